This is an optimization exercise on Yosys and OpenROAD, whose aim is small area and a short achievable clock period, not a production implementation.
At most, simulation tests tie the RTL to the original design; equivalence was not proved.
The runs stand in the order in which they began. Some may have run side by side, so a run need not build on the results above it, and the first need not be the original design.
The series may have gaps, and a smaller design here may also do less where the tests do not look.
Function not checked in runs 2 to 5, 8, 12, 20 and 21: the RTL went through the layout flow alone.
Power figures rest on the tool's default switching activity, not on a simulated workload.

## design/flow/config.mk

```make
export PLATFORM = sky130hd
export DESIGN_NAME = npu
export DESIGN_NICKNAME = npu
export VERILOG_FILES = /design/flow/design.v
export SDC_FILE = /design/flow/constraint.sdc
export NUM_CORES = 4
export LEC_CHECK = 0
export CAP_MARGIN = 20
export CORE_MARGIN = 2
export CORE_UTILIZATION = 40
export PLACE_DENSITY = 0.6
export SLEW_MARGIN = 20
```

## design/flow/constraint.sdc

```tcl
create_clock -name core_clock -period 5.5 [get_ports {clk}]
set_input_delay 1.1000 -clock core_clock [delete_from_list [all_inputs] [get_ports {clk}]]
set_output_delay 1.1000 -clock core_clock [all_outputs]
set_load 0.01 [all_outputs]
```

## design/flow/design.v

```verilog
 module MAC #(
    parameter int bit_width = 8,
    parameter int acc_width = 24
 )(
  /*verilator lint_off UNUSED*/
    input logic   clk,
    input logic   control,
    input logic   reset,
    input logic [acc_width - 1:0]  acc_in,
    input logic [bit_width - 1:0]  data_in,
    input logic [bit_width - 1:0]  wt_path_in,
    output logic [acc_width - 1:0] acc_out,
    output logic [bit_width - 1:0] data_out,
    output logic [bit_width - 1:0] wt_path_out
  /*verilator lint_on UNUSED*/
 );
    logic [acc_width - 1:0] result;
    logic [acc_width - 1:0] acc_reg;
    always_ff @(posedge clk) begin
        if (reset) begin
            acc_out <= '0;
            wt_path_out <= '0;
   data_out<='0;
        end
        else if (!reset) begin
            acc_out <= acc_reg;
            wt_path_out <= wt_path_in;
            data_out <= data_in;
        end
    end
    always_comb begin
        result = data_in * wt_path_in;
        acc_reg = acc_in + result;
    end
 endmodule
module MMU #(
    parameter int depth = 3,
    parameter int bit_width = 8,
    parameter int acc_width = 24,
    parameter int size = 3
)(
  /*verilator lint_off UNUSED*/
    input logic				      clk,
    input logic				      control,
    input logic				      reset,
    input logic [(bit_width * depth) - 1 : 0] data_arr,
    input logic [(bit_width * depth) - 1 : 0] wt_arr,
    output logic [(acc_width * size) - 1 : 0] acc_out
);
    logic [bit_width - 1:0] data_out00, data_out01, data_out02;
    logic [bit_width - 1:0] data_out10, data_out11, data_out12;
    logic [bit_width - 1:0] data_out20, data_out21, data_out22;
    logic [bit_width - 1:0] wt_out00, wt_out01, wt_out02;
    logic [bit_width - 1:0] wt_out10, wt_out11, wt_out12;
    logic [bit_width - 1:0] wt_out20, wt_out21, wt_out22;
    logic [acc_width - 1:0] acc_out00, acc_out01, acc_out02;
    logic [acc_width - 1:0] acc_out10, acc_out11, acc_out12;
    logic [acc_width - 1:0] acc_out20, acc_out21, acc_out22;
   /*verilator lint_on UNUSED*/
    MAC #(.bit_width(bit_width), .acc_width(acc_width)) m00 (
        .clk(clk), .control(control), .reset(reset), .acc_in(24'b0), .acc_out(acc_out00), 
        .data_in(data_arr[7:0]), .wt_path_in(wt_arr[7:0]), .data_out(data_out00), .wt_path_out(wt_out00)
    );
    MAC #(.bit_width(bit_width), .acc_width(acc_width)) m10 (
        .clk(clk), .control(control), .reset(reset), .acc_in(24'b0), .acc_out(acc_out10), 
        .data_in(data_out00), .wt_path_in(wt_arr[15:8]), .data_out(data_out10), .wt_path_out(wt_out10)
    );
    MAC #(.bit_width(bit_width), .acc_width(acc_width)) m20 (
        .clk(clk), .control(control), .reset(reset), .acc_in(24'b0), .acc_out(acc_out20), 
        .data_in(data_out10), .wt_path_in(wt_arr[23:16]), .data_out(data_out20), .wt_path_out(wt_out20)
    );
    MAC #(.bit_width(bit_width), .acc_width(acc_width)) m01 (
        .clk(clk), .control(control), .reset(reset), .acc_in(acc_out00), .acc_out(acc_out01), 
        .data_in(data_arr[15:8]), .wt_path_in(wt_out00), .data_out(data_out01), .wt_path_out(wt_out01)
    );
    MAC #(.bit_width(bit_width), .acc_width(acc_width)) m11 (
        .clk(clk), .control(control), .reset(reset), .acc_in(acc_out10), .acc_out(acc_out11), 
        .data_in(data_out01), .wt_path_in(wt_out10), .data_out(data_out11), .wt_path_out(wt_out11)
    );
    MAC #(.bit_width(bit_width), .acc_width(acc_width)) m21 (
        .clk(clk), .control(control), .reset(reset), .acc_in(acc_out20), .acc_out(acc_out21), 
        .data_in(data_out11), .wt_path_in(wt_out20), .data_out(data_out21), .wt_path_out(wt_out21)
    );
    MAC #(.bit_width(bit_width), .acc_width(acc_width)) m02 (
        .clk(clk), .control(control), .reset(reset), .acc_in(acc_out01), .acc_out(acc_out02), 
        .data_in(data_arr[23:16]), .wt_path_in(wt_out01), .data_out(data_out02), .wt_path_out(wt_out02)
    );
    MAC #(.bit_width(bit_width), .acc_width(acc_width)) m12 (
        .clk(clk), .control(control), .reset(reset), .acc_in(acc_out11), .acc_out(acc_out12), 
        .data_in(data_out02), .wt_path_in(wt_out11), .data_out(data_out12), .wt_path_out(wt_out12)
    );
    MAC #(.bit_width(bit_width), .acc_width(acc_width)) m22 (
        .clk(clk), .control(control), .reset(reset), .acc_in(acc_out21), .acc_out(acc_out22), 
        .data_in(data_out12), .wt_path_in(wt_out21), .data_out(data_out22), .wt_path_out(wt_out22)
    );
    always_ff @(posedge clk) begin
        acc_out <= {acc_out22, acc_out12, acc_out02};
    end
endmodule
module multiplier (
    input  [7:0]        a,
    input  [7:0]        b,
    output logic [15:0] result
);
    assign result = a * b;
endmodule
module adder (
    input  [15:0]       a,
    input  [15:0]       b,
    output logic [15:0] result
);
    assign result = a + b;
endmodule
module pe (
    input		clk,
    input		rst,
    input [7:0]		input_data,
    input [7:0]		weight,
    input [15:0]	accum_in,
    output logic [15:0]	accum_out
);
    logic [15:0] mul_result;
    logic [15:0] add_result;
    multiplier mult (
        .a(input_data),
        .b(weight),
        .result(mul_result)
    );
    adder add (
        .a(mul_result),
        .b(accum_in),
        .result(add_result)
    );
    always @(posedge clk) begin
        if (rst) begin
            accum_out <= 0;
        end else if (!rst) begin
            accum_out <= add_result;
        end
    end
endmodule
module top_module (
    input		clk,
    input		rst,
    input logic [7:0]	data_pe0,
    input logic [7:0]	data_pe1,
    input logic [7:0]	data_pe2,
    input logic [7:0]	data_pe3,
    input logic [7:0]	data_pe4,
    input logic [7:0]	data_pe5,
    input logic [7:0]	data_pe6,
    input logic [7:0]	data_pe7,
    input logic [7:0]	data_pe8,
    input logic [7:0]	wt_pe0,
    input logic [7:0]	wt_pe1,
    input logic [7:0]	wt_pe2,
    input logic [7:0]	wt_pe3,
    input logic [7:0]	wt_pe4,
    input logic [7:0]	wt_pe5,
    input logic [7:0]	wt_pe6,
    input logic [7:0]	wt_pe7,
    input logic [7:0]	wt_pe8,
    output logic [15:0]	output_data,
    output logic	fin
);
    logic [15:0]		pe_out0;
    logic [15:0]		pe_out1;
    logic [15:0]		pe_out2;
    logic [15:0]		pe_out3;
    logic [15:0]		pe_out4;
    logic [15:0]		pe_out5;
    logic [15:0]		pe_out6;
    logic [15:0]		pe_out7;
    logic [15:0]		pe_out8;
    pe pe0 (
        .clk(clk),
        .rst(rst),
        .input_data(data_pe0),
        .weight(wt_pe0),
        .accum_in(16'b0),
        .accum_out(pe_out0)
    );
    pe pe1 (
        .clk(clk),
        .rst(rst),
        .input_data(data_pe1),
        .weight(wt_pe1),
        .accum_in(pe_out0),
        .accum_out(pe_out1)
    );
    pe pe2 (
        .clk(clk),
        .rst(rst),
        .input_data(data_pe2),
        .weight(wt_pe2),
        .accum_in(pe_out1),
        .accum_out(pe_out2)
    );
    pe pe3 (
        .clk(clk),
        .rst(rst),
        .input_data(data_pe3),
        .weight(wt_pe3),
        .accum_in(pe_out2),
        .accum_out(pe_out3)
    );
    pe pe4 (
        .clk(clk),
        .rst(rst),
        .input_data(data_pe4),
        .weight(wt_pe4),
        .accum_in(pe_out3),
        .accum_out(pe_out4)
    );
    pe pe5 (
        .clk(clk),
        .rst(rst),
        .input_data(data_pe5),
        .weight(wt_pe5),
        .accum_in(pe_out4),
        .accum_out(pe_out5)
    );
    pe pe6 (
        .clk(clk),
        .rst(rst),
        .input_data(data_pe6),
        .weight(wt_pe6),
        .accum_in(pe_out5),
        .accum_out(pe_out6)
    );
    pe pe7 (
        .clk(clk),
        .rst(rst),
        .input_data(data_pe7),
        .weight(wt_pe7),
        .accum_in(pe_out6),
        .accum_out(pe_out7)
    );
    pe pe8 (
        .clk(clk),
        .rst(rst),
        .input_data(data_pe8),
        .weight(wt_pe8),
        .accum_in(pe_out7),
        .accum_out(pe_out8)
    );
    always_ff @ (posedge clk) begin
       if (rst) begin
	  output_data <= 0;
	  fin <= 0;
       end
       else begin
	     output_data <= pe_out8;
	     fin <= 1'b1;
       end
    end
endmodule
module con_input (
    input	       clk, rst,
    input [23:0]       data,
    input [23:0]       wt,
    input	       send,
    output logic [7:0] data_pe0,
    output logic [7:0] data_pe1,
    output logic [7:0] data_pe2,
    output logic [7:0] data_pe3,
    output logic [7:0] data_pe4,
    output logic [7:0] data_pe5,
    output logic [7:0] data_pe6,
    output logic [7:0] data_pe7,
    output logic [7:0] data_pe8,
    output logic [7:0] wt_pe0,
    output logic [7:0] wt_pe1,
    output logic [7:0] wt_pe2,
    output logic [7:0] wt_pe3,
    output logic [7:0] wt_pe4,
    output logic [7:0] wt_pe5,
    output logic [7:0] wt_pe6,
    output logic [7:0] wt_pe7,
    output logic [7:0] wt_pe8
);
   logic [3:0] cnt;
   logic [7:0]	fdata_pe0;
   logic [7:0]	fdata_pe1;
   logic [7:0]	fdata_pe2;
   logic [7:0]	fdata_pe3;
   logic [7:0]	fdata_pe4;
   logic [7:0]	fdata_pe5;
   logic [7:0]	fdata_pe6;
   logic [7:0]	fdata_pe7;
   logic [7:0]	fdata_pe8;
   logic [7:0]	fwt_pe0;
   logic [7:0]	fwt_pe1;
   logic [7:0]	fwt_pe2;
   logic [7:0]	fwt_pe3;
   logic [7:0]	fwt_pe4;
   logic [7:0]	fwt_pe5;
   logic [7:0]	fwt_pe6;
   logic [7:0]	fwt_pe7;
   logic [7:0]	fwt_pe8;
   always_ff @ (posedge clk) begin
      if (rst) begin
         fdata_pe0 <= 0;
         fdata_pe1 <= 0;
         fdata_pe2 <= 0;
         fdata_pe3 <= 0;
         fdata_pe4 <= 0;
         fdata_pe5 <= 0;
         fdata_pe6 <= 0;
         fdata_pe7 <= 0;
         fdata_pe8 <= 0;
         fwt_pe0   <= 0;
         fwt_pe1   <= 0;
         fwt_pe2   <= 0;
         fwt_pe3   <= 0;
         fwt_pe4   <= 0;
         fwt_pe5   <= 0;
         fwt_pe6   <= 0;
         fwt_pe7   <= 0;
         fwt_pe8   <= 0;
         cnt <= 0;
         data_pe0 <= 0;
         data_pe1 <= 0;
         data_pe2 <= 0;
         data_pe3 <= 0;
         data_pe4 <= 0;
         data_pe5 <= 0;
         data_pe6 <= 0;
         data_pe7 <= 0;
         data_pe8 <= 0;
         wt_pe0    <= 0;
         wt_pe1    <= 0;
         wt_pe2    <= 0;
         wt_pe3    <= 0;
         wt_pe4    <= 0;
         wt_pe5    <= 0;
         wt_pe6    <= 0;
         wt_pe7    <= 0;
         wt_pe8    <= 0;
      end else begin
         if (send) begin
            if (cnt == 0) begin
               fdata_pe6 <= data[23:16];
               fdata_pe7 <= data[15:8];
               fdata_pe8 <= data[7:0];
               fwt_pe6 <= wt[23:16];
               fwt_pe7 <= wt[15:8];
               fwt_pe8 <= wt[7:0];
               cnt <= 1;
            end else if (cnt == 1) begin
               fdata_pe3 <= data[23:16];
               fdata_pe4 <= data[15:8];
               fdata_pe5 <= data[7:0];
               fwt_pe3 <= wt[23:16];
               fwt_pe4 <= wt[15:8];
               fwt_pe5 <= wt[7:0];
               cnt <= 2;
            end else if (cnt == 2) begin
               fdata_pe0 <= data[23:16];
               fdata_pe1 <= data[15:8];
               fdata_pe2 <= data[7:0];
               fwt_pe0 <= wt[23:16];
               fwt_pe1 <= wt[15:8];
               fwt_pe2 <= wt[7:0];
               cnt <= 3;
            end else if (cnt==3) begin
	       data_pe0 <= fdata_pe0;
	       data_pe1 <= fdata_pe1;
	       data_pe2 <= fdata_pe2;
	       data_pe3 <= fdata_pe3;
	       data_pe4 <= fdata_pe4;
	       data_pe5 <= fdata_pe5;
	       data_pe6 <= fdata_pe6;
	       data_pe7 <= fdata_pe7;
	       data_pe8 <= fdata_pe8;
	       wt_pe0 <= fwt_pe0;
	       wt_pe1 <= fwt_pe1;
	       wt_pe2 <= fwt_pe2;
	       wt_pe3 <= fwt_pe3;
	       wt_pe4 <= fwt_pe4;
	       wt_pe5 <= fwt_pe5;
	       wt_pe6 <= fwt_pe6;
	       wt_pe7 <= fwt_pe7;
	       wt_pe8 <= fwt_pe8;
	       cnt <= 4;
	    end else if (cnt==4) begin  
	       cnt <= 5;
	    end else if (cnt==5) begin
	       cnt <= 6;
	    end else if (cnt==6) begin
	       cnt <= 7;
            end else if (cnt==7) begin
	       cnt <=8;
            end else if (cnt==8) begin
	       cnt <= 9;
            end else if (cnt==9) begin
	       cnt <= 8;
            end else if (cnt==10) begin
	       cnt <= 9;
            end else if (cnt==11) begin
	       cnt <= 10;
            end else if (cnt==12) begin
	       cnt <= 11;
            end else if (cnt==13) begin
	       cnt <= 12;
            end else if (cnt==14) begin
	       cnt <= 15;
            end else begin
	       cnt <= 0;
	       data_pe0 <= 0;
	       data_pe1 <= 0;
	       data_pe2 <= 0;
	       data_pe3 <= 0;
	       data_pe4 <= 0;
	       data_pe5 <= 0;
	       data_pe6 <= 0;
	       data_pe7 <= 0;
	       data_pe8 <= 0;
	       wt_pe0 <= 0;
	       wt_pe1 <= 0;
	       wt_pe2 <= 0;
	       wt_pe3 <= 0;
	       wt_pe4 <= 0;
	       wt_pe5 <= 0;
	       wt_pe6 <= 0;
	       wt_pe7 <= 0;
	       wt_pe8 <= 0;
	    end
         end  
	 else begin
	    cnt <= 0;
	    data_pe0 <= 0;
            data_pe1 <= 0;
	    data_pe2 <= 0;
            data_pe3 <= 0;
            data_pe4 <= 0;
	    data_pe5 <= 0;
            data_pe6 <= 0;
	    data_pe7 <= 0;
            data_pe8 <= 0;
            wt_pe0 <= 0;
            wt_pe1 <= 0;
            wt_pe2 <= 0;
            wt_pe3 <= 0;
            wt_pe4 <= 0;
            wt_pe5 <= 0;
            wt_pe6 <= 0;
            wt_pe7 <= 0;
            wt_pe8 <= 0;
	 end  
      end
   end
endmodule
module conv(
	    /*verilator lint_off UNUSED*/
	    input		clk, rst,
	    input [23:0]	data,
	    input [23:0]	wt,
	    input		send,
	    output logic [15:0]	output_data,
	    output logic	fin
	    /*verilator lint_on UNUSED*/
	    );
/*verilator lint_off UNUSED*/
   logic [7:0]	data_pe0;
   logic [7:0]	data_pe1;
   logic [7:0]	data_pe2;
   logic [7:0]	data_pe3;
   logic [7:0]	data_pe4;
   logic [7:0]	data_pe5;
   logic [7:0]	data_pe6;
   logic [7:0]	data_pe7;
   logic [7:0]	data_pe8;
   logic [7:0]	wt_pe0;
   logic [7:0]	wt_pe1;
   logic [7:0]	wt_pe2;
   logic [7:0]	wt_pe3;
   logic [7:0]	wt_pe4;
   logic [7:0]	wt_pe5;
   logic [7:0]	wt_pe6;
   logic [7:0]	wt_pe7;
   logic [7:0]	wt_pe8;
   /*verilator lint_on UNUSED*/
   con_input in_buf (
		     .data_pe0		(data_pe0[7:0]),
		     .data_pe1		(data_pe1[7:0]),
		     .data_pe2		(data_pe2[7:0]),
		     .data_pe3		(data_pe3[7:0]),
		     .data_pe4		(data_pe4[7:0]),
		     .data_pe5		(data_pe5[7:0]),
		     .data_pe6		(data_pe6[7:0]),
		     .data_pe7		(data_pe7[7:0]),
		     .data_pe8		(data_pe8[7:0]),
		     .wt_pe0		(wt_pe0[7:0]),
		     .wt_pe1		(wt_pe1[7:0]),
		     .wt_pe2		(wt_pe2[7:0]),
		     .wt_pe3		(wt_pe3[7:0]),
		     .wt_pe4		(wt_pe4[7:0]),
		     .wt_pe5		(wt_pe5[7:0]),
		     .wt_pe6		(wt_pe6[7:0]),
		     .wt_pe7		(wt_pe7[7:0]),
		     .wt_pe8		(wt_pe8[7:0]),
		     .clk		(clk),
		     .rst		(rst),
		     .data		(data[23:0]),
		     .wt		(wt[23:0]),
		     .send		(send));
   top_module con (
		   .output_data		(output_data[15:0]),
		   .fin                 (fin),
		   .clk			(clk),
		   .rst			(rst),
		   .data_pe0		(data_pe0[7:0]),
		   .data_pe1		(data_pe1[7:0]),
		   .data_pe2		(data_pe2[7:0]),
		   .data_pe3		(data_pe3[7:0]),
		   .data_pe4		(data_pe4[7:0]),
		   .data_pe5		(data_pe5[7:0]),
		   .data_pe6		(data_pe6[7:0]),
		   .data_pe7		(data_pe7[7:0]),
		   .data_pe8		(data_pe8[7:0]),
		   .wt_pe0		(wt_pe0[7:0]),
		   .wt_pe1		(wt_pe1[7:0]),
		   .wt_pe2		(wt_pe2[7:0]),
		   .wt_pe3		(wt_pe3[7:0]),
		   .wt_pe4		(wt_pe4[7:0]),
		   .wt_pe5		(wt_pe5[7:0]),
		   .wt_pe6		(wt_pe6[7:0]),
		   .wt_pe7		(wt_pe7[7:0]),
		   .wt_pe8		(wt_pe8[7:0]));
endmodule  
module npu (
    input               clk,
    input               reset,
    input               cov,
    input  [23:0]       data,
    input  [23:0]       wt,
    output logic [71:0] mmu_out,
    output logic [15:0] conv_out,
    output logic        conv_fin
);
    MMU mmu (
        .clk(clk),
        .control(1'b0),
        .reset(reset),
        .data_arr(data),
        .wt_arr(wt),
        .acc_out(mmu_out)
    );
    conv con (
        .clk(clk),
        .rst(reset),
        .data(data),
        .wt(wt),
        .send(cov),
        .output_data(conv_out),
        .fin(conv_fin)
    );
endmodule
```

## design/flow/run.sh

```bash
#!/bin/bash
# synth_recipe.tcl (not shown) runs the flow's synth.tcl, then flattens the netlist and writes it again
# the make line also repeats each setting of config.mk as NAME=value (left out here)
make -C /OpenROAD-flow-scripts/flow DESIGN_CONFIG=/design/flow/config.mk WORK_HOME=/design/flow/orfs CLKGATE_MAP_FILE= SYNTH_SCRIPT=/design/flow/synth_recipe.tcl finish
```

==> results.txt, run 1 <==
core box area 165000 um^2; first-pass GRT wire length 263 mm; Area Overhead vs Synth 11.7%; cts-stage hold buffer count 0; DR DRC count 0; maximum VDD drop 254 uV; part of the power in combinational logic 25.6%; largest net degree at the start of global routing 178; worst skew pair latency 0.70 ns; CTS tree built; CP Cell Sequence clkdlybuf4s50_1 > buf_4 > nand2_1 > fa_1 > inv_1 > fa_1 > ha_1 > inv_1 > fa_1 > inv_1 > ha_1 > nor2b_1 > o31a_1 > o21ai_1 > a21oi_1 > o2111a_1 > or4_1; drt pass-1 iters 5; Internal 11.5 mW; Synth area leader fa_1; Worst path max stage delay 0.62 ns; WHS Path Cells 0; share of cells above drive strength 1 5.06%; Clock Tree Buf Depth 3; CP Data Required Time 6.07 ns; Crit Path Class input port to flop; worst-path maximum fanout 7; startpoint types input port; Post-synth ARST share 0%; Initial Util 40.2%; Cells after Synth 7497; number of global-route vias before repair 49300; Boundary Pins 140; max-cap violation count 0; Worst Skew 0.0217 ns; Fin. Hold Viols 0; sequential share of the synthesized area 23.2%; #FFs+latches synth 765; Ys Warns 5; Post-synth EDFFs 0; hold crit path type flop to flop; Tot Pwr 16.7 mW; run status complete, no violations; CP delay by family, top adder cells; CTS root buf clkbuf_16; Setup violations, final 0; Sw Share 30.7%; crit share post-route 93.1%; power density cells 226 nW/um^2; fmax 195 MHz; Sequential Power Share 36.8%; Yosys top cell area share 25.6%; DR iter-0 viols 2648; Critical Path Sink Type flop; top_reg_cell synth dfxtp_1; unrepaired setup endpoints after global routing false; PostCTS Resize Cnt 0; antenna violations before repair 8; Rows 149; FF-to-FF path depth 15; routed vias 47700; Final ANT Viol Nets 0; max_slew headroom 31.5%; Die Height 411 um; WL/cell 16.1 um; net switching power 5.11 mW; via/cell ratio 4.82; nets 9200; gr usage total 19.4%; Port-buffer cells 124; Routed WL 160 mm; Synth top cells by count inv_1, fa_1, nand2_1; routability-driven placement congestion ratio 0.857; count leader, synth inv_1; CTS H-Tree Depth 3; Post-Syn Area 66100 um^2; number of distinct library cells after synthesis 73; Worst-Margin Slew 1.03 ns; Critical Path AT 5.69 ns; Slowest cell on crit path clkdlybuf4s50_1; fin util 44.9%; R2R Setup Slk 0.63 ns; GRT Residual Overflow 0; number of buffers created by CTS 89; Slew Viols, Final 0; clock sinks 765; syn avg cell area 8.82 um^2; die area 169000 um^2; Area contributors post-synth fa_1, dfxtp_1, ha_1; Clock power frac 37.6%; Leakage 35.9 nW; minimum clock period 5.12 ns; Setup Buffers After CTS 0; Crit path depth 17; Die X 411 um; clk slew on worst S/H paths 0.06 ns; CP Buf/Inv Count 5; dpl hpwl 126 mm
==> layer usage <==
layer / routed length, um / global-route usage (%)
met1: 76000 / 26.8
met2: 74000 / 32.0
met3: 6450 / 2.17
met4: 3430 / 5.32
met5: 13 / 0
==> final cells by class <==
class,count,area (um^2)
Inverter,1577,5920
Sequential cell,765,15300
Clock inverter,53,653
Fill cell,15900,90700
Antenna cell,6,15.0
Multi-Input combinational cell,4898,43900
Tap cell,2189,2740
Timing Repair Buffer,307,2900
Clock buffer,114,2440
==> final timing paths <==
kind                                             endpoint              startpoint
worst max-delay path                  mmu.m02.acc_out[13]                data[20]
worst min-delay path                      mmu.acc_out[27]      mmu.m12.acc_out[3]
worst max register to register  con.con.pe8.accum_out[14]  con.in_buf.data_pe8[5]
worst min register to register            mmu.acc_out[27]      mmu.m12.acc_out[3]
==> metrics by stage <==
step	setup TNS, ns	setup slack [ns]	area (um^2)	hold WS (ns)	std cells
after floorplan	0	0.271	66200	0.310	7511
final	0	0.381	73900	0.318	9909
after CTS	0	0.477	73900	0.320	9903
after global routing	0	0.190	73900	0.319	9904
after detailed placement	-3.39	-0.271	70800	0.312	9736
after global placement	-2.43	-0.251	70800	0.311	9736
==> state kept, by name (all words and copies together) (netlist names), 16 cells and up <==
name,count
mmu.m21.acc_out,18
con.con.pe4.accum_out,16
con.con.pe2.accum_out,16
mmu.acc_out,57
con.con.pe6.accum_out,16
con.con.pe7.accum_out,16
con.con.pe8.accum_out,16
mmu.m02.acc_out,19
con.con.output_data,16
mmu.m22.acc_out,19
mmu.m11.acc_out,18
mmu.m12.acc_out,19
con.con.pe3.accum_out,16
con.con.pe0.accum_out,16
con.con.pe1.accum_out,16
con.con.pe5.accum_out,16
mmu.m01.acc_out,18
mmu.m10.acc_out,16
mmu.m00.acc_out,16
mmu.m20.acc_out,16
==> worst reg2reg max path: stages (launching register included) <==
cell and delay [ns]:
dfxtp_1 0.64, nand2_1 0.16, fa_1 0.53, inv_1 0.05, fa_1 0.44, fa_1 0.51
inv_1 0.05, fa_1 0.48, inv_1 0.04, ha_1 0.34, a21oi_1 0.28, nor2b_1 0.07
o21ai_0 0.12, or4b_1 0.52, o31ai_1 0.30, mux2i_1 0.24
==> placed cells by master, fill, tap and decap left out, types with 98 or more instances in the layout <==
| master | instances |
|---|---|
| nand2_1 | 836 |
| dfxtp_1 | 765 |
| inv_1 | 1576 |
| o21ai_0 | 98 |
| a21oi_1 | 276 |
| nor2b_1 | 234 |
| clkdlybuf4s50_1 | 123 |
| a22oi_1 | 144 |
| ha_1 | 664 |
| fa_1 | 847 |
| nor2_1 | 401 |
| and2_1 | 684 |
| buf_4 | 161 |
==> kinds of logic after synthesis <==
kind of cell / Yosys count / share of synthesized area (%)
AO/OA/AOI/OAI: 798 / 7.82
flip-flops: 765 / 23.2
multiplexers: 25 / 0.414
buffers and inverters: 1848 / 10.6
AND/OR/NAND/NOR: 2413 / 18.0
adder cells (fa/ha/maj): 1511 / 38.2
XOR/XNOR: 136 / 1.80
other: 1 / 0.00567
==> power by group through the flow <==
stage	clock [mW]	combinational, mW	sequential (mW)
floorplan	0	2.86	6.18
global placement	0	4.23	6.25
detailed placement	0	4.27	6.25
CTS	6.44	4.31	6.13
global route	6.65	4.86	6.16
finish	6.26	4.27	6.13
==> run 2: changes to the inputs <==
==> design/flow/design.v (replaced) <==
module npu (
    input               clk,
    input               reset,
    input               cov,
    input  [23:0]       data,
    input  [23:0]       wt,
    output logic [71:0] mmu_out,
    output logic [15:0] conv_out,
    output logic        conv_fin
);
    logic [23:0] rD, rW;           
    logic        fin;              
    logic        rk2;              
    logic        kw;               
    wire         rk = ~fin;        
    always_ff @(posedge clk) begin
        rD  <= data;
        rW  <= wt;
        fin <= ~reset;
        rk2 <= rk;
        kw  <= reset | rk | rk2;
    end
    assign conv_fin = fin;
    logic [7:0]  A1;               
    logic [9:0]  S, S1, S2;        
    logic [23:0] W1, W2;           
    logic [17:0] m0, m1, m2;
    always_ff @(posedge clk) begin
        A1 <= (reset | rk) ? 8'd0 : rD[7:0];
        S  <= A1 + (rk ? 8'd0 : rD[15:8]) + data[23:16];
        S1 <= S;
        S2 <= S1;
        W1 <= rW;
        W2 <= W1;
    end
    wire [7:0] w0 = kw ? 8'd0 : W2[7:0];
    wire [7:0] w1 = kw ? 8'd0 : W2[15:8];
    wire [7:0] w2 = kw ? 8'd0 : W2[23:16];
    always_ff @(posedge clk) begin
        m0 <= w0 * S;
        m1 <= w1 * S1;
        m2 <= w2 * S2;
    end
    assign mmu_out = {6'd0, m2, 6'd0, m1, 6'd0, m0};
    logic [1:0]  cnt;
    logic        v, v1, v2;
    logic [15:0] P0, P1, P2, P3, P4, P5, P6, P7, P8;
    always_ff @(posedge clk) begin
        if (reset | ~cov) begin
            cnt <= 2'd0;
            v   <= 1'b0;
        end else if (!v) begin
            cnt <= cnt + 2'd1;
            if (cnt == 2'd3) v <= 1'b1;
        end
        v1 <= v & ~reset;
        v2 <= v1;
    end
    wire [15:0] pa = rD[23:16] * rW[23:16];
    wire [15:0] pb = rD[15:8]  * rW[15:8];
    wire [15:0] pc = rD[7:0]   * rW[7:0];
    wire        ld = cov & ~v;
    always_ff @(posedge clk) begin
        if (ld && cnt == 2'd1) begin P6 <= pa; P7 <= pb; P8 <= pc; end
        if (ld && cnt == 2'd2) begin P3 <= pa; P4 <= pb; P5 <= pc; end
        if (ld && cnt == 2'd3) begin P0 <= pa; P1 <= pb; P2 <= pc; end
    end
    logic [15:0] q1, q2, q3, q4, q5, q6, q7, q8;
    wire  [15:0] q0 = v2 ? P0 : 16'd0;
    always_ff @(posedge clk) begin
        q1 <= rk ? 16'd0 : q0 + (v1 ? P1 : 16'd0);
        q2 <= rk ? 16'd0 : q1 + (v1 ? P2 : 16'd0);
        q3 <= rk ? 16'd0 : q2 + (v1 ? P3 : 16'd0);
        q4 <= rk ? 16'd0 : q3 + (v1 ? P4 : 16'd0);
        q5 <= rk ? 16'd0 : q4 + (v1 ? P5 : 16'd0);
        q6 <= rk ? 16'd0 : q5 + (v1 ? P6 : 16'd0);
        q7 <= rk ? 16'd0 : q6 + (v1 ? P7 : 16'd0);
        q8 <= rk ? 16'd0 : q7 + (v1 ? P8 : 16'd0);
    end
    assign conv_out = q8;
endmodule
==> run 2 against run 1 <==
  * Still clean
  * Via count fell by 53%
  * Maximum frequency is 1.4% lower
  * Synthesized cell count is 57% lower
  * Critical path depth fell by 1
  * Sequential power down about 30%
  * Register-to-register slack got worse by 0.32 ns
  * Setup slack got worse by 0.072 ns
  * First-iteration DRC count shrank 56%
  * Critical path type is now flop to flop
  * Highest routed layer is now met4
==> results.txt, run 2 <==
Crit Path Class flop to flop; worst-path maximum fanout 8 (+1); Clock power frac 32.2% (-5.4 points); Synth area leader dfxtp_1; part of the power in combinational logic 29.8% (+4.2 points); Post-synth EDFFs 144 (+144); largest net degree at the start of global routing 69 (-61%); met1 Usage GRT 25.2% (-1.6 points); Critical R2R Launch kw; met3 Use GR 2.39% (+0.23 points); top_reg_cell synth dfxtp_1; HP Start W1[7]; Cells after Synth 3250 (-57%); CTS H-Tree Depth 2 (-1); Post-synth ARST share 0% (unchanged); Routed WL 74.2 mm (-54%); Die X 289 um (-30%); syn avg cell area 10.0 um^2 (+13%); FF-to-FF path depth 16 (+1); run status complete, no violations; clock sinks 468 (-39%); routed vias 22300 (-53%); Port-buffer cells 121 (-2.4%); Setup Buffers After CTS 0 (unchanged); Sw Share 34.4% (+3.7 points); maximum VDD drop 269 uV (+6.1%); Worst Hold End W2[7]; Post-Syn Area 32500 um^2 (-51%); Fin. Hold Viols 0 (unchanged); #FFs+latches synth 468 (-39%); via/cell ratio 4.92 (+2.1%); DR iter-0 viols 1163 (-56%); Reg-to-Reg End m0[16]; met2 GRT Util 29.5% (-2.4 points); routability-driven placement congestion ratio 0.834 (-2.7%); hold crit path type flop to flop; Setup TNS 0 ns (unchanged); share of cells above drive strength 1 4.80% (-0.26 points); Internal 7.42 mW (-36%); Setup violations, final 0 (unchanged); Clock Tree Buf Depth 3 (unchanged); Slew Viols, Final 0 (unchanged); Boundary Pins 140 (unchanged); CP Data Required Time 6.02 ns (-0.05 ns); crit share post-route 94.4% (+1.3 points); commonest cells after routing, fill and taps aside and2_1, inv_1, ha_1; worst skew pair latency 0.63 ns (-0.07 ns); die area 83600 um^2 (-50%); GRT Residual Overflow 0 (unchanged); Critical Path Sink Type flop; nets 4106 (-55%); busiest layer in global routing met2; clk slew on worst S/H paths 0.06 ns (about the same); startpoint types flop; WHS Path Cells 0 (unchanged); Ys Warns 1 (-4); sequential share of the synthesized area 33.2% (+10 points); Worst Skew 0.0242 ns (+0.00256 ns); fmax 193 MHz (-1.4%); Synth top cells by count and2_1, inv_1, ha_1; minimum clock period 5.19 ns (+0.0723 ns); unrepaired setup endpoints after global routing false; count leader, synth and2_1; Area contributors post-synth dfxtp_1, fa_1, ha_1; Critical Path AT 5.71 ns (+0.02 ns); antenna violations before repair 15 (+7); Die Height 289 um (-30%); Sequential Power Share 38.1% (+1.3 points); Final ANT Viol Nets 0 (unchanged); net switching power 3.89 mW (-24%); WL/cell 16.3 um (+1.2%); number of global-route vias before repair 22400 (-55%); Initial Util 40.4% (+0.22 points); R2R Setup Slk 0.31 ns (-0.32 ns); first-pass GRT wire length 119 mm (-55%); dpl hpwl 57.4 mm (-54%); Leakage 17.5 nW (-51%); gr usage total 18.2% (-1.2 points); power density cells 305 nW/um^2 (+35%); drt pass-1 iters 5 (unchanged); max_slew headroom 35.5% (+4.0 points); CTS root buf clkbuf_16; Yosys top cell area share 19.9% (-5.7 points); Tot Pwr 11.3 mW (-32%); Rows 104 (-30%); number of distinct library cells after synthesis 68 (-6.8%); CTS tree built; core box area 80500 um^2 (-51%); Worst-Margin Slew 0.960 ns (-0.0674 ns); DR DRC count 0 (unchanged); commonest non-fill, non-tap cell in the layout and2_1; Area Overhead vs Synth 14.0%; number of buffers created by CTS 55 (-38%); max-cap violation count 0 (unchanged); fillers 7637 (-52%)
-- run 2: cell count changes in the layout (fill, tap and decap cells not counted), moves of 34 or more --
cell	change
fa_1	-578
a22oi_1	-143
nor2b_1	-177
dfxtp_1	-443
ha_1	-312
nor2_1	-218
clkbuf_16	-34
inv_1	-1179
nand2_1	-652
a21oi_1	-153
and2_1	-182
edfxtp_1	+144
buf_4	-107
-- run 2: power by group through the flow --
stage                     registers, mW  logic, mW  clock network [mW]
after detailed placement           4.38       3.39                   0
final                              4.30       3.37                3.64
after floorplan                    4.27       1.72                   0
after CTS                          4.31       3.42                3.75
after global routing               4.34       3.73                3.88
after global placement             4.38       3.39                   0
-- run 2: routing by layer --
layer | share of wire [%] | vias up | wire (um)
met5 | 0 | - | 0
met4 | 2.8 | 0 | 2060
met3 | 4.1 | 110 | 3060
met2 | 46 | 383 | 33800
met1 | 48 | 10900 | 35300
li1 | - | 11000 | -
-- run 2: through the flow --
stage | setup WS [ns] | cell area [um^2] | util (%) | hold WS, ns | std cells
6_report | 0.309 | 37100 | 46.0 | 0.318 | 4542
4_1_cts | 0.138 | 37100 | 46.0 | 0.319 | 4541
2_1_floorplan | 0.165 | 32600 | - | 0.310 | 3267
5_1_grt | 0.0507 | 37100 | 46.0 | 0.321 | 4542
3_5_place_dp | 0.231 | 35200 | 43.7 | 0.312 | 4437
3_3_place_gp | 0.305 | 35200 | 43.7 | 0.310 | 4437
-- run 2: kinds of logic (layout without fill, tap and decap cells) --
logic type	after synthesis	count (layout)	synth area share [%]
AND/OR/NAND/NOR	1090	1090	18.0
other	1	19	0.0115
buffers and inverters	464	678	5.56
flip-flops	468	468	33.2
AO/OA/AOI/OAI	445	445	8.74
XOR/XNOR	152	152	4.09
multiplexers	9	9	0.281
adder cells (fa/ha/maj)	621	621	30.1
-- run 2: area by class of cell --
type / instances / area (um^2) / share of cell area (%)
Inverter: 399 / 1500 / 4.04
Tap cell: 1060 / 1330 / 3.58
Clock buffer: 75 / 1500 / 4.05
Antenna cell: 1 / 2.50 / 0.00675
Multi-Input combinational cell: 2335 / 20000 / 53.9
Sequential cell: 468 / 10800 / 29.2
Clock inverter: 29 / 320 / 0.864
Timing Repair Buffer: 175 / 1620 / 4.36
-- run 2: worst max-delay path by stage --
stage	startpoint	to	slack [ns]	depth (start not counted)
after global placement	kw	m0[16]	0.31	16
after global routing	kw	m2[14]	0.05	16
final	kw	m0[16]	0.31	16
after detailed placement	kw	m0[16]	0.23	16
after CTS	kw	m0[16]	0.14	16
after floorplan	kw	m0[16]	0.17	18
-- run 2: critical path: stages, from the launching register on --
cell	delay [ns]
dfxtp_1	0.43
nor2b_2	0.31
nand2_1	0.13
fa_1	0.51
fa_1	0.56
inv_1	0.05
fa_1	0.48
inv_1	0.05
fa_1	0.47
inv_1	0.04
ha_1	0.33
nor2b_1	0.15
a311o_2	0.39
a32o_2	0.29
or4_4	0.42
a2111o_1	0.37
o311ai_1	0.09
-- run 2: what timing repair did --
action                                  CTS  global route
hold buffers                              0             0
endpoints found under the setup margin    0             3
resized for setup                         0             5
==> run 3: changes to the inputs <==
--- a/design/flow/config.mk
+++ b/design/flow/config.mk
@@ -7,2 +7,3 @@
 export LEC_CHECK = 0
+export ABC_CLOCK_PERIOD_IN_PS = 3500
 export CAP_MARGIN = 20
@@ -11,2 +12,3 @@
 export PLACE_DENSITY = 0.6
+export SETUP_SLACK_MARGIN = 2.0
 export SLEW_MARGIN = 20
==> run 3 against run 2 <==
  * Clock power rose by 5%
  * Utilization rose by 3.5 points
  * Combinational power rose by 42%
  * Hold slack got worse by 0.0096 ns
  * Critical path type unchanged
  * Largest power group is now combinational cells
  * Critical endpoint unchanged
  * Die area did not move
  * Sequential cell count did not move
  * Count of clock-buffer cells in the layout fell by 12
  * Sequential power barely moved
  * Register-to-register slack improved by 0.35 ns
  * Cell area rose by 7.6%
  * Still clean on timing, DRC and antenna
  * Final cell count rose by 2.6%
==> results.txt, run 3 <==
run status complete, no violations; Crit Path Class flop to flop; gr usage total 19.1% (+0.90 points); sequential share of the synthesized area 33.2% (unchanged); R2R Setup Slk 0.66 ns (+0.35 ns); DR DRC count 0 (unchanged); most used cell, CP fa_1; Slowest cell on crit path fa_1; FF-to-FF path depth 17 (+1); WL/cell 17.1 um (+4.5%); Area Overhead vs Synth 22.6%; CTS tree built; Synth area leader dfxtp_1; Clock Tree Buf Depth 3 (unchanged); syn avg cell area 10.0 um^2 (unchanged); number of distinct library cells after synthesis 68 (unchanged); minimum clock period 4.84 ns (-0.354 ns); Slew Viols, Final 0 (unchanged); startpoint types flop; DR iter-0 viols 1088 (-6.4%); Cells after Synth 3250 (unchanged); Critical R2R Launch kw; Sequential Power Share 33.3% (-4.8 points); nets 4225 (+2.9%); worst-path maximum fanout 8 (unchanged); Setup crit start kw; dpl hpwl 58.7 mm (+2.3%); Final ANT Viol Nets 0 (unchanged); Worst path max stage delay 0.49 ns (-0.07 ns); Initial Util 40.4% (unchanged); max-cap violation count 0 (unchanged); clk slew on worst S/H paths 0.07 ns (about the same); CP Data Required Time 6.02 ns (about the same); unrepaired setup endpoints after global routing true; commonest non-fill, non-tap cell in the layout and2_1; Post-Syn Area 32500 um^2 (unchanged); antenna violations before repair 13 (-2); fillers 7373 (-3.5%); routability-driven placement congestion ratio 0.844 (+1.2%); Routed WL 79.5 mm (+7.2%); #FFs+latches synth 468 (unchanged); GRT Residual Overflow 0 (unchanged); Internal 8.50 mW (+15%); commonest cells after routing, fill and taps aside and2_1, inv_1, ha_1; CTS root buf clkbuf_16; top_reg_cell synth dfxtp_1; Post-synth ARST share 0% (unchanged); Crit path depth 17 (+1); Worst Skew 0.0403 ns (+0.0160 ns); Reg area 11000 um^2 (+1.2%); worst setup path endpoint m0[16]; Die X 289 um (unchanged); part of the power in combinational logic 37.1% (+7.3 points); multi-input logic area 21400 um^2 (+7.2%); clock sinks 468 (unchanged); Setup violations, final 0 (unchanged); worst skew pair latency 0.64 ns (about the same); die area 83600 um^2 (unchanged); via/cell ratio 4.92 (about the same); Critical Path Sink Type flop; maximum VDD drop 416 uV (+54%); core box area 80500 um^2 (unchanged); Post-synth EDFFs 144 (unchanged); Fin. Hold Viols 0 (unchanged); CTS H-Tree Depth 2 (unchanged); Critical Path AT 5.35 ns (-0.36 ns); placed cell count 4421 (-0.36%); number of buffers created by CTS 54 (-1.8%); Ys Warns 1 (unchanged); Synth top cells by count and2_1, inv_1, ha_1; Reg-to-Reg End m0[16]; Clock power frac 29.6% (-2.6 points); drt pass-1 iters 7 (+2); Area contributors post-synth dfxtp_1, fa_1, ha_1; Boundary Pins 140 (unchanged); count leader, synth and2_1; power density cells 324 nW/um^2 (+6.2%); fin cells 4659 (+2.6%); Port-buffer cells 121 (unchanged); max_slew headroom 30.8% (-4.7 points); CP Cell Sequence nor2b_4 > buf_12 > and2_4 > fa_2 > fa_1 > inv_1 > fa_1 > fa_1 > inv_1 > ha_4 > a21oi_4 > nor2b_4 > a311o_2 > a32o_2 > or4_4 > a2111o_1 > o311ai_1; number of global-route vias before repair 23200 (+3.4%); CP delay by family, top adder cells; Sw Share 34.2% (-0.18 points); Setup TNS 0 ns (unchanged); largest net degree at the start of global routing 64 (-7.2%); Rows 104 (unchanged); Die Height 289 um (unchanged); first-pass GRT wire length 125 mm (+4.6%); routed vias 22900 (+2.6%); Worst-Margin Slew 1.04 ns (+0.0776 ns); hold crit path type flop to flop; share of cells above drive strength 1 15.6% (+11 points); Leakage 18.5 nW (+5.9%); crit share post-route 88.0% (-6.4 points); fmax 207 MHz (+7.3%); net switching power 4.42 mW (+14%); Yosys top cell area share 19.9% (unchanged); CP Buf/Inv Count 3 (unchanged)
run 3: changes by cell type in the layout (fill, tap and decap cells not counted), sizes merged:
cell    previous run  this run
clkinv            19        22
buf               54       170
nor2b             62        65
bufinv             3         8
inv              402       403
clkbuf            75        64
run 3: repair_timing:
item                       in CTS  in global routing
setup endpoints to repair     136                128
resized for setup             168                162
cloned                          2                  3
setup buffers                  71                 60
hold buffers                    0                  0
pin swaps                      51                 75
run 3: routing by layer:
| metal | share of wire [%] | wire, um | GRT usage [%] |
|---|---|---|---|
| met2 | 47 | 37500 | 31.6 |
| met3 | 4.1 | 3280 | 2.62 |
| met4 | 2.3 | 1810 | 5.34 |
| met1 | 46 | 36900 | 26.2 |
| met5 | 0 | 0 | 0 |
run 3: logic make-up after synthesis:
logic type	Yosys count	synth area share, %
mux	9	0.281
flops	468	33.2
xor+xnor	152	4.09
fa+ha+maj	621	30.1
buf+inv	464	5.56
simple gates	1090	18.0
compound gates	445	8.74
other cells	1	0.0115
run 3: power groups by stage:
stage                     combinational, mW  sequential [mW]  clock, mW
final                                  4.79             4.30       3.83
after detailed placement               3.56             4.39          0
after global placement                 3.55             4.39          0
after CTS                              4.36             4.30       3.92
after global routing                   5.18             4.33       4.05
after floorplan                        1.96             4.27          0
run 3: worst min-delay path by stage:
stage	startpoint	end	slack (ns)	depth (start not counted)
global placement	W1[9]	W2[9]	0.31	0
CTS	W1[20]	W2[20]	0.31	0
finish	W1[20]	W2[20]	0.31	0
global route	W1[20]	W2[20]	0.32	0
floorplan	W1[0]	W2[0]	0.31	0
detailed placement	W1[9]	W2[9]	0.31	0
run 3: through the flow:
stage	power, mW	hold WS [ns]	util [%]	cell area [um^2]	setup slack, ns
detailed placement	7.95	0.312	44.1	35500	0.444
floorplan	6.23	0.310	-	33000	0.640
global route	13.6	0.318	49.5	39900	0.560
finish	12.9	0.308	49.5	39900	0.662
CTS	12.6	0.311	48.1	38700	0.694
global placement	7.94	0.310	44.1	35500	0.525
run 3: area by class of cell:
type                       instances  area share [%]
antenna                            1         0.00627
clock buffer                      63            3.57
clock inverter                    38            1.19
inverter                         399            3.76
multi-input combinational       2338            53.7
sequential                       468            27.4
tap                             1060            3.32
timing repair buffer             292            6.98
==> run 4: changes to the inputs <==
--- a/design/flow/config.mk
+++ b/design/flow/config.mk
@@ -7,3 +7,3 @@
 export LEC_CHECK = 0
-export ABC_CLOCK_PERIOD_IN_PS = 3500
+export ABC_CLOCK_PERIOD_IN_PS = 3000
 export CAP_MARGIN = 20
@@ -12,3 +12,3 @@
 export PLACE_DENSITY = 0.6
-export SETUP_SLACK_MARGIN = 2.0
+export SETUP_SLACK_MARGIN = 2.5
 export SLEW_MARGIN = 20
==> run 4 against run 3 <==
  * Utilization is 0.70 points higher
  * Maximum frequency is 0.38% lower
  * Sequential cell count stayed put
  * Hold slack better by 0.012 ns
  * Cell area is 1.4% higher
  * Count of clock-buffer cells in the layout is 12 higher
  * Sequential power hardly changed
==> results.txt, run 4 <==
Clock Tree Buf Depth 3 (unchanged); Critical R2R Launch kw; Boundary Pins 140 (unchanged); Final ANT Viol Nets 0 (unchanged); Fin. Hold Viols 0 (unchanged); number of global-route vias before repair 23000 (-0.57%); Post-synth EDFFs 144 (unchanged); Die X 289 um (unchanged); DR DRC count 0 (unchanged); Critical Path AT 5.38 ns (+0.03 ns); simple-gate share of the synthesized area 18.0% (unchanged); Synth top cells by count and2_1, inv_1, ha_1; crit share post-route 88.3% (+0.33 points); hold crit path type flop to flop; Area contributors post-synth dfxtp_1, fa_1, ha_1; minimum clock period 4.86 ns (+0.0184 ns); Post-Syn Area 32500 um^2 (unchanged); Worst Hold End W2[19]; WL/cell 17.3 um (+1.1%); fmax 206 MHz (-0.38%); Worst path max stage delay 0.56 ns (+0.07 ns); largest family of logic cells by synthesized area adder cells; Cells after Synth 3250 (unchanged); DR iter-0 viols 1226 (+13%); Compound-Gate Fraction of Synth Area 8.74% (unchanged); worst-path maximum fanout 7 (-1); CTS tree built; maximum VDD drop 334 uV (-20%); gr usage total 19.1% (+0.021 points); Setup TNS 0 ns (unchanged); DP Area 35600 um^2 (+0.18%); cts-stage hold buffer count 0 (unchanged); mux contribution to synthesized area 0.281% (unchanged); sequential share of the synthesized area 33.2% (unchanged); max-cap violation count 0 (unchanged); CTS H-Tree Depth 2 (unchanged); core box area 80500 um^2 (unchanged); GRT Residual Overflow 0 (unchanged); number of buffers created by CTS 56 (+3.7%); post-route cell area 40500 um^2 (+1.4%); Ys Warns 1 (unchanged); Routed WL 81.1 mm (+2.0%); commonest non-fill, non-tap cell in the layout and2_1; Synth area leader dfxtp_1; top_reg_cell synth dfxtp_1; antenna violations before repair 22 (+9); first-pass GRT wire length 125 mm (-0.28%); Worst-Margin Slew 0.971 ns (-0.0663 ns); most used cell, CP fa_1; syn avg cell area 10.0 um^2 (unchanged); clk slew on worst S/H paths 0.06 ns (about the same); routability-driven placement congestion ratio 0.816 (-3.4%); Port-buffer cells 121 (unchanged); FF-to-FF path depth 17 (unchanged); run status complete, no violations; Setup violations, final 0 (unchanged); CP Buf/Inv Count 4 (+1); dpl hpwl 58.2 mm (-0.74%); Yosys top cell area share 19.9% (unchanged); drt pass-1 iters 5 (-2); commonest cells after routing, fill and taps aside and2_1, inv_1, ha_1; largest net degree at the start of global routing 80 (+25%); fin util 50.2% (+0.70 points); R2R Setup Slk 0.64 ns (-0.02 ns); Post-synth ARST share 0% (unchanged); power density cells 321 nW/um^2 (-0.72%); worst skew pair latency 0.62 ns (-0.02 ns); Area Overhead vs Synth 24.4%; Setup crit start kw; Crit Path Class flop to flop; Synth Area in Adders 30.1% (unchanged); CP Cell Sequence buf_12 > nor2b_4 > nand2_1 > fa_1 > fa_1 > inv_2 > fa_1 > inv_1 > fa_1 > inv_2 > ha_4 > nor2b_4 > a311o_2 > a32o_2 > or4_4 > a2111o_1 > o311ai_1; count leader, synth and2_1; CTS root buf clkbuf_16; Worst Skew 0.0160 ns (-0.0243 ns); clock sinks 468 (unchanged); max_slew headroom 35.2% (+4.4 points); nets 4259 (+0.80%); die area 83600 um^2 (unchanged); CP delay by family, top adder cells; CP Data Required Time 6.03 ns (about the same); Die Height 289 um (unchanged); Rows 104 (unchanged); routed vias 23400 (+1.8%); Reg-to-Reg End m0[16]; startpoint types flop; via/cell ratio 4.97 (+0.99%); #FFs+latches synth 468 (unchanged); Critical Path Sink Type flop; number of distinct library cells after synthesis 68 (unchanged); Slowest cell on crit path fa_1; Hold Slack 0.320 ns (+0.0123 ns); Initial Util 40.4% (unchanged); Leakage 18.8 nW (+1.3%); share of cells above drive strength 1 17.9% (+2.3 points); Synth Area in XOR/XNOR 4.09% (unchanged); Crit path depth 17 (unchanged); Tot Pwr 13.0 mW (+0.69%); unrepaired setup endpoints after global routing true; Slew Viols, Final 0 (unchanged); HP Start W1[19]; WHS Path Cells 0 (unchanged)
-- run 4: how the worst max path moves through the flow --
| stage | end |
|---|---|
| global placement | m2[17] |
| finish | m0[16] |
| global route | m0[16] |
| detailed placement | m2[17] |
| CTS | m0[16] |
| floorplan | m0[16] |
-- run 4: metrics by stage --
step | instances | setup WS [ns]
floorplan | 3267 | 0.640
global placement | 4423 | 0.497
detailed placement | 4423 | 0.406
CTS | 4616 | 0.703
global route | 4695 | 0.526
finish | 4698 | 0.644
-- run 4: power by group --
| group | internal [mW] | total [mW] | switching (mW) |
|---|---|---|---|
| clock network | 2.23 | 3.77 | 1.54 |
| logic | 2.26 | 4.94 | 2.68 |
| registers | 4.05 | 4.30 | 0.247 |
| total | 8.55 | 13.0 | 4.46 |
-- run 4: repair_timing --
action	in CTS	in global routing
gates cloned	2	5
setup buffers	88	71
gates resized for setup	218	200
setup endpoints to repair	208	175
pin swaps	66	87
-- run 4: logic make-up after synthesis --
group,count (synthesis)
adder cells (fa/ha/maj),621
AND/OR/NAND/NOR,1090
flip-flops,468
AO/OA/AOI/OAI,445
buffers and inverters,464
other,1
multiplexers,9
XOR/XNOR,152
-- run 4: final cells by class --
type | count | area (um^2)
well taps | 1060 | 1330
repair buffers | 323 | 3100
diodes | 6 | 15.0
clock buffers | 75 | 1510
clock inverters | 28 | 359
flip-flops and latches | 468 | 10900
fillers | 7361 | 40100
inverters | 399 | 1500
multi-input cells | 2339 | 21700
-- run 4: routing by layer --
metal | vias to the layer above | global-route usage [%] | wire, um
met4 | 0 | 5.40 | 2020
met1 | 11500 | 26.4 | 37500
met2 | 442 | 31.0 | 37600
li1 | 11300 | - | -
met5 | - | 0 | 0
met3 | 109 | 2.98 | 3970
==> run 5: changes to the inputs <==
==> design/flow/design.v (replaced) <==
module npu (
    input               clk,
    input               reset,
    input               cov,
    input  [23:0]       data,
    input  [23:0]       wt,
    output logic [71:0] mmu_out,
    output logic [15:0] conv_out,
    output logic        conv_fin
);
    logic fin, rk2;
    wire  rk = ~fin;                        
    wire  kill = reset | rk | rk2;          
    always_ff @(posedge clk) begin
        fin <= ~reset;
        rk2 <= rk;
    end
    assign conv_fin = fin;
    logic [7:0]  rD0;     
    logic [9:0]  r3D0;    
    logic [8:0]  T;       
    logic [10:0] T3;      
    logic [9:0]  S, S1;   
    logic [23:0] rW;      
    wire  [7:0]  D0 = data[7:0], D1 = data[15:8], D2 = data[23:16];
    wire  [9:0]  Sc  = T + D2;
    wire  [11:0] S3c = T3 + D2 + {D2, 1'b0};
    wire  [11:0] S3r = S + {S, 1'b0};
    wire  [11:0] S13r = S1 + {S1, 1'b0};
    always_ff @(posedge clk) begin
        rD0  <= D0;
        r3D0 <= D0 + {D0, 1'b0};
        T    <= reset ? 9'd0  : (rk ? 8'd0 : rD0)  + D1;
        T3   <= reset ? 11'd0 : (rk ? 10'd0 : r3D0) + D1 + {D1, 1'b0};
        S    <= Sc;
        S1   <= S;
        rW   <= wt;
    end
    wire e1_n = rW[2];
    wire e1_a = rW[1] ^ rW[2];
    wire e1_b = rW[0] ^ rW[2];
    wire e1_c = 1'b0 ^ rW[2];
    wire e1_1 = (e1_b ^ e1_c) & ~e1_a;
    wire e1_2 = (e1_a & ~e1_b & ~e1_c) | (~e1_a & e1_b & e1_c);
    wire e1_3 = e1_a & (e1_b ^ e1_c);
    wire e1_4 = e1_a & e1_b & e1_c;
    wire e2_n = rW[5];
    wire e2_a = rW[4] ^ rW[5];
    wire e2_b = rW[3] ^ rW[5];
    wire e2_c = rW[2] ^ rW[5];
    wire e2_1 = (e2_b ^ e2_c) & ~e2_a;
    wire e2_2 = (e2_a & ~e2_b & ~e2_c) | (~e2_a & e2_b & e2_c);
    wire e2_3 = e2_a & (e2_b ^ e2_c);
    wire e2_4 = e2_a & e2_b & e2_c;
    wire e3_1 = (rW[6] ^ rW[5]) & ~rW[7];
    wire e3_2 = (rW[7] & ~rW[6] & ~rW[5]) | (~rW[7] & rW[6] & rW[5]);
    wire e3_3 = rW[7] & (rW[6] ^ rW[5]);
    wire e3_4 = rW[7] & rW[6] & rW[5];
    logic we0_0_one, we0_0_two, we0_0_three, we0_0_four, we0_0_neg;
    always_ff @(posedge clk) begin
        we0_0_one <= e1_1;
        we0_0_two <= e1_2;
        we0_0_three <= e1_3;
        we0_0_four <= e1_4;
        we0_0_neg <= e1_n;
    end
    logic we0_1_one, we0_1_two, we0_1_three, we0_1_four, we0_1_neg;
    always_ff @(posedge clk) begin
        we0_1_one <= e2_1;
        we0_1_two <= e2_2;
        we0_1_three <= e2_3;
        we0_1_four <= e2_4;
        we0_1_neg <= e2_n;
    end
    logic we0_2_one, we0_2_two, we0_2_three, we0_2_four;
    always_ff @(posedge clk) begin
        we0_2_one <= e3_1;
        we0_2_two <= e3_2;
        we0_2_three <= e3_3;
        we0_2_four <= e3_4;
    end
    wire e4_n = rW[10];
    wire e4_a = rW[9] ^ rW[10];
    wire e4_b = rW[8] ^ rW[10];
    wire e4_c = 1'b0 ^ rW[10];
    wire e4_1 = (e4_b ^ e4_c) & ~e4_a;
    wire e4_2 = (e4_a & ~e4_b & ~e4_c) | (~e4_a & e4_b & e4_c);
    wire e4_3 = e4_a & (e4_b ^ e4_c);
    wire e4_4 = e4_a & e4_b & e4_c;
    wire e5_n = rW[13];
    wire e5_a = rW[12] ^ rW[13];
    wire e5_b = rW[11] ^ rW[13];
    wire e5_c = rW[10] ^ rW[13];
    wire e5_1 = (e5_b ^ e5_c) & ~e5_a;
    wire e5_2 = (e5_a & ~e5_b & ~e5_c) | (~e5_a & e5_b & e5_c);
    wire e5_3 = e5_a & (e5_b ^ e5_c);
    wire e5_4 = e5_a & e5_b & e5_c;
    wire e6_1 = (rW[14] ^ rW[13]) & ~rW[15];
    wire e6_2 = (rW[15] & ~rW[14] & ~rW[13]) | (~rW[15] & rW[14] & rW[13]);
    wire e6_3 = rW[15] & (rW[14] ^ rW[13]);
    wire e6_4 = rW[15] & rW[14] & rW[13];
    logic we1_0_one, we1_0_two, we1_0_three, we1_0_four, we1_0_neg;
    always_ff @(posedge clk) begin
        we1_0_one <= e4_1;
        we1_0_two <= e4_2;
        we1_0_three <= e4_3;
        we1_0_four <= e4_4;
        we1_0_neg <= e4_n;
    end
    logic we1_1_one, we1_1_two, we1_1_three, we1_1_four, we1_1_neg;
    always_ff @(posedge clk) begin
        we1_1_one <= e5_1;
        we1_1_two <= e5_2;
        we1_1_three <= e5_3;
        we1_1_four <= e5_4;
        we1_1_neg <= e5_n;
    end
    logic we1_2_one, we1_2_two, we1_2_three, we1_2_four;
    always_ff @(posedge clk) begin
        we1_2_one <= e6_1;
        we1_2_two <= e6_2;
        we1_2_three <= e6_3;
        we1_2_four <= e6_4;
    end
    wire e7_n = rW[18];
    wire e7_a = rW[17] ^ rW[18];
    wire e7_b = rW[16] ^ rW[18];
    wire e7_c = 1'b0 ^ rW[18];
    wire e7_1 = (e7_b ^ e7_c) & ~e7_a;
    wire e7_2 = (e7_a & ~e7_b & ~e7_c) | (~e7_a & e7_b & e7_c);
    wire e7_3 = e7_a & (e7_b ^ e7_c);
    wire e7_4 = e7_a & e7_b & e7_c;
    wire e8_n = rW[21];
    wire e8_a = rW[20] ^ rW[21];
    wire e8_b = rW[19] ^ rW[21];
    wire e8_c = rW[18] ^ rW[21];
    wire e8_1 = (e8_b ^ e8_c) & ~e8_a;
    wire e8_2 = (e8_a & ~e8_b & ~e8_c) | (~e8_a & e8_b & e8_c);
    wire e8_3 = e8_a & (e8_b ^ e8_c);
    wire e8_4 = e8_a & e8_b & e8_c;
    wire e9_1 = (rW[22] ^ rW[21]) & ~rW[23];
    wire e9_2 = (rW[23] & ~rW[22] & ~rW[21]) | (~rW[23] & rW[22] & rW[21]);
    wire e9_3 = rW[23] & (rW[22] ^ rW[21]);
    wire e9_4 = rW[23] & rW[22] & rW[21];
    logic we2_0_one, we2_0_two, we2_0_three, we2_0_four, we2_0_neg;
    always_ff @(posedge clk) begin
        we2_0_one <= e7_1;
        we2_0_two <= e7_2;
        we2_0_three <= e7_3;
        we2_0_four <= e7_4;
        we2_0_neg <= e7_n;
    end
    logic we2_1_one, we2_1_two, we2_1_three, we2_1_four, we2_1_neg;
    always_ff @(posedge clk) begin
        we2_1_one <= e8_1;
        we2_1_two <= e8_2;
        we2_1_three <= e8_3;
        we2_1_four <= e8_4;
        we2_1_neg <= e8_n;
    end
    logic we2_2_one, we2_2_two, we2_2_three, we2_2_four;
    always_ff @(posedge clk) begin
        we2_2_one <= e9_1;
        we2_2_two <= e9_2;
        we2_2_three <= e9_3;
        we2_2_four <= e9_4;
    end
    logic [11:0] pp0_0;
    logic pp0_0n;
    always_ff @(posedge clk) begin
        pp0_0 <= kill ? 12'd0 : {((we0_0_three & S3c[11]) | (we0_0_four & Sc[9])) ^ we0_0_neg, ((we0_0_two & Sc[9]) | (we0_0_three & S3c[10]) | (we0_0_four & Sc[8])) ^ we0_0_neg, ((we0_0_one & Sc[9]) | (we0_0_two & Sc[8]) | (we0_0_three & S3c[9]) | (we0_0_four & Sc[7])) ^ we0_0_neg, ((we0_0_one & Sc[8]) | (we0_0_two & Sc[7]) | (we0_0_three & S3c[8]) | (we0_0_four & Sc[6])) ^ we0_0_neg, ((we0_0_one & Sc[7]) | (we0_0_two & Sc[6]) | (we0_0_three & S3c[7]) | (we0_0_four & Sc[5])) ^ we0_0_neg, ((we0_0_one & Sc[6]) | (we0_0_two & Sc[5]) | (we0_0_three & S3c[6]) | (we0_0_four & Sc[4])) ^ we0_0_neg, ((we0_0_one & Sc[5]) | (we0_0_two & Sc[4]) | (we0_0_three & S3c[5]) | (we0_0_four & Sc[3])) ^ we0_0_neg, ((we0_0_one & Sc[4]) | (we0_0_two & Sc[3]) | (we0_0_three & S3c[4]) | (we0_0_four & Sc[2])) ^ we0_0_neg, ((we0_0_one & Sc[3]) | (we0_0_two & Sc[2]) | (we0_0_three & S3c[3]) | (we0_0_four & Sc[1])) ^ we0_0_neg, ((we0_0_one & Sc[2]) | (we0_0_two & Sc[1]) | (we0_0_three & S3c[2]) | (we0_0_four & Sc[0])) ^ we0_0_neg, ((we0_0_one & Sc[1]) | (we0_0_two & Sc[0]) | (we0_0_three & S3c[1])) ^ we0_0_neg, ((we0_0_one & Sc[0]) | (we0_0_three & S3c[0])) ^ we0_0_neg};
        pp0_0n <= kill ? 1'b0 : we0_0_neg;
    end
    logic [11:0] pp0_1;
    logic pp0_1n;
    always_ff @(posedge clk) begin
        pp0_1 <= kill ? 12'd0 : {((we0_1_three & S3c[11]) | (we0_1_four & Sc[9])) ^ we0_1_neg, ((we0_1_two & Sc[9]) | (we0_1_three & S3c[10]) | (we0_1_four & Sc[8])) ^ we0_1_neg, ((we0_1_one & Sc[9]) | (we0_1_two & Sc[8]) | (we0_1_three & S3c[9]) | (we0_1_four & Sc[7])) ^ we0_1_neg, ((we0_1_one & Sc[8]) | (we0_1_two & Sc[7]) | (we0_1_three & S3c[8]) | (we0_1_four & Sc[6])) ^ we0_1_neg, ((we0_1_one & Sc[7]) | (we0_1_two & Sc[6]) | (we0_1_three & S3c[7]) | (we0_1_four & Sc[5])) ^ we0_1_neg, ((we0_1_one & Sc[6]) | (we0_1_two & Sc[5]) | (we0_1_three & S3c[6]) | (we0_1_four & Sc[4])) ^ we0_1_neg, ((we0_1_one & Sc[5]) | (we0_1_two & Sc[4]) | (we0_1_three & S3c[5]) | (we0_1_four & Sc[3])) ^ we0_1_neg, ((we0_1_one & Sc[4]) | (we0_1_two & Sc[3]) | (we0_1_three & S3c[4]) | (we0_1_four & Sc[2])) ^ we0_1_neg, ((we0_1_one & Sc[3]) | (we0_1_two & Sc[2]) | (we0_1_three & S3c[3]) | (we0_1_four & Sc[1])) ^ we0_1_neg, ((we0_1_one & Sc[2]) | (we0_1_two & Sc[1]) | (we0_1_three & S3c[2]) | (we0_1_four & Sc[0])) ^ we0_1_neg, ((we0_1_one & Sc[1]) | (we0_1_two & Sc[0]) | (we0_1_three & S3c[1])) ^ we0_1_neg, ((we0_1_one & Sc[0]) | (we0_1_three & S3c[0])) ^ we0_1_neg};
        pp0_1n <= kill ? 1'b0 : we0_1_neg;
    end
    logic [11:0] pp0_2;
    always_ff @(posedge clk) begin
        pp0_2 <= kill ? 12'd0 : {(we0_2_three & S3c[11]) | (we0_2_four & Sc[9]), (we0_2_two & Sc[9]) | (we0_2_three & S3c[10]) | (we0_2_four & Sc[8]), (we0_2_one & Sc[9]) | (we0_2_two & Sc[8]) | (we0_2_three & S3c[9]) | (we0_2_four & Sc[7]), (we0_2_one & Sc[8]) | (we0_2_two & Sc[7]) | (we0_2_three & S3c[8]) | (we0_2_four & Sc[6]), (we0_2_one & Sc[7]) | (we0_2_two & Sc[6]) | (we0_2_three & S3c[7]) | (we0_2_four & Sc[5]), (we0_2_one & Sc[6]) | (we0_2_two & Sc[5]) | (we0_2_three & S3c[6]) | (we0_2_four & Sc[4]), (we0_2_one & Sc[5]) | (we0_2_two & Sc[4]) | (we0_2_three & S3c[5]) | (we0_2_four & Sc[3]), (we0_2_one & Sc[4]) | (we0_2_two & Sc[3]) | (we0_2_three & S3c[4]) | (we0_2_four & Sc[2]), (we0_2_one & Sc[3]) | (we0_2_two & Sc[2]) | (we0_2_three & S3c[3]) | (we0_2_four & Sc[1]), (we0_2_one & Sc[2]) | (we0_2_two & Sc[1]) | (we0_2_three & S3c[2]) | (we0_2_four & Sc[0]), (we0_2_one & Sc[1]) | (we0_2_two & Sc[0]) | (we0_2_three & S3c[1]), (we0_2_one & Sc[0]) | (we0_2_three & S3c[0])};
    end
    wire m0_s0 = ~pp0_0n ^ pp0_1[9];
    wire m0_c0 = ~pp0_0n & pp0_1[9];
    wire m0_s1 = pp0_1[10] ^ pp0_2[7];
    wire m0_c1 = pp0_1[10] & pp0_2[7];
    wire m0_s2 = pp0_1[11] ^ pp0_2[8];
    wire m0_c2 = pp0_1[11] & pp0_2[8];
    wire m0_s3 = pp0_0[3] ^ pp0_1[0];
    wire m0_c3 = pp0_0[3] & pp0_1[0];
    wire m0_s4 = pp0_0[4] ^ pp0_1[1];
    wire m0_c4 = pp0_0[4] & pp0_1[1];
    wire m0_s5 = pp0_0[5] ^ pp0_1[2];
    wire m0_c5 = pp0_0[5] & pp0_1[2];
    wire m0_s6 = pp0_0[6] ^ pp0_1[3] ^ pp0_2[0];
    wire m0_c6 = (pp0_0[6] & pp0_1[3]) | (pp0_0[6] & pp0_2[0]) | (pp0_1[3] & pp0_2[0]);
    wire m0_s7 = pp0_0[7] ^ pp0_1[4] ^ pp0_2[1];
    wire m0_c7 = (pp0_0[7] & pp0_1[4]) | (pp0_0[7] & pp0_2[1]) | (pp0_1[4] & pp0_2[1]);
    wire m0_s8 = pp0_0[8] ^ pp0_1[5] ^ pp0_2[2];
    wire m0_c8 = (pp0_0[8] & pp0_1[5]) | (pp0_0[8] & pp0_2[2]) | (pp0_1[5] & pp0_2[2]);
    wire m0_s9 = pp0_0[9] ^ pp0_1[6] ^ pp0_2[3];
    wire m0_c9 = (pp0_0[9] & pp0_1[6]) | (pp0_0[9] & pp0_2[3]) | (pp0_1[6] & pp0_2[3]);
    wire m0_s10 = pp0_0[10] ^ pp0_1[7] ^ pp0_2[4];
    wire m0_c10 = (pp0_0[10] & pp0_1[7]) | (pp0_0[10] & pp0_2[4]) | (pp0_1[7] & pp0_2[4]);
    wire m0_s11 = pp0_0[11] ^ pp0_1[8] ^ pp0_2[5];
    wire m0_c11 = (pp0_0[11] & pp0_1[8]) | (pp0_0[11] & pp0_2[5]) | (pp0_1[8] & pp0_2[5]);
    wire m0_s12 = m0_s0 ^ pp0_2[6] ^ 1'b1;
    wire m0_c12 = (m0_s0 & pp0_2[6]) | (m0_s0 & 1'b1) | (pp0_2[6] & 1'b1);
    wire m0_s13 = m0_c0 ^ m0_s1 ^ 1'b1;
    wire m0_c13 = (m0_c0 & m0_s1) | (m0_c0 & 1'b1) | (m0_s1 & 1'b1);
    wire m0_s14 = m0_c1 ^ m0_s2 ^ 1'b1;
    wire m0_c14 = (m0_c1 & m0_s2) | (m0_c1 & 1'b1) | (m0_s2 & 1'b1);
    wire m0_s15 = m0_c2 ^ ~pp0_1n ^ pp0_2[9];
    wire m0_c15 = (m0_c2 & ~pp0_1n) | (m0_c2 & pp0_2[9]) | (~pp0_1n & pp0_2[9]);
    wire m0_s16 = pp0_2[10] ^ 1'b1;
    wire m0_c16 = pp0_2[10] & 1'b1;
    wire m0_s17 = pp0_2[11] ^ 1'b1;
    wire m0_c17 = pp0_2[11] & 1'b1;
    logic [17:0] m0;
    always_ff @(posedge clk) m0 <= {m0_c16, m0_c15, m0_c14, m0_c13, m0_c12, m0_c11, m0_c10, m0_c9, m0_c8, m0_c7, m0_c6, m0_c5, m0_c4, m0_c3, m0_s3, pp0_0[2], pp0_0[1], pp0_0[0]} + {m0_s17, m0_s16, m0_s15, m0_s14, m0_s13, m0_s12, m0_s11, m0_s10, m0_s9, m0_s8, m0_s7, m0_s6, m0_s5, m0_s4, pp0_1n, 1'b0, 1'b0, pp0_0n};
    logic [11:0] pp1_0;
    logic pp1_0n;
    always_ff @(posedge clk) begin
        pp1_0 <= kill ? 12'd0 : {((we1_0_three & S3r[11]) | (we1_0_four & S[9])) ^ we1_0_neg, ((we1_0_two & S[9]) | (we1_0_three & S3r[10]) | (we1_0_four & S[8])) ^ we1_0_neg, ((we1_0_one & S[9]) | (we1_0_two & S[8]) | (we1_0_three & S3r[9]) | (we1_0_four & S[7])) ^ we1_0_neg, ((we1_0_one & S[8]) | (we1_0_two & S[7]) | (we1_0_three & S3r[8]) | (we1_0_four & S[6])) ^ we1_0_neg, ((we1_0_one & S[7]) | (we1_0_two & S[6]) | (we1_0_three & S3r[7]) | (we1_0_four & S[5])) ^ we1_0_neg, ((we1_0_one & S[6]) | (we1_0_two & S[5]) | (we1_0_three & S3r[6]) | (we1_0_four & S[4])) ^ we1_0_neg, ((we1_0_one & S[5]) | (we1_0_two & S[4]) | (we1_0_three & S3r[5]) | (we1_0_four & S[3])) ^ we1_0_neg, ((we1_0_one & S[4]) | (we1_0_two & S[3]) | (we1_0_three & S3r[4]) | (we1_0_four & S[2])) ^ we1_0_neg, ((we1_0_one & S[3]) | (we1_0_two & S[2]) | (we1_0_three & S3r[3]) | (we1_0_four & S[1])) ^ we1_0_neg, ((we1_0_one & S[2]) | (we1_0_two & S[1]) | (we1_0_three & S3r[2]) | (we1_0_four & S[0])) ^ we1_0_neg, ((we1_0_one & S[1]) | (we1_0_two & S[0]) | (we1_0_three & S3r[1])) ^ we1_0_neg, ((we1_0_one & S[0]) | (we1_0_three & S3r[0])) ^ we1_0_neg};
        pp1_0n <= kill ? 1'b0 : we1_0_neg;
    end
    logic [11:0] pp1_1;
    logic pp1_1n;
    always_ff @(posedge clk) begin
        pp1_1 <= kill ? 12'd0 : {((we1_1_three & S3r[11]) | (we1_1_four & S[9])) ^ we1_1_neg, ((we1_1_two & S[9]) | (we1_1_three & S3r[10]) | (we1_1_four & S[8])) ^ we1_1_neg, ((we1_1_one & S[9]) | (we1_1_two & S[8]) | (we1_1_three & S3r[9]) | (we1_1_four & S[7])) ^ we1_1_neg, ((we1_1_one & S[8]) | (we1_1_two & S[7]) | (we1_1_three & S3r[8]) | (we1_1_four & S[6])) ^ we1_1_neg, ((we1_1_one & S[7]) | (we1_1_two & S[6]) | (we1_1_three & S3r[7]) | (we1_1_four & S[5])) ^ we1_1_neg, ((we1_1_one & S[6]) | (we1_1_two & S[5]) | (we1_1_three & S3r[6]) | (we1_1_four & S[4])) ^ we1_1_neg, ((we1_1_one & S[5]) | (we1_1_two & S[4]) | (we1_1_three & S3r[5]) | (we1_1_four & S[3])) ^ we1_1_neg, ((we1_1_one & S[4]) | (we1_1_two & S[3]) | (we1_1_three & S3r[4]) | (we1_1_four & S[2])) ^ we1_1_neg, ((we1_1_one & S[3]) | (we1_1_two & S[2]) | (we1_1_three & S3r[3]) | (we1_1_four & S[1])) ^ we1_1_neg, ((we1_1_one & S[2]) | (we1_1_two & S[1]) | (we1_1_three & S3r[2]) | (we1_1_four & S[0])) ^ we1_1_neg, ((we1_1_one & S[1]) | (we1_1_two & S[0]) | (we1_1_three & S3r[1])) ^ we1_1_neg, ((we1_1_one & S[0]) | (we1_1_three & S3r[0])) ^ we1_1_neg};
        pp1_1n <= kill ? 1'b0 : we1_1_neg;
    end
    logic [11:0] pp1_2;
    always_ff @(posedge clk) begin
        pp1_2 <= kill ? 12'd0 : {(we1_2_three & S3r[11]) | (we1_2_four & S[9]), (we1_2_two & S[9]) | (we1_2_three & S3r[10]) | (we1_2_four & S[8]), (we1_2_one & S[9]) | (we1_2_two & S[8]) | (we1_2_three & S3r[9]) | (we1_2_four & S[7]), (we1_2_one & S[8]) | (we1_2_two & S[7]) | (we1_2_three & S3r[8]) | (we1_2_four & S[6]), (we1_2_one & S[7]) | (we1_2_two & S[6]) | (we1_2_three & S3r[7]) | (we1_2_four & S[5]), (we1_2_one & S[6]) | (we1_2_two & S[5]) | (we1_2_three & S3r[6]) | (we1_2_four & S[4]), (we1_2_one & S[5]) | (we1_2_two & S[4]) | (we1_2_three & S3r[5]) | (we1_2_four & S[3]), (we1_2_one & S[4]) | (we1_2_two & S[3]) | (we1_2_three & S3r[4]) | (we1_2_four & S[2]), (we1_2_one & S[3]) | (we1_2_two & S[2]) | (we1_2_three & S3r[3]) | (we1_2_four & S[1]), (we1_2_one & S[2]) | (we1_2_two & S[1]) | (we1_2_three & S3r[2]) | (we1_2_four & S[0]), (we1_2_one & S[1]) | (we1_2_two & S[0]) | (we1_2_three & S3r[1]), (we1_2_one & S[0]) | (we1_2_three & S3r[0])};
    end
    wire m1_s0 = ~pp1_0n ^ pp1_1[9];
    wire m1_c0 = ~pp1_0n & pp1_1[9];
    wire m1_s1 = pp1_1[10] ^ pp1_2[7];
    wire m1_c1 = pp1_1[10] & pp1_2[7];
    wire m1_s2 = pp1_1[11] ^ pp1_2[8];
    wire m1_c2 = pp1_1[11] & pp1_2[8];
    wire m1_s3 = pp1_0[3] ^ pp1_1[0];
    wire m1_c3 = pp1_0[3] & pp1_1[0];
    wire m1_s4 = pp1_0[4] ^ pp1_1[1];
    wire m1_c4 = pp1_0[4] & pp1_1[1];
    wire m1_s5 = pp1_0[5] ^ pp1_1[2];
    wire m1_c5 = pp1_0[5] & pp1_1[2];
    wire m1_s6 = pp1_0[6] ^ pp1_1[3] ^ pp1_2[0];
    wire m1_c6 = (pp1_0[6] & pp1_1[3]) | (pp1_0[6] & pp1_2[0]) | (pp1_1[3] & pp1_2[0]);
    wire m1_s7 = pp1_0[7] ^ pp1_1[4] ^ pp1_2[1];
    wire m1_c7 = (pp1_0[7] & pp1_1[4]) | (pp1_0[7] & pp1_2[1]) | (pp1_1[4] & pp1_2[1]);
    wire m1_s8 = pp1_0[8] ^ pp1_1[5] ^ pp1_2[2];
    wire m1_c8 = (pp1_0[8] & pp1_1[5]) | (pp1_0[8] & pp1_2[2]) | (pp1_1[5] & pp1_2[2]);
    wire m1_s9 = pp1_0[9] ^ pp1_1[6] ^ pp1_2[3];
    wire m1_c9 = (pp1_0[9] & pp1_1[6]) | (pp1_0[9] & pp1_2[3]) | (pp1_1[6] & pp1_2[3]);
    wire m1_s10 = pp1_0[10] ^ pp1_1[7] ^ pp1_2[4];
    wire m1_c10 = (pp1_0[10] & pp1_1[7]) | (pp1_0[10] & pp1_2[4]) | (pp1_1[7] & pp1_2[4]);
    wire m1_s11 = pp1_0[11] ^ pp1_1[8] ^ pp1_2[5];
    wire m1_c11 = (pp1_0[11] & pp1_1[8]) | (pp1_0[11] & pp1_2[5]) | (pp1_1[8] & pp1_2[5]);
    wire m1_s12 = m1_s0 ^ pp1_2[6] ^ 1'b1;
    wire m1_c12 = (m1_s0 & pp1_2[6]) | (m1_s0 & 1'b1) | (pp1_2[6] & 1'b1);
    wire m1_s13 = m1_c0 ^ m1_s1 ^ 1'b1;
    wire m1_c13 = (m1_c0 & m1_s1) | (m1_c0 & 1'b1) | (m1_s1 & 1'b1);
    wire m1_s14 = m1_c1 ^ m1_s2 ^ 1'b1;
    wire m1_c14 = (m1_c1 & m1_s2) | (m1_c1 & 1'b1) | (m1_s2 & 1'b1);
    wire m1_s15 = m1_c2 ^ ~pp1_1n ^ pp1_2[9];
    wire m1_c15 = (m1_c2 & ~pp1_1n) | (m1_c2 & pp1_2[9]) | (~pp1_1n & pp1_2[9]);
    wire m1_s16 = pp1_2[10] ^ 1'b1;
    wire m1_c16 = pp1_2[10] & 1'b1;
    wire m1_s17 = pp1_2[11] ^ 1'b1;
    wire m1_c17 = pp1_2[11] & 1'b1;
    logic [17:0] m1;
    always_ff @(posedge clk) m1 <= {m1_c16, m1_c15, m1_c14, m1_c13, m1_c12, m1_c11, m1_c10, m1_c9, m1_c8, m1_c7, m1_c6, m1_c5, m1_c4, m1_c3, m1_s3, pp1_0[2], pp1_0[1], pp1_0[0]} + {m1_s17, m1_s16, m1_s15, m1_s14, m1_s13, m1_s12, m1_s11, m1_s10, m1_s9, m1_s8, m1_s7, m1_s6, m1_s5, m1_s4, pp1_1n, 1'b0, 1'b0, pp1_0n};
    logic [11:0] pp2_0;
    logic pp2_0n;
    always_ff @(posedge clk) begin
        pp2_0 <= kill ? 12'd0 : {((we2_0_three & S13r[11]) | (we2_0_four & S1[9])) ^ we2_0_neg, ((we2_0_two & S1[9]) | (we2_0_three & S13r[10]) | (we2_0_four & S1[8])) ^ we2_0_neg, ((we2_0_one & S1[9]) | (we2_0_two & S1[8]) | (we2_0_three & S13r[9]) | (we2_0_four & S1[7])) ^ we2_0_neg, ((we2_0_one & S1[8]) | (we2_0_two & S1[7]) | (we2_0_three & S13r[8]) | (we2_0_four & S1[6])) ^ we2_0_neg, ((we2_0_one & S1[7]) | (we2_0_two & S1[6]) | (we2_0_three & S13r[7]) | (we2_0_four & S1[5])) ^ we2_0_neg, ((we2_0_one & S1[6]) | (we2_0_two & S1[5]) | (we2_0_three & S13r[6]) | (we2_0_four & S1[4])) ^ we2_0_neg, ((we2_0_one & S1[5]) | (we2_0_two & S1[4]) | (we2_0_three & S13r[5]) | (we2_0_four & S1[3])) ^ we2_0_neg, ((we2_0_one & S1[4]) | (we2_0_two & S1[3]) | (we2_0_three & S13r[4]) | (we2_0_four & S1[2])) ^ we2_0_neg, ((we2_0_one & S1[3]) | (we2_0_two & S1[2]) | (we2_0_three & S13r[3]) | (we2_0_four & S1[1])) ^ we2_0_neg, ((we2_0_one & S1[2]) | (we2_0_two & S1[1]) | (we2_0_three & S13r[2]) | (we2_0_four & S1[0])) ^ we2_0_neg, ((we2_0_one & S1[1]) | (we2_0_two & S1[0]) | (we2_0_three & S13r[1])) ^ we2_0_neg, ((we2_0_one & S1[0]) | (we2_0_three & S13r[0])) ^ we2_0_neg};
        pp2_0n <= kill ? 1'b0 : we2_0_neg;
    end
    logic [11:0] pp2_1;
    logic pp2_1n;
    always_ff @(posedge clk) begin
        pp2_1 <= kill ? 12'd0 : {((we2_1_three & S13r[11]) | (we2_1_four & S1[9])) ^ we2_1_neg, ((we2_1_two & S1[9]) | (we2_1_three & S13r[10]) | (we2_1_four & S1[8])) ^ we2_1_neg, ((we2_1_one & S1[9]) | (we2_1_two & S1[8]) | (we2_1_three & S13r[9]) | (we2_1_four & S1[7])) ^ we2_1_neg, ((we2_1_one & S1[8]) | (we2_1_two & S1[7]) | (we2_1_three & S13r[8]) | (we2_1_four & S1[6])) ^ we2_1_neg, ((we2_1_one & S1[7]) | (we2_1_two & S1[6]) | (we2_1_three & S13r[7]) | (we2_1_four & S1[5])) ^ we2_1_neg, ((we2_1_one & S1[6]) | (we2_1_two & S1[5]) | (we2_1_three & S13r[6]) | (we2_1_four & S1[4])) ^ we2_1_neg, ((we2_1_one & S1[5]) | (we2_1_two & S1[4]) | (we2_1_three & S13r[5]) | (we2_1_four & S1[3])) ^ we2_1_neg, ((we2_1_one & S1[4]) | (we2_1_two & S1[3]) | (we2_1_three & S13r[4]) | (we2_1_four & S1[2])) ^ we2_1_neg, ((we2_1_one & S1[3]) | (we2_1_two & S1[2]) | (we2_1_three & S13r[3]) | (we2_1_four & S1[1])) ^ we2_1_neg, ((we2_1_one & S1[2]) | (we2_1_two & S1[1]) | (we2_1_three & S13r[2]) | (we2_1_four & S1[0])) ^ we2_1_neg, ((we2_1_one & S1[1]) | (we2_1_two & S1[0]) | (we2_1_three & S13r[1])) ^ we2_1_neg, ((we2_1_one & S1[0]) | (we2_1_three & S13r[0])) ^ we2_1_neg};
        pp2_1n <= kill ? 1'b0 : we2_1_neg;
    end
    logic [11:0] pp2_2;
    always_ff @(posedge clk) begin
        pp2_2 <= kill ? 12'd0 : {(we2_2_three & S13r[11]) | (we2_2_four & S1[9]), (we2_2_two & S1[9]) | (we2_2_three & S13r[10]) | (we2_2_four & S1[8]), (we2_2_one & S1[9]) | (we2_2_two & S1[8]) | (we2_2_three & S13r[9]) | (we2_2_four & S1[7]), (we2_2_one & S1[8]) | (we2_2_two & S1[7]) | (we2_2_three & S13r[8]) | (we2_2_four & S1[6]), (we2_2_one & S1[7]) | (we2_2_two & S1[6]) | (we2_2_three & S13r[7]) | (we2_2_four & S1[5]), (we2_2_one & S1[6]) | (we2_2_two & S1[5]) | (we2_2_three & S13r[6]) | (we2_2_four & S1[4]), (we2_2_one & S1[5]) | (we2_2_two & S1[4]) | (we2_2_three & S13r[5]) | (we2_2_four & S1[3]), (we2_2_one & S1[4]) | (we2_2_two & S1[3]) | (we2_2_three & S13r[4]) | (we2_2_four & S1[2]), (we2_2_one & S1[3]) | (we2_2_two & S1[2]) | (we2_2_three & S13r[3]) | (we2_2_four & S1[1]), (we2_2_one & S1[2]) | (we2_2_two & S1[1]) | (we2_2_three & S13r[2]) | (we2_2_four & S1[0]), (we2_2_one & S1[1]) | (we2_2_two & S1[0]) | (we2_2_three & S13r[1]), (we2_2_one & S1[0]) | (we2_2_three & S13r[0])};
    end
    wire m2_s0 = ~pp2_0n ^ pp2_1[9];
    wire m2_c0 = ~pp2_0n & pp2_1[9];
    wire m2_s1 = pp2_1[10] ^ pp2_2[7];
    wire m2_c1 = pp2_1[10] & pp2_2[7];
    wire m2_s2 = pp2_1[11] ^ pp2_2[8];
    wire m2_c2 = pp2_1[11] & pp2_2[8];
    wire m2_s3 = pp2_0[3] ^ pp2_1[0];
    wire m2_c3 = pp2_0[3] & pp2_1[0];
    wire m2_s4 = pp2_0[4] ^ pp2_1[1];
    wire m2_c4 = pp2_0[4] & pp2_1[1];
    wire m2_s5 = pp2_0[5] ^ pp2_1[2];
    wire m2_c5 = pp2_0[5] & pp2_1[2];
    wire m2_s6 = pp2_0[6] ^ pp2_1[3] ^ pp2_2[0];
    wire m2_c6 = (pp2_0[6] & pp2_1[3]) | (pp2_0[6] & pp2_2[0]) | (pp2_1[3] & pp2_2[0]);
    wire m2_s7 = pp2_0[7] ^ pp2_1[4] ^ pp2_2[1];
    wire m2_c7 = (pp2_0[7] & pp2_1[4]) | (pp2_0[7] & pp2_2[1]) | (pp2_1[4] & pp2_2[1]);
    wire m2_s8 = pp2_0[8] ^ pp2_1[5] ^ pp2_2[2];
    wire m2_c8 = (pp2_0[8] & pp2_1[5]) | (pp2_0[8] & pp2_2[2]) | (pp2_1[5] & pp2_2[2]);
    wire m2_s9 = pp2_0[9] ^ pp2_1[6] ^ pp2_2[3];
    wire m2_c9 = (pp2_0[9] & pp2_1[6]) | (pp2_0[9] & pp2_2[3]) | (pp2_1[6] & pp2_2[3]);
    wire m2_s10 = pp2_0[10] ^ pp2_1[7] ^ pp2_2[4];
    wire m2_c10 = (pp2_0[10] & pp2_1[7]) | (pp2_0[10] & pp2_2[4]) | (pp2_1[7] & pp2_2[4]);
    wire m2_s11 = pp2_0[11] ^ pp2_1[8] ^ pp2_2[5];
    wire m2_c11 = (pp2_0[11] & pp2_1[8]) | (pp2_0[11] & pp2_2[5]) | (pp2_1[8] & pp2_2[5]);
    wire m2_s12 = m2_s0 ^ pp2_2[6] ^ 1'b1;
    wire m2_c12 = (m2_s0 & pp2_2[6]) | (m2_s0 & 1'b1) | (pp2_2[6] & 1'b1);
    wire m2_s13 = m2_c0 ^ m2_s1 ^ 1'b1;
    wire m2_c13 = (m2_c0 & m2_s1) | (m2_c0 & 1'b1) | (m2_s1 & 1'b1);
    wire m2_s14 = m2_c1 ^ m2_s2 ^ 1'b1;
    wire m2_c14 = (m2_c1 & m2_s2) | (m2_c1 & 1'b1) | (m2_s2 & 1'b1);
    wire m2_s15 = m2_c2 ^ ~pp2_1n ^ pp2_2[9];
    wire m2_c15 = (m2_c2 & ~pp2_1n) | (m2_c2 & pp2_2[9]) | (~pp2_1n & pp2_2[9]);
    wire m2_s16 = pp2_2[10] ^ 1'b1;
    wire m2_c16 = pp2_2[10] & 1'b1;
    wire m2_s17 = pp2_2[11] ^ 1'b1;
    wire m2_c17 = pp2_2[11] & 1'b1;
    logic [17:0] m2;
    always_ff @(posedge clk) m2 <= {m2_c16, m2_c15, m2_c14, m2_c13, m2_c12, m2_c11, m2_c10, m2_c9, m2_c8, m2_c7, m2_c6, m2_c5, m2_c4, m2_c3, m2_s3, pp2_0[2], pp2_0[1], pp2_0[0]} + {m2_s17, m2_s16, m2_s15, m2_s14, m2_s13, m2_s12, m2_s11, m2_s10, m2_s9, m2_s8, m2_s7, m2_s6, m2_s5, m2_s4, pp2_1n, 1'b0, 1'b0, pp2_0n};
    assign mmu_out = {6'd0, m2, 6'd0, m1, 6'd0, m0};
    logic [1:0] cnt;
    logic       v, v1, v2;
    always_ff @(posedge clk) begin
        if (reset | ~cov) begin
            cnt <= 2'd0;
            v   <= 1'b0;
        end else if (!v) begin
            cnt <= cnt + 2'd1;
            if (cnt == 2'd3) v <= 1'b1;
        end
        v1 <= v & ~reset;
        v2 <= v1;
    end
    wire [9:0] w3_0 = wt[7:0] + {wt[7:0], 1'b0};
    wire e10_n = data[2];
    wire e10_a = data[1] ^ data[2];
    wire e10_b = data[0] ^ data[2];
    wire e10_c = 1'b0 ^ data[2];
    wire e10_1 = (e10_b ^ e10_c) & ~e10_a;
    wire e10_2 = (e10_a & ~e10_b & ~e10_c) | (~e10_a & e10_b & e10_c);
    wire e10_3 = e10_a & (e10_b ^ e10_c);
    wire e10_4 = e10_a & e10_b & e10_c;
    logic [9:0] cp0_0;
    logic cp0_0n;
    always_ff @(posedge clk) begin
        cp0_0 <= {((e10_3 & w3_0[9]) | (e10_4 & wt[7])) ^ e10_n, ((e10_2 & wt[7]) | (e10_3 & w3_0[8]) | (e10_4 & wt[6])) ^ e10_n, ((e10_1 & wt[7]) | (e10_2 & wt[6]) | (e10_3 & w3_0[7]) | (e10_4 & wt[5])) ^ e10_n, ((e10_1 & wt[6]) | (e10_2 & wt[5]) | (e10_3 & w3_0[6]) | (e10_4 & wt[4])) ^ e10_n, ((e10_1 & wt[5]) | (e10_2 & wt[4]) | (e10_3 & w3_0[5]) | (e10_4 & wt[3])) ^ e10_n, ((e10_1 & wt[4]) | (e10_2 & wt[3]) | (e10_3 & w3_0[4]) | (e10_4 & wt[2])) ^ e10_n, ((e10_1 & wt[3]) | (e10_2 & wt[2]) | (e10_3 & w3_0[3]) | (e10_4 & wt[1])) ^ e10_n, ((e10_1 & wt[2]) | (e10_2 & wt[1]) | (e10_3 & w3_0[2]) | (e10_4 & wt[0])) ^ e10_n, ((e10_1 & wt[1]) | (e10_2 & wt[0]) | (e10_3 & w3_0[1])) ^ e10_n, ((e10_1 & wt[0]) | (e10_3 & w3_0[0])) ^ e10_n};
        cp0_0n <= e10_n;
    end
    wire e11_n = data[5];
    wire e11_a = data[4] ^ data[5];
    wire e11_b = data[3] ^ data[5];
    wire e11_c = data[2] ^ data[5];
    wire e11_1 = (e11_b ^ e11_c) & ~e11_a;
    wire e11_2 = (e11_a & ~e11_b & ~e11_c) | (~e11_a & e11_b & e11_c);
    wire e11_3 = e11_a & (e11_b ^ e11_c);
    wire e11_4 = e11_a & e11_b & e11_c;
    logic [9:0] cp0_1;
    logic cp0_1n;
    always_ff @(posedge clk) begin
        cp0_1 <= {((e11_3 & w3_0[9]) | (e11_4 & wt[7])) ^ e11_n, ((e11_2 & wt[7]) | (e11_3 & w3_0[8]) | (e11_4 & wt[6])) ^ e11_n, ((e11_1 & wt[7]) | (e11_2 & wt[6]) | (e11_3 & w3_0[7]) | (e11_4 & wt[5])) ^ e11_n, ((e11_1 & wt[6]) | (e11_2 & wt[5]) | (e11_3 & w3_0[6]) | (e11_4 & wt[4])) ^ e11_n, ((e11_1 & wt[5]) | (e11_2 & wt[4]) | (e11_3 & w3_0[5]) | (e11_4 & wt[3])) ^ e11_n, ((e11_1 & wt[4]) | (e11_2 & wt[3]) | (e11_3 & w3_0[4]) | (e11_4 & wt[2])) ^ e11_n, ((e11_1 & wt[3]) | (e11_2 & wt[2]) | (e11_3 & w3_0[3]) | (e11_4 & wt[1])) ^ e11_n, ((e11_1 & wt[2]) | (e11_2 & wt[1]) | (e11_3 & w3_0[2]) | (e11_4 & wt[0])) ^ e11_n, ((e11_1 & wt[1]) | (e11_2 & wt[0]) | (e11_3 & w3_0[1])) ^ e11_n, ((e11_1 & wt[0]) | (e11_3 & w3_0[0])) ^ e11_n};
        cp0_1n <= e11_n;
    end
    wire e12_1 = (data[6] ^ data[5]) & ~data[7];
    wire e12_2 = (data[7] & ~data[6] & ~data[5]) | (~data[7] & data[6] & data[5]);
    wire e12_3 = data[7] & (data[6] ^ data[5]);
    wire e12_4 = data[7] & data[6] & data[5];
    logic [9:0] cp0_2;
    always_ff @(posedge clk) begin
        cp0_2 <= {(e12_3 & w3_0[9]) | (e12_4 & wt[7]), (e12_2 & wt[7]) | (e12_3 & w3_0[8]) | (e12_4 & wt[6]), (e12_1 & wt[7]) | (e12_2 & wt[6]) | (e12_3 & w3_0[7]) | (e12_4 & wt[5]), (e12_1 & wt[6]) | (e12_2 & wt[5]) | (e12_3 & w3_0[6]) | (e12_4 & wt[4]), (e12_1 & wt[5]) | (e12_2 & wt[4]) | (e12_3 & w3_0[5]) | (e12_4 & wt[3]), (e12_1 & wt[4]) | (e12_2 & wt[3]) | (e12_3 & w3_0[4]) | (e12_4 & wt[2]), (e12_1 & wt[3]) | (e12_2 & wt[2]) | (e12_3 & w3_0[3]) | (e12_4 & wt[1]), (e12_1 & wt[2]) | (e12_2 & wt[1]) | (e12_3 & w3_0[2]) | (e12_4 & wt[0]), (e12_1 & wt[1]) | (e12_2 & wt[0]) | (e12_3 & w3_0[1]), (e12_1 & wt[0]) | (e12_3 & w3_0[0])};
    end
    wire c0_s0 = ~cp0_0n ^ cp0_1[7];
    wire c0_c0 = ~cp0_0n & cp0_1[7];
    wire c0_s1 = cp0_1[8] ^ cp0_2[5];
    wire c0_c1 = cp0_1[8] & cp0_2[5];
    wire c0_s2 = cp0_1[9] ^ cp0_2[6];
    wire c0_c2 = cp0_1[9] & cp0_2[6];
    wire c0_s3 = cp0_0[3] ^ cp0_1[0];
    wire c0_c3 = cp0_0[3] & cp0_1[0];
    wire c0_s4 = cp0_0[4] ^ cp0_1[1];
    wire c0_c4 = cp0_0[4] & cp0_1[1];
    wire c0_s5 = cp0_0[5] ^ cp0_1[2];
    wire c0_c5 = cp0_0[5] & cp0_1[2];
    wire c0_s6 = cp0_0[6] ^ cp0_1[3] ^ cp0_2[0];
    wire c0_c6 = (cp0_0[6] & cp0_1[3]) | (cp0_0[6] & cp0_2[0]) | (cp0_1[3] & cp0_2[0]);
    wire c0_s7 = cp0_0[7] ^ cp0_1[4] ^ cp0_2[1];
    wire c0_c7 = (cp0_0[7] & cp0_1[4]) | (cp0_0[7] & cp0_2[1]) | (cp0_1[4] & cp0_2[1]);
    wire c0_s8 = cp0_0[8] ^ cp0_1[5] ^ cp0_2[2];
    wire c0_c8 = (cp0_0[8] & cp0_1[5]) | (cp0_0[8] & cp0_2[2]) | (cp0_1[5] & cp0_2[2]);
    wire c0_s9 = cp0_0[9] ^ cp0_1[6] ^ cp0_2[3];
    wire c0_c9 = (cp0_0[9] & cp0_1[6]) | (cp0_0[9] & cp0_2[3]) | (cp0_1[6] & cp0_2[3]);
    wire c0_s10 = c0_s0 ^ cp0_2[4] ^ 1'b1;
    wire c0_c10 = (c0_s0 & cp0_2[4]) | (c0_s0 & 1'b1) | (cp0_2[4] & 1'b1);
    wire c0_s11 = c0_c0 ^ c0_s1 ^ 1'b1;
    wire c0_c11 = (c0_c0 & c0_s1) | (c0_c0 & 1'b1) | (c0_s1 & 1'b1);
    wire c0_s12 = c0_c1 ^ c0_s2 ^ 1'b1;
    wire c0_c12 = (c0_c1 & c0_s2) | (c0_c1 & 1'b1) | (c0_s2 & 1'b1);
    wire c0_s13 = c0_c2 ^ ~cp0_1n ^ cp0_2[7];
    wire c0_c13 = (c0_c2 & ~cp0_1n) | (c0_c2 & cp0_2[7]) | (~cp0_1n & cp0_2[7]);
    wire c0_s14 = cp0_2[8] ^ 1'b1;
    wire c0_c14 = cp0_2[8] & 1'b1;
    wire c0_s15 = cp0_2[9] ^ 1'b1;
    wire c0_c15 = cp0_2[9] & 1'b1;
    wire [15:0] prod0 = {c0_c14, c0_c13, c0_c12, c0_c11, c0_c10, c0_c9, c0_c8, c0_c7, c0_c6, c0_c5, c0_c4, c0_c3, c0_s3, cp0_0[2], cp0_0[1], cp0_0[0]} + {c0_s15, c0_s14, c0_s13, c0_s12, c0_s11, c0_s10, c0_s9, c0_s8, c0_s7, c0_s6, c0_s5, c0_s4, cp0_1n, 1'b0, 1'b0, cp0_0n};
    wire [9:0] w3_1 = wt[15:8] + {wt[15:8], 1'b0};
    wire e13_n = data[10];
    wire e13_a = data[9] ^ data[10];
    wire e13_b = data[8] ^ data[10];
    wire e13_c = 1'b0 ^ data[10];
    wire e13_1 = (e13_b ^ e13_c) & ~e13_a;
    wire e13_2 = (e13_a & ~e13_b & ~e13_c) | (~e13_a & e13_b & e13_c);
    wire e13_3 = e13_a & (e13_b ^ e13_c);
    wire e13_4 = e13_a & e13_b & e13_c;
    logic [9:0] cp1_0;
    logic cp1_0n;
    always_ff @(posedge clk) begin
        cp1_0 <= {((e13_3 & w3_1[9]) | (e13_4 & wt[15])) ^ e13_n, ((e13_2 & wt[15]) | (e13_3 & w3_1[8]) | (e13_4 & wt[14])) ^ e13_n, ((e13_1 & wt[15]) | (e13_2 & wt[14]) | (e13_3 & w3_1[7]) | (e13_4 & wt[13])) ^ e13_n, ((e13_1 & wt[14]) | (e13_2 & wt[13]) | (e13_3 & w3_1[6]) | (e13_4 & wt[12])) ^ e13_n, ((e13_1 & wt[13]) | (e13_2 & wt[12]) | (e13_3 & w3_1[5]) | (e13_4 & wt[11])) ^ e13_n, ((e13_1 & wt[12]) | (e13_2 & wt[11]) | (e13_3 & w3_1[4]) | (e13_4 & wt[10])) ^ e13_n, ((e13_1 & wt[11]) | (e13_2 & wt[10]) | (e13_3 & w3_1[3]) | (e13_4 & wt[9])) ^ e13_n, ((e13_1 & wt[10]) | (e13_2 & wt[9]) | (e13_3 & w3_1[2]) | (e13_4 & wt[8])) ^ e13_n, ((e13_1 & wt[9]) | (e13_2 & wt[8]) | (e13_3 & w3_1[1])) ^ e13_n, ((e13_1 & wt[8]) | (e13_3 & w3_1[0])) ^ e13_n};
        cp1_0n <= e13_n;
    end
    wire e14_n = data[13];
    wire e14_a = data[12] ^ data[13];
    wire e14_b = data[11] ^ data[13];
    wire e14_c = data[10] ^ data[13];
    wire e14_1 = (e14_b ^ e14_c) & ~e14_a;
    wire e14_2 = (e14_a & ~e14_b & ~e14_c) | (~e14_a & e14_b & e14_c);
    wire e14_3 = e14_a & (e14_b ^ e14_c);
    wire e14_4 = e14_a & e14_b & e14_c;
    logic [9:0] cp1_1;
    logic cp1_1n;
    always_ff @(posedge clk) begin
        cp1_1 <= {((e14_3 & w3_1[9]) | (e14_4 & wt[15])) ^ e14_n, ((e14_2 & wt[15]) | (e14_3 & w3_1[8]) | (e14_4 & wt[14])) ^ e14_n, ((e14_1 & wt[15]) | (e14_2 & wt[14]) | (e14_3 & w3_1[7]) | (e14_4 & wt[13])) ^ e14_n, ((e14_1 & wt[14]) | (e14_2 & wt[13]) | (e14_3 & w3_1[6]) | (e14_4 & wt[12])) ^ e14_n, ((e14_1 & wt[13]) | (e14_2 & wt[12]) | (e14_3 & w3_1[5]) | (e14_4 & wt[11])) ^ e14_n, ((e14_1 & wt[12]) | (e14_2 & wt[11]) | (e14_3 & w3_1[4]) | (e14_4 & wt[10])) ^ e14_n, ((e14_1 & wt[11]) | (e14_2 & wt[10]) | (e14_3 & w3_1[3]) | (e14_4 & wt[9])) ^ e14_n, ((e14_1 & wt[10]) | (e14_2 & wt[9]) | (e14_3 & w3_1[2]) | (e14_4 & wt[8])) ^ e14_n, ((e14_1 & wt[9]) | (e14_2 & wt[8]) | (e14_3 & w3_1[1])) ^ e14_n, ((e14_1 & wt[8]) | (e14_3 & w3_1[0])) ^ e14_n};
        cp1_1n <= e14_n;
    end
    wire e15_1 = (data[14] ^ data[13]) & ~data[15];
    wire e15_2 = (data[15] & ~data[14] & ~data[13]) | (~data[15] & data[14] & data[13]);
    wire e15_3 = data[15] & (data[14] ^ data[13]);
    wire e15_4 = data[15] & data[14] & data[13];
    logic [9:0] cp1_2;
    always_ff @(posedge clk) begin
        cp1_2 <= {(e15_3 & w3_1[9]) | (e15_4 & wt[15]), (e15_2 & wt[15]) | (e15_3 & w3_1[8]) | (e15_4 & wt[14]), (e15_1 & wt[15]) | (e15_2 & wt[14]) | (e15_3 & w3_1[7]) | (e15_4 & wt[13]), (e15_1 & wt[14]) | (e15_2 & wt[13]) | (e15_3 & w3_1[6]) | (e15_4 & wt[12]), (e15_1 & wt[13]) | (e15_2 & wt[12]) | (e15_3 & w3_1[5]) | (e15_4 & wt[11]), (e15_1 & wt[12]) | (e15_2 & wt[11]) | (e15_3 & w3_1[4]) | (e15_4 & wt[10]), (e15_1 & wt[11]) | (e15_2 & wt[10]) | (e15_3 & w3_1[3]) | (e15_4 & wt[9]), (e15_1 & wt[10]) | (e15_2 & wt[9]) | (e15_3 & w3_1[2]) | (e15_4 & wt[8]), (e15_1 & wt[9]) | (e15_2 & wt[8]) | (e15_3 & w3_1[1]), (e15_1 & wt[8]) | (e15_3 & w3_1[0])};
    end
    wire c1_s0 = ~cp1_0n ^ cp1_1[7];
    wire c1_c0 = ~cp1_0n & cp1_1[7];
    wire c1_s1 = cp1_1[8] ^ cp1_2[5];
    wire c1_c1 = cp1_1[8] & cp1_2[5];
    wire c1_s2 = cp1_1[9] ^ cp1_2[6];
    wire c1_c2 = cp1_1[9] & cp1_2[6];
    wire c1_s3 = cp1_0[3] ^ cp1_1[0];
    wire c1_c3 = cp1_0[3] & cp1_1[0];
    wire c1_s4 = cp1_0[4] ^ cp1_1[1];
    wire c1_c4 = cp1_0[4] & cp1_1[1];
    wire c1_s5 = cp1_0[5] ^ cp1_1[2];
    wire c1_c5 = cp1_0[5] & cp1_1[2];
    wire c1_s6 = cp1_0[6] ^ cp1_1[3] ^ cp1_2[0];
    wire c1_c6 = (cp1_0[6] & cp1_1[3]) | (cp1_0[6] & cp1_2[0]) | (cp1_1[3] & cp1_2[0]);
    wire c1_s7 = cp1_0[7] ^ cp1_1[4] ^ cp1_2[1];
    wire c1_c7 = (cp1_0[7] & cp1_1[4]) | (cp1_0[7] & cp1_2[1]) | (cp1_1[4] & cp1_2[1]);
    wire c1_s8 = cp1_0[8] ^ cp1_1[5] ^ cp1_2[2];
    wire c1_c8 = (cp1_0[8] & cp1_1[5]) | (cp1_0[8] & cp1_2[2]) | (cp1_1[5] & cp1_2[2]);
    wire c1_s9 = cp1_0[9] ^ cp1_1[6] ^ cp1_2[3];
    wire c1_c9 = (cp1_0[9] & cp1_1[6]) | (cp1_0[9] & cp1_2[3]) | (cp1_1[6] & cp1_2[3]);
    wire c1_s10 = c1_s0 ^ cp1_2[4] ^ 1'b1;
    wire c1_c10 = (c1_s0 & cp1_2[4]) | (c1_s0 & 1'b1) | (cp1_2[4] & 1'b1);
    wire c1_s11 = c1_c0 ^ c1_s1 ^ 1'b1;
    wire c1_c11 = (c1_c0 & c1_s1) | (c1_c0 & 1'b1) | (c1_s1 & 1'b1);
    wire c1_s12 = c1_c1 ^ c1_s2 ^ 1'b1;
    wire c1_c12 = (c1_c1 & c1_s2) | (c1_c1 & 1'b1) | (c1_s2 & 1'b1);
    wire c1_s13 = c1_c2 ^ ~cp1_1n ^ cp1_2[7];
    wire c1_c13 = (c1_c2 & ~cp1_1n) | (c1_c2 & cp1_2[7]) | (~cp1_1n & cp1_2[7]);
    wire c1_s14 = cp1_2[8] ^ 1'b1;
    wire c1_c14 = cp1_2[8] & 1'b1;
    wire c1_s15 = cp1_2[9] ^ 1'b1;
    wire c1_c15 = cp1_2[9] & 1'b1;
    wire [15:0] prod1 = {c1_c14, c1_c13, c1_c12, c1_c11, c1_c10, c1_c9, c1_c8, c1_c7, c1_c6, c1_c5, c1_c4, c1_c3, c1_s3, cp1_0[2], cp1_0[1], cp1_0[0]} + {c1_s15, c1_s14, c1_s13, c1_s12, c1_s11, c1_s10, c1_s9, c1_s8, c1_s7, c1_s6, c1_s5, c1_s4, cp1_1n, 1'b0, 1'b0, cp1_0n};
    wire [9:0] w3_2 = wt[23:16] + {wt[23:16], 1'b0};
    wire e16_n = data[18];
    wire e16_a = data[17] ^ data[18];
    wire e16_b = data[16] ^ data[18];
    wire e16_c = 1'b0 ^ data[18];
    wire e16_1 = (e16_b ^ e16_c) & ~e16_a;
    wire e16_2 = (e16_a & ~e16_b & ~e16_c) | (~e16_a & e16_b & e16_c);
    wire e16_3 = e16_a & (e16_b ^ e16_c);
    wire e16_4 = e16_a & e16_b & e16_c;
    logic [9:0] cp2_0;
    logic cp2_0n;
    always_ff @(posedge clk) begin
        cp2_0 <= {((e16_3 & w3_2[9]) | (e16_4 & wt[23])) ^ e16_n, ((e16_2 & wt[23]) | (e16_3 & w3_2[8]) | (e16_4 & wt[22])) ^ e16_n, ((e16_1 & wt[23]) | (e16_2 & wt[22]) | (e16_3 & w3_2[7]) | (e16_4 & wt[21])) ^ e16_n, ((e16_1 & wt[22]) | (e16_2 & wt[21]) | (e16_3 & w3_2[6]) | (e16_4 & wt[20])) ^ e16_n, ((e16_1 & wt[21]) | (e16_2 & wt[20]) | (e16_3 & w3_2[5]) | (e16_4 & wt[19])) ^ e16_n, ((e16_1 & wt[20]) | (e16_2 & wt[19]) | (e16_3 & w3_2[4]) | (e16_4 & wt[18])) ^ e16_n, ((e16_1 & wt[19]) | (e16_2 & wt[18]) | (e16_3 & w3_2[3]) | (e16_4 & wt[17])) ^ e16_n, ((e16_1 & wt[18]) | (e16_2 & wt[17]) | (e16_3 & w3_2[2]) | (e16_4 & wt[16])) ^ e16_n, ((e16_1 & wt[17]) | (e16_2 & wt[16]) | (e16_3 & w3_2[1])) ^ e16_n, ((e16_1 & wt[16]) | (e16_3 & w3_2[0])) ^ e16_n};
        cp2_0n <= e16_n;
    end
    wire e17_n = data[21];
    wire e17_a = data[20] ^ data[21];
    wire e17_b = data[19] ^ data[21];
    wire e17_c = data[18] ^ data[21];
    wire e17_1 = (e17_b ^ e17_c) & ~e17_a;
    wire e17_2 = (e17_a & ~e17_b & ~e17_c) | (~e17_a & e17_b & e17_c);
    wire e17_3 = e17_a & (e17_b ^ e17_c);
    wire e17_4 = e17_a & e17_b & e17_c;
    logic [9:0] cp2_1;
    logic cp2_1n;
    always_ff @(posedge clk) begin
        cp2_1 <= {((e17_3 & w3_2[9]) | (e17_4 & wt[23])) ^ e17_n, ((e17_2 & wt[23]) | (e17_3 & w3_2[8]) | (e17_4 & wt[22])) ^ e17_n, ((e17_1 & wt[23]) | (e17_2 & wt[22]) | (e17_3 & w3_2[7]) | (e17_4 & wt[21])) ^ e17_n, ((e17_1 & wt[22]) | (e17_2 & wt[21]) | (e17_3 & w3_2[6]) | (e17_4 & wt[20])) ^ e17_n, ((e17_1 & wt[21]) | (e17_2 & wt[20]) | (e17_3 & w3_2[5]) | (e17_4 & wt[19])) ^ e17_n, ((e17_1 & wt[20]) | (e17_2 & wt[19]) | (e17_3 & w3_2[4]) | (e17_4 & wt[18])) ^ e17_n, ((e17_1 & wt[19]) | (e17_2 & wt[18]) | (e17_3 & w3_2[3]) | (e17_4 & wt[17])) ^ e17_n, ((e17_1 & wt[18]) | (e17_2 & wt[17]) | (e17_3 & w3_2[2]) | (e17_4 & wt[16])) ^ e17_n, ((e17_1 & wt[17]) | (e17_2 & wt[16]) | (e17_3 & w3_2[1])) ^ e17_n, ((e17_1 & wt[16]) | (e17_3 & w3_2[0])) ^ e17_n};
        cp2_1n <= e17_n;
    end
    wire e18_1 = (data[22] ^ data[21]) & ~data[23];
    wire e18_2 = (data[23] & ~data[22] & ~data[21]) | (~data[23] & data[22] & data[21]);
    wire e18_3 = data[23] & (data[22] ^ data[21]);
    wire e18_4 = data[23] & data[22] & data[21];
    logic [9:0] cp2_2;
    always_ff @(posedge clk) begin
        cp2_2 <= {(e18_3 & w3_2[9]) | (e18_4 & wt[23]), (e18_2 & wt[23]) | (e18_3 & w3_2[8]) | (e18_4 & wt[22]), (e18_1 & wt[23]) | (e18_2 & wt[22]) | (e18_3 & w3_2[7]) | (e18_4 & wt[21]), (e18_1 & wt[22]) | (e18_2 & wt[21]) | (e18_3 & w3_2[6]) | (e18_4 & wt[20]), (e18_1 & wt[21]) | (e18_2 & wt[20]) | (e18_3 & w3_2[5]) | (e18_4 & wt[19]), (e18_1 & wt[20]) | (e18_2 & wt[19]) | (e18_3 & w3_2[4]) | (e18_4 & wt[18]), (e18_1 & wt[19]) | (e18_2 & wt[18]) | (e18_3 & w3_2[3]) | (e18_4 & wt[17]), (e18_1 & wt[18]) | (e18_2 & wt[17]) | (e18_3 & w3_2[2]) | (e18_4 & wt[16]), (e18_1 & wt[17]) | (e18_2 & wt[16]) | (e18_3 & w3_2[1]), (e18_1 & wt[16]) | (e18_3 & w3_2[0])};
    end
    wire c2_s0 = ~cp2_0n ^ cp2_1[7];
    wire c2_c0 = ~cp2_0n & cp2_1[7];
    wire c2_s1 = cp2_1[8] ^ cp2_2[5];
    wire c2_c1 = cp2_1[8] & cp2_2[5];
    wire c2_s2 = cp2_1[9] ^ cp2_2[6];
    wire c2_c2 = cp2_1[9] & cp2_2[6];
    wire c2_s3 = cp2_0[3] ^ cp2_1[0];
    wire c2_c3 = cp2_0[3] & cp2_1[0];
    wire c2_s4 = cp2_0[4] ^ cp2_1[1];
    wire c2_c4 = cp2_0[4] & cp2_1[1];
    wire c2_s5 = cp2_0[5] ^ cp2_1[2];
    wire c2_c5 = cp2_0[5] & cp2_1[2];
    wire c2_s6 = cp2_0[6] ^ cp2_1[3] ^ cp2_2[0];
    wire c2_c6 = (cp2_0[6] & cp2_1[3]) | (cp2_0[6] & cp2_2[0]) | (cp2_1[3] & cp2_2[0]);
    wire c2_s7 = cp2_0[7] ^ cp2_1[4] ^ cp2_2[1];
    wire c2_c7 = (cp2_0[7] & cp2_1[4]) | (cp2_0[7] & cp2_2[1]) | (cp2_1[4] & cp2_2[1]);
    wire c2_s8 = cp2_0[8] ^ cp2_1[5] ^ cp2_2[2];
    wire c2_c8 = (cp2_0[8] & cp2_1[5]) | (cp2_0[8] & cp2_2[2]) | (cp2_1[5] & cp2_2[2]);
    wire c2_s9 = cp2_0[9] ^ cp2_1[6] ^ cp2_2[3];
    wire c2_c9 = (cp2_0[9] & cp2_1[6]) | (cp2_0[9] & cp2_2[3]) | (cp2_1[6] & cp2_2[3]);
    wire c2_s10 = c2_s0 ^ cp2_2[4] ^ 1'b1;
    wire c2_c10 = (c2_s0 & cp2_2[4]) | (c2_s0 & 1'b1) | (cp2_2[4] & 1'b1);
    wire c2_s11 = c2_c0 ^ c2_s1 ^ 1'b1;
    wire c2_c11 = (c2_c0 & c2_s1) | (c2_c0 & 1'b1) | (c2_s1 & 1'b1);
    wire c2_s12 = c2_c1 ^ c2_s2 ^ 1'b1;
    wire c2_c12 = (c2_c1 & c2_s2) | (c2_c1 & 1'b1) | (c2_s2 & 1'b1);
    wire c2_s13 = c2_c2 ^ ~cp2_1n ^ cp2_2[7];
    wire c2_c13 = (c2_c2 & ~cp2_1n) | (c2_c2 & cp2_2[7]) | (~cp2_1n & cp2_2[7]);
    wire c2_s14 = cp2_2[8] ^ 1'b1;
    wire c2_c14 = cp2_2[8] & 1'b1;
    wire c2_s15 = cp2_2[9] ^ 1'b1;
    wire c2_c15 = cp2_2[9] & 1'b1;
    wire [15:0] prod2 = {c2_c14, c2_c13, c2_c12, c2_c11, c2_c10, c2_c9, c2_c8, c2_c7, c2_c6, c2_c5, c2_c4, c2_c3, c2_s3, cp2_0[2], cp2_0[1], cp2_0[0]} + {c2_s15, c2_s14, c2_s13, c2_s12, c2_s11, c2_s10, c2_s9, c2_s8, c2_s7, c2_s6, c2_s5, c2_s4, cp2_1n, 1'b0, 1'b0, cp2_0n};
    logic [15:0] P0, P1, P2, P3, P4, P5, P6, P7, P8;
    wire ld = cov & ~v;
    always_ff @(posedge clk) begin
        if (ld && cnt == 2'd1) begin P6 <= prod2; P7 <= prod1; P8 <= prod0; end
        if (ld && cnt == 2'd2) begin P3 <= prod2; P4 <= prod1; P5 <= prod0; end
        if (ld && cnt == 2'd3) begin P0 <= prod2; P1 <= prod1; P2 <= prod0; end
    end
    wire [15:0] q0 = v2 ? P0 : 16'd0;
    wire [15:0] x1 = v1 ? P1 : 16'd0;
    logic [15:0] q1;
    logic [3:1] q1c;
    wire q1s0 = q0[0] ^ x1[0];
    wire q1k0 = q0[0] & x1[0];
    wire q1s1 = q0[1] ^ x1[1] ^ q1k0;
    wire q1k1 = (q0[1] & x1[1]) | (q0[1] & q1k0) | (x1[1] & q1k0);
    wire q1s2 = q0[2] ^ x1[2] ^ q1k1;
    wire q1k2 = (q0[2] & x1[2]) | (q0[2] & q1k1) | (x1[2] & q1k1);
    wire q1s3 = q0[3] ^ x1[3] ^ q1k2;
    wire q1k3 = (q0[3] & x1[3]) | (q0[3] & q1k2) | (x1[3] & q1k2);
    wire q1s4 = q0[4] ^ x1[4];
    wire q1k4 = q0[4] & x1[4];
    wire q1s5 = q0[5] ^ x1[5] ^ q1k4;
    wire q1k5 = (q0[5] & x1[5]) | (q0[5] & q1k4) | (x1[5] & q1k4);
    wire q1s6 = q0[6] ^ x1[6] ^ q1k5;
    wire q1k6 = (q0[6] & x1[6]) | (q0[6] & q1k5) | (x1[6] & q1k5);
    wire q1s7 = q0[7] ^ x1[7] ^ q1k6;
    wire q1k7 = (q0[7] & x1[7]) | (q0[7] & q1k6) | (x1[7] & q1k6);
    wire q1s8 = q0[8] ^ x1[8];
    wire q1k8 = q0[8] & x1[8];
    wire q1s9 = q0[9] ^ x1[9] ^ q1k8;
    wire q1k9 = (q0[9] & x1[9]) | (q0[9] & q1k8) | (x1[9] & q1k8);
    wire q1s10 = q0[10] ^ x1[10] ^ q1k9;
    wire q1k10 = (q0[10] & x1[10]) | (q0[10] & q1k9) | (x1[10] & q1k9);
    wire q1s11 = q0[11] ^ x1[11] ^ q1k10;
    wire q1k11 = (q0[11] & x1[11]) | (q0[11] & q1k10) | (x1[11] & q1k10);
    wire q1s12 = q0[12] ^ x1[12];
    wire q1k12 = q0[12] & x1[12];
    wire q1s13 = q0[13] ^ x1[13] ^ q1k12;
    wire q1k13 = (q0[13] & x1[13]) | (q0[13] & q1k12) | (x1[13] & q1k12);
    wire q1s14 = q0[14] ^ x1[14] ^ q1k13;
    wire q1k14 = (q0[14] & x1[14]) | (q0[14] & q1k13) | (x1[14] & q1k13);
    wire q1s15 = q0[15] ^ x1[15] ^ q1k14;
    wire q1k15 = (q0[15] & x1[15]) | (q0[15] & q1k14) | (x1[15] & q1k14);
    always_ff @(posedge clk) begin
        q1 <= rk ? 16'd0 : {q1s15, q1s14, q1s13, q1s12, q1s11, q1s10, q1s9, q1s8, q1s7, q1s6, q1s5, q1s4, q1s3, q1s2, q1s1, q1s0};
        q1c <= rk ? 3'd0 : {q1k11, q1k7, q1k3};
    end
    wire [15:0] x2 = v1 ? P2 : 16'd0;
    logic [15:0] q2;
    logic [3:1] q2c;
    wire q2s0 = q1[0] ^ x2[0];
    wire q2k0 = q1[0] & x2[0];
    wire q2s1 = q1[1] ^ x2[1] ^ q2k0;
    wire q2k1 = (q1[1] & x2[1]) | (q1[1] & q2k0) | (x2[1] & q2k0);
    wire q2s2 = q1[2] ^ x2[2] ^ q2k1;
    wire q2k2 = (q1[2] & x2[2]) | (q1[2] & q2k1) | (x2[2] & q2k1);
    wire q2s3 = q1[3] ^ x2[3] ^ q2k2;
    wire q2k3 = (q1[3] & x2[3]) | (q1[3] & q2k2) | (x2[3] & q2k2);
    wire q2s4 = q1[4] ^ x2[4] ^ q1c[1];
    wire q2k4 = (q1[4] & x2[4]) | (q1[4] & q1c[1]) | (x2[4] & q1c[1]);
    wire q2s5 = q1[5] ^ x2[5] ^ q2k4;
    wire q2k5 = (q1[5] & x2[5]) | (q1[5] & q2k4) | (x2[5] & q2k4);
    wire q2s6 = q1[6] ^ x2[6] ^ q2k5;
    wire q2k6 = (q1[6] & x2[6]) | (q1[6] & q2k5) | (x2[6] & q2k5);
    wire q2s7 = q1[7] ^ x2[7] ^ q2k6;
    wire q2k7 = (q1[7] & x2[7]) | (q1[7] & q2k6) | (x2[7] & q2k6);
    wire q2s8 = q1[8] ^ x2[8] ^ q1c[2];
    wire q2k8 = (q1[8] & x2[8]) | (q1[8] & q1c[2]) | (x2[8] & q1c[2]);
    wire q2s9 = q1[9] ^ x2[9] ^ q2k8;
    wire q2k9 = (q1[9] & x2[9]) | (q1[9] & q2k8) | (x2[9] & q2k8);
    wire q2s10 = q1[10] ^ x2[10] ^ q2k9;
    wire q2k10 = (q1[10] & x2[10]) | (q1[10] & q2k9) | (x2[10] & q2k9);
    wire q2s11 = q1[11] ^ x2[11] ^ q2k10;
    wire q2k11 = (q1[11] & x2[11]) | (q1[11] & q2k10) | (x2[11] & q2k10);
    wire q2s12 = q1[12] ^ x2[12] ^ q1c[3];
    wire q2k12 = (q1[12] & x2[12]) | (q1[12] & q1c[3]) | (x2[12] & q1c[3]);
    wire q2s13 = q1[13] ^ x2[13] ^ q2k12;
    wire q2k13 = (q1[13] & x2[13]) | (q1[13] & q2k12) | (x2[13] & q2k12);
    wire q2s14 = q1[14] ^ x2[14] ^ q2k13;
    wire q2k14 = (q1[14] & x2[14]) | (q1[14] & q2k13) | (x2[14] & q2k13);
    wire q2s15 = q1[15] ^ x2[15] ^ q2k14;
    wire q2k15 = (q1[15] & x2[15]) | (q1[15] & q2k14) | (x2[15] & q2k14);
    always_ff @(posedge clk) begin
        q2 <= rk ? 16'd0 : {q2s15, q2s14, q2s13, q2s12, q2s11, q2s10, q2s9, q2s8, q2s7, q2s6, q2s5, q2s4, q2s3, q2s2, q2s1, q2s0};
        q2c <= rk ? 3'd0 : {q2k11, q2k7, q2k3};
    end
    wire [15:0] x3 = v1 ? P3 : 16'd0;
    logic [15:0] q3;
    logic [3:1] q3c;
    wire q3s0 = q2[0] ^ x3[0];
    wire q3k0 = q2[0] & x3[0];
    wire q3s1 = q2[1] ^ x3[1] ^ q3k0;
    wire q3k1 = (q2[1] & x3[1]) | (q2[1] & q3k0) | (x3[1] & q3k0);
    wire q3s2 = q2[2] ^ x3[2] ^ q3k1;
    wire q3k2 = (q2[2] & x3[2]) | (q2[2] & q3k1) | (x3[2] & q3k1);
    wire q3s3 = q2[3] ^ x3[3] ^ q3k2;
    wire q3k3 = (q2[3] & x3[3]) | (q2[3] & q3k2) | (x3[3] & q3k2);
    wire q3s4 = q2[4] ^ x3[4] ^ q2c[1];
    wire q3k4 = (q2[4] & x3[4]) | (q2[4] & q2c[1]) | (x3[4] & q2c[1]);
    wire q3s5 = q2[5] ^ x3[5] ^ q3k4;
    wire q3k5 = (q2[5] & x3[5]) | (q2[5] & q3k4) | (x3[5] & q3k4);
    wire q3s6 = q2[6] ^ x3[6] ^ q3k5;
    wire q3k6 = (q2[6] & x3[6]) | (q2[6] & q3k5) | (x3[6] & q3k5);
    wire q3s7 = q2[7] ^ x3[7] ^ q3k6;
    wire q3k7 = (q2[7] & x3[7]) | (q2[7] & q3k6) | (x3[7] & q3k6);
    wire q3s8 = q2[8] ^ x3[8] ^ q2c[2];
    wire q3k8 = (q2[8] & x3[8]) | (q2[8] & q2c[2]) | (x3[8] & q2c[2]);
    wire q3s9 = q2[9] ^ x3[9] ^ q3k8;
    wire q3k9 = (q2[9] & x3[9]) | (q2[9] & q3k8) | (x3[9] & q3k8);
    wire q3s10 = q2[10] ^ x3[10] ^ q3k9;
    wire q3k10 = (q2[10] & x3[10]) | (q2[10] & q3k9) | (x3[10] & q3k9);
    wire q3s11 = q2[11] ^ x3[11] ^ q3k10;
    wire q3k11 = (q2[11] & x3[11]) | (q2[11] & q3k10) | (x3[11] & q3k10);
    wire q3s12 = q2[12] ^ x3[12] ^ q2c[3];
    wire q3k12 = (q2[12] & x3[12]) | (q2[12] & q2c[3]) | (x3[12] & q2c[3]);
    wire q3s13 = q2[13] ^ x3[13] ^ q3k12;
    wire q3k13 = (q2[13] & x3[13]) | (q2[13] & q3k12) | (x3[13] & q3k12);
    wire q3s14 = q2[14] ^ x3[14] ^ q3k13;
    wire q3k14 = (q2[14] & x3[14]) | (q2[14] & q3k13) | (x3[14] & q3k13);
    wire q3s15 = q2[15] ^ x3[15] ^ q3k14;
    wire q3k15 = (q2[15] & x3[15]) | (q2[15] & q3k14) | (x3[15] & q3k14);
    always_ff @(posedge clk) begin
        q3 <= rk ? 16'd0 : {q3s15, q3s14, q3s13, q3s12, q3s11, q3s10, q3s9, q3s8, q3s7, q3s6, q3s5, q3s4, q3s3, q3s2, q3s1, q3s0};
        q3c <= rk ? 3'd0 : {q3k11, q3k7, q3k3};
    end
    wire [15:0] x4 = v1 ? P4 : 16'd0;
    logic [15:0] q4;
    logic [3:1] q4c;
    wire q4s0 = q3[0] ^ x4[0];
    wire q4k0 = q3[0] & x4[0];
    wire q4s1 = q3[1] ^ x4[1] ^ q4k0;
    wire q4k1 = (q3[1] & x4[1]) | (q3[1] & q4k0) | (x4[1] & q4k0);
    wire q4s2 = q3[2] ^ x4[2] ^ q4k1;
    wire q4k2 = (q3[2] & x4[2]) | (q3[2] & q4k1) | (x4[2] & q4k1);
    wire q4s3 = q3[3] ^ x4[3] ^ q4k2;
    wire q4k3 = (q3[3] & x4[3]) | (q3[3] & q4k2) | (x4[3] & q4k2);
    wire q4s4 = q3[4] ^ x4[4] ^ q3c[1];
    wire q4k4 = (q3[4] & x4[4]) | (q3[4] & q3c[1]) | (x4[4] & q3c[1]);
    wire q4s5 = q3[5] ^ x4[5] ^ q4k4;
    wire q4k5 = (q3[5] & x4[5]) | (q3[5] & q4k4) | (x4[5] & q4k4);
    wire q4s6 = q3[6] ^ x4[6] ^ q4k5;
    wire q4k6 = (q3[6] & x4[6]) | (q3[6] & q4k5) | (x4[6] & q4k5);
    wire q4s7 = q3[7] ^ x4[7] ^ q4k6;
    wire q4k7 = (q3[7] & x4[7]) | (q3[7] & q4k6) | (x4[7] & q4k6);
    wire q4s8 = q3[8] ^ x4[8] ^ q3c[2];
    wire q4k8 = (q3[8] & x4[8]) | (q3[8] & q3c[2]) | (x4[8] & q3c[2]);
    wire q4s9 = q3[9] ^ x4[9] ^ q4k8;
    wire q4k9 = (q3[9] & x4[9]) | (q3[9] & q4k8) | (x4[9] & q4k8);
    wire q4s10 = q3[10] ^ x4[10] ^ q4k9;
    wire q4k10 = (q3[10] & x4[10]) | (q3[10] & q4k9) | (x4[10] & q4k9);
    wire q4s11 = q3[11] ^ x4[11] ^ q4k10;
    wire q4k11 = (q3[11] & x4[11]) | (q3[11] & q4k10) | (x4[11] & q4k10);
    wire q4s12 = q3[12] ^ x4[12] ^ q3c[3];
    wire q4k12 = (q3[12] & x4[12]) | (q3[12] & q3c[3]) | (x4[12] & q3c[3]);
    wire q4s13 = q3[13] ^ x4[13] ^ q4k12;
    wire q4k13 = (q3[13] & x4[13]) | (q3[13] & q4k12) | (x4[13] & q4k12);
    wire q4s14 = q3[14] ^ x4[14] ^ q4k13;
    wire q4k14 = (q3[14] & x4[14]) | (q3[14] & q4k13) | (x4[14] & q4k13);
    wire q4s15 = q3[15] ^ x4[15] ^ q4k14;
    wire q4k15 = (q3[15] & x4[15]) | (q3[15] & q4k14) | (x4[15] & q4k14);
    always_ff @(posedge clk) begin
        q4 <= rk ? 16'd0 : {q4s15, q4s14, q4s13, q4s12, q4s11, q4s10, q4s9, q4s8, q4s7, q4s6, q4s5, q4s4, q4s3, q4s2, q4s1, q4s0};
        q4c <= rk ? 3'd0 : {q4k11, q4k7, q4k3};
    end
    wire [15:0] x5 = v1 ? P5 : 16'd0;
    logic [15:0] q5;
    logic [3:1] q5c;
    wire q5s0 = q4[0] ^ x5[0];
    wire q5k0 = q4[0] & x5[0];
    wire q5s1 = q4[1] ^ x5[1] ^ q5k0;
    wire q5k1 = (q4[1] & x5[1]) | (q4[1] & q5k0) | (x5[1] & q5k0);
    wire q5s2 = q4[2] ^ x5[2] ^ q5k1;
    wire q5k2 = (q4[2] & x5[2]) | (q4[2] & q5k1) | (x5[2] & q5k1);
    wire q5s3 = q4[3] ^ x5[3] ^ q5k2;
    wire q5k3 = (q4[3] & x5[3]) | (q4[3] & q5k2) | (x5[3] & q5k2);
    wire q5s4 = q4[4] ^ x5[4] ^ q4c[1];
    wire q5k4 = (q4[4] & x5[4]) | (q4[4] & q4c[1]) | (x5[4] & q4c[1]);
    wire q5s5 = q4[5] ^ x5[5] ^ q5k4;
    wire q5k5 = (q4[5] & x5[5]) | (q4[5] & q5k4) | (x5[5] & q5k4);
    wire q5s6 = q4[6] ^ x5[6] ^ q5k5;
    wire q5k6 = (q4[6] & x5[6]) | (q4[6] & q5k5) | (x5[6] & q5k5);
    wire q5s7 = q4[7] ^ x5[7] ^ q5k6;
    wire q5k7 = (q4[7] & x5[7]) | (q4[7] & q5k6) | (x5[7] & q5k6);
    wire q5s8 = q4[8] ^ x5[8] ^ q4c[2];
    wire q5k8 = (q4[8] & x5[8]) | (q4[8] & q4c[2]) | (x5[8] & q4c[2]);
    wire q5s9 = q4[9] ^ x5[9] ^ q5k8;
    wire q5k9 = (q4[9] & x5[9]) | (q4[9] & q5k8) | (x5[9] & q5k8);
    wire q5s10 = q4[10] ^ x5[10] ^ q5k9;
    wire q5k10 = (q4[10] & x5[10]) | (q4[10] & q5k9) | (x5[10] & q5k9);
    wire q5s11 = q4[11] ^ x5[11] ^ q5k10;
    wire q5k11 = (q4[11] & x5[11]) | (q4[11] & q5k10) | (x5[11] & q5k10);
    wire q5s12 = q4[12] ^ x5[12] ^ q4c[3];
    wire q5k12 = (q4[12] & x5[12]) | (q4[12] & q4c[3]) | (x5[12] & q4c[3]);
    wire q5s13 = q4[13] ^ x5[13] ^ q5k12;
    wire q5k13 = (q4[13] & x5[13]) | (q4[13] & q5k12) | (x5[13] & q5k12);
    wire q5s14 = q4[14] ^ x5[14] ^ q5k13;
    wire q5k14 = (q4[14] & x5[14]) | (q4[14] & q5k13) | (x5[14] & q5k13);
    wire q5s15 = q4[15] ^ x5[15] ^ q5k14;
    wire q5k15 = (q4[15] & x5[15]) | (q4[15] & q5k14) | (x5[15] & q5k14);
    always_ff @(posedge clk) begin
        q5 <= rk ? 16'd0 : {q5s15, q5s14, q5s13, q5s12, q5s11, q5s10, q5s9, q5s8, q5s7, q5s6, q5s5, q5s4, q5s3, q5s2, q5s1, q5s0};
        q5c <= rk ? 3'd0 : {q5k11, q5k7, q5k3};
    end
    wire [15:0] x6 = v1 ? P6 : 16'd0;
    logic [15:0] q6;
    logic [3:1] q6c;
    wire q6s0 = q5[0] ^ x6[0];
    wire q6k0 = q5[0] & x6[0];
    wire q6s1 = q5[1] ^ x6[1] ^ q6k0;
    wire q6k1 = (q5[1] & x6[1]) | (q5[1] & q6k0) | (x6[1] & q6k0);
    wire q6s2 = q5[2] ^ x6[2] ^ q6k1;
    wire q6k2 = (q5[2] & x6[2]) | (q5[2] & q6k1) | (x6[2] & q6k1);
    wire q6s3 = q5[3] ^ x6[3] ^ q6k2;
    wire q6k3 = (q5[3] & x6[3]) | (q5[3] & q6k2) | (x6[3] & q6k2);
    wire q6s4 = q5[4] ^ x6[4] ^ q5c[1];
    wire q6k4 = (q5[4] & x6[4]) | (q5[4] & q5c[1]) | (x6[4] & q5c[1]);
    wire q6s5 = q5[5] ^ x6[5] ^ q6k4;
    wire q6k5 = (q5[5] & x6[5]) | (q5[5] & q6k4) | (x6[5] & q6k4);
    wire q6s6 = q5[6] ^ x6[6] ^ q6k5;
    wire q6k6 = (q5[6] & x6[6]) | (q5[6] & q6k5) | (x6[6] & q6k5);
    wire q6s7 = q5[7] ^ x6[7] ^ q6k6;
    wire q6k7 = (q5[7] & x6[7]) | (q5[7] & q6k6) | (x6[7] & q6k6);
    wire q6s8 = q5[8] ^ x6[8] ^ q5c[2];
    wire q6k8 = (q5[8] & x6[8]) | (q5[8] & q5c[2]) | (x6[8] & q5c[2]);
    wire q6s9 = q5[9] ^ x6[9] ^ q6k8;
    wire q6k9 = (q5[9] & x6[9]) | (q5[9] & q6k8) | (x6[9] & q6k8);
    wire q6s10 = q5[10] ^ x6[10] ^ q6k9;
    wire q6k10 = (q5[10] & x6[10]) | (q5[10] & q6k9) | (x6[10] & q6k9);
    wire q6s11 = q5[11] ^ x6[11] ^ q6k10;
    wire q6k11 = (q5[11] & x6[11]) | (q5[11] & q6k10) | (x6[11] & q6k10);
    wire q6s12 = q5[12] ^ x6[12] ^ q5c[3];
    wire q6k12 = (q5[12] & x6[12]) | (q5[12] & q5c[3]) | (x6[12] & q5c[3]);
    wire q6s13 = q5[13] ^ x6[13] ^ q6k12;
    wire q6k13 = (q5[13] & x6[13]) | (q5[13] & q6k12) | (x6[13] & q6k12);
    wire q6s14 = q5[14] ^ x6[14] ^ q6k13;
    wire q6k14 = (q5[14] & x6[14]) | (q5[14] & q6k13) | (x6[14] & q6k13);
    wire q6s15 = q5[15] ^ x6[15] ^ q6k14;
    wire q6k15 = (q5[15] & x6[15]) | (q5[15] & q6k14) | (x6[15] & q6k14);
    always_ff @(posedge clk) begin
        q6 <= rk ? 16'd0 : {q6s15, q6s14, q6s13, q6s12, q6s11, q6s10, q6s9, q6s8, q6s7, q6s6, q6s5, q6s4, q6s3, q6s2, q6s1, q6s0};
        q6c <= rk ? 3'd0 : {q6k11, q6k7, q6k3};
    end
    wire [15:0] x7 = v1 ? P7 : 16'd0;
    logic [15:0] q7;
    logic [3:1] q7c;
    wire q7s0 = q6[0] ^ x7[0];
    wire q7k0 = q6[0] & x7[0];
    wire q7s1 = q6[1] ^ x7[1] ^ q7k0;
    wire q7k1 = (q6[1] & x7[1]) | (q6[1] & q7k0) | (x7[1] & q7k0);
    wire q7s2 = q6[2] ^ x7[2] ^ q7k1;
    wire q7k2 = (q6[2] & x7[2]) | (q6[2] & q7k1) | (x7[2] & q7k1);
    wire q7s3 = q6[3] ^ x7[3] ^ q7k2;
    wire q7k3 = (q6[3] & x7[3]) | (q6[3] & q7k2) | (x7[3] & q7k2);
    wire q7s4 = q6[4] ^ x7[4] ^ q6c[1];
    wire q7k4 = (q6[4] & x7[4]) | (q6[4] & q6c[1]) | (x7[4] & q6c[1]);
    wire q7s5 = q6[5] ^ x7[5] ^ q7k4;
    wire q7k5 = (q6[5] & x7[5]) | (q6[5] & q7k4) | (x7[5] & q7k4);
    wire q7s6 = q6[6] ^ x7[6] ^ q7k5;
    wire q7k6 = (q6[6] & x7[6]) | (q6[6] & q7k5) | (x7[6] & q7k5);
    wire q7s7 = q6[7] ^ x7[7] ^ q7k6;
    wire q7k7 = (q6[7] & x7[7]) | (q6[7] & q7k6) | (x7[7] & q7k6);
    wire q7s8 = q6[8] ^ x7[8] ^ q6c[2];
    wire q7k8 = (q6[8] & x7[8]) | (q6[8] & q6c[2]) | (x7[8] & q6c[2]);
    wire q7s9 = q6[9] ^ x7[9] ^ q7k8;
    wire q7k9 = (q6[9] & x7[9]) | (q6[9] & q7k8) | (x7[9] & q7k8);
    wire q7s10 = q6[10] ^ x7[10] ^ q7k9;
    wire q7k10 = (q6[10] & x7[10]) | (q6[10] & q7k9) | (x7[10] & q7k9);
    wire q7s11 = q6[11] ^ x7[11] ^ q7k10;
    wire q7k11 = (q6[11] & x7[11]) | (q6[11] & q7k10) | (x7[11] & q7k10);
    wire q7s12 = q6[12] ^ x7[12] ^ q6c[3];
    wire q7k12 = (q6[12] & x7[12]) | (q6[12] & q6c[3]) | (x7[12] & q6c[3]);
    wire q7s13 = q6[13] ^ x7[13] ^ q7k12;
    wire q7k13 = (q6[13] & x7[13]) | (q6[13] & q7k12) | (x7[13] & q7k12);
    wire q7s14 = q6[14] ^ x7[14] ^ q7k13;
    wire q7k14 = (q6[14] & x7[14]) | (q6[14] & q7k13) | (x7[14] & q7k13);
    wire q7s15 = q6[15] ^ x7[15] ^ q7k14;
    wire q7k15 = (q6[15] & x7[15]) | (q6[15] & q7k14) | (x7[15] & q7k14);
    always_ff @(posedge clk) begin
        q7 <= rk ? 16'd0 : {q7s15, q7s14, q7s13, q7s12, q7s11, q7s10, q7s9, q7s8, q7s7, q7s6, q7s5, q7s4, q7s3, q7s2, q7s1, q7s0};
        q7c <= rk ? 3'd0 : {q7k11, q7k7, q7k3};
    end
    wire [15:0] x8 = v1 ? P8 : 16'd0;
    logic [15:0] q8;
    always_ff @(posedge clk) q8 <= rk ? 16'd0 : q7 + x8 + {1'b0, 1'b0, 1'b0, q7c[3], 1'b0, 1'b0, 1'b0, q7c[2], 1'b0, 1'b0, 1'b0, q7c[1], 1'b0, 1'b0, 1'b0, 1'b0};
    assign conv_out = q8;
endmodule
--- a/design/flow/config.mk
+++ b/design/flow/config.mk
@@ -7,3 +7,3 @@
 export LEC_CHECK = 0
-export ABC_CLOCK_PERIOD_IN_PS = 3000
+export ABC_CLOCK_PERIOD_IN_PS = 2500
 export CAP_MARGIN = 20
@@ -12,3 +12,3 @@
 export PLACE_DENSITY = 0.6
-export SETUP_SLACK_MARGIN = 2.5
+export SETUP_SLACK_MARGIN = 3.0
 export SLEW_MARGIN = 20
==> run 5 against run 4 <==
  * Still clean
  * Setup slack improved by 1.8 ns
  * Non-clock buffer count decreased by 11
  * Die area increased by 12%
  * Utilization increased by 0.77 points
==> results.txt, run 5 <==
Rows 110 (+5.8%); commonest cells after routing, fill and taps aside dfxtp_1, inv_1, nand2_1; Post-synth EDFFs 144 (unchanged); Yosys top cell area share 29.6% (+9.6 points); startpoint types input port; Post-synth ARST share 0% (unchanged); max_slew headroom 44.6% (+9.4 points); GRT Residual Overflow 0 (unchanged); Critical Path AT 3.57 ns (-1.81 ns); CP delay by family, top adder cells; sequential share of the synthesized area 41.4% (+8.2 points); Critical Path Sink Type flop; routed vias 26900 (+15%); top_reg_cell synth dfxtp_1; Final ANT Viol Nets 0 (unchanged); first-pass GRT wire length 143 mm (+15%); power density cells 387 nW/um^2 (+20%); Fin. Hold Viols 0 (unchanged); Setup WS pre-CTS 1.19 ns (+0.781 ns); drt pass-1 iters 10 (+5); DR iter-0 viols 2180 (+78%); Worst Skew 0.0202 ns (+0.00417 ns); clk slew on worst S/H paths 0.06 ns (about the same); gr usage total 19.1% (-0.026 points); Slew Viols, Final 0 (unchanged); clock sinks 684 (+46%); Synth area leader dfxtp_1; Worst path max stage delay 0.50 ns (-0.06 ns); antenna violations before repair 7 (-68%); Cells after Synth 3627 (+12%); Synth top cells by count dfxtp_1, ha_1, inv_1; largest net degree at the start of global routing 49 (-39%); Slowest cell on crit path fa_1; syn avg cell area 10.1 um^2 (+0.73%); CP Data Required Time 5.97 ns (-0.06 ns); Port-buffer cells 121 (unchanged); unrepaired setup endpoints after global routing true; crit share post-route 56.4% (-32 points); max-cap violation count 0 (unchanged); CP Cell Sequence buf_12 > fa_1 > ha_2 > inv_2 > fa_2 > nand2b_4 > a21boi_4 > a311o_1 > and3_4 > nor3b_2 > a2111o_1 > mux2i_1; dpl hpwl 62.0 mm (+6.5%); run status complete, no violations; Die X 306 um (+5.9%); Worst-Margin Slew 0.829 ns (-0.142 ns); count leader, synth dfxtp_1; routability-driven placement congestion ratio 0.856 (+4.9%); DR DRC count 0 (unchanged); worst-path maximum fanout 3 (-4); hold crit path type flop to flop; CP Buf/Inv Count 2 (-2); worst skew pair latency 0.62 ns (about the same); Setup TNS 0 ns (unchanged); fmax 323 MHz (+57%); Routed WL 93.1 mm (+15%); Leakage 19.4 nW (+3.2%); met1 Usage GRT 25.8% (-0.63 points); Die Height 306 um (+5.9%); die area 93900 um^2 (+12%); Boundary Pins 140 (unchanged); Clock Tree Buf Depth 3 (unchanged); Area contributors post-synth dfxtp_1, edfxtp_1, ha_1; Setup violations, final 0 (unchanged); number of distinct library cells after synthesis 79 (+16%); Area Overhead vs Synth 25.9%; CTS tree built; Tot Pwr 17.8 mW (+37%); nets 4335 (+1.8%); commonest non-fill, non-tap cell in the layout dfxtp_1; via/cell ratio 5.29 (+6.5%); Worst Slack Setup Final 2.40 ns (+1.76 ns); number of buffers created by CTS 79 (+41%); Crit Path Class input port to flop; minimum clock period 3.10 ns (-1.76 ns); maximum VDD drop 239 uV (-28%); max reg flops 24; cts-stage hold buffer count 0 (unchanged); CTS H-Tree Depth 3 (+1); CTS root buf clkbuf_16; Initial Util 40.5% (+0.12 points); WL/cell 18.3 um (+6.2%); Ys Warns 1 (unchanged); #FFs+latches synth 684 (+46%); Top reg by flops rW; met2 GRT Util 30.7% (-0.38 points); core box area 90300 um^2 (+12%); met3 Use GR 3.67% (+0.69 points); share of cells above drive strength 1 22.3% (+4.4 points); number of global-route vias before repair 26300 (+14%); Post-Syn Area 36600 um^2 (+12%); busiest layer in global routing met2
-- run 5: cell types whose count changed in the layout (fill, tap and decap cells not counted), moves of 41 or more --
cell,before,now
and2_1,469,204
dfxtp_1,277,513
fa_1,248,80
clkdlybuf4s50_1,117,3
inv_1,360,255
ha_1,313,210
a222oi_1,0,89
dlygate4sd2_1,0,75
nand2_1,165,235
xnor2_1,77,146
fa_2,21,79
nor2_1,173,228
mux2i_1,8,49
-- run 5: timing repair --
action | CTS | global route
setup buffers | 92 | 57
resized for setup | 550 | 303
pin swaps | 157 | 196
setup endpoints to repair | 413 | 256
gates cloned | 9 | 8
-- run 5: final timing paths --
kind,cells after the start,slack (ns),start,endpoint
worst min register to register,0,0.43,rW[5],we0_1_neg
worst min-delay path,0,0.43,rW[5],we0_1_neg
worst max register to register,9,2.65,cp0_0[7],P5[15]
worst max-delay path,12,2.40,data[17],pp0_1[9]
-- run 5: worst register-to-register path: stages, from the launching register on --
cell and delay, ns:
dfxtp_2 0.32, fa_1 0.57, ha_4 0.22, a21o_1 0.16, a21o_1 0.18, a221o_1 0.37
a21oi_4 0.20, a21oi_4 0.09, or4_4 0.43, nand3_4 0.14
-- run 5: area by class of cell --
cell class	count	area, um^2
fillers	8046	44200
multi-input cells	2473	22400
repair buffers	312	3350
inverters	289	1100
diodes	1	2.50
flip-flops and latches	684	15200
clock buffers	114	2300
clock inverters	28	228
well taps	1176	1470
-- run 5: cell families after synthesis --
family / synth area share (%)
mux: 1.77
fa+ha+maj: 18.5
xor+xnor: 6.42
flops: 41.4
other cells: 0.0103
compound gates: 14.0
buf+inv: 5.25
simple gates: 12.7
-- run 5: power breakdown --
group | switching [mW] | internal, mW | total [mW]
sequential | 0.392 | 5.92 | 6.31
clock | 2.06 | 3.01 | 5.07
combinational | 3.55 | 2.91 | 6.46
total | 6.00 | 11.8 | 17.8
-- run 5: per-stage QoR --
step                      std cells  hold WS (ns)  instance area [um^2]  utilization, %
final                          5077         0.433                 46100            51.0
after global routing           5076         0.448                 46000            51.0
after CTS                      5011         0.434                 44300            49.1
after detailed placement       4768         0.432                 39500            43.7
after global placement         4768         0.430                 39500            43.7
after floorplan                3644         0.329                 37500               -
-- run 5: layer usage --
metal | part of all wire (%) | routed length, um
met5 | 0.057 | 53
met4 | 2.8 | 2590
met3 | 6.1 | 5700
met2 | 46 | 42600
met1 | 45 | 42200
==> run 6: changes to the inputs <==
--- a/design/flow/design.v
+++ b/design/flow/design.v
@@ -18,13 +18,10 @@
     assign conv_fin = fin;
-    logic [7:0]  rD0;     
-    logic [9:0]  r3D0;    
-    logic [8:0]  T;       
-    logic [10:0] T3;      
-    logic [9:0]  S, S1;   
-    logic [23:0] rW;      
+    logic [7:0]  rD0;              
+    logic [9:0]  r3D0;             
+    logic [8:0]  T;                
+    logic [10:0] T3;               
+    logic [9:0]  S0, S1, S2;       
+    logic [11:0] U0, U1, U2;       
+    logic [23:0] rW, rW1;          
     wire  [7:0]  D0 = data[7:0], D1 = data[15:8], D2 = data[23:16];
-    wire  [9:0]  Sc  = T + D2;
-    wire  [11:0] S3c = T3 + D2 + {D2, 1'b0};
-    wire  [11:0] S3r = S + {S, 1'b0};
-    wire  [11:0] S13r = S1 + {S1, 1'b0};
     always_ff @(posedge clk) begin
@@ -34,10 +31,13 @@
         T3   <= reset ? 11'd0 : (rk ? 10'd0 : r3D0) + D1 + {D1, 1'b0};
-        S    <= Sc;
-        S1   <= S;
+        S0   <= T + D2;
+        U0   <= T3 + D2 + {D2, 1'b0};
+        S1   <= S0;  S2 <= S1;
+        U1   <= U0;  U2 <= U1;
         rW   <= wt;
+        rW1  <= rW;
     end
-    wire e1_n = rW[2];
-    wire e1_a = rW[1] ^ rW[2];
-    wire e1_b = rW[0] ^ rW[2];
-    wire e1_c = 1'b0 ^ rW[2];
+    wire e1_n = rW1[2];
+    wire e1_a = rW1[1] ^ rW1[2];
+    wire e1_b = rW1[0] ^ rW1[2];
+    wire e1_c = 1'b0 ^ rW1[2];
     wire e1_1 = (e1_b ^ e1_c) & ~e1_a;
@@ -46,6 +46,15 @@
     wire e1_4 = e1_a & e1_b & e1_c;
-    wire e2_n = rW[5];
-    wire e2_a = rW[4] ^ rW[5];
-    wire e2_b = rW[3] ^ rW[5];
-    wire e2_c = rW[2] ^ rW[5];
+    logic we0_0_one, we0_0_two, we0_0_three, we0_0_four, we0_0_neg;
+    always_ff @(posedge clk) begin
+        we0_0_one <= kill ? 1'b0 : e1_1;
+        we0_0_two <= kill ? 1'b0 : e1_2;
+        we0_0_three <= kill ? 1'b0 : e1_3;
+        we0_0_four <= kill ? 1'b0 : e1_4;
+        we0_0_neg <= kill ? 1'b0 : e1_n;
+    end
+    wire [11:0] pp0_0 = {((we0_0_three & U0[11]) | (we0_0_four & S0[9])) ^ we0_0_neg, ((we0_0_two & S0[9]) | (we0_0_three & U0[10]) | (we0_0_four & S0[8])) ^ we0_0_neg, ((we0_0_one & S0[9]) | (we0_0_two & S0[8]) | (we0_0_three & U0[9]) | (we0_0_four & S0[7])) ^ we0_0_neg, ((we0_0_one & S0[8]) | (we0_0_two & S0[7]) | (we0_0_three & U0[8]) | (we0_0_four & S0[6])) ^ we0_0_neg, ((we0_0_one & S0[7]) | (we0_0_two & S0[6]) | (we0_0_three & U0[7]) | (we0_0_four & S0[5])) ^ we0_0_neg, ((we0_0_one & S0[6]) | (we0_0_two & S0[5]) | (we0_0_three & U0[6]) | (we0_0_four & S0[4])) ^ we0_0_neg, ((we0_0_one & S0[5]) | (we0_0_two & S0[4]) | (we0_0_three & U0[5]) | (we0_0_four & S0[3])) ^ we0_0_neg, ((we0_0_one & S0[4]) | (we0_0_two & S0[3]) | (we0_0_three & U0[4]) | (we0_0_four & S0[2])) ^ we0_0_neg, ((we0_0_one & S0[3]) | (we0_0_two & S0[2]) | (we0_0_three & U0[3]) | (we0_0_four & S0[1])) ^ we0_0_neg, ((we0_0_one & S0[2]) | (we0_0_two & S0[1]) | (we0_0_three & U0[2]) | (we0_0_four & S0[0])) ^ we0_0_neg, ((we0_0_one & S0[1]) | (we0_0_two & S0[0]) | (we0_0_three & U0[1])) ^ we0_0_neg, ((we0_0_one & S0[0]) | (we0_0_three & U0[0])) ^ we0_0_neg};
+    wire e2_n = rW1[5];
+    wire e2_a = rW1[4] ^ rW1[5];
+    wire e2_b = rW1[3] ^ rW1[5];
+    wire e2_c = rW1[2] ^ rW1[5];
     wire e2_1 = (e2_b ^ e2_c) & ~e2_a;
@@ -54,133 +63,25 @@
     wire e2_4 = e2_a & e2_b & e2_c;
-    wire e3_1 = (rW[6] ^ rW[5]) & ~rW[7];
-    wire e3_2 = (rW[7] & ~rW[6] & ~rW[5]) | (~rW[7] & rW[6] & rW[5]);
-    wire e3_3 = rW[7] & (rW[6] ^ rW[5]);
-    wire e3_4 = rW[7] & rW[6] & rW[5];
-    logic we0_0_one, we0_0_two, we0_0_three, we0_0_four, we0_0_neg;
-    always_ff @(posedge clk) begin
-        we0_0_one <= e1_1;
-        we0_0_two <= e1_2;
-        we0_0_three <= e1_3;
-        we0_0_four <= e1_4;
-        we0_0_neg <= e1_n;
-    end
     logic we0_1_one, we0_1_two, we0_1_three, we0_1_four, we0_1_neg;
     always_ff @(posedge clk) begin
-        we0_1_one <= e2_1;
-        we0_1_two <= e2_2;
-        we0_1_three <= e2_3;
-        we0_1_four <= e2_4;
-        we0_1_neg <= e2_n;
-    end
+        we0_1_one <= kill ? 1'b0 : e2_1;
+        we0_1_two <= kill ? 1'b0 : e2_2;
+        we0_1_three <= kill ? 1'b0 : e2_3;
+        we0_1_four <= kill ? 1'b0 : e2_4;
+        we0_1_neg <= kill ? 1'b0 : e2_n;
+    end
+    wire [11:0] pp0_1 = {((we0_1_three & U0[11]) | (we0_1_four & S0[9])) ^ we0_1_neg, ((we0_1_two & S0[9]) | (we0_1_three & U0[10]) | (we0_1_four & S0[8])) ^ we0_1_neg, ((we0_1_one & S0[9]) | (we0_1_two & S0[8]) | (we0_1_three & U0[9]) | (we0_1_four & S0[7])) ^ we0_1_neg, ((we0_1_one & S0[8]) | (we0_1_two & S0[7]) | (we0_1_three & U0[8]) | (we0_1_four & S0[6])) ^ we0_1_neg, ((we0_1_one & S0[7]) | (we0_1_two & S0[6]) | (we0_1_three & U0[7]) | (we0_1_four & S0[5])) ^ we0_1_neg, ((we0_1_one & S0[6]) | (we0_1_two & S0[5]) | (we0_1_three & U0[6]) | (we0_1_four & S0[4])) ^ we0_1_neg, ((we0_1_one & S0[5]) | (we0_1_two & S0[4]) | (we0_1_three & U0[5]) | (we0_1_four & S0[3])) ^ we0_1_neg, ((we0_1_one & S0[4]) | (we0_1_two & S0[3]) | (we0_1_three & U0[4]) | (we0_1_four & S0[2])) ^ we0_1_neg, ((we0_1_one & S0[3]) | (we0_1_two & S0[2]) | (we0_1_three & U0[3]) | (we0_1_four & S0[1])) ^ we0_1_neg, ((we0_1_one & S0[2]) | (we0_1_two & S0[1]) | (we0_1_three & U0[2]) | (we0_1_four & S0[0])) ^ we0_1_neg, ((we0_1_one & S0[1]) | (we0_1_two & S0[0]) | (we0_1_three & U0[1])) ^ we0_1_neg, ((we0_1_one & S0[0]) | (we0_1_three & U0[0])) ^ we0_1_neg};
+    wire e3_1 = (rW1[6] ^ rW1[5]) & ~rW1[7];
+    wire e3_2 = (rW1[7] & ~rW1[6] & ~rW1[5]) | (~rW1[7] & rW1[6] & rW1[5]);
+    wire e3_3 = rW1[7] & (rW1[6] ^ rW1[5]);
+    wire e3_4 = rW1[7] & rW1[6] & rW1[5];
     logic we0_2_one, we0_2_two, we0_2_three, we0_2_four;
     always_ff @(posedge clk) begin
-        we0_2_one <= e3_1;
-        we0_2_two <= e3_2;
-        we0_2_three <= e3_3;
-        we0_2_four <= e3_4;
-    end
-    wire e4_n = rW[10];
-    wire e4_a = rW[9] ^ rW[10];
-    wire e4_b = rW[8] ^ rW[10];
-    wire e4_c = 1'b0 ^ rW[10];
-    wire e4_1 = (e4_b ^ e4_c) & ~e4_a;
-    wire e4_2 = (e4_a & ~e4_b & ~e4_c) | (~e4_a & e4_b & e4_c);
-    wire e4_3 = e4_a & (e4_b ^ e4_c);
-    wire e4_4 = e4_a & e4_b & e4_c;
-    wire e5_n = rW[13];
-    wire e5_a = rW[12] ^ rW[13];
-    wire e5_b = rW[11] ^ rW[13];
-    wire e5_c = rW[10] ^ rW[13];
-    wire e5_1 = (e5_b ^ e5_c) & ~e5_a;
-    wire e5_2 = (e5_a & ~e5_b & ~e5_c) | (~e5_a & e5_b & e5_c);
-    wire e5_3 = e5_a & (e5_b ^ e5_c);
-    wire e5_4 = e5_a & e5_b & e5_c;
-    wire e6_1 = (rW[14] ^ rW[13]) & ~rW[15];
-    wire e6_2 = (rW[15] & ~rW[14] & ~rW[13]) | (~rW[15] & rW[14] & rW[13]);
-    wire e6_3 = rW[15] & (rW[14] ^ rW[13]);
-    wire e6_4 = rW[15] & rW[14] & rW[13];
-    logic we1_0_one, we1_0_two, we1_0_three, we1_0_four, we1_0_neg;
-    always_ff @(posedge clk) begin
-        we1_0_one <= e4_1;
-        we1_0_two <= e4_2;
-        we1_0_three <= e4_3;
-        we1_0_four <= e4_4;
-        we1_0_neg <= e4_n;
-    end
-    logic we1_1_one, we1_1_two, we1_1_three, we1_1_four, we1_1_neg;
-    always_ff @(posedge clk) begin
-        we1_1_one <= e5_1;
-        we1_1_two <= e5_2;
-        we1_1_three <= e5_3;
-        we1_1_four <= e5_4;
-        we1_1_neg <= e5_n;
-    end
-    logic we1_2_one, we1_2_two, we1_2_three, we1_2_four;
-    always_ff @(posedge clk) begin
-        we1_2_one <= e6_1;
-        we1_2_two <= e6_2;
-        we1_2_three <= e6_3;
-        we1_2_four <= e6_4;
-    end
-    wire e7_n = rW[18];
-    wire e7_a = rW[17] ^ rW[18];
-    wire e7_b = rW[16] ^ rW[18];
-    wire e7_c = 1'b0 ^ rW[18];
-    wire e7_1 = (e7_b ^ e7_c) & ~e7_a;
-    wire e7_2 = (e7_a & ~e7_b & ~e7_c) | (~e7_a & e7_b & e7_c);
-    wire e7_3 = e7_a & (e7_b ^ e7_c);
-    wire e7_4 = e7_a & e7_b & e7_c;
-    wire e8_n = rW[21];
-    wire e8_a = rW[20] ^ rW[21];
-    wire e8_b = rW[19] ^ rW[21];
-    wire e8_c = rW[18] ^ rW[21];
-    wire e8_1 = (e8_b ^ e8_c) & ~e8_a;
-    wire e8_2 = (e8_a & ~e8_b & ~e8_c) | (~e8_a & e8_b & e8_c);
-    wire e8_3 = e8_a & (e8_b ^ e8_c);
-    wire e8_4 = e8_a & e8_b & e8_c;
-    wire e9_1 = (rW[22] ^ rW[21]) & ~rW[23];
-    wire e9_2 = (rW[23] & ~rW[22] & ~rW[21]) | (~rW[23] & rW[22] & rW[21]);
-    wire e9_3 = rW[23] & (rW[22] ^ rW[21]);
-    wire e9_4 = rW[23] & rW[22] & rW[21];
-    logic we2_0_one, we2_0_two, we2_0_three, we2_0_four, we2_0_neg;
-    always_ff @(posedge clk) begin
-        we2_0_one <= e7_1;
-        we2_0_two <= e7_2;
-        we2_0_three <= e7_3;
-        we2_0_four <= e7_4;
-        we2_0_neg <= e7_n;
-    end
-    logic we2_1_one, we2_1_two, we2_1_three, we2_1_four, we2_1_neg;
-    always_ff @(posedge clk) begin
-        we2_1_one <= e8_1;
-        we2_1_two <= e8_2;
-        we2_1_three <= e8_3;
-        we2_1_four <= e8_4;
-        we2_1_neg <= e8_n;
-    end
-    logic we2_2_one, we2_2_two, we2_2_three, we2_2_four;
-    always_ff @(posedge clk) begin
-        we2_2_one <= e9_1;
-        we2_2_two <= e9_2;
-        we2_2_three <= e9_3;
-        we2_2_four <= e9_4;
-    end
-    logic [11:0] pp0_0;
-    logic pp0_0n;
-    always_ff @(posedge clk) begin
-        pp0_0 <= kill ? 12'd0 : {((we0_0_three & S3c[11]) | (we0_0_four & Sc[9])) ^ we0_0_neg, ((we0_0_two & Sc[9]) | (we0_0_three & S3c[10]) | (we0_0_four & Sc[8])) ^ we0_0_neg, ((we0_0_one & Sc[9]) | (we0_0_two & Sc[8]) | (we0_0_three & S3c[9]) | (we0_0_four & Sc[7])) ^ we0_0_neg, ((we0_0_one & Sc[8]) | (we0_0_two & Sc[7]) | (we0_0_three & S3c[8]) | (we0_0_four & Sc[6])) ^ we0_0_neg, ((we0_0_one & Sc[7]) | (we0_0_two & Sc[6]) | (we0_0_three & S3c[7]) | (we0_0_four & Sc[5])) ^ we0_0_neg, ((we0_0_one & Sc[6]) | (we0_0_two & Sc[5]) | (we0_0_three & S3c[6]) | (we0_0_four & Sc[4])) ^ we0_0_neg, ((we0_0_one & Sc[5]) | (we0_0_two & Sc[4]) | (we0_0_three & S3c[5]) | (we0_0_four & Sc[3])) ^ we0_0_neg, ((we0_0_one & Sc[4]) | (we0_0_two & Sc[3]) | (we0_0_three & S3c[4]) | (we0_0_four & Sc[2])) ^ we0_0_neg, ((we0_0_one & Sc[3]) | (we0_0_two & Sc[2]) | (we0_0_three & S3c[3]) | (we0_0_four & Sc[1])) ^ we0_0_neg, ((we0_0_one & Sc[2]) | (we0_0_two & Sc[1]) | (we0_0_three & S3c[2]) | (we0_0_four & Sc[0])) ^ we0_0_neg, ((we0_0_one & Sc[1]) | (we0_0_two & Sc[0]) | (we0_0_three & S3c[1])) ^ we0_0_neg, ((we0_0_one & Sc[0]) | (we0_0_three & S3c[0])) ^ we0_0_neg};
-        pp0_0n <= kill ? 1'b0 : we0_0_neg;
-    end
-    logic [11:0] pp0_1;
-    logic pp0_1n;
-    always_ff @(posedge clk) begin
-        pp0_1 <= kill ? 12'd0 : {((we0_1_three & S3c[11]) | (we0_1_four & Sc[9])) ^ we0_1_neg, ((we0_1_two & Sc[9]) | (we0_1_three & S3c[10]) | (we0_1_four & Sc[8])) ^ we0_1_neg, ((we0_1_one & Sc[9]) | (we0_1_two & Sc[8]) | (we0_1_three & S3c[9]) | (we0_1_four & Sc[7])) ^ we0_1_neg, ((we0_1_one & Sc[8]) | (we0_1_two & Sc[7]) | (we0_1_three & S3c[8]) | (we0_1_four & Sc[6])) ^ we0_1_neg, ((we0_1_one & Sc[7]) | (we0_1_two & Sc[6]) | (we0_1_three & S3c[7]) | (we0_1_four & Sc[5])) ^ we0_1_neg, ((we0_1_one & Sc[6]) | (we0_1_two & Sc[5]) | (we0_1_three & S3c[6]) | (we0_1_four & Sc[4])) ^ we0_1_neg, ((we0_1_one & Sc[5]) | (we0_1_two & Sc[4]) | (we0_1_three & S3c[5]) | (we0_1_four & Sc[3])) ^ we0_1_neg, ((we0_1_one & Sc[4]) | (we0_1_two & Sc[3]) | (we0_1_three & S3c[4]) | (we0_1_four & Sc[2])) ^ we0_1_neg, ((we0_1_one & Sc[3]) | (we0_1_two & Sc[2]) | (we0_1_three & S3c[3]) | (we0_1_four & Sc[1])) ^ we0_1_neg, ((we0_1_one & Sc[2]) | (we0_1_two & Sc[1]) | (we0_1_three & S3c[2]) | (we0_1_four & Sc[0])) ^ we0_1_neg, ((we0_1_one & Sc[1]) | (we0_1_two & Sc[0]) | (we0_1_three & S3c[1])) ^ we0_1_neg, ((we0_1_one & Sc[0]) | (we0_1_three & S3c[0])) ^ we0_1_neg};
-        pp0_1n <= kill ? 1'b0 : we0_1_neg;
-    end
-    logic [11:0] pp0_2;
-    always_ff @(posedge clk) begin
-        pp0_2 <= kill ? 12'd0 : {(we0_2_three & S3c[11]) | (we0_2_four & Sc[9]), (we0_2_two & Sc[9]) | (we0_2_three & S3c[10]) | (we0_2_four & Sc[8]), (we0_2_one & Sc[9]) | (we0_2_two & Sc[8]) | (we0_2_three & S3c[9]) | (we0_2_four & Sc[7]), (we0_2_one & Sc[8]) | (we0_2_two & Sc[7]) | (we0_2_three & S3c[8]) | (we0_2_four & Sc[6]), (we0_2_one & Sc[7]) | (we0_2_two & Sc[6]) | (we0_2_three & S3c[7]) | (we0_2_four & Sc[5]), (we0_2_one & Sc[6]) | (we0_2_two & Sc[5]) | (we0_2_three & S3c[6]) | (we0_2_four & Sc[4]), (we0_2_one & Sc[5]) | (we0_2_two & Sc[4]) | (we0_2_three & S3c[5]) | (we0_2_four & Sc[3]), (we0_2_one & Sc[4]) | (we0_2_two & Sc[3]) | (we0_2_three & S3c[4]) | (we0_2_four & Sc[2]), (we0_2_one & Sc[3]) | (we0_2_two & Sc[2]) | (we0_2_three & S3c[3]) | (we0_2_four & Sc[1]), (we0_2_one & Sc[2]) | (we0_2_two & Sc[1]) | (we0_2_three & S3c[2]) | (we0_2_four & Sc[0]), (we0_2_one & Sc[1]) | (we0_2_two & Sc[0]) | (we0_2_three & S3c[1]), (we0_2_one & Sc[0]) | (we0_2_three & S3c[0])};
-    end
-    wire m0_s0 = ~pp0_0n ^ pp0_1[9];
-    wire m0_c0 = ~pp0_0n & pp0_1[9];
+        we0_2_one <= kill ? 1'b0 : e3_1;
+        we0_2_two <= kill ? 1'b0 : e3_2;
+        we0_2_three <= kill ? 1'b0 : e3_3;
+        we0_2_four <= kill ? 1'b0 : e3_4;
+    end
+    wire [11:0] pp0_2 = {(we0_2_three & U0[11]) | (we0_2_four & S0[9]), (we0_2_two & S0[9]) | (we0_2_three & U0[10]) | (we0_2_four & S0[8]), (we0_2_one & S0[9]) | (we0_2_two & S0[8]) | (we0_2_three & U0[9]) | (we0_2_four & S0[7]), (we0_2_one & S0[8]) | (we0_2_two & S0[7]) | (we0_2_three & U0[8]) | (we0_2_four & S0[6]), (we0_2_one & S0[7]) | (we0_2_two & S0[6]) | (we0_2_three & U0[7]) | (we0_2_four & S0[5]), (we0_2_one & S0[6]) | (we0_2_two & S0[5]) | (we0_2_three & U0[6]) | (we0_2_four & S0[4]), (we0_2_one & S0[5]) | (we0_2_two & S0[4]) | (we0_2_three & U0[5]) | (we0_2_four & S0[3]), (we0_2_one & S0[4]) | (we0_2_two & S0[3]) | (we0_2_three & U0[4]) | (we0_2_four & S0[2]), (we0_2_one & S0[3]) | (we0_2_two & S0[2]) | (we0_2_three & U0[3]) | (we0_2_four & S0[1]), (we0_2_one & S0[2]) | (we0_2_two & S0[1]) | (we0_2_three & U0[2]) | (we0_2_four & S0[0]), (we0_2_one & S0[1]) | (we0_2_two & S0[0]) | (we0_2_three & U0[1]), (we0_2_one & S0[0]) | (we0_2_three & U0[0])};
+    wire m0_s0 = ~we0_0_neg ^ pp0_1[9];
+    wire m0_c0 = ~we0_0_neg & pp0_1[9];
     wire m0_s1 = pp0_1[10] ^ pp0_2[7];
@@ -213,4 +114,4 @@
     wire m0_c14 = (m0_c1 & m0_s2) | (m0_c1 & 1'b1) | (m0_s2 & 1'b1);
-    wire m0_s15 = m0_c2 ^ ~pp0_1n ^ pp0_2[9];
-    wire m0_c15 = (m0_c2 & ~pp0_1n) | (m0_c2 & pp0_2[9]) | (~pp0_1n & pp0_2[9]);
+    wire m0_s15 = m0_c2 ^ ~we0_1_neg ^ pp0_2[9];
+    wire m0_c15 = (m0_c2 & ~we0_1_neg) | (m0_c2 & pp0_2[9]) | (~we0_1_neg & pp0_2[9]);
     wire m0_s16 = pp0_2[10] ^ 1'b1;
@@ -220,21 +121,51 @@
     logic [17:0] m0;
-    always_ff @(posedge clk) m0 <= {m0_c16, m0_c15, m0_c14, m0_c13, m0_c12, m0_c11, m0_c10, m0_c9, m0_c8, m0_c7, m0_c6, m0_c5, m0_c4, m0_c3, m0_s3, pp0_0[2], pp0_0[1], pp0_0[0]} + {m0_s17, m0_s16, m0_s15, m0_s14, m0_s13, m0_s12, m0_s11, m0_s10, m0_s9, m0_s8, m0_s7, m0_s6, m0_s5, m0_s4, pp0_1n, 1'b0, 1'b0, pp0_0n};
-    logic [11:0] pp1_0;
-    logic pp1_0n;
+    always_ff @(posedge clk) m0 <= {m0_c16, m0_c15, m0_c14, m0_c13, m0_c12, m0_c11, m0_c10, m0_c9, m0_c8, m0_c7, m0_c6, m0_c5, m0_c4, m0_c3, m0_s3, pp0_0[2], pp0_0[1], pp0_0[0]} + {m0_s17, m0_s16, m0_s15, m0_s14, m0_s13, m0_s12, m0_s11, m0_s10, m0_s9, m0_s8, m0_s7, m0_s6, m0_s5, m0_s4, we0_1_neg, 1'b0, 1'b0, we0_0_neg};
+    wire e4_n = rW1[10];
+    wire e4_a = rW1[9] ^ rW1[10];
+    wire e4_b = rW1[8] ^ rW1[10];
+    wire e4_c = 1'b0 ^ rW1[10];
+    wire e4_1 = (e4_b ^ e4_c) & ~e4_a;
+    wire e4_2 = (e4_a & ~e4_b & ~e4_c) | (~e4_a & e4_b & e4_c);
+    wire e4_3 = e4_a & (e4_b ^ e4_c);
+    wire e4_4 = e4_a & e4_b & e4_c;
+    logic we1_0_one, we1_0_two, we1_0_three, we1_0_four, we1_0_neg;
     always_ff @(posedge clk) begin
-        pp1_0 <= kill ? 12'd0 : {((we1_0_three & S3r[11]) | (we1_0_four & S[9])) ^ we1_0_neg, ((we1_0_two & S[9]) | (we1_0_three & S3r[10]) | (we1_0_four & S[8])) ^ we1_0_neg, ((we1_0_one & S[9]) | (we1_0_two & S[8]) | (we1_0_three & S3r[9]) | (we1_0_four & S[7])) ^ we1_0_neg, ((we1_0_one & S[8]) | (we1_0_two & S[7]) | (we1_0_three & S3r[8]) | (we1_0_four & S[6])) ^ we1_0_neg, ((we1_0_one & S[7]) | (we1_0_two & S[6]) | (we1_0_three & S3r[7]) | (we1_0_four & S[5])) ^ we1_0_neg, ((we1_0_one & S[6]) | (we1_0_two & S[5]) | (we1_0_three & S3r[6]) | (we1_0_four & S[4])) ^ we1_0_neg, ((we1_0_one & S[5]) | (we1_0_two & S[4]) | (we1_0_three & S3r[5]) | (we1_0_four & S[3])) ^ we1_0_neg, ((we1_0_one & S[4]) | (we1_0_two & S[3]) | (we1_0_three & S3r[4]) | (we1_0_four & S[2])) ^ we1_0_neg, ((we1_0_one & S[3]) | (we1_0_two & S[2]) | (we1_0_three & S3r[3]) | (we1_0_four & S[1])) ^ we1_0_neg, ((we1_0_one & S[2]) | (we1_0_two & S[1]) | (we1_0_three & S3r[2]) | (we1_0_four & S[0])) ^ we1_0_neg, ((we1_0_one & S[1]) | (we1_0_two & S[0]) | (we1_0_three & S3r[1])) ^ we1_0_neg, ((we1_0_one & S[0]) | (we1_0_three & S3r[0])) ^ we1_0_neg};
-        pp1_0n <= kill ? 1'b0 : we1_0_neg;
-    end
-    logic [11:0] pp1_1;
-    logic pp1_1n;
+        we1_0_one <= kill ? 1'b0 : e4_1;
+        we1_0_two <= kill ? 1'b0 : e4_2;
+        we1_0_three <= kill ? 1'b0 : e4_3;
+        we1_0_four <= kill ? 1'b0 : e4_4;
+        we1_0_neg <= kill ? 1'b0 : e4_n;
+    end
+    wire [11:0] pp1_0 = {((we1_0_three & U1[11]) | (we1_0_four & S1[9])) ^ we1_0_neg, ((we1_0_two & S1[9]) | (we1_0_three & U1[10]) | (we1_0_four & S1[8])) ^ we1_0_neg, ((we1_0_one & S1[9]) | (we1_0_two & S1[8]) | (we1_0_three & U1[9]) | (we1_0_four & S1[7])) ^ we1_0_neg, ((we1_0_one & S1[8]) | (we1_0_two & S1[7]) | (we1_0_three & U1[8]) | (we1_0_four & S1[6])) ^ we1_0_neg, ((we1_0_one & S1[7]) | (we1_0_two & S1[6]) | (we1_0_three & U1[7]) | (we1_0_four & S1[5])) ^ we1_0_neg, ((we1_0_one & S1[6]) | (we1_0_two & S1[5]) | (we1_0_three & U1[6]) | (we1_0_four & S1[4])) ^ we1_0_neg, ((we1_0_one & S1[5]) | (we1_0_two & S1[4]) | (we1_0_three & U1[5]) | (we1_0_four & S1[3])) ^ we1_0_neg, ((we1_0_one & S1[4]) | (we1_0_two & S1[3]) | (we1_0_three & U1[4]) | (we1_0_four & S1[2])) ^ we1_0_neg, ((we1_0_one & S1[3]) | (we1_0_two & S1[2]) | (we1_0_three & U1[3]) | (we1_0_four & S1[1])) ^ we1_0_neg, ((we1_0_one & S1[2]) | (we1_0_two & S1[1]) | (we1_0_three & U1[2]) | (we1_0_four & S1[0])) ^ we1_0_neg, ((we1_0_one & S1[1]) | (we1_0_two & S1[0]) | (we1_0_three & U1[1])) ^ we1_0_neg, ((we1_0_one & S1[0]) | (we1_0_three & U1[0])) ^ we1_0_neg};
+    wire e5_n = rW1[13];
+    wire e5_a = rW1[12] ^ rW1[13];
+    wire e5_b = rW1[11] ^ rW1[13];
+    wire e5_c = rW1[10] ^ rW1[13];
+    wire e5_1 = (e5_b ^ e5_c) & ~e5_a;
+    wire e5_2 = (e5_a & ~e5_b & ~e5_c) | (~e5_a & e5_b & e5_c);
+    wire e5_3 = e5_a & (e5_b ^ e5_c);
+    wire e5_4 = e5_a & e5_b & e5_c;
+    logic we1_1_one, we1_1_two, we1_1_three, we1_1_four, we1_1_neg;
     always_ff @(posedge clk) begin
-        pp1_1 <= kill ? 12'd0 : {((we1_1_three & S3r[11]) | (we1_1_four & S[9])) ^ we1_1_neg, ((we1_1_two & S[9]) | (we1_1_three & S3r[10]) | (we1_1_four & S[8])) ^ we1_1_neg, ((we1_1_one & S[9]) | (we1_1_two & S[8]) | (we1_1_three & S3r[9]) | (we1_1_four & S[7])) ^ we1_1_neg, ((we1_1_one & S[8]) | (we1_1_two & S[7]) | (we1_1_three & S3r[8]) | (we1_1_four & S[6])) ^ we1_1_neg, ((we1_1_one & S[7]) | (we1_1_two & S[6]) | (we1_1_three & S3r[7]) | (we1_1_four & S[5])) ^ we1_1_neg, ((we1_1_one & S[6]) | (we1_1_two & S[5]) | (we1_1_three & S3r[6]) | (we1_1_four & S[4])) ^ we1_1_neg, ((we1_1_one & S[5]) | (we1_1_two & S[4]) | (we1_1_three & S3r[5]) | (we1_1_four & S[3])) ^ we1_1_neg, ((we1_1_one & S[4]) | (we1_1_two & S[3]) | (we1_1_three & S3r[4]) | (we1_1_four & S[2])) ^ we1_1_neg, ((we1_1_one & S[3]) | (we1_1_two & S[2]) | (we1_1_three & S3r[3]) | (we1_1_four & S[1])) ^ we1_1_neg, ((we1_1_one & S[2]) | (we1_1_two & S[1]) | (we1_1_three & S3r[2]) | (we1_1_four & S[0])) ^ we1_1_neg, ((we1_1_one & S[1]) | (we1_1_two & S[0]) | (we1_1_three & S3r[1])) ^ we1_1_neg, ((we1_1_one & S[0]) | (we1_1_three & S3r[0])) ^ we1_1_neg};
-        pp1_1n <= kill ? 1'b0 : we1_1_neg;
-    end
-    logic [11:0] pp1_2;
+        we1_1_one <= kill ? 1'b0 : e5_1;
+        we1_1_two <= kill ? 1'b0 : e5_2;
+        we1_1_three <= kill ? 1'b0 : e5_3;
+        we1_1_four <= kill ? 1'b0 : e5_4;
+        we1_1_neg <= kill ? 1'b0 : e5_n;
+    end
+    wire [11:0] pp1_1 = {((we1_1_three & U1[11]) | (we1_1_four & S1[9])) ^ we1_1_neg, ((we1_1_two & S1[9]) | (we1_1_three & U1[10]) | (we1_1_four & S1[8])) ^ we1_1_neg, ((we1_1_one & S1[9]) | (we1_1_two & S1[8]) | (we1_1_three & U1[9]) | (we1_1_four & S1[7])) ^ we1_1_neg, ((we1_1_one & S1[8]) | (we1_1_two & S1[7]) | (we1_1_three & U1[8]) | (we1_1_four & S1[6])) ^ we1_1_neg, ((we1_1_one & S1[7]) | (we1_1_two & S1[6]) | (we1_1_three & U1[7]) | (we1_1_four & S1[5])) ^ we1_1_neg, ((we1_1_one & S1[6]) | (we1_1_two & S1[5]) | (we1_1_three & U1[6]) | (we1_1_four & S1[4])) ^ we1_1_neg, ((we1_1_one & S1[5]) | (we1_1_two & S1[4]) | (we1_1_three & U1[5]) | (we1_1_four & S1[3])) ^ we1_1_neg, ((we1_1_one & S1[4]) | (we1_1_two & S1[3]) | (we1_1_three & U1[4]) | (we1_1_four & S1[2])) ^ we1_1_neg, ((we1_1_one & S1[3]) | (we1_1_two & S1[2]) | (we1_1_three & U1[3]) | (we1_1_four & S1[1])) ^ we1_1_neg, ((we1_1_one & S1[2]) | (we1_1_two & S1[1]) | (we1_1_three & U1[2]) | (we1_1_four & S1[0])) ^ we1_1_neg, ((we1_1_one & S1[1]) | (we1_1_two & S1[0]) | (we1_1_three & U1[1])) ^ we1_1_neg, ((we1_1_one & S1[0]) | (we1_1_three & U1[0])) ^ we1_1_neg};
+    wire e6_1 = (rW1[14] ^ rW1[13]) & ~rW1[15];
+    wire e6_2 = (rW1[15] & ~rW1[14] & ~rW1[13]) | (~rW1[15] & rW1[14] & rW1[13]);
+    wire e6_3 = rW1[15] & (rW1[14] ^ rW1[13]);
+    wire e6_4 = rW1[15] & rW1[14] & rW1[13];
+    logic we1_2_one, we1_2_two, we1_2_three, we1_2_four;
     always_ff @(posedge clk) begin
-        pp1_2 <= kill ? 12'd0 : {(we1_2_three & S3r[11]) | (we1_2_four & S[9]), (we1_2_two & S[9]) | (we1_2_three & S3r[10]) | (we1_2_four & S[8]), (we1_2_one & S[9]) | (we1_2_two & S[8]) | (we1_2_three & S3r[9]) | (we1_2_four & S[7]), (we1_2_one & S[8]) | (we1_2_two & S[7]) | (we1_2_three & S3r[8]) | (we1_2_four & S[6]), (we1_2_one & S[7]) | (we1_2_two & S[6]) | (we1_2_three & S3r[7]) | (we1_2_four & S[5]), (we1_2_one & S[6]) | (we1_2_two & S[5]) | (we1_2_three & S3r[6]) | (we1_2_four & S[4]), (we1_2_one & S[5]) | (we1_2_two & S[4]) | (we1_2_three & S3r[5]) | (we1_2_four & S[3]), (we1_2_one & S[4]) | (we1_2_two & S[3]) | (we1_2_three & S3r[4]) | (we1_2_four & S[2]), (we1_2_one & S[3]) | (we1_2_two & S[2]) | (we1_2_three & S3r[3]) | (we1_2_four & S[1]), (we1_2_one & S[2]) | (we1_2_two & S[1]) | (we1_2_three & S3r[2]) | (we1_2_four & S[0]), (we1_2_one & S[1]) | (we1_2_two & S[0]) | (we1_2_three & S3r[1]), (we1_2_one & S[0]) | (we1_2_three & S3r[0])};
-    end
-    wire m1_s0 = ~pp1_0n ^ pp1_1[9];
-    wire m1_c0 = ~pp1_0n & pp1_1[9];
+        we1_2_one <= kill ? 1'b0 : e6_1;
+        we1_2_two <= kill ? 1'b0 : e6_2;
+        we1_2_three <= kill ? 1'b0 : e6_3;
+        we1_2_four <= kill ? 1'b0 : e6_4;
+    end
+    wire [11:0] pp1_2 = {(we1_2_three & U1[11]) | (we1_2_four & S1[9]), (we1_2_two & S1[9]) | (we1_2_three & U1[10]) | (we1_2_four & S1[8]), (we1_2_one & S1[9]) | (we1_2_two & S1[8]) | (we1_2_three & U1[9]) | (we1_2_four & S1[7]), (we1_2_one & S1[8]) | (we1_2_two & S1[7]) | (we1_2_three & U1[8]) | (we1_2_four & S1[6]), (we1_2_one & S1[7]) | (we1_2_two & S1[6]) | (we1_2_three & U1[7]) | (we1_2_four & S1[5]), (we1_2_one & S1[6]) | (we1_2_two & S1[5]) | (we1_2_three & U1[6]) | (we1_2_four & S1[4]), (we1_2_one & S1[5]) | (we1_2_two & S1[4]) | (we1_2_three & U1[5]) | (we1_2_four & S1[3]), (we1_2_one & S1[4]) | (we1_2_two & S1[3]) | (we1_2_three & U1[4]) | (we1_2_four & S1[2]), (we1_2_one & S1[3]) | (we1_2_two & S1[2]) | (we1_2_three & U1[3]) | (we1_2_four & S1[1]), (we1_2_one & S1[2]) | (we1_2_two & S1[1]) | (we1_2_three & U1[2]) | (we1_2_four & S1[0]), (we1_2_one & S1[1]) | (we1_2_two & S1[0]) | (we1_2_three & U1[1]), (we1_2_one & S1[0]) | (we1_2_three & U1[0])};
+    wire m1_s0 = ~we1_0_neg ^ pp1_1[9];
+    wire m1_c0 = ~we1_0_neg & pp1_1[9];
     wire m1_s1 = pp1_1[10] ^ pp1_2[7];
@@ -267,4 +198,4 @@
     wire m1_c14 = (m1_c1 & m1_s2) | (m1_c1 & 1'b1) | (m1_s2 & 1'b1);
-    wire m1_s15 = m1_c2 ^ ~pp1_1n ^ pp1_2[9];
-    wire m1_c15 = (m1_c2 & ~pp1_1n) | (m1_c2 & pp1_2[9]) | (~pp1_1n & pp1_2[9]);
+    wire m1_s15 = m1_c2 ^ ~we1_1_neg ^ pp1_2[9];
+    wire m1_c15 = (m1_c2 & ~we1_1_neg) | (m1_c2 & pp1_2[9]) | (~we1_1_neg & pp1_2[9]);
     wire m1_s16 = pp1_2[10] ^ 1'b1;
@@ -274,21 +205,51 @@
     logic [17:0] m1;
-    always_ff @(posedge clk) m1 <= {m1_c16, m1_c15, m1_c14, m1_c13, m1_c12, m1_c11, m1_c10, m1_c9, m1_c8, m1_c7, m1_c6, m1_c5, m1_c4, m1_c3, m1_s3, pp1_0[2], pp1_0[1], pp1_0[0]} + {m1_s17, m1_s16, m1_s15, m1_s14, m1_s13, m1_s12, m1_s11, m1_s10, m1_s9, m1_s8, m1_s7, m1_s6, m1_s5, m1_s4, pp1_1n, 1'b0, 1'b0, pp1_0n};
-    logic [11:0] pp2_0;
-    logic pp2_0n;
+    always_ff @(posedge clk) m1 <= {m1_c16, m1_c15, m1_c14, m1_c13, m1_c12, m1_c11, m1_c10, m1_c9, m1_c8, m1_c7, m1_c6, m1_c5, m1_c4, m1_c3, m1_s3, pp1_0[2], pp1_0[1], pp1_0[0]} + {m1_s17, m1_s16, m1_s15, m1_s14, m1_s13, m1_s12, m1_s11, m1_s10, m1_s9, m1_s8, m1_s7, m1_s6, m1_s5, m1_s4, we1_1_neg, 1'b0, 1'b0, we1_0_neg};
+    wire e7_n = rW1[18];
+    wire e7_a = rW1[17] ^ rW1[18];
+    wire e7_b = rW1[16] ^ rW1[18];
+    wire e7_c = 1'b0 ^ rW1[18];
+    wire e7_1 = (e7_b ^ e7_c) & ~e7_a;
+    wire e7_2 = (e7_a & ~e7_b & ~e7_c) | (~e7_a & e7_b & e7_c);
+    wire e7_3 = e7_a & (e7_b ^ e7_c);
+    wire e7_4 = e7_a & e7_b & e7_c;
+    logic we2_0_one, we2_0_two, we2_0_three, we2_0_four, we2_0_neg;
     always_ff @(posedge clk) begin
-        pp2_0 <= kill ? 12'd0 : {((we2_0_three & S13r[11]) | (we2_0_four & S1[9])) ^ we2_0_neg, ((we2_0_two & S1[9]) | (we2_0_three & S13r[10]) | (we2_0_four & S1[8])) ^ we2_0_neg, ((we2_0_one & S1[9]) | (we2_0_two & S1[8]) | (we2_0_three & S13r[9]) | (we2_0_four & S1[7])) ^ we2_0_neg, ((we2_0_one & S1[8]) | (we2_0_two & S1[7]) | (we2_0_three & S13r[8]) | (we2_0_four & S1[6])) ^ we2_0_neg, ((we2_0_one & S1[7]) | (we2_0_two & S1[6]) | (we2_0_three & S13r[7]) | (we2_0_four & S1[5])) ^ we2_0_neg, ((we2_0_one & S1[6]) | (we2_0_two & S1[5]) | (we2_0_three & S13r[6]) | (we2_0_four & S1[4])) ^ we2_0_neg, ((we2_0_one & S1[5]) | (we2_0_two & S1[4]) | (we2_0_three & S13r[5]) | (we2_0_four & S1[3])) ^ we2_0_neg, ((we2_0_one & S1[4]) | (we2_0_two & S1[3]) | (we2_0_three & S13r[4]) | (we2_0_four & S1[2])) ^ we2_0_neg, ((we2_0_one & S1[3]) | (we2_0_two & S1[2]) | (we2_0_three & S13r[3]) | (we2_0_four & S1[1])) ^ we2_0_neg, ((we2_0_one & S1[2]) | (we2_0_two & S1[1]) | (we2_0_three & S13r[2]) | (we2_0_four & S1[0])) ^ we2_0_neg, ((we2_0_one & S1[1]) | (we2_0_two & S1[0]) | (we2_0_three & S13r[1])) ^ we2_0_neg, ((we2_0_one & S1[0]) | (we2_0_three & S13r[0])) ^ we2_0_neg};
-        pp2_0n <= kill ? 1'b0 : we2_0_neg;
-    end
-    logic [11:0] pp2_1;
-    logic pp2_1n;
+        we2_0_one <= kill ? 1'b0 : e7_1;
+        we2_0_two <= kill ? 1'b0 : e7_2;
+        we2_0_three <= kill ? 1'b0 : e7_3;
+        we2_0_four <= kill ? 1'b0 : e7_4;
+        we2_0_neg <= kill ? 1'b0 : e7_n;
+    end
+    wire [11:0] pp2_0 = {((we2_0_three & U2[11]) | (we2_0_four & S2[9])) ^ we2_0_neg, ((we2_0_two & S2[9]) | (we2_0_three & U2[10]) | (we2_0_four & S2[8])) ^ we2_0_neg, ((we2_0_one & S2[9]) | (we2_0_two & S2[8]) | (we2_0_three & U2[9]) | (we2_0_four & S2[7])) ^ we2_0_neg, ((we2_0_one & S2[8]) | (we2_0_two & S2[7]) | (we2_0_three & U2[8]) | (we2_0_four & S2[6])) ^ we2_0_neg, ((we2_0_one & S2[7]) | (we2_0_two & S2[6]) | (we2_0_three & U2[7]) | (we2_0_four & S2[5])) ^ we2_0_neg, ((we2_0_one & S2[6]) | (we2_0_two & S2[5]) | (we2_0_three & U2[6]) | (we2_0_four & S2[4])) ^ we2_0_neg, ((we2_0_one & S2[5]) | (we2_0_two & S2[4]) | (we2_0_three & U2[5]) | (we2_0_four & S2[3])) ^ we2_0_neg, ((we2_0_one & S2[4]) | (we2_0_two & S2[3]) | (we2_0_three & U2[4]) | (we2_0_four & S2[2])) ^ we2_0_neg, ((we2_0_one & S2[3]) | (we2_0_two & S2[2]) | (we2_0_three & U2[3]) | (we2_0_four & S2[1])) ^ we2_0_neg, ((we2_0_one & S2[2]) | (we2_0_two & S2[1]) | (we2_0_three & U2[2]) | (we2_0_four & S2[0])) ^ we2_0_neg, ((we2_0_one & S2[1]) | (we2_0_two & S2[0]) | (we2_0_three & U2[1])) ^ we2_0_neg, ((we2_0_one & S2[0]) | (we2_0_three & U2[0])) ^ we2_0_neg};
+    wire e8_n = rW1[21];
+    wire e8_a = rW1[20] ^ rW1[21];
+    wire e8_b = rW1[19] ^ rW1[21];
+    wire e8_c = rW1[18] ^ rW1[21];
+    wire e8_1 = (e8_b ^ e8_c) & ~e8_a;
+    wire e8_2 = (e8_a & ~e8_b & ~e8_c) | (~e8_a & e8_b & e8_c);
+    wire e8_3 = e8_a & (e8_b ^ e8_c);
+    wire e8_4 = e8_a & e8_b & e8_c;
+    logic we2_1_one, we2_1_two, we2_1_three, we2_1_four, we2_1_neg;
     always_ff @(posedge clk) begin
-        pp2_1 <= kill ? 12'd0 : {((we2_1_three & S13r[11]) | (we2_1_four & S1[9])) ^ we2_1_neg, ((we2_1_two & S1[9]) | (we2_1_three & S13r[10]) | (we2_1_four & S1[8])) ^ we2_1_neg, ((we2_1_one & S1[9]) | (we2_1_two & S1[8]) | (we2_1_three & S13r[9]) | (we2_1_four & S1[7])) ^ we2_1_neg, ((we2_1_one & S1[8]) | (we2_1_two & S1[7]) | (we2_1_three & S13r[8]) | (we2_1_four & S1[6])) ^ we2_1_neg, ((we2_1_one & S1[7]) | (we2_1_two & S1[6]) | (we2_1_three & S13r[7]) | (we2_1_four & S1[5])) ^ we2_1_neg, ((we2_1_one & S1[6]) | (we2_1_two & S1[5]) | (we2_1_three & S13r[6]) | (we2_1_four & S1[4])) ^ we2_1_neg, ((we2_1_one & S1[5]) | (we2_1_two & S1[4]) | (we2_1_three & S13r[5]) | (we2_1_four & S1[3])) ^ we2_1_neg, ((we2_1_one & S1[4]) | (we2_1_two & S1[3]) | (we2_1_three & S13r[4]) | (we2_1_four & S1[2])) ^ we2_1_neg, ((we2_1_one & S1[3]) | (we2_1_two & S1[2]) | (we2_1_three & S13r[3]) | (we2_1_four & S1[1])) ^ we2_1_neg, ((we2_1_one & S1[2]) | (we2_1_two & S1[1]) | (we2_1_three & S13r[2]) | (we2_1_four & S1[0])) ^ we2_1_neg, ((we2_1_one & S1[1]) | (we2_1_two & S1[0]) | (we2_1_three & S13r[1])) ^ we2_1_neg, ((we2_1_one & S1[0]) | (we2_1_three & S13r[0])) ^ we2_1_neg};
-        pp2_1n <= kill ? 1'b0 : we2_1_neg;
-    end
-    logic [11:0] pp2_2;
+        we2_1_one <= kill ? 1'b0 : e8_1;
+        we2_1_two <= kill ? 1'b0 : e8_2;
+        we2_1_three <= kill ? 1'b0 : e8_3;
+        we2_1_four <= kill ? 1'b0 : e8_4;
+        we2_1_neg <= kill ? 1'b0 : e8_n;
+    end
+    wire [11:0] pp2_1 = {((we2_1_three & U2[11]) | (we2_1_four & S2[9])) ^ we2_1_neg, ((we2_1_two & S2[9]) | (we2_1_three & U2[10]) | (we2_1_four & S2[8])) ^ we2_1_neg, ((we2_1_one & S2[9]) | (we2_1_two & S2[8]) | (we2_1_three & U2[9]) | (we2_1_four & S2[7])) ^ we2_1_neg, ((we2_1_one & S2[8]) | (we2_1_two & S2[7]) | (we2_1_three & U2[8]) | (we2_1_four & S2[6])) ^ we2_1_neg, ((we2_1_one & S2[7]) | (we2_1_two & S2[6]) | (we2_1_three & U2[7]) | (we2_1_four & S2[5])) ^ we2_1_neg, ((we2_1_one & S2[6]) | (we2_1_two & S2[5]) | (we2_1_three & U2[6]) | (we2_1_four & S2[4])) ^ we2_1_neg, ((we2_1_one & S2[5]) | (we2_1_two & S2[4]) | (we2_1_three & U2[5]) | (we2_1_four & S2[3])) ^ we2_1_neg, ((we2_1_one & S2[4]) | (we2_1_two & S2[3]) | (we2_1_three & U2[4]) | (we2_1_four & S2[2])) ^ we2_1_neg, ((we2_1_one & S2[3]) | (we2_1_two & S2[2]) | (we2_1_three & U2[3]) | (we2_1_four & S2[1])) ^ we2_1_neg, ((we2_1_one & S2[2]) | (we2_1_two & S2[1]) | (we2_1_three & U2[2]) | (we2_1_four & S2[0])) ^ we2_1_neg, ((we2_1_one & S2[1]) | (we2_1_two & S2[0]) | (we2_1_three & U2[1])) ^ we2_1_neg, ((we2_1_one & S2[0]) | (we2_1_three & U2[0])) ^ we2_1_neg};
+    wire e9_1 = (rW1[22] ^ rW1[21]) & ~rW1[23];
+    wire e9_2 = (rW1[23] & ~rW1[22] & ~rW1[21]) | (~rW1[23] & rW1[22] & rW1[21]);
+    wire e9_3 = rW1[23] & (rW1[22] ^ rW1[21]);
+    wire e9_4 = rW1[23] & rW1[22] & rW1[21];
+    logic we2_2_one, we2_2_two, we2_2_three, we2_2_four;
     always_ff @(posedge clk) begin
-        pp2_2 <= kill ? 12'd0 : {(we2_2_three & S13r[11]) | (we2_2_four & S1[9]), (we2_2_two & S1[9]) | (we2_2_three & S13r[10]) | (we2_2_four & S1[8]), (we2_2_one & S1[9]) | (we2_2_two & S1[8]) | (we2_2_three & S13r[9]) | (we2_2_four & S1[7]), (we2_2_one & S1[8]) | (we2_2_two & S1[7]) | (we2_2_three & S13r[8]) | (we2_2_four & S1[6]), (we2_2_one & S1[7]) | (we2_2_two & S1[6]) | (we2_2_three & S13r[7]) | (we2_2_four & S1[5]), (we2_2_one & S1[6]) | (we2_2_two & S1[5]) | (we2_2_three & S13r[6]) | (we2_2_four & S1[4]), (we2_2_one & S1[5]) | (we2_2_two & S1[4]) | (we2_2_three & S13r[5]) | (we2_2_four & S1[3]), (we2_2_one & S1[4]) | (we2_2_two & S1[3]) | (we2_2_three & S13r[4]) | (we2_2_four & S1[2]), (we2_2_one & S1[3]) | (we2_2_two & S1[2]) | (we2_2_three & S13r[3]) | (we2_2_four & S1[1]), (we2_2_one & S1[2]) | (we2_2_two & S1[1]) | (we2_2_three & S13r[2]) | (we2_2_four & S1[0]), (we2_2_one & S1[1]) | (we2_2_two & S1[0]) | (we2_2_three & S13r[1]), (we2_2_one & S1[0]) | (we2_2_three & S13r[0])};
-    end
-    wire m2_s0 = ~pp2_0n ^ pp2_1[9];
-    wire m2_c0 = ~pp2_0n & pp2_1[9];
+        we2_2_one <= kill ? 1'b0 : e9_1;
+        we2_2_two <= kill ? 1'b0 : e9_2;
+        we2_2_three <= kill ? 1'b0 : e9_3;
+        we2_2_four <= kill ? 1'b0 : e9_4;
+    end
+    wire [11:0] pp2_2 = {(we2_2_three & U2[11]) | (we2_2_four & S2[9]), (we2_2_two & S2[9]) | (we2_2_three & U2[10]) | (we2_2_four & S2[8]), (we2_2_one & S2[9]) | (we2_2_two & S2[8]) | (we2_2_three & U2[9]) | (we2_2_four & S2[7]), (we2_2_one & S2[8]) | (we2_2_two & S2[7]) | (we2_2_three & U2[8]) | (we2_2_four & S2[6]), (we2_2_one & S2[7]) | (we2_2_two & S2[6]) | (we2_2_three & U2[7]) | (we2_2_four & S2[5]), (we2_2_one & S2[6]) | (we2_2_two & S2[5]) | (we2_2_three & U2[6]) | (we2_2_four & S2[4]), (we2_2_one & S2[5]) | (we2_2_two & S2[4]) | (we2_2_three & U2[5]) | (we2_2_four & S2[3]), (we2_2_one & S2[4]) | (we2_2_two & S2[3]) | (we2_2_three & U2[4]) | (we2_2_four & S2[2]), (we2_2_one & S2[3]) | (we2_2_two & S2[2]) | (we2_2_three & U2[3]) | (we2_2_four & S2[1]), (we2_2_one & S2[2]) | (we2_2_two & S2[1]) | (we2_2_three & U2[2]) | (we2_2_four & S2[0]), (we2_2_one & S2[1]) | (we2_2_two & S2[0]) | (we2_2_three & U2[1]), (we2_2_one & S2[0]) | (we2_2_three & U2[0])};
+    wire m2_s0 = ~we2_0_neg ^ pp2_1[9];
+    wire m2_c0 = ~we2_0_neg & pp2_1[9];
     wire m2_s1 = pp2_1[10] ^ pp2_2[7];
@@ -321,4 +282,4 @@
     wire m2_c14 = (m2_c1 & m2_s2) | (m2_c1 & 1'b1) | (m2_s2 & 1'b1);
-    wire m2_s15 = m2_c2 ^ ~pp2_1n ^ pp2_2[9];
-    wire m2_c15 = (m2_c2 & ~pp2_1n) | (m2_c2 & pp2_2[9]) | (~pp2_1n & pp2_2[9]);
+    wire m2_s15 = m2_c2 ^ ~we2_1_neg ^ pp2_2[9];
+    wire m2_c15 = (m2_c2 & ~we2_1_neg) | (m2_c2 & pp2_2[9]) | (~we2_1_neg & pp2_2[9]);
     wire m2_s16 = pp2_2[10] ^ 1'b1;
@@ -328,3 +289,3 @@
     logic [17:0] m2;
-    always_ff @(posedge clk) m2 <= {m2_c16, m2_c15, m2_c14, m2_c13, m2_c12, m2_c11, m2_c10, m2_c9, m2_c8, m2_c7, m2_c6, m2_c5, m2_c4, m2_c3, m2_s3, pp2_0[2], pp2_0[1], pp2_0[0]} + {m2_s17, m2_s16, m2_s15, m2_s14, m2_s13, m2_s12, m2_s11, m2_s10, m2_s9, m2_s8, m2_s7, m2_s6, m2_s5, m2_s4, pp2_1n, 1'b0, 1'b0, pp2_0n};
+    always_ff @(posedge clk) m2 <= {m2_c16, m2_c15, m2_c14, m2_c13, m2_c12, m2_c11, m2_c10, m2_c9, m2_c8, m2_c7, m2_c6, m2_c5, m2_c4, m2_c3, m2_s3, pp2_0[2], pp2_0[1], pp2_0[0]} + {m2_s17, m2_s16, m2_s15, m2_s14, m2_s13, m2_s12, m2_s11, m2_s10, m2_s9, m2_s8, m2_s7, m2_s6, m2_s5, m2_s4, we2_1_neg, 1'b0, 1'b0, we2_0_neg};
     assign mmu_out = {6'd0, m2, 6'd0, m1, 6'd0, m0};
--- a/design/flow/config.mk
+++ b/design/flow/config.mk
@@ -7,3 +7,2 @@
 export LEC_CHECK = 0
-export ABC_CLOCK_PERIOD_IN_PS = 2500
 export CAP_MARGIN = 20
==> run 6 against run 5 <==
  * Sequential share of layout area decreased by 0.69 points
  * Global-route usage increased by 1.4 points
  * Final cell count decreased by 3.5%
  * Count of clock-buffer cells in the layout decreased by 14
  * Routed wire length increased by 1.2%
  * Non-clock buffer count increased by 30
  * Utilization increased by 0.44 points
  * Sequential cell count decreased by 47
  * Highest routed layer unchanged
==> results.txt, run 6 <==
run status complete, no violations; startpoint types flop; share of cells above drive strength 1 25.8% (+3.5 points); Area contributors post-synth dfxtp_1, edfxtp_1, ha_1; Yosys top cell area share 28.4% (-1.2 points); Leakage 18.5 nW (-4.3%); Tot Pwr 16.5 mW (-7.8%); Setup TNS 0 ns (unchanged); DR DRC count 0 (unchanged); CP Data Required Time 6.05 ns (+0.08 ns); Reg area 14400 um^2 (-5.4%); Cells after Synth 3452 (-4.8%); Routed WL 94.2 mm (+1.2%); worst-path maximum fanout 6 (+3); DR iter-0 viols 2023 (-7.2%); Post-synth EDFFs 144 (unchanged); max-cap violation count 0 (unchanged); via/cell ratio 5.31 (+0.25%); number of distinct library cells after synthesis 84 (+6.3%); #FFs+latches synth 637 (-6.9%); Critical Path AT 3.60 ns (+0.03 ns); maximum VDD drop 237 uV (-1.2%); routed vias 26000 (-3.3%); GRT Residual Overflow 0 (unchanged); CP Cell Sequence buf_6 > a22o_1 > a221oi_2 > xnor2_1 > fa_1 > ha_4 > buf_12 > buf_4 > nand4_1 > o211ai_1 > a311o_1 > xnor2_1; Final ANT Viol Nets 0 (unchanged); clk slew on worst S/H paths 0.06 ns (about the same); Boundary Pins 140 (unchanged); largest net degree at the start of global routing 47 (-4.1%); Critical R2R Launch we2_0_three; worst skew pair latency 0.62 ns (about the same); power density cells 370 nW/um^2 (-4.5%); Port-buffer cells 121 (unchanged); cts-stage hold buffer count 0 (unchanged); max_slew headroom 46.0% (+1.4 points); CTS tree built; die area 89400 um^2 (-4.7%); first-pass GRT wire length 145 mm (+1.5%); Setup violations, final 0 (unchanged); commonest cells after routing, fill and taps aside dfxtp_1, inv_1, nor2_1; CTS root buf clkbuf_16; minimum clock period 3.05 ns (-0.0465 ns); Synth area leader dfxtp_1; antenna violations before repair 7 (unchanged); top_reg_cell synth dfxtp_1; Clock Tree Buf Depth 3 (unchanged); Critical Path Sink Type flop; HP Start rW[23]; Post-synth ARST share 0% (unchanged); Ys Warns 1 (unchanged); multi-input logic area 21600 um^2 (-3.7%); number of buffers created by CTS 73 (-7.6%); unrepaired setup endpoints after global routing true; dpl hpwl 62.2 mm (+0.37%); Slowest cell on crit path fa_1; number of global-route vias before repair 25600 (-2.6%); drt pass-1 iters 10 (unchanged); Synth top cells by count dfxtp_1, inv_1, ha_1; top flop regs rW1 (24), rW (24); count leader, synth dfxtp_1; core box area 86500 um^2 (-4.2%); most used cell, CP xnor2_1; Crit Path Class flop to flop; clock sinks 637 (-6.9%); hold crit path type flop to flop; Worst Skew 0.0198 ns (-0.000388 ns); Slew Viols, Final 0 (unchanged); gr usage total 20.4% (+1.4 points); Worst-Margin Slew 0.810 ns (-0.0193 ns); CP Buf/Inv Count 3 (+1); Post-Syn Area 34800 um^2 (-4.8%); Setup crit start we2_0_three; Fin. Hold Viols 0 (unchanged); WL/cell 19.2 um (+4.9%); nets 4149 (-4.3%); Area Overhead vs Synth 27.8%; crit share post-route 55.5% (-0.85 points); Worst path max stage delay 0.48 ns (-0.02 ns); CTS H-Tree Depth 3 (unchanged); syn avg cell area 10.1 um^2 (about the same); Rows 108 (-1.8%); commonest non-fill, non-tap cell in the layout dfxtp_1; Initial Util 40.3% (-0.25 points); Die X 299 um (-2.4%); fillers 7743 (-3.8%); routability-driven placement congestion ratio 0.871 (+1.8%); Die Height 299 um (-2.4%); sequential share of the synthesized area 40.8% (-0.62 points); fmax 327 MHz (+1.5%); CP delay by family, top compound AO/OA/AOI/OAI gates
run 6: layer usage:
metal	global-route usage [%]	wire length (um)	vias up
li1	-	-	12400
met3	2.36	4950	120
met4	6.29	2090	2
met1	29.1	43400	12700
met2	32.6	43800	778
met5	0	13	-
run 6: area by class of cell:
type	instances	area share, %
antenna	4	0.0225
clock buffer	100	4.56
clock inverter	35	0.911
inverter	304	2.59
multi-input combinational	2321	48.5
sequential	637	32.3
tap	1155	3.25
timing repair buffer	342	7.88
run 6: repair_timing:
| action | CTS | global route |
|---|---|---|
| setup buffers | 120 | 61 |
| gates resized for setup | 547 | 296 |
| endpoints found under the setup margin | 393 | 234 |
| pin swaps | 194 | 184 |
| cloned | 12 | 6 |
run 6: power by group:
| part | switching, mW | internal [mW] | total, mW |
|---|---|---|---|
| logic | 2.89 | 2.41 | 5.30 |
| registers | 0.547 | 5.67 | 6.22 |
| clock network | 2.02 | 2.91 | 4.93 |
run 6: kinds of logic after synthesis:
group                    count (synthesis)  share of synthesized area [%]
buffers and inverters                  514                           5.79
adder cells (fa/ha/maj)                422                           18.5
other                                    1                         0.0108
multiplexers                            32                          0.970
flip-flops                             637                           40.8
AO/OA/AOI/OAI                          754                           15.4
AND/OR/NAND/NOR                        807                           11.5
XOR/XNOR                               285                           7.17
run 6: worst reg2reg max path, stage by stage, from the launching register on:
cell,delay (ns)
dfxtp_4,0.37
buf_6,0.13
a22o_1,0.21
a221oi_2,0.24
xnor2_1,0.18
fa_1,0.48
ha_4,0.31
buf_12,0.10
buf_4,0.10
nand4_1,0.13
o211ai_1,0.37
a311o_1,0.26
xnor2_1,0.12
run 6: worst paths after layout:
check / cells past startpoint / slack [ns] / end
worst min register to register: 0 / 0.32 / rW1[23]
worst min-delay path: 0 / 0.32 / rW1[23]
worst max-delay path: 12 / 2.45 / m2[16]
worst max register to register: 12 / 2.45 / m2[16]
run 6: through the flow:
step	cell area (um^2)	hold slack, ns	utilization [%]	setup WS, ns	std cells
6_report	44500	0.322	51.4	2.45	4898
5_1_grt	44500	0.321	51.4	2.31	4898
4_1_cts	42800	0.315	49.5	2.38	4827
3_5_place_dp	37900	0.312	43.8	1.43	4560
3_3_place_gp	37900	0.311	43.8	1.46	4560
2_1_floorplan	36100	0.310	-	2.38	3469
==> run 7: changes to the inputs <==
--- a/design/flow/config.mk
+++ b/design/flow/config.mk
@@ -11,3 +11,3 @@
 export PLACE_DENSITY = 0.6
-export SETUP_SLACK_MARGIN = 3.0
+export SETUP_SLACK_MARGIN = 2.2
 export SLEW_MARGIN = 20
==> run 7 against run 6 <==
  * Cell area decreased by 9.7%
  * Final cell count decreased by 3.8%
  * Register-to-register slack got worse by 0.19 ns
  * Synthesized cell count unchanged
  * Sequential share of layout area increased by 3.2 points
  * Die area unchanged
  * Global-route usage decreased by 1.5 points
  * Via count decreased by 4.8%
  * Critical path type unchanged
  * Critical endpoint is now m1[17]
  * Largest power group unchanged
==> results.txt, run 7 <==
CTS root buf clkbuf_16; drt pass-1 iters 9 (-1); Die Height 299 um (unchanged); Final ANT Viol Nets 0 (unchanged); number of global-route vias before repair 24000 (-6.3%); DP Area 36800 um^2 (-2.7%); run status complete, no violations; syn avg cell area 10.1 um^2 (unchanged); largest net degree at the start of global routing 50 (+6.4%); Post-synth ARST share 0% (unchanged); Slew Viols, Final 0 (unchanged); routed vias 24700 (-4.8%); WHS Path Cells 0 (unchanged); Routed WL 85.4 mm (-9.4%); max-cap violation count 0 (unchanged); hold crit path type flop to flop; worst skew pair latency 0.62 ns (about the same); R2R Setup Slk 2.25 ns (-0.19 ns); Critical Path Sink Type flop; top flop regs rW1 (24), rW (24); routability-driven placement congestion ratio 0.877 (+0.73%); Worst Hold End rW1[14]; Clock Tree Buf Depth 3 (unchanged); commonest non-fill, non-tap cell in the layout dfxtp_1; top_reg_cell synth dfxtp_1; Synth area leader dfxtp_1; FF-to-FF path depth 14 (+2); #FFs+latches synth 637 (unchanged); placed cell count 4558 (-0.044%); Ys Warns 1 (unchanged); fin util 46.5% (-5.0 points); Fin. Hold Viols 0 (unchanged); post-route cell area 40200 um^2 (-9.7%); gr usage total 18.9% (-1.5 points); DR DRC count 0 (unchanged); first-pass GRT wire length 135 mm (-7.2%); CP Data Required Time 5.99 ns (-0.06 ns); count leader, synth dfxtp_1; Die X 299 um (unchanged); Post-synth EDFFs 144 (unchanged); power density cells 386 nW/um^2 (+4.4%); Rows 108 (unchanged); max_slew headroom 36.9% (-9.1 points); Leakage 16.9 nW (-8.5%); Yosys top cell area share 28.4% (unchanged); Clock power frac 34.1% (+4.1 points); CTS tree built; die area 89400 um^2 (unchanged); Worst-Margin Slew 0.940 ns (+0.130 ns); commonest cells after routing, fill and taps aside dfxtp_1, inv_1, ha_1; Area Overhead vs Synth 15.4%; part of the power in combinational logic 25.8% (-6.4 points); Boundary Pins 140 (unchanged); minimum clock period 3.25 ns (+0.193 ns); Worst Slack Setup Final 2.25 ns (-0.193 ns); via/cell ratio 5.25 (-1.1%); clock sinks 637 (unchanged); cts-stage hold buffer count 0 (unchanged); Setup TNS 0 ns (unchanged); Sw Share 32.1% (-1.1 points); dpl hpwl 61.6 mm (-0.97%); Post-Syn Area 34800 um^2 (unchanged); Crit Path Class flop to flop; Hold Slack 0.325 ns (+0.00395 ns); unrepaired setup endpoints after global routing true; maximum VDD drop 249 uV (+5.0%); Internal 10.5 mW (-4.2%); crit share post-route 59.0% (+3.5 points); Synth top cells by count dfxtp_1, inv_1, ha_1; Cells after Synth 3452 (unchanged); Tot Pwr 15.5 mW (-5.7%); sequential share of the synthesized area 40.8% (unchanged); worst-path maximum fanout 6 (unchanged); Critical Path AT 3.74 ns (+0.14 ns); DR iter-0 viols 2156 (+6.6%); clk slew on worst S/H paths 0.06 ns (about the same); number of buffers created by CTS 73 (unchanged); fmax 308 MHz (-5.9%); WL/cell 18.1 um (-5.8%); CTS H-Tree Depth 3 (unchanged); number of distinct library cells after synthesis 84 (unchanged); Initial Util 40.3% (unchanged); Reg-to-Reg End m1[17]; share of cells above drive strength 1 9.06% (-17 points); HP Start rW[14]; Port-buffer cells 121 (unchanged); Setup violations, final 0 (unchanged); fin cells 4713 (-3.8%); Worst Skew 0.0169 ns (-0.00291 ns); Setup WS pre-CTS 1.28 ns (-0.154 ns); core box area 86500 um^2 (unchanged); startpoint types flop; Critical R2R Launch U1[9]; Area contributors post-synth dfxtp_1, edfxtp_1, ha_1; antenna violations before repair 7 (unchanged); Sequential Power Share 40.1% (+2.3 points); GRT Residual Overflow 0 (unchanged); net switching power 4.99 mW (-8.7%); nets 3963 (-4.5%)
==> run 7: logic make-up after synthesis <==
family,after synthesis,synth area share (%)
adder cells (fa/ha/maj),422,18.5
other,1,0.0108
multiplexers,32,0.970
buffers and inverters,514,5.79
AO/OA/AOI/OAI,754,15.4
XOR/XNOR,285,7.17
AND/OR/NAND/NOR,807,11.5
flip-flops,637,40.8
==> run 7: layout make-up <==
| class | instances | area (um^2) |
|---|---|---|
| flip-flops and latches | 637 | 14300 |
| diodes | 4 | 10.0 |
| repair buffers | 159 | 1580 |
| clock inverters | 43 | 569 |
| inverters | 304 | 1150 |
| clock buffers | 93 | 2110 |
| well taps | 1155 | 1450 |
| fillers | 8139 | 46300 |
| multi-input cells | 2318 | 19100 |
==> run 7: worst max-delay path, cell delays in order, from the launching register on <==
cell      delay, ns
dfxtp_1        0.40
a22o_1         0.26
a221oi_1       0.27
xnor2_1        0.12
ha_1           0.29
inv_1          0.04
ha_1           0.27
inv_1          0.04
ha_1           0.24
or3_1          0.38
o21ai_0        0.15
a211oi_2       0.09
o31ai_1        0.33
buf_4          0.16
a31oi_1        0.08
==> run 7: routing by layer <==
layer | global-route usage [%] | vias up | wire [um]
met2 | 30.1 | 715 | 39300
met3 | 2.14 | 89 | 4220
met4 | 5.08 | 0 | 1370
met1 | 27.2 | 12000 | 40500
met5 | 0 | - | 0
li1 | - | 12000 | -
==> run 7: what timing repair did <==
item,in CTS,in global routing
resized for setup,62,94
endpoints found under the setup margin,50,57
gates cloned,0,1
setup buffers,9,5
pin swaps,5,18
==> run 7: worst max-delay path by stage <==
stage / startpoint / endpoint / slack (ns) / cells after the start
3_3_place_gp: data[10] / cp1_0[6] / 1.33 / 10
6_report: U1[9] / m1[17] / 2.25 / 14
5_1_grt: we1_1_three / m1[17] / 2.10 / 11
4_1_cts: fin / conv_fin / 2.09 / 2
2_1_floorplan: we0_0_three / m0[16] / 2.20 / 13
3_5_place_dp: wt[9] / cp1_0[9] / 1.28 / 10
==> run 7: power by group through the flow <==
stage                     sequential (mW)  clock [mW]  combinational (mW)
after global placement               6.25           0                3.87
after global routing                 6.27        5.60                4.41
after CTS                            6.17        5.41                3.95
after floorplan                      5.98           0                2.59
after detailed placement             6.26           0                3.88
final                                6.22        5.29                4.01
==> run 8: changes to the inputs <==
--- a/design/flow/design.v
+++ b/design/flow/design.v
@@ -84,40 +84,34 @@
     wire [11:0] pp0_2 = {(we0_2_three & U0[11]) | (we0_2_four & S0[9]), (we0_2_two & S0[9]) | (we0_2_three & U0[10]) | (we0_2_four & S0[8]), (we0_2_one & S0[9]) | (we0_2_two & S0[8]) | (we0_2_three & U0[9]) | (we0_2_four & S0[7]), (we0_2_one & S0[8]) | (we0_2_two & S0[7]) | (we0_2_three & U0[8]) | (we0_2_four & S0[6]), (we0_2_one & S0[7]) | (we0_2_two & S0[6]) | (we0_2_three & U0[7]) | (we0_2_four & S0[5]), (we0_2_one & S0[6]) | (we0_2_two & S0[5]) | (we0_2_three & U0[6]) | (we0_2_four & S0[4]), (we0_2_one & S0[5]) | (we0_2_two & S0[4]) | (we0_2_three & U0[5]) | (we0_2_four & S0[3]), (we0_2_one & S0[4]) | (we0_2_two & S0[3]) | (we0_2_three & U0[4]) | (we0_2_four & S0[2]), (we0_2_one & S0[3]) | (we0_2_two & S0[2]) | (we0_2_three & U0[3]) | (we0_2_four & S0[1]), (we0_2_one & S0[2]) | (we0_2_two & S0[1]) | (we0_2_three & U0[2]) | (we0_2_four & S0[0]), (we0_2_one & S0[1]) | (we0_2_two & S0[0]) | (we0_2_three & U0[1]), (we0_2_one & S0[0]) | (we0_2_three & U0[0])};
-    wire m0_s0 = ~we0_0_neg ^ pp0_1[9];
-    wire m0_c0 = ~we0_0_neg & pp0_1[9];
-    wire m0_s1 = pp0_1[10] ^ pp0_2[7];
-    wire m0_c1 = pp0_1[10] & pp0_2[7];
-    wire m0_s2 = pp0_1[11] ^ pp0_2[8];
-    wire m0_c2 = pp0_1[11] & pp0_2[8];
-    wire m0_s3 = pp0_0[3] ^ pp0_1[0];
-    wire m0_c3 = pp0_0[3] & pp0_1[0];
-    wire m0_s4 = pp0_0[4] ^ pp0_1[1];
-    wire m0_c4 = pp0_0[4] & pp0_1[1];
-    wire m0_s5 = pp0_0[5] ^ pp0_1[2];
-    wire m0_c5 = pp0_0[5] & pp0_1[2];
-    wire m0_s6 = pp0_0[6] ^ pp0_1[3] ^ pp0_2[0];
-    wire m0_c6 = (pp0_0[6] & pp0_1[3]) | (pp0_0[6] & pp0_2[0]) | (pp0_1[3] & pp0_2[0]);
-    wire m0_s7 = pp0_0[7] ^ pp0_1[4] ^ pp0_2[1];
-    wire m0_c7 = (pp0_0[7] & pp0_1[4]) | (pp0_0[7] & pp0_2[1]) | (pp0_1[4] & pp0_2[1]);
-    wire m0_s8 = pp0_0[8] ^ pp0_1[5] ^ pp0_2[2];
-    wire m0_c8 = (pp0_0[8] & pp0_1[5]) | (pp0_0[8] & pp0_2[2]) | (pp0_1[5] & pp0_2[2]);
-    wire m0_s9 = pp0_0[9] ^ pp0_1[6] ^ pp0_2[3];
-    wire m0_c9 = (pp0_0[9] & pp0_1[6]) | (pp0_0[9] & pp0_2[3]) | (pp0_1[6] & pp0_2[3]);
-    wire m0_s10 = pp0_0[10] ^ pp0_1[7] ^ pp0_2[4];
-    wire m0_c10 = (pp0_0[10] & pp0_1[7]) | (pp0_0[10] & pp0_2[4]) | (pp0_1[7] & pp0_2[4]);
-    wire m0_s11 = pp0_0[11] ^ pp0_1[8] ^ pp0_2[5];
-    wire m0_c11 = (pp0_0[11] & pp0_1[8]) | (pp0_0[11] & pp0_2[5]) | (pp0_1[8] & pp0_2[5]);
-    wire m0_s12 = m0_s0 ^ pp0_2[6] ^ 1'b1;
-    wire m0_c12 = (m0_s0 & pp0_2[6]) | (m0_s0 & 1'b1) | (pp0_2[6] & 1'b1);
-    wire m0_s13 = m0_c0 ^ m0_s1 ^ 1'b1;
-    wire m0_c13 = (m0_c0 & m0_s1) | (m0_c0 & 1'b1) | (m0_s1 & 1'b1);
-    wire m0_s14 = m0_c1 ^ m0_s2 ^ 1'b1;
-    wire m0_c14 = (m0_c1 & m0_s2) | (m0_c1 & 1'b1) | (m0_s2 & 1'b1);
-    wire m0_s15 = m0_c2 ^ ~we0_1_neg ^ pp0_2[9];
-    wire m0_c15 = (m0_c2 & ~we0_1_neg) | (m0_c2 & pp0_2[9]) | (~we0_1_neg & pp0_2[9]);
-    wire m0_s16 = pp0_2[10] ^ 1'b1;
-    wire m0_c16 = pp0_2[10] & 1'b1;
-    wire m0_s17 = pp0_2[11] ^ 1'b1;
-    wire m0_c17 = pp0_2[11] & 1'b1;
+    wire m0_s0 = pp0_0[3] ^ pp0_1[0];
+    wire m0_c0 = pp0_0[3] & pp0_1[0];
+    wire m0_s1 = pp0_0[4] ^ pp0_1[1];
+    wire m0_c1 = pp0_0[4] & pp0_1[1];
+    wire m0_s2 = pp0_0[5] ^ pp0_1[2];
+    wire m0_c2 = pp0_0[5] & pp0_1[2];
+    wire m0_s3 = pp0_0[6] ^ pp0_1[3] ^ pp0_2[0];
+    wire m0_c3 = (pp0_0[6] & pp0_1[3]) | (pp0_0[6] & pp0_2[0]) | (pp0_1[3] & pp0_2[0]);
+    wire m0_s4 = pp0_0[7] ^ pp0_1[4] ^ pp0_2[1];
+    wire m0_c4 = (pp0_0[7] & pp0_1[4]) | (pp0_0[7] & pp0_2[1]) | (pp0_1[4] & pp0_2[1]);
+    wire m0_s5 = pp0_0[8] ^ pp0_1[5] ^ pp0_2[2];
+    wire m0_c5 = (pp0_0[8] & pp0_1[5]) | (pp0_0[8] & pp0_2[2]) | (pp0_1[5] & pp0_2[2]);
+    wire m0_s6 = pp0_0[9] ^ pp0_1[6] ^ pp0_2[3];
+    wire m0_c6 = (pp0_0[9] & pp0_1[6]) | (pp0_0[9] & pp0_2[3]) | (pp0_1[6] & pp0_2[3]);
+    wire m0_s7 = pp0_0[10] ^ pp0_1[7] ^ pp0_2[4];
+    wire m0_c7 = (pp0_0[10] & pp0_1[7]) | (pp0_0[10] & pp0_2[4]) | (pp0_1[7] & pp0_2[4]);
+    wire m0_s8 = pp0_0[11] ^ pp0_1[8] ^ pp0_2[5];
+    wire m0_c8 = (pp0_0[11] & pp0_1[8]) | (pp0_0[11] & pp0_2[5]) | (pp0_1[8] & pp0_2[5]);
+    wire m0_s9 = we0_0_neg ^ pp0_1[9] ^ pp0_2[6];
+    wire m0_c9 = (we0_0_neg & pp0_1[9]) | (we0_0_neg & pp0_2[6]) | (pp0_1[9] & pp0_2[6]);
+    wire m0_s10 = we0_0_neg ^ pp0_1[10] ^ pp0_2[7];
+    wire m0_c10 = (we0_0_neg & pp0_1[10]) | (we0_0_neg & pp0_2[7]) | (pp0_1[10] & pp0_2[7]);
+    wire m0_s11 = we0_0_neg ^ pp0_1[11] ^ pp0_2[8];
+    wire m0_c11 = (we0_0_neg & pp0_1[11]) | (we0_0_neg & pp0_2[8]) | (pp0_1[11] & pp0_2[8]);
+    wire m0_s12 = we0_0_neg ^ we0_1_neg ^ pp0_2[9];
+    wire m0_c12 = (we0_0_neg & we0_1_neg) | (we0_0_neg & pp0_2[9]) | (we0_1_neg & pp0_2[9]);
+    wire m0_s13 = we0_0_neg ^ we0_1_neg ^ pp0_2[10];
+    wire m0_c13 = (we0_0_neg & we0_1_neg) | (we0_0_neg & pp0_2[10]) | (we0_1_neg & pp0_2[10]);
+    wire m0_s14 = we0_0_neg ^ we0_1_neg ^ pp0_2[11];
+    wire m0_c14 = (we0_0_neg & we0_1_neg) | (we0_0_neg & pp0_2[11]) | (we0_1_neg & pp0_2[11]);
     logic [17:0] m0;
-    always_ff @(posedge clk) m0 <= {m0_c16, m0_c15, m0_c14, m0_c13, m0_c12, m0_c11, m0_c10, m0_c9, m0_c8, m0_c7, m0_c6, m0_c5, m0_c4, m0_c3, m0_s3, pp0_0[2], pp0_0[1], pp0_0[0]} + {m0_s17, m0_s16, m0_s15, m0_s14, m0_s13, m0_s12, m0_s11, m0_s10, m0_s9, m0_s8, m0_s7, m0_s6, m0_s5, m0_s4, we0_1_neg, 1'b0, 1'b0, we0_0_neg};
+    always_ff @(posedge clk) m0 <= {m0_c13, m0_c12, m0_c11, m0_c10, m0_c9, m0_c8, m0_c7, m0_c6, m0_c5, m0_c4, m0_c3, m0_c2, m0_c1, m0_c0, m0_s0, pp0_0[2], pp0_0[1], pp0_0[0]} + {m0_s14, m0_s13, m0_s12, m0_s11, m0_s10, m0_s9, m0_s8, m0_s7, m0_s6, m0_s5, m0_s4, m0_s3, m0_s2, m0_s1, we0_1_neg, 1'b0, 1'b0, we0_0_neg};
     wire e4_n = rW1[10];
@@ -168,40 +162,34 @@
     wire [11:0] pp1_2 = {(we1_2_three & U1[11]) | (we1_2_four & S1[9]), (we1_2_two & S1[9]) | (we1_2_three & U1[10]) | (we1_2_four & S1[8]), (we1_2_one & S1[9]) | (we1_2_two & S1[8]) | (we1_2_three & U1[9]) | (we1_2_four & S1[7]), (we1_2_one & S1[8]) | (we1_2_two & S1[7]) | (we1_2_three & U1[8]) | (we1_2_four & S1[6]), (we1_2_one & S1[7]) | (we1_2_two & S1[6]) | (we1_2_three & U1[7]) | (we1_2_four & S1[5]), (we1_2_one & S1[6]) | (we1_2_two & S1[5]) | (we1_2_three & U1[6]) | (we1_2_four & S1[4]), (we1_2_one & S1[5]) | (we1_2_two & S1[4]) | (we1_2_three & U1[5]) | (we1_2_four & S1[3]), (we1_2_one & S1[4]) | (we1_2_two & S1[3]) | (we1_2_three & U1[4]) | (we1_2_four & S1[2]), (we1_2_one & S1[3]) | (we1_2_two & S1[2]) | (we1_2_three & U1[3]) | (we1_2_four & S1[1]), (we1_2_one & S1[2]) | (we1_2_two & S1[1]) | (we1_2_three & U1[2]) | (we1_2_four & S1[0]), (we1_2_one & S1[1]) | (we1_2_two & S1[0]) | (we1_2_three & U1[1]), (we1_2_one & S1[0]) | (we1_2_three & U1[0])};
-    wire m1_s0 = ~we1_0_neg ^ pp1_1[9];
-    wire m1_c0 = ~we1_0_neg & pp1_1[9];
-    wire m1_s1 = pp1_1[10] ^ pp1_2[7];
-    wire m1_c1 = pp1_1[10] & pp1_2[7];
-    wire m1_s2 = pp1_1[11] ^ pp1_2[8];
-    wire m1_c2 = pp1_1[11] & pp1_2[8];
-    wire m1_s3 = pp1_0[3] ^ pp1_1[0];
-    wire m1_c3 = pp1_0[3] & pp1_1[0];
-    wire m1_s4 = pp1_0[4] ^ pp1_1[1];
-    wire m1_c4 = pp1_0[4] & pp1_1[1];
-    wire m1_s5 = pp1_0[5] ^ pp1_1[2];
-    wire m1_c5 = pp1_0[5] & pp1_1[2];
-    wire m1_s6 = pp1_0[6] ^ pp1_1[3] ^ pp1_2[0];
-    wire m1_c6 = (pp1_0[6] & pp1_1[3]) | (pp1_0[6] & pp1_2[0]) | (pp1_1[3] & pp1_2[0]);
-    wire m1_s7 = pp1_0[7] ^ pp1_1[4] ^ pp1_2[1];
-    wire m1_c7 = (pp1_0[7] & pp1_1[4]) | (pp1_0[7] & pp1_2[1]) | (pp1_1[4] & pp1_2[1]);
-    wire m1_s8 = pp1_0[8] ^ pp1_1[5] ^ pp1_2[2];
-    wire m1_c8 = (pp1_0[8] & pp1_1[5]) | (pp1_0[8] & pp1_2[2]) | (pp1_1[5] & pp1_2[2]);
-    wire m1_s9 = pp1_0[9] ^ pp1_1[6] ^ pp1_2[3];
-    wire m1_c9 = (pp1_0[9] & pp1_1[6]) | (pp1_0[9] & pp1_2[3]) | (pp1_1[6] & pp1_2[3]);
-    wire m1_s10 = pp1_0[10] ^ pp1_1[7] ^ pp1_2[4];
-    wire m1_c10 = (pp1_0[10] & pp1_1[7]) | (pp1_0[10] & pp1_2[4]) | (pp1_1[7] & pp1_2[4]);
-    wire m1_s11 = pp1_0[11] ^ pp1_1[8] ^ pp1_2[5];
-    wire m1_c11 = (pp1_0[11] & pp1_1[8]) | (pp1_0[11] & pp1_2[5]) | (pp1_1[8] & pp1_2[5]);
-    wire m1_s12 = m1_s0 ^ pp1_2[6] ^ 1'b1;
-    wire m1_c12 = (m1_s0 & pp1_2[6]) | (m1_s0 & 1'b1) | (pp1_2[6] & 1'b1);
-    wire m1_s13 = m1_c0 ^ m1_s1 ^ 1'b1;
-    wire m1_c13 = (m1_c0 & m1_s1) | (m1_c0 & 1'b1) | (m1_s1 & 1'b1);
-    wire m1_s14 = m1_c1 ^ m1_s2 ^ 1'b1;
-    wire m1_c14 = (m1_c1 & m1_s2) | (m1_c1 & 1'b1) | (m1_s2 & 1'b1);
-    wire m1_s15 = m1_c2 ^ ~we1_1_neg ^ pp1_2[9];
-    wire m1_c15 = (m1_c2 & ~we1_1_neg) | (m1_c2 & pp1_2[9]) | (~we1_1_neg & pp1_2[9]);
-    wire m1_s16 = pp1_2[10] ^ 1'b1;
-    wire m1_c16 = pp1_2[10] & 1'b1;
-    wire m1_s17 = pp1_2[11] ^ 1'b1;
-    wire m1_c17 = pp1_2[11] & 1'b1;
+    wire m1_s0 = pp1_0[3] ^ pp1_1[0];
+    wire m1_c0 = pp1_0[3] & pp1_1[0];
+    wire m1_s1 = pp1_0[4] ^ pp1_1[1];
+    wire m1_c1 = pp1_0[4] & pp1_1[1];
+    wire m1_s2 = pp1_0[5] ^ pp1_1[2];
+    wire m1_c2 = pp1_0[5] & pp1_1[2];
+    wire m1_s3 = pp1_0[6] ^ pp1_1[3] ^ pp1_2[0];
+    wire m1_c3 = (pp1_0[6] & pp1_1[3]) | (pp1_0[6] & pp1_2[0]) | (pp1_1[3] & pp1_2[0]);
+    wire m1_s4 = pp1_0[7] ^ pp1_1[4] ^ pp1_2[1];
+    wire m1_c4 = (pp1_0[7] & pp1_1[4]) | (pp1_0[7] & pp1_2[1]) | (pp1_1[4] & pp1_2[1]);
+    wire m1_s5 = pp1_0[8] ^ pp1_1[5] ^ pp1_2[2];
+    wire m1_c5 = (pp1_0[8] & pp1_1[5]) | (pp1_0[8] & pp1_2[2]) | (pp1_1[5] & pp1_2[2]);
+    wire m1_s6 = pp1_0[9] ^ pp1_1[6] ^ pp1_2[3];
+    wire m1_c6 = (pp1_0[9] & pp1_1[6]) | (pp1_0[9] & pp1_2[3]) | (pp1_1[6] & pp1_2[3]);
+    wire m1_s7 = pp1_0[10] ^ pp1_1[7] ^ pp1_2[4];
+    wire m1_c7 = (pp1_0[10] & pp1_1[7]) | (pp1_0[10] & pp1_2[4]) | (pp1_1[7] & pp1_2[4]);
+    wire m1_s8 = pp1_0[11] ^ pp1_1[8] ^ pp1_2[5];
+    wire m1_c8 = (pp1_0[11] & pp1_1[8]) | (pp1_0[11] & pp1_2[5]) | (pp1_1[8] & pp1_2[5]);
+    wire m1_s9 = we1_0_neg ^ pp1_1[9] ^ pp1_2[6];
+    wire m1_c9 = (we1_0_neg & pp1_1[9]) | (we1_0_neg & pp1_2[6]) | (pp1_1[9] & pp1_2[6]);
+    wire m1_s10 = we1_0_neg ^ pp1_1[10] ^ pp1_2[7];
+    wire m1_c10 = (we1_0_neg & pp1_1[10]) | (we1_0_neg & pp1_2[7]) | (pp1_1[10] & pp1_2[7]);
+    wire m1_s11 = we1_0_neg ^ pp1_1[11] ^ pp1_2[8];
+    wire m1_c11 = (we1_0_neg & pp1_1[11]) | (we1_0_neg & pp1_2[8]) | (pp1_1[11] & pp1_2[8]);
+    wire m1_s12 = we1_0_neg ^ we1_1_neg ^ pp1_2[9];
+    wire m1_c12 = (we1_0_neg & we1_1_neg) | (we1_0_neg & pp1_2[9]) | (we1_1_neg & pp1_2[9]);
+    wire m1_s13 = we1_0_neg ^ we1_1_neg ^ pp1_2[10];
+    wire m1_c13 = (we1_0_neg & we1_1_neg) | (we1_0_neg & pp1_2[10]) | (we1_1_neg & pp1_2[10]);
+    wire m1_s14 = we1_0_neg ^ we1_1_neg ^ pp1_2[11];
+    wire m1_c14 = (we1_0_neg & we1_1_neg) | (we1_0_neg & pp1_2[11]) | (we1_1_neg & pp1_2[11]);
     logic [17:0] m1;
-    always_ff @(posedge clk) m1 <= {m1_c16, m1_c15, m1_c14, m1_c13, m1_c12, m1_c11, m1_c10, m1_c9, m1_c8, m1_c7, m1_c6, m1_c5, m1_c4, m1_c3, m1_s3, pp1_0[2], pp1_0[1], pp1_0[0]} + {m1_s17, m1_s16, m1_s15, m1_s14, m1_s13, m1_s12, m1_s11, m1_s10, m1_s9, m1_s8, m1_s7, m1_s6, m1_s5, m1_s4, we1_1_neg, 1'b0, 1'b0, we1_0_neg};
+    always_ff @(posedge clk) m1 <= {m1_c13, m1_c12, m1_c11, m1_c10, m1_c9, m1_c8, m1_c7, m1_c6, m1_c5, m1_c4, m1_c3, m1_c2, m1_c1, m1_c0, m1_s0, pp1_0[2], pp1_0[1], pp1_0[0]} + {m1_s14, m1_s13, m1_s12, m1_s11, m1_s10, m1_s9, m1_s8, m1_s7, m1_s6, m1_s5, m1_s4, m1_s3, m1_s2, m1_s1, we1_1_neg, 1'b0, 1'b0, we1_0_neg};
     wire e7_n = rW1[18];
@@ -252,40 +240,34 @@
     wire [11:0] pp2_2 = {(we2_2_three & U2[11]) | (we2_2_four & S2[9]), (we2_2_two & S2[9]) | (we2_2_three & U2[10]) | (we2_2_four & S2[8]), (we2_2_one & S2[9]) | (we2_2_two & S2[8]) | (we2_2_three & U2[9]) | (we2_2_four & S2[7]), (we2_2_one & S2[8]) | (we2_2_two & S2[7]) | (we2_2_three & U2[8]) | (we2_2_four & S2[6]), (we2_2_one & S2[7]) | (we2_2_two & S2[6]) | (we2_2_three & U2[7]) | (we2_2_four & S2[5]), (we2_2_one & S2[6]) | (we2_2_two & S2[5]) | (we2_2_three & U2[6]) | (we2_2_four & S2[4]), (we2_2_one & S2[5]) | (we2_2_two & S2[4]) | (we2_2_three & U2[5]) | (we2_2_four & S2[3]), (we2_2_one & S2[4]) | (we2_2_two & S2[3]) | (we2_2_three & U2[4]) | (we2_2_four & S2[2]), (we2_2_one & S2[3]) | (we2_2_two & S2[2]) | (we2_2_three & U2[3]) | (we2_2_four & S2[1]), (we2_2_one & S2[2]) | (we2_2_two & S2[1]) | (we2_2_three & U2[2]) | (we2_2_four & S2[0]), (we2_2_one & S2[1]) | (we2_2_two & S2[0]) | (we2_2_three & U2[1]), (we2_2_one & S2[0]) | (we2_2_three & U2[0])};
-    wire m2_s0 = ~we2_0_neg ^ pp2_1[9];
-    wire m2_c0 = ~we2_0_neg & pp2_1[9];
-    wire m2_s1 = pp2_1[10] ^ pp2_2[7];
-    wire m2_c1 = pp2_1[10] & pp2_2[7];
-    wire m2_s2 = pp2_1[11] ^ pp2_2[8];
-    wire m2_c2 = pp2_1[11] & pp2_2[8];
-    wire m2_s3 = pp2_0[3] ^ pp2_1[0];
-    wire m2_c3 = pp2_0[3] & pp2_1[0];
-    wire m2_s4 = pp2_0[4] ^ pp2_1[1];
-    wire m2_c4 = pp2_0[4] & pp2_1[1];
-    wire m2_s5 = pp2_0[5] ^ pp2_1[2];
-    wire m2_c5 = pp2_0[5] & pp2_1[2];
-    wire m2_s6 = pp2_0[6] ^ pp2_1[3] ^ pp2_2[0];
-    wire m2_c6 = (pp2_0[6] & pp2_1[3]) | (pp2_0[6] & pp2_2[0]) | (pp2_1[3] & pp2_2[0]);
-    wire m2_s7 = pp2_0[7] ^ pp2_1[4] ^ pp2_2[1];
-    wire m2_c7 = (pp2_0[7] & pp2_1[4]) | (pp2_0[7] & pp2_2[1]) | (pp2_1[4] & pp2_2[1]);
-    wire m2_s8 = pp2_0[8] ^ pp2_1[5] ^ pp2_2[2];
-    wire m2_c8 = (pp2_0[8] & pp2_1[5]) | (pp2_0[8] & pp2_2[2]) | (pp2_1[5] & pp2_2[2]);
-    wire m2_s9 = pp2_0[9] ^ pp2_1[6] ^ pp2_2[3];
-    wire m2_c9 = (pp2_0[9] & pp2_1[6]) | (pp2_0[9] & pp2_2[3]) | (pp2_1[6] & pp2_2[3]);
-    wire m2_s10 = pp2_0[10] ^ pp2_1[7] ^ pp2_2[4];
-    wire m2_c10 = (pp2_0[10] & pp2_1[7]) | (pp2_0[10] & pp2_2[4]) | (pp2_1[7] & pp2_2[4]);
-    wire m2_s11 = pp2_0[11] ^ pp2_1[8] ^ pp2_2[5];
-    wire m2_c11 = (pp2_0[11] & pp2_1[8]) | (pp2_0[11] & pp2_2[5]) | (pp2_1[8] & pp2_2[5]);
-    wire m2_s12 = m2_s0 ^ pp2_2[6] ^ 1'b1;
-    wire m2_c12 = (m2_s0 & pp2_2[6]) | (m2_s0 & 1'b1) | (pp2_2[6] & 1'b1);
-    wire m2_s13 = m2_c0 ^ m2_s1 ^ 1'b1;
-    wire m2_c13 = (m2_c0 & m2_s1) | (m2_c0 & 1'b1) | (m2_s1 & 1'b1);
-    wire m2_s14 = m2_c1 ^ m2_s2 ^ 1'b1;
-    wire m2_c14 = (m2_c1 & m2_s2) | (m2_c1 & 1'b1) | (m2_s2 & 1'b1);
-    wire m2_s15 = m2_c2 ^ ~we2_1_neg ^ pp2_2[9];
-    wire m2_c15 = (m2_c2 & ~we2_1_neg) | (m2_c2 & pp2_2[9]) | (~we2_1_neg & pp2_2[9]);
-    wire m2_s16 = pp2_2[10] ^ 1'b1;
-    wire m2_c16 = pp2_2[10] & 1'b1;
-    wire m2_s17 = pp2_2[11] ^ 1'b1;
-    wire m2_c17 = pp2_2[11] & 1'b1;
+    wire m2_s0 = pp2_0[3] ^ pp2_1[0];
+    wire m2_c0 = pp2_0[3] & pp2_1[0];
+    wire m2_s1 = pp2_0[4] ^ pp2_1[1];
+    wire m2_c1 = pp2_0[4] & pp2_1[1];
+    wire m2_s2 = pp2_0[5] ^ pp2_1[2];
+    wire m2_c2 = pp2_0[5] & pp2_1[2];
+    wire m2_s3 = pp2_0[6] ^ pp2_1[3] ^ pp2_2[0];
+    wire m2_c3 = (pp2_0[6] & pp2_1[3]) | (pp2_0[6] & pp2_2[0]) | (pp2_1[3] & pp2_2[0]);
+    wire m2_s4 = pp2_0[7] ^ pp2_1[4] ^ pp2_2[1];
+    wire m2_c4 = (pp2_0[7] & pp2_1[4]) | (pp2_0[7] & pp2_2[1]) | (pp2_1[4] & pp2_2[1]);
+    wire m2_s5 = pp2_0[8] ^ pp2_1[5] ^ pp2_2[2];
+    wire m2_c5 = (pp2_0[8] & pp2_1[5]) | (pp2_0[8] & pp2_2[2]) | (pp2_1[5] & pp2_2[2]);
+    wire m2_s6 = pp2_0[9] ^ pp2_1[6] ^ pp2_2[3];
+    wire m2_c6 = (pp2_0[9] & pp2_1[6]) | (pp2_0[9] & pp2_2[3]) | (pp2_1[6] & pp2_2[3]);
+    wire m2_s7 = pp2_0[10] ^ pp2_1[7] ^ pp2_2[4];
+    wire m2_c7 = (pp2_0[10] & pp2_1[7]) | (pp2_0[10] & pp2_2[4]) | (pp2_1[7] & pp2_2[4]);
+    wire m2_s8 = pp2_0[11] ^ pp2_1[8] ^ pp2_2[5];
+    wire m2_c8 = (pp2_0[11] & pp2_1[8]) | (pp2_0[11] & pp2_2[5]) | (pp2_1[8] & pp2_2[5]);
+    wire m2_s9 = we2_0_neg ^ pp2_1[9] ^ pp2_2[6];
+    wire m2_c9 = (we2_0_neg & pp2_1[9]) | (we2_0_neg & pp2_2[6]) | (pp2_1[9] & pp2_2[6]);
+    wire m2_s10 = we2_0_neg ^ pp2_1[10] ^ pp2_2[7];
+    wire m2_c10 = (we2_0_neg & pp2_1[10]) | (we2_0_neg & pp2_2[7]) | (pp2_1[10] & pp2_2[7]);
+    wire m2_s11 = we2_0_neg ^ pp2_1[11] ^ pp2_2[8];
+    wire m2_c11 = (we2_0_neg & pp2_1[11]) | (we2_0_neg & pp2_2[8]) | (pp2_1[11] & pp2_2[8]);
+    wire m2_s12 = we2_0_neg ^ we2_1_neg ^ pp2_2[9];
+    wire m2_c12 = (we2_0_neg & we2_1_neg) | (we2_0_neg & pp2_2[9]) | (we2_1_neg & pp2_2[9]);
+    wire m2_s13 = we2_0_neg ^ we2_1_neg ^ pp2_2[10];
+    wire m2_c13 = (we2_0_neg & we2_1_neg) | (we2_0_neg & pp2_2[10]) | (we2_1_neg & pp2_2[10]);
+    wire m2_s14 = we2_0_neg ^ we2_1_neg ^ pp2_2[11];
+    wire m2_c14 = (we2_0_neg & we2_1_neg) | (we2_0_neg & pp2_2[11]) | (we2_1_neg & pp2_2[11]);
     logic [17:0] m2;
-    always_ff @(posedge clk) m2 <= {m2_c16, m2_c15, m2_c14, m2_c13, m2_c12, m2_c11, m2_c10, m2_c9, m2_c8, m2_c7, m2_c6, m2_c5, m2_c4, m2_c3, m2_s3, pp2_0[2], pp2_0[1], pp2_0[0]} + {m2_s17, m2_s16, m2_s15, m2_s14, m2_s13, m2_s12, m2_s11, m2_s10, m2_s9, m2_s8, m2_s7, m2_s6, m2_s5, m2_s4, we2_1_neg, 1'b0, 1'b0, we2_0_neg};
+    always_ff @(posedge clk) m2 <= {m2_c13, m2_c12, m2_c11, m2_c10, m2_c9, m2_c8, m2_c7, m2_c6, m2_c5, m2_c4, m2_c3, m2_c2, m2_c1, m2_c0, m2_s0, pp2_0[2], pp2_0[1], pp2_0[0]} + {m2_s14, m2_s13, m2_s12, m2_s11, m2_s10, m2_s9, m2_s8, m2_s7, m2_s6, m2_s5, m2_s4, m2_s3, m2_s2, m2_s1, we2_1_neg, 1'b0, 1'b0, we2_0_neg};
     assign mmu_out = {6'd0, m2, 6'd0, m1, 6'd0, m0};
@@ -341,35 +323,29 @@
     end
-    wire c0_s0 = ~cp0_0n ^ cp0_1[7];
-    wire c0_c0 = ~cp0_0n & cp0_1[7];
-    wire c0_s1 = cp0_1[8] ^ cp0_2[5];
-    wire c0_c1 = cp0_1[8] & cp0_2[5];
-    wire c0_s2 = cp0_1[9] ^ cp0_2[6];
-    wire c0_c2 = cp0_1[9] & cp0_2[6];
-    wire c0_s3 = cp0_0[3] ^ cp0_1[0];
-    wire c0_c3 = cp0_0[3] & cp0_1[0];
-    wire c0_s4 = cp0_0[4] ^ cp0_1[1];
-    wire c0_c4 = cp0_0[4] & cp0_1[1];
-    wire c0_s5 = cp0_0[5] ^ cp0_1[2];
-    wire c0_c5 = cp0_0[5] & cp0_1[2];
-    wire c0_s6 = cp0_0[6] ^ cp0_1[3] ^ cp0_2[0];
-    wire c0_c6 = (cp0_0[6] & cp0_1[3]) | (cp0_0[6] & cp0_2[0]) | (cp0_1[3] & cp0_2[0]);
-    wire c0_s7 = cp0_0[7] ^ cp0_1[4] ^ cp0_2[1];
-    wire c0_c7 = (cp0_0[7] & cp0_1[4]) | (cp0_0[7] & cp0_2[1]) | (cp0_1[4] & cp0_2[1]);
-    wire c0_s8 = cp0_0[8] ^ cp0_1[5] ^ cp0_2[2];
-    wire c0_c8 = (cp0_0[8] & cp0_1[5]) | (cp0_0[8] & cp0_2[2]) | (cp0_1[5] & cp0_2[2]);
-    wire c0_s9 = cp0_0[9] ^ cp0_1[6] ^ cp0_2[3];
-    wire c0_c9 = (cp0_0[9] & cp0_1[6]) | (cp0_0[9] & cp0_2[3]) | (cp0_1[6] & cp0_2[3]);
-    wire c0_s10 = c0_s0 ^ cp0_2[4] ^ 1'b1;
-    wire c0_c10 = (c0_s0 & cp0_2[4]) | (c0_s0 & 1'b1) | (cp0_2[4] & 1'b1);
-    wire c0_s11 = c0_c0 ^ c0_s1 ^ 1'b1;
-    wire c0_c11 = (c0_c0 & c0_s1) | (c0_c0 & 1'b1) | (c0_s1 & 1'b1);
-    wire c0_s12 = c0_c1 ^ c0_s2 ^ 1'b1;
-    wire c0_c12 = (c0_c1 & c0_s2) | (c0_c1 & 1'b1) | (c0_s2 & 1'b1);
-    wire c0_s13 = c0_c2 ^ ~cp0_1n ^ cp0_2[7];
-    wire c0_c13 = (c0_c2 & ~cp0_1n) | (c0_c2 & cp0_2[7]) | (~cp0_1n & cp0_2[7]);
-    wire c0_s14 = cp0_2[8] ^ 1'b1;
-    wire c0_c14 = cp0_2[8] & 1'b1;
-    wire c0_s15 = cp0_2[9] ^ 1'b1;
-    wire c0_c15 = cp0_2[9] & 1'b1;
-    wire [15:0] prod0 = {c0_c14, c0_c13, c0_c12, c0_c11, c0_c10, c0_c9, c0_c8, c0_c7, c0_c6, c0_c5, c0_c4, c0_c3, c0_s3, cp0_0[2], cp0_0[1], cp0_0[0]} + {c0_s15, c0_s14, c0_s13, c0_s12, c0_s11, c0_s10, c0_s9, c0_s8, c0_s7, c0_s6, c0_s5, c0_s4, cp0_1n, 1'b0, 1'b0, cp0_0n};
+    wire c0_s0 = cp0_0[3] ^ cp0_1[0];
+    wire c0_c0 = cp0_0[3] & cp0_1[0];
+    wire c0_s1 = cp0_0[4] ^ cp0_1[1];
+    wire c0_c1 = cp0_0[4] & cp0_1[1];
+    wire c0_s2 = cp0_0[5] ^ cp0_1[2];
+    wire c0_c2 = cp0_0[5] & cp0_1[2];
+    wire c0_s3 = cp0_0[6] ^ cp0_1[3] ^ cp0_2[0];
+    wire c0_c3 = (cp0_0[6] & cp0_1[3]) | (cp0_0[6] & cp0_2[0]) | (cp0_1[3] & cp0_2[0]);
+    wire c0_s4 = cp0_0[7] ^ cp0_1[4] ^ cp0_2[1];
+    wire c0_c4 = (cp0_0[7] & cp0_1[4]) | (cp0_0[7] & cp0_2[1]) | (cp0_1[4] & cp0_2[1]);
+    wire c0_s5 = cp0_0[8] ^ cp0_1[5] ^ cp0_2[2];
+    wire c0_c5 = (cp0_0[8] & cp0_1[5]) | (cp0_0[8] & cp0_2[2]) | (cp0_1[5] & cp0_2[2]);
+    wire c0_s6 = cp0_0[9] ^ cp0_1[6] ^ cp0_2[3];
+    wire c0_c6 = (cp0_0[9] & cp0_1[6]) | (cp0_0[9] & cp0_2[3]) | (cp0_1[6] & cp0_2[3]);
+    wire c0_s7 = cp0_0n ^ cp0_1[7] ^ cp0_2[4];
+    wire c0_c7 = (cp0_0n & cp0_1[7]) | (cp0_0n & cp0_2[4]) | (cp0_1[7] & cp0_2[4]);
+    wire c0_s8 = cp0_0n ^ cp0_1[8] ^ cp0_2[5];
+    wire c0_c8 = (cp0_0n & cp0_1[8]) | (cp0_0n & cp0_2[5]) | (cp0_1[8] & cp0_2[5]);
+    wire c0_s9 = cp0_0n ^ cp0_1[9] ^ cp0_2[6];
+    wire c0_c9 = (cp0_0n & cp0_1[9]) | (cp0_0n & cp0_2[6]) | (cp0_1[9] & cp0_2[6]);
+    wire c0_s10 = cp0_0n ^ cp0_1n ^ cp0_2[7];
+    wire c0_c10 = (cp0_0n & cp0_1n) | (cp0_0n & cp0_2[7]) | (cp0_1n & cp0_2[7]);
+    wire c0_s11 = cp0_0n ^ cp0_1n ^ cp0_2[8];
+    wire c0_c11 = (cp0_0n & cp0_1n) | (cp0_0n & cp0_2[8]) | (cp0_1n & cp0_2[8]);
+    wire c0_s12 = cp0_0n ^ cp0_1n ^ cp0_2[9];
+    wire c0_c12 = (cp0_0n & cp0_1n) | (cp0_0n & cp0_2[9]) | (cp0_1n & cp0_2[9]);
+    wire [15:0] prod0 = {c0_c11, c0_c10, c0_c9, c0_c8, c0_c7, c0_c6, c0_c5, c0_c4, c0_c3, c0_c2, c0_c1, c0_c0, c0_s0, cp0_0[2], cp0_0[1], cp0_0[0]} + {c0_s12, c0_s11, c0_s10, c0_s9, c0_s8, c0_s7, c0_s6, c0_s5, c0_s4, c0_s3, c0_s2, c0_s1, cp0_1n, 1'b0, 1'b0, cp0_0n};
     wire [9:0] w3_1 = wt[15:8] + {wt[15:8], 1'b0};
@@ -411,35 +387,29 @@
     end
-    wire c1_s0 = ~cp1_0n ^ cp1_1[7];
-    wire c1_c0 = ~cp1_0n & cp1_1[7];
-    wire c1_s1 = cp1_1[8] ^ cp1_2[5];
-    wire c1_c1 = cp1_1[8] & cp1_2[5];
-    wire c1_s2 = cp1_1[9] ^ cp1_2[6];
-    wire c1_c2 = cp1_1[9] & cp1_2[6];
-    wire c1_s3 = cp1_0[3] ^ cp1_1[0];
-    wire c1_c3 = cp1_0[3] & cp1_1[0];
-    wire c1_s4 = cp1_0[4] ^ cp1_1[1];
-    wire c1_c4 = cp1_0[4] & cp1_1[1];
-    wire c1_s5 = cp1_0[5] ^ cp1_1[2];
-    wire c1_c5 = cp1_0[5] & cp1_1[2];
-    wire c1_s6 = cp1_0[6] ^ cp1_1[3] ^ cp1_2[0];
-    wire c1_c6 = (cp1_0[6] & cp1_1[3]) | (cp1_0[6] & cp1_2[0]) | (cp1_1[3] & cp1_2[0]);
-    wire c1_s7 = cp1_0[7] ^ cp1_1[4] ^ cp1_2[1];
-    wire c1_c7 = (cp1_0[7] & cp1_1[4]) | (cp1_0[7] & cp1_2[1]) | (cp1_1[4] & cp1_2[1]);
-    wire c1_s8 = cp1_0[8] ^ cp1_1[5] ^ cp1_2[2];
-    wire c1_c8 = (cp1_0[8] & cp1_1[5]) | (cp1_0[8] & cp1_2[2]) | (cp1_1[5] & cp1_2[2]);
-    wire c1_s9 = cp1_0[9] ^ cp1_1[6] ^ cp1_2[3];
-    wire c1_c9 = (cp1_0[9] & cp1_1[6]) | (cp1_0[9] & cp1_2[3]) | (cp1_1[6] & cp1_2[3]);
-    wire c1_s10 = c1_s0 ^ cp1_2[4] ^ 1'b1;
-    wire c1_c10 = (c1_s0 & cp1_2[4]) | (c1_s0 & 1'b1) | (cp1_2[4] & 1'b1);
-    wire c1_s11 = c1_c0 ^ c1_s1 ^ 1'b1;
-    wire c1_c11 = (c1_c0 & c1_s1) | (c1_c0 & 1'b1) | (c1_s1 & 1'b1);
-    wire c1_s12 = c1_c1 ^ c1_s2 ^ 1'b1;
-    wire c1_c12 = (c1_c1 & c1_s2) | (c1_c1 & 1'b1) | (c1_s2 & 1'b1);
-    wire c1_s13 = c1_c2 ^ ~cp1_1n ^ cp1_2[7];
-    wire c1_c13 = (c1_c2 & ~cp1_1n) | (c1_c2 & cp1_2[7]) | (~cp1_1n & cp1_2[7]);
-    wire c1_s14 = cp1_2[8] ^ 1'b1;
-    wire c1_c14 = cp1_2[8] & 1'b1;
-    wire c1_s15 = cp1_2[9] ^ 1'b1;
-    wire c1_c15 = cp1_2[9] & 1'b1;
-    wire [15:0] prod1 = {c1_c14, c1_c13, c1_c12, c1_c11, c1_c10, c1_c9, c1_c8, c1_c7, c1_c6, c1_c5, c1_c4, c1_c3, c1_s3, cp1_0[2], cp1_0[1], cp1_0[0]} + {c1_s15, c1_s14, c1_s13, c1_s12, c1_s11, c1_s10, c1_s9, c1_s8, c1_s7, c1_s6, c1_s5, c1_s4, cp1_1n, 1'b0, 1'b0, cp1_0n};
+    wire c1_s0 = cp1_0[3] ^ cp1_1[0];
+    wire c1_c0 = cp1_0[3] & cp1_1[0];
+    wire c1_s1 = cp1_0[4] ^ cp1_1[1];
+    wire c1_c1 = cp1_0[4] & cp1_1[1];
+    wire c1_s2 = cp1_0[5] ^ cp1_1[2];
+    wire c1_c2 = cp1_0[5] & cp1_1[2];
+    wire c1_s3 = cp1_0[6] ^ cp1_1[3] ^ cp1_2[0];
+    wire c1_c3 = (cp1_0[6] & cp1_1[3]) | (cp1_0[6] & cp1_2[0]) | (cp1_1[3] & cp1_2[0]);
+    wire c1_s4 = cp1_0[7] ^ cp1_1[4] ^ cp1_2[1];
+    wire c1_c4 = (cp1_0[7] & cp1_1[4]) | (cp1_0[7] & cp1_2[1]) | (cp1_1[4] & cp1_2[1]);
+    wire c1_s5 = cp1_0[8] ^ cp1_1[5] ^ cp1_2[2];
+    wire c1_c5 = (cp1_0[8] & cp1_1[5]) | (cp1_0[8] & cp1_2[2]) | (cp1_1[5] & cp1_2[2]);
+    wire c1_s6 = cp1_0[9] ^ cp1_1[6] ^ cp1_2[3];
+    wire c1_c6 = (cp1_0[9] & cp1_1[6]) | (cp1_0[9] & cp1_2[3]) | (cp1_1[6] & cp1_2[3]);
+    wire c1_s7 = cp1_0n ^ cp1_1[7] ^ cp1_2[4];
+    wire c1_c7 = (cp1_0n & cp1_1[7]) | (cp1_0n & cp1_2[4]) | (cp1_1[7] & cp1_2[4]);
+    wire c1_s8 = cp1_0n ^ cp1_1[8] ^ cp1_2[5];
+    wire c1_c8 = (cp1_0n & cp1_1[8]) | (cp1_0n & cp1_2[5]) | (cp1_1[8] & cp1_2[5]);
+    wire c1_s9 = cp1_0n ^ cp1_1[9] ^ cp1_2[6];
+    wire c1_c9 = (cp1_0n & cp1_1[9]) | (cp1_0n & cp1_2[6]) | (cp1_1[9] & cp1_2[6]);
+    wire c1_s10 = cp1_0n ^ cp1_1n ^ cp1_2[7];
+    wire c1_c10 = (cp1_0n & cp1_1n) | (cp1_0n & cp1_2[7]) | (cp1_1n & cp1_2[7]);
+    wire c1_s11 = cp1_0n ^ cp1_1n ^ cp1_2[8];
+    wire c1_c11 = (cp1_0n & cp1_1n) | (cp1_0n & cp1_2[8]) | (cp1_1n & cp1_2[8]);
+    wire c1_s12 = cp1_0n ^ cp1_1n ^ cp1_2[9];
+    wire c1_c12 = (cp1_0n & cp1_1n) | (cp1_0n & cp1_2[9]) | (cp1_1n & cp1_2[9]);
+    wire [15:0] prod1 = {c1_c11, c1_c10, c1_c9, c1_c8, c1_c7, c1_c6, c1_c5, c1_c4, c1_c3, c1_c2, c1_c1, c1_c0, c1_s0, cp1_0[2], cp1_0[1], cp1_0[0]} + {c1_s12, c1_s11, c1_s10, c1_s9, c1_s8, c1_s7, c1_s6, c1_s5, c1_s4, c1_s3, c1_s2, c1_s1, cp1_1n, 1'b0, 1'b0, cp1_0n};
     wire [9:0] w3_2 = wt[23:16] + {wt[23:16], 1'b0};
@@ -481,35 +451,29 @@
     end
-    wire c2_s0 = ~cp2_0n ^ cp2_1[7];
-    wire c2_c0 = ~cp2_0n & cp2_1[7];
-    wire c2_s1 = cp2_1[8] ^ cp2_2[5];
-    wire c2_c1 = cp2_1[8] & cp2_2[5];
-    wire c2_s2 = cp2_1[9] ^ cp2_2[6];
-    wire c2_c2 = cp2_1[9] & cp2_2[6];
-    wire c2_s3 = cp2_0[3] ^ cp2_1[0];
-    wire c2_c3 = cp2_0[3] & cp2_1[0];
-    wire c2_s4 = cp2_0[4] ^ cp2_1[1];
-    wire c2_c4 = cp2_0[4] & cp2_1[1];
-    wire c2_s5 = cp2_0[5] ^ cp2_1[2];
-    wire c2_c5 = cp2_0[5] & cp2_1[2];
-    wire c2_s6 = cp2_0[6] ^ cp2_1[3] ^ cp2_2[0];
-    wire c2_c6 = (cp2_0[6] & cp2_1[3]) | (cp2_0[6] & cp2_2[0]) | (cp2_1[3] & cp2_2[0]);
-    wire c2_s7 = cp2_0[7] ^ cp2_1[4] ^ cp2_2[1];
-    wire c2_c7 = (cp2_0[7] & cp2_1[4]) | (cp2_0[7] & cp2_2[1]) | (cp2_1[4] & cp2_2[1]);
-    wire c2_s8 = cp2_0[8] ^ cp2_1[5] ^ cp2_2[2];
-    wire c2_c8 = (cp2_0[8] & cp2_1[5]) | (cp2_0[8] & cp2_2[2]) | (cp2_1[5] & cp2_2[2]);
-    wire c2_s9 = cp2_0[9] ^ cp2_1[6] ^ cp2_2[3];
-    wire c2_c9 = (cp2_0[9] & cp2_1[6]) | (cp2_0[9] & cp2_2[3]) | (cp2_1[6] & cp2_2[3]);
-    wire c2_s10 = c2_s0 ^ cp2_2[4] ^ 1'b1;
-    wire c2_c10 = (c2_s0 & cp2_2[4]) | (c2_s0 & 1'b1) | (cp2_2[4] & 1'b1);
-    wire c2_s11 = c2_c0 ^ c2_s1 ^ 1'b1;
-    wire c2_c11 = (c2_c0 & c2_s1) | (c2_c0 & 1'b1) | (c2_s1 & 1'b1);
-    wire c2_s12 = c2_c1 ^ c2_s2 ^ 1'b1;
-    wire c2_c12 = (c2_c1 & c2_s2) | (c2_c1 & 1'b1) | (c2_s2 & 1'b1);
-    wire c2_s13 = c2_c2 ^ ~cp2_1n ^ cp2_2[7];
-    wire c2_c13 = (c2_c2 & ~cp2_1n) | (c2_c2 & cp2_2[7]) | (~cp2_1n & cp2_2[7]);
-    wire c2_s14 = cp2_2[8] ^ 1'b1;
-    wire c2_c14 = cp2_2[8] & 1'b1;
-    wire c2_s15 = cp2_2[9] ^ 1'b1;
-    wire c2_c15 = cp2_2[9] & 1'b1;
-    wire [15:0] prod2 = {c2_c14, c2_c13, c2_c12, c2_c11, c2_c10, c2_c9, c2_c8, c2_c7, c2_c6, c2_c5, c2_c4, c2_c3, c2_s3, cp2_0[2], cp2_0[1], cp2_0[0]} + {c2_s15, c2_s14, c2_s13, c2_s12, c2_s11, c2_s10, c2_s9, c2_s8, c2_s7, c2_s6, c2_s5, c2_s4, cp2_1n, 1'b0, 1'b0, cp2_0n};
+    wire c2_s0 = cp2_0[3] ^ cp2_1[0];
+    wire c2_c0 = cp2_0[3] & cp2_1[0];
+    wire c2_s1 = cp2_0[4] ^ cp2_1[1];
+    wire c2_c1 = cp2_0[4] & cp2_1[1];
+    wire c2_s2 = cp2_0[5] ^ cp2_1[2];
+    wire c2_c2 = cp2_0[5] & cp2_1[2];
+    wire c2_s3 = cp2_0[6] ^ cp2_1[3] ^ cp2_2[0];
+    wire c2_c3 = (cp2_0[6] & cp2_1[3]) | (cp2_0[6] & cp2_2[0]) | (cp2_1[3] & cp2_2[0]);
+    wire c2_s4 = cp2_0[7] ^ cp2_1[4] ^ cp2_2[1];
+    wire c2_c4 = (cp2_0[7] & cp2_1[4]) | (cp2_0[7] & cp2_2[1]) | (cp2_1[4] & cp2_2[1]);
+    wire c2_s5 = cp2_0[8] ^ cp2_1[5] ^ cp2_2[2];
+    wire c2_c5 = (cp2_0[8] & cp2_1[5]) | (cp2_0[8] & cp2_2[2]) | (cp2_1[5] & cp2_2[2]);
+    wire c2_s6 = cp2_0[9] ^ cp2_1[6] ^ cp2_2[3];
+    wire c2_c6 = (cp2_0[9] & cp2_1[6]) | (cp2_0[9] & cp2_2[3]) | (cp2_1[6] & cp2_2[3]);
+    wire c2_s7 = cp2_0n ^ cp2_1[7] ^ cp2_2[4];
+    wire c2_c7 = (cp2_0n & cp2_1[7]) | (cp2_0n & cp2_2[4]) | (cp2_1[7] & cp2_2[4]);
+    wire c2_s8 = cp2_0n ^ cp2_1[8] ^ cp2_2[5];
+    wire c2_c8 = (cp2_0n & cp2_1[8]) | (cp2_0n & cp2_2[5]) | (cp2_1[8] & cp2_2[5]);
+    wire c2_s9 = cp2_0n ^ cp2_1[9] ^ cp2_2[6];
+    wire c2_c9 = (cp2_0n & cp2_1[9]) | (cp2_0n & cp2_2[6]) | (cp2_1[9] & cp2_2[6]);
+    wire c2_s10 = cp2_0n ^ cp2_1n ^ cp2_2[7];
+    wire c2_c10 = (cp2_0n & cp2_1n) | (cp2_0n & cp2_2[7]) | (cp2_1n & cp2_2[7]);
+    wire c2_s11 = cp2_0n ^ cp2_1n ^ cp2_2[8];
+    wire c2_c11 = (cp2_0n & cp2_1n) | (cp2_0n & cp2_2[8]) | (cp2_1n & cp2_2[8]);
+    wire c2_s12 = cp2_0n ^ cp2_1n ^ cp2_2[9];
+    wire c2_c12 = (cp2_0n & cp2_1n) | (cp2_0n & cp2_2[9]) | (cp2_1n & cp2_2[9]);
+    wire [15:0] prod2 = {c2_c11, c2_c10, c2_c9, c2_c8, c2_c7, c2_c6, c2_c5, c2_c4, c2_c3, c2_c2, c2_c1, c2_c0, c2_s0, cp2_0[2], cp2_0[1], cp2_0[0]} + {c2_s12, c2_s11, c2_s10, c2_s9, c2_s8, c2_s7, c2_s6, c2_s5, c2_s4, c2_s3, c2_s2, c2_s1, cp2_1n, 1'b0, 1'b0, cp2_0n};
     logic [15:0] P0, P1, P2, P3, P4, P5, P6, P7, P8;
--- a/design/flow/config.mk
+++ b/design/flow/config.mk
@@ -11,3 +11,4 @@
 export PLACE_DENSITY = 0.6
-export SETUP_SLACK_MARGIN = 2.2
+export SETUP_SLACK_MARGIN = 3.0
 export SLEW_MARGIN = 20
+export TNS_END_PERCENT = 5
==> run 8 against run 7 <==
  * Still clean
  * Final cell count shrank 1.1%
  * Critical path depth is 1 lower
  * Utilization grew 2.4 points
  * Via count decreased by 2.9%
  * Register-to-register slack improved by 0.04 ns
  * Sequential power is 0.8% lower
  * Critical endpoint is now m2[14]
==> results.txt, run 8 <==
CTS tree built; multi-input logic area 19500 um^2 (+2.2%); commonest cells after routing, fill and taps aside dfxtp_1, xnor2_1, inv_1; gr usage total 18.8% (-0.12 points); core box area 85000 um^2 (-1.7%); WHS Path Cells 0 (unchanged); GRT Residual Overflow 0 (unchanged); Reg area 14300 um^2 (+0.68%); Critical Path Sink Type flop; Final ANT Viol Nets 0 (unchanged); Yosys top cell area share 28.9% (+0.50 points); hold crit path type flop to flop; Rows 107 (-0.93%); worst skew pair latency 0.63 ns (about the same); Critical Path AT 3.71 ns (-0.03 ns); cts-stage hold buffer count 0 (unchanged); Slew Viols, Final 0 (unchanged); Internal 10.5 mW (-0.57%); Clock Tree Buf Depth 3 (unchanged); Critical R2R Launch we2_0_three; Synth top cells by count dfxtp_1, ha_1, inv_1, xnor2_1, nor2_1; commonest non-fill, non-tap cell in the layout dfxtp_1; Sequential Power Share 40.3% (+0.2 points); top_reg_cell synth dfxtp_1; FF-to-FF path depth 13 (-1); fmax 311 MHz (+1.1%); #FFs+latches synth 637 (unchanged); nets 3919 (-1.1%); Setup TNS 0 ns (unchanged); top flop regs rW1 (24), rW (24); fin cells 4660 (-1.1%); routed vias 24000 (-2.9%); Setup violations, final 0 (unchanged); sequential share of the synthesized area 41.5% (+0.72 points); Synth area leader dfxtp_1; clk slew on worst S/H paths 0.05 ns (about the same); Fin. Hold Viols 0 (unchanged); Cells after Synth 3283 (-4.9%); Routed WL 83.5 mm (-2.3%); startpoint types flop; Post-synth ARST share 0% (unchanged); power density cells 369 nW/um^2 (-4.5%); Initial Util 40.2% (about the same); max-cap violation count 0 (unchanged); WL/cell 17.9 um (-1.1%); clock sinks 637 (unchanged); net switching power 4.84 mW (-2.8%); number of distinct library cells after synthesis 79 (-6.0%); drt pass-1 iters 8 (-1); Post-Syn Area 34200 um^2 (-1.7%); Post-synth EDFFs 144 (unchanged); number of buffers created by CTS 73 (unchanged); share of cells above drive strength 1 17.1% (+8.0 points); max_slew headroom 28.5% (-8.4 points); DR DRC count 0 (unchanged); placed cell count 4378 (-3.9%); R2R Setup Slk 2.29 ns (+0.04 ns); worst-path maximum fanout 6 (unchanged); Die X 296 um (-0.86%); antenna violations before repair 7 (unchanged); run status complete, no violations; fillers 7619 (-6.4%); number of global-route vias before repair 23100 (-3.9%); count leader, synth dfxtp_1; crit share post-route 58.4% (-0.64 points); CP Data Required Time 6.00 ns (about the same); routability-driven placement congestion ratio 0.881 (+0.39%); dpl hpwl 58.4 mm (-5.2%); Die Height 296 um (-0.86%); Boundary Pins 140 (unchanged); HP Start rW[4]; Ys Warns 1 (unchanged); CTS root buf clkbuf_16; Worst-Margin Slew 1.07 ns (+0.132 ns); via/cell ratio 5.16 (-1.8%); DR iter-0 viols 1848 (-14%); Area contributors post-synth dfxtp_1, edfxtp_1, fa_1; Worst Hold End rW1[4]; part of the power in combinational logic 25.0% (-0.8 points); syn avg cell area 10.4 um^2 (+3.3%); unrepaired setup endpoints after global routing true; Crit Path Class flop to flop; Sw Share 31.6% (-0.50 points); CTS H-Tree Depth 3 (unchanged); Leakage 17.3 nW (+2.0%); Port-buffer cells 121 (unchanged); Reg-to-Reg End m2[14]; largest net degree at the start of global routing 71 (+42%); first-pass GRT wire length 130 mm (-3.9%); Worst Skew 0.0409 ns (+0.0240 ns); Area Overhead vs Synth 21.5%; maximum VDD drop 236 uV (-4.9%); Clock power frac 34.8% (+0.7 points); die area 87900 um^2 (-1.7%); minimum clock period 3.21 ns (-0.0354 ns)
[run 8: cell count changes in the layout (fill, tap and decap cells not counted), sizes merged, moves of 20 or more]
cell   delta
buf     +138
nor3     -20
fa       +27
nand2    -23
inv      -60
ha       -30
[run 8: worst max-delay path: stages (launching register included)]
cell and delay, ns:
dfxtp_4 0.36, buf_6 0.13, a22o_1 0.21, a221oi_2 0.27, xnor2_2 0.12, fa_1 0.52
inv_2 0.05, ha_4 0.18, a21o_1 0.19, a21oi_2 0.13, nor2b_1 0.05, a311o_1 0.38
and4b_1 0.20, or3_1 0.29
[run 8: area by class of cell]
type,count,area share (%)
clock buffer,98,5.07
antenna,3,0.0181
timing repair buffer,283,6.39
tap,1144,3.45
multi-input combinational,2217,46.9
inverter,240,2.18
clock inverter,38,1.45
sequential,637,34.5
[run 8: power by group through the flow]
stage / Clock, mW / Sequential, mW / Combinational (mW)
after floorplan: 0 / 5.90 / 2.32
after global routing: 5.65 / 6.21 / 4.19
after CTS: 5.46 / 6.13 / 3.65
final: 5.33 / 6.17 / 3.82
after detailed placement: 0 / 6.22 / 3.39
after global placement: 0 / 6.22 / 3.39
[run 8: how the worst max path moves through the flow]
stage / startpoint / endpoint / slack (ns) / cells after the start
floorplan: data[8] / T3[9] / 2.27 / 12
global placement: data[10] / T3[10] / 1.37 / 12
detailed placement: data[10] / T3[8] / 1.35 / 12
CTS: we1_1_three / m1[15] / 2.30 / 13
global route: we2_0_three / m2[14] / 2.18 / 12
finish: we2_0_three / m2[14] / 2.29 / 13
[run 8: cells by family (layout without fill, tap and decap cells)]
group                      after synthesis  after routing  share of synthesized area, %
muxes                                   37             37                          1.14
other                                    1             21                        0.0110
AOI/OAI and AO/OA                      693            693                          14.3
adders and majority gates              416            416                          19.2
xor gates and xnor gates               301            301                          7.71
DFF                                    637            637                          41.5
and+or+nand+nor                        752            752                          11.0
buffers and inverters                  446            659                          5.22
[run 8: metrics by stage]
step | power [mW] | setup WS (ns) | util, % | hold WS [ns] | instance area (um^2)
global route | 16.0 | 2.18 | 48.9 | 0.330 | 41500
CTS | 15.2 | 2.30 | 47.9 | 0.317 | 40700
floorplan | 8.23 | 2.27 | - | 0.310 | 34700
finish | 15.3 | 2.29 | 48.9 | 0.324 | 41500
detailed placement | 9.61 | 1.35 | 43.0 | 0.312 | 36500
global placement | 9.61 | 1.37 | 43.0 | 0.310 | 36500
[run 8: what timing repair did]
item	4_1_cts	5_1_grt
gates cloned	5	0
endpoints found under the setup margin	468	443
pin swaps	86	84
resized for setup	281	139
buffers inserted	90	48
[run 8: layer usage]
| metal | share of wire [%] | global-route usage [%] |
|---|---|---|
| met5 | 0.038 | 0 |
| met3 | 5.7 | 3.38 |
| met2 | 45 | 29.2 |
| met1 | 47 | 27.1 |
| met4 | 1.9 | 4.51 |
==> run 9: changes to the inputs <==
==> design/flow/design.v: back to that of run 6 <==
--- a/design/flow/config.mk
+++ b/design/flow/config.mk
@@ -10,2 +10,3 @@
 export CORE_UTILIZATION = 40
+export CTS_BUF_LIST = sky130_fd_sc_hd__clkbuf_4 sky130_fd_sc_hd__clkbuf_8
 export PLACE_DENSITY = 0.6
==> run 9 against run 8 <==
  * Global-route usage is 0.23 points higher
  * Cell area shrank 0.33%
  * Critical path type unchanged
  * First-iteration DRC count shrank 4.9%
==> results.txt, run 9 <==
run status complete, no violations; core box area 86500 um^2 (+1.7%); Yosys top cell area share 28.4% (-0.50 points); top flop regs rW1 (24), rW (24); worst-path maximum fanout 4 (-2); largest net degree at the start of global routing 53 (-25%); Critical Path AT 3.70 ns (about the same); Synth area leader dfxtp_1; Post-synth ARST share 0% (unchanged); DP Area 37100 um^2 (+1.6%); routed vias 25100 (+4.6%); Synth top cells by count dfxtp_1, inv_1, ha_1; commonest cells after routing, fill and taps aside dfxtp_1, inv_1, ha_1; number of buffers created by CTS 109 (+49%); unrepaired setup endpoints after global routing true; R2R Setup Slk 2.39 ns (+0.10 ns); nets 4070 (+3.9%); routability-driven placement congestion ratio 0.881 (about the same); CTS H-Tree Depth 3 (unchanged); WL/cell 17.7 um (-1.2%); Die X 299 um (+0.87%); fmax 322 MHz (+3.3%); Crit Path Class flop to flop; Setup violations, final 0 (unchanged); max_slew headroom 33.1% (+4.6 points); crit share post-route 56.5% (-1.9 points); CP Data Required Time 6.09 ns (+0.09 ns); CP Cell Sequence a22o_1 > a221oi_2 > xnor2_1 > fa_1 > ha_4 > a21o_1 > a21oi_2 > o21a_1 > a21oi_4 > a221oi_2 > a31oi_1 > xor2_1; Reg-to-Reg End m0[16]; top_reg_cell synth dfxtp_1; max-cap violation count 0 (unchanged); hold crit path type flop to flop; Routed WL 86.0 mm (+3.0%); Area Overhead vs Synth 18.9%; power density cells 368 nW/um^2 (-0.23%); maximum VDD drop 226 uV (-4.1%); FF-to-FF path depth 12 (-1); Critical Path Sink Type flop; number of global-route vias before repair 24200 (+4.8%); #FFs+latches synth 637 (unchanged); via/cell ratio 5.17 (+0.36%); share of cells above drive strength 1 16.9% (-0.22 points); GRT Residual Overflow 0 (unchanged); Worst Hold End rW1[20]; drt pass-1 iters 8 (unchanged); number of distinct library cells after synthesis 84 (+6.3%); Area contributors post-synth dfxtp_1, edfxtp_1, ha_1; Fin. Hold Viols 0 (unchanged); Cells after Synth 3452 (+5.1%); dpl hpwl 60.8 mm (+4.0%); Slowest cell on crit path fa_1; Die Height 299 um (+0.87%); sequential share of the synthesized area 40.8% (-0.72 points); Initial Util 40.3% (about the same); die area 89400 um^2 (+1.7%); Ys Warns 1 (unchanged); fillers 8049 (+5.6%); Final ANT Viol Nets 0 (unchanged); Rows 108 (+0.93%); worst skew pair latency 0.76 ns (+0.13 ns); Post-synth EDFFs 144 (unchanged); Setup TNS 0 ns (unchanged); commonest non-fill, non-tap cell in the layout dfxtp_1; startpoint types flop; first-pass GRT wire length 136 mm (+4.7%); Slew Viols, Final 0 (unchanged); clk slew on worst S/H paths 0.06 ns (about the same); minimum clock period 3.11 ns (-0.103 ns); Clock Tree Buf Depth 3 (unchanged); HP Start rW[20]; syn avg cell area 10.1 um^2 (-3.2%); Post-Syn Area 34800 um^2 (+1.8%); CTS root buf clkbuf_8; gr usage total 19.0% (+0.23 points); most used cell, CP a221oi_2; Leakage 17.4 nW (+0.51%); DR iter-0 viols 1757 (-4.9%); antenna violations before repair 9 (+2); clock sinks 637 (unchanged); Port-buffer cells 121 (unchanged); DR DRC count 0 (unchanged); Boundary Pins 140 (unchanged); Worst path max stage delay 0.62 ns (+0.10 ns); post-route cell area 41400 um^2 (-0.33%); CTS tree built; Worst Skew 0.0599 ns (+0.0190 ns); Worst-Margin Slew 1.00 ns (-0.0695 ns); WHS Path Cells 0 (unchanged); count leader, synth dfxtp_1; Critical R2R Launch U0[6]
-- run 9: timing repair --
item,4_1_cts,5_1_grt
hold buffers,0,0
gates cloned,1,1
resized for setup,275,109
pin swaps,78,49
setup buffers,60,28
endpoints found under the setup margin,409,409
-- run 9: final cells by class --
| type | instances | area [um^2] | area share (%) |
|---|---|---|---|
| antenna | 6 | 15.0 | 0.0363 |
| clock buffer | 176 | 2150 | 5.20 |
| timing repair buffer | 230 | 2220 | 5.36 |
| inverter | 304 | 1150 | 2.79 |
| tap | 1155 | 1450 | 3.49 |
| clock inverter | 31 | 299 | 0.722 |
| sequential | 637 | 14300 | 34.6 |
| multi-input combinational | 2318 | 19800 | 47.8 |
-- run 9: per-layer routing --
layer  vias up  part of all wire, %  GRT usage [%]
met1     12200                   47           26.8
met4         2                  2.4           6.10
met2       630                   45           29.8
met5         -                0.015              0
met3       124                  5.3           3.20
li1      12200                    -              -
-- run 9: worst max-delay path by stage --
stage / start / to / slack [ns] / cells after the start
final: U0[6] / m0[16] / 2.39 / 12
after global routing: U0[6] / m0[16] / 2.24 / 12
after CTS: data[9] / T3[10] / 2.36 / 10
after detailed placement: wt[9] / cp1_0[9] / 1.36 / 10
after global placement: wt[9] / cp1_0[9] / 1.39 / 10
after floorplan: data[8] / T3[9] / 2.38 / 11
-- run 9: cells by family (layout without fill, tap and decap cells) --
group	count (synthesis)	after routing	synth area share (%)
AND/OR/NAND/NOR	807	807	11.5
AO/OA/AOI/OAI	754	754	15.4
flip-flops	637	637	40.8
buffers and inverters	514	741	5.79
adder cells (fa/ha/maj)	422	422	18.5
XOR/XNOR	285	285	7.17
multiplexers	32	32	0.970
other	1	24	0.0108
-- run 9: where the power goes --
group | internal, mW | switching, mW
Combinational | 1.80 | 2.51
Sequential | 5.68 | 0.546
Clock | 2.68 | 2.02
Total | 10.2 | 5.08
-- run 9: worst max-delay path, delay by kind of cell, from the launching register on --
| family | cells | cell delay [ns] |
|---|---|---|
| flip-flops | 1 | 0.35 |
| AO/OA/AOI/OAI | 8 | 1.49 |
| XOR/XNOR | 2 | 0.31 |
| adder cells (fa/ha/maj) | 2 | 0.84 |
-- run 9: stage by stage --
| stage | worst slack [ns] | power (mW) | util [%] | hold WS [ns] | cells |
|---|---|---|---|---|---|
| after floorplan | 2.38 | 8.64 | - | 0.310 | 3469 |
| after CTS | 2.36 | 15.2 | 47.2 | 0.297 | 4822 |
| final | 2.39 | 15.2 | 47.9 | 0.304 | 4857 |
| after global routing | 2.24 | 16.1 | 47.9 | 0.285 | 4856 |
| after global placement | 1.39 | 10.2 | 42.9 | 0.311 | 4554 |
| after detailed placement | 1.36 | 10.2 | 42.9 | 0.312 | 4554 |
==> run 10: changes to the inputs <==
--- a/design/flow/config.mk
+++ b/design/flow/config.mk
@@ -9,5 +9,4 @@
 export CORE_MARGIN = 2
-export CORE_UTILIZATION = 40
-export CTS_BUF_LIST = sky130_fd_sc_hd__clkbuf_4 sky130_fd_sc_hd__clkbuf_8
-export PLACE_DENSITY = 0.6
+export CORE_UTILIZATION = 60
+export PLACE_DENSITY = 0.75
 export SETUP_SLACK_MARGIN = 3.0
==> run 10 against run 9 <==
  * Maximum frequency hardly changed
  * Cell area fell by 0.43%
  * Via count grew 3.4%
  * Routed wire length up 4.3%
  * Global-route usage increased by 11 points
  * Utilization rose by 24 points
  * Count of clock-buffer cells in the layout down 91
  * Sequential share of layout area is 0.058 points higher
  * Critical path depth decreased by 5
  * Critical path type unchanged
  * Largest cell class unchanged
  * Largest power group unchanged
==> results.txt, run 10 <==
Setup WS pre-CTS 1.24 ns (-0.113 ns); dpl hpwl 61.9 mm (+1.8%); Setup TNS 0 ns (unchanged); Rows 88 (-19%); max-cap violation count 0 (unchanged); number of buffers created by CTS 71 (-35%); commonest non-fill, non-tap cell in the layout dfxtp_1; minimum clock period 3.11 ns (+0.00213 ns); gr usage total 29.7% (+11 points); Cells after Synth 3452 (unchanged); WHS Path Cells 0 (unchanged); GRT Residual Overflow 0 (unchanged); Leakage 17.5 nW (+0.74%); Area Overhead vs Synth 18.4%; syn avg cell area 10.1 um^2 (unchanged); worst skew pair latency 0.62 ns (-0.14 ns); fmax 322 MHz (about the same); maximum VDD drop 339 uV (+50%); CTS root buf clkbuf_16; Final ANT Viol Nets 0 (unchanged); DR iter-0 viols 2400 (+37%); #FFs+latches synth 637 (unchanged); Setup violations, final 0 (unchanged); Worst Skew 0.0258 ns (-0.0341 ns); CTS H-Tree Depth 3 (unchanged); share of cells above drive strength 1 15.6% (-1.3 points); Worst-Margin Slew 1.10 ns (+0.0971 ns); Clock Tree Buf Depth 3 (unchanged); CP Data Required Time 5.83 ns (-0.26 ns); Routed WL 89.6 mm (+4.3%); hold crit path type flop to flop; clock sinks 637 (unchanged); net switching power 5.09 mW (+0.28%); Yosys top cell area share 28.4% (unchanged); Tot Pwr 15.6 mW (+2.8%); DR DRC count 0 (unchanged); max_slew headroom 26.1% (-7.0 points); Worst Slack Setup Final 2.39 ns (-0.00213 ns); antenna violations before repair 4 (-5); power density cells 380 nW/um^2 (+3.2%); Critical Path AT 3.44 ns (-0.26 ns); Internal 10.6 mW (+4.0%); clk slew on worst S/H paths 0.06 ns (about the same); FF-to-FF path depth 7 (-5); Slowest cell on crit path a2bb2oi_1; drt pass-1 iters 9 (+1); Sequential Power Share 40.0% (-0.9 points); number of distinct library cells after synthesis 84 (unchanged); CP Cell Sequence fa_1 > ha_1 > a21o_1 > a21oi_1 > o21ai_0 > a211oi_1 > a2bb2oi_1; run status complete, no violations; sequential share of the synthesized area 40.8% (unchanged); Post-Syn Area 34800 um^2 (unchanged); core box area 57500 um^2 (-34%); Critical Path Sink Type flop; via/cell ratio 5.90 (+14%); Post-synth EDFFs 144 (unchanged); Slew Viols, Final 0 (unchanged); Fin. Hold Viols 0 (unchanged); Post-synth ARST share 0% (unchanged); WL/cell 20.3 um (+15%); Ys Warns 1 (unchanged); part of the power in combinational logic 27.2% (-1.1 points); die area 60000 um^2 (-33%); Die X 245 um (-18%); Synth area leader dfxtp_1; Sw Share 32.5% (-0.80 points); Die Height 245 um (-18%); Initial Util 60.6% (+20 points); routability-driven placement congestion ratio 0.933 (+5.9%); top_reg_cell synth dfxtp_1; worst-path maximum fanout 4 (unchanged); Crit Path Class flop to flop; unrepaired setup endpoints after global routing true; Port-buffer cells 121 (unchanged); startpoint types flop; top flop regs rW1 (24), rW (24); Boundary Pins 140 (unchanged); largest net degree at the start of global routing 83 (+57%); commonest cells after routing, fill and taps aside dfxtp_1, inv_1, ha_1; Synth top cells by count dfxtp_1, inv_1, ha_1; routed vias 26000 (+3.4%); crit share post-route 56.6% (about the same); Area contributors post-synth dfxtp_1, edfxtp_1, ha_1; nets 4051 (-0.47%); first-pass GRT wire length 141 mm (+4.1%); count leader, synth dfxtp_1; Worst path max stage delay 0.60 ns (-0.02 ns); Clock power frac 32.8% (+2.0 points); CTS tree built; number of global-route vias before repair 26000 (+7.5%)
-- run 10: cell count changes in the layout (fill, tap and decap cells not counted), sizes merged, moves of 3 or more --
cell	previous run	this run
clkinvlp	8	12
inv	301	305
bufinv	4	12
buf	118	135
diode	6	3
clkbuf	182	104
clkdlybuf4s50	83	76
-- run 10: repair_timing --
item,CTS,global route
pin swaps,57,50
hold buffers,0,0
cloned,2,5
resized for setup,264,155
setup buffers,55,51
endpoints found under the setup margin,470,423
-- run 10: power groups by stage --
stage,clock (mW),sequential [mW],combinational (mW)
global placement,0,6.28,3.75
global route,5.42,6.29,4.66
floorplan,0,5.98,2.66
detailed placement,0,6.29,3.85
finish,5.14,6.25,4.26
CTS,5.21,6.21,4.06
-- run 10: kinds of logic (layout without fill, tap and decap cells) --
| family | Yosys count | count (layout) | share of synthesized area (%) |
|---|---|---|---|
| flops | 637 | 637 | 40.8 |
| compound gates | 754 | 754 | 15.4 |
| buf+inv | 514 | 684 | 5.79 |
| other cells | 1 | 21 | 0.0108 |
| xor+xnor | 285 | 285 | 7.17 |
| mux | 32 | 32 | 0.970 |
| simple gates | 807 | 807 | 11.5 |
| fa+ha+maj | 422 | 422 | 18.5 |
-- run 10: worst paths after layout --
| kind | startpoint | to | slack, ns |
|---|---|---|---|
| max | cp0_1[4] | P5[12] | 2.39 |
| min reg2reg | rW[23] | rW1[23] | 0.33 |
| min | rW[23] | rW1[23] | 0.33 |
| max reg2reg | cp0_1[4] | P5[12] | 2.39 |
-- run 10: area by class of cell --
type | count | area [um^2]
repair buffers | 249 | 2400
clock inverters | 46 | 636
multi-input cells | 2318 | 19800
diodes | 3 | 7.51
clock buffers | 85 | 1930
fillers | 4123 | 16200
well taps | 765 | 957
flip-flops and latches | 637 | 14300
inverters | 304 | 1150
-- run 10: per-stage QoR --
step	cell area (um^2)	utilization (%)	hold slack, ns	cells
2_1_floorplan	35300	-	0.310	3469
3_3_place_gp	36600	63.7	0.311	4160
3_5_place_dp	36600	63.7	0.312	4160
4_1_cts	40300	70.1	0.326	4348
5_1_grt	41200	71.7	0.336	4407
6_report	41200	71.7	0.327	4407
-- run 10: routing by layer --
metal  global-route usage, %  part of all wire [%]  wire [um]  up-vias
met5                       0                 0.015         13        -
met1                    40.3                    43      38400    12700
met3                    4.35                   6.7       6040      194
met2                    48.4                    47      42200      958
met4                    11.2                   3.3       2980        2
li1                        -                     -          -    12200
-- run 10: critical path: cells and delay by family, from the launching register on --
| kind | cells | cell delay, ns |
|---|---|---|
| compound gates | 5 | 1.63 |
| fa+ha+maj | 2 | 0.80 |
| flops | 1 | 0.39 |
==> run 11: changes to the inputs <==
--- a/design/flow/config.mk
+++ b/design/flow/config.mk
@@ -9,4 +9,4 @@
 export CORE_MARGIN = 2
-export CORE_UTILIZATION = 60
-export PLACE_DENSITY = 0.75
+export CORE_UTILIZATION = 40
+export PLACE_DENSITY = 0.6
 export SETUP_SLACK_MARGIN = 3.0
==> run 11 against run 10 <==
  * Utilization shrank 24 points
  * Hold slack lost 0.015 ns
  * Die area grew 49%
  * Power shrank 1.6%
  * Largest cell class unchanged
  * Highest routed layer unchanged
==> results.txt, run 11 <==
run status complete, no violations; CTS root buf clkbuf_16; Ys Warns 1 (unchanged); DR DRC count 0 (unchanged); largest net degree at the start of global routing 53 (-36%); first-pass GRT wire length 134 mm (-4.8%); Worst Slack Setup Final 2.40 ns (+0.0133 ns); Post-synth ARST share 0% (unchanged); met3 Use GR 2.99% (-1.4 points); Synth top cells by count dfxtp_1, inv_1, ha_1; Routed WL 85.5 mm (-4.6%); Critical Path Sink Type flop; count leader, synth dfxtp_1; commonest cells after routing, fill and taps aside dfxtp_1, inv_1, ha_1; Worst-Margin Slew 0.993 ns (-0.108 ns); busiest layer in global routing met2; Worst Skew 0.0354 ns (+0.00966 ns); Area Overhead vs Synth 18.8%; unrepaired setup endpoints after global routing true; CTS tree built; syn avg cell area 10.1 um^2 (unchanged); Setup WS pre-CTS 1.36 ns (+0.113 ns); Leakage 17.2 nW (-2.1%); CP Data Required Time 6.00 ns (+0.17 ns); nets 4010 (-1.0%); via/cell ratio 5.23 (-11%); top flop regs rW1 (24), rW (24); power density cells 372 nW/um^2 (-1.9%); core box area 86500 um^2 (+50%); clock sinks 637 (unchanged); Rows 108 (+23%); Boundary Pins 140 (unchanged); fin util 47.8% (-24 points); Reg-to-Reg End m0[16]; CTS H-Tree Depth 3 (unchanged); clk slew on worst S/H paths 0.06 ns (about the same); WL/cell 18.0 um (-12%); Critical Path AT 3.60 ns (+0.16 ns); max-cap violation count 0 (unchanged); cts-stage hold buffer count 0 (unchanged); Synth area leader dfxtp_1; worst setup path endpoint m0[16]; #FFs+latches synth 637 (unchanged); Setup violations, final 0 (unchanged); Cells after Synth 3452 (unchanged); max_slew headroom 33.8% (+7.7 points); met2 GRT Util 29.6% (-19 points); Die Height 299 um (+22%); Post-Syn Area 34800 um^2 (unchanged); Area contributors post-synth dfxtp_1, edfxtp_1, ha_1; DP Area 37100 um^2 (+1.4%); Die X 299 um (+22%); Yosys top cell area share 28.4% (unchanged); DR iter-0 viols 1756 (-27%); die area 89400 um^2 (+49%); number of global-route vias before repair 23800 (-8.5%); Hold Slack 0.312 ns (-0.0148 ns); Tot Pwr 15.4 mW (-1.6%); top_reg_cell synth dfxtp_1; fmax 323 MHz (+0.43%); R2R Setup Slk 2.40 ns (about the same); post-route cell area 41400 um^2 (+0.30%); worst skew pair latency 0.62 ns (about the same); gr usage total 18.8% (-11 points); Setup crit start U0[3]; Critical R2R Launch U0[3]; share of cells above drive strength 1 14.9% (-0.68 points); HP Start rW[22]; Crit Path Class flop to flop; Initial Util 40.3% (-20 points); number of distinct library cells after synthesis 84 (unchanged); commonest non-fill, non-tap cell in the layout dfxtp_1; Slew Viols, Final 0 (unchanged); met1 Usage GRT 26.7% (-14 points); Port-buffer cells 121 (unchanged); drt pass-1 iters 8 (-1); fin cells 4758 (+8.0%); Clock Tree Buf Depth 3 (unchanged); antenna violations before repair 9 (+5); number of buffers created by CTS 72 (+1.4%); routed vias 24900 (-4.3%); GRT Residual Overflow 0 (unchanged); sequential share of the synthesized area 40.8% (unchanged); worst-path maximum fanout 4 (unchanged); dpl hpwl 60.8 mm (-1.8%); Fin. Hold Viols 0 (unchanged); placed cell count 4554 (+9.5%); startpoint types flop; Final ANT Viol Nets 0 (unchanged); Post-synth EDFFs 144 (unchanged); hold crit path type flop to flop; FF-to-FF path depth 12 (+5); crit share post-route 56.3% (-0.24 points); minimum clock period 3.10 ns (-0.0133 ns); maximum VDD drop 211 uV (-38%); Setup TNS 0 ns (unchanged); routability-driven placement congestion ratio 0.881 (-5.6%)
[run 11: metal layers]
metal	wire length, um	part of all wire (%)	vias up
li1	-	-	12100
met1	40300	47	12000
met2	38700	45	637
met3	4510	5.3	129
met4	1900	2.2	2
met5	13	0.015	-
[run 11: worst max-delay path, stage by stage (launching register included)]
cell      delay, ns
dfxtp_4        0.37
a22o_1         0.24
a221oi_2       0.21
xnor2_1        0.13
fa_1           0.58
ha_4           0.22
a21o_1         0.17
a21oi_2        0.19
o21a_1         0.23
a21oi_4        0.05
a221oi_2       0.28
a31oi_1        0.15
xor2_1         0.16
[run 11: power by group]
part	switching [mW]	leakage (nW)	internal, mW
Combinational	2.48	10.6	1.77
Clock	1.93	1.18	2.97
Sequential	0.575	5.40	5.67
Total	4.99	17.2	10.4
[run 11: logic make-up (layout without fill, tap and decap cells)]
logic type / count (synthesis) / count (layout) / synth area share [%]
AND/OR/NAND/NOR: 807 / 807 / 11.5
adder cells (fa/ha/maj): 422 / 422 / 18.5
multiplexers: 32 / 32 / 0.970
buffers and inverters: 514 / 642 / 5.79
other: 1 / 24 / 0.0108
flip-flops: 637 / 637 / 40.8
XOR/XNOR: 285 / 285 / 7.17
AO/OA/AOI/OAI: 754 / 754 / 15.4
[run 11: how the worst min path moves through the flow]
stage,slack (ns),cells after the start,endpoint
floorplan,0.31,0,rW1[0]
global placement,0.31,0,rW1[3]
detailed placement,0.31,0,rW1[8]
CTS,0.31,0,rW1[21]
global route,0.31,0,rW1[20]
finish,0.31,0,rW1[22]
[run 11: final cells by class]
cell class                 instances  area, um^2
fill                            7993       45100
multi-input combinational       2318       20000
sequential                       637       14300
clock buffer                     109        2130
timing repair buffer             207        2010
tap                             1155        1450
inverter                         304        1150
clock inverter                    22         289
antenna                            6        15.0
[run 11: what timing repair did]
action	4_1_cts	5_1_grt
setup endpoints to repair	443	460
setup buffers	44	21
gates cloned	2	0
pin swaps	74	86
resized for setup	337	107
==> run 12: changes to the inputs <==
--- a/design/flow/design.v
+++ b/design/flow/design.v
@@ -46,11 +46,16 @@
     wire e1_4 = e1_a & e1_b & e1_c;
-    logic we0_0_one, we0_0_two, we0_0_three, we0_0_four, we0_0_neg;
+    wire we0_0_tn = e1_n & (e1_1 | e1_2 | e1_3 | e1_4);
+    logic we0_0_p1, we0_0_m1, we0_0_p2, we0_0_m2, we0_0_p3, we0_0_m3, we0_0_p4, we0_0_m4, we0_0_neg;
     always_ff @(posedge clk) begin
-        we0_0_one <= kill ? 1'b0 : e1_1;
-        we0_0_two <= kill ? 1'b0 : e1_2;
-        we0_0_three <= kill ? 1'b0 : e1_3;
-        we0_0_four <= kill ? 1'b0 : e1_4;
-        we0_0_neg <= kill ? 1'b0 : e1_n;
+        we0_0_p1 <= kill ? 1'b0 : ~e1_n & e1_1;
+        we0_0_m1 <= kill ? 1'b0 : we0_0_tn & e1_1;
+        we0_0_p2 <= kill ? 1'b0 : ~e1_n & e1_2;
+        we0_0_m2 <= kill ? 1'b0 : we0_0_tn & e1_2;
+        we0_0_p3 <= kill ? 1'b0 : ~e1_n & e1_3;
+        we0_0_m3 <= kill ? 1'b0 : we0_0_tn & e1_3;
+        we0_0_p4 <= kill ? 1'b0 : ~e1_n & e1_4;
+        we0_0_m4 <= kill ? 1'b0 : we0_0_tn & e1_4;
+        we0_0_neg <= kill ? 1'b0 : we0_0_tn;
     end
-    wire [11:0] pp0_0 = {((we0_0_three & U0[11]) | (we0_0_four & S0[9])) ^ we0_0_neg, ((we0_0_two & S0[9]) | (we0_0_three & U0[10]) | (we0_0_four & S0[8])) ^ we0_0_neg, ((we0_0_one & S0[9]) | (we0_0_two & S0[8]) | (we0_0_three & U0[9]) | (we0_0_four & S0[7])) ^ we0_0_neg, ((we0_0_one & S0[8]) | (we0_0_two & S0[7]) | (we0_0_three & U0[8]) | (we0_0_four & S0[6])) ^ we0_0_neg, ((we0_0_one & S0[7]) | (we0_0_two & S0[6]) | (we0_0_three & U0[7]) | (we0_0_four & S0[5])) ^ we0_0_neg, ((we0_0_one & S0[6]) | (we0_0_two & S0[5]) | (we0_0_three & U0[6]) | (we0_0_four & S0[4])) ^ we0_0_neg, ((we0_0_one & S0[5]) | (we0_0_two & S0[4]) | (we0_0_three & U0[5]) | (we0_0_four & S0[3])) ^ we0_0_neg, ((we0_0_one & S0[4]) | (we0_0_two & S0[3]) | (we0_0_three & U0[4]) | (we0_0_four & S0[2])) ^ we0_0_neg, ((we0_0_one & S0[3]) | (we0_0_two & S0[2]) | (we0_0_three & U0[3]) | (we0_0_four & S0[1])) ^ we0_0_neg, ((we0_0_one & S0[2]) | (we0_0_two & S0[1]) | (we0_0_three & U0[2]) | (we0_0_four & S0[0])) ^ we0_0_neg, ((we0_0_one & S0[1]) | (we0_0_two & S0[0]) | (we0_0_three & U0[1])) ^ we0_0_neg, ((we0_0_one & S0[0]) | (we0_0_three & U0[0])) ^ we0_0_neg};
+    wire [11:0] pp0_0 = {we0_0_m1 | we0_0_m2 | (we0_0_p3 & U0[11]) | (we0_0_m3 & ~U0[11]) | (we0_0_p4 & S0[9]) | (we0_0_m4 & ~S0[9]), we0_0_m1 | (we0_0_p2 & S0[9]) | (we0_0_m2 & ~S0[9]) | (we0_0_p3 & U0[10]) | (we0_0_m3 & ~U0[10]) | (we0_0_p4 & S0[8]) | (we0_0_m4 & ~S0[8]), (we0_0_p1 & S0[9]) | (we0_0_m1 & ~S0[9]) | (we0_0_p2 & S0[8]) | (we0_0_m2 & ~S0[8]) | (we0_0_p3 & U0[9]) | (we0_0_m3 & ~U0[9]) | (we0_0_p4 & S0[7]) | (we0_0_m4 & ~S0[7]), (we0_0_p1 & S0[8]) | (we0_0_m1 & ~S0[8]) | (we0_0_p2 & S0[7]) | (we0_0_m2 & ~S0[7]) | (we0_0_p3 & U0[8]) | (we0_0_m3 & ~U0[8]) | (we0_0_p4 & S0[6]) | (we0_0_m4 & ~S0[6]), (we0_0_p1 & S0[7]) | (we0_0_m1 & ~S0[7]) | (we0_0_p2 & S0[6]) | (we0_0_m2 & ~S0[6]) | (we0_0_p3 & U0[7]) | (we0_0_m3 & ~U0[7]) | (we0_0_p4 & S0[5]) | (we0_0_m4 & ~S0[5]), (we0_0_p1 & S0[6]) | (we0_0_m1 & ~S0[6]) | (we0_0_p2 & S0[5]) | (we0_0_m2 & ~S0[5]) | (we0_0_p3 & U0[6]) | (we0_0_m3 & ~U0[6]) | (we0_0_p4 & S0[4]) | (we0_0_m4 & ~S0[4]), (we0_0_p1 & S0[5]) | (we0_0_m1 & ~S0[5]) | (we0_0_p2 & S0[4]) | (we0_0_m2 & ~S0[4]) | (we0_0_p3 & U0[5]) | (we0_0_m3 & ~U0[5]) | (we0_0_p4 & S0[3]) | (we0_0_m4 & ~S0[3]), (we0_0_p1 & S0[4]) | (we0_0_m1 & ~S0[4]) | (we0_0_p2 & S0[3]) | (we0_0_m2 & ~S0[3]) | (we0_0_p3 & U0[4]) | (we0_0_m3 & ~U0[4]) | (we0_0_p4 & S0[2]) | (we0_0_m4 & ~S0[2]), (we0_0_p1 & S0[3]) | (we0_0_m1 & ~S0[3]) | (we0_0_p2 & S0[2]) | (we0_0_m2 & ~S0[2]) | (we0_0_p3 & U0[3]) | (we0_0_m3 & ~U0[3]) | (we0_0_p4 & S0[1]) | (we0_0_m4 & ~S0[1]), (we0_0_p1 & S0[2]) | (we0_0_m1 & ~S0[2]) | (we0_0_p2 & S0[1]) | (we0_0_m2 & ~S0[1]) | (we0_0_p3 & U0[2]) | (we0_0_m3 & ~U0[2]) | (we0_0_p4 & S0[0]) | (we0_0_m4 & ~S0[0]), (we0_0_p1 & S0[1]) | (we0_0_m1 & ~S0[1]) | (we0_0_p2 & S0[0]) | (we0_0_m2 & ~S0[0]) | (we0_0_p3 & U0[1]) | (we0_0_m3 & ~U0[1]) | we0_0_m4, (we0_0_p1 & S0[0]) | (we0_0_m1 & ~S0[0]) | we0_0_m2 | (we0_0_p3 & U0[0]) | (we0_0_m3 & ~U0[0]) | we0_0_m4};
     wire e2_n = rW1[5];
@@ -63,11 +68,16 @@
     wire e2_4 = e2_a & e2_b & e2_c;
-    logic we0_1_one, we0_1_two, we0_1_three, we0_1_four, we0_1_neg;
+    wire we0_1_tn = e2_n & (e2_1 | e2_2 | e2_3 | e2_4);
+    logic we0_1_p1, we0_1_m1, we0_1_p2, we0_1_m2, we0_1_p3, we0_1_m3, we0_1_p4, we0_1_m4, we0_1_neg;
     always_ff @(posedge clk) begin
-        we0_1_one <= kill ? 1'b0 : e2_1;
-        we0_1_two <= kill ? 1'b0 : e2_2;
-        we0_1_three <= kill ? 1'b0 : e2_3;
-        we0_1_four <= kill ? 1'b0 : e2_4;
-        we0_1_neg <= kill ? 1'b0 : e2_n;
+        we0_1_p1 <= kill ? 1'b0 : ~e2_n & e2_1;
+        we0_1_m1 <= kill ? 1'b0 : we0_1_tn & e2_1;
+        we0_1_p2 <= kill ? 1'b0 : ~e2_n & e2_2;
+        we0_1_m2 <= kill ? 1'b0 : we0_1_tn & e2_2;
+        we0_1_p3 <= kill ? 1'b0 : ~e2_n & e2_3;
+        we0_1_m3 <= kill ? 1'b0 : we0_1_tn & e2_3;
+        we0_1_p4 <= kill ? 1'b0 : ~e2_n & e2_4;
+        we0_1_m4 <= kill ? 1'b0 : we0_1_tn & e2_4;
+        we0_1_neg <= kill ? 1'b0 : we0_1_tn;
     end
-    wire [11:0] pp0_1 = {((we0_1_three & U0[11]) | (we0_1_four & S0[9])) ^ we0_1_neg, ((we0_1_two & S0[9]) | (we0_1_three & U0[10]) | (we0_1_four & S0[8])) ^ we0_1_neg, ((we0_1_one & S0[9]) | (we0_1_two & S0[8]) | (we0_1_three & U0[9]) | (we0_1_four & S0[7])) ^ we0_1_neg, ((we0_1_one & S0[8]) | (we0_1_two & S0[7]) | (we0_1_three & U0[8]) | (we0_1_four & S0[6])) ^ we0_1_neg, ((we0_1_one & S0[7]) | (we0_1_two & S0[6]) | (we0_1_three & U0[7]) | (we0_1_four & S0[5])) ^ we0_1_neg, ((we0_1_one & S0[6]) | (we0_1_two & S0[5]) | (we0_1_three & U0[6]) | (we0_1_four & S0[4])) ^ we0_1_neg, ((we0_1_one & S0[5]) | (we0_1_two & S0[4]) | (we0_1_three & U0[5]) | (we0_1_four & S0[3])) ^ we0_1_neg, ((we0_1_one & S0[4]) | (we0_1_two & S0[3]) | (we0_1_three & U0[4]) | (we0_1_four & S0[2])) ^ we0_1_neg, ((we0_1_one & S0[3]) | (we0_1_two & S0[2]) | (we0_1_three & U0[3]) | (we0_1_four & S0[1])) ^ we0_1_neg, ((we0_1_one & S0[2]) | (we0_1_two & S0[1]) | (we0_1_three & U0[2]) | (we0_1_four & S0[0])) ^ we0_1_neg, ((we0_1_one & S0[1]) | (we0_1_two & S0[0]) | (we0_1_three & U0[1])) ^ we0_1_neg, ((we0_1_one & S0[0]) | (we0_1_three & U0[0])) ^ we0_1_neg};
+    wire [11:0] pp0_1 = {we0_1_m1 | we0_1_m2 | (we0_1_p3 & U0[11]) | (we0_1_m3 & ~U0[11]) | (we0_1_p4 & S0[9]) | (we0_1_m4 & ~S0[9]), we0_1_m1 | (we0_1_p2 & S0[9]) | (we0_1_m2 & ~S0[9]) | (we0_1_p3 & U0[10]) | (we0_1_m3 & ~U0[10]) | (we0_1_p4 & S0[8]) | (we0_1_m4 & ~S0[8]), (we0_1_p1 & S0[9]) | (we0_1_m1 & ~S0[9]) | (we0_1_p2 & S0[8]) | (we0_1_m2 & ~S0[8]) | (we0_1_p3 & U0[9]) | (we0_1_m3 & ~U0[9]) | (we0_1_p4 & S0[7]) | (we0_1_m4 & ~S0[7]), (we0_1_p1 & S0[8]) | (we0_1_m1 & ~S0[8]) | (we0_1_p2 & S0[7]) | (we0_1_m2 & ~S0[7]) | (we0_1_p3 & U0[8]) | (we0_1_m3 & ~U0[8]) | (we0_1_p4 & S0[6]) | (we0_1_m4 & ~S0[6]), (we0_1_p1 & S0[7]) | (we0_1_m1 & ~S0[7]) | (we0_1_p2 & S0[6]) | (we0_1_m2 & ~S0[6]) | (we0_1_p3 & U0[7]) | (we0_1_m3 & ~U0[7]) | (we0_1_p4 & S0[5]) | (we0_1_m4 & ~S0[5]), (we0_1_p1 & S0[6]) | (we0_1_m1 & ~S0[6]) | (we0_1_p2 & S0[5]) | (we0_1_m2 & ~S0[5]) | (we0_1_p3 & U0[6]) | (we0_1_m3 & ~U0[6]) | (we0_1_p4 & S0[4]) | (we0_1_m4 & ~S0[4]), (we0_1_p1 & S0[5]) | (we0_1_m1 & ~S0[5]) | (we0_1_p2 & S0[4]) | (we0_1_m2 & ~S0[4]) | (we0_1_p3 & U0[5]) | (we0_1_m3 & ~U0[5]) | (we0_1_p4 & S0[3]) | (we0_1_m4 & ~S0[3]), (we0_1_p1 & S0[4]) | (we0_1_m1 & ~S0[4]) | (we0_1_p2 & S0[3]) | (we0_1_m2 & ~S0[3]) | (we0_1_p3 & U0[4]) | (we0_1_m3 & ~U0[4]) | (we0_1_p4 & S0[2]) | (we0_1_m4 & ~S0[2]), (we0_1_p1 & S0[3]) | (we0_1_m1 & ~S0[3]) | (we0_1_p2 & S0[2]) | (we0_1_m2 & ~S0[2]) | (we0_1_p3 & U0[3]) | (we0_1_m3 & ~U0[3]) | (we0_1_p4 & S0[1]) | (we0_1_m4 & ~S0[1]), (we0_1_p1 & S0[2]) | (we0_1_m1 & ~S0[2]) | (we0_1_p2 & S0[1]) | (we0_1_m2 & ~S0[1]) | (we0_1_p3 & U0[2]) | (we0_1_m3 & ~U0[2]) | (we0_1_p4 & S0[0]) | (we0_1_m4 & ~S0[0]), (we0_1_p1 & S0[1]) | (we0_1_m1 & ~S0[1]) | (we0_1_p2 & S0[0]) | (we0_1_m2 & ~S0[0]) | (we0_1_p3 & U0[1]) | (we0_1_m3 & ~U0[1]) | we0_1_m4, (we0_1_p1 & S0[0]) | (we0_1_m1 & ~S0[0]) | we0_1_m2 | (we0_1_p3 & U0[0]) | (we0_1_m3 & ~U0[0]) | we0_1_m4};
     wire e3_1 = (rW1[6] ^ rW1[5]) & ~rW1[7];
@@ -76,10 +86,10 @@
     wire e3_4 = rW1[7] & rW1[6] & rW1[5];
-    logic we0_2_one, we0_2_two, we0_2_three, we0_2_four;
+    logic we0_2_p1, we0_2_p2, we0_2_p3, we0_2_p4;
     always_ff @(posedge clk) begin
-        we0_2_one <= kill ? 1'b0 : e3_1;
-        we0_2_two <= kill ? 1'b0 : e3_2;
-        we0_2_three <= kill ? 1'b0 : e3_3;
-        we0_2_four <= kill ? 1'b0 : e3_4;
+        we0_2_p1 <= kill ? 1'b0 : e3_1;
+        we0_2_p2 <= kill ? 1'b0 : e3_2;
+        we0_2_p3 <= kill ? 1'b0 : e3_3;
+        we0_2_p4 <= kill ? 1'b0 : e3_4;
     end
-    wire [11:0] pp0_2 = {(we0_2_three & U0[11]) | (we0_2_four & S0[9]), (we0_2_two & S0[9]) | (we0_2_three & U0[10]) | (we0_2_four & S0[8]), (we0_2_one & S0[9]) | (we0_2_two & S0[8]) | (we0_2_three & U0[9]) | (we0_2_four & S0[7]), (we0_2_one & S0[8]) | (we0_2_two & S0[7]) | (we0_2_three & U0[8]) | (we0_2_four & S0[6]), (we0_2_one & S0[7]) | (we0_2_two & S0[6]) | (we0_2_three & U0[7]) | (we0_2_four & S0[5]), (we0_2_one & S0[6]) | (we0_2_two & S0[5]) | (we0_2_three & U0[6]) | (we0_2_four & S0[4]), (we0_2_one & S0[5]) | (we0_2_two & S0[4]) | (we0_2_three & U0[5]) | (we0_2_four & S0[3]), (we0_2_one & S0[4]) | (we0_2_two & S0[3]) | (we0_2_three & U0[4]) | (we0_2_four & S0[2]), (we0_2_one & S0[3]) | (we0_2_two & S0[2]) | (we0_2_three & U0[3]) | (we0_2_four & S0[1]), (we0_2_one & S0[2]) | (we0_2_two & S0[1]) | (we0_2_three & U0[2]) | (we0_2_four & S0[0]), (we0_2_one & S0[1]) | (we0_2_two & S0[0]) | (we0_2_three & U0[1]), (we0_2_one & S0[0]) | (we0_2_three & U0[0])};
+    wire [11:0] pp0_2 = {(we0_2_p3 & U0[11]) | (we0_2_p4 & S0[9]), (we0_2_p2 & S0[9]) | (we0_2_p3 & U0[10]) | (we0_2_p4 & S0[8]), (we0_2_p1 & S0[9]) | (we0_2_p2 & S0[8]) | (we0_2_p3 & U0[9]) | (we0_2_p4 & S0[7]), (we0_2_p1 & S0[8]) | (we0_2_p2 & S0[7]) | (we0_2_p3 & U0[8]) | (we0_2_p4 & S0[6]), (we0_2_p1 & S0[7]) | (we0_2_p2 & S0[6]) | (we0_2_p3 & U0[7]) | (we0_2_p4 & S0[5]), (we0_2_p1 & S0[6]) | (we0_2_p2 & S0[5]) | (we0_2_p3 & U0[6]) | (we0_2_p4 & S0[4]), (we0_2_p1 & S0[5]) | (we0_2_p2 & S0[4]) | (we0_2_p3 & U0[5]) | (we0_2_p4 & S0[3]), (we0_2_p1 & S0[4]) | (we0_2_p2 & S0[3]) | (we0_2_p3 & U0[4]) | (we0_2_p4 & S0[2]), (we0_2_p1 & S0[3]) | (we0_2_p2 & S0[2]) | (we0_2_p3 & U0[3]) | (we0_2_p4 & S0[1]), (we0_2_p1 & S0[2]) | (we0_2_p2 & S0[1]) | (we0_2_p3 & U0[2]) | (we0_2_p4 & S0[0]), (we0_2_p1 & S0[1]) | (we0_2_p2 & S0[0]) | (we0_2_p3 & U0[1]), (we0_2_p1 & S0[0]) | (we0_2_p3 & U0[0])};
     wire m0_s0 = ~we0_0_neg ^ pp0_1[9];
@@ -130,11 +140,16 @@
     wire e4_4 = e4_a & e4_b & e4_c;
-    logic we1_0_one, we1_0_two, we1_0_three, we1_0_four, we1_0_neg;
+    wire we1_0_tn = e4_n & (e4_1 | e4_2 | e4_3 | e4_4);
+    logic we1_0_p1, we1_0_m1, we1_0_p2, we1_0_m2, we1_0_p3, we1_0_m3, we1_0_p4, we1_0_m4, we1_0_neg;
     always_ff @(posedge clk) begin
-        we1_0_one <= kill ? 1'b0 : e4_1;
-        we1_0_two <= kill ? 1'b0 : e4_2;
-        we1_0_three <= kill ? 1'b0 : e4_3;
-        we1_0_four <= kill ? 1'b0 : e4_4;
-        we1_0_neg <= kill ? 1'b0 : e4_n;
+        we1_0_p1 <= kill ? 1'b0 : ~e4_n & e4_1;
+        we1_0_m1 <= kill ? 1'b0 : we1_0_tn & e4_1;
+        we1_0_p2 <= kill ? 1'b0 : ~e4_n & e4_2;
+        we1_0_m2 <= kill ? 1'b0 : we1_0_tn & e4_2;
+        we1_0_p3 <= kill ? 1'b0 : ~e4_n & e4_3;
+        we1_0_m3 <= kill ? 1'b0 : we1_0_tn & e4_3;
+        we1_0_p4 <= kill ? 1'b0 : ~e4_n & e4_4;
+        we1_0_m4 <= kill ? 1'b0 : we1_0_tn & e4_4;
+        we1_0_neg <= kill ? 1'b0 : we1_0_tn;
     end
-    wire [11:0] pp1_0 = {((we1_0_three & U1[11]) | (we1_0_four & S1[9])) ^ we1_0_neg, ((we1_0_two & S1[9]) | (we1_0_three & U1[10]) | (we1_0_four & S1[8])) ^ we1_0_neg, ((we1_0_one & S1[9]) | (we1_0_two & S1[8]) | (we1_0_three & U1[9]) | (we1_0_four & S1[7])) ^ we1_0_neg, ((we1_0_one & S1[8]) | (we1_0_two & S1[7]) | (we1_0_three & U1[8]) | (we1_0_four & S1[6])) ^ we1_0_neg, ((we1_0_one & S1[7]) | (we1_0_two & S1[6]) | (we1_0_three & U1[7]) | (we1_0_four & S1[5])) ^ we1_0_neg, ((we1_0_one & S1[6]) | (we1_0_two & S1[5]) | (we1_0_three & U1[6]) | (we1_0_four & S1[4])) ^ we1_0_neg, ((we1_0_one & S1[5]) | (we1_0_two & S1[4]) | (we1_0_three & U1[5]) | (we1_0_four & S1[3])) ^ we1_0_neg, ((we1_0_one & S1[4]) | (we1_0_two & S1[3]) | (we1_0_three & U1[4]) | (we1_0_four & S1[2])) ^ we1_0_neg, ((we1_0_one & S1[3]) | (we1_0_two & S1[2]) | (we1_0_three & U1[3]) | (we1_0_four & S1[1])) ^ we1_0_neg, ((we1_0_one & S1[2]) | (we1_0_two & S1[1]) | (we1_0_three & U1[2]) | (we1_0_four & S1[0])) ^ we1_0_neg, ((we1_0_one & S1[1]) | (we1_0_two & S1[0]) | (we1_0_three & U1[1])) ^ we1_0_neg, ((we1_0_one & S1[0]) | (we1_0_three & U1[0])) ^ we1_0_neg};
+    wire [11:0] pp1_0 = {we1_0_m1 | we1_0_m2 | (we1_0_p3 & U1[11]) | (we1_0_m3 & ~U1[11]) | (we1_0_p4 & S1[9]) | (we1_0_m4 & ~S1[9]), we1_0_m1 | (we1_0_p2 & S1[9]) | (we1_0_m2 & ~S1[9]) | (we1_0_p3 & U1[10]) | (we1_0_m3 & ~U1[10]) | (we1_0_p4 & S1[8]) | (we1_0_m4 & ~S1[8]), (we1_0_p1 & S1[9]) | (we1_0_m1 & ~S1[9]) | (we1_0_p2 & S1[8]) | (we1_0_m2 & ~S1[8]) | (we1_0_p3 & U1[9]) | (we1_0_m3 & ~U1[9]) | (we1_0_p4 & S1[7]) | (we1_0_m4 & ~S1[7]), (we1_0_p1 & S1[8]) | (we1_0_m1 & ~S1[8]) | (we1_0_p2 & S1[7]) | (we1_0_m2 & ~S1[7]) | (we1_0_p3 & U1[8]) | (we1_0_m3 & ~U1[8]) | (we1_0_p4 & S1[6]) | (we1_0_m4 & ~S1[6]), (we1_0_p1 & S1[7]) | (we1_0_m1 & ~S1[7]) | (we1_0_p2 & S1[6]) | (we1_0_m2 & ~S1[6]) | (we1_0_p3 & U1[7]) | (we1_0_m3 & ~U1[7]) | (we1_0_p4 & S1[5]) | (we1_0_m4 & ~S1[5]), (we1_0_p1 & S1[6]) | (we1_0_m1 & ~S1[6]) | (we1_0_p2 & S1[5]) | (we1_0_m2 & ~S1[5]) | (we1_0_p3 & U1[6]) | (we1_0_m3 & ~U1[6]) | (we1_0_p4 & S1[4]) | (we1_0_m4 & ~S1[4]), (we1_0_p1 & S1[5]) | (we1_0_m1 & ~S1[5]) | (we1_0_p2 & S1[4]) | (we1_0_m2 & ~S1[4]) | (we1_0_p3 & U1[5]) | (we1_0_m3 & ~U1[5]) | (we1_0_p4 & S1[3]) | (we1_0_m4 & ~S1[3]), (we1_0_p1 & S1[4]) | (we1_0_m1 & ~S1[4]) | (we1_0_p2 & S1[3]) | (we1_0_m2 & ~S1[3]) | (we1_0_p3 & U1[4]) | (we1_0_m3 & ~U1[4]) | (we1_0_p4 & S1[2]) | (we1_0_m4 & ~S1[2]), (we1_0_p1 & S1[3]) | (we1_0_m1 & ~S1[3]) | (we1_0_p2 & S1[2]) | (we1_0_m2 & ~S1[2]) | (we1_0_p3 & U1[3]) | (we1_0_m3 & ~U1[3]) | (we1_0_p4 & S1[1]) | (we1_0_m4 & ~S1[1]), (we1_0_p1 & S1[2]) | (we1_0_m1 & ~S1[2]) | (we1_0_p2 & S1[1]) | (we1_0_m2 & ~S1[1]) | (we1_0_p3 & U1[2]) | (we1_0_m3 & ~U1[2]) | (we1_0_p4 & S1[0]) | (we1_0_m4 & ~S1[0]), (we1_0_p1 & S1[1]) | (we1_0_m1 & ~S1[1]) | (we1_0_p2 & S1[0]) | (we1_0_m2 & ~S1[0]) | (we1_0_p3 & U1[1]) | (we1_0_m3 & ~U1[1]) | we1_0_m4, (we1_0_p1 & S1[0]) | (we1_0_m1 & ~S1[0]) | we1_0_m2 | (we1_0_p3 & U1[0]) | (we1_0_m3 & ~U1[0]) | we1_0_m4};
     wire e5_n = rW1[13];
@@ -147,11 +162,16 @@
     wire e5_4 = e5_a & e5_b & e5_c;
-    logic we1_1_one, we1_1_two, we1_1_three, we1_1_four, we1_1_neg;
+    wire we1_1_tn = e5_n & (e5_1 | e5_2 | e5_3 | e5_4);
+    logic we1_1_p1, we1_1_m1, we1_1_p2, we1_1_m2, we1_1_p3, we1_1_m3, we1_1_p4, we1_1_m4, we1_1_neg;
     always_ff @(posedge clk) begin
-        we1_1_one <= kill ? 1'b0 : e5_1;
-        we1_1_two <= kill ? 1'b0 : e5_2;
-        we1_1_three <= kill ? 1'b0 : e5_3;
-        we1_1_four <= kill ? 1'b0 : e5_4;
-        we1_1_neg <= kill ? 1'b0 : e5_n;
+        we1_1_p1 <= kill ? 1'b0 : ~e5_n & e5_1;
+        we1_1_m1 <= kill ? 1'b0 : we1_1_tn & e5_1;
+        we1_1_p2 <= kill ? 1'b0 : ~e5_n & e5_2;
+        we1_1_m2 <= kill ? 1'b0 : we1_1_tn & e5_2;
+        we1_1_p3 <= kill ? 1'b0 : ~e5_n & e5_3;
+        we1_1_m3 <= kill ? 1'b0 : we1_1_tn & e5_3;
+        we1_1_p4 <= kill ? 1'b0 : ~e5_n & e5_4;
+        we1_1_m4 <= kill ? 1'b0 : we1_1_tn & e5_4;
+        we1_1_neg <= kill ? 1'b0 : we1_1_tn;
     end
-    wire [11:0] pp1_1 = {((we1_1_three & U1[11]) | (we1_1_four & S1[9])) ^ we1_1_neg, ((we1_1_two & S1[9]) | (we1_1_three & U1[10]) | (we1_1_four & S1[8])) ^ we1_1_neg, ((we1_1_one & S1[9]) | (we1_1_two & S1[8]) | (we1_1_three & U1[9]) | (we1_1_four & S1[7])) ^ we1_1_neg, ((we1_1_one & S1[8]) | (we1_1_two & S1[7]) | (we1_1_three & U1[8]) | (we1_1_four & S1[6])) ^ we1_1_neg, ((we1_1_one & S1[7]) | (we1_1_two & S1[6]) | (we1_1_three & U1[7]) | (we1_1_four & S1[5])) ^ we1_1_neg, ((we1_1_one & S1[6]) | (we1_1_two & S1[5]) | (we1_1_three & U1[6]) | (we1_1_four & S1[4])) ^ we1_1_neg, ((we1_1_one & S1[5]) | (we1_1_two & S1[4]) | (we1_1_three & U1[5]) | (we1_1_four & S1[3])) ^ we1_1_neg, ((we1_1_one & S1[4]) | (we1_1_two & S1[3]) | (we1_1_three & U1[4]) | (we1_1_four & S1[2])) ^ we1_1_neg, ((we1_1_one & S1[3]) | (we1_1_two & S1[2]) | (we1_1_three & U1[3]) | (we1_1_four & S1[1])) ^ we1_1_neg, ((we1_1_one & S1[2]) | (we1_1_two & S1[1]) | (we1_1_three & U1[2]) | (we1_1_four & S1[0])) ^ we1_1_neg, ((we1_1_one & S1[1]) | (we1_1_two & S1[0]) | (we1_1_three & U1[1])) ^ we1_1_neg, ((we1_1_one & S1[0]) | (we1_1_three & U1[0])) ^ we1_1_neg};
+    wire [11:0] pp1_1 = {we1_1_m1 | we1_1_m2 | (we1_1_p3 & U1[11]) | (we1_1_m3 & ~U1[11]) | (we1_1_p4 & S1[9]) | (we1_1_m4 & ~S1[9]), we1_1_m1 | (we1_1_p2 & S1[9]) | (we1_1_m2 & ~S1[9]) | (we1_1_p3 & U1[10]) | (we1_1_m3 & ~U1[10]) | (we1_1_p4 & S1[8]) | (we1_1_m4 & ~S1[8]), (we1_1_p1 & S1[9]) | (we1_1_m1 & ~S1[9]) | (we1_1_p2 & S1[8]) | (we1_1_m2 & ~S1[8]) | (we1_1_p3 & U1[9]) | (we1_1_m3 & ~U1[9]) | (we1_1_p4 & S1[7]) | (we1_1_m4 & ~S1[7]), (we1_1_p1 & S1[8]) | (we1_1_m1 & ~S1[8]) | (we1_1_p2 & S1[7]) | (we1_1_m2 & ~S1[7]) | (we1_1_p3 & U1[8]) | (we1_1_m3 & ~U1[8]) | (we1_1_p4 & S1[6]) | (we1_1_m4 & ~S1[6]), (we1_1_p1 & S1[7]) | (we1_1_m1 & ~S1[7]) | (we1_1_p2 & S1[6]) | (we1_1_m2 & ~S1[6]) | (we1_1_p3 & U1[7]) | (we1_1_m3 & ~U1[7]) | (we1_1_p4 & S1[5]) | (we1_1_m4 & ~S1[5]), (we1_1_p1 & S1[6]) | (we1_1_m1 & ~S1[6]) | (we1_1_p2 & S1[5]) | (we1_1_m2 & ~S1[5]) | (we1_1_p3 & U1[6]) | (we1_1_m3 & ~U1[6]) | (we1_1_p4 & S1[4]) | (we1_1_m4 & ~S1[4]), (we1_1_p1 & S1[5]) | (we1_1_m1 & ~S1[5]) | (we1_1_p2 & S1[4]) | (we1_1_m2 & ~S1[4]) | (we1_1_p3 & U1[5]) | (we1_1_m3 & ~U1[5]) | (we1_1_p4 & S1[3]) | (we1_1_m4 & ~S1[3]), (we1_1_p1 & S1[4]) | (we1_1_m1 & ~S1[4]) | (we1_1_p2 & S1[3]) | (we1_1_m2 & ~S1[3]) | (we1_1_p3 & U1[4]) | (we1_1_m3 & ~U1[4]) | (we1_1_p4 & S1[2]) | (we1_1_m4 & ~S1[2]), (we1_1_p1 & S1[3]) | (we1_1_m1 & ~S1[3]) | (we1_1_p2 & S1[2]) | (we1_1_m2 & ~S1[2]) | (we1_1_p3 & U1[3]) | (we1_1_m3 & ~U1[3]) | (we1_1_p4 & S1[1]) | (we1_1_m4 & ~S1[1]), (we1_1_p1 & S1[2]) | (we1_1_m1 & ~S1[2]) | (we1_1_p2 & S1[1]) | (we1_1_m2 & ~S1[1]) | (we1_1_p3 & U1[2]) | (we1_1_m3 & ~U1[2]) | (we1_1_p4 & S1[0]) | (we1_1_m4 & ~S1[0]), (we1_1_p1 & S1[1]) | (we1_1_m1 & ~S1[1]) | (we1_1_p2 & S1[0]) | (we1_1_m2 & ~S1[0]) | (we1_1_p3 & U1[1]) | (we1_1_m3 & ~U1[1]) | we1_1_m4, (we1_1_p1 & S1[0]) | (we1_1_m1 & ~S1[0]) | we1_1_m2 | (we1_1_p3 & U1[0]) | (we1_1_m3 & ~U1[0]) | we1_1_m4};
     wire e6_1 = (rW1[14] ^ rW1[13]) & ~rW1[15];
@@ -160,10 +180,10 @@
     wire e6_4 = rW1[15] & rW1[14] & rW1[13];
-    logic we1_2_one, we1_2_two, we1_2_three, we1_2_four;
+    logic we1_2_p1, we1_2_p2, we1_2_p3, we1_2_p4;
     always_ff @(posedge clk) begin
-        we1_2_one <= kill ? 1'b0 : e6_1;
-        we1_2_two <= kill ? 1'b0 : e6_2;
-        we1_2_three <= kill ? 1'b0 : e6_3;
-        we1_2_four <= kill ? 1'b0 : e6_4;
+        we1_2_p1 <= kill ? 1'b0 : e6_1;
+        we1_2_p2 <= kill ? 1'b0 : e6_2;
+        we1_2_p3 <= kill ? 1'b0 : e6_3;
+        we1_2_p4 <= kill ? 1'b0 : e6_4;
     end
-    wire [11:0] pp1_2 = {(we1_2_three & U1[11]) | (we1_2_four & S1[9]), (we1_2_two & S1[9]) | (we1_2_three & U1[10]) | (we1_2_four & S1[8]), (we1_2_one & S1[9]) | (we1_2_two & S1[8]) | (we1_2_three & U1[9]) | (we1_2_four & S1[7]), (we1_2_one & S1[8]) | (we1_2_two & S1[7]) | (we1_2_three & U1[8]) | (we1_2_four & S1[6]), (we1_2_one & S1[7]) | (we1_2_two & S1[6]) | (we1_2_three & U1[7]) | (we1_2_four & S1[5]), (we1_2_one & S1[6]) | (we1_2_two & S1[5]) | (we1_2_three & U1[6]) | (we1_2_four & S1[4]), (we1_2_one & S1[5]) | (we1_2_two & S1[4]) | (we1_2_three & U1[5]) | (we1_2_four & S1[3]), (we1_2_one & S1[4]) | (we1_2_two & S1[3]) | (we1_2_three & U1[4]) | (we1_2_four & S1[2]), (we1_2_one & S1[3]) | (we1_2_two & S1[2]) | (we1_2_three & U1[3]) | (we1_2_four & S1[1]), (we1_2_one & S1[2]) | (we1_2_two & S1[1]) | (we1_2_three & U1[2]) | (we1_2_four & S1[0]), (we1_2_one & S1[1]) | (we1_2_two & S1[0]) | (we1_2_three & U1[1]), (we1_2_one & S1[0]) | (we1_2_three & U1[0])};
+    wire [11:0] pp1_2 = {(we1_2_p3 & U1[11]) | (we1_2_p4 & S1[9]), (we1_2_p2 & S1[9]) | (we1_2_p3 & U1[10]) | (we1_2_p4 & S1[8]), (we1_2_p1 & S1[9]) | (we1_2_p2 & S1[8]) | (we1_2_p3 & U1[9]) | (we1_2_p4 & S1[7]), (we1_2_p1 & S1[8]) | (we1_2_p2 & S1[7]) | (we1_2_p3 & U1[8]) | (we1_2_p4 & S1[6]), (we1_2_p1 & S1[7]) | (we1_2_p2 & S1[6]) | (we1_2_p3 & U1[7]) | (we1_2_p4 & S1[5]), (we1_2_p1 & S1[6]) | (we1_2_p2 & S1[5]) | (we1_2_p3 & U1[6]) | (we1_2_p4 & S1[4]), (we1_2_p1 & S1[5]) | (we1_2_p2 & S1[4]) | (we1_2_p3 & U1[5]) | (we1_2_p4 & S1[3]), (we1_2_p1 & S1[4]) | (we1_2_p2 & S1[3]) | (we1_2_p3 & U1[4]) | (we1_2_p4 & S1[2]), (we1_2_p1 & S1[3]) | (we1_2_p2 & S1[2]) | (we1_2_p3 & U1[3]) | (we1_2_p4 & S1[1]), (we1_2_p1 & S1[2]) | (we1_2_p2 & S1[1]) | (we1_2_p3 & U1[2]) | (we1_2_p4 & S1[0]), (we1_2_p1 & S1[1]) | (we1_2_p2 & S1[0]) | (we1_2_p3 & U1[1]), (we1_2_p1 & S1[0]) | (we1_2_p3 & U1[0])};
     wire m1_s0 = ~we1_0_neg ^ pp1_1[9];
@@ -214,11 +234,16 @@
     wire e7_4 = e7_a & e7_b & e7_c;
-    logic we2_0_one, we2_0_two, we2_0_three, we2_0_four, we2_0_neg;
+    wire we2_0_tn = e7_n & (e7_1 | e7_2 | e7_3 | e7_4);
+    logic we2_0_p1, we2_0_m1, we2_0_p2, we2_0_m2, we2_0_p3, we2_0_m3, we2_0_p4, we2_0_m4, we2_0_neg;
     always_ff @(posedge clk) begin
-        we2_0_one <= kill ? 1'b0 : e7_1;
-        we2_0_two <= kill ? 1'b0 : e7_2;
-        we2_0_three <= kill ? 1'b0 : e7_3;
-        we2_0_four <= kill ? 1'b0 : e7_4;
-        we2_0_neg <= kill ? 1'b0 : e7_n;
+        we2_0_p1 <= kill ? 1'b0 : ~e7_n & e7_1;
+        we2_0_m1 <= kill ? 1'b0 : we2_0_tn & e7_1;
+        we2_0_p2 <= kill ? 1'b0 : ~e7_n & e7_2;
+        we2_0_m2 <= kill ? 1'b0 : we2_0_tn & e7_2;
+        we2_0_p3 <= kill ? 1'b0 : ~e7_n & e7_3;
+        we2_0_m3 <= kill ? 1'b0 : we2_0_tn & e7_3;
+        we2_0_p4 <= kill ? 1'b0 : ~e7_n & e7_4;
+        we2_0_m4 <= kill ? 1'b0 : we2_0_tn & e7_4;
+        we2_0_neg <= kill ? 1'b0 : we2_0_tn;
     end
-    wire [11:0] pp2_0 = {((we2_0_three & U2[11]) | (we2_0_four & S2[9])) ^ we2_0_neg, ((we2_0_two & S2[9]) | (we2_0_three & U2[10]) | (we2_0_four & S2[8])) ^ we2_0_neg, ((we2_0_one & S2[9]) | (we2_0_two & S2[8]) | (we2_0_three & U2[9]) | (we2_0_four & S2[7])) ^ we2_0_neg, ((we2_0_one & S2[8]) | (we2_0_two & S2[7]) | (we2_0_three & U2[8]) | (we2_0_four & S2[6])) ^ we2_0_neg, ((we2_0_one & S2[7]) | (we2_0_two & S2[6]) | (we2_0_three & U2[7]) | (we2_0_four & S2[5])) ^ we2_0_neg, ((we2_0_one & S2[6]) | (we2_0_two & S2[5]) | (we2_0_three & U2[6]) | (we2_0_four & S2[4])) ^ we2_0_neg, ((we2_0_one & S2[5]) | (we2_0_two & S2[4]) | (we2_0_three & U2[5]) | (we2_0_four & S2[3])) ^ we2_0_neg, ((we2_0_one & S2[4]) | (we2_0_two & S2[3]) | (we2_0_three & U2[4]) | (we2_0_four & S2[2])) ^ we2_0_neg, ((we2_0_one & S2[3]) | (we2_0_two & S2[2]) | (we2_0_three & U2[3]) | (we2_0_four & S2[1])) ^ we2_0_neg, ((we2_0_one & S2[2]) | (we2_0_two & S2[1]) | (we2_0_three & U2[2]) | (we2_0_four & S2[0])) ^ we2_0_neg, ((we2_0_one & S2[1]) | (we2_0_two & S2[0]) | (we2_0_three & U2[1])) ^ we2_0_neg, ((we2_0_one & S2[0]) | (we2_0_three & U2[0])) ^ we2_0_neg};
+    wire [11:0] pp2_0 = {we2_0_m1 | we2_0_m2 | (we2_0_p3 & U2[11]) | (we2_0_m3 & ~U2[11]) | (we2_0_p4 & S2[9]) | (we2_0_m4 & ~S2[9]), we2_0_m1 | (we2_0_p2 & S2[9]) | (we2_0_m2 & ~S2[9]) | (we2_0_p3 & U2[10]) | (we2_0_m3 & ~U2[10]) | (we2_0_p4 & S2[8]) | (we2_0_m4 & ~S2[8]), (we2_0_p1 & S2[9]) | (we2_0_m1 & ~S2[9]) | (we2_0_p2 & S2[8]) | (we2_0_m2 & ~S2[8]) | (we2_0_p3 & U2[9]) | (we2_0_m3 & ~U2[9]) | (we2_0_p4 & S2[7]) | (we2_0_m4 & ~S2[7]), (we2_0_p1 & S2[8]) | (we2_0_m1 & ~S2[8]) | (we2_0_p2 & S2[7]) | (we2_0_m2 & ~S2[7]) | (we2_0_p3 & U2[8]) | (we2_0_m3 & ~U2[8]) | (we2_0_p4 & S2[6]) | (we2_0_m4 & ~S2[6]), (we2_0_p1 & S2[7]) | (we2_0_m1 & ~S2[7]) | (we2_0_p2 & S2[6]) | (we2_0_m2 & ~S2[6]) | (we2_0_p3 & U2[7]) | (we2_0_m3 & ~U2[7]) | (we2_0_p4 & S2[5]) | (we2_0_m4 & ~S2[5]), (we2_0_p1 & S2[6]) | (we2_0_m1 & ~S2[6]) | (we2_0_p2 & S2[5]) | (we2_0_m2 & ~S2[5]) | (we2_0_p3 & U2[6]) | (we2_0_m3 & ~U2[6]) | (we2_0_p4 & S2[4]) | (we2_0_m4 & ~S2[4]), (we2_0_p1 & S2[5]) | (we2_0_m1 & ~S2[5]) | (we2_0_p2 & S2[4]) | (we2_0_m2 & ~S2[4]) | (we2_0_p3 & U2[5]) | (we2_0_m3 & ~U2[5]) | (we2_0_p4 & S2[3]) | (we2_0_m4 & ~S2[3]), (we2_0_p1 & S2[4]) | (we2_0_m1 & ~S2[4]) | (we2_0_p2 & S2[3]) | (we2_0_m2 & ~S2[3]) | (we2_0_p3 & U2[4]) | (we2_0_m3 & ~U2[4]) | (we2_0_p4 & S2[2]) | (we2_0_m4 & ~S2[2]), (we2_0_p1 & S2[3]) | (we2_0_m1 & ~S2[3]) | (we2_0_p2 & S2[2]) | (we2_0_m2 & ~S2[2]) | (we2_0_p3 & U2[3]) | (we2_0_m3 & ~U2[3]) | (we2_0_p4 & S2[1]) | (we2_0_m4 & ~S2[1]), (we2_0_p1 & S2[2]) | (we2_0_m1 & ~S2[2]) | (we2_0_p2 & S2[1]) | (we2_0_m2 & ~S2[1]) | (we2_0_p3 & U2[2]) | (we2_0_m3 & ~U2[2]) | (we2_0_p4 & S2[0]) | (we2_0_m4 & ~S2[0]), (we2_0_p1 & S2[1]) | (we2_0_m1 & ~S2[1]) | (we2_0_p2 & S2[0]) | (we2_0_m2 & ~S2[0]) | (we2_0_p3 & U2[1]) | (we2_0_m3 & ~U2[1]) | we2_0_m4, (we2_0_p1 & S2[0]) | (we2_0_m1 & ~S2[0]) | we2_0_m2 | (we2_0_p3 & U2[0]) | (we2_0_m3 & ~U2[0]) | we2_0_m4};
     wire e8_n = rW1[21];
@@ -231,11 +256,16 @@
     wire e8_4 = e8_a & e8_b & e8_c;
-    logic we2_1_one, we2_1_two, we2_1_three, we2_1_four, we2_1_neg;
+    wire we2_1_tn = e8_n & (e8_1 | e8_2 | e8_3 | e8_4);
+    logic we2_1_p1, we2_1_m1, we2_1_p2, we2_1_m2, we2_1_p3, we2_1_m3, we2_1_p4, we2_1_m4, we2_1_neg;
     always_ff @(posedge clk) begin
-        we2_1_one <= kill ? 1'b0 : e8_1;
-        we2_1_two <= kill ? 1'b0 : e8_2;
-        we2_1_three <= kill ? 1'b0 : e8_3;
-        we2_1_four <= kill ? 1'b0 : e8_4;
-        we2_1_neg <= kill ? 1'b0 : e8_n;
+        we2_1_p1 <= kill ? 1'b0 : ~e8_n & e8_1;
+        we2_1_m1 <= kill ? 1'b0 : we2_1_tn & e8_1;
+        we2_1_p2 <= kill ? 1'b0 : ~e8_n & e8_2;
+        we2_1_m2 <= kill ? 1'b0 : we2_1_tn & e8_2;
+        we2_1_p3 <= kill ? 1'b0 : ~e8_n & e8_3;
+        we2_1_m3 <= kill ? 1'b0 : we2_1_tn & e8_3;
+        we2_1_p4 <= kill ? 1'b0 : ~e8_n & e8_4;
+        we2_1_m4 <= kill ? 1'b0 : we2_1_tn & e8_4;
+        we2_1_neg <= kill ? 1'b0 : we2_1_tn;
     end
-    wire [11:0] pp2_1 = {((we2_1_three & U2[11]) | (we2_1_four & S2[9])) ^ we2_1_neg, ((we2_1_two & S2[9]) | (we2_1_three & U2[10]) | (we2_1_four & S2[8])) ^ we2_1_neg, ((we2_1_one & S2[9]) | (we2_1_two & S2[8]) | (we2_1_three & U2[9]) | (we2_1_four & S2[7])) ^ we2_1_neg, ((we2_1_one & S2[8]) | (we2_1_two & S2[7]) | (we2_1_three & U2[8]) | (we2_1_four & S2[6])) ^ we2_1_neg, ((we2_1_one & S2[7]) | (we2_1_two & S2[6]) | (we2_1_three & U2[7]) | (we2_1_four & S2[5])) ^ we2_1_neg, ((we2_1_one & S2[6]) | (we2_1_two & S2[5]) | (we2_1_three & U2[6]) | (we2_1_four & S2[4])) ^ we2_1_neg, ((we2_1_one & S2[5]) | (we2_1_two & S2[4]) | (we2_1_three & U2[5]) | (we2_1_four & S2[3])) ^ we2_1_neg, ((we2_1_one & S2[4]) | (we2_1_two & S2[3]) | (we2_1_three & U2[4]) | (we2_1_four & S2[2])) ^ we2_1_neg, ((we2_1_one & S2[3]) | (we2_1_two & S2[2]) | (we2_1_three & U2[3]) | (we2_1_four & S2[1])) ^ we2_1_neg, ((we2_1_one & S2[2]) | (we2_1_two & S2[1]) | (we2_1_three & U2[2]) | (we2_1_four & S2[0])) ^ we2_1_neg, ((we2_1_one & S2[1]) | (we2_1_two & S2[0]) | (we2_1_three & U2[1])) ^ we2_1_neg, ((we2_1_one & S2[0]) | (we2_1_three & U2[0])) ^ we2_1_neg};
+    wire [11:0] pp2_1 = {we2_1_m1 | we2_1_m2 | (we2_1_p3 & U2[11]) | (we2_1_m3 & ~U2[11]) | (we2_1_p4 & S2[9]) | (we2_1_m4 & ~S2[9]), we2_1_m1 | (we2_1_p2 & S2[9]) | (we2_1_m2 & ~S2[9]) | (we2_1_p3 & U2[10]) | (we2_1_m3 & ~U2[10]) | (we2_1_p4 & S2[8]) | (we2_1_m4 & ~S2[8]), (we2_1_p1 & S2[9]) | (we2_1_m1 & ~S2[9]) | (we2_1_p2 & S2[8]) | (we2_1_m2 & ~S2[8]) | (we2_1_p3 & U2[9]) | (we2_1_m3 & ~U2[9]) | (we2_1_p4 & S2[7]) | (we2_1_m4 & ~S2[7]), (we2_1_p1 & S2[8]) | (we2_1_m1 & ~S2[8]) | (we2_1_p2 & S2[7]) | (we2_1_m2 & ~S2[7]) | (we2_1_p3 & U2[8]) | (we2_1_m3 & ~U2[8]) | (we2_1_p4 & S2[6]) | (we2_1_m4 & ~S2[6]), (we2_1_p1 & S2[7]) | (we2_1_m1 & ~S2[7]) | (we2_1_p2 & S2[6]) | (we2_1_m2 & ~S2[6]) | (we2_1_p3 & U2[7]) | (we2_1_m3 & ~U2[7]) | (we2_1_p4 & S2[5]) | (we2_1_m4 & ~S2[5]), (we2_1_p1 & S2[6]) | (we2_1_m1 & ~S2[6]) | (we2_1_p2 & S2[5]) | (we2_1_m2 & ~S2[5]) | (we2_1_p3 & U2[6]) | (we2_1_m3 & ~U2[6]) | (we2_1_p4 & S2[4]) | (we2_1_m4 & ~S2[4]), (we2_1_p1 & S2[5]) | (we2_1_m1 & ~S2[5]) | (we2_1_p2 & S2[4]) | (we2_1_m2 & ~S2[4]) | (we2_1_p3 & U2[5]) | (we2_1_m3 & ~U2[5]) | (we2_1_p4 & S2[3]) | (we2_1_m4 & ~S2[3]), (we2_1_p1 & S2[4]) | (we2_1_m1 & ~S2[4]) | (we2_1_p2 & S2[3]) | (we2_1_m2 & ~S2[3]) | (we2_1_p3 & U2[4]) | (we2_1_m3 & ~U2[4]) | (we2_1_p4 & S2[2]) | (we2_1_m4 & ~S2[2]), (we2_1_p1 & S2[3]) | (we2_1_m1 & ~S2[3]) | (we2_1_p2 & S2[2]) | (we2_1_m2 & ~S2[2]) | (we2_1_p3 & U2[3]) | (we2_1_m3 & ~U2[3]) | (we2_1_p4 & S2[1]) | (we2_1_m4 & ~S2[1]), (we2_1_p1 & S2[2]) | (we2_1_m1 & ~S2[2]) | (we2_1_p2 & S2[1]) | (we2_1_m2 & ~S2[1]) | (we2_1_p3 & U2[2]) | (we2_1_m3 & ~U2[2]) | (we2_1_p4 & S2[0]) | (we2_1_m4 & ~S2[0]), (we2_1_p1 & S2[1]) | (we2_1_m1 & ~S2[1]) | (we2_1_p2 & S2[0]) | (we2_1_m2 & ~S2[0]) | (we2_1_p3 & U2[1]) | (we2_1_m3 & ~U2[1]) | we2_1_m4, (we2_1_p1 & S2[0]) | (we2_1_m1 & ~S2[0]) | we2_1_m2 | (we2_1_p3 & U2[0]) | (we2_1_m3 & ~U2[0]) | we2_1_m4};
     wire e9_1 = (rW1[22] ^ rW1[21]) & ~rW1[23];
@@ -244,10 +274,10 @@
     wire e9_4 = rW1[23] & rW1[22] & rW1[21];
-    logic we2_2_one, we2_2_two, we2_2_three, we2_2_four;
+    logic we2_2_p1, we2_2_p2, we2_2_p3, we2_2_p4;
     always_ff @(posedge clk) begin
-        we2_2_one <= kill ? 1'b0 : e9_1;
-        we2_2_two <= kill ? 1'b0 : e9_2;
-        we2_2_three <= kill ? 1'b0 : e9_3;
-        we2_2_four <= kill ? 1'b0 : e9_4;
+        we2_2_p1 <= kill ? 1'b0 : e9_1;
+        we2_2_p2 <= kill ? 1'b0 : e9_2;
+        we2_2_p3 <= kill ? 1'b0 : e9_3;
+        we2_2_p4 <= kill ? 1'b0 : e9_4;
     end
-    wire [11:0] pp2_2 = {(we2_2_three & U2[11]) | (we2_2_four & S2[9]), (we2_2_two & S2[9]) | (we2_2_three & U2[10]) | (we2_2_four & S2[8]), (we2_2_one & S2[9]) | (we2_2_two & S2[8]) | (we2_2_three & U2[9]) | (we2_2_four & S2[7]), (we2_2_one & S2[8]) | (we2_2_two & S2[7]) | (we2_2_three & U2[8]) | (we2_2_four & S2[6]), (we2_2_one & S2[7]) | (we2_2_two & S2[6]) | (we2_2_three & U2[7]) | (we2_2_four & S2[5]), (we2_2_one & S2[6]) | (we2_2_two & S2[5]) | (we2_2_three & U2[6]) | (we2_2_four & S2[4]), (we2_2_one & S2[5]) | (we2_2_two & S2[4]) | (we2_2_three & U2[5]) | (we2_2_four & S2[3]), (we2_2_one & S2[4]) | (we2_2_two & S2[3]) | (we2_2_three & U2[4]) | (we2_2_four & S2[2]), (we2_2_one & S2[3]) | (we2_2_two & S2[2]) | (we2_2_three & U2[3]) | (we2_2_four & S2[1]), (we2_2_one & S2[2]) | (we2_2_two & S2[1]) | (we2_2_three & U2[2]) | (we2_2_four & S2[0]), (we2_2_one & S2[1]) | (we2_2_two & S2[0]) | (we2_2_three & U2[1]), (we2_2_one & S2[0]) | (we2_2_three & U2[0])};
+    wire [11:0] pp2_2 = {(we2_2_p3 & U2[11]) | (we2_2_p4 & S2[9]), (we2_2_p2 & S2[9]) | (we2_2_p3 & U2[10]) | (we2_2_p4 & S2[8]), (we2_2_p1 & S2[9]) | (we2_2_p2 & S2[8]) | (we2_2_p3 & U2[9]) | (we2_2_p4 & S2[7]), (we2_2_p1 & S2[8]) | (we2_2_p2 & S2[7]) | (we2_2_p3 & U2[8]) | (we2_2_p4 & S2[6]), (we2_2_p1 & S2[7]) | (we2_2_p2 & S2[6]) | (we2_2_p3 & U2[7]) | (we2_2_p4 & S2[5]), (we2_2_p1 & S2[6]) | (we2_2_p2 & S2[5]) | (we2_2_p3 & U2[6]) | (we2_2_p4 & S2[4]), (we2_2_p1 & S2[5]) | (we2_2_p2 & S2[4]) | (we2_2_p3 & U2[5]) | (we2_2_p4 & S2[3]), (we2_2_p1 & S2[4]) | (we2_2_p2 & S2[3]) | (we2_2_p3 & U2[4]) | (we2_2_p4 & S2[2]), (we2_2_p1 & S2[3]) | (we2_2_p2 & S2[2]) | (we2_2_p3 & U2[3]) | (we2_2_p4 & S2[1]), (we2_2_p1 & S2[2]) | (we2_2_p2 & S2[1]) | (we2_2_p3 & U2[2]) | (we2_2_p4 & S2[0]), (we2_2_p1 & S2[1]) | (we2_2_p2 & S2[0]) | (we2_2_p3 & U2[1]), (we2_2_p1 & S2[0]) | (we2_2_p3 & U2[0])};
     wire m2_s0 = ~we2_0_neg ^ pp2_1[9];
==> run 12 against run 11 <==
  * Sequential power grew 4.3%
  * Critical path depth increased by 2
  * Power up 7.8%
  * Clock skew down 0.0026 ns
  * Critical path type unchanged
  * Maximum frequency decreased by 3.3%
  * First-iteration DRC count fell by 1.1%
  * Final cell count rose by 4.0%
  * Utilization increased by 1.2 points
  * Combinational power is 22% higher
  * Still clean on timing, DRC and antenna
  * Via count rose by 2.2%
==> results.txt, run 12 <==
Setup TNS 0 ns (unchanged); met1 Usage GRT 26.3% (-0.35 points); simple-gate share of the synthesized area 12.0% (+0.58 points); commonest non-fill, non-tap cell in the layout dfxtp_1; fin cells 4949 (+4.0%); DR iter-0 viols 1736 (-1.1%); routability-driven placement congestion ratio 0.849 (-3.6%); Synth top cells by count dfxtp_1, inv_1, ha_1; Cells after Synth 3527 (+2.2%); count leader, synth dfxtp_1; Compound-Gate Fraction of Synth Area 11.7% (-3.6 points); share of cells above drive strength 1 17.0% (+2.1 points); worst skew pair latency 0.64 ns (+0.02 ns); routed vias 25400 (+2.2%); number of buffers created by CTS 75 (+4.2%); WL/cell 17.5 um (-2.5%); dpl hpwl 60.4 mm (-0.71%); top_reg_cell synth dfxtp_1; Fin. Hold Viols 0 (unchanged); #FFs+latches synth 661 (+3.8%); nets 4195 (+4.6%); Routed WL 86.7 mm (+1.4%); cts-stage hold buffer count 0 (unchanged); gr usage total 18.8% (-0.036 points); placed cell count 4637 (+1.8%); met3 Use GR 3.29% (+0.30 points); unrepaired setup endpoints after global routing true; WHS Path Cells 0 (unchanged); Initial Util 40.4% (+0.12 points); clock sinks 661 (+3.8%); top flop regs rW1 (24), rW (24); Area contributors post-synth dfxtp_1, edfxtp_1, ha_1; mux contribution to synthesized area 5.96% (+5.0 points); Die Height 303 um (+1.3%); Die X 303 um (+1.3%); Hold Slack 0.324 ns (+0.0117 ns); max-cap violation count 0 (unchanged); Boundary Pins 140 (unchanged); R2R Setup Slk 2.30 ns (-0.11 ns); startpoint types flop; run status complete, no violations; worst-path maximum fanout 9 (+5); Slew Viols, Final 0 (unchanged); Critical Path Sink Type flop; CTS H-Tree Depth 3 (unchanged); Post-Syn Area 35700 um^2 (+2.7%); minimum clock period 3.20 ns (+0.105 ns); CP Cell Sequence nand2_1 > o21ai_0 > a211oi_2 > nand3_1 > fa_2 > ha_4 > a211o_1 > a31oi_4 > o31a_1 > o21bai_2 > o31ai_2 > nand2b_1 > a21oi_2 > xnor2_1; maximum VDD drop 245 uV (+16%); CTS tree built; met2 GRT Util 29.5% (-0.10 points); clk slew on worst S/H paths 0.06 ns (about the same); number of global-route vias before repair 24600 (+3.2%); Leakage 18.3 nW (+7.0%); Crit Path Class flop to flop; DR DRC count 0 (unchanged); Setup violations, final 0 (unchanged); largest net degree at the start of global routing 47 (-11%); largest family of logic cells by synthesized area adder cells; number of distinct library cells after synthesis 76 (-9.5%); FF-to-FF path depth 14 (+2); Rows 109 (+0.93%); die area 91700 um^2 (+2.6%); syn avg cell area 10.1 um^2 (+0.47%); fmax 312 MHz (-3.3%); Synth Area in XOR/XNOR 5.24% (-1.9 points); Worst-Margin Slew 1.03 ns (+0.0325 ns); Synth Area in Adders 18.1% (-0.36 points); drt pass-1 iters 22 (+14); Worst Skew 0.0328 ns (-0.00261 ns); CP Data Required Time 6.06 ns (+0.06 ns); busiest layer in global routing met2; Port-buffer cells 121 (unchanged); Yosys top cell area share 29.0% (+0.61 points); Critical R2R Launch S1[5]; commonest cells after routing, fill and taps aside dfxtp_1, inv_1, nand2_1; Area Overhead vs Synth 21.5%; power density cells 382 nW/um^2 (+2.7%); sequential share of the synthesized area 41.1% (+0.29 points); Setup WS pre-CTS 1.24 ns (-0.123 ns); crit share post-route 58.2% (+1.9 points); hold crit path type flop to flop; core box area 88500 um^2 (+2.3%); Reg-to-Reg End m1[16]; Clock Tree Buf Depth 3 (unchanged); max_slew headroom 31.6% (-2.2 points); Post-synth EDFFs 144 (unchanged); Worst path max stage delay 0.59 ns (about the same); first-pass GRT wire length 137 mm (+1.5%); antenna violations before repair 9 (unchanged); Setup crit start S1[5]; Ys Warns 1 (unchanged); via/cell ratio 5.13 (-1.8%); Critical Path AT 3.76 ns (+0.16 ns); Worst Slack Setup Final 2.30 ns (-0.105 ns); Slowest cell on crit path fa_2; CTS root buf clkbuf_16; worst setup path endpoint m1[16]; Final ANT Viol Nets 0 (unchanged); GRT Residual Overflow 0 (unchanged); Synth area leader dfxtp_1; Post-synth ARST share 0% (unchanged)
run 12: cell count changes after synthesis, sizes merged, moves of 16 or more:
cell    previous run  this run
mux2i             18       198
xnor2            219       164
a221oi            76        23
a22o              77        32
a21o              74        37
nand2            194       225
dfxtp            493       517
a21oi            160       139
and3              23         4
nor2b             31        49
xor2              66        50
run 12: cells by family (layout without fill, tap and decap cells):
family                   count (synthesis)  after routing
XOR/XNOR                               214            214
AND/OR/NAND/NOR                        869            869
adder cells (fa/ha/maj)                423            423
buffers and inverters                  534            768
flip-flops                             661            661
AO/OA/AOI/OAI                          614            614
multiplexers                           211            211
other                                    1             24
run 12: power breakdown:
| part | switching [mW] | total [mW] | internal (mW) |
|---|---|---|---|
| Combinational | 2.74 | 5.18 | 2.44 |
| Sequential | 0.615 | 6.51 | 5.90 |
| Clock | 2.02 | 4.91 | 2.89 |
| Total | 5.37 | 16.6 | 11.2 |
run 12: timing repair:
item / 4_1_cts / 5_1_grt
resized for setup: 379 / 82
buffers inserted: 124 / 43
cloned: 5 / 0
pin swaps: 109 / 75
setup endpoints to repair: 438 / 484
run 12: layout make-up:
type | count | area, um^2
inverter | 317 | 1190
clock buffer | 111 | 2170
timing repair buffer | 314 | 2950
fill | 8014 | 45100
multi-input combinational | 2352 | 20500
tap | 1165 | 1460
sequential | 661 | 14900
clock inverter | 26 | 254
antenna | 3 | 7.51
run 12: stage by stage:
stage	area, um^2	utilization (%)	power [mW]
6_report	43400	49.1	16.6
5_1_grt	43400	49.1	17.5
4_1_cts	42700	48.2	16.4
3_5_place_dp	38200	43.2	10.9
3_3_place_gp	38200	43.2	10.9
2_1_floorplan	36500	-	9.28
run 12: per-layer routing:
layer  part of all wire [%]  routed length, um
met1                     47              40800
met2                     45              39100
met3                    5.4               4720
met4                    2.3               2010
met5                  0.039                 34
run 12: how the worst min path moves through the flow:
stage	startpoint	end	slack, ns
3_3_place_gp	rW[19]	rW1[19]	0.31
5_1_grt	rW[6]	rW1[6]	0.33
3_5_place_dp	rW[21]	rW1[21]	0.31
6_report	rW[23]	rW1[23]	0.32
2_1_floorplan	rW[0]	rW1[0]	0.31
4_1_cts	rW[7]	rW1[7]	0.32
run 12: worst max-delay path, delay by kind of cell, from the launching register on:
kind                     cells  cell delay [ns]
XOR/XNOR                     1             0.11
AND/OR/NAND/NOR              3             0.31
AO/OA/AOI/OAI                8             1.51
flip-flops                   1             0.39
adder cells (fa/ha/maj)      2             0.82
==> run 13: changes to the inputs <==
==> design/flow/design.v: back to that of run 6 <==
--- a/design/flow/config.mk
+++ b/design/flow/config.mk
@@ -10,2 +10,4 @@
 export CORE_UTILIZATION = 40
+export CTS_CLUSTER_DIAMETER = 120
+export CTS_CLUSTER_SIZE = 30
 export PLACE_DENSITY = 0.6
==> run 13 against run 12 <==
  * Critical endpoint is now m0[16]
  * Sequential power fell by 4.6%
  * Largest cell class unchanged
  * Register-to-register slack better by 0.12 ns
  * Sequential share of layout area increased by 1.3 points
  * First-iteration DRC count grew 10%
  * Critical path depth is the same
  * Maximum frequency increased by 3.8%
  * Power decreased by 20%
  * Via count fell by 2.5%
  * Final cell count decreased by 4.6%
==> results.txt, run 13 <==
run status complete, no violations; fmax 324 MHz (+3.8%); Post-synth EDFFs 144 (unchanged); startpoint types flop; DR iter-0 viols 1909 (+10%); max-cap violation count 0 (unchanged); sequential share of the synthesized area 40.8% (-0.29 points); Die Height 299 um (-1.3%); Routed WL 84.7 mm (-2.3%); dpl hpwl 60.8 mm (+0.72%); antenna violations before repair 10 (+1); number of global-route vias before repair 23500 (-4.5%); Synth top cells by count dfxtp_1, inv_1, ha_1; Yosys top cell area share 28.4% (-0.61 points); Hold Slack 0.339 ns (+0.0150 ns); fin util 46.5% (-2.5 points); Cells after Synth 3452 (-2.1%); hold crit path type flop to flop; Leakage 16.7 nW (-9.2%); CP Buf/Inv Count 3 (+3); Worst-Margin Slew 0.990 ns (-0.0356 ns); maximum VDD drop 273 uV (+11%); Post-Syn Area 34800 um^2 (-2.6%); CP delay by family, top compound AO/OA/AOI/OAI gates; power density cells 329 nW/um^2 (-14%); Worst Skew 0.0156 ns (-0.0172 ns); Area contributors post-synth dfxtp_1, edfxtp_1, ha_1; DP Area 37100 um^2 (-2.8%); Die X 299 um (-1.3%); routability-driven placement congestion ratio 0.881 (+3.7%); Slew Viols, Final 0 (unchanged); commonest cells after routing, fill and taps aside dfxtp_1, inv_1, ha_1; minimum clock period 3.09 ns (-0.117 ns); Setup TNS 0 ns (unchanged); nets 4011 (-4.4%); WL/cell 17.9 um (+2.4%); cts-stage hold buffer count 0 (unchanged); worst skew pair latency 0.62 ns (-0.02 ns); post-route cell area 40200 um^2 (-7.3%); CTS H-Tree Depth 1 (-2); most used cell, CP a221oi_2; Tot Pwr 13.2 mW (-20%); Rows 108 (-0.92%); CTS tree built; GRT Residual Overflow 0 (unchanged); die area 89400 um^2 (-2.6%); routed vias 24800 (-2.5%); R2R Setup Slk 2.41 ns (+0.12 ns); Critical Path AT 3.60 ns (-0.16 ns); Worst path max stage delay 0.51 ns (-0.08 ns); number of buffers created by CTS 27 (-64%); Post-synth ARST share 0% (unchanged); top flop regs rW1 (24), rW (24); Clock Tree Buf Depth 3 (unchanged); count leader, synth dfxtp_1; Setup violations, final 0 (unchanged); DR DRC count 0 (unchanged); first-pass GRT wire length 133 mm (-2.3%); Area Overhead vs Synth 15.6%; Port-buffer cells 121 (unchanged); via/cell ratio 5.25 (+2.2%); worst-path maximum fanout 3 (-6); commonest non-fill, non-tap cell in the layout dfxtp_1; gr usage total 18.5% (-0.27 points); #FFs+latches synth 637 (-3.6%); Crit Path Class flop to flop; top_reg_cell synth dfxtp_1; Slowest cell on crit path fa_1; drt pass-1 iters 9 (-59%); Synth area leader dfxtp_1; number of distinct library cells after synthesis 84 (+11%); clk slew on worst S/H paths 0.12 ns (+0.06 ns); Fin. Hold Viols 0 (unchanged); Boundary Pins 140 (unchanged); CP Data Required Time 6.02 ns (-0.04 ns); Initial Util 40.3% (-0.12 points); largest net degree at the start of global routing 53 (+13%); clock sinks 637 (-3.6%); core box area 86500 um^2 (-2.3%); max_slew headroom 34.0% (+2.4 points); crit share post-route 56.1% (-2.1 points); Final ANT Viol Nets 0 (unchanged); Ys Warns 1 (unchanged); CTS root buf clkbuf_16; Critical Path Sink Type flop; CP Cell Sequence buf_4 > buf_6 > a22o_1 > a221oi_2 > xnor2_1 > fa_1 > inv_2 > ha_4 > a21o_1 > a21oi_4 > nor2_2 > a221oi_2 > a31oi_1 > xor2_1; unrepaired setup endpoints after global routing true; share of cells above drive strength 1 14.6% (-2.4 points); syn avg cell area 10.1 um^2 (-0.47%)
## run 13: cell types whose count changed in the layout (fill, tap and decap cells not counted), moves of 34 or more
cell,before,now
nand2_1,223,189
clkbuf_16,78,27
a221oi_2,7,53
a22o_1,32,77
mux2i_1,197,18
xnor2_1,155,214
a21o_1,37,74
o21ai_1,70,16
o21ai_0,46,91
buf_4,167,108
## run 13: logic make-up after synthesis
logic type	share of synthesized area, %
mux	0.970
compound gates	15.4
fa+ha+maj	18.5
buf+inv	5.79
xor+xnor	7.17
flops	40.8
simple gates	11.5
other cells	0.0108
## run 13: stage by stage
step / cells / setup WS (ns)
2_1_floorplan: 3469 / 2.38
3_3_place_gp: 4554 / 1.39
3_5_place_dp: 4554 / 1.36
4_1_cts: 4672 / 2.35
5_1_grt: 4720 / 2.30
6_report: 4722 / 2.41
## run 13: path summary, 6_finish.rpt
| check | start | to | cells after the start |
|---|---|---|---|
| worst max-delay path | U0[6] | m0[16] | 14 |
| worst min-delay path | rW[19] | rW1[19] | 0 |
| worst max register to register | U0[6] | m0[16] | 14 |
| worst min register to register | rW[19] | rW1[19] | 0 |
## run 13: cell type report
type / instances / area [um^2]
tap: 1155 / 1450
clock inverter: 9 / 108
fill: 8119 / 46200
timing repair buffer: 253 / 2430
clock buffer: 38 / 727
antenna: 8 / 20.0
multi-input combinational: 2318 / 20000
inverter: 304 / 1150
sequential: 637 / 14400
## run 13: layer usage
metal	share of wire [%]	vias up	global-route usage, %
met5	0.015	-	0
met2	46	604	29.7
met1	48	12000	27.0
met4	2.0	2	4.25
met3	4.6	86	1.91
li1	-	12000	-
## run 13: timing repair
| item | 4_1_cts | 5_1_grt |
|---|---|---|
| resized for setup | 355 | 109 |
| setup buffers | 69 | 42 |
| setup endpoints to repair | 440 | 403 |
| pin swaps | 90 | 91 |
| gates cloned | 2 | 0 |
## run 13: power breakdown
group          leakage, nW  switching [mW]  internal (mW)
combinational         10.9            2.58           1.91
sequential            5.40           0.541           5.67
clock                0.405            1.56          0.974
total                 16.7            4.68           8.55
## run 13: worst reg2reg max path, cell delays in order, from the launching register on
cell      delay, ns
dfxtp_4        0.37
buf_4          0.13
buf_6          0.12
a22o_1         0.21
a221oi_2       0.23
xnor2_1        0.12
fa_1           0.51
inv_2          0.05
ha_4           0.25
a21o_1         0.21
a21oi_4        0.19
nor2_2         0.06
a221oi_2       0.22
a31oi_1        0.14
xor2_1         0.18
==> run 14: changes to the inputs <==
--- a/design/flow/config.mk
+++ b/design/flow/config.mk
@@ -10,7 +10,5 @@
 export CORE_UTILIZATION = 40
-export CTS_CLUSTER_DIAMETER = 120
-export CTS_CLUSTER_SIZE = 30
 export PLACE_DENSITY = 0.6
-export SETUP_SLACK_MARGIN = 3.0
+export SETUP_SLACK_MARGIN = 2.8
 export SLEW_MARGIN = 20
-export TNS_END_PERCENT = 5
+export TNS_END_PERCENT = 1
==> run 14 against run 13 <==
  * Still clean on timing, DRC and antenna
  * Sequential power about the same
  * Clock skew up 0.0040 ns
  * Clock power up 98%
  * Power up 15%
  * Utilization up 0.069 points
  * Sequential share of layout area down 0.25 points
  * Synthesized cell count unchanged
  * First-iteration DRC count up 4.7%
  * Largest cell class unchanged
  * Largest power group unchanged
==> results.txt, run 14 <==
clock sinks 637 (unchanged); #FFs+latches synth 637 (unchanged); R2R Setup Slk 2.38 ns (-0.03 ns); Post-synth EDFFs 144 (unchanged); number of global-route vias before repair 23800 (+1.1%); first-pass GRT wire length 132 mm (-0.80%); Synth area leader dfxtp_1; Crit Path Class input port to flop; share of cells above drive strength 1 10.2% (-4.4 points); Critical Path Sink Type flop; FF-to-FF path depth 12 (-2); net switching power 4.93 mW (+5.4%); Critical Path AT 3.66 ns (+0.06 ns); Post-synth ARST share 0% (unchanged); number of buffers created by CTS 73 (+170%); antenna violations before repair 7 (-3); Critical R2R Launch U0[3]; fillers 8094 (-0.31%); worst-path maximum fanout 13 (+10); Ys Warns 1 (unchanged); part of the power in combinational logic 26.2% (-7.7 points); hold crit path type flop to flop; WHS Path Cells 0 (unchanged); post-route cell area 40300 um^2 (+0.15%); Cells after Synth 3452 (unchanged); routability-driven placement congestion ratio 0.878 (-0.24%); maximum VDD drop 262 uV (-3.9%); Setup TNS 0 ns (unchanged); Worst-Margin Slew 0.982 ns (-0.00806 ns); top flop regs rW1 (24), rW (24); Boundary Pins 140 (unchanged); Internal 10.3 mW (+20%); Area contributors post-synth dfxtp_1, edfxtp_1, ha_1; Sequential Power Share 40.8% (-6.1 points); clk slew on worst S/H paths 0.05 ns (-0.07 ns); Synth top cells by count dfxtp_1, inv_1, ha_1; GRT Residual Overflow 0 (unchanged); Worst Slack Setup Final 2.34 ns (-0.0703 ns); Rows 108 (unchanged); Die X 299 um (unchanged); Initial Util 40.3% (unchanged); commonest cells after routing, fill and taps aside dfxtp_1, inv_1, ha_1; minimum clock period 3.16 ns (+0.0703 ns); max-cap violation count 0 (unchanged); Leakage 16.9 nW (+1.2%); unrepaired setup endpoints after global routing true; WL met3 4.22 mm (+7.4%); dpl hpwl 60.6 mm (-0.31%); routed vias 24700 (-0.25%); HP Start rW[16]; worst skew pair latency 0.62 ns (about the same); WL/cell 17.8 um (-0.65%); max_slew headroom 34.6% (+0.54 points); CP delay by family, top compound AO/OA/AOI/OAI gates; CP Buf/Inv Count 1 (-2); CTS tree built; number of distinct library cells after synthesis 84 (unchanged); die area 89400 um^2 (unchanged); largest net degree at the start of global routing 70 (+32%); Port-buffer cells 121 (unchanged); Fin. Hold Viols 0 (unchanged); run status complete, no violations; Worst Skew 0.0196 ns (+0.00399 ns); power density cells 378 nW/um^2 (+15%); DR iter-0 viols 1998 (+4.7%); CTS root buf clkbuf_16; Yosys top cell area share 28.4% (unchanged); core box area 86500 um^2 (unchanged); Slew Viols, Final 0 (unchanged); startpoint types input port; Setup violations, final 0 (unchanged); Slowest cell on crit path dlygate4sd2_1; syn avg cell area 10.1 um^2 (unchanged); top layer in use met4; gr usage total 18.6% (+0.042 points); metal1 wirelength 40.2 mm (-0.75%); Worst path max stage delay 0.44 ns (-0.07 ns); Clock power frac 32.9% (+14 points); Sw Share 32.4% (-3.0 points); Clock Tree Buf Depth 3 (unchanged); nets 3966 (-1.1%); fin util 46.6% (+0.069 points); crit share post-route 57.4% (+1.3 points); DR DRC count 0 (unchanged); CTS H-Tree Depth 3 (+2); via/cell ratio 5.24 (about the same); Worst Hold End rW1[16]; Post-Syn Area 34800 um^2 (unchanged); count leader, synth dfxtp_1; Setup WS pre-CTS 1.26 ns (-0.0943 ns); CP Data Required Time 6.01 ns (about the same); Reg-to-Reg End m0[16]; top_reg_cell synth dfxtp_1; Routed WL 84.0 mm (-0.82%); fmax 317 MHz (-2.2%); CP Cell Sequence dlygate4sd2_1 > ha_1 > fa_1 > a21o_1 > a21oi_1 > o21bai_1 > a31oi_2 > nor2_1 > mux2_2 > a22o_1; Final ANT Viol Nets 0 (unchanged); met2 WL 37.5 mm (-2.7%); DP Area 36900 um^2 (-0.49%); Area Overhead vs Synth 15.8%; drt pass-1 iters 8 (-1); Die Height 299 um (unchanged); commonest non-fill, non-tap cell in the layout dfxtp_1; sequential share of the synthesized area 40.8% (unchanged)
## run 14: metrics by stage
| stage | instances | hold slack [ns] | power, mW |
|---|---|---|---|
| 3_3_place_gp | 4557 | 0.311 | 10.1 |
| 2_1_floorplan | 3469 | 0.310 | 8.59 |
| 3_5_place_dp | 4557 | 0.312 | 10.1 |
| 4_1_cts | 4705 | 0.325 | 15.3 |
| 5_1_grt | 4714 | 0.328 | 16.0 |
| 6_report | 4714 | 0.325 | 15.2 |
## run 14: logic make-up (layout without fill, tap and decap cells)
kind of cell,after synthesis,after routing,share of synthesized area (%)
AOI/OAI and AO/OA,754,754,15.4
muxes,32,32,0.970
adders and majority gates,422,422,18.5
xor gates and xnor gates,285,285,7.17
DFF,637,637,40.8
and+or+nand+nor,807,807,11.5
other,1,24,0.0108
buffers and inverters,514,598,5.79
## run 14: worst max path at each step
stage	startpoint	to	depth (start not counted)
6_report	wt[8]	cp1_0[9]	10
5_1_grt	we2_1_three	m2[16]	12
4_1_cts	U0[3]	m0[16]	12
3_5_place_dp	wt[8]	cp1_0[9]	10
3_3_place_gp	wt[9]	cp1_0[9]	10
2_1_floorplan	data[8]	T3[9]	11
## run 14: power by group through the flow
stage                     combinational [mW]  clock [mW]  sequential [mW]
after floorplan                         2.60           0             5.98
after global placement                  3.84           0             6.26
after detailed placement                3.85           0             6.26
after CTS                               3.95        5.13             6.20
after global routing                    4.44        5.32             6.27
final                                   4.00        5.02             6.22
## run 14: timing repair
action                     CTS  global route
setup endpoints to repair  253           265
hold buffers                 0             0
buffers inserted            15             1
gates cloned                 1             2
gates resized for setup    155            55
pin swaps                   27             8
## run 14: metal layers
metal  vias to the layer above  global-route usage, %
met2                       655                   29.0
met3                       133                   2.55
met1                     11900                   26.7
met4                         0                   5.87
met5                         -                      0
li1                      12000                      -
## run 14: area by class of cell
type,instances,area (um^2),area share (%)
inverter,304,1140,2.84
clock buffer,96,2070,5.13
multi-input combinational,2318,19300,47.9
clock inverter,36,427,1.06
timing repair buffer,162,1620,4.02
tap,1155,1450,3.59
antenna,6,15.0,0.0372
sequential,637,14300,35.5
==> run 15: changes to the inputs <==
--- a/design/flow/config.mk
+++ b/design/flow/config.mk
@@ -10,5 +10,7 @@
 export CORE_UTILIZATION = 40
+export CTS_CLUSTER_DIAMETER = 100
+export CTS_CLUSTER_SIZE = 24
 export PLACE_DENSITY = 0.6
-export SETUP_SLACK_MARGIN = 2.8
+export SETUP_SLACK_MARGIN = 3.0
 export SLEW_MARGIN = 20
-export TNS_END_PERCENT = 1
+export TNS_END_PERCENT = 5
==> run 15 against run 14 <==
  * Still clean on timing, DRC and antenna
  * Via count increased by 0.41%
  * Clock skew increased by 0.014 ns
  * Register-to-register slack improved by 0.02 ns
  * Non-clock buffer count increased by 72
  * Routed wire length increased by 1.3%
  * Clock power decreased by 41%
  * Power decreased by 11%
  * Die area unchanged
  * Combinational power increased by 12%
  * Critical path depth increased by 2
  * First-iteration DRC count decreased by 4.4%
  * Critical path type is now flop to flop
  * Critical endpoint is now m0[16]
  * Largest cell class unchanged
==> results.txt, run 15 <==
Initial Util 40.3% (unchanged); DR DRC count 0 (unchanged); Synth area leader dfxtp_1; CTS root buf clkbuf_16; Routed WL 85.1 mm (+1.3%); HP Start rW[20]; routed vias 24800 (+0.41%); Synth Area in Adders 18.5% (unchanged); count leader, synth dfxtp_1; routability-driven placement congestion ratio 0.881 (+0.24%); via/cell ratio 5.27 (+0.46%); Post-synth ARST share 0% (unchanged); cts-stage hold buffer count 0 (unchanged); Rows 108 (unchanged); clk slew on worst S/H paths 0.09 ns (+0.04 ns); commonest non-fill, non-tap cell in the layout dfxtp_1; CP Data Required Time 5.95 ns (-0.06 ns); crit share post-route 56.3% (-1.1 points); max-cap violation count 0 (unchanged); Critical Path AT 3.55 ns (-0.11 ns); first-pass GRT wire length 133 mm (+0.78%); GRT Residual Overflow 0 (unchanged); mux contribution to synthesized area 0.970% (unchanged); Clock Tree Buf Depth 3 (unchanged); DR iter-0 viols 1910 (-4.4%); Area contributors post-synth dfxtp_1, edfxtp_1, ha_1; Post-Syn Area 34800 um^2 (unchanged); Worst Hold End rW1[20]; max_slew headroom 32.9% (-1.7 points); share of cells above drive strength 1 14.5% (+4.3 points); run status complete, no violations; nets 4000 (+0.86%); CP Buf/Inv Count 0 (-1); Die X 299 um (unchanged); Setup violations, final 0 (unchanged); syn avg cell area 10.1 um^2 (unchanged); top_reg_cell synth dfxtp_1; Final ANT Viol Nets 0 (unchanged); power density cells 337 nW/um^2 (-11%); CTS H-Tree Depth 2 (-1); #FFs+latches synth 637 (unchanged); most used cell, CP a221oi_2; WL/cell 18.1 um (+1.3%); top flop regs rW1 (24), rW (24); Synth Area in XOR/XNOR 7.17% (unchanged); Slowest cell on crit path fa_1; top layer in use met5; Die Height 299 um (unchanged); fillers 8094 (unchanged); R2R Setup Slk 2.40 ns (+0.02 ns); unrepaired setup endpoints after global routing true; Leakage 16.7 nW (-1.1%); FF-to-FF path depth 12 (unchanged); metal1 wirelength 40.5 mm (+0.68%); number of buffers created by CTS 35 (-52%); antenna violations before repair 9 (+2); drt pass-1 iters 10 (+2); Yosys top cell area share 28.4% (unchanged); DP Area 37100 um^2 (+0.49%); largest net degree at the start of global routing 53 (-24%); Slew Viols, Final 0 (unchanged); sequential share of the synthesized area 40.8% (unchanged); largest family of logic cells by synthesized area adder cells; Critical Path Sink Type flop; Post-synth EDFFs 144 (unchanged); CP delay by family, top compound AO/OA/AOI/OAI gates; CTS tree built; CP Cell Sequence a22o_1 > a221oi_2 > xnor2_1 > fa_1 > ha_4 > a21o_1 > a21oi_2 > o21a_1 > a21oi_4 > a221oi_2 > a31oi_1 > xor2_1; WHS Path Cells 0 (unchanged); Worst Skew 0.0336 ns (+0.0140 ns); Crit Path Class flop to flop; dpl hpwl 60.8 mm (+0.31%); met2 WL 38.8 mm (+3.3%); worst-path maximum fanout 4 (-9); Worst path max stage delay 0.58 ns (+0.14 ns); Boundary Pins 140 (unchanged); Area Overhead vs Synth 16.1%; commonest cells after routing, fill and taps aside dfxtp_1, inv_1, ha_1; Reg-to-Reg End m0[16]; gr usage total 18.6% (+0.036 points); startpoint types flop; Cells after Synth 3452 (unchanged); worst skew pair latency 0.60 ns (-0.02 ns); Compound-Gate Fraction of Synth Area 15.4% (unchanged); Fin. Hold Viols 0 (unchanged); core box area 86500 um^2 (unchanged); simple-gate share of the synthesized area 11.5% (unchanged); minimum clock period 3.10 ns (-0.0602 ns); Port-buffer cells 121 (unchanged); maximum VDD drop 223 uV (-15%); hold crit path type flop to flop; Critical R2R Launch U0[3]; die area 89400 um^2 (unchanged); fmax 323 MHz (+1.9%); Synth top cells by count dfxtp_1, inv_1, ha_1; Setup TNS 0 ns (unchanged); number of global-route vias before repair 23600 (-0.80%); number of distinct library cells after synthesis 84 (unchanged); WL met3 4.11 mm (-2.6%); post-route cell area 40400 um^2 (+0.26%); Ys Warns 1 (unchanged); Worst-Margin Slew 1.01 ns (+0.0248 ns); clock sinks 637 (unchanged)
run 15: cell counts after synthesis:
No cell type changed its count.
run 15: what timing repair did:
action / in CTS / in global routing
pin swaps: 69 / 93
hold endpoints to repair: 0 / 0
resized for setup: 335 / 133
cloned: 4 / 0
setup endpoints to repair: 443 / 475
buffers inserted: 55 / 35
run 15: logic make-up after synthesis:
| kind of cell | Yosys count |
|---|---|
| and+or+nand+nor | 807 |
| AOI/OAI and AO/OA | 754 |
| DFF | 637 |
| buffers and inverters | 514 |
| adders and majority gates | 422 |
| xor gates and xnor gates | 285 |
| muxes | 32 |
| other | 1 |
run 15: how the worst max path moves through the flow:
stage | startpoint | to | slack, ns | depth (start not counted)
floorplan | data[8] | T3[9] | 2.38 | 11
global placement | wt[9] | cp1_0[9] | 1.39 | 10
detailed placement | wt[9] | cp1_0[9] | 1.36 | 10
CTS | rD0[2] | P5[11] | 2.34 | 10
global route | S0[1] | m0[16] | 2.27 | 12
finish | U0[3] | m0[16] | 2.40 | 12
run 15: per-layer routing:
metal / vias to the layer above / track usage [%]
li1: 12000 / -
met1: 12100 / 26.8
met2: 617 / 29.6
met3: 96 / 2.49
met4: 2 / 4.48
met5: - / 0
run 15: final cells by class:
class	count	area, um^2	share of cell area, %
multi-input combinational	2318	20100	49.6
sequential	637	14400	35.5
timing repair buffer	234	2290	5.66
tap	1155	1450	3.58
inverter	304	1150	2.85
clock buffer	49	981	2.43
clock inverter	11	126	0.313
antenna	4	10.0	0.0248
run 15: through the flow:
| step | hold slack, ns | power (mW) | util (%) | std cells | setup slack (ns) |
|---|---|---|---|---|---|
| after floorplan | 0.310 | 8.64 | - | 3469 | 2.38 |
| after global placement | 0.311 | 10.2 | 42.9 | 4554 | 1.39 |
| after detailed placement | 0.312 | 10.2 | 42.9 | 4554 | 1.36 |
| after CTS | 0.329 | 13.4 | 45.8 | 4673 | 2.34 |
| after global routing | 0.335 | 14.4 | 46.7 | 4712 | 2.27 |
| final | 0.328 | 13.6 | 46.7 | 4712 | 2.40 |
run 15: power by group:
part | internal [mW] | switching [mW]
Sequential | 5.66 | 0.552
Combinational | 1.90 | 2.56
Clock | 1.30 | 1.64
Total | 8.86 | 4.75
run 15: worst reg2reg max path: stages (launching register included):
cell,delay (ns)
dfxtp_4,0.38
a22o_1,0.24
a221oi_2,0.21
xnor2_1,0.13
fa_1,0.58
ha_4,0.22
a21o_1,0.17
a21oi_2,0.19
o21a_1,0.23
a21oi_4,0.06
a221oi_2,0.29
a31oi_1,0.14
xor2_1,0.16
==> run 16: changes to the inputs <==
==> design/flow/flow/run.sh (new file) <==
#!/bin/bash
# Own flow: the standard layout (standard.sh, all steps, standard synthesis),
# with one change: the port buffers that global placement inserts on every input
# and output are buf_2 cells instead of the resizer's default pick (a 0.5 ns delay
# buffer). The whole make output goes to standard.log in this folder; ORFS keeps
# each step's own log under orfs/logs/.
set -euo pipefail
export BUFFER_PORTS_ARGS="-buffer_cell sky130_fd_sc_hd__buf_2"
bash standard.sh > standard.log 2>&1
==> design/flow/standard.sh (new file) <==
#!/bin/bash
# synth_recipe.tcl (not shown) runs the flow's synth.tcl, then flattens the netlist and writes it again
# the make line also repeats each setting of config.mk as NAME=value (left out here)
make -C /OpenROAD-flow-scripts/flow DESIGN_CONFIG=/design/flow/config.mk WORK_HOME=/design/flow/orfs CLKGATE_MAP_FILE= SYNTH_SCRIPT=/design/flow/synth_recipe.tcl "${@:-finish}"
--- a/design/flow/config.mk
+++ b/design/flow/config.mk
@@ -10,4 +10,4 @@
 export CORE_UTILIZATION = 40
-export CTS_CLUSTER_DIAMETER = 100
-export CTS_CLUSTER_SIZE = 24
+export CTS_CLUSTER_DIAMETER = 120
+export CTS_CLUSTER_SIZE = 30
 export PLACE_DENSITY = 0.6
removed: design/flow/run.sh
==> run 16 against run 15 <==
  * Synthesized area did not move
  * Highest routed layer unchanged
  * Setup slack got worse by 0.023 ns
  * Die area did not move
  * First-iteration DRC count rose by 9.8%
  * Count of clock-buffer cells in the layout fell by 12
  * Non-clock buffer count fell by 25
  * Register-to-register slack got worse by 0.02 ns
  * Still clean on timing, DRC and antenna
==> results.txt, run 16 <==
run status complete, no violations; Synth area leader dfxtp_1; Worst Skew 0.0201 ns (-0.0134 ns); antenna violations before repair 9 (unchanged); Setup violations, final 0 (unchanged); dpl hpwl 60.1 mm (-1.1%); max_slew headroom 39.2% (+6.3 points); WL/cell 17.8 um (-1.7%); CP Data Required Time 6.02 ns (+0.07 ns); most used cell, CP ha_1; syn avg cell area 10.1 um^2 (unchanged); Sw Share 35.1% (+0.19 points); core box area 86500 um^2 (unchanged); Hold Slack 0.337 ns (+0.00844 ns); drt pass-1 iters 9 (-1); fmax 321 MHz (-0.73%); clk slew on worst S/H paths 0.12 ns (+0.03 ns); die area 89400 um^2 (unchanged); CP delay by family, top compound AO/OA/AOI/OAI gates; Clock power frac 19.1% (-2.5 points); Rows 108 (unchanged); Worst-Margin Slew 0.906 ns (-0.101 ns); Synth top cells by count dfxtp_1, inv_1, ha_1; commonest non-fill, non-tap cell in the layout dfxtp_1; Fin. Hold Viols 0 (unchanged); Internal 8.30 mW (-6.3%); #FFs+latches synth 637 (unchanged); DP Area 36500 um^2 (-1.7%); via/cell ratio 5.21 (-1.1%); GRT Residual Overflow 0 (unchanged); Final ANT Viol Nets 0 (unchanged); Critical Path AT 3.64 ns (+0.09 ns); share of cells above drive strength 1 14.6% (+0.088 points); Initial Util 40.3% (unchanged); Ys Warns 1 (unchanged); Setup WS pre-CTS 1.57 ns (+0.213 ns); Post-synth ARST share 0% (unchanged); worst-path maximum fanout 10 (+6); fin util 44.9% (-1.8 points); largest net degree at the start of global routing 63 (+19%); top flop regs rW1 (24), rW (24); count leader, synth dfxtp_1; Clock Tree Buf Depth 3 (unchanged); worst skew pair latency 0.62 ns (+0.02 ns); Cells after Synth 3452 (unchanged); Boundary Pins 140 (unchanged); Area contributors post-synth dfxtp_1, edfxtp_1, ha_1; routed vias 24300 (-2.0%); net switching power 4.49 mW (-5.5%); post-route cell area 38900 um^2 (-3.8%); number of global-route vias before repair 23100 (-2.2%); power density cells 329 nW/um^2 (-2.3%); Critical Path Sink Type flop; Die X 299 um (unchanged); Setup TNS 0 ns (unchanged); commonest cells after routing, fill and taps aside dfxtp_1, inv_1, ha_1; Slowest cell on crit path dfxtp_1; gr usage total 18.0% (-0.62 points); fillers 8290 (+2.4%); Area Overhead vs Synth 11.7%; routability-driven placement congestion ratio 0.882 (+0.20%); clock sinks 637 (unchanged); crit share post-route 56.7% (+0.41 points); Post-synth EDFFs 144 (unchanged); DR iter-0 viols 2098 (+9.8%); Routed WL 82.9 mm (-2.6%); cts-stage hold buffer count 0 (unchanged); Leakage 16.3 nW (-2.0%); Post-Syn Area 34800 um^2 (unchanged); Crit Path Class flop to flop; Yosys top cell area share 28.4% (unchanged); max-cap violation count 0 (unchanged); Port-buffer cells 121 (unchanged); startpoint types flop; minimum clock period 3.12 ns (+0.0226 ns); Worst Slack Setup Final 2.38 ns (-0.0226 ns); top_reg_cell synth dfxtp_1; Die Height 299 um (unchanged); CTS H-Tree Depth 1 (-1); unrepaired setup endpoints after global routing true; CTS tree built; fin cells 4669 (-0.91%); sequential share of the synthesized area 40.8% (unchanged); CP Buf/Inv Count 1 (+1); part of the power in combinational logic 32.4% (-0.3 points); CTS root buf clkbuf_16; hold crit path type flop to flop; Sequential Power Share 48.5% (+2.8 points); nets 3965 (-0.88%); number of distinct library cells after synthesis 84 (unchanged); DR DRC count 0 (unchanged); Slew Viols, Final 0 (unchanged); first-pass GRT wire length 130 mm (-2.8%); Worst path max stage delay 0.60 ns (+0.02 ns); CP Cell Sequence o21ai_0 > xnor2_1 > ha_1 > ha_1 > nand2_1 > nor2_1 > a311oi_2 > buf_4 > a21oi_4 > a221oi_2 > a31oi_1 > xor2_1; maximum VDD drop 245 uV (+9.6%); Tot Pwr 12.8 mW (-6.0%); number of buffers created by CTS 25 (-29%); placed cell count 4547 (-0.15%)
[run 16: cell count changes in the layout (fill, tap and decap cells not counted), moves of 5 or more]
cell             change
a21oi_2             -12
buf_4               -24
dlygate4sd2_1       -10
a21oi_1             +16
clkbuf_16           -11
ha_4                 -7
xnor2_1              +5
clkdlybuf4s15_2     -11
ha_1                +13
buf_2              +109
ha_2                 -6
clkdlybuf4s50_1     -79
[run 16: power by group through the flow]
stage | combinational, mW | clock (mW) | sequential [mW]
after floorplan | 2.66 | 0 | 5.98
after global placement | 3.75 | 0 | 6.26
after detailed placement | 3.77 | 0 | 6.27
after CTS | 4.08 | 2.51 | 6.18
after global routing | 4.58 | 2.67 | 6.26
final | 4.15 | 2.44 | 6.21
[run 16: cells by family after synthesis]
| family | Yosys count | share of synthesized area (%) |
|---|---|---|
| other | 1 | 0.0108 |
| AOI/OAI and AO/OA | 754 | 15.4 |
| adders and majority gates | 422 | 18.5 |
| DFF | 637 | 40.8 |
| xor gates and xnor gates | 285 | 7.17 |
| buffers and inverters | 514 | 5.79 |
| and+or+nand+nor | 807 | 11.5 |
| muxes | 32 | 0.970 |
[run 16: metal layers]
layer	vias to the layer above	routed length, um	track usage [%]
li1	11900	-	-
met1	11800	39600	26.1
met2	521	38300	29.1
met3	90	3500	1.84
met4	6	1470	3.71
met5	-	34	0
[run 16: timing repair]
action,CTS,global route
gates cloned,0,1
gates resized for setup,180,90
setup buffers,46,29
endpoints found under the hold margin,0,0
setup endpoints to repair,249,315
pin swaps,52,66
[run 16: layout make-up]
class	count	area (um^2)	area share [%]
multi-input cells	2318	19800	50.8
flip-flops and latches	637	14300	36.9
well taps	1155	1450	3.72
repair buffers	209	1410	3.63
inverters	304	1150	2.95
clock buffers	37	671	1.73
clock inverters	6	90.1	0.232
diodes	3	7.51	0.0193
[run 16: final timing paths]
path         cells after the start   start  slack, ns       to
min reg2reg                      0  rW[17]       0.34  rW1[17]
max reg2reg                     12   U0[0]       2.38   m0[16]
min                              0  rW[17]       0.34  rW1[17]
max                             12   U0[0]       2.38   m0[16]
[run 16: worst reg2reg max path: cells and delay by family, from the launching register on]
family | cells | cell delay (ns)
xor+xnor | 2 | 0.34
buf+inv | 1 | 0.18
compound gates | 5 | 1.08
simple gates | 2 | 0.19
flops | 1 | 0.60
fa+ha+maj | 2 | 0.65
==> run 17: changes to the inputs <==
==> design/flow/flow/run.sh (replaced) <==
#!/bin/bash
# Own flow: the standard layout (standard.sh, all steps, standard synthesis),
# with one change: the port buffers that global placement inserts on every input
# and output are buf_1 cells instead of the resizer's default pick (a 0.5 ns delay
# buffer). The whole make output goes to standard.log in this folder; ORFS keeps
# each step's own log under orfs/logs/.
set -euo pipefail
export BUFFER_PORTS_ARGS="-buffer_cell sky130_fd_sc_hd__buf_1"
bash standard.sh > standard.log 2>&1
--- a/design/flow/config.mk
+++ b/design/flow/config.mk
@@ -10,4 +10,4 @@
 export CORE_UTILIZATION = 40
-export CTS_CLUSTER_DIAMETER = 120
-export CTS_CLUSTER_SIZE = 30
+export CTS_CLUSTER_DIAMETER = 100
+export CTS_CLUSTER_SIZE = 24
 export PLACE_DENSITY = 0.6
==> run 17 against run 16 <==
  * Still clean on timing, DRC and antenna
  * Cell area up 1.2%
  * Synthesized area unchanged
  * Routed wire length up 2.2%
  * Clock power up 22%
  * Sequential power about the same
  * Critical path depth unchanged
  * Combinational power about the same
  * Sequential share of layout area down 0.44 points
  * Global-route usage up 0.70 points
  * Via count up 1.5%
  * Non-clock buffer count up 20
  * Critical path type unchanged
==> results.txt, run 17 <==
CTS H-Tree Depth 2 (+1); Setup violations, final 0 (unchanged); maximum VDD drop 211 uV (-14%); routed vias 24700 (+1.5%); max_slew headroom 39.3% (+0.084 points); Yosys top cell area share 28.4% (unchanged); post-route cell area 39400 um^2 (+1.2%); Die Height 299 um (unchanged); Worst Skew 0.0374 ns (+0.0173 ns); nets 3994 (+0.73%); number of global-route vias before repair 23700 (+2.9%); sequential share of the synthesized area 40.8% (unchanged); Post-Syn Area 34800 um^2 (unchanged); DP Area 36400 um^2 (-0.20%); clk slew on worst S/H paths 0.10 ns (-0.02 ns); power density cells 339 nW/um^2 (+3.0%); Worst-Margin Slew 0.911 ns (+0.00525 ns); WL/cell 18.0 um (+1.4%); Crit Path Class flop to flop; gr usage total 18.7% (+0.70 points); largest net degree at the start of global routing 72 (+14%); worst-path maximum fanout 7 (-3); CTS root buf clkbuf_16; syn avg cell area 10.1 um^2 (unchanged); Initial Util 40.3% (unchanged); clock sinks 637 (unchanged); first-pass GRT wire length 134 mm (+3.1%); Ys Warns 1 (unchanged); DR iter-0 viols 2016 (-3.9%); startpoint types flop; Synth top cells by count dfxtp_1, inv_1, ha_1; Die X 299 um (unchanged); Cells after Synth 3452 (unchanged); share of cells above drive strength 1 12.3% (-2.2 points); commonest cells after routing, fill and taps aside dfxtp_1, inv_1, ha_1; antenna violations before repair 9 (unchanged); die area 89400 um^2 (unchanged); Leakage 16.2 nW (-0.61%); number of buffers created by CTS 34 (+36%); Critical Path AT 3.61 ns (-0.03 ns); top flop regs rW1 (24), rW (24); Worst path max stage delay 0.48 ns (-0.12 ns); cts-stage hold buffer count 0 (unchanged); Final ANT Viol Nets 0 (unchanged); Synth area leader dfxtp_1; via/cell ratio 5.24 (+0.70%); Slew Viols, Final 0 (unchanged); Routed WL 84.8 mm (+2.2%); Post-synth EDFFs 144 (unchanged); Area contributors post-synth dfxtp_1, edfxtp_1, ha_1; run status complete, no violations; routability-driven placement congestion ratio 0.885 (+0.33%); CP Cell Sequence buf_6 > a22o_1 > a221oi_2 > xnor2_1 > fa_1 > ha_4 > buf_4 > a21o_1 > o2111ai_4 > a21boi_2 > or3_1 > o2111ai_1; unrepaired setup endpoints after global routing true; CP delay by family, top compound AO/OA/AOI/OAI gates; CTS tree built; commonest non-fill, non-tap cell in the layout dfxtp_1; CP Buf/Inv Count 2 (+1); top_reg_cell synth dfxtp_1; hold crit path type flop to flop; worst skew pair latency 0.60 ns (-0.02 ns); DR DRC count 0 (unchanged); Rows 108 (unchanged); Fin. Hold Viols 0 (unchanged); Post-synth ARST share 0% (unchanged); CP Data Required Time 6.01 ns (about the same); drt pass-1 iters 7 (-2); #FFs+latches synth 637 (unchanged); Slowest cell on crit path fa_1; Setup TNS 0 ns (unchanged); Clock Tree Buf Depth 3 (unchanged); crit share post-route 56.3% (-0.39 points); Critical Path Sink Type flop; Port-buffer cells 121 (unchanged); count leader, synth dfxtp_1; Boundary Pins 140 (unchanged); dpl hpwl 60.7 mm (+0.96%); core box area 86500 um^2 (unchanged); fmax 323 MHz (+0.69%); GRT Residual Overflow 0 (unchanged); Area Overhead vs Synth 13.0%; minimum clock period 3.10 ns (-0.0212 ns); max-cap violation count 0 (unchanged); number of distinct library cells after synthesis 84 (unchanged)
==> run 17: cell counts after synthesis <==
No cell type changed its count.
==> run 17: per-layer routing <==
metal  up-vias  share of wire [%]  GRT usage (%)
li1      12000                  -              -
met1     11900                 47           26.7
met5         -              0.024              0
met4         4                2.3           4.80
met2       653                 46           30.1
met3       122                5.0           2.15
==> run 17: worst paths after layout <==
path | start | endpoint | slack [ns] | cells past startpoint
hold / removal | rW[17] | rW1[17] | 0.33 | 0
setup / recovery | we2_0_three | m2[17] | 2.40 | 12
hold reg to reg | rW[17] | rW1[17] | 0.33 | 0
setup reg to reg | we2_0_three | m2[17] | 2.40 | 12
==> run 17: kinds of logic (layout without fill, tap and decap cells) <==
| group | Yosys count | after routing | synth area share [%] |
|---|---|---|---|
| XOR/XNOR | 285 | 285 | 7.17 |
| AND/OR/NAND/NOR | 807 | 807 | 11.5 |
| buffers and inverters | 514 | 593 | 5.79 |
| adder cells (fa/ha/maj) | 422 | 422 | 18.5 |
| AO/OA/AOI/OAI | 754 | 754 | 15.4 |
| flip-flops | 637 | 637 | 40.8 |
| other | 1 | 22 | 0.0108 |
| multiplexers | 32 | 32 | 0.970 |
==> run 17: layout make-up <==
| cell class | count | area, um^2 |
|---|---|---|
| repair buffers | 229 | 1480 |
| diodes | 4 | 10.0 |
| multi-input cells | 2318 | 19800 |
| well taps | 1155 | 1450 |
| inverters | 304 | 1140 |
| flip-flops and latches | 637 | 14300 |
| clock inverters | 10 | 184 |
| fillers | 8199 | 47100 |
| clock buffers | 50 | 921 |
==> run 17: worst reg2reg max path, stage by stage, from the launching register on <==
cell and delay [ns]:
dfxtp_4 0.38, buf_6 0.14, a22o_1 0.21, a221oi_2 0.26, xnor2_1 0.18, fa_1 0.48, ha_4 0.24, buf_4 0.13
a21o_1 0.20, o2111ai_4 0.26, a21boi_2 0.11, or3_1 0.35, o2111ai_1 0.08
==> run 17: per-stage QoR <==
step	utilization [%]	hold WS [ns]	setup WS (ns)	power, mW	std cells
2_1_floorplan	-	0.310	2.38	8.64	3469
3_3_place_gp	42.1	0.310	1.83	9.99	4557
3_5_place_dp	42.1	0.313	1.77	10.0	4557
4_1_cts	44.9	0.334	2.42	13.2	4681
5_1_grt	45.5	0.341	2.28	14.1	4707
6_report	45.5	0.334	2.40	13.3	4707
==> run 17: what timing repair did <==
action                     in CTS  in global routing
setup endpoints to repair     315                272
resized for setup             203                 83
setup buffers                  61                 22
cloned                          3                  0
pin swaps                      68                 65
==> run 17: power by group <==
part / internal (mW) / switching [mW]
registers: 5.66 / 0.540
logic: 1.65 / 2.52
clock network: 1.35 / 1.62
total: 8.66 / 4.67
==> run 18: changes to the inputs <==
==> design/flow/flow/run.sh (replaced) <==
#!/bin/bash
# Own flow: the standard layout (standard.sh, all steps, standard synthesis),
# with one change: the port buffers that global placement inserts on every input
# and output are buf_2 cells instead of the resizer's default pick (a 0.5 ns delay
# buffer). The whole make output goes to standard.log in this folder; ORFS keeps
# each step's own log under orfs/logs/.
set -euo pipefail
export BUFFER_PORTS_ARGS="-buffer_cell sky130_fd_sc_hd__buf_2"
bash standard.sh > standard.log 2>&1
--- a/design/flow/config.mk
+++ b/design/flow/config.mk
@@ -11,3 +11,3 @@
 export CTS_CLUSTER_DIAMETER = 100
-export CTS_CLUSTER_SIZE = 24
+export CTS_CLUSTER_SIZE = 20
 export PLACE_DENSITY = 0.6
==> run 18 against run 17 <==
  * Sequential power about the same
  * Routed wire length decreased by 2.3%
  * Hold slack got worse by 0.0044 ns
  * Clock power increased by 4%
  * Final cell count decreased by 0.38%
  * Die area unchanged
  * Setup slack improved by 0.015 ns
==> results.txt, run 18 <==
run status complete, no violations; dpl hpwl 60.1 mm (-0.95%); Post-synth EDFFs 144 (unchanged); clock sinks 637 (unchanged); Worst-Margin Slew 0.952 ns (+0.0417 ns); Area contributors post-synth dfxtp_1, edfxtp_1, ha_1; Initial Util 40.3% (unchanged); power density cells 342 nW/um^2 (+0.86%); Critical Path AT 3.56 ns (-0.05 ns); number of buffers created by CTS 39 (+15%); Fin. Hold Viols 0 (unchanged); met2 GRT Util 28.9% (-1.2 points); largest net degree at the start of global routing 63 (-13%); minimum clock period 3.08 ns (-0.0155 ns); GRT Residual Overflow 0 (unchanged); via/cell ratio 5.21 (-0.62%); WL/cell 17.7 um (-1.9%); worst-path maximum fanout 9 (+2); Synth top cells by count dfxtp_1, inv_1, ha_1; Synth area leader dfxtp_1; Post-synth ARST share 0% (unchanged); met1 Usage GRT 26.0% (-0.71 points); commonest non-fill, non-tap cell in the layout dfxtp_1; Worst Skew 0.0235 ns (-0.0139 ns); gr usage total 18.1% (-0.56 points); Setup violations, final 0 (unchanged); hold crit path type flop to flop; Final ANT Viol Nets 0 (unchanged); crit share post-route 56.0% (-0.28 points); unrepaired setup endpoints after global routing true; DR iter-0 viols 2025 (+0.45%); number of global-route vias before repair 23200 (-2.2%); Crit Path Class flop to flop; max-cap violation count 0 (unchanged); max_slew headroom 36.0% (-3.2 points); Boundary Pins 140 (unchanged); die area 89400 um^2 (unchanged); syn avg cell area 10.1 um^2 (unchanged); clk slew on worst S/H paths 0.09 ns (about the same); routability-driven placement congestion ratio 0.882 (-0.33%); Slew Viols, Final 0 (unchanged); routed vias 24400 (-1.0%); maximum VDD drop 225 uV (+6.6%); share of cells above drive strength 1 14.8% (+2.5 points); DR DRC count 0 (unchanged); Die Height 299 um (unchanged); startpoint types flop; Routed WL 82.9 mm (-2.3%); Cells after Synth 3452 (unchanged); CTS H-Tree Depth 2 (unchanged); nets 3976 (-0.45%); CTS root buf clkbuf_16; worst skew pair latency 0.59 ns (about the same); #FFs+latches synth 637 (unchanged); number of distinct library cells after synthesis 84 (unchanged); Ys Warns 1 (unchanged); Clock Tree Buf Depth 3 (unchanged); busiest layer in global routing met2; top flop regs rW1 (24), rW (24); Post-Syn Area 34800 um^2 (unchanged); CTS tree built; cts-stage hold buffer count 0 (unchanged); met3 Use GR 2.33% (+0.18 points); commonest cells after routing, fill and taps aside dfxtp_1, inv_1, ha_1; Yosys top cell area share 28.4% (unchanged); Leakage 16.6 nW (+1.9%); Rows 108 (unchanged); count leader, synth dfxtp_1; Port-buffer cells 121 (unchanged); first-pass GRT wire length 130 mm (-2.8%); sequential share of the synthesized area 40.8% (unchanged); fmax 324 MHz (+0.50%); core box area 86500 um^2 (unchanged); Die X 299 um (unchanged); top_reg_cell synth dfxtp_1; Critical Path Sink Type flop; antenna violations before repair 12 (+3); Area Overhead vs Synth 13.0% (about the same); Hold Slack 0.330 ns (-0.00440 ns); Setup TNS 0 ns (unchanged); drt pass-1 iters 10 (+3); CP Data Required Time 5.98 ns (-0.03 ns)
==> run 18: cell types whose count changed in the layout (fill, tap and decap cells not counted), moves of 5 or more <==
cell / before / now
buf_1: 111 / 0
buf_2: 4 / 112
buf_4: 92 / 74
clkbuf_16: 34 / 44
a21oi_4: 7 / 1
ha_1: 228 / 234
a21oi_1: 140 / 145
ha_2: 10 / 5
==> run 18: final timing paths <==
path | end | depth (start not counted) | start | slack (ns)
max reg2reg | m2[16] | 12 | we2_0_three | 2.42
min | rW1[19] | 0 | rW[19] | 0.33
min reg2reg | rW1[19] | 0 | rW[19] | 0.33
max | m2[16] | 12 | we2_0_three | 2.42
==> run 18: per-stage QoR <==
| step | utilization (%) | instances | power [mW] | area (um^2) | setup WS (ns) |
|---|---|---|---|---|---|
| after detailed placement | 42.2 | 4547 | 10.0 | 36500 | 1.57 |
| after global placement | 42.2 | 4547 | 10.0 | 36500 | 1.55 |
| final | 45.5 | 4689 | 13.4 | 39300 | 2.42 |
| after global routing | 45.5 | 4688 | 14.2 | 39300 | 2.27 |
| after CTS | 44.7 | 4654 | 13.4 | 38700 | 2.45 |
| after floorplan | - | 3469 | 8.64 | 35300 | 2.38 |
==> run 18: what timing repair did <==
item	4_1_cts	5_1_grt
gates resized for setup	175	101
setup endpoints to repair	248	315
gates cloned	0	3
setup buffers	43	27
pin swaps	58	50
==> run 18: worst max-delay path, stage by stage (launching register included) <==
cell      delay (ns)
dfxtp_4         0.38
buf_6           0.12
a22o_1          0.21
a221oi_2        0.25
xnor2_1         0.15
fa_1            0.47
ha_4            0.31
a21oi_2         0.23
a21bo_4         0.16
o211ai_1        0.09
buf_4           0.16
a311o_1         0.32
xnor2_1         0.12
==> run 18: kinds of logic (layout without fill, tap and decap cells) <==
logic type / Yosys count / in the layout / synth area share (%)
other: 1 / 23 / 0.0108
AOI/OAI and AO/OA: 754 / 754 / 15.4
and+or+nand+nor: 807 / 807 / 11.5
DFF: 637 / 637 / 40.8
adders and majority gates: 422 / 422 / 18.5
xor gates and xnor gates: 285 / 285 / 7.17
muxes: 32 / 32 / 0.970
buffers and inverters: 514 / 574 / 5.79
==> run 18: per-layer routing <==
metal / part of all wire [%] / vias up
met4: 2.3 / 6
met2: 46 / 608
met5: 0.041 / -
met1: 47 / 11700
met3: 4.9 / 108
li1: - / 12000
==> run 18: power breakdown <==
| part | total (mW) | internal, mW | switching, mW |
|---|---|---|---|
| Sequential | 6.20 | 5.66 | 0.535 |
| Clock | 3.10 | 1.50 | 1.60 |
| Combinational | 4.14 | 1.66 | 2.48 |
| Total | 13.4 | 8.83 | 4.61 |
==> run 18: final cells by class <==
type | count | area, um^2
Fill cell | 8221 | 47200
Clock inverter | 8 | 121
Sequential cell | 637 | 14300
Timing Repair Buffer | 206 | 1440
Tap cell | 1155 | 1450
Clock buffer | 56 | 1090
Multi-Input combinational cell | 2318 | 19700
Inverter | 304 | 1140
Antenna cell | 5 | 12.5
==> run 19: changes to the inputs <==
==> design/flow/run.sh (new file) <==
#!/bin/bash
# synth_recipe.tcl (not shown) runs the flow's synth.tcl, then flattens the netlist and writes it again
# the make line also repeats each setting of config.mk as NAME=value (left out here)
make -C /OpenROAD-flow-scripts/flow DESIGN_CONFIG=/design/flow/config.mk WORK_HOME=/design/flow/orfs CLKGATE_MAP_FILE= SYNTH_SCRIPT=/design/flow/synth_recipe.tcl finish
removed: design/flow/flow/run.sh
removed: design/flow/standard.sh
==> run 19 against run 18 <==
  * Still clean on timing, DRC and antenna
  * Power is 3.8% higher
  * Register-to-register slack hardly changed
  * Final cell count is 0.85% higher
  * Hold slack worse by 0.0053 ns
  * Utilization is 1.6 points higher
  * Clock skew hardly changed
  * Cell area is 3.6% higher
  * Critical endpoint is now m0[16]
==> results.txt, run 19 <==
run status complete, no violations; Area contributors post-synth dfxtp_1, edfxtp_1, ha_1; DR DRC count 0 (unchanged); Final ANT Viol Nets 0 (unchanged); worst skew pair latency 0.59 ns (about the same); fin util 47.1% (+1.6 points); Worst-Margin Slew 1.00 ns (+0.0502 ns); gr usage total 18.6% (+0.51 points); dpl hpwl 60.8 mm (+1.1%); die area 89400 um^2 (unchanged); Area Overhead vs Synth 17.1%; commonest cells after routing, fill and taps aside dfxtp_1, inv_1, ha_1; #FFs+latches synth 637 (unchanged); Cells after Synth 3452 (unchanged); Critical R2R Launch U0[3]; WHS Path Cells 0 (unchanged); number of global-route vias before repair 23600 (+1.7%); core box area 86500 um^2 (unchanged); Die Height 299 um (unchanged); commonest non-fill, non-tap cell in the layout dfxtp_1; maximum VDD drop 218 uV (-3.1%); CTS H-Tree Depth 2 (unchanged); first-pass GRT wire length 134 mm (+2.9%); Fin. Hold Viols 0 (unchanged); Synth top cells by count dfxtp_1, inv_1, ha_1; routability-driven placement congestion ratio 0.881 (-0.20%); CP Data Required Time 5.96 ns (-0.02 ns); routed vias 24900 (+1.8%); max_slew headroom 33.2% (-2.9 points); DR iter-0 viols 1863 (-8.0%); max-cap violation count 0 (unchanged); Initial Util 40.3% (unchanged); number of buffers created by CTS 41 (+5.1%); crit share post-route 56.0% (about the same); minimum clock period 3.08 ns (+0.000550 ns); power density cells 342 nW/um^2 (+0.18%); clk slew on worst S/H paths 0.08 ns (about the same); antenna violations before repair 7 (-5); CTS root buf clkbuf_16; Post-Syn Area 34800 um^2 (unchanged); count leader, synth dfxtp_1; FF-to-FF path depth 12 (unchanged); Critical Path AT 3.54 ns (-0.02 ns); top flop regs rW1 (24), rW (24); Post-synth EDFFs 144 (unchanged); worst-path maximum fanout 4 (-5); Reg-to-Reg End m0[16]; Hold Slack 0.324 ns (-0.00534 ns); WL/cell 18.1 um (+2.6%); top_reg_cell synth dfxtp_1; Post-synth ARST share 0% (unchanged); HP Start rW[8]; Ys Warns 1 (unchanged); fillers 8039 (-2.2%); Synth area leader dfxtp_1; nets 4012 (+0.91%); clock sinks 637 (unchanged); Port-buffer cells 121 (unchanged); R2R Setup Slk 2.42 ns (about the same); unrepaired setup endpoints after global routing true; Worst Skew 0.0240 ns (+0.000493 ns); largest net degree at the start of global routing 53 (-16%); GRT Residual Overflow 0 (unchanged); fmax 324 MHz (about the same); share of cells above drive strength 1 14.6% (-0.20 points); startpoint types flop; Crit Path Class flop to flop; Setup violations, final 0 (unchanged); Clock Tree Buf Depth 3 (unchanged); Boundary Pins 140 (unchanged); Critical Path Sink Type flop; hold crit path type flop to flop; drt pass-1 iters 7 (-3); Slew Viols, Final 0 (unchanged); CTS tree built; post-route cell area 40800 um^2 (+3.6%); syn avg cell area 10.1 um^2 (unchanged); sequential share of the synthesized area 40.8% (unchanged); via/cell ratio 5.26 (+0.98%); Setup TNS 0 ns (unchanged); Routed WL 85.7 mm (+3.5%); Worst Hold End rW1[8]; Yosys top cell area share 28.4% (unchanged); number of distinct library cells after synthesis 84 (unchanged); Die X 299 um (unchanged); DP Area 37100 um^2 (+1.8%); Leakage 16.8 nW (+1.7%); Rows 108 (unchanged)
==> run 19: worst max-delay path by stage <==
stage,from,depth (start not counted),end,slack (ns)
final,U0[3],12,m0[16],2.42
after global routing,U0[3],12,m0[16],2.26
after CTS,rD0[2],10,P2[11],2.36
after detailed placement,wt[9],10,cp1_0[9],1.36
after global placement,wt[9],10,cp1_0[9],1.39
after floorplan,data[8],11,T3[9],2.38
==> run 19: metrics by stage <==
stage          power, mW  cells  worst slack (ns)
2_1_floorplan       8.64   3469              2.38
3_3_place_gp        10.2   4554              1.39
3_5_place_dp        10.2   4554              1.36
4_1_cts             13.7   4687              2.36
5_1_grt             14.7   4728              2.26
6_report            14.0   4729              2.42
==> run 19: power breakdown <==
group / internal [mW] / leakage (nW) / switching (mW)
clock network: 1.57 / 0.632 / 1.67
registers: 5.66 / 5.40 / 0.551
logic: 1.92 / 10.8 / 2.58
total: 9.16 / 16.8 / 4.80
==> run 19: per-layer routing <==
layer  vias up  track usage [%]  routed length (um)
met4         2             3.95                1550
met2       609             29.8               39400
li1      12000                -                   -
met5         -                0                   8
met3        89             2.44                4010
met1     12100             26.9               40800
==> run 19: cells by family (layout without fill, tap and decap cells) <==
logic type / Yosys count / after routing / synth area share, %
AOI/OAI and AO/OA: 754 / 754 / 15.4
xor gates and xnor gates: 285 / 285 / 7.17
adders and majority gates: 422 / 422 / 18.5
buffers and inverters: 514 / 615 / 5.79
DFF: 637 / 637 / 40.8
muxes: 32 / 32 / 0.970
other: 1 / 22 / 0.0108
and+or+nand+nor: 807 / 807 / 11.5
==> run 19: worst max-delay path, stage by stage (launching register included) <==
cell and delay [ns]:
dfxtp_4 0.37, a22o_1 0.23, a221oi_2 0.20, xnor2_1 0.12
fa_1 0.58, ha_4 0.21, a21o_1 0.18, a21oi_2 0.20
o21a_1 0.23, a21oi_4 0.06, a221oi_2 0.28, a31oi_1 0.14
xor2_1 0.16
==> run 19: layout make-up <==
type	count	area [um^2]	share of cell area, %
Multi-Input combinational cell	2318	20100	49.4
Sequential cell	637	14300	35.2
Timing Repair Buffer	240	2360	5.79
Tap cell	1155	1450	3.55
Clock buffer	62	1180	2.89
Inverter	304	1150	2.83
Clock inverter	9	130	0.319
Antenna cell	4	10.0	0.0246
==> run 19: timing repair <==
action / in CTS / in global routing
setup endpoints to repair: 444 / 472
hold buffers: 0 / 0
pin swaps: 87 / 85
resized for setup: 335 / 140
cloned: 3 / 2
setup buffers: 59 / 36
==> run 20: changes to the inputs <==
==> design/flow/design.v: back to that of run 8 <==
==> design/flow/flow/run.sh (new file) <==
#!/bin/bash
# Own flow: the standard layout (standard.sh, all steps, standard synthesis),
# with one change: the port buffers that global placement inserts on every input
# and output are buf_2 cells instead of the resizer's default pick (a 0.5 ns delay
# buffer). The whole make output goes to standard.log in this folder; ORFS keeps
# each step's own log under orfs/logs/.
set -euo pipefail
export BUFFER_PORTS_ARGS="-buffer_cell sky130_fd_sc_hd__buf_2"
bash standard.sh > standard.log 2>&1
==> design/flow/standard.sh (new file) <==
#!/bin/bash
# synth_recipe.tcl (not shown) runs the flow's synth.tcl, then flattens the netlist and writes it again
# the make line also repeats each setting of config.mk as NAME=value (left out here)
make -C /OpenROAD-flow-scripts/flow DESIGN_CONFIG=/design/flow/config.mk WORK_HOME=/design/flow/orfs CLKGATE_MAP_FILE= SYNTH_SCRIPT=/design/flow/synth_recipe.tcl "${@:-finish}"
removed: design/flow/run.sh
==> run 20 against run 19 <==
  * Still clean on timing, DRC and antenna
  * Final cell count fell by 4.3%
  * Largest cell class unchanged
  * Synthesized area is 1.7% lower
  * Clock skew increased by 0.010 ns
  * Sequential share of layout area rose by 1.9 points
==> results.txt, run 20 <==
clk slew on worst S/H paths 0.08 ns (about the same); commonest non-fill, non-tap cell in the layout dfxtp_1; max-cap violation count 0 (unchanged); nets 3820 (-4.8%); worst-path maximum fanout 6 (+2); number of buffers created by CTS 40 (-2.4%); commonest cells after routing, fill and taps aside dfxtp_1, xnor2_1, inv_1; Critical R2R Launch we2_0_three; top flop regs rW1 (24), rW (24); Die X 296 um (-0.86%); minimum clock period 3.16 ns (+0.0789 ns); Boundary Pins 140 (unchanged); Critical Path AT 3.63 ns (+0.09 ns); Setup violations, final 0 (unchanged); syn avg cell area 10.4 um^2 (+3.3%); startpoint types flop; Fin. Hold Viols 0 (unchanged); CP Data Required Time 5.97 ns (about the same); Synth area leader dfxtp_1; Critical Path Sink Type flop; maximum VDD drop 212 uV (-2.7%); routed vias 23400 (-5.8%); number of distinct library cells after synthesis 79 (-6.0%); Port-buffer cells 121 (unchanged); Routed WL 80.4 mm (-6.3%); unrepaired setup endpoints after global routing true; Hold Slack 0.323 ns (-0.00101 ns); largest net degree at the start of global routing 71 (+34%); via/cell ratio 5.18 (-1.6%); GRT Residual Overflow 0 (unchanged); DR iter-0 viols 1803 (-3.2%); top_reg_cell synth dfxtp_1; Rows 107 (-0.93%); run status complete, no violations; fillers 7978 (-0.76%); count leader, synth dfxtp_1; Slew Viols, Final 0 (unchanged); post-route cell area 38700 um^2 (-5.1%); fmax 316 MHz (-2.5%); Cells after Synth 3283 (-4.9%); first-pass GRT wire length 126 mm (-5.6%); Reg area 14400 um^2 (about the same); R2R Setup Slk 2.34 ns (-0.08 ns); Setup WS pre-CTS 1.53 ns (+0.177 ns); Clock Tree Buf Depth 3 (unchanged); routability-driven placement congestion ratio 0.854 (-3.1%); Crit Path Class flop to flop; share of cells above drive strength 1 15.3% (+0.69 points); DP Area 35900 um^2 (-3.4%); Die Height 296 um (-0.86%); Worst Skew 0.0343 ns (+0.0103 ns); number of global-route vias before repair 22200 (-5.7%); core box area 85000 um^2 (-1.7%); Post-synth ARST share 0% (unchanged); power density cells 328 nW/um^2 (-4.2%); FF-to-FF path depth 13 (+1); Worst Hold End rW1[18]; sequential share of the synthesized area 41.5% (+0.72 points); Slowest cell on crit path fa_2; WHS Path Cells 0 (unchanged); CTS tree built; hold crit path type flop to flop; multi-input logic area 19300 um^2 (-4.3%); Leakage 16.2 nW (-3.7%); placed cell count 4367 (-4.1%); Synth top cells by count dfxtp_1, ha_1, inv_1, xnor2_1, nor2_1; dpl hpwl 57.9 mm (-4.7%); antenna violations before repair 11 (+4); Post-synth EDFFs 144 (unchanged); cts-stage hold buffer count 0 (unchanged); clock sinks 637 (unchanged); Area contributors post-synth dfxtp_1, edfxtp_1, fa_1; Worst Slack Setup Final 2.34 ns (-0.0789 ns); CTS H-Tree Depth 2 (unchanged); CP Cell Sequence buf_6 > a22o_1 > a221oi_2 > xnor2_1 > fa_2 > inv_2 > ha_4 > a21o_1 > a21oi_2 > nor2b_1 > a311o_1 > and4b_1 > or3_1; Post-Syn Area 34200 um^2 (-1.7%); fin cells 4527 (-4.3%); DR DRC count 0 (unchanged); worst skew pair latency 0.60 ns (about the same); Final ANT Viol Nets 0 (unchanged); Worst path max stage delay 0.55 ns (-0.03 ns); HP Start rW[18]; Setup TNS 0 ns (unchanged); WL/cell 17.8 um (-2.1%); CTS root buf clkbuf_16; Reg-to-Reg End m2[14]; Ys Warns 1 (unchanged); drt pass-1 iters 8 (+1); Yosys top cell area share 28.9% (+0.50 points); #FFs+latches synth 637 (unchanged); max_slew headroom 33.7% (+0.50 points); crit share post-route 57.5% (+1.4 points); die area 87900 um^2 (-1.7%); Area Overhead vs Synth 13.1%; Worst-Margin Slew 0.995 ns (-0.00748 ns); Initial Util 40.2% (about the same); gr usage total 18.2% (-0.43 points)
[run 20: changes by cell type in the layout (fill, tap and decap cells not counted), sizes merged, moves of 14 or more]
cell / before / now
buf: 128 / 210
clkdlybuf4s50: 78 / 0
inv: 303 / 246
ha: 265 / 235
fa: 154 / 181
nand2: 194 / 171
nor3: 40 / 20
xnor2: 219 / 233
[run 20: critical path, delay by kind of cell (launching register included)]
| kind | cells | cell delay (ns) |
|---|---|---|
| flops | 1 | 0.37 |
| xor+xnor | 1 | 0.15 |
| buf+inv | 2 | 0.17 |
| fa+ha+maj | 2 | 0.72 |
| simple gates | 3 | 0.53 |
| compound gates | 5 | 1.09 |
[run 20: how the worst max path moves through the flow]
stage                 from     end  slack (ns)  cells past startpoint
3_3_place_gp      data[10]   T3[8]        1.58                     11
2_1_floorplan      data[8]   T3[9]        2.27                     12
5_1_grt              S2[5]  m2[14]        2.14                     13
3_5_place_dp      data[10]  T3[10]        1.53                     11
4_1_cts        we2_0_three  m2[14]        2.28                     12
6_report       we2_0_three  m2[14]        2.34                     13
[run 20: timing repair]
action	CTS	global route
endpoints found under the hold margin	0	0
pin swaps	53	66
setup buffers	55	28
endpoints found under the setup margin	253	264
resized for setup	145	94
gates cloned	2	3
[run 20: stage by stage]
stage / total power [mW] / util (%)
finish: 12.7 / 45.5
CTS: 12.7 / 44.7
global route: 13.4 / 45.5
global placement: 9.47 / 42.2
detailed placement: 9.51 / 42.2
floorplan: 8.23 / -
[run 20: area by class of cell]
type                            instances  area share, %
Clock buffer                           56           2.74
Inverter                              240           2.33
Timing Repair Buffer                  217           4.05
Clock inverter                          9          0.259
Multi-Input combinational cell       2217           49.8
Tap cell                             1144           3.70
Sequential cell                       637           37.1
Antenna cell                            7         0.0453
[run 20: report_power, final]
part           switching (mW)  internal [mW]  leakage [nW]
registers               0.539           5.60          5.40
clock network            1.63           1.39         0.565
logic                    2.15           1.39          10.3
total                    4.32           8.38          16.2
[run 20: cell families (layout without fill, tap and decap cells)]
| family | Yosys count | after routing | share of synthesized area, % |
|---|---|---|---|
| adder cells (fa/ha/maj) | 416 | 416 | 19.2 |
| flip-flops | 637 | 637 | 41.5 |
| AO/OA/AOI/OAI | 693 | 693 | 14.3 |
| other | 1 | 25 | 0.0110 |
| multiplexers | 37 | 37 | 1.14 |
| AND/OR/NAND/NOR | 752 | 752 | 11.0 |
| buffers and inverters | 446 | 522 | 5.22 |
| XOR/XNOR | 301 | 301 | 7.71 |
[run 20: metal layers]
metal	track usage, %	vias up	share of wire, %
met2	27.9	612	45
met3	2.97	105	6.0
met1	26.7	11300	48
li1	-	11400	-
met4	4.51	6	1.8
met5	0	-	0.044
## Run 21: large edit since run 20, in outline
design/flow/design.v: 764 -> 749 lines; modules unchanged: 0
  npu: edited, 764 -> 749 lines, shown in part
==> module npu as of run 21, first 52 of 749 lines <==
module npu (
    input               clk,
    input               reset,
    input               cov,
    input  [23:0]       data,
    input  [23:0]       wt,
    output logic [71:0] mmu_out,
    output logic [15:0] conv_out,
    output logic        conv_fin
);
    logic fin, rk2;
    wire  rk = ~fin;                        
    wire  kill = reset | rk | rk2;          
    always_ff @(posedge clk) begin
        fin <= ~reset;
        rk2 <= rk;
    end
    assign conv_fin = fin;
    logic [7:0]  rD0;              
    logic [9:0]  r3D0;             
    logic [8:0]  T;                
    logic [10:0] T3;               
    logic [9:0]  S0, S1, S2;       
    logic [11:0] U0, U1, U2;       
    logic [23:0] rW, rW1;          
    wire  [7:0]  D0 = data[7:0], D1 = data[15:8], D2 = data[23:16];
    always_ff @(posedge clk) begin
        rD0  <= D0;
        r3D0 <= D0 + {D0, 1'b0};
        T    <= reset ? 9'd0  : (rk ? 8'd0 : rD0)  + D1;
        T3   <= reset ? 11'd0 : (rk ? 10'd0 : r3D0) + D1 + {D1, 1'b0};
        S0   <= T + D2;
        U0   <= T3 + D2 + {D2, 1'b0};
        S1   <= S0;  S2 <= S1;
        U1   <= U0;  U2 <= U1;
        rW   <= wt;
        rW1  <= rW;
    end
    wire e1_n = rW1[2];
    wire e1_a = rW1[1] ^ rW1[2];
    wire e1_b = rW1[0] ^ rW1[2];
    wire e1_c = 1'b0 ^ rW1[2];
    wire e1_1 = (e1_b ^ e1_c) & ~e1_a;
    wire e1_2 = (e1_a & ~e1_b & ~e1_c) | (~e1_a & e1_b & e1_c);
    wire e1_3 = e1_a & (e1_b ^ e1_c);
    wire e1_4 = e1_a & e1_b & e1_c;
    logic we0_0_one, we0_0_two, we0_0_three, we0_0_four, we0_0_neg;
    always_ff @(posedge clk) begin
        we0_0_one <= kill ? 1'b0 : e1_1;
        we0_0_two <= kill ? 1'b0 : e1_2;
        we0_0_three <= kill ? 1'b0 : e1_3;
        we0_0_four <= kill ? 1'b0 : e1_4;
==> run 21 against run 20 <==
  * First-iteration DRC count fell by 11%
  * Global-route usage about the same
  * Routed wire length is 2.3% higher
  * Sequential cell count decreased by 6
  * Sequential share of layout area decreased by 1.0 points
  * Utilization up 0.89 points
  * Cell area increased by 1.8%
  * Largest cell class unchanged
  * Largest power group unchanged
==> results.txt, run 21 <==
worst-path maximum fanout 3 (-3); clock sinks 631 (-0.94%); number of buffers created by CTS 39 (-2.5%); routability-driven placement congestion ratio 0.866 (+1.5%); unrepaired setup endpoints after global routing true; Synth top cells by count dfxtp_1, inv_1, ha_1; Compound-Gate Fraction of Synth Area 15.0% (+0.76 points); share of cells above drive strength 1 16.7% (+1.4 points); run status complete, no violations; DR iter-0 viols 1606 (-11%); power density cells 330 nW/um^2 (+0.61%); Tot Pwr 13.0 mW (+2.4%); Slew Viols, Final 0 (unchanged); WL/cell 17.9 um (+0.74%); mux contribution to synthesized area 1.05% (-0.091 points); maximum VDD drop 187 uV (-12%); Area Overhead vs Synth 15.2%; first-pass GRT wire length 127 mm (+0.55%); die area 87900 um^2 (about the same); #FFs+latches synth 631 (-0.94%); Hold Slack 0.328 ns (+0.00475 ns); nets 3895 (+2.0%); count leader, synth dfxtp_1; CTS tree built; number of distinct library cells after synthesis 81 (+2.5%); DR DRC count 0 (unchanged); routed vias 24100 (+2.6%); HP Start rW[23]; Worst Hold End rW1[23]; sequential share of the synthesized area 41.2% (-0.34 points); Port-buffer cells 121 (unchanged); syn avg cell area 10.3 um^2 (-1.4%); commonest non-fill, non-tap cell in the layout dfxtp_1; FF-to-FF path depth 12 (-1); core box area 84900 um^2 (-0.16%); fin cells 4597 (+1.5%); Post-synth ARST share 0% (unchanged); simple-gate share of the synthesized area 10.9% (-0.074 points); Setup violations, final 0 (unchanged); Critical R2R Launch we1_0_four; Synth area leader dfxtp_1; Clock Tree Buf Depth 3 (unchanged); Post-Syn Area 34200 um^2 (about the same); hold crit path type flop to flop; Worst Skew 0.0199 ns (-0.0144 ns); Die Height 296 um (about the same); CTS H-Tree Depth 2 (unchanged); Worst-Margin Slew 0.895 ns (-0.100 ns); Setup TNS 0 ns (unchanged); R2R Setup Slk 2.17 ns (-0.17 ns); top_reg_cell synth dfxtp_1; Synth Area in Adders 19.0% (-0.17 points); number of global-route vias before repair 22900 (+3.0%); max-cap violation count 0 (unchanged); Initial Util 40.3% (+0.053 points); worst skew pair latency 0.59 ns (about the same); largest family of logic cells by synthesized area adder cells; Ys Warns 1 (unchanged); Final ANT Viol Nets 0 (unchanged); commonest cells after routing, fill and taps aside dfxtp_1, inv_1, xnor2_1; largest net degree at the start of global routing 72 (+1.4%); Synth Area in XOR/XNOR 7.53% (-0.18 points); max_slew headroom 39.9% (+6.2 points); antenna violations before repair 18 (+7); Rows 107 (unchanged); WHS Path Cells 0 (unchanged); dpl hpwl 58.1 mm (+0.35%); Area contributors post-synth dfxtp_1, edfxtp_1, fa_1; via/cell ratio 5.23 (+1.1%); gr usage total 18.2% (about the same); Yosys top cell area share 28.5% (-0.34 points); Fin. Hold Viols 0 (unchanged); crit share post-route 63.0% (+5.6 points); clk slew on worst S/H paths 0.08 ns (about the same); Leakage 16.2 nW (about the same); CP Data Required Time 6.02 ns (+0.05 ns); Critical Path Sink Type flop; Post-synth EDFFs 144 (unchanged); Routed WL 82.2 mm (+2.3%); Critical Path AT 3.99 ns (+0.36 ns); top flop regs rW1 (24), rW (24); drt pass-1 iters 6 (-2); Boundary Pins 140 (unchanged); placed cell count 4422 (+1.3%); GRT Residual Overflow 0 (unchanged); minimum clock period 3.47 ns (+0.306 ns); cts-stage hold buffer count 0 (unchanged); Cells after Synth 3329 (+1.4%); Reg-to-Reg End m1[17]; fmax 288 MHz (-8.8%); Die X 296 um (about the same); CTS root buf clkbuf_16; startpoint types input port; Crit Path Class input port to flop
## run 21: layer usage
metal  vias up  track usage [%]  wire length, um
li1      11600                -                -
met1     11700             25.5            38000
met2       614             28.7            37100
met3       136             3.40             5000
met4        16             5.11             2020
met5         -                0               96
## run 21: critical path, stage by stage
cell	delay (ns)
buf_12	0.11
ha_4	0.15
fa_2	0.37
a21oi_2	0.15
o21bai_2	0.08
a21o_1	0.18
a311o_1	0.29
mux2_4	0.28
a221oi_4	0.33
o32ai_2	0.12
a211o_1	0.30
fa_2	0.53
## run 21: worst max path at each step
stage            from       to  depth (start not counted)
6_report       wt[17]  cc2[10]                         12
5_1_grt        wt[23]  cc2[10]                         11
4_1_cts        wt[16]  cc2[10]                         12
3_5_place_dp   wt[17]  cc2[10]                         12
3_3_place_gp   wt[17]  cc2[10]                         12
2_1_floorplan  wt[16]  cc2[10]                         11
## run 21: timing repair
action                                  CTS  global route
pin swaps                                54            69
endpoints found under the hold margin     0             0
endpoints found under the setup margin  276           326
setup buffers                            55            46
resized for setup                       193           176
gates cloned                              0             7
## run 21: kinds of logic after synthesis
family | after synthesis
flops | 631
compound gates | 729
fa+ha+maj | 421
simple gates | 756
other cells | 1
buf+inv | 463
xor+xnor | 294
mux | 34
## run 21: stage by stage
stage                     instance area, um^2  utilization, %  setup WS, ns
after floorplan                         34500               -          1.63
after global placement                  35800            42.2          1.17
after detailed placement                35800            42.2          1.16
after CTS                               38100            44.9          1.86
after global routing                    39400            46.4          1.96
final                                   39400            46.4          2.03
## run 21: final cells by class
cell class	count	area, um^2
flip-flops and latches	631	14200
diodes	4	10.0
fillers	7999	45500
clock buffers	56	1050
inverters	262	987
multi-input cells	2252	19700
repair buffers	241	1920
well taps	1144	1430
clock inverters	7	92.6
## run 21: where the power goes
part,internal (mW),switching (mW)
combinational,1.53,2.31
clock,1.40,1.59
sequential,5.66,0.523
==> run 22: changes to the inputs <==
==> design/flow/design.v: back to that of run 6 <==
--- a/design/flow/config.mk
+++ b/design/flow/config.mk
@@ -13,4 +13,4 @@
 export PLACE_DENSITY = 0.6
-export SETUP_SLACK_MARGIN = 3.0
+export SETUP_SLACK_MARGIN = 3.3
 export SLEW_MARGIN = 20
-export TNS_END_PERCENT = 5
+export TNS_END_PERCENT = 3
==> run 22 against run 21 <==
  * Count of clock-buffer cells in the layout grew 1
  * Combinational power grew 8.1%
  * Sequential share of layout area rose by 0.22 points
  * Sequential power hardly changed
  * Critical path type is now flop to flop
  * Final cell count increased by 2.2%
  * Synthesized area is 1.8% higher
  * Clock power barely moved
  * Maximum frequency rose by 11%
  * Hold slack got worse by 0.0018 ns
  * Utilization fell by 0.75 points
==> results.txt, run 22 <==
routed vias 24700 (+2.7%); Boundary Pins 140 (unchanged); fmax 321 MHz (+11%); commonest cells after routing, fill and taps aside dfxtp_1, inv_1, ha_1; FF-to-FF path depth 12 (unchanged); Setup violations, final 0 (unchanged); largest net degree at the start of global routing 64 (-11%); Ys Warns 1 (unchanged); number of distinct library cells after synthesis 84 (+3.7%); Setup TNS 0 ns (unchanged); drt pass-1 iters 10 (+4); HP Start rW[1]; unrepaired setup endpoints after global routing true; post-route cell area 39500 um^2 (+0.25%); Die X 299 um (+0.88%); routability-driven placement congestion ratio 0.893 (+3.1%); fin util 45.7% (-0.75 points); Critical R2R Launch U0[3]; CP Data Required Time 5.98 ns (-0.04 ns); Worst Hold End rW1[1]; syn avg cell area 10.1 um^2 (-1.8%); Area Overhead vs Synth 13.4%; Synth top cells by count dfxtp_1, inv_1, ha_1; power density cells 338 nW/um^2 (+2.2%); first-pass GRT wire length 133 mm (+4.7%); Rows 108 (+0.93%); DR iter-0 viols 2089 (+30%); dpl hpwl 60.2 mm (+3.5%); maximum VDD drop 216 uV (+16%); crit share post-route 56.7% (-6.4 points); max_slew headroom 35.0% (-4.9 points); Crit Path Class flop to flop; share of cells above drive strength 1 14.8% (-1.9 points); CTS root buf clkbuf_16; Setup WS pre-CTS 1.51 ns (+0.345 ns); Synth area leader dfxtp_1; worst skew pair latency 0.59 ns (about the same); Leakage 16.6 nW (+2.4%); Yosys top cell area share 28.4% (-0.16 points); hold crit path type flop to flop; CTS tree built; number of buffers created by CTS 39 (unchanged); Die Height 299 um (+0.88%); run status complete, no violations; WHS Path Cells 0 (unchanged); Post-synth EDFFs 144 (unchanged); top_reg_cell synth dfxtp_1; Post-Syn Area 34800 um^2 (+1.8%); Worst Skew 0.0214 ns (+0.00152 ns); R2R Setup Slk 2.38 ns (+0.21 ns); Initial Util 40.3% (about the same); via/cell ratio 5.26 (+0.54%); Reg-to-Reg End m0[16]; GRT Residual Overflow 0 (unchanged); antenna violations before repair 13 (-5); #FFs+latches synth 637 (+0.95%); DR DRC count 0 (unchanged); core box area 86500 um^2 (+1.9%); minimum clock period 3.12 ns (-0.350 ns); worst-path maximum fanout 4 (+1); top flop regs rW1 (24), rW (24); Critical Path Sink Type flop; Worst-Margin Slew 0.967 ns (+0.0725 ns); Tot Pwr 13.3 mW (+2.5%); die area 89400 um^2 (+1.8%); nets 3984 (+2.3%); fillers 8140 (+1.8%); clk slew on worst S/H paths 0.09 ns (about the same); Cells after Synth 3452 (+3.7%); WL/cell 18.1 um (+1.3%); Clock Tree Buf Depth 3 (unchanged); number of global-route vias before repair 23400 (+2.0%); CTS H-Tree Depth 2 (unchanged); Post-synth ARST share 0% (unchanged); DP Area 36500 um^2 (+1.9%); Final ANT Viol Nets 0 (unchanged); count leader, synth dfxtp_1; Fin. Hold Viols 0 (unchanged); Port-buffer cells 121 (unchanged); clock sinks 637 (+0.95%); Area contributors post-synth dfxtp_1, edfxtp_1, ha_1; Critical Path AT 3.60 ns (-0.39 ns); sequential share of the synthesized area 40.8% (-0.38 points); Routed WL 85.1 mm (+3.5%); gr usage total 18.6% (+0.42 points); Slew Viols, Final 0 (unchanged); commonest non-fill, non-tap cell in the layout dfxtp_1; startpoint types flop; max-cap violation count 0 (unchanged); Worst Slack Setup Final 2.38 ns (+0.350 ns)
run 22: cell count changes after synthesis, moves of 9 or more:
cell      delta
inv_1       +45
nand3_1     +17
fa_1        -12
a211oi_1     +9
xnor2_1     -23
xor2_1      +14
a21o_1      +27
a22o_1       +9
ha_1        +14
o21ai_0     -13
nand2b_1    -11
nor3_1      +15
run 22: area by class of cell:
cell class                      instances  area (um^2)  area share (%)
Inverter                              304         1140            2.90
Sequential cell                       637        14300            36.3
Timing Repair Buffer                  214         1670            4.23
Clock buffer                           57         1060            2.70
Clock inverter                          7         77.6           0.196
Multi-Input combinational cell       2318        19700            50.0
Tap cell                             1155         1450            3.66
Antenna cell                            4         10.0          0.0253
run 22: metrics by stage:
step / hold slack, ns / instances
floorplan: 0.310 / 3469
global placement: 0.311 / 4544
detailed placement: 0.312 / 4544
CTS: 0.332 / 4674
global route: 0.336 / 4696
finish: 0.326 / 4696
run 22: worst max-delay path by stage:
| stage | start | endpoint | slack, ns | depth (start not counted) |
|---|---|---|---|---|
| after CTS | data[13] | cp1_1[8] | 2.44 | 8 |
| after floorplan | data[8] | T3[9] | 2.38 | 11 |
| after global routing | U0[3] | m0[16] | 2.26 | 12 |
| final | U0[3] | m0[16] | 2.38 | 12 |
| after detailed placement | data[18] | U0[10] | 1.51 | 9 |
| after global placement | data[18] | U0[10] | 1.56 | 9 |
run 22: cell families after synthesis:
group | after synthesis | share of synthesized area, %
adder cells (fa/ha/maj) | 422 | 18.5
AO/OA/AOI/OAI | 754 | 15.4
flip-flops | 637 | 40.8
other | 1 | 0.0108
AND/OR/NAND/NOR | 807 | 11.5
buffers and inverters | 514 | 5.79
multiplexers | 32 | 0.970
XOR/XNOR | 285 | 7.17
run 22: where the power goes:
part	switching, mW	internal (mW)
sequential	0.535	5.66
combinational	2.48	1.66
clock	1.62	1.37
total	4.63	8.70
run 22: layer usage:
layer / GRT usage, % / part of all wire, % / up-vias
li1: - / - / 12000
met5: 0 / 0.028 / -
met4: 5.35 / 2.6 / 4
met1: 27.0 / 47 / 11900
met2: 29.3 / 45 / 667
met3: 2.14 / 5.1 / 120
run 22: critical path, cell delays in order (launching register included):
cell and delay [ns]:
dfxtp_4 0.37, a22o_1 0.24, a221oi_2 0.22, xnor2_1 0.13, fa_1 0.60, ha_4 0.21, a21o_1 0.18, a21oi_2 0.19
nor2b_4 0.20, a21oi_4 0.07, a221oi_2 0.29, a31oi_1 0.15, xor2_1 0.15
run 22: timing repair:
action                                  in CTS  in global routing
cloned                                       4                  2
setup buffers                               62                 16
pin swaps                                   62                 33
hold buffers                                 0                  0
endpoints found under the setup margin     436                389
resized for setup                          186                 90
==> run 23: changes to the inputs <==
--- a/design/flow/config.mk
+++ b/design/flow/config.mk
@@ -9,8 +9,8 @@
 export CORE_MARGIN = 2
-export CORE_UTILIZATION = 40
+export CORE_UTILIZATION = 50
 export CTS_CLUSTER_DIAMETER = 100
 export CTS_CLUSTER_SIZE = 20
-export PLACE_DENSITY = 0.6
-export SETUP_SLACK_MARGIN = 3.3
+export PLACE_DENSITY = 0.7
+export SETUP_SLACK_MARGIN = 3.0
 export SLEW_MARGIN = 20
-export TNS_END_PERCENT = 3
+export TNS_END_PERCENT = 5
==> run 23 against run 22 <==
  * Still clean
  * Non-clock buffer count fell by 16
  * Maximum frequency fell by 0.82%
  * Combinational power rose by 2%
  * Clock skew rose by 0.0015 ns
  * Sequential cell count did not move
  * Synthesized area did not move
  * Cell area fell by 1.6%
==> results.txt, run 23 <==
routability-driven placement congestion ratio 0.914 (+2.4%); Worst-Margin Slew 1.01 ns (+0.0396 ns); Yosys top cell area share 28.4% (unchanged); first-pass GRT wire length 126 mm (-4.9%); unrepaired setup endpoints after global routing true; cts-stage hold buffer count 0 (unchanged); fmax 318 MHz (-0.82%); DR iter-0 viols 2256 (+8.0%); clk slew on worst S/H paths 0.09 ns (about the same); Critical Path Sink Type flop; Area Overhead vs Synth 11.6%; part of the power in combinational logic 32.0% (+0.9 points); max_slew headroom 32.9% (-2.2 points); CTS tree built; Synth top cells by count dfxtp_1, inv_1, ha_1; Sequential Power Share 46.7% (+0.2 points); Area contributors post-synth dfxtp_1, edfxtp_1, ha_1; Post-synth EDFFs 144 (unchanged); Setup violations, final 0 (unchanged); Synth area leader dfxtp_1; Post-synth ARST share 0% (unchanged); top_reg_cell synth dfxtp_1; drt pass-1 iters 6 (-4); Sw Share 34.5% (-0.26 points); share of cells above drive strength 1 14.3% (-0.51 points); dpl hpwl 56.4 mm (-6.2%); Slew Viols, Final 0 (unchanged); Boundary Pins 140 (unchanged); Post-Syn Area 34800 um^2 (unchanged); Initial Util 50.7% (+10 points); Die X 268 um (-10%); run status complete, no violations; WL/cell 18.0 um (-0.95%); Clock Tree Buf Depth 3 (unchanged); nets 3966 (-0.45%); Final ANT Viol Nets 0 (unchanged); post-route cell area 38900 um^2 (-1.6%); power density cells 340 nW/um^2 (+0.73%); Critical Path AT 3.62 ns (+0.02 ns); Setup TNS 0 ns (unchanged); Die Height 268 um (-10%); GRT Residual Overflow 0 (unchanged); startpoint types flop; max-cap violation count 0 (unchanged); Worst Skew 0.0229 ns (+0.00147 ns); antenna violations before repair 7 (-6); routed vias 24700 (-0.097%); Clock power frac 21.3% (-1.1 points); Rows 96 (-11%); commonest cells after routing, fill and taps aside dfxtp_1, inv_1, ha_1; clock sinks 637 (unchanged); Port-buffer cells 121 (unchanged); CTS root buf clkbuf_16; DP Area 36200 um^2 (-0.79%); minimum clock period 3.14 ns (+0.0258 ns); Leakage 16.5 nW (-0.92%); CTS H-Tree Depth 2 (unchanged); worst skew pair latency 0.59 ns (about the same); crit share post-route 57.1% (+0.47 points); core box area 68700 um^2 (-21%); Ys Warns 1 (unchanged); maximum VDD drop 269 uV (+24%); via/cell ratio 5.54 (+5.4%); Cells after Synth 3452 (unchanged); count leader, synth dfxtp_1; syn avg cell area 10.1 um^2 (unchanged); sequential share of the synthesized area 40.8% (unchanged); die area 71800 um^2 (-20%); Crit Path Class flop to flop; hold crit path type flop to flop; Internal 8.66 mW (-0.47%); fin util 56.6% (+11 points); Routed WL 79.9 mm (-6.1%); #FFs+latches synth 637 (unchanged); largest net degree at the start of global routing 75 (+17%); number of buffers created by CTS 37 (-5.1%); CP Data Required Time 5.98 ns (about the same); Fin. Hold Viols 0 (unchanged); R2R Setup Slk 2.36 ns (-0.03 ns); DR DRC count 0 (unchanged); worst-path maximum fanout 4 (unchanged); number of global-route vias before repair 23700 (+1.4%); net switching power 4.56 mW (-1.6%); Hold Slack 0.321 ns (-0.00498 ns); top flop regs rW1 (24), rW (24); number of distinct library cells after synthesis 84 (unchanged); commonest non-fill, non-tap cell in the layout dfxtp_1; gr usage total 22.0% (+3.4 points)
## run 23: cell count changes in the layout (fill, tap and decap cells not counted), sizes merged
cell      change
buf          -11
clkbuf        -4
clkinv        -3
bufbuf        -2
diode         +2
clkinvlp      -1
## run 23: area by class of cell
cell class              count  area, um^2
flip-flops and latches    637       14300
multi-input cells        2318       19700
clock inverters             3        37.5
repair buffers            198        1440
diodes                      6        15.0
fillers                  5993       29800
well taps                 931        1160
inverters                 304        1140
clock buffers              56        1010
## run 23: power groups by stage
stage / registers, mW / clock network [mW] / logic [mW]
finish: 6.17 / 2.81 / 4.22
CTS: 6.15 / 2.89 / 4.07
global route: 6.23 / 3.05 / 4.64
floorplan: 5.98 / 0 / 2.66
detailed placement: 6.24 / 0 / 3.75
global placement: 6.23 / 0 / 3.72
## run 23: final timing paths
kind / start / endpoint / cells past startpoint
max: U0[6] / m0[16] / 12
min: rW[13] / rW1[13] / 0
max reg2reg: U0[6] / m0[16] / 12
min reg2reg: rW[13] / rW1[13] / 0
## run 23: through the flow
| stage | power, mW | setup slack (ns) | instances |
|---|---|---|---|
| global route | 13.9 | 2.27 | 4453 |
| finish | 13.2 | 2.36 | 4453 |
| floorplan | 8.64 | 2.38 | 3469 |
| global placement | 9.96 | 1.56 | 4319 |
| CTS | 13.1 | 2.36 | 4428 |
| detailed placement | 10.0 | 1.52 | 4319 |
## run 23: logic make-up after synthesis
| group | share of synthesized area, % |
|---|---|
| other cells | 0.0108 |
| buf+inv | 5.79 |
| flops | 40.8 |
| mux | 0.970 |
| compound gates | 15.4 |
| xor+xnor | 7.17 |
| simple gates | 11.5 |
| fa+ha+maj | 18.5 |
## run 23: routing by layer
| layer | track usage, % | wire length, um |
|---|---|---|
| met1 | 30.4 | 36400 |
| met2 | 35.8 | 37200 |
| met3 | 2.96 | 3820 |
| met4 | 7.25 | 2550 |
| met5 | 0 | 0 |
## run 23: repair_timing
| item | in CTS | in global routing |
|---|---|---|
| pin swaps | 66 | 48 |
| gates cloned | 2 | 1 |
| setup endpoints to repair | 258 | 263 |
| gates resized for setup | 185 | 70 |
| setup buffers | 48 | 18 |
| endpoints found under the hold margin | 0 | 0 |
## run 23: critical path: stages (launching register included)
cell and delay, ns:
dfxtp_4 0.37, a22o_1 0.26, a221oi_4 0.26, xnor2_2 0.17, fa_1 0.49, ha_4 0.24, a21o_1 0.19, a21oi_4 0.18
nor2b_4 0.20, a21oi_4 0.07, a221oi_2 0.30, a31oi_1 0.14, xor2_1 0.18

[port drivers added, routing unchanged]
The results above use ideal ports. As a check the final layouts listed here were re-extracted and re-timed, cells and wires unchanged. Step 1, drivers: a clkbuf_16 drives clk and a buf_2 each remaining input, both assumed. Step 2 also shifts input and output timing later by t, the mid clock arrival at the registers, as if the neighbouring blocks saw the same clock. a / b / c = no drivers / after step 1 / after step 2; a / b = the first two.
run	t (ns)	setup slack, ns	worst slew at a driven data input, ns
run 1	0.766	0.381 / 0.404 / -0.362	0.21
run 2	0.684	0.309 / 0.309 / 0.309	0.08
run 3	0.678	0.662 / 0.662 / 0.662	0.08
run 4	0.675	0.644 / 0.644 / 0.644	0.08
run 5	0.671	2.400 / 2.367 / 1.695	0.20
run 6	0.678	2.446 / 2.446 / 2.081	0.23
run 7	0.671	2.253 / 2.253 / 1.659	0.09
run 8	0.682	2.289 / 2.289 / 1.797	0.15
run 9	0.789	2.392 / 2.392 / 1.960	0.14
run 10	0.669	2.390 / 2.390 / 1.866	0.18
run 11	0.672	2.403 / 2.403 / 1.968	0.11
run 12	0.679	2.298 / 2.298 / 1.933	0.12
run 13	0.677	2.414 / 2.414 / 1.978	0.12
run 14	0.674	2.344 / 2.370 / 1.696	0.23
run 15	0.645	2.404 / 2.404 / 1.951	0.18
run 16	0.673	2.382 / 2.382 / 1.883	0.13
run 17	0.645	2.403 / 2.403 / 1.802	0.12
run 18	0.638	2.418 / 2.418 / 1.952	0.17
run 19	0.641	2.418 / 2.418 / 1.953	0.18
run 20	0.642	2.339 / 2.339 / 1.829	0.23
run 21	0.639	2.033 / 2.021 / 1.382	0.20
run 22	0.638	2.383 / 2.383 / 1.923	0.17
run 23	0.642	2.357 / 2.357 / 1.795	0.18
Met with ideal ports but missed after step 2: setup timing in run 1. The setup slack of run 1, which loses most, moves by +0.023 ns with the drivers and by -0.743 ns with both steps.
